This is an optimization exercise on Yosys and OpenROAD, whose aim is small area and a short achievable clock period, not a production implementation. Where RTL was checked, it was by simulation tests only, not by an equivalence proof against the original. Runs are listed by start time; runs that overlapped did not see each other's results, and the first one shown may already differ from the original design. Not every run is shown, and edits may drop behaviour that the tests do not exercise. Function not checked in runs 2 to 19, 24 to 26, 28, 38, 39, 43, 47, 50, 51, 55 to 57 and 59: the RTL went through the layout flow alone. Power is estimated from default activity; no workload was simulated.

==> flow/design.v <==
`timescale 1ns / 1ps
module and64(
    input [63:0] A,
    input [63:0] B,
    output [63:0] S
    );
	assign S = A & B;
endmodule
`timescale 1ns / 1ps
module or64(
    input [63:0] A,
    input [63:0] B,
    output [63:0] S
    );
	assign S = A | B;
endmodule
`timescale 1ns / 1ps
module xnor64(
    input [63:0] A,
    input [63:0] B,
    output [63:0] S
    );
	assign S = A ^ B;
endmodule
`timescale 1ns / 1ps
module xor64_by_1(
    input [63:0] A,
    input B,
    output [63:0] S
    );
	assign S = A ^ {64{B}};
endmodule
`timescale 1ns / 1ps
module comp_sign_extend(
    input [63:0] din,
    input ext,
    output [64:0] dout
    );
	 assign dout[64:0] = {~ext & din[63], din[63:0]};
endmodule
`timescale 1ns / 1ps
module set_lsb(
    input set,
    output [63:0] dout
    );
	 assign dout[63:0] = {63'd0, set};
endmodule
`timescale 1ns / 1ps
module vadder64(
    input [63:0] A,
    input [63:0] B,
    input Cin,
    output Cout,
    output [63:0] S
    );
	 reg [64:0] out;
	 assign S = out[63:0];
	 assign Cout = out[64];
	 always @(*)
	 begin
		out = A + B + Cin;
	 end
endmodule
`timescale 1ns / 1ps
module shift64(
    input signed [63:0] A,
    input [5:0] V,
	 input [1:0] M,
    output [63:0] S
    );
	reg [63:0] out;
	assign S = out;
	always @(*)
	begin
		case (M)
			2'b00:	out = A << V;
			2'b01:	out = A >> V;
			2'b10:	out = A << V;
			2'b11: 	out = A >>> V;
		endcase
	end
endmodule
`timescale 1ns / 1ps
module lt65(
    input [64:0] a,
    input [64:0] b,
    output a_lt_b
    );
	assign a_lt_b = $signed(a) < $signed(b);
endmodule
`timescale 1ns / 1ps
module gt65(
    input [64:0] a,
    input [64:0] b,
    output a_gt_b
    );
	assign a_gt_b = $signed(a) > $signed(b);
endmodule
`timescale 1ns / 1ps
module mux8_to_1_x64(
    input [63:0] X0,
    input [63:0] X1,
    input [63:0] X2,
    input [63:0] X3,
    input [63:0] X4,
    input [63:0] X5,
    input [63:0] X6,
    input [63:0] X7,
	 input [63:0] XD,
    input [2:0] S,
	 input EN,
    output [63:0] Q
    );
	reg [63:0] out;
	assign Q = out;
	always @(*)
	begin
		if (EN)
		begin
			case (S)
				3'b000:	out = X0;
				3'b001:	out = X1;
				3'b010:	out = X2;
				3'b011:	out = X3;
				3'b100:	out = X4;
				3'b101:	out = X5;
				3'b110:	out = X6;
				3'b111:	out = X7;
				default:	out = X0;
			endcase
		end
		else
		begin
			out = XD;
		end
	end
endmodule
`timescale 1ns / 1ps
module alu64(en, 
             MD, 
             OP, 
             R1, 
             R2, 
             EQ, 
             GT, 
             LT, 
             OVR, 
             Q);
    input en;
    input MD;
    input [2:0] OP;
    input [63:0] R1;
    input [63:0] R2;
   output EQ;
   output GT;
   output LT;
   output OVR;
   output [63:0] Q;
   wire [63:0] add_out;
   wire [63:0] and_out;
   wire [63:0] or_out;
   wire [64:0] R1_cmp;
   wire [64:0] R2_cmp;
   wire [63:0] sgt_out;
   wire [63:0] shift_out;
   wire [63:0] slt_out;
   wire [63:0] XLXN_11;
   wire [63:0] xnor_out;
   wire LT_DUMMY;
   wire GT_DUMMY;
   assign GT = GT_DUMMY;
   assign LT = LT_DUMMY;
   and64 XLXI_2 (.A(R1[63:0]), 
                 .B(R2[63:0]), 
                 .S(and_out[63:0]));
   or64 XLXI_3 (.A(R1[63:0]), 
                .B(R2[63:0]), 
                .S(or_out[63:0]));
   xor64_by_1 XLXI_8 (.A(R2[63:0]), 
                      .B(MD), 
                      .S(XLXN_11[63:0]));
   shift64 XLXI_12 (.A(R1[63:0]), 
                    .M({MD, OP[2]}), 
                    .V(R2[5:0]), 
                    .S(shift_out[63:0]));
   assign EQ = ~(GT_DUMMY | LT_DUMMY);
   xnor64 XLXI_54 (.A(R1[63:0]), 
                   .B(R2[63:0]), 
                   .S(xnor_out[63:0]));
   gt65 XLXI_58 (.a(R1_cmp[64:0]), 
                 .b(R2_cmp[64:0]), 
                 .a_gt_b(GT_DUMMY));
   lt65 XLXI_59 (.a(R1_cmp[64:0]), 
                 .b(R2_cmp[64:0]), 
                 .a_lt_b(LT_DUMMY));
   comp_sign_extend XLXI_60 (.din(R1[63:0]), 
                             .ext(MD), 
                             .dout(R1_cmp[64:0]));
   comp_sign_extend XLXI_61 (.din(R2[63:0]), 
                             .ext(MD), 
                             .dout(R2_cmp[64:0]));
   set_lsb XLXI_64 (.set(LT_DUMMY), 
                    .dout(slt_out[63:0]));
   set_lsb XLXI_65 (.set(GT_DUMMY), 
                    .dout(sgt_out[63:0]));
   vadder64 XLXI_67 (.A(R1[63:0]), 
                     .B(XLXN_11[63:0]), 
                     .Cin(MD), 
                     .Cout(OVR), 
                     .S(add_out[63:0]));
   mux8_to_1_x64 XLXI_69 (.EN(en), 
                          .S(OP[2:0]), 
                          .XD(R1[63:0]), 
                          .X0(add_out[63:0]), 
                          .X1(shift_out[63:0]), 
                          .X2(slt_out[63:0]), 
                          .X3(sgt_out[63:0]), 
                          .X4(xnor_out[63:0]), 
                          .X5(shift_out[63:0]), 
                          .X6(or_out[63:0]), 
                          .X7(and_out[63:0]), 
                          .Q(Q[63:0]));
endmodule
`timescale 1ns / 1ps
module alu64_sync(
    input clk,
    input en,
    input MD,
    input [2:0] OP,
    input [63:0] R1,
    input [63:0] R2,
    output reg EQ,
    output reg GT,
    output reg LT,
    output reg OVR,
    output reg [63:0] Q
    );
	reg en_r, MD_r;
	reg [2:0] OP_r;
	reg [63:0] R1_r, R2_r;
	wire EQ_w, GT_w, LT_w, OVR_w;
	wire [63:0] Q_w;
	always @(posedge clk)
	begin
		en_r <= en;
		MD_r <= MD;
		OP_r <= OP;
		R1_r <= R1;
		R2_r <= R2;
		EQ <= EQ_w;
		GT <= GT_w;
		LT <= LT_w;
		OVR <= OVR_w;
		Q <= Q_w;
	end
	alu64 u_alu (
		.en(en_r),
		.MD(MD_r),
		.OP(OP_r),
		.R1(R1_r),
		.R2(R2_r),
		.EQ(EQ_w),
		.GT(GT_w),
		.LT(LT_w),
		.OVR(OVR_w),
		.Q(Q_w));
endmodule
==> flow/run.sh <==
#!/bin/bash
# synth_recipe.tcl (not shown) runs the flow's synth.tcl, then flattens the netlist and writes it again
# the make line also repeats each setting of config.mk as NAME=value (left out here)
make -C /OpenROAD-flow-scripts/flow DESIGN_CONFIG=/design/flow/config.mk WORK_HOME=/design/flow/orfs CLKGATE_MAP_FILE= SYNTH_SCRIPT=/design/flow/synth_recipe.tcl finish
==> flow/config.mk <==
export PLATFORM = sky130hd
export DESIGN_NAME = alu64_sync
export DESIGN_NICKNAME = alu64_sync
export VERILOG_FILES = /design/flow/design.v
export SDC_FILE = /design/flow/constraint.sdc
export NUM_CORES = 4
export LEC_CHECK = 0
export CAP_MARGIN = 20
export CORE_MARGIN = 2
export CORE_UTILIZATION = 40
export SLEW_MARGIN = 20
==> flow/constraint.sdc <==
create_clock -name core_clock -period 4.0 [get_ports {clk}]
set_input_delay 0.8000 -clock core_clock [delete_from_list [all_inputs] [get_ports {clk}]]
set_output_delay 0.8000 -clock core_clock [all_outputs]
set_load 0.01 [all_outputs]
==> summary.txt, run 1 <==
- The maximum clock frequency is 260 MHz.
- The aggregate global-route resource usage is 36.5%.
- Cell internal power was estimated by the tool at 5.10 mW.
- The post-route netlist has 14.8% of its cells at a drive strength greater than 1.
- Entering global routing, the biggest net connects 148 pins.
- The switching portion of total power is 41.1%.
- The floorplan step set the die height to 249 um.
- The number of setup buffers added after CTS is 0.
- The die is 249 um wide.
- The clock insertion delay at the later pin of the skew report is 0.56 ns.
- The global-route wire length before repair is 169000 um.
- The final worst hold slack is 0.538 ns.
- The critical path is of the reg2reg type.
- The post-route worst setup slack is 0.154 ns.
- The peak fanout along the critical path is 66.
- Sorting the synthesized cells by area gives the leading types as sky130_fd_sc_hd__dfxtp_1 (17%), sky130_fd_sc_hd__ha_1 (13%), sky130_fd_sc_hd__mux4_2 (9.6%), sky130_fd_sc_hd__nor2_1 (6.4%), sky130_fd_sc_hd__a21oi_1 (5.7%).
- The sequential element share of the synthesized area is 16.8%.
- The data arrival time of the critical path is 4.32 ns.
- The number of levels in the clock H-tree is 1.
- The relative contribution of the clock network to total power is 26.7%.
- The root buffer cell is sky130_fd_sc_hd__clkbuf_16.
- The count of fill cells added during filler insertion is 5857.
- The worst path required time is 4.48 ns.
- The total area of multi-input combinational cells is 18000 um2.
- The clock skew after layout is 0.0212 ns.
- The relative max-transition margin is 27.0%.
- The capture instance of the worst register-to-register path is Q[21].
- By instance count, the leading cell after synthesis is sky130_fd_sc_hd__nor2_1.
- On the worst path, the slowest cell contributes a delay of 0.84 ns.
- The total net switching power is 3.56 mW.
- Synthesis produced a netlist with a net count of 3390.
- After the flow finishes, the layout carries non-filler instances totaling 4043.
- The worst hold path belongs to the class reg2reg.
- The congestion estimate from routability-driven global placement came to 1.01.
- The minimum clock period is 3.85 ns.
- Walking the worst path, the cells encountered are buf_12 -> buf_4 -> mux4_2 -> nor2_1 -> nor2_1 -> a21oi_1 -> o22ai_1 -> o21ai_0 -> o22ai_1 -> a221oi_1 -> nor2_1.
- Synthesis produced a netlist whose cell count is 2998.
- The floorplan has 89 rows.
- Sorting the synthesized cells by how often they occur yields sky130_fd_sc_hd__nor2_1 (406), sky130_fd_sc_hd__a21oi_1 (275), sky130_fd_sc_hd__ha_1 (257).
- Using the TritonRoute via totals, the vias-per-cell ratio works out to 6.29.
- The number of enable flip-flop cells after synthesis is 0.
- The capturing element type of the critical path is a flop.
- The cell area after synthesis is 24000 um2.
- The primary flip-flop cell chosen by synthesis mapping is sky130_fd_sc_hd__dfxtp_1.
- For this design the static power due to leakage is 12.3 nW.
- The total count of hold-check failures in the final report came to 0.
- Setup repair after global routing could not meet its margin everywhere.
- The quantity of I/O buffers inserted on ports is 201.
- The worst-case IR drop observed on VDD is 386 uV.
- The slew of the pin with the lowest slew margin is 1.09 ns.
- The clock drives 201 sinks.
- The layout overhead on the synthesized area is 19.2%.
- The starting density of the core is 40.5%.
- The clock tree from TritonCTS is yes.
- The wire-length estimate of the detail-placed layout is 93200 um.
- Among all stages on the critical path, the largest delay is contributed by sky130_fd_sc_hd__o22ai_1.
- After clock tree synthesis, the clock-pin slew on the worst setup and hold paths is 0.06 ns.
- The worst-case setup slack after placement is 0.0578 ns.
- The largest area contributor in the synthesized netlist is sky130_fd_sc_hd__dfxtp_1.
- The kind of cell with the highest combined delay along the critical path is compound AO/OA/AOI/OAI gates.
- The worst hold path stage count is 2.
- The worst register-to-register path has a depth of 11.
- The tool flagged a number of max-cap violations equal to 0.
- After detailed routing, the number of remaining DRC violations is 0.
- The startpoint identified for the worst hold timing path is R1_r[6].
- The final-report max-slew violation count is 0.
- Yosys printed 4 warnings.
- The ratio of total power to cell area is 303 nW/um2.
- The total area inside the core boundary comes to 59100 um2.
- The floorplan step defined a die boundary enclosing 61900 um2.
- The worst setup slack for register-to-register paths is 0.15 ns.
- Each instance of the synthesized netlist takes up on average 7.99 um2.
- The combinational share of power is 46.2%.
- The worst register-to-register path begins at R2_r[1].
- The cell that appears most often on the critical path is sky130_fd_sc_hd__nor2_1.
- The largest buffer count on any clock path is 3.
- The kind of start point of the critical path is a flop.
- The number of global-route vias before repair is 24.0k.
- The share of async-settable or async-resettable flops after synthesis is 0%.
- The register area is 4050 um2.
- For this block, the via count after detailed routing is 25.4k.
- The sum of overflow across all layers after global routing is 0.
- The number of storage elements in the synthesis netlist is 201.
- After the last flow step, the layout net total stands at 3642.
- In this run the remaining antenna-violating nets after routing total 0.
- The number of antenna violations at the first check in global routing is 8.
- The flow ran to the end and the layout has no timing, DRC or antenna violations.
- The path with the worst hold slack has its endpoint at Q[6].
- The setup-violating endpoint count in the final report is 0.
- After detailed routing, the average wire length per cell comes to 28.9 um.
- The number of DRC markers in iteration 0 is 3373.
- The distinct cell type count after synthesis is 106.
- The buffering stage count on the worst path with inverters included is 2.
- For the final routed database, the setup TNS stands at 0 ns.
- After synthesis, the largest area contributor takes up 16.8% of total cell area.
- The total clock buffers created by CTS is 25.
- After detailed routing, the total wire length is 117000 um.
- The I/O pin count is 202.
- The instance count after placement with tap cells included is 3996.
- The post-route fraction of the period consumed by the critical path is 96.1%.
- The total iterations of the first detailed-routing run is 6.
- The share of total power dissipated in sequential elements is 27.2%.
## area by class of cell
| class | count | area share [%] |
|---|---|---|
| tap | 773 | 3.39 |
| sequential | 201 | 14.2 |
| multi-input combinational | 2387 | 63.2 |
| inverter | 194 | 2.56 |
| clock buffer | 27 | 2.29 |
| antenna | 2 | 0.0175 |
| timing repair buffer | 441 | 13.7 |
| clock inverter | 18 | 0.631 |
## how the worst max path moves through the flow
stage	from	endpoint	slack (ns)	cells after the start
after global placement	R1_r[15]	Q[0]	0.16	11
after global routing	MD_r	Q[61]	-0.005	15
after detailed placement	R1_r[15]	Q[0]	0.06	11
after floorplan	MD_r	Q[55]	-0.04	16
after CTS	R2_r[1]	Q[10]	0.18	14
final	R2_r[1]	Q[21]	0.15	11
## per-layer routing
layer,up-vias,GRT usage [%],wire [um]
met1,12400,52.9,50900
met3,179,8.09,13000
met2,1461,53.2,48500
li1,11400,-,-
met4,8,12.3,4330
met5,-,0,42
## state kept, by name, indices dropped and copies added, names as in the netlist, 3 cells and up
name and cells:
Q 64, R2_r 64, OP_r 3, R1_r 64
## power by group through the flow
stage	Combinational, mW	Clock, mW	Sequential (mW)
detailed placement	3.86	0	2.39
floorplan	2.29	0	2.37
CTS	3.88	2.37	2.35
finish	4.00	2.31	2.35
global placement	3.86	0	2.39
global route	4.24	2.44	2.37
## layout by cell type (no fill, tap or decap), types with 19 or more instances in the layout
master                              n
sky130_fd_sc_hd__nor2_1           404
sky130_fd_sc_hd__a21oi_1          274
sky130_fd_sc_hd__ha_1             257
sky130_fd_sc_hd__buf_4            232
sky130_fd_sc_hd__nand2_1          219
sky130_fd_sc_hd__clkdlybuf4s50_1  201
sky130_fd_sc_hd__o21ai_0          194
sky130_fd_sc_hd__dfxtp_1          191
sky130_fd_sc_hd__inv_1            189
sky130_fd_sc_hd__mux2i_1          108
sky130_fd_sc_hd__mux4_2           102
sky130_fd_sc_hd__xor2_1            78
sky130_fd_sc_hd__nor3_1            55
sky130_fd_sc_hd__a211oi_1          44
sky130_fd_sc_hd__a21o_1            42
sky130_fd_sc_hd__a31oi_1           41
sky130_fd_sc_hd__mux2_2            40
sky130_fd_sc_hd__a22oi_1           37
sky130_fd_sc_hd__o22ai_1           36
sky130_fd_sc_hd__nand3_1           35
sky130_fd_sc_hd__o21bai_1          27
sky130_fd_sc_hd__xnor2_1           26
sky130_fd_sc_hd__clkbuf_16         26
sky130_fd_sc_hd__o211ai_1          21
sky130_fd_sc_hd__mux4_1            20
sky130_fd_sc_hd__o21a_1            19
sky130_fd_sc_hd__a221oi_1          19
## logic make-up (layout without fill, tap and decap cells)
family | Yosys count | count (layout) | share of synthesized area [%]
flip-flops | 201 | 201 | 16.8
other | 0 | 2 | 0
AO/OA/AOI/OAI | 907 | 907 | 24.3
adder cells (fa/ha/maj) | 258 | 258 | 13.5
AND/OR/NAND/NOR | 848 | 848 | 15.4
multiplexers | 270 | 270 | 18.2
buffers and inverters | 410 | 680 | 8.06
XOR/XNOR | 104 | 104 | 3.80
## worst min-delay path, stage by stage, from the launching register on
cell and delay [ns]:
sky130_fd_sc_hd__dfxtp_1 0.31, sky130_fd_sc_hd__inv_1 0.07, sky130_fd_sc_hd__o21ai_0 0.10
## repair_timing
action	CTS	global route
setup endpoints to repair	1	6
gates resized for setup	1	4
hold buffers	0	0
## per-stage QoR
stage / cell area (um2) / util [%] / power [mW]
finish: 28600 / 48.3 / 8.66
global route: 28500 / 48.3 / 9.05
floorplan: 24000 / - / 4.65
global placement: 27700 / 46.8 / 6.25
detailed placement: 27700 / 46.8 / 6.25
CTS: 28500 / 48.2 / 8.60
--- run 2: outline of the changes from run 1 ---
flow/design.v: 267 -> 1198 lines; modules unchanged: 12
  alu64: edited, 85 -> 1016 lines, shown in part
==> module alu64 as of run 2, first 50 of 1016 lines <==
module alu64(en, MD, OP, R1, R2, EQ, GT, LT, OVR, Q);
    input en;
    input MD;
    input [2:0] OP;
    input [63:0] R1;
    input [63:0] R2;
    output EQ;
    output GT;
    output LT;
    output OVR;
    output [63:0] Q;
    wire [63:0] a = R1;
    wire [63:0] b = R2;
    wire [63:0] x = a ^ b;           
    wire [63:0] an = a & b;          
    wire [63:0] gt = a & ~b;         
    wire [63:0] p = x ^ {64{MD}};
    wire [63:0] g = MD ? gt : an;
    wire g0c = g[0] | (p[0] & MD);
    wire G0_1 = g[1] | (p[1] & g0c);
    wire P0_1 = p[1] & p[0];
    wire G0_3 = g[3] | (p[3] & g[2]);
    wire P0_3 = p[3] & p[2];
    wire G0_5 = g[5] | (p[5] & g[4]);
    wire P0_5 = p[5] & p[4];
    wire G0_7 = g[7] | (p[7] & g[6]);
    wire P0_7 = p[7] & p[6];
    wire G0_9 = g[9] | (p[9] & g[8]);
    wire P0_9 = p[9] & p[8];
    wire G0_11 = g[11] | (p[11] & g[10]);
    wire P0_11 = p[11] & p[10];
    wire G0_13 = g[13] | (p[13] & g[12]);
    wire P0_13 = p[13] & p[12];
    wire G0_15 = g[15] | (p[15] & g[14]);
    wire P0_15 = p[15] & p[14];
    wire G0_17 = g[17] | (p[17] & g[16]);
    wire P0_17 = p[17] & p[16];
    wire G0_19 = g[19] | (p[19] & g[18]);
    wire P0_19 = p[19] & p[18];
    wire G0_21 = g[21] | (p[21] & g[20]);
    wire P0_21 = p[21] & p[20];
    wire G0_23 = g[23] | (p[23] & g[22]);
    wire P0_23 = p[23] & p[22];
    wire G0_25 = g[25] | (p[25] & g[24]);
    wire P0_25 = p[25] & p[24];
    wire G0_27 = g[27] | (p[27] & g[26]);
    wire P0_27 = p[27] & p[26];
    wire G0_29 = g[29] | (p[29] & g[28]);
    wire P0_29 = p[29] & p[28];
    wire G0_31 = g[31] | (p[31] & g[30]);
--- a/flow/config.mk
+++ b/flow/config.mk
@@ -5,6 +5,7 @@
 export SDC_FILE = /design/flow/constraint.sdc
 export NUM_CORES = 4
 export LEC_CHECK = 0
+export ABC_AREA = 1
 export CAP_MARGIN = 20
 export CORE_MARGIN = 2
 export CORE_UTILIZATION = 40
==> summary.txt, run 2 <==
- In this run the power spent charging and discharging nets is 3.02 mW.
- The category of cells accounting for the largest share of critical-path delay is compound AO/OA/AOI/OAI gates.
- The total area of multi-input combinational cells is 14100 um2.
- In this run the worst hold path is classified as in2reg.
- The count of fill cells added during filler insertion is 5253.
- Global routing used 33.4% of the available tracks across all layers.
- The number of warnings printed during yosys synthesis is 1.
- Sorting the synthesized cells by how often they occur yields sky130_fd_sc_hd__nand2_1 (1357), sky130_fd_sc_hd__nand3_1 (582), sky130_fd_sc_hd__inv_1 (276).
- The classification of the worst setup path is reg2reg.
- The clock-pin slew reported for the worst setup and hold paths after clock tree synthesis is 0.06 ns.
- Synthesis produced a netlist whose cell count is 3403.
- The post-route worst setup slack is 0.484 ns.
- The combinational share of power is 36.9%.
- Once the clock tree was built, the setup fixing pass inserted 0 buffers.
- The final total power is 7.64 mW.
- The maximum single-stage delay on the critical path is 0.64 ns.
- The setup TNS after final layout is 0 ns.
- Static timing analysis puts the maximum clock frequency at 284 MHz.
- Among all stages on the critical path, the largest delay is contributed by sky130_fd_sc_hd__a221oi_1.
- Yosys mapped the design onto 51 distinct sky130hd cell types.
- Setup violations remaining at the end of the flow were counted as 0.
- The slew of the pin with the lowest slew margin is 1.05 ns.
- The routed via count divided by cell count is 5.45.
- The overall routed net length is 88000 um.
- The number of storage elements in the synthesis netlist is 201.
- In this run the remaining antenna-violating nets after routing total 0.
- The global placer's final weighted congestion is 1.00.
- Across the run, the number of max-cap violations was 0.
- In the post-synthesis netlist, the cell with the most instances is sky130_fd_sc_hd__nand2_1.
- The largest registers in the layout are Q x64, R1_r x64, R2_r x64.
- The floorplan step set the die height to 228 um.
- In this run the number of H-tree levels came out at 1.
- The total number of placement rows is 81.
- The count of instances resized after the clock tree is built is 0.
- The run finished with no timing, DRC or antenna violations.
- Headroom to the max-slew limit came out at 30.0%.
- Across the VDD grid, the largest voltage drop is 472 uV.
- The HPWL after detailed placement is 69000 um.
- 0 antenna diodes ended up in the layout.
- The share of total power dissipated in the clock network is 32.4%.
- Counting every net in the synthesized netlist gives 3735.
- Sequential cells account for 30.7% of the total power.
- The internal portion of the total power is 4.62 mW.
- The total count of hold-check failures in the final report was 0.
- The primary flip-flop cell chosen by synthesis mapping is sky130_fd_sc_hd__dfxtp_1.
- The standby leakage power is 11.6 nW.
- The number of buffers and inverters on the critical path is 1.
- Entering global routing, the biggest net connects 105 pins.
- The post-route fraction of the period consumed by the critical path is 87.9%.
- The number of global-route vias before repair is 21.1k.
- TritonCTS created 26 clock buffers.
- The sum of overflow across all layers after global routing is 0.
- During I/O placement, the number of pins put on the boundary was 202.
- Buffers inserted to repair hold after CTS numbered 0.
- Timing analysis after detailed placement gives a worst setup slack of 0.573 ns.
- The largest buffer count on any clock path is 3.
- The die covers 51800 um2.
- The largest total area in the synthesized netlist belongs to sky130_fd_sc_hd__nand2_1.
- Across the routed clock network, the largest skew measured is 0.0358 ns.
- The via count is 22.8k.
- The number of enable flip-flop cells after synthesis is 0.
- The average size of a mapped cell is 5.88 um2.
- The minimum clock period is 3.52 ns.
- The capturing element type of the critical path is a flop.
- For this design the ratio of total power to cell area is 326 nW/um2.
- The signal on the critical path passes through buf_12 -> o21ai_0 -> ha_1 -> a21oi_1 -> nand2_1 -> nand3_1 -> nand2_1 -> nand3_1 -> nand2_2 -> nand3_1 -> nand2_2 -> ha_1 -> nand2_1 -> o21ai_0 -> a221oi_1 -> nand2_1.
- STA puts the critical path data required time at 4.42 ns.
- Leaving out fill and tap cells, the most frequent cells in the layout are sky130_fd_sc_hd__nand2_1 (1357), sky130_fd_sc_hd__nand3_1 (582), sky130_fd_sc_hd__inv_1 (273).
- The final worst hold slack is 0.655 ns.
- The first global-routing pass estimated 130000 um of wire.
- Setup repair after global routing left no endpoint under its margin.
## run 2: path summary, 6_finish.rpt
kind,depth (start not counted),startpoint,slack [ns],end
setup / recovery,16,R2_r[0],0.48,Q[16]
hold / removal,1,R1[14],0.66,R1_r[14]
setup reg to reg,16,R2_r[0],0.48,Q[16]
hold reg to reg,3,R2_r[30],0.70,Q[30]
## run 2: per-layer routing
layer	up-vias	GRT usage (%)	part of all wire, %
met3	148	5.06	7.0
met4	2	14.0	4.9
met5	-	0	0.010
li1	11200	-	-
met2	969	56.3	46
met1	10500	42.6	42
## run 2: cell families after synthesis
kind of cell	share of synthesized area, %
AOI/OAI and AO/OA	8.88
xor gates and xnor gates	3.36
adders and majority gates	12.4
buffers and inverters	9.83
DFF	20.1
muxes	0.200
and+or+nand+nor	45.2
## run 2: area by class of cell
class	count	area share [%]
Sequential cell	201	17.2
Timing Repair Buffer	257	10.7
Tap cell	664	3.55
Clock buffer	34	3.08
Multi-Input combinational cell	2730	60.1
Inverter	290	4.65
Clock inverter	13	0.721
## run 2: through the flow
step	util [%]	instance area (um2)	cells
2_1_floorplan	-	20000	3403
4_1_cts	47.6	23400	4189
6_report	47.6	23400	4189
3_5_place_dp	45.8	22500	4142
5_1_grt	47.6	23400	4189
3_3_place_gp	45.8	22500	4142
## run 2: power by group through the flow
| stage | sequential [mW] | combinational [mW] | clock [mW] |
|---|---|---|---|
| 2_1_floorplan | 2.34 | 1.74 | 0 |
| 3_3_place_gp | 2.39 | 2.75 | 0 |
| 3_5_place_dp | 2.39 | 2.77 | 0 |
| 4_1_cts | 2.35 | 2.79 | 2.52 |
| 5_1_grt | 2.36 | 3.11 | 2.58 |
| 6_report | 2.35 | 2.82 | 2.47 |
## Run 3: large edit since run 2, in outline
flow/design.v: 1198 -> 1181 lines; modules unchanged: 11
  alu64: edited, 1016 -> 999 lines, shown in part
  alu64_sync: edited, 43 -> 43 lines
==> module alu64, changes in run 3, first 29 of 1553 lines <==
@@ -1,21 +1,19 @@
-module alu64(en, MD, OP, R1, R2, EQ, GT, LT, OVR, Q);
+module alu64(en, MD, OP, a, h, EQ, GT, LT, OVR, Q);
     input en;
     input MD;
     input [2:0] OP;
-    input [63:0] R1;
-    input [63:0] R2;
+    input [63:0] a;
+    input [63:0] h;
     output EQ;
     output GT;
     output LT;
     output OVR;
     output [63:0] Q;
-    wire [63:0] a = R1;
-    wire [63:0] b = R2;
-    wire [63:0] x = a ^ b;           
-    wire [63:0] an = a & b;          
-    wire [63:0] gt = a & ~b;         
-    wire [63:0] p = x ^ {64{MD}};
-    wire [63:0] g = MD ? gt : an;
+    wire [63:0] p;                   
+    assign p[63:6] = h[63:6];
+    assign p[5:0] = a[5:0] ^ h[5:0] ^ {6{MD}};
+    wire [63:0] x = p ^ {64{MD}};    
+    wire [63:0] g = a & ~p;          
     wire g0c = g[0] | (p[0] & MD);
     wire G0_1 = g[1] | (p[1] & g0c);
==> module alu64_sync as of run 3 <==
module alu64_sync(
    input clk,
    input en,
    input MD,
    input [2:0] OP,
    input [63:0] R1,
    input [63:0] R2,
    output reg EQ,
    output reg GT,
    output reg LT,
    output reg OVR,
    output reg [63:0] Q
    );
	reg en_r, MD_r;
	reg [2:0] OP_r;
	reg [63:0] R1_r, H_r;
	wire EQ_w, GT_w, LT_w, OVR_w;
	wire [63:0] Q_w;
	always @(posedge clk)
	begin
		en_r <= en;
		MD_r <= MD;
		OP_r <= OP;
		R1_r <= R1;
		H_r <= {R1[63:6] ^ R2[63:6] ^ {58{MD}}, R2[5:0]};
		EQ <= EQ_w;
		GT <= GT_w;
		LT <= LT_w;
		OVR <= OVR_w;
		Q <= Q_w;
	end
	alu64 u_alu (
		.en(en_r),
		.MD(MD_r),
		.OP(OP_r),
		.a(R1_r),
		.h(H_r),
		.EQ(EQ_w),
		.GT(GT_w),
		.LT(LT_w),
		.OVR(OVR_w),
		.Q(Q_w));
endmodule
--- a/flow/config.mk
+++ b/flow/config.mk
@@ -9,4 +9,5 @@
 export CAP_MARGIN = 20
 export CORE_MARGIN = 2
 export CORE_UTILIZATION = 40
+export SETUP_SLACK_MARGIN = 1.5
 export SLEW_MARGIN = 20
==> summary.txt, run 3 <==
- The flow ran to the end and the layout has no timing, DRC or antenna violations.
- In this run the number of H-tree levels came out at 1.
- In this run the mean area of a mapped cell was 6.29 um2.
- The launch point of the worst hold path is R1_r[24].
- The remaining design rule violation count is 0.
- The starting density of the core is 40.7%.
- The setup-violating endpoint count in the final report is 0.
- The number of global-route vias before repair is 17.7k.
- The post-synth net total is 2648.
- For this run, the number of Yosys warnings is 1.
- The number of antenna diodes in the final layout is 0.
- The total count of hold-check failures in the final report is 0.
- The largest buffer count on any clock path is 3.
- Among all flip-flop cells after synthesis, the most frequent one is sky130_fd_sc_hd__dfxtp_1.
- The global placer's final weighted congestion is 0.955.
- The capture instance of the worst register-to-register path is Q[0].
- The floorplan step defined a die boundary enclosing 41100 um2.
- For this block, the via count after detailed routing is 19.3k.
- The minimum clock period is 2.80 ns.
- The worst pin sits at a relative slew slack of 32.3%.
- The largest individual stage delay along the critical path comes from the cell sky130_fd_sc_hd__dfxtp_4.
- The classification of the worst setup path is reg2reg.
- Global routing used 32.9% of the available tracks.
- The remaining antenna violation count is 0.
- After routing, the total negative slack on setup checks comes to 0 ns.
- The largest registers in the layout are H_r x64, Q x64, R1_r x64.
- The HPWL after detailed placement is 50800 um.
- The clock arrives with 0.0204 ns of skew.
- The worst path required time is 4.43 ns.
- For hold timing, the worst endpoint is Q[24].
- The clock-pin slew reported for the worst setup and hold paths after clock tree synthesis is 0.06 ns.
- From left edge to right edge, the die measures 203 um.
- Ranked by total cell area, the synthesized netlist is headed by sky130_fd_sc_hd__dfxtp_1 (25%), sky130_fd_sc_hd__nand2_1 (15%), sky130_fd_sc_hd__o21ai_0 (11%), sky130_fd_sc_hd__xnor2_1 (5.6%), sky130_fd_sc_hd__inv_1 (5.0%).
- The placement-stage cell area is 18300 um2.
- The area of the core region is 38800 um2.
- Setup repair after global routing could not meet its margin everywhere.
- Leaving out fill and tap cells, the most frequent cells in the layout are sky130_fd_sc_hd__nand2_1 (588), sky130_fd_sc_hd__inv_1 (201), sky130_fd_sc_hd__clkdlybuf4s50_1 (201).
- The share of async-settable or async-resettable flops after synthesis is 0%.
- The largest area contributor in the synthesized netlist is sky130_fd_sc_hd__dfxtp_1.
- The worst register-to-register path begins at MD_r.
- The total iterations of the first detailed-routing run is 6.
- The commonest cells after synthesis are sky130_fd_sc_hd__nand2_1 (650), sky130_fd_sc_hd__o21ai_0 (350), sky130_fd_sc_hd__inv_1 (211).
- The standby leakage power is 9.41 nW.
- The tool flagged a number of max-cap violations equal to 0.
- After synthesis the cells add up to 15800 um2.
- The root buffer cell is sky130_fd_sc_hd__clkbuf_16.
- The library cell used most frequently in the layout, excluding fill and tap cells, is sky130_fd_sc_hd__nand2_1.
- The most numerous cell in the Yosys netlist is sky130_fd_sc_hd__nand2_1.
- The cell type with the highest occurrence count on the critical path is sky130_fd_sc_hd__buf_4.
- The class of the most critical hold timing path is reg2reg.
- The share of post-route cells with drive strength above 1 is 22.2%.
- The number of DRC markers in iteration 0 is 2300.
- TritonCTS built the clock tree.
- The peak fanout along the critical path is 5.
- The clock reaches the later pin of the worst-skew pair after 0.56 ns.
- In this run, CTS created clock tree buffers numbering 23.
- Of the synthesized area, sequential elements account for 25.5%.
- The post-route cell area is 22100 um2.
- The final-report max-slew violation count is 0.
- The data arrival time of the critical path is 3.23 ns.
- The cell count after synthesis is 2513.
- Power spread over the standard cell area amounts to 364 nW/um2.
- In the routed layout, each cell is associated on average with a via count of 5.87.
- The maximum clock frequency is 358 MHz.
- The cell count of the worst reg-to-reg path is 15.
- The maximum single-stage delay on the critical path is 0.40 ns.
- The number of enable flip-flop cells after synthesis is 0.
- The global-route wire length before repair is 104000 um.
- The worst setup path is captured at a flop.
- The final layout net count is 2894.
- The largest net degree at the start of global routing is 62.
## run 3: cells by family after synthesis
| group | Yosys count | share of synthesized area (%) |
|---|---|---|
| buf+inv | 378 | 9.65 |
| simple gates | 1076 | 29.1 |
| flops | 201 | 25.5 |
| xor+xnor | 175 | 9.69 |
| compound gates | 641 | 23.4 |
| fa+ha+maj | 1 | 0.0791 |
| mux | 41 | 2.60 |
## run 3: cell type report
type                            instances  area (um2)
Tap cell                              518         648
Clock inverter                          6        72.6
Multi-Input combinational cell       1934       11900
Fill cell                            3766       16700
Sequential cell                       201        4060
Inverter                              227         876
Timing Repair Buffer                  372        3910
Clock buffer                           33         643
## run 3: how the worst max path moves through the flow
stage / from / slack, ns / to / depth (start not counted)
after global placement: OP_r[2] / 0.58 / Q[40] / 13
after global routing: R1_r[32] / 1.04 / Q[59] / 19
after detailed placement: OP_r[2] / 0.58 / Q[34] / 16
after CTS: OP_r[2] / 1.20 / Q[63] / 17
after floorplan: MD_r / 1.78 / Q[47] / 24
final: MD_r / 1.20 / Q[0] / 15
## run 3: power by group
group	switching (mW)	internal (mW)
registers	0.295	2.27
logic	1.99	1.44
clock network	0.854	1.18
## run 3: repair_timing
action / in CTS / in global routing
resized for setup: 253 / 439
pin swaps: 41 / 89
endpoints found under the setup margin: 68 / 68
gates cloned: 5 / 11
buffers inserted: 64 / 35
## run 3: routing by layer
| layer | GRT usage (%) | vias up | routed length (um) |
|---|---|---|---|
| li1 | - | 8970 | - |
| met1 | 46.1 | 9139 | 30500 |
| met2 | 50.8 | 1036 | 32000 |
| met3 | 5.07 | 177 | 7060 |
| met4 | 12.3 | 4 | 3140 |
| met5 | 0 | - | 27 |
## run 3: stage by stage
step                hold WS (ns)  power [mW]  utilization, %  setup slack (ns)  std cells
finish                     0.523        8.04            56.9              1.20       3291
global route               0.546        8.43            56.9              1.04       3291
floorplan                  0.475        4.16               -              1.78       2513
CTS                        0.523        7.63            52.6              1.20       3245
global placement           0.529        5.27            47.2             0.584       3137
detailed placement         0.509        5.28            47.2             0.577       3137
==> run 4: changes to the inputs <==
--- a/flow/config.mk
+++ b/flow/config.mk
@@ -9,5 +9,4 @@
 export CAP_MARGIN = 20
 export CORE_MARGIN = 2
 export CORE_UTILIZATION = 40
-export SETUP_SLACK_MARGIN = 1.5
 export SLEW_MARGIN = 20
==> summary.txt, run 4 <==
- The run finished with no timing, DRC or antenna violations.
- The post-route worst setup slack is 0.399 ns.
- The number of storage elements in the synthesis netlist is 201.
- The setup TNS after final layout is 0 ns.
- The share of total power dissipated in combinational logic is 37.4%.
- The overall routed net length is 65900 um.
- In the synthesized netlist the dominant register cell turns out to be sky130_fd_sc_hd__dfxtp_1.
- The placement-stage cell area is 18300 um2.
- The number of different library cells used by synthesis comes to 55.
- In the layout the commonest cells are sky130_fd_sc_hd__nand2_1 (649), sky130_fd_sc_hd__o21ai_0 (350), sky130_fd_sc_hd__inv_1 (210).
- The clock period could shrink to 3.60 ns.
- The capturing element type of the critical path is a flop.
- The routed via count divided by cell count is 5.73.
- Entering global routing, the biggest net connects 85 pins.
- Of all cell types, the one taking the most synthesized area is sky130_fd_sc_hd__dfxtp_1.
- Buffers inserted during clock tree synthesis total 23.
- The relative max-transition margin is 34.6%.
- The maximum clock frequency is 278 MHz.
- The overall die area is 41100 um2.
- The root buffer cell chosen for the clock tree is sky130_fd_sc_hd__clkbuf_16.
- The area of the core region is 38800 um2.
- Setup repair after global routing left no endpoint under its margin.
- For this design the static power due to leakage is 8.18 nW.
- The number of antenna violations at the first check in global routing is 1.
- Summing every instance area after synthesis gives 15800 um2.
- The aggregate global-route resource usage is 31.3%.
- For this design the ratio of total power to cell area is 385 nW/um2.
- In this run, flip-flops and latches consume 35.0% of the power.
- Once the floorplan was initialized, standard cells occupied 40.7% of the core.
- The cell count after synthesis is 2513.
- The quantity of I/O buffers inserted on ports is 201.
- After layout, the worst path uses 90.0% of the clock period.
- By area the synthesized netlist is led by sky130_fd_sc_hd__dfxtp_1 (25%), sky130_fd_sc_hd__nand2_1 (15%), sky130_fd_sc_hd__o21ai_0 (11%), sky130_fd_sc_hd__xnor2_1 (5.6%), sky130_fd_sc_hd__inv_1 (5.0%).
- For this block, the initial DRC count from the detailed router was 2074.
- The die is 203 um wide.
- The post-CTS setup buffer count is 0.
- Summing all multi-input logic gate instances after layout gives 10300 um2.
- The post-route cell area is 19100 um2.
- The final total power is 7.33 mW.
- The share of the core filled with cells in the final layout is 49.1%.
- Prior to clock tree synthesis, the placed netlist has a worst setup slack of 0.577 ns.
- The most numerous cell in the Yosys netlist is sky130_fd_sc_hd__nand2_1.
- The setup-violating endpoint count in the final report is 0.
- After synthesis, the most frequently instantiated cells are sky130_fd_sc_hd__nand2_1 (650), sky130_fd_sc_hd__o21ai_0 (350), sky130_fd_sc_hd__inv_1 (211).
- The post-synth net total is 2648.
- The commonest non-fill, non-tap cell in the layout is sky130_fd_sc_hd__nand2_1.
- At the end of routability-driven placement, the weighted congestion stood at 0.955.
- The clock-pin slew reported for the worst setup and hold paths after clock tree synthesis is 0.06 ns.
- The I/O pin count is 202.
- The worst setup path is of the reg2reg kind.
- In this run the remaining antenna-violating nets after routing total 0.
- The total number of placement rows is 72.
- The die is 203 um tall.
- The switching portion of total power is 38.2%.
- The clock distribution power is 2.03 mW.
- After detailed routing, the number of remaining DRC violations is 0.
- The count of instances resized after the clock tree is built is 0.
- The first TritonRoute pass finished after 6 iterations.
- The sequential cells in the finished layout cover a total of 4040 um2.
- The number of violations of the max-capacitance limit is 0.
- For the worst setup path, the data arrival time is 4.04 ns.
- The final route contains 18.2k vias.
- The final worst hold slack is 0.528 ns.
- For this run, the post-layout net count is 2779.
- Along the worst path, the maximum fanout reaches 84.
- The power of the sequential group is 2.56 mW.
- The clock tree from TritonCTS is yes.
- The largest buffer count on any clock path is 3.
- The number of hold buffers added after CTS was 0.
- The number of antenna repair diodes is 0.
- The number of enable flip-flop cells after synthesis is 0.
## run 4: critical path, cell delays in order, from the launching register on
cell and delay [ns]:
sky130_fd_sc_hd__dfxtp_4 0.81, sky130_fd_sc_hd__buf_4 0.40, sky130_fd_sc_hd__nand2_1 0.09, sky130_fd_sc_hd__o21ai_0 0.12
sky130_fd_sc_hd__o21ai_0 0.15, sky130_fd_sc_hd__nand2_1 0.08, sky130_fd_sc_hd__nand2_1 0.09, sky130_fd_sc_hd__o21ai_0 0.28
sky130_fd_sc_hd__nand2_1 0.13, sky130_fd_sc_hd__o21ai_0 0.16, sky130_fd_sc_hd__o21ai_0 0.17, sky130_fd_sc_hd__buf_4 0.20
sky130_fd_sc_hd__o21ai_0 0.49, sky130_fd_sc_hd__a21oi_1 0.13, sky130_fd_sc_hd__o221ai_1 0.11
## run 4: path summary, 6_finish.rpt
path	startpoint	endpoint	slack (ns)	cells past startpoint
max	OP_r[2]	Q[34]	0.40	14
min	R1_r[24]	Q[24]	0.53	2
max reg2reg	OP_r[2]	Q[34]	0.40	14
min reg2reg	R1_r[24]	Q[24]	0.53	2
## run 4: cell families after synthesis
| kind of cell | count (synthesis) | synth area share (%) |
|---|---|---|
| buffers and inverters | 378 | 9.65 |
| xor gates and xnor gates | 175 | 9.69 |
| and+or+nand+nor | 1076 | 29.1 |
| DFF | 201 | 25.5 |
| muxes | 41 | 2.60 |
| AOI/OAI and AO/OA | 641 | 23.4 |
| adders and majority gates | 1 | 0.0791 |
## run 4: area by class of cell
class                   instances  area share, %
multi-input cells            1934           54.0
well taps                     518           3.40
repair buffers                257           13.2
clock inverters                 6          0.381
clock buffers                  33           3.37
flip-flops and latches        201           21.2
inverters                     227           4.48
## run 4: layer usage
metal / GRT usage (%) / share of wire (%) / vias up
li1: - / - / 8706
met1: 44.1 / 45 / 8499
met2: 47.7 / 43 / 860
met3: 4.98 / 8.2 / 124
met4: 11.9 / 4.1 / 0
met5: 0 / 0 / -
==> run 5: changes to the inputs <==
--- a/flow/design.v
+++ b/flow/design.v
@@ -150,7 +150,6 @@
     wire [63:0] p;                   
     assign p[63:6] = h[63:6];
     assign p[5:0] = a[5:0] ^ h[5:0] ^ {6{MD}};
-    wire [63:0] x = p ^ {64{MD}};    
     wire [63:0] g = a & ~p;          
     wire g0c = g[0] | (p[0] & MD);
     wire G0_1 = g[1] | (p[1] & g0c);
@@ -463,9 +462,9 @@
     assign OVR = c[64];
     wire [63:0] lg;   
     wire [63:0] le;   
-    assign lg[62:0] = ~a[62:0] & x[62:0];
-    assign lg[63] = MD ? (~a[63] & x[63]) : (a[63] & x[63]);
-    assign le = ~x;
+    assign lg[62:0] = ~a[62:0] & p[62:0];
+    assign lg[63] = a[63] & p[63];
+    assign le = ~p;
     wire CL0_0 = lg[1] | (le[1] & lg[0]);
     wire CE0_0 = le[1] & le[0];
     wire CL0_1 = lg[3] | (le[3] & lg[2]);
@@ -592,8 +591,11 @@
     wire CE4_1 = CE3_3 & CE3_2;
     wire CL5_0 = CL4_1 | (CE4_1 & CL4_0);
     wire CE5_0 = CE4_1 & CE4_0;
-    assign LT = CL5_0;
-    assign EQ = CE5_0;
+    wire lt0 = CL5_0;
+    wire eq0 = CE5_0;
+    wire eq1 = &p;
+    assign LT = MD ? ~c[64] : lt0;
+    assign EQ = MD ? eq1 : eq0;
     assign GT = ~(LT | EQ);
     wire left = ~OP[2];               
     wire fill = MD & a[63] & OP[2];   
--- a/flow/config.mk
+++ b/flow/config.mk
@@ -9,4 +9,5 @@
 export CAP_MARGIN = 20
 export CORE_MARGIN = 2
 export CORE_UTILIZATION = 40
+export SETUP_SLACK_MARGIN = 1.5
 export SLEW_MARGIN = 20
==> summary.txt, run 5 <==
- The largest buffer count on any clock path is 3.
- The total count of hold-check failures in the final report is 0.
- The primary flip-flop cell chosen by synthesis mapping is sky130_fd_sc_hd__dfxtp_1.
- The setup TNS after final layout is 0 ns.
- The capture instance of the worst register-to-register path is Q[13].
- In the post-synthesis netlist, the biggest area contributors are sky130_fd_sc_hd__dfxtp_1 (25%), sky130_fd_sc_hd__nand2_1 (17%), sky130_fd_sc_hd__o21ai_0 (11%), sky130_fd_sc_hd__nand3_1 (5.6%), sky130_fd_sc_hd__inv_1 (4.4%).
- The overall die area is 41200 um2.
- The worst path required time is 4.44 ns.
- The post-synthesis simple-gate area fraction is 31.6%.
- The number of global-route vias before repair is 17.7k.
- For this run, global-route usage on met1 was measured as 49.8%.
- TritonCTS created 24 clock buffers.
- sky130_fd_sc_hd__nand2_1 is the most common cell in the netlist.
- The aggregate global-route resource usage is 35.5%.
- The sum of overflow across all layers after global routing is 0.
- The commonest non-fill, non-tap cell in the layout is sky130_fd_sc_hd__nand2_1.
- The post-route worst setup slack is 1.28 ns.
- Along the worst hold path, the cell count comes to 2.
- The run finished with no timing, DRC or antenna violations.
- The global placer's final weighted congestion is 1.03.
- The setup-violating endpoint count in the final report is 0.
- Measured in cells, the most critical reg-to-reg path has a length of 20.
- The number of antenna violations at the first check in global routing is 1.
- In this run, synthesis inferred 0 flip-flops with an integrated enable.
- In this run the power density over the cells is 369 nW/um2.
- The instance count after placement with tap cells included is 3198.
- The global routing's busiest layer is met2.
- In the final layout, flip-flops and latches occupy 4080 um2.
- The root buffer cell is sky130_fd_sc_hd__clkbuf_16.
- Summing the sequential cell areas from Yosys gives 25.4% of the chip area.
- After detailed placement, the total cell area comes to 18300 um2.
- The class of the most critical hold timing path is reg2reg.
- The final-report max-slew violation count is 0.
- The wire-length estimate of the detail-placed layout is 55800 um.
- The number of antenna repair diodes is 0.
- For this run, asynchronously set or reset flops after synthesis account for 0%.
- STA classifies the critical path startpoint as a flop.
- Once the floorplan was initialized, standard cells occupied 40.7% of the core.
- The routed length on met1 is 33400 um.
- The area fraction in compound gates after synthesis is 25.0%.
- Dividing the synthesized area by the synthesized cell count gives 6.11 um2.
- The number of nets in the synthesized netlist is 2728.
- Setup repair after global routing could not meet its margin everywhere.
- The largest area contributor in the synthesized netlist is sky130_fd_sc_hd__dfxtp_1.
- The overall routed net length is 78300 um.
- The cell count after synthesis is 2594.
- From bottom edge to top edge, the die measures 203 um.
- Following the worst setup path forward leads to its endpoint at Q[13].
- The quantity of I/O buffers inserted on ports is 201.
- The startpoint of the lowest-slack register-to-register path is OP_r[2].
- The clock tree from TritonCTS is yes.
- The worst setup slack for register-to-register paths is 1.28 ns.
- After detailed routing, the number of remaining DRC violations is 0.
- Clock-pin slew was measured on the worst setup and hold paths at 0.07 ns.
- Tracing the worst setup path back leads to its startpoint at OP_r[2].
- The mux share of post-synthesis cell area is 2.08%.
- The relative max-transition margin is 23.6%.
- The distinct cell type count after synthesis is 54.
- Across the VDD grid, the largest voltage drop is 359 uV.
- The detailed router finished its first iteration with 2602 violations.
- In this run the biggest area consumer among cell types represents 25.4% of the synthesized area.
- The data arrival time of the critical path is 3.16 ns.
- The pre-antenna-repair detailed-routing pass consisted of 6 iterations.
- In this run the post-CTS setup repair buffer count came out at 55.
- The core region is 38900 um2.
- The first global-routing pass estimated 111000 um of wire.
- Summing all multi-input logic gate instances after layout gives 12100 um2.
- For met2 alone, demand over resource in global routing was 53.9%.
- The endpoint of the worst hold path is Q[60].
- Detailed routing placed a total of 33200 um of wire on met2.
- OpenSTA, run right after detailed placement, puts the worst setup slack at 0.748 ns.
[run 5: changes by cell type after synthesis, sizes merged, moves of 11 or more]
cell    before  now
a21oi       90  105
a311oi       2   13
a31oi       26   42
a32oi       35    9
inv        225  202
nand2      689  747
nand3      153  186
o21ai      371  399
o22ai       27   10
or2         10   26
xnor2      101   58
xor2        74   62
[run 5: logic make-up after synthesis]
family	after synthesis
and+or+nand+nor	1181
DFF	201
buffers and inverters	366
AOI/OAI and AO/OA	693
xor gates and xnor gates	120
muxes	33
[run 5: power breakdown]
group	switching, mW	leakage, nW	internal, mW
combinational	1.99	7.10	1.32
clock	0.973	0.405	1.34
sequential	0.304	1.70	2.26
total	3.27	9.20	4.93
[run 5: worst max-delay path: stages (launching register included)]
cell and delay, ns:
sky130_fd_sc_hd__dfxtp_4 0.36, sky130_fd_sc_hd__buf_12 0.15, sky130_fd_sc_hd__buf_8 0.14, sky130_fd_sc_hd__buf_16 0.14, sky130_fd_sc_hd__nand2_2 0.06, sky130_fd_sc_hd__o21ai_2 0.08, sky130_fd_sc_hd__o21ai_2 0.21, sky130_fd_sc_hd__nand2_1 0.10
sky130_fd_sc_hd__o21ai_2 0.12, sky130_fd_sc_hd__nand2_1 0.08, sky130_fd_sc_hd__o21ai_1 0.08, sky130_fd_sc_hd__inv_1 0.09, sky130_fd_sc_hd__nand2_1 0.06, sky130_fd_sc_hd__o21ai_1 0.08, sky130_fd_sc_hd__nand2_1 0.14, sky130_fd_sc_hd__o21ai_4 0.11
sky130_fd_sc_hd__nor2_1 0.14, sky130_fd_sc_hd__a31oi_1 0.06, sky130_fd_sc_hd__buf_4 0.23, sky130_fd_sc_hd__nand2_2 0.06, sky130_fd_sc_hd__nand4_1 0.10
[run 5: final cells by class]
type / count / area share [%]
multi-input combinational: 2027 / 54.6
sequential: 201 / 18.4
timing repair buffer: 348 / 16.5
inverter: 204 / 3.78
clock buffer: 33 / 3.08
tap: 518 / 2.92
clock inverter: 10 / 0.631
timing repair inverter: 2 / 0.0733
==> run 6: changes to the inputs <==
==> flow/flow/run.sh (new file) <==
#!/bin/bash
# Standard ORFS layout (standard.sh), with the port buffers made from the
# smallest buffer cell instead of the one buffer_ports picks by default.
set -euo pipefail
bash standard.sh BUFFER_PORTS_ARGS="-buffer_cell sky130_fd_sc_hd__buf_1" finish > standard.log 2>&1
==> flow/standard.sh (new file) <==
#!/bin/bash
# synth_recipe.tcl (not shown) runs the flow's synth.tcl, then flattens the netlist and writes it again
# the make line also repeats each setting of config.mk as NAME=value (left out here)
make -C /OpenROAD-flow-scripts/flow DESIGN_CONFIG=/design/flow/config.mk WORK_HOME=/design/flow/orfs CLKGATE_MAP_FILE= SYNTH_SCRIPT=/design/flow/synth_recipe.tcl "${@:-finish}"
removed: flow/run.sh
==> summary.txt, run 6 <==
- The largest registers in the layout are H_r x64, Q x64, R1_r x64.
- The final layout contains 2940 nets.
- The root buffer cell is sky130_fd_sc_hd__clkbuf_16.
- The worst setup path is launched from a flop.
- For this block, the initial DRC count from the detailed router was 2420.
- The clock-pin slew reported for the worst setup and hold paths after clock tree synthesis is 0.07 ns.
- The number of antenna repair diodes is 0.
- The I/O pin count is 202.
- The number of global-route vias before repair is 17.7k.
- The flow ran to the end and the layout has no timing, DRC or antenna violations.
- The total iterations of the first detailed-routing run is 6.
- The largest individual stage delay along the critical path comes from the cell sky130_fd_sc_hd__dfxtp_4.
- The distinct cell type count after synthesis is 54.
- For the worst-skew pair, the clock arrives at the later sink with an insertion delay of 0.54 ns.
- For the worst flop-to-flop path, the logic depth is 15.
- The minimum clock period is 2.73 ns.
- The final total power is 7.84 mW.
- Of all cell types, the one taking the most synthesized area is sky130_fd_sc_hd__dfxtp_1.
- The largest buffer count on any clock path is 3.
- The number of warnings printed during yosys synthesis is 1.
- The sum of overflow across all layers after global routing is 0.
- The path with the worst hold slack has its endpoint at H_r[1].
- The share of the core filled with cells in the final layout is 53.7%.
- After legalization and detailed placement, the total HPWL measured 52900 um.
- The total count of hold-check failures in the final report is 0.
- The largest net degree at the start of global routing is 63.
- The quantity of I/O buffers inserted on ports is 201.
- The post-route fraction of the period consumed by the critical path is 68.2%.
- After synthesis, the share of flip-flops with an asynchronous set or reset is 0%.
- The class of the most critical hold timing path is in2reg.
- The final-report max-slew violation count came to 0.
- The overall routed net length is 74800 um.
- The worst pin sits at a relative slew slack of 40.8%.
- Along the worst hold path, the cell count comes to 1.
- The final worst hold slack is 0.364 ns.
- The first global-routing pass estimated 108000 um of wire.
- The setup check on the worst reg-to-reg path leaves a slack of 1.27 ns.
- The commonest non-fill, non-tap cell in the layout is sky130_fd_sc_hd__nand2_1.
- Across the run, the number of max-cap violations was 0.
- Across every metal layer, demand over resource in global routing totals 34.3%.
- The via count is 19.6k.
- The maximum single-stage delay on the critical path is 0.44 ns.
- The clock skew after layout is 0.0181 ns.
- For this run, design rule violations remaining after detail routing come to 0.
- The startpoint identified for the worst register-to-register timing path is OP_r[2].
- At the end of routability-driven placement, the weighted congestion stood at 1.04.
- The synthesized design devotes to its leading area cell type 25.4% of total area.
- The capturing element type of the critical path is a flop.
- The capture instance of the worst register-to-register path is Q[53].
- The remaining antenna violation count is 0.
- TritonCTS built the clock tree.
- The total clock buffers created by CTS is 23.
- The finished cells cover 20900 um2.
- The synthesized design contains 201 register bits.
- The share of post-route cells with drive strength above 1 is 22.6%.
- After technology mapping, the gate count stands at 2594.
- For the worst setup path, the data required time is 4.39 ns.
- Of all nets on the critical path, the largest fanout is 8.
- Setup repair after global routing could not meet its margin everywhere.
- The setup TNS after final layout is 0 ns.
- In this run the power density over the cells is 375 nW/um2.
- The die covers 41200 um2.
- The placement-stage cell area is 17000 um2.
- Counting the fill cells in the layout gives 4020.
- The worst voltage drop across the vdd grid is 299 uV.
- Ranked by total cell area, the synthesized netlist is headed by sky130_fd_sc_hd__dfxtp_1 (25%), sky130_fd_sc_hd__nand2_1 (17%), sky130_fd_sc_hd__o21ai_0 (11%), sky130_fd_sc_hd__nand3_1 (5.6%), sky130_fd_sc_hd__inv_1 (4.4%).
- The library cells used most frequently in the layout, excluding fill and tap cells, are sky130_fd_sc_hd__nand2_1 (665), sky130_fd_sc_hd__buf_1 (201), sky130_fd_sc_hd__dfxtp_1 (176).
- In this run, placement finished with an instance count of 3199.
- The die is 203 um tall.
- After synthesis, the most frequently instantiated cells are sky130_fd_sc_hd__nand2_1 (725), sky130_fd_sc_hd__o21ai_0 (354), sky130_fd_sc_hd__dfxtp_1 (201).
- The total number of placement rows is 72.
## run 6: cell counts after synthesis
Identical to the previous run, type by type.
## run 6: cell families (layout without fill, tap and decap cells)
| family | after synthesis | after routing | synth area share, % |
|---|---|---|---|
| simple gates | 1181 | 1181 | 31.6 |
| flops | 201 | 201 | 25.4 |
| buf+inv | 366 | 594 | 9.23 |
| compound gates | 693 | 693 | 25.0 |
| mux | 33 | 33 | 2.08 |
| xor+xnor | 120 | 120 | 6.63 |
## run 6: area by class of cell
type | count | area, um2 | share of cell area (%)
Timing Repair Buffer | 347 | 2360 | 11.3
Clock buffer | 31 | 676 | 3.23
Clock inverter | 10 | 121 | 0.581
Sequential cell | 201 | 4080 | 19.5
Inverter | 204 | 827 | 3.96
Tap cell | 518 | 648 | 3.10
Multi-Input combinational cell | 2027 | 12200 | 58.2
Timing Repair inverter | 2 | 13.8 | 0.0659
## run 6: layer usage
metal	routed length [um]	track usage (%)	up-vias
met5	0	0	-
met4	2900	12.2	0
met3	8300	5.94	162
met2	31800	52.8	1057
met1	31800	48.2	9110
li1	-	-	9239
## run 6: power breakdown
group          internal (mW)  switching, mW  total [mW]
clock                   1.32          0.892        2.22
sequential              2.27          0.298        2.56
combinational           1.09           1.97        3.06
total                   4.68           3.16        7.84
## run 6: worst max path at each step
| stage | to | depth (start not counted) | slack [ns] |
|---|---|---|---|
| after floorplan | Q[29] | 21 | 1.81 |
| after global placement | Q[3] | 13 | 0.58 |
| after detailed placement | Q[3] | 13 | 0.62 |
| after CTS | Q[31] | 18 | 1.32 |
| after global routing | Q[18] | 17 | 1.20 |
| final | Q[53] | 15 | 1.27 |
## run 6: repair_timing
action                                  CTS  global route
endpoints found under the setup margin   68            67
setup buffers                            49            39
cloned                                    7             5
hold buffers                              0             0
resized for setup                       326           405
pin swaps                                44           112
## run 6: worst max-delay path: cells and delay by family, from the launching register on
kind,cells,cell delay (ns)
compound gates,7,1.13
buf+inv,4,0.60
flops,1,0.44
simple gates,4,0.41
==> run 7: too many edits to list; what changed since run 6 <==
flow/design.v: 1183 -> 1327 lines; modules unchanged: 12
  alu64: edited, 1001 -> 1145 lines, shown in part
==> module alu64, changes in run 7, first 48 of 563 lines <==
@@ -78,247 +78,391 @@
     wire P0_61 = p[61] & p[60];
     wire G0_63 = g[63] | (p[63] & g[62]);
     wire P0_63 = p[63] & p[62];
+    wire G1_2 = g[2] | (p[2] & G0_1);
+    wire P1_2 = p[2] & P0_1;
     wire G1_3 = G0_3 | (P0_3 & G0_1);
     wire P1_3 = P0_3 & P0_1;
+    wire G1_6 = g[6] | (p[6] & G0_5);
+    wire P1_6 = p[6] & P0_5;
     wire G1_7 = G0_7 | (P0_7 & G0_5);
     wire P1_7 = P0_7 & P0_5;
+    wire G1_10 = g[10] | (p[10] & G0_9);
+    wire P1_10 = p[10] & P0_9;
     wire G1_11 = G0_11 | (P0_11 & G0_9);
     wire P1_11 = P0_11 & P0_9;
+    wire G1_14 = g[14] | (p[14] & G0_13);
+    wire P1_14 = p[14] & P0_13;
     wire G1_15 = G0_15 | (P0_15 & G0_13);
     wire P1_15 = P0_15 & P0_13;
+    wire G1_18 = g[18] | (p[18] & G0_17);
+    wire P1_18 = p[18] & P0_17;
     wire G1_19 = G0_19 | (P0_19 & G0_17);
     wire P1_19 = P0_19 & P0_17;
+    wire G1_22 = g[22] | (p[22] & G0_21);
+    wire P1_22 = p[22] & P0_21;
     wire G1_23 = G0_23 | (P0_23 & G0_21);
     wire P1_23 = P0_23 & P0_21;
+    wire G1_26 = g[26] | (p[26] & G0_25);
+    wire P1_26 = p[26] & P0_25;
     wire G1_27 = G0_27 | (P0_27 & G0_25);
     wire P1_27 = P0_27 & P0_25;
+    wire G1_30 = g[30] | (p[30] & G0_29);
+    wire P1_30 = p[30] & P0_29;
     wire G1_31 = G0_31 | (P0_31 & G0_29);
     wire P1_31 = P0_31 & P0_29;
+    wire G1_34 = g[34] | (p[34] & G0_33);
+    wire P1_34 = p[34] & P0_33;
     wire G1_35 = G0_35 | (P0_35 & G0_33);
     wire P1_35 = P0_35 & P0_33;
+    wire G1_38 = g[38] | (p[38] & G0_37);
+    wire P1_38 = p[38] & P0_37;
     wire G1_39 = G0_39 | (P0_39 & G0_37);
     wire P1_39 = P0_39 & P0_37;
+    wire G1_42 = g[42] | (p[42] & G0_41);
+    wire P1_42 = p[42] & P0_41;
     wire G1_43 = G0_43 | (P0_43 & G0_41);
     wire P1_43 = P0_43 & P0_41;
==> summary.txt, run 7 <==
- The maximum clock frequency is 382 MHz.
- Overall power consumption after layout is estimated at 7.97 mW.
- In this run, distinct cell masters in the synthesized netlist total 52.
- In this run the count of I/O pins placed on the die edge is 202.
- The slowest stage of the critical path is the sky130_fd_sc_hd__dfxtp_4 cell.
- The post-synth net total is 3023.
- The clock insertion delay at the later pin of the skew report is 0.59 ns.
- The worst setup path startpoint is OP_r[2].
- The maximum single-stage delay on the critical path is 0.40 ns.
- For this run, the register share of the synthesized area comes to 23.6%.
- The clock tree from TritonCTS is yes.
- The HPWL after detailed placement is 70700 um.
- The capturing element type of the critical path is a flop.
- The aggregate global-route resource usage is 41.0%.
- The sum of overflow across all layers after global routing is 0.
- From synthesis to final layout, the design area changed by 20.8%.
- Final hold analysis gives a worst-case slack of 0.311 ns.
- Each instance of the synthesized netlist takes up on average 5.91 um2.
- The detailed router placed 22.1k vias in this run.
- The total iterations of the first detailed-routing run is 6.
- The quantity of I/O buffers inserted on ports is 201.
- Together, buffers and inverters on the worst path number 2.
- The cell area after synthesis is 17100 um2.
- The classification of the worst setup path is reg2reg.
- The core region is 42000 um2.
- CTS built an H-tree with a depth of 1.
- Counting cells, the worst reg-to-reg path comes to 15.
- The largest net degree at the start of global routing is 78.
- The primary flip-flop cell chosen by synthesis mapping is sky130_fd_sc_hd__dfxtp_1.
- Cell internal power was estimated by the tool at 4.55 mW.
- The remaining design rule violation count is 0.
- Dividing the detail-routed wire length by the instance count gives 26.5 um.
- At the pin with the least slew margin, the transition time is 1.01 ns.
- The most numerous cell in the Yosys netlist is sky130_fd_sc_hd__nand2_1.
- The worst voltage drop across the vdd grid is 351 uV.
- The number of enable flip-flop cells after synthesis is 0.
- The analysis attributes to net switching a power of 3.42 mW.
- The number of clock sinks is 201.
- Walking the worst path, the cells encountered are buf_12 -> clkbuf_16 -> o21ai_1 -> nand2_1 -> o21ai_4 -> or2_2 -> nand3_1 -> nand3_1 -> nand2_1 -> nand2_1 -> nand3_4 -> nand3_1 -> nand3_1 -> nor2_1 -> nand2_1.
- Per report_power, the sequential group accounts for 32.9% of the total.
- Synthesis handed over a netlist of 2889 instances.
- 0 antenna diodes ended up in the layout.
- The detailed router finished its first iteration with 2914 violations.
- The worst hold path belongs to the class in2reg.
- The number of antenna violations at the first check in global routing is 6.
- The run finished with no timing, DRC or antenna violations.
- The longest clock path from root to sink contains 3 buffers.
- Setup repair after global routing could not meet its margin everywhere.
- The vertical die dimension is 211 um.
- The count of fill cells added during filler insertion is 4506.
- For the finished layout, the period the worst path requires is 2.62 ns.
- The starting density of the core is 40.6%.
- Counting flops and latches in the post-synthesis netlist gives 201.
- In the layout the commonest cells are sky130_fd_sc_hd__nand2_1 (749), sky130_fd_sc_hd__nand3_1 (447), sky130_fd_sc_hd__buf_1 (201).
- The number of hold buffers added after CTS was 0.
- After synthesis, the share of flip-flops with an asynchronous set or reset is 0%.
- The post-layout instance count excluding filler cells is 3578.
- The synthesized design spends more area on one cell type than any other, namely sky130_fd_sc_hd__dfxtp_1.
- The root buffer cell is sky130_fd_sc_hd__clkbuf_16.
- Of the total power, the share spent switching nets is 42.9%.
- The total count of hold-check failures in the final report came to 0.
- The floorplan step defined a die boundary enclosing 44400 um2.
- At the end of the flow, the number of nets in the layout was 3155.
- The kind of start point of the critical path is a flop.
- In this run the static leakage power is 8.87 nW.
- The overall routed net length is 94700 um.
- The tool flagged a number of max-cap violations equal to 0.
- Along the worst path, the maximum fanout reaches 9.
- The first global-routing pass estimated 134000 um of wire.
- The die is 211 um wide.
- The remaining antenna violation count is 0.
[run 7: cell count changes after synthesis, sizes merged, moves of 12 or more]
cell / change
a21oi: +12
clkbuf: +30
mux2i: -32
nand2: +51
nand3: +341
o2111ai: -18
o211ai: +55
o21ai: -131
or2: +18
[run 7: stage by stage]
step	area, um2	setup slack [ns]
after global placement	18200	0.710
after global routing	20600	1.33
after CTS	19800	1.38
final	20600	1.38
after floorplan	17100	1.98
after detailed placement	18200	0.711
[run 7: path summary, 6_finish.rpt]
path / end / slack (ns)
max: Q[23] / 1.38
min reg2reg: Q[59] / 0.57
min: R1_r[3] / 0.31
max reg2reg: Q[23] / 1.38
[run 7: kinds of logic after synthesis]
| logic type | after synthesis | synth area share [%] |
|---|---|---|
| flops | 201 | 23.6 |
| mux | 1 | 0.0586 |
| simple gates | 1603 | 41.5 |
| compound gates | 572 | 19.4 |
| buf+inv | 396 | 9.52 |
| xor+xnor | 116 | 5.95 |
[run 7: what timing repair did]
action	4_1_cts	5_1_grt
resized for setup	159	192
hold endpoints to repair	0	0
pin swaps	13	53
buffers inserted	19	10
gates cloned	7	3
setup endpoints to repair	67	67
[run 7: layout make-up]
cell class              count  area [um2]  area share (%)
well taps                 539         674            3.27
inverters                 211         821            3.98
clock buffers              30         664            3.22
flip-flops and latches    201        4070            19.7
repair inverters            1        6.26          0.0303
multi-input cells        2294       12500            60.4
clock inverters            15         158           0.765
repair buffers            287        1780            8.61
[run 7: power by group through the flow]
stage          sequential, mW  combinational [mW]  clock, mW
2_1_floorplan            2.50                1.75          0
3_3_place_gp             2.65                2.59          0
3_5_place_dp             2.64                2.59          0
4_1_cts                  2.60                2.79       2.36
5_1_grt                  2.65                3.24       2.42
6_report                 2.62                3.02       2.33
[run 7: metal layers]
| metal | GRT usage [%] | up-vias | share of wire, % |
|---|---|---|---|
| met5 | 0 | - | 0.058 |
| met4 | 26.3 | 8 | 8.1 |
| met3 | 8.16 | 322 | 11 |
| met2 | 60.7 | 1459 | 41 |
| met1 | 54.4 | 10200 | 40 |
| li1 | - | 10100 | - |
==> run 8: changes to the inputs <==
==> flow/design.v: back to that of run 5 <==
--- a/flow/config.mk
+++ b/flow/config.mk
@@ -9,5 +9,5 @@
 export CAP_MARGIN = 20
 export CORE_MARGIN = 2
 export CORE_UTILIZATION = 40
-export SETUP_SLACK_MARGIN = 1.5
+export SETUP_SLACK_MARGIN = 2.0
 export SLEW_MARGIN = 20
==> summary.txt, run 8 <==
- Setup slack on the worst reg-to-reg path comes out at 1.15 ns.
- The peak fanout along the critical path is 6.
- The kind of start point of the critical path is a flop.
- Clock tree synthesis found a total of 201 sinks.
- For the combinational group, total power comes out at 3.10 mW.
- The flow ran to the end and the layout has no timing, DRC or antenna violations.
- For this block, the routed nets add up to 75700 um of wire.
- In this run the number of H-tree levels came out at 1.
- In the layout the commonest cells are sky130_fd_sc_hd__nand2_1 (649), sky130_fd_sc_hd__buf_1 (201), sky130_fd_sc_hd__inv_1 (163).
- Among all flip-flop cells after synthesis, the most frequent one is sky130_fd_sc_hd__dfxtp_1.
- The floorplan step defined a die boundary enclosing 41200 um2.
- Derived from the worst setup path, the maximum achievable clock frequency is 351 MHz.
- The cell at the slowest stage of the critical path is sky130_fd_sc_hd__o211ai_1.
- sky130_fd_sc_hd__nand2_1 is the most common cell in the netlist.
- In the final routed layout, each cell accounts on average for 22.6 um.
- The cell type with the highest occurrence count on the critical path is sky130_fd_sc_hd__o21ai_2.
- From bottom edge to top edge, the die measures 203 um.
- The first global-routing pass estimated 109000 um of wire.
- The relative max-transition margin is 41.0%.
- Measured in cells, the most critical reg-to-reg path has a length of 15.
- The portion of total power attributed to sequential cells is 33.0%.
- The share of post-route cells with drive strength above 1 is 25.1%.
- At the worst endpoint, the arrival time is 3.25 ns.
- The class of the most critical hold timing path is in2reg.
- The share of total power dissipated in the clock network is 27.6%.
- The commonest non-fill, non-tap cell in the layout is sky130_fd_sc_hd__nand2_1.
- The largest area contributor in the synthesized netlist is sky130_fd_sc_hd__dfxtp_1.
- The share of the core filled with cells in the final layout is 54.5%.
- During I/O placement, the number of pins put on the boundary was 202.
- In this run the most critical hold path is launched from R2[2].
- Counting flops with a built-in enable in the synthesized netlist gives 0.
- At the end of routability-driven placement, the weighted congestion stood at 1.02.
- The capture instance of the worst register-to-register path is Q[23].
- The routed length on met1 is 30600 um.
- The number of antenna diodes in the final layout is 0.
- Internal power comes to 4.67 mW.
- Buffers inserted during clock tree synthesis total 22.
- The cell count after synthesis is 2594.
- The global routing usage on met1 is 47.6%.
- The minimum clock period is 2.85 ns.
- The total number of placement rows is 72.
- The post-CTS setup buffer count is 69.
- The total length of routed met3 wires is 9130 um.
- The critical path goes through buf_12 -> buf_8 -> nand2_2 -> o21ai_2 -> nand2_1 -> o21ai_2 -> buf_4 -> mux2i_4 -> o21ai_2 -> o21ai_2 -> o211ai_1 -> o21ai_4 -> buf_4 -> nand2_1 -> nand4_1.
- The clock tree from TritonCTS is yes.
- Entering global routing, the biggest net connects 59 pins.
- In this run the deepest clock path goes through 3 buffers.
- The routed design uses 32000 um of met2 wire.
- Synthesis instantiated 54 different standard cells from the library.
- Setup violations remaining at the end of the flow were counted as 0.
- Setup repair after global routing could not meet its margin everywhere.
- The mapped netlist covers 15900 um2.
- After synthesis, the cell types taking the most area are sky130_fd_sc_hd__dfxtp_1 (25%), sky130_fd_sc_hd__nand2_1 (17%), sky130_fd_sc_hd__o21ai_0 (11%), sky130_fd_sc_hd__nand3_1 (5.6%), sky130_fd_sc_hd__inv_1 (4.4%).
- The core region is 38900 um2.
- The root buffer cell is sky130_fd_sc_hd__clkbuf_16.
- The number of antenna violations at the first check in global routing was 0.
- After synthesis, the share of flip-flops with an asynchronous set or reset is 0%.
- The largest registers in the layout are H_r x64, Q x64, R1_r x64.
- Clock-pin slew was measured on the worst setup and hold paths at 0.07 ns.
- In this run, power in the clock network comes to 2.17 mW.
- The tool flagged a number of max-cap violations equal to 0.
- Clock latency on the worst-skew pair, taken at its later pin, is 0.55 ns.
- The area growth from synthesis to layout is 33.8%.
- The worst hold path stage count is 1.
- The highest metal layer with signal wires is met4.
- The final layout net count is 2952.
- The met2 usage is 51.5%.
- Of the synthesized area, sequential elements account for 25.4%.
- The routed layout has 20.1k vias.
- In the global route stage, met3 resource usage came out at 7.96%.
- The quantity of I/O buffers inserted on ports is 201.
run 8: changes by cell type in the layout (fill, tap and decap cells not counted), sizes merged, moves of 13 or more:
cell / previous run / this run
buf: 282 / 353
inv: 212 / 199
mux2i: 1 / 33
nand2: 800 / 747
nand3: 527 / 186
o2111ai: 2 / 20
o211ai: 85 / 30
o21ai: 268 / 399
or2: 44 / 26
run 8: worst max-delay path: cells and delay by family, from the launching register on:
family	cells	cell delay, ns
simple gates	4	0.32
buf+inv	4	0.66
compound gates	6	1.22
flops	1	0.43
mux	1	0.07
run 8: metrics by stage:
| step | hold slack, ns | cells | setup slack, ns | cell area [um2] | power, mW |
|---|---|---|---|---|---|
| 2_1_floorplan | 0.496 | 2594 | 1.83 | 16000 | 4.12 |
| 3_3_place_gp | 0.556 | 3188 | 0.636 | 17000 | 4.92 |
| 3_5_place_dp | 0.575 | 3188 | 0.642 | 17000 | 4.94 |
| 4_1_cts | 0.323 | 3307 | 1.31 | 19900 | 7.54 |
| 5_1_grt | 0.328 | 3351 | 1.16 | 21200 | 8.23 |
| 6_report | 0.336 | 3351 | 1.15 | 21200 | 7.86 |
run 8: cells by family (layout without fill, tap and decap cells):
logic type,after synthesis,after routing,synth area share [%]
AOI/OAI and AO/OA,693,693,25.0
xor gates and xnor gates,120,120,6.63
buffers and inverters,366,605,9.23
DFF,201,201,25.4
muxes,33,33,2.08
and+or+nand+nor,1181,1181,31.6
run 8: worst max-delay path by stage:
stage             from    end  slack (ns)
6_report       OP_r[2]  Q[23]        1.15
5_1_grt        OP_r[2]  Q[23]        1.16
4_1_cts        OP_r[2]  Q[45]        1.31
3_5_place_dp   OP_r[2]   Q[0]        0.64
3_3_place_gp   OP_r[2]  Q[62]        0.64
2_1_floorplan     MD_r  Q[53]        1.83
run 8: cell type report:
class	instances	area [um2]
Fill cell	3885	17700
Multi-Input combinational cell	2027	12400
Sequential cell	201	4120
Timing Repair Buffer	359	2440
Inverter	204	833
Clock buffer	28	656
Tap cell	518	648
Clock inverter	11	121
Timing Repair inverter	3	21.3
==> run 9: changes to the inputs <==
--- a/flow/config.mk
+++ b/flow/config.mk
@@ -9,5 +9,5 @@
 export CAP_MARGIN = 20
 export CORE_MARGIN = 2
 export CORE_UTILIZATION = 40
-export SETUP_SLACK_MARGIN = 2.0
+export SETUP_SLACK_MARGIN = 1.0
 export SLEW_MARGIN = 20
==> summary.txt, run 9 <==
- The fraction of post-synthesis cell area in the top cell type by area is 25.4%.
- The routed via count divided by cell count is 5.81.
- The total clock buffers created by CTS is 23.
- Among all cell types in the netlist, the one instantiated most often is sky130_fd_sc_hd__nand2_1.
- The number of levels in the clock H-tree is 1.
- Dividing total power by cell area gives a power density of 398 nW/um2.
- Global routing used 32.9% of the available tracks across all layers.
- The signal on the critical path passes through buf_4 -> buf_8 -> nand2_1 -> o21ai_0 -> nand2_1 -> o21ai_0 -> mux2i_1 -> o21ai_1 -> nor2_1 -> a31oi_1 -> o211ai_1 -> o21ai_1 -> nor2_1 -> nor2_1 -> nand3_1.
- The clock-pin slew reported for the worst setup and hold paths after clock tree synthesis is 0.07 ns.
- For this run, the share of the core covered by cells in the final layout is 47.0%.
- The number of DRC markers in iteration 0 is 2307.
- The worst setup path startpoint is OP_r[2].
- The sum of overflow across all layers after global routing is 0.
- The kind of start point of the critical path is a flop.
- Of all nets on the critical path, the largest fanout is 24.
- The top cell types in the final layout, fill and taps aside, are sky130_fd_sc_hd__nand2_1 (719), sky130_fd_sc_hd__o21ai_0 (292), sky130_fd_sc_hd__buf_1 (201).
- The flow ran to the end and the layout has no timing, DRC or antenna violations.
- TritonCTS built the clock tree.
- The first global-routing pass estimated 104000 um of wire.
- In the final layout, the multi-input gates occupy 10600 um2.
- Once layout is done, the placed cells without fillers occupy 18300 um2.
- The HPWL after detailed placement is 52900 um.
- The commonest non-fill, non-tap cell in the layout is sky130_fd_sc_hd__nand2_1.
- The setup TNS after final layout is 0 ns.
- The remaining design rule violation count is 0.
- The count of fill cells added during filler insertion is 4240.
- Ranked by total cell area, the synthesized netlist is headed by sky130_fd_sc_hd__dfxtp_1 (25%), sky130_fd_sc_hd__nand2_1 (17%), sky130_fd_sc_hd__o21ai_0 (11%), sky130_fd_sc_hd__nand3_1 (5.6%), sky130_fd_sc_hd__inv_1 (4.4%).
- The worst path uses 75.6% of the clock period.
- The worst register-to-register path ends at Q[55].
- For the worst flop-to-flop path, the logic depth is 15.
- The routed layout has 18.9k vias.
- The largest single stage delay on the critical path is 0.53 ns.
- Clock latency on the worst-skew pair, taken at its later pin, is 0.54 ns.
- The number of antenna violations at the first check in global routing is 3.
- The area growth from synthesis to layout is 15.5%.
- The relative max-transition margin is 22.4%.
- Entering global routing, the biggest net connects 64 pins.
- Each instance of the synthesized netlist takes up on average 6.11 um2.
- The overall routed net length is 71100 um.
- Dividing the detail-routed wire length by the instance count gives 21.8 um.
- The synthesized netlist occupies a cell area of 15900 um2.
- The maximum clock frequency is 331 MHz.
- The worst path required time is 4.47 ns.
- The largest buffer count on any clock path is 3.
- The overall die area is 41200 um2.
- The number of enable flip-flop cells after synthesis is 0.
- The largest registers in the layout are H_r x64, Q x64, R1_r x64.
- Excluding fillers, the count of instances in the completed layout stands at 3257.
- For this run, the number of Yosys warnings is 1.
- The width of the die is 203 um.
- After synthesis, flip-flops and latches occupy 25.4% of the total area.
- The instance count after placement with tap cells included is 3199.
- The largest area contributor in the synthesized netlist is sky130_fd_sc_hd__dfxtp_1.
- The clock skew after layout is 0.0132 ns.
- In this run the critical register-to-register path is launched from OP_r[2].
- The total iterations of the first detailed-routing run is 6.
- The cell count after synthesis is 2594.
- The floorplan step defined a core boundary enclosing 38900 um2.
- The total number of placement rows is 72.
- The repair_antennas step left the layout with diodes totalling 0.
- The kind of cell with the highest combined delay along the critical path is compound AO/OA/AOI/OAI gates.
- Setup repair after global routing could not meet its margin everywhere.
- The number of nets handed over by synthesis was 2728.
- Clock tree synthesis found a total of 201 sinks.
- The number of violations of the max-capacitance limit is 0.
- The capturing element type of the critical path is a flop.
- Once detail routing completed, the nets flagged for antenna violations numbered 0.
- The worst setup slack for register-to-register paths is 0.98 ns.
- The class of the most critical hold timing path is in2reg.
- The data arrival time of the critical path is 3.50 ns.
- The register area is 4050 um2.
-- run 9: cell counts after synthesis --
No cell type changed its count.
-- run 9: cells by family after synthesis --
logic type | count (synthesis) | synth area share (%)
xor gates and xnor gates | 120 | 6.63
and+or+nand+nor | 1181 | 31.6
buffers and inverters | 366 | 9.23
muxes | 33 | 2.08
AOI/OAI and AO/OA | 693 | 25.0
DFF | 201 | 25.4
-- run 9: worst max-delay path by stage --
| stage | to | depth (start not counted) |
|---|---|---|
| after global routing | Q[55] | 15 |
| final | Q[55] | 15 |
| after CTS | Q[10] | 10 |
| after global placement | Q[3] | 13 |
| after floorplan | Q[29] | 21 |
| after detailed placement | Q[3] | 13 |
-- run 9: per-layer routing --
metal  GRT usage (%)  up-vias  part of all wire, %
li1                -     9039                    -
met1            47.2     8747                   44
met2            50.6     1024                   42
met3            4.69      122                   10
met4            10.7        4                  3.4
met5               0        -                0.037
-- run 9: power breakdown --
part           internal [mW]  leakage (nW)  switching (mW)
sequential              2.26          1.70           0.284
clock                   1.32         0.400           0.889
combinational          0.819          5.66            1.71
total                   4.40          7.75            2.89
-- run 9: layout make-up --
type,instances,share of cell area [%]
clock buffer,31,3.69
clock inverter,10,0.663
tap,518,3.54
inverter,204,4.32
timing repair buffer,265,7.55
sequential,201,22.1
timing repair inverter,1,0.0478
multi-input combinational,2027,58.1
-- run 9: stage by stage --
stage | setup WS [ns] | power (mW)
after floorplan | 1.81 | 4.09
after global placement | 0.585 | 4.92
after detailed placement | 0.617 | 4.93
after CTS | 1.00 | 7.17
after global routing | 0.900 | 7.67
final | 0.976 | 7.29
-- run 9: timing repair --
action / CTS / global route
pin swaps: 0 / 6
resized for setup: 23 / 127
hold endpoints to repair: 0 / 0
endpoints found under the setup margin: 58 / 64
hold buffers: 0 / 0
buffers inserted: 2 / 11
cloned: 0 / 4
==> run 10: changes to the inputs <==
==> flow/design.v: back to that of run 7 <==
==> summary.txt, run 10 <==
- The run finished with no timing, DRC or antenna violations.
- The detailed router used layers up to and including met5.
- Ranked by total cell area, the synthesized netlist is headed by sky130_fd_sc_hd__dfxtp_1 (24%), sky130_fd_sc_hd__nand2_1 (17%), sky130_fd_sc_hd__nand3_1 (15%), sky130_fd_sc_hd__o21ai_0 (7.0%), sky130_fd_sc_hd__inv_1 (4.3%).
- The clock skew after layout is 0.0162 ns.
- The global routing usage on met1 is 52.6%.
- The kind of start point of the critical path is a flop.
- The placement-stage cell area is 18200 um2.
- The worst setup slack for register-to-register paths is 1.04 ns.
- The commonest cells after synthesis are sky130_fd_sc_hd__nand2_1 (780), sky130_fd_sc_hd__nand3_1 (522), sky130_fd_sc_hd__o21ai_0 (240).
- The number of violations of the max-capacitance limit is 0.
- The clock period could shrink to 2.96 ns.
- The library cells used most frequently in the layout, excluding fill and tap cells, are sky130_fd_sc_hd__nand2_1 (779), sky130_fd_sc_hd__nand3_1 (516), sky130_fd_sc_hd__o21ai_0 (223).
- For this design the static power due to leakage is 8.36 nW.
- In this run the critical register-to-register path is captured at Q[15].
- Routability-driven placement finished with a final weighted congestion of 1.06.
- The cell count of the worst reg-to-reg path is 11.
- The cell area after synthesis is 17100 um2.
- After synthesis, the largest family of logic cells by area is simple AND/OR/NAND/NOR gates.
- From synthesis to final layout, the design area changed by 12.3%.
- During I/O placement, the number of pins put on the boundary was 202.
- The total count of hold-check failures in the final report is 0.
- The overall die area is 44400 um2.
- No sink is reached through more buffers than the 3 on the longest clock path.
- The largest area contributor in the synthesized netlist is sky130_fd_sc_hd__dfxtp_1.
- The internal portion of the total power is 4.41 mW.
- After synthesis, the share of cell area in mux cells is 0.0586%.
- The total net switching power is 3.25 mW.
- The share of post-route cells with drive strength above 1 is 6.62%.
- For this run, the total global-route usage over all layers was measured as 39.8%.
- After Yosys synthesis, XOR and XNOR cells account for 5.95% of the synthesized area.
- The final worst hold slack is 0.314 ns.
- The post-route cell area is 19200 um2.
- Yosys mapped a number of flops with a built-in enable equal to 0.
- Yosys instantiated no cell more often than sky130_fd_sc_hd__nand2_1.
- The global-route wire length before repair is 130000 um.
- Counting flops and latches in the post-synthesis netlist gives 201.
- The worst voltage drop across the vdd grid is 346 uV.
- Of the available clock period, the critical path in the final layout requires 74.1%.
- The slew of the pin with the lowest slew margin is 1.03 ns.
- Timing would allow up to 338 MHz.
- The setup TNS after final layout is 0 ns.
- The HPWL after detailed placement is 70700 um.
- Setup violations remaining at the end of the flow were counted as 0.
- After detailed routing, the average wire length per cell comes to 25.8 um.
- The global routing's busiest layer is met2.
- The met2 usage is 60.7%.
- The length of routed met2 wiring is 38600 um.
- Clock tree synthesis inserted a total of 25 buffers.
- The number of warnings printed during yosys synthesis is 1.
- The number of levels in the clock H-tree is 1.
- The remaining antenna violation count is 0.
- Hold repair after CTS inserted 0 buffers.
- The worst pin sits at a relative slew slack of 31.1%.
- The critical path starts at R1_r[7].
- The clock insertion delay at the later pin of the skew report is 0.59 ns.
- The area fraction in compound gates after synthesis is 19.4%.
- Leaving out fill and tap cells, the most frequent cell in the layout is sky130_fd_sc_hd__nand2_1.
- Counting distinct cell types in the post-synthesis netlist gives 52.
- At the worst endpoint, the required time is 4.49 ns.
- In this run, the number of DRC markers left after iteration 0 of detailed routing was 3086.
- The instance count after placement with tap cells included is 3494.
- A synthesized cell averages 5.91 um2.
- The share of total power dissipated in combinational logic is 35.5%.
- In this run, flip-flops and latches consume 34.1% of the power.
- The width of the die is 211 um.
- The primary flip-flop cell chosen by synthesis mapping is sky130_fd_sc_hd__dfxtp_1.
- Once the floorplan was initialized, standard cells occupied 40.6% of the core.
- The critical path ends at Q[15].
- The number of clock sinks is 201.
- The post-layout instance count excluding filler cells is 3543.
- Summed over all layers, the routed wires come to 91500 um.
==> run 10: cell count changes after synthesis, sizes merged, moves of 8 or more <==
cell,change
o2111ai,-18
clkbuf,+30
a21oi,+12
o21a,-8
or2,+18
o211ai,+55
nand2,+51
o31ai,-8
mux2i,-32
nand3,+341
nand4,+10
o21ai,-131
==> run 10: power groups by stage <==
stage	Sequential (mW)	Combinational (mW)	Clock, mW
after floorplan	2.50	1.75	0
after global placement	2.65	2.59	0
after detailed placement	2.64	2.59	0
after CTS	2.60	2.62	2.36
after global routing	2.64	2.94	2.42
final	2.61	2.72	2.32
==> run 10: critical path, stage by stage (launching register included) <==
cell	delay (ns)
sky130_fd_sc_hd__dfxtp_1	0.75
sky130_fd_sc_hd__o21ai_0	0.24
sky130_fd_sc_hd__nand2_1	0.09
sky130_fd_sc_hd__o21ai_0	0.18
sky130_fd_sc_hd__or2_2	0.34
sky130_fd_sc_hd__nand3_1	0.09
sky130_fd_sc_hd__nand3_1	0.18
sky130_fd_sc_hd__nand2_1	0.12
sky130_fd_sc_hd__nand2_1	0.08
sky130_fd_sc_hd__nand3_1	0.29
sky130_fd_sc_hd__nand3_1	0.23
sky130_fd_sc_hd__nand4_1	0.27
==> run 10: worst min-delay path by stage <==
stage               slack (ns)      end  cells after the start      from
finish                    0.31   H_r[3]                      1     R2[3]
global route              0.32  R1_r[3]                      1     R1[3]
CTS                       0.31  R1_r[3]                      1     R1[3]
detailed placement        0.55    Q[59]                      3   H_r[59]
global placement          0.55    Q[59]                      3   H_r[59]
floorplan                 0.47    Q[22]                      2  R1_r[22]
==> run 10: final cells by class <==
| class | instances | area (um2) |
|---|---|---|
| repair buffers | 255 | 1300 |
| inverters | 211 | 810 |
| fillers | 4620 | 22900 |
| clock buffers | 30 | 664 |
| flip-flops and latches | 201 | 4040 |
| well taps | 539 | 674 |
| clock inverters | 15 | 158 |
| multi-input cells | 2292 | 11500 |
==> run 10: repair_timing <==
action	4_1_cts	5_1_grt
gates resized for setup	6	33
setup endpoints to repair	27	46
setup buffers	1	1
pin swaps	0	0
gates cloned	0	2
==> run 11: changes to the inputs <==
==> flow/flow/run.sh (replaced) <==
#!/bin/bash
# Layout flow: standard.sh throughout, with two changes.
#  1. Synthesis runs with a copy of the ORFS scripts whose ABC area script is
#     replaced by flow/abc_area.script (area-oriented mapping with amap);
#     everything else in synthesis (synth_recipe.tcl, synth.tcl) is unchanged.
#  2. The port buffers use the smallest buffer cell (buf_1).
set -euo pipefail
rm -rf scripts_mod
cp -r "$FLOW_HOME/scripts" scripts_mod
cp flow/abc_area.script scripts_mod/abc_area.script
bash standard.sh SCRIPTS_DIR="$PWD/scripts_mod" ABC_AREA=1 synth > synth.log 2>&1
bash standard.sh BUFFER_PORTS_ARGS="-buffer_cell sky130_fd_sc_hd__buf_1" finish > standard.log 2>&1
==> flow/flow/abc_area.script (new file) <==
strash
dch
amap
topo
--- a/flow/config.mk
+++ b/flow/config.mk
@@ -9,5 +9,5 @@
 export CAP_MARGIN = 20
 export CORE_MARGIN = 2
 export CORE_UTILIZATION = 40
-export SETUP_SLACK_MARGIN = 1.0
+export SETUP_SLACK_MARGIN = 1.5
 export SLEW_MARGIN = 20
==> summary.txt, run 11 <==
- The run finished with no timing, DRC or antenna violations.
- For this design the static power due to leakage is 7.04 nW.
- For the pin with the worst max-slew slack, the measured transition is 0.897 ns.
- Of the available clock period, the critical path in the final layout requires 93.0%.
- The signal on the critical path passes through clkinv_8 -> o22ai_4 -> nor2_2 -> a21oi_4 -> inv_4 -> buf_6 -> o21ai_4 -> a222oi_1 -> buf_4 -> o221ai_4 -> a31oi_4 -> buf_4 -> buf_6 -> o21ai_4 -> buf_6 -> inv_2 -> o21ai_2 -> nor2b_4 -> nor2_2 -> nor2_2 -> a211oi_2 -> a2111oi_4 -> o221ai_1.
- The layout overhead on the synthesized area is 43.3%.
- Dividing total power by cell area gives a power density of 367 nW/um2.
- In the layout the commonest cells are sky130_fd_sc_hd__nor2_1 (271), sky130_fd_sc_hd__buf_1 (201), sky130_fd_sc_hd__buf_4 (201).
- The fraction of post-synthesis cell area in the top cell type by area is 29.0%.
- Counting I/O delays and the setup requirement, the final critical path takes 3.72 ns.
- The clock insertion delay at the later pin of the skew report is 0.54 ns.
- After clock tree synthesis, the clock-pin slew on the worst setup and hold paths is 0.07 ns.
- The root buffer cell is sky130_fd_sc_hd__clkbuf_16.
- The clock tree from TritonCTS is yes.
- For this run the aggregate overflow at the end of global routing stands at 0.
- Based on the critical path, the design can be clocked at up to 269 MHz.
- Setup repair after global routing could not meet its margin everywhere.
- Counting the fill cells in the layout gives 3271.
- The largest area contributor in the synthesized netlist is sky130_fd_sc_hd__dfxtp_1.
- The net count of the finished layout is 2565.
- After routing the design area is 19900 um2.
- The post-route worst setup slack is 0.280 ns.
- The width of the die is 190 um.
- After synthesis, the largest family of logic cells by area is compound AO/OA/AOI/OAI gates.
- At the end of routability-driven placement, the weighted congestion stood at 0.999.
- The finished layout holds 2900 standard cells, fillers aside.
- The area of the core region is 34400 um2.
- In this run the number of H-tree levels came out at 1.
- The final total power is 7.30 mW.
- The instance count after placement with tap cells included is 2759.
- The routed via count divided by cell count is 6.53.
- The starting density of the core is 40.3%.
- The worst-case setup slack after placement is -0.344 ns.
- The data arrival time of the critical path is 4.10 ns.
- The largest registers in the layout are H_r x64, Q x64, R1_r x64.
- In this run the cell area measured after placement is 16500 um2.
- The area share of fa/ha/maj cells after synthesis is 0%.
- The area share of xor/xnor cells in the synthesized design is 0%.
- Entering global routing, the biggest net connects 67 pins.
- The setup-violating endpoint count in the final report is 0.
- The capturing element type of the critical path is a flop.
- The commonest cells after synthesis are sky130_fd_sc_hd__nor2_1 (303), sky130_fd_sc_hd__a21oi_1 (219), sky130_fd_sc_hd__dfxtp_1 (201).
- The share of post-route cells with drive strength above 1 is 24.6%.
- The kind of start point of the critical path is a flop.
- The mux share of post-synthesis cell area is 0%.
- The cell at the slowest stage of the critical path is sky130_fd_sc_hd__a2111oi_4.
- The relative max-transition margin is 40.2%.
- In this run, synthesis produced a sequential element count of 201.
- The via count is 18.9k.
- The number of clock sinks is 201.
- The total count of hold-check failures in the final report came to 0.
- The cell count after synthesis is 1961.
- The remaining antenna violation count is 0.
- In this run the critical register-to-register path is captured at Q[29].
- Counting both buffers and inverters, the worst setup path holds a total of 8.
- A synthesized cell averages 7.07 um2.
- For this run, the slowest stage of the critical path takes 0.44 ns.
- For this run, the detailed router's first-pass iteration total came to 8.
- In this run, synthesis inferred 0 flip-flops with an integrated enable.
- Across all register-to-register paths, the minimum setup slack is 0.28 ns.
- The worst voltage drop across the vdd grid is 327 uV.
- After detailed routing, the number of remaining DRC violations is 0.
- The worst setup path startpoint is H_r[1].
- The total clock buffers created by CTS is 23.
- In this run the worst setup path terminates at Q[29].
- The area fraction in compound gates after synthesis is 47.4%.
- The number of warnings printed during yosys synthesis is 1.
- For the final routed database, the setup TNS stands at 0 ns.
- The category of cells accounting for the largest share of critical-path delay is compound AO/OA/AOI/OAI gates.
- The final worst hold slack is 0.357 ns.
- The primary flip-flop cell chosen by synthesis mapping is sky130_fd_sc_hd__dfxtp_1.
-- run 11: how the worst min path moves through the flow --
stage          startpoint  endpoint  slack, ns  depth (start not counted)
3_3_place_gp      H_r[53]     Q[53]       0.64                          3
5_1_grt             OP[2]   OP_r[2]       0.35                          1
2_1_floorplan    R1_r[63]       OVR       0.53                          2
6_report            OP[2]   OP_r[2]       0.36                          1
4_1_cts             R1[0]   R1_r[0]       0.34                          1
3_5_place_dp      H_r[28]     Q[28]       0.63                          2
-- run 11: report_power, final --
| part | internal [mW] | switching (mW) |
|---|---|---|
| clock network | 1.27 | 0.838 |
| registers | 2.21 | 0.214 |
| logic | 1.10 | 1.67 |
| total | 4.58 | 2.72 |
-- run 11: area by class of cell --
| cell class | count | area [um2] | share of cell area, % |
|---|---|---|---|
| tap | 455 | 569 | 2.86 |
| multi-input combinational | 1625 | 11000 | 55.2 |
| clock inverter | 8 | 97.6 | 0.491 |
| sequential | 201 | 4090 | 20.6 |
| timing repair buffer | 444 | 2850 | 14.3 |
| clock buffer | 30 | 652 | 3.28 |
| inverter | 135 | 629 | 3.17 |
| timing repair inverter | 1 | 11.3 | 0.0567 |
| antenna | 1 | 2.50 | 0.0126 |
-- run 11: logic make-up (layout without fill, tap and decap cells) --
| logic type | Yosys count | count (layout) |
|---|---|---|
| buffers and inverters | 135 | 618 |
| DFF | 201 | 201 |
| AOI/OAI and AO/OA | 974 | 974 |
| other | 0 | 1 |
| and+or+nand+nor | 651 | 651 |
-- run 11: what timing repair did --
item,CTS,global route
pin swaps,70,101
resized for setup,174,267
endpoints found under the setup margin,68,68
hold buffers,0,0
gates cloned,1,2
buffers inserted,36,63
-- run 11: metal layers --
| metal | routed length [um] | track usage [%] | share of wire (%) | vias up |
|---|---|---|---|---|
| met2 | 31000 | 57.4 | 44 | 1047 |
| met1 | 28700 | 46.8 | 41 | 8869 |
| met3 | 5750 | 5.24 | 8.2 | 251 |
| met5 | 13 | 0 | 0.019 | - |
| li1 | - | - | - | 8761 |
| met4 | 4420 | 17.9 | 6.3 | 2 |
==> run 12: changes to the inputs <==
--- a/flow/config.mk
+++ b/flow/config.mk
@@ -9,5 +9,5 @@
 export CAP_MARGIN = 20
 export CORE_MARGIN = 2
 export CORE_UTILIZATION = 40
-export SETUP_SLACK_MARGIN = 1.5
+export SETUP_SLACK_MARGIN = 1.0
 export SLEW_MARGIN = 20
==> summary.txt, run 12 <==
- The total number of placement rows is 68.
- The minimum clock period is 3.75 ns.
- In this run the standard cell core region covers 34400 um2.
- The aggregate global-route resource usage is 35.2%.
- The root buffer cell is sky130_fd_sc_hd__clkbuf_16.
- In this run the most critical hold path is launched from R1[4].
- The maximum single-stage delay on the critical path is 0.43 ns.
- The classification of the worst setup path is reg2reg.
- In the final design database the tool counted 2477 nets.
- For the pin with the worst max-slew slack, the measured transition is 1.11 ns.
- The remaining antenna violation count is 0.
- The share of async-settable or async-resettable flops after synthesis is 0%.
- The number of levels in the clock H-tree is 1.
- Summing the sequential cell areas from Yosys gives 29.0% of the chip area.
- In the routed design, unresolved DRC markers number 0.
- The post-synth net total is 2095.
- The synthesized netlist occupies a cell area of 13900 um2.
- In this run the vertical extent of the chip is 190 um.
- The kind of start point of the critical path is a flop.
- The number of antenna violations at the first check in global routing is 2.
- The worst setup path startpoint is R1_r[18].
- The post-route fraction of the period consumed by the critical path is 93.7%.
- In this run, synthesis inferred 0 flip-flops with an integrated enable.
- The first global-routing pass estimated 97300 um of wire.
- STA puts the critical path data required time at 4.39 ns.
- The number of global-route vias before repair is 16.2k.
- The worst voltage drop across the vdd grid is 325 uV.
- The routed via count divided by cell count is 6.52.
- The number of storage elements in the synthesis netlist is 201.
- In the synthesized netlist the dominant register cell turns out to be sky130_fd_sc_hd__dfxtp_1.
- The first detailed-routing pass ran for 6 iterations.
- The via count is 18.3k.
- The data arrival time of the critical path is 4.14 ns.
- The cell at the slowest stage of the critical path is sky130_fd_sc_hd__or3_4.
- The mean routed wirelength per cell is 24.1 um.
- Of all nets on the critical path, the largest fanout is 5.
- The most common cell in the synthesized netlist is sky130_fd_sc_hd__nor2_1.
- The cell type with the highest occurrence count on the critical path is sky130_fd_sc_hd__buf_4.
- During placement, the flow inserted port buffers numbering 201.
- By area the synthesized netlist is led by sky130_fd_sc_hd__dfxtp_1 (29%), sky130_fd_sc_hd__o22ai_1 (9.0%), sky130_fd_sc_hd__o22a_1 (9.0%), sky130_fd_sc_hd__nor2_1 (8.2%), sky130_fd_sc_hd__a21oi_1 (7.9%).
- The capturing element type of the critical path is a flop.
- For this run, the share of the core covered by cells in the final layout is 53.9%.
- The average size of a mapped cell is 7.07 um2.
- On the final layout, the worst hold slack is 0.348 ns.
- The min-delay analysis places its worst path in the category in2reg.
- The cell count after synthesis came out at 1961.
- Setup repair after global routing could not meet its margin everywhere.
- Once the floorplan was initialized, standard cells occupied 40.3% of the core.
- Measured against its own limit, the worst slew margin works out to 25.3%.
- The sum of overflow across all layers after global routing is 0.
- Timing would allow up to 267 MHz.
- The startpoint of the lowest-slack register-to-register path is R1_r[18].
- The share of synthesized area in the top cell type comes to 29.0%.
- The number of DRC markers in iteration 0 is 2159.
- The library cells used most frequently in the layout, excluding fill and tap cells, are sky130_fd_sc_hd__nor2_1 (277), sky130_fd_sc_hd__buf_1 (201), sky130_fd_sc_hd__a21oi_1 (184), sky130_fd_sc_hd__nand2_1 (184), sky130_fd_sc_hd__dfxtp_1 (176).
- Entering global routing, the biggest net connects 67 pins.
- Max-cap violations in this run came to 0.
- The final-report max-slew violation count came to 0.
- In the final layout, the share of cells above drive strength 1 is 17.9%.
- The I/O pin count is 202.
- The setup TNS after final layout is 0 ns.
- The clock tree from TritonCTS is yes.
- The ratio of total power to cell area is 380 nW/um2.
- Overall power consumption after layout is estimated at 7.03 mW.
- The distinct cell type count after synthesis is 48.
- The overall routed net length is 67800 um.
- For this design, the CTS-stage hold fixing added 0 buffers.
- For the worst-skew pair, the clock arrives at the later sink with an insertion delay of 0.54 ns.
- The analysis attributes to cell leakage a power of 6.41 nW.
- The placement-stage cell area is 16200 um2.
- The run finished with no timing, DRC or antenna violations.
[run 12: cell counts after synthesis]
Identical to the previous run, type by type.
[run 12: cell families (layout without fill, tap and decap cells)]
| logic type | Yosys count | after routing | share of synthesized area, % |
|---|---|---|---|
| compound gates | 974 | 974 | 47.4 |
| simple gates | 651 | 651 | 19.9 |
| buf+inv | 135 | 533 | 3.65 |
| flops | 201 | 201 | 29.0 |
[run 12: worst max-delay path: cells and delay by family (launching register included)]
kind,cells,cell delay [ns]
AO/OA/AOI/OAI,7,1.03
AND/OR/NAND/NOR,6,1.23
buffers and inverters,7,0.95
flip-flops,1,0.40
[run 12: through the flow]
step | worst slack, ns | std cells
global route | 0.159 | 2814
finish | 0.252 | 2814
floorplan | -0.255 | 1961
global placement | 0.218 | 2715
detailed placement | 0.177 | 2715
CTS | 0.392 | 2785
[run 12: power breakdown]
group | switching (mW) | internal (mW)
Combinational | 1.56 | 0.970
Sequential | 0.220 | 2.21
Clock | 0.862 | 1.21
[run 12: area by class of cell]
cell class | count | area, um2
fill | 3450 | 15900
multi-input combinational | 1625 | 10400
timing repair inverter | 1 | 11.3
tap | 455 | 569
inverter | 135 | 637
clock inverter | 9 | 104
timing repair buffer | 356 | 2120
sequential | 201 | 4080
clock buffer | 32 | 619
[run 12: final timing paths]
check                           endpoint  slack, ns  depth (start not counted)
worst max-delay path               Q[56]       0.25                         20
worst min-delay path             R1_r[4]       0.35                          1
worst max register to register     Q[56]       0.25                         20
worst min register to register      Q[2]       0.64                          2
[run 12: routing by layer]
metal / vias up / share of wire (%) / track usage, %
li1: 8574 / - / -
met1: 8542 / 41 / 45.9
met2: 1016 / 44 / 56.0
met3: 216 / 8.4 / 5.20
met4: 0 / 6.2 / 19.0
met5: - / 0 / 0
[run 12: repair_timing]
item,CTS,global route
resized for setup,149,149
pin swaps,81,83
gates cloned,0,2
setup endpoints to repair,61,67
buffers inserted,29,27
==> run 13: too many edits to list; what changed since run 12 <==
flow/design.v: 1327 -> 1239 lines; modules unchanged: 10
  shift64: edited, 18 -> 529 lines, shown in part
  alu64: edited, 1145 -> 540 lines, not shown
  alu64_sync: edited, 43 -> 49 lines, not shown
==> module shift64, changes in run 13, first 55 of 547 lines <==
@@ -1,18 +1,529 @@
-module shift64(
-    input signed [63:0] A,
-    input [5:0] V,
-	 input [1:0] M,
-    output [63:0] S
-    );
-	reg [63:0] out;
-	assign S = out;
-	always @(*)
-	begin
-		case (M)
-			2'b00:	out = A << V;
-			2'b01:	out = A >> V;
-			2'b10:	out = A << V;
-			2'b11: 	out = A >>> V;
-		endcase
-	end
+module shift64(D, V, FILL, REV, ADD, BC, S);
+    input [63:0] D;
+    input [5:0] V;
+    input FILL;
+    input REV;
+    input ADD;
+    input [7:1] BC;
+    output [63:0] S;
+    wire [63:0] fl;
+    assign fl[0] = 1'b0;
+    assign fl[1] = 1'b0;
+    assign fl[2] = 1'b0;
+    assign fl[3] = 1'b0;
+    assign fl[4] = 1'b0;
+    assign fl[5] = 1'b0;
+    assign fl[6] = 1'b0;
+    assign fl[7] = 1'b0;
+    assign fl[8] = BC[1];
+    assign fl[9] = BC[1] & (&D[8:8]);
+    assign fl[10] = BC[1] & (&D[9:8]);
+    assign fl[11] = BC[1] & (&D[10:8]);
+    assign fl[12] = BC[1] & (&D[11:8]);
+    assign fl[13] = BC[1] & (&D[12:8]);
+    assign fl[14] = BC[1] & (&D[13:8]);
+    assign fl[15] = BC[1] & (&D[14:8]);
+    assign fl[16] = BC[2];
+    assign fl[17] = BC[2] & (&D[16:16]);
+    assign fl[18] = BC[2] & (&D[17:16]);
+    assign fl[19] = BC[2] & (&D[18:16]);
+    assign fl[20] = BC[2] & (&D[19:16]);
+    assign fl[21] = BC[2] & (&D[20:16]);
+    assign fl[22] = BC[2] & (&D[21:16]);
+    assign fl[23] = BC[2] & (&D[22:16]);
+    assign fl[24] = BC[3];
+    assign fl[25] = BC[3] & (&D[24:24]);
+    assign fl[26] = BC[3] & (&D[25:24]);
+    assign fl[27] = BC[3] & (&D[26:24]);
removed: flow/flow/abc_area.script
==> flow/flow/run.sh (replaced) <==
#!/bin/bash
# Standard ORFS layout (standard.sh), with the port buffers made from the
# smallest buffer cell instead of the one buffer_ports picks by default.
set -euo pipefail
bash standard.sh BUFFER_PORTS_ARGS="-buffer_cell sky130_fd_sc_hd__buf_1" finish > standard.log 2>&1
==> summary.txt, run 13 <==
- The clock passes through at most 2 buffers.
- Walking the worst path, the cells encountered are buf_1 -> nor3_1 -> buf_4 -> nor2_2 -> buf_4 -> nor3_1 -> a2111oi_0 -> o21ai_0.
- The number of antenna repair diodes is 0.
- The cell at the slowest stage of the critical path is sky130_fd_sc_hd__a2111oi_0.
- The global placer's final weighted congestion is 1.01.
- The share of post-route cells with drive strength above 1 is 4.20%.
- The min-delay analysis places its worst path in the category reg2reg.
- The post-layout instance count excluding filler cells is 3667.
- The root buffer cell chosen for the clock tree is sky130_fd_sc_hd__clkbuf_16.
- Counting the buffers created by CTS gives 17.
- The detail route stage leaves a number of antenna-violating nets equal to 0.
- At the later pin of the worst-skew pair, clock insertion delay measures 0.47 ns.
- The number of levels in the clock H-tree is 4.
- The cell count after synthesis is 3018.
- By area the synthesized netlist is led by sky130_fd_sc_hd__nand2_1 (27%), sky130_fd_sc_hd__dfxtp_1 (19%), sky130_fd_sc_hd__nand3_1 (13%), sky130_fd_sc_hd__o21ai_0 (7.6%), sky130_fd_sc_hd__inv_1 (6.9%).
- Dividing total power by cell area gives a power density of 321 nW/um2.
- The number of enable flip-flop cells after synthesis is 0.
- The slew of the pin with the lowest slew margin is 1.00 ns.
- The number of clock sinks is 153.
- sky130_fd_sc_hd__nand2_1 is the most common cell in the netlist.
- The routed via count divided by cell count is 5.60.
- After layout, the worst path uses 71.2% of the clock period.
- Timing would allow up to 351 MHz.
- The average size of a mapped cell is 5.38 um2.
- Of all cell types, the one taking the most synthesized area is sky130_fd_sc_hd__nand2_1.
- The largest registers in the layout are D_r x64, Q x64, BC_r x7.
- The run finished with no timing, DRC or antenna violations.
- The commonest cells after synthesis are sky130_fd_sc_hd__nand2_1 (1155), sky130_fd_sc_hd__nand3_1 (426), sky130_fd_sc_hd__inv_1 (300).
- The data arrival time of the critical path is 3.10 ns.
- The via count is 20.5k.
- The final-report max-slew violation count was 0.
- The distinct cell type count after synthesis is 50.
- Sequential cells were found to cover 18.9% of the synthesized design area.
- The worst-case setup slack after placement is 0.817 ns.
- The top cell types in the final layout, fill and taps aside, are sky130_fd_sc_hd__nand2_1 (1155), sky130_fd_sc_hd__nand3_1 (426), sky130_fd_sc_hd__inv_1 (300).
- The final layout net count is 3270.
- The number of violations of the max-capacitance limit is 0.
- Setup repair after global routing left no endpoint under its margin.
- Wires add up to 67900 um.
- The die covers 42200 um2.
- The width of the die is 205 um.
- The total count of hold-check failures in the final report is 0.
- The largest net degree at the start of global routing is 69.
- The starting density of the core is 40.7%.
- The classification of the worst setup path is in2reg.
- Synthesis produced a netlist with a net count of 3159.
- The HPWL after detailed placement is 52800 um.
- The maximum single-stage delay on the critical path is 0.67 ns.
- The initialized floorplan defines 73 standard-cell rows.
- After floorplanning, the core was sized to cover 39900 um2.
- Setup total negative slack on the finished layout was measured at 0 ns.
- Once routing completed, OpenROAD measured the worst setup slack at 1.15 ns.
- The kind of start point of the critical path is a primary input.
- After detailed routing, the average wire length per cell comes to 18.5 um.
- Setup violations remaining at the end of the flow were counted as 0.
- The first routing iteration left 2262 violations.
- Across the VDD grid, the largest voltage drop is 193 uV.
- The worst path required time is 4.25 ns.
- The sum of overflow across all layers after global routing is 0.
- The clock tree from TritonCTS is yes.
- Once placement completed, the tool counted placed cells totaling 3634.
- The global-route wire length before repair is 102000 um.
- The clock arrives with 0.0190 ns of skew.
- Summing internal, switching and leakage power gives 5.76 mW.
- Once placement finished, the instance area stood at 17300 um2.
- The total area of multi-input combinational cells is 11300 um2.
- The standby leakage power is 8.89 nW.
- The count of fill cells added during filler insertion is 4447.
- The register area is 3070 um2.
- In the global route stage, overall resource usage came out at 31.7%.
- The primary flip-flop cell chosen by synthesis mapping is sky130_fd_sc_hd__dfxtp_1.
## run 13: changes by cell type in the layout (fill, tap and decap cells not counted), moves of 119 or more
cell,delta
sky130_fd_sc_hd__nand2_1,+971
sky130_fd_sc_hd__nand3_1,+403
sky130_fd_sc_hd__inv_1,+300
sky130_fd_sc_hd__o22a_1,-142
sky130_fd_sc_hd__o22ai_1,-140
sky130_fd_sc_hd__nor2_1,-133
sky130_fd_sc_hd__o21ai_0,+119
## run 13: cell type report
class / instances / area share [%]
multi-input cells: 2401 / 63.3
clock inverters: 13 / 0.663
inverters: 318 / 6.66
repair buffers: 238 / 6.08
clock buffers: 19 / 2.53
well taps: 525 / 3.67
flip-flops and latches: 153 / 17.1
## run 13: per-layer routing
metal,vias up,global-route usage [%],share of wire (%)
met3,111,4.04,8.7
li1,10100,-,-
met1,9319,45.4,45
met4,0,11.1,3.6
met2,981,48.6,43
met5,-,0,0
## run 13: repair_timing
item,4_1_cts,5_1_grt
resized for setup,0,1
setup endpoints to repair,0,41
setup buffers,0,1
## run 13: path summary, 6_finish.rpt
path	startpoint	endpoint	slack, ns	cells past startpoint
max	OP[0]	D_r[43]	1.15	8
min	OVR_r	OVR	0.36	0
max reg2reg	V_r[1]	Q[40]	1.26	11
min reg2reg	OVR_r	OVR	0.36	0
## run 13: worst max-delay path, delay by kind of cell
family          cells  cell delay [ns]
simple gates        3             0.34
buf+inv             3             0.93
compound gates      2             1.00
## run 13: cell families after synthesis
group	after synthesis	synth area share (%)
and+or+nand+nor	1816	46.6
AOI/OAI and AO/OA	516	18.3
buffers and inverters	464	11.5
DFF	153	18.9
muxes	32	1.97
xor gates and xnor gates	30	2.24
adders and majority gates	7	0.540
## run 13: stage by stage
stage / hold WS (ns) / util, %
4_1_cts: 0.360 / 44.8
3_5_place_dp: 0.350 / 43.4
3_3_place_gp: 0.355 / 43.4
5_1_grt: 0.361 / 44.9
6_report: 0.356 / 44.9
2_1_floorplan: 0.310 / -
## run 13: where the power goes
part	internal, mW	switching [mW]	total [mW]
clock	0.889	0.712	1.60
combinational	0.687	1.59	2.28
sequential	1.74	0.140	1.88
total	3.32	2.44	5.76
==> run 14: changes to the inputs <==
--- a/flow/config.mk
+++ b/flow/config.mk
@@ -5,9 +5,9 @@
 export SDC_FILE = /design/flow/constraint.sdc
 export NUM_CORES = 4
 export LEC_CHECK = 0
-export ABC_AREA = 1
+export ABC_AREA = 0
 export CAP_MARGIN = 20
 export CORE_MARGIN = 2
 export CORE_UTILIZATION = 40
-export SETUP_SLACK_MARGIN = 1.0
+export SETUP_SLACK_MARGIN = 1.5
 export SLEW_MARGIN = 20
==> summary.txt, run 14 <==
- Once the floorplan was initialized, standard cells occupied 40.5% of the core.
- The cell area after synthesis is 19400 um2.
- Clock skew on the completed layout was measured at 0.0129 ns.
- The worst hold path stage count is 0.
- The first global-routing pass estimated 126000 um of wire.
- The top cell types in the final layout, fill and taps aside, are sky130_fd_sc_hd__nand2_1 (310), sky130_fd_sc_hd__buf_4 (223), sky130_fd_sc_hd__o21ai_0 (206).
- In the post-synthesis netlist, the biggest area contributors are sky130_fd_sc_hd__dfxtp_1 (16%), sky130_fd_sc_hd__o21ai_0 (8.4%), sky130_fd_sc_hd__nand2_1 (6.9%), sky130_fd_sc_hd__mux4_2 (6.6%), sky130_fd_sc_hd__a21oi_1 (5.8%).
- The worst path required time is 4.34 ns.
- The number of antenna violations at the first check in global routing is 11.
- The hold buffer count at CTS is 0.
- The post-route cell area is 26200 um2.
- For this run, the number of Yosys warnings is 1.
- The maximum single-stage delay on the critical path is 0.57 ns.
- The launch point of the worst hold path is OVR_r.
- The number of different library cells used by synthesis comes to 102.
- The path with the worst hold slack has its endpoint at OVR.
- The cell count after synthesis is 2755.
- The final-report max-slew violation count was 0.
- The remaining antenna violation count is 0.
- From left edge to right edge, the die measures 224 um.
- The placement-stage cell area is 21000 um2.
- sky130_fd_sc_hd__nand2_1 is the most common cell in the netlist.
- Setup repair after global routing could not meet its margin everywhere.
- The category of cells accounting for the largest share of critical-path delay is compound AO/OA/AOI/OAI gates.
- The flow ran to the end and the layout has no timing, DRC or antenna violations.
- The total area of multi-input combinational cells is 17300 um2.
- The instance count after placement with tap cells included is 3405.
- The number of levels in the clock H-tree is 4.
- Across all hold checks on the routed design, the worst slack comes to 0.366 ns.
- The average size of a mapped cell is 7.04 um2.
- Measured along the y axis, the die boundary spans 224 um.
- Counting both buffers and inverters, the worst setup path holds a total of 2.
- The minimum clock period is 2.97 ns.
- The class of the most critical hold timing path is reg2reg.
- In this run the critical register-to-register path is captured at Q[27].
- The root buffer cell is sky130_fd_sc_hd__clkbuf_16.
- TritonCTS built the clock tree.
- The fraction of post-synthesis cell area in the top cell type by area is 15.8%.
- The overall routed net length is 85300 um.
- The remaining design rule violation count is 0.
- The clock-pin slew reported for the worst setup and hold paths after clock tree synthesis is 0.07 ns.
- The count of fill cells added during filler insertion is 4564.
- The number of clock sinks is 153.
- The largest area contributor in the synthesized netlist is sky130_fd_sc_hd__dfxtp_1.
- The signal on the critical path passes through buf_2 -> inv_1 -> a21oi_2 -> a211oi_1 -> maj3_1 -> mux2i_1 -> a31oi_2 -> o21ai_0 -> a31oi_1 -> or4b_1 -> o311a_1.
- The kind of start point of the critical path is a primary input.
- Across the VDD grid, the largest voltage drop is 295 uV.
- In this run the critical register-to-register path is launched from V_r[0].
- The commonest non-fill, non-tap cell in the layout is sky130_fd_sc_hd__nand2_1.
- The total count of hold-check failures in the final report is 0.
- The worst pin sits at a relative slew slack of 39.7%.
- The number of global-route vias before repair came to 21.0k.
- The analysis attributes to cell leakage a power of 9.96 nW.
- The commonest cells after synthesis are sky130_fd_sc_hd__nand2_1 (359), sky130_fd_sc_hd__o21ai_0 (327), sky130_fd_sc_hd__a21oi_1 (225).
- Counting every net in the synthesized netlist gives 2896.
- After legalization and detailed placement, the total HPWL measured 60300 um.
- The post-route netlist has 32.9% of its cells at a drive strength greater than 1.
- For this block, the initial DRC count from the detailed router was 2827.
- After floorplanning, the core was sized to cover 47800 um2.
- The layout overhead on the synthesized area is 35.3%.
- For the worst flop-to-flop path, the logic depth is 12.
- Of all flip-flops after synthesis, the portion carrying an async set or reset was 0%.
- The sequential cells in the finished layout cover a total of 3080 um2.
- The aggregate global-route resource usage is 32.1%.
- The largest net degree at the start of global routing is 82.
- Max-cap violations in this run came to 0.
- The sequential element share of the synthesized area is 15.8%.
- The global placer's final weighted congestion is 1.02.
- The design draws 7.39 mW.
- After layout, the worst path uses 74.3% of the clock period.
- The largest registers in the layout are D_r x64, Q x64, BC_r x7.
## run 14: area by class of cell
cell class                      instances  share of cell area, %
Timing Repair Buffer                  503                   15.7
Clock buffer                           19                   1.65
Sequential cell                       153                   11.7
Timing Repair inverter                  2                 0.0668
Clock inverter                         13                  0.644
Inverter                               83                   1.29
Tap cell                              615                   2.93
Multi-Input combinational cell       2227                   65.9
Antenna cell                            6                 0.0572
## run 14: what timing repair did
item                       in CTS  in global routing
pin swaps                     117                160
setup buffers                 112                 50
gates cloned                   13                  3
setup endpoints to repair     100                111
resized for setup             482                331
## run 14: kinds of logic after synthesis
family | Yosys count | synth area share, %
xor+xnor | 210 | 9.55
buf+inv | 375 | 8.61
fa+ha+maj | 73 | 3.90
mux | 137 | 10.9
simple gates | 842 | 19.7
flops | 153 | 15.8
compound gates | 965 | 31.6
## run 14: report_power, final
group / internal (mW) / switching, mW / total [mW] / leakage [nW]
registers: 1.74 / 0.193 / 1.93 / 1.28
clock network: 0.988 / 0.692 / 1.68 / 0.292
logic: 1.62 / 2.16 / 3.78 / 8.38
## run 14: layer usage
| layer | vias up | part of all wire [%] | track usage [%] |
|---|---|---|---|
| li1 | 10500 | - | - |
| met1 | 11300 | 41 | 43.7 |
| met2 | 1315 | 45 | 51.1 |
| met3 | 217 | 8.8 | 4.49 |
| met4 | 6 | 4.4 | 13.9 |
| met5 | - | 0.040 | 0 |
## run 14: worst max-delay path by stage
stage | startpoint | endpoint | slack (ns) | cells past startpoint
5_1_grt | R1[13] | LT_r | 0.99 | 11
4_1_cts | R2[0] | LT_r | 1.04 | 11
3_3_place_gp | R2[4] | LT_r | 0.22 | 11
6_report | R1[13] | LT_r | 1.03 | 11
3_5_place_dp | R2[4] | LT_r | 0.17 | 11
2_1_floorplan | R2[0] | LT_r | 0.78 | 11
## run 14: metrics by stage
step	util (%)	worst slack (ns)
after global placement	44.0	0.223
after global routing	54.8	0.989
after CTS	51.3	1.04
after detailed placement	44.0	0.171
after floorplan	-	0.784
final	54.8	1.03
==> run 15: changes to the inputs <==
--- a/flow/config.mk
+++ b/flow/config.mk
@@ -5,7 +5,7 @@
 export SDC_FILE = /design/flow/constraint.sdc
 export NUM_CORES = 4
 export LEC_CHECK = 0
-export ABC_AREA = 0
+export ABC_AREA = 1
 export CAP_MARGIN = 20
 export CORE_MARGIN = 2
 export CORE_UTILIZATION = 40
==> summary.txt, run 15 <==
- At the pin with the least slew margin, the transition time is 1.07 ns.
- The total count of hold-check failures in the final report came to 0.
- In this run the register-to-register setup slack is 1.57 ns.
- The root buffer cell is sky130_fd_sc_hd__clkbuf_16.
- The total clock buffers created by CTS is 17.
- The standby leakage power is 9.06 nW.
- Among all cell types in the netlist, the one instantiated most often is sky130_fd_sc_hd__nand2_1.
- The setup-violating endpoint count in the final report is 0.
- The kind of start point of the critical path is a flop.
- Hold timing on the final database bottoms out at a slack of 0.356 ns.
- The maximum clock frequency is 411 MHz.
- The number of global-route vias before repair is 18.0k.
- The post-layout instance count excluding filler cells is 3679.
- The total iterations of the first detailed-routing run is 6.
- The remaining design rule violation count is 0.
- Measured along the x axis, the die boundary spans 205 um.
- The top power group is combinational logic.
- After layout, the worst path uses 60.8% of the clock period.
- In this run the power spent charging and discharging nets is 2.48 mW.
- The post-route netlist has 6.06% of its cells at a drive strength greater than 1.
- The number of enable flip-flop cells after synthesis is 0.
- The run finished with no timing, DRC or antenna violations.
- The relative max-transition margin is 28.4%.
- The startpoint identified for the worst hold timing path is OVR_r.
- The combinational share of power is 40.4%.
- Cell internal power was estimated by the tool at 3.36 mW.
- The floorplan step defined a die boundary enclosing 42200 um2.
- The fraction of post-synthesis cell area in the top cell type by area is 26.7%.
- The cell type with the highest occurrence count on the critical path is sky130_fd_sc_hd__nand2_1.
- The endpoint of the worst hold path is OVR.
- The count of nets left with antenna violations once routing finished came out at 0.
- In the synthesized netlist, the number of instances is 3018.
- The portion of total power attributed to sequential cells is 32.2%.
- The worst voltage drop across the vdd grid is 192 uV.
- The clock tree from TritonCTS is yes.
- In this run, post-CTS hold repair placed 0 buffers.
- The number of warnings printed during yosys synthesis is 1.
- The capture instance of the worst register-to-register path is Q[39].
- The final-report max-slew violation count is 0.
- The I/O pin count is 202.
- The clock arrives with 0.0184 ns of skew.
- In the final layout, the registers with the most flip-flops are D_r x64, Q x64, BC_r x7.
- Yosys attributes the largest share of cell area to sky130_fd_sc_hd__nand2_1 (27%), sky130_fd_sc_hd__dfxtp_1 (19%), sky130_fd_sc_hd__nand3_1 (13%), sky130_fd_sc_hd__o21ai_0 (7.6%), sky130_fd_sc_hd__inv_1 (6.9%).
- In the routed layout, each cell is associated on average with a via count of 5.62.
- The quantity of I/O buffers inserted on ports is 201.
- Once layout is done, the placed cells without fillers occupy 18400 um2.
- The area growth from synthesis to layout is 13.0%.
- Summing all multi-input logic gate instances after layout gives 11500 um2.
- Detailed placement finished with a half-perimeter wire length of 52800 um.
- The cell count of the worst reg-to-reg path is 14.
- The final layout net count is 3282.
- The number of antenna violations at the first check in global routing is 0.
- 0 antenna diodes ended up in the layout.
- Of all nets on the critical path, the largest fanout is 14.
- The synthesized netlist contains 50 unique library cells.
- In this run the deepest clock path goes through 2 buffers.
- Clock-pin slew was measured on the worst setup and hold paths at 0.06 ns.
- The class of the most critical hold timing path is reg2reg.
- The clock distribution power is 1.60 mW.
- After detailed routing, the average wire length per cell comes to 18.8 um.
- The number of clock sinks is 153.
- Setup repair after global routing could not meet its margin everywhere.
- Entering global routing, the biggest net connects 69 pins.
- The overall routed net length is 69300 um.
- The worst-case setup slack after placement is 0.817 ns.
- The average size of a mapped cell is 5.38 um2.
- The synthesized netlist occupies a cell area of 16200 um2.
- The most used flip-flop cell after synthesis is sky130_fd_sc_hd__dfxtp_1.
- The global placer's final weighted congestion is 1.01.
- Power comes to 5.84 mW.
- The classification of the worst setup path is reg2reg.
-- run 15: cell count changes after synthesis, sizes merged, moves of 36 or more --
cell    delta
buf       -36
nand3    +368
o21ai     -52
xnor2    -113
nor2      -45
mux4      -57
xor2      -66
a221oi    -71
clkbuf   -110
a22oi     -46
a21oi    -141
maj3      -66
inv      +234
nand2    +799
-- run 15: cells by family (layout without fill, tap and decap cells) --
kind of cell | count (synthesis) | after routing | synth area share (%)
flops | 153 | 153 | 18.9
buf+inv | 464 | 600 | 11.5
compound gates | 516 | 516 | 18.3
mux | 32 | 32 | 1.97
simple gates | 1816 | 1816 | 46.6
fa+ha+maj | 7 | 7 | 0.540
xor+xnor | 30 | 30 | 2.24
-- run 15: layout make-up --
class | count | share of cell area (%)
multi-input cells | 2401 | 62.8
flip-flops and latches | 153 | 16.7
repair buffers | 250 | 7.21
inverters | 318 | 6.60
well taps | 525 | 3.58
clock buffers | 19 | 2.47
clock inverters | 13 | 0.648
-- run 15: how the worst max path moves through the flow --
stage	startpoint	cells past startpoint	slack, ns	endpoint
after floorplan	MD	13	1.76	BC_r[5]
after global placement	en	9	0.87	D_r[43]
after detailed placement	OP[0]	8	0.82	D_r[43]
after CTS	V_r[1]	12	1.48	Q[25]
after global routing	V_r[0]	10	1.43	Q[1]
final	V_r[0]	14	1.57	Q[39]
-- run 15: metal layers --
layer,up-vias,track usage [%],share of wire (%)
met3,128,4.07,9.0
li1,10100,-,-
met5,-,0,0
met2,997,48.6,43
met1,9414,45.3,45
met4,0,11.4,3.7
-- run 15: worst max-delay path, delay by kind of cell (launching register included) --
family | cells | cell delay (ns)
AOI/OAI and AO/OA | 3 | 0.43
muxes | 1 | 0.30
and+or+nand+nor | 7 | 0.67
buffers and inverters | 3 | 0.50
DFF | 1 | 0.38
-- run 15: timing repair --
| action | CTS | global route |
|---|---|---|
| resized for setup | 11 | 90 |
| setup buffers | 3 | 5 |
| setup endpoints to repair | 65 | 102 |
| gates cloned | 0 | 5 |
| pin swaps | 0 | 4 |
==> run 16: changes to the inputs <==
--- a/flow/config.mk
+++ b/flow/config.mk
@@ -9,5 +9,5 @@
 export CAP_MARGIN = 20
 export CORE_MARGIN = 2
 export CORE_UTILIZATION = 40
-export SETUP_SLACK_MARGIN = 1.5
+export SETUP_SLACK_MARGIN = 1.8
 export SLEW_MARGIN = 20
==> summary.txt, run 16 <==
- The run finished with no timing, DRC or antenna violations.
- After synthesis the netlist holds a flip-flop and latch count of 153.
- The category of cells accounting for the largest share of critical-path delay is multiplexers.
- The number of global-route vias before repair came to 19.0k.
- Along the worst path, the maximum fanout reaches 7.
- The largest total area in the synthesized netlist belongs to sky130_fd_sc_hd__nand2_1.
- The number of clock sinks is 153.
- The startpoint identified for the worst hold timing path is OVR_r.
- The most numerous cell in the Yosys netlist is sky130_fd_sc_hd__nand2_1.
- The share of post-route cells with drive strength above 1 is 20.5%.
- The final total power is 6.22 mW.
- For met2 alone, demand over resource in global routing was 52.1%.
- The critical path starts at V_r[0].
- Entering global routing, the biggest net connects 72 pins.
- After synthesis the cells add up to 16200 um2.
- Setup repair after global routing could not meet its margin everywhere.
- In the global route stage, met1 resource usage came out at 47.1%.
- The minimum clock period is 2.24 ns.
- Summed over all nets, the half-perimeter wirelength after detailed placement is 53900 um.
- The relative max-transition margin is 36.0%.
- The cell at the slowest stage of the critical path is sky130_fd_sc_hd__dfxtp_4.
- The width of the die is 205 um.
- The root buffer cell is sky130_fd_sc_hd__clkbuf_16.
- In the layout the commonest cells are sky130_fd_sc_hd__nand2_1 (1025), sky130_fd_sc_hd__nand3_1 (378), sky130_fd_sc_hd__inv_1 (273).
- The library cell used most frequently in the layout, excluding fill and tap cells, is sky130_fd_sc_hd__nand2_1.
- In this run the deepest clock path goes through 2 buffers.
- The mean routed wirelength per cell is 20.5 um.
- The global-route wire length before repair is 110000 um.
- Yosys attributes the largest share of cell area to sky130_fd_sc_hd__nand2_1 (27%), sky130_fd_sc_hd__dfxtp_1 (19%), sky130_fd_sc_hd__nand3_1 (13%), sky130_fd_sc_hd__o21ai_0 (7.6%), sky130_fd_sc_hd__inv_1 (6.9%).
- After detailed placement, the design holds a cell count of 3634.
- In this design, the stage delay of the slowest critical-path cell is 0.44 ns.
- The largest registers in the layout are D_r x64, Q x64, BC_r x7.
- STA classifies the critical path startpoint as a flop.
- The area share of fa/ha/maj cells after synthesis is 0.540%.
- The clock-pin slew reported for the worst setup and hold paths after clock tree synthesis is 0.06 ns.
- The distinct cell type count after synthesis is 50.
- The total count of hold-check failures in the final report is 0.
- The final-report max-slew violation count came to 0.
- The via count is 21.8k.
- Of all flip-flops after synthesis, the portion carrying an async set or reset was 0%.
- Routability-driven placement finished with a final weighted congestion of 1.02.
- Row generation in the floorplan step produced 73 rows.
- The final layout net count is 3366.
- The quantity of I/O buffers inserted on ports is 201.
- The synthesized netlist devotes 2.24% of its cell area to XOR and XNOR gates.
- Dividing the detail-routed via count by the number of cells gives 5.78.
- The aggregate global-route resource usage is 34.5%.
- The synthesized netlist devotes 46.6% of its cell area to simple gates.
- The detail route stage leaves a number of antenna-violating nets equal to 0.
- The die covers 42200 um2.
- The cell count after synthesis is 3018.
- The share of the Yosys chip area taken by registers is 18.9%.
- At the worst endpoint, the arrival time is 2.57 ns.
- When the netlist entered floorplanning its net count stood at 3159.
- The worst-case IR drop observed on VDD is 308 uV.
- The global routing stage identified its most utilized layer as met2.
- The I/O pin count is 202.
- Together, buffers and inverters on the worst path number 2.
- In the synthesized netlist, mux cells make up 1.97% of the area.
- The number of DRC markers in iteration 0 is 2279.
- In the final layout, flip-flops and latches occupy 3080 um2.
- The layout overhead on the synthesized area is 28.7%.
- The setup-violating endpoint count in the final report is 0.
- By area, the combinational part of the netlist is dominated by simple AND/OR/NAND/NOR gates.
- The signal on the critical path passes through buf_12 -> buf_6 -> o21ai_1 -> mux2i_1 -> mux2i_1 -> o211ai_1 -> nand3_2 -> nand3_2 -> nand3_1.
- STA puts the critical path data required time at 4.34 ns.
- The H-tree generated during clock tree synthesis spans 4 levels.
- The starting density of the core is 40.7%.
- Power spread over the standard cell area amounts to 298 nW/um2.
- The total area of multi-input combinational cells is 12900 um2.
- The number of warnings printed during yosys synthesis is 1.
## run 16: worst reg2reg max path, delay by kind of cell, from the launching register on
kind                   cells  cell delay [ns]
buffers and inverters      2             0.34
AO/OA/AOI/OAI              2             0.42
AND/OR/NAND/NOR            3             0.39
multiplexers               2             0.54
flip-flops                 1             0.44
## run 16: cell families after synthesis
group | count (synthesis)
and+or+nand+nor | 1816
AOI/OAI and AO/OA | 516
buffers and inverters | 464
DFF | 153
muxes | 32
xor gates and xnor gates | 30
adders and majority gates | 7
## run 16: final cells by class
cell class / instances / share of cell area, %
clock buffer: 19 / 2.17
timing repair inverter: 7 / 0.503
tap: 525 / 3.14
sequential: 153 / 14.7
antenna: 1 / 0.0120
clock inverter: 13 / 0.473
timing repair buffer: 327 / 11.0
inverter: 318 / 6.03
multi-input combinational: 2401 / 61.9
## run 16: power breakdown
part	internal, mW	switching, mW
Clock	0.826	0.688
Sequential	1.74	0.128
Combinational	0.962	1.88
## run 16: metrics by stage
step	hold slack, ns	setup WS, ns	instance area [um2]	util (%)
2_1_floorplan	0.310	1.80	16400	-
3_3_place_gp	0.311	0.774	17400	43.6
3_5_place_dp	0.316	0.711	17400	43.6
4_1_cts	0.329	1.72	18800	47.1
5_1_grt	0.330	1.66	20900	52.3
6_report	0.327	1.76	20900	52.3
## run 16: worst paths after layout
kind,slack (ns),endpoint,depth (start not counted)
max,1.76,Q[56],9
min,0.33,OVR,0
max reg2reg,1.76,Q[56],9
min reg2reg,0.33,OVR,0
## run 16: metal layers
layer / wire length, um / share of wire [%]
met1: 32000 / 41
met2: 32700 / 42
met3: 7760 / 10
met4: 4720 / 6.1
met5: 10 / 0.013
## run 16: what timing repair did
item	4_1_cts	5_1_grt
hold endpoints to repair	0	0
gates resized for setup	183	493
endpoints found under the setup margin	136	133
gates cloned	10	15
buffers inserted	21	51
pin swaps	20	115
==> run 17: changes to the inputs <==
--- a/flow/config.mk
+++ b/flow/config.mk
@@ -9,5 +9,5 @@
 export CAP_MARGIN = 20
 export CORE_MARGIN = 2
 export CORE_UTILIZATION = 40
-export SETUP_SLACK_MARGIN = 1.8
+export SETUP_SLACK_MARGIN = 2.1
 export SLEW_MARGIN = 20
==> summary.txt, run 17 <==
- The global routing usage on met3 is 6.11%.
- The most critical setup path has its startpoint at V_r[0].
- The total count of hold-check failures in the final report came to 0.
- The I/O pin count is 202.
- The remaining design rule violation count is 0.
- The sequential element share of the synthesized area is 18.9%.
- Combinational logic burns 48.8% of the power.
- The via count is 22.9k.
- The root buffer cell is sky130_fd_sc_hd__clkbuf_16.
- At the end of the flow, the number of nets in the layout was 3506.
- After global routing, the most crowded layer is met2.
- The commonest cells after synthesis are sky130_fd_sc_hd__nand2_1 (1155), sky130_fd_sc_hd__nand3_1 (426), sky130_fd_sc_hd__inv_1 (300).
- The number of enable flip-flop cells after synthesis is 0.
- In this run the vertical extent of the chip is 205 um.
- The maximum clock frequency is 440 MHz.
- Summed over all cells, the static leakage comes to 11.5 nW.
- The pre-antenna-repair detailed-routing pass consisted of 6 iterations.
- The primary flip-flop cell chosen by synthesis mapping is sky130_fd_sc_hd__dfxtp_1.
- Summing all multi-input logic gate instances after layout gives 14600 um2.
- After the first detailed-routing iteration, the DRC count stood at 2567.
- The total length of routed met3 wires is 8130 um.
- In this run the deepest clock path goes through 2 buffers.
- The overall die area is 42200 um2.
- The final worst hold slack is 0.348 ns.
- The met2 usage is 55.8%.
- The run finished with no timing, DRC or antenna violations.
- After detailed placement, the design holds a cell count of 3632.
- The largest registers in the layout are D_r x64, Q x64, BC_r x7.
- The internal power of the cells totals 3.95 mW.
- The worst hold path stage count is 0.
- The sum of overflow across all layers after global routing is 0.
- The aggregate global-route resource usage is 36.3%.
- In the layout the commonest cells are sky130_fd_sc_hd__nand2_1 (916), sky130_fd_sc_hd__nand3_1 (304), sky130_fd_sc_hd__inv_1 (235).
- The total clock buffers created by CTS is 17.
- The data arrival time of the critical path is 2.63 ns.
- Sorting the synthesized cells by area gives the leading types as sky130_fd_sc_hd__nand2_1 (27%), sky130_fd_sc_hd__dfxtp_1 (19%), sky130_fd_sc_hd__nand3_1 (13%), sky130_fd_sc_hd__o21ai_0 (7.6%), sky130_fd_sc_hd__inv_1 (6.9%).
- Cells fill 60.9% of the core in the end.
- The count of nets left with antenna violations once routing finished came out at 0.
- At the later pin of the worst-skew pair, clock insertion delay measures 0.48 ns.
- The clock distribution power is 1.74 mW.
- The final-report max-slew violation count came to 0.
- The starting density of the core is 40.7%.
- The kind of start point of the critical path is a flop.
- The area growth from synthesis to layout is 49.6%.
- The setup TNS after final layout is 0 ns.
- The clock tree from TritonCTS is yes.
- The highest metal layer with signal wires is met4.
- The average size of a mapped cell is 5.38 um2.
- Once routing completed, OpenROAD measured the worst setup slack at 1.73 ns.
- The number of antenna violations at the first check in global routing is 1.
- The number of warnings printed during yosys synthesis is 1.
- For the worst flop-to-flop path, the logic depth is 13.
- Dividing the detail-routed wire length by the instance count gives 21.8 um.
- The HPWL after detailed placement is 54500 um.
- The clock-pin slew reported for the worst setup and hold paths after clock tree synthesis is 0.08 ns.
- The clock skew after layout is 0.0220 ns.
- Of all nets on the critical path, the largest fanout is 6.
- The final critical path takes up 56.9% of the cycle.
- The cell area after synthesis is 16200 um2.
- The cell count after synthesis came out at 3018.
- Entering global routing, the biggest net connects 65 pins.
- The worst-case setup slack after placement is 0.879 ns.
- The worst register-to-register path ends at Q[28].
- The post-route cell area is 24300 um2.
- The relative contribution of the clock network to total power is 24.6%.
- The clock net in this run drives a total of 153 sinks.
- The switching portion of total power is 44.1%.
- The distinct cell type count after synthesis is 50.
- The post-layout instance count excluding filler cells is 3904.
- In the final routing, the length of wire on met1 measures 33500 um.
- In the routed layout, each cell is associated on average with a via count of 5.87.
[run 17: changes by cell type in the layout (fill, tap and decap cells not counted), moves of 34 or more]
cell,before,now
sky130_fd_sc_hd__nand2_2,117,177
sky130_fd_sc_hd__buf_4,88,159
sky130_fd_sc_hd__nand2_4,16,65
sky130_fd_sc_hd__o21ai_0,144,103
sky130_fd_sc_hd__nand2_1,1025,916
sky130_fd_sc_hd__buf_6,15,49
sky130_fd_sc_hd__nand3_1,378,304
sky130_fd_sc_hd__inv_1,273,235
sky130_fd_sc_hd__buf_2,11,55
sky130_fd_sc_hd__nand3_2,47,99
[run 17: area by class of cell]
class / instances / share of cell area, %
well taps: 525 / 2.70
clock inverters: 15 / 0.731
diodes: 1 / 0.0103
repair buffers: 460 / 15.9
clock buffers: 17 / 1.75
inverters: 318 / 5.35
multi-input cells: 2401 / 60.0
repair inverters: 14 / 0.881
flip-flops and latches: 153 / 12.7
[run 17: cell families after synthesis]
kind of cell / count (synthesis) / share of synthesized area (%)
muxes: 32 / 1.97
DFF: 153 / 18.9
adders and majority gates: 7 / 0.540
xor gates and xnor gates: 30 / 2.24
and+or+nand+nor: 1816 / 46.6
AOI/OAI and AO/OA: 516 / 18.3
buffers and inverters: 464 / 11.5
[run 17: timing repair]
item	4_1_cts	5_1_grt
setup endpoints to repair	139	137
endpoints found under the hold margin	0	0
resized for setup	555	558
pin swaps	118	183
cloned	20	13
buffers inserted	130	76
[run 17: critical path, stage by stage, from the launching register on]
cell                       delay, ns
sky130_fd_sc_hd__dfxtp_4        0.39
sky130_fd_sc_hd__buf_8          0.16
sky130_fd_sc_hd__buf_12         0.14
sky130_fd_sc_hd__buf_16         0.14
sky130_fd_sc_hd__nand2_2        0.06
sky130_fd_sc_hd__o21ai_2        0.07
sky130_fd_sc_hd__mux2i_2        0.27
sky130_fd_sc_hd__nand2_1        0.13
sky130_fd_sc_hd__o21ai_2        0.11
sky130_fd_sc_hd__nand2_1        0.09
sky130_fd_sc_hd__nand3_1        0.09
sky130_fd_sc_hd__o211ai_1       0.23
sky130_fd_sc_hd__nand3_1        0.18
sky130_fd_sc_hd__nand3_1        0.08
==> run 18: too many edits to list; what changed since run 17 <==
flow/design.v: 1239 -> 1184 lines; modules unchanged: 10
  shift64: edited, 529 -> 463 lines, shown in part
  alu64: edited, 540 -> 544 lines, not shown
  alu64_sync: edited, 49 -> 56 lines, not shown
==> module shift64 as of run 18, first 46 of 463 lines <==
module shift64(D, V, FILL, REV, ADD, BC, S);
    input [63:0] D;
    input [5:0] V;
    input FILL;
    input REV;
    input ADD;
    input [7:1] BC;
    output [63:0] S;
    wire [63:0] fl;
    assign fl[0] = 1'b0;
    assign fl[1] = 1'b0;
    assign fl[2] = 1'b0;
    assign fl[3] = 1'b0;
    assign fl[4] = 1'b0;
    assign fl[5] = 1'b0;
    assign fl[6] = 1'b0;
    assign fl[7] = 1'b0;
    assign fl[8] = BC[1];
    assign fl[9] = BC[1] & (&D[8:8]);
    assign fl[10] = BC[1] & (&D[9:8]);
    assign fl[11] = BC[1] & (&D[10:8]);
    assign fl[12] = BC[1] & (&D[11:8]);
    assign fl[13] = BC[1] & (&D[12:8]);
    assign fl[14] = BC[1] & (&D[13:8]);
    assign fl[15] = BC[1] & (&D[14:8]);
    assign fl[16] = BC[2];
    assign fl[17] = BC[2] & (&D[16:16]);
    assign fl[18] = BC[2] & (&D[17:16]);
    assign fl[19] = BC[2] & (&D[18:16]);
    assign fl[20] = BC[2] & (&D[19:16]);
    assign fl[21] = BC[2] & (&D[20:16]);
    assign fl[22] = BC[2] & (&D[21:16]);
    assign fl[23] = BC[2] & (&D[22:16]);
    assign fl[24] = BC[3];
    assign fl[25] = BC[3] & (&D[24:24]);
    assign fl[26] = BC[3] & (&D[25:24]);
    assign fl[27] = BC[3] & (&D[26:24]);
    assign fl[28] = BC[3] & (&D[27:24]);
    assign fl[29] = BC[3] & (&D[28:24]);
    assign fl[30] = BC[3] & (&D[29:24]);
    assign fl[31] = BC[3] & (&D[30:24]);
    assign fl[32] = BC[4];
    assign fl[33] = BC[4] & (&D[32:32]);
    assign fl[34] = BC[4] & (&D[33:32]);
    assign fl[35] = BC[4] & (&D[34:32]);
    assign fl[36] = BC[4] & (&D[35:32]);
--- a/flow/config.mk
+++ b/flow/config.mk
@@ -9,5 +9,5 @@
 export CAP_MARGIN = 20
 export CORE_MARGIN = 2
 export CORE_UTILIZATION = 40
-export SETUP_SLACK_MARGIN = 2.1
+export SETUP_SLACK_MARGIN = 1.5
 export SLEW_MARGIN = 20
==> summary.txt, run 18 <==
- The final layout net count is 3166.
- The worst path required time is 4.29 ns.
- The run finished with no timing, DRC or antenna violations.
- The classification of the worst setup path is reg2reg.
- The total count of hold-check failures in the final report is 0.
- The startpoint identified for the worst register-to-register timing path is V_r[1].
- The global-route wire length before repair is 106000 um.
- The post-route fraction of the period consumed by the critical path is 63.6%.
- Leaving out fill and tap cells, the most frequent cells in the layout are sky130_fd_sc_hd__nand2_1 (941), sky130_fd_sc_hd__inv_1 (274), sky130_fd_sc_hd__o21ai_0 (271).
- The final total power is 5.77 mW.
- The relative max-transition margin is 28.5%.
- The mean routed wirelength per cell is 19.8 um.
- Row generation in the floorplan step produced 73 rows.
- The routed design has 70500 um of wire.
- The number of violations of the max-capacitance limit is 0.
- The post-synth net total is 3048.
- For this configuration, the core starts out at a cell density of 40.5%.
- The maximum clock frequency is 393 MHz.
- Setup repair after global routing could not meet its margin everywhere.
- The clock-pin slew reported for the worst setup and hold paths after clock tree synthesis is 0.07 ns.
- The data arrival time of the critical path is 2.83 ns.
- The final-report max-slew violation count is 0.
- The most used flip-flop cell after synthesis is sky130_fd_sc_hd__dfxtp_1.
- The minimum clock period is 2.55 ns.
- The standby leakage power is 8.40 nW.
- The sum of overflow across all layers after global routing is 0.
- By instance count, the leading cell after synthesis is sky130_fd_sc_hd__nand2_1.
- Final hold analysis gives a worst-case slack of 0.336 ns.
- 0 antenna diodes ended up in the layout.
- The aggregate global-route resource usage is 32.9%.
- In the routed layout, each cell is associated on average with a via count of 5.81.
- The I/O pin count is 202.
- Setup violations remaining at the end of the flow were counted as 0.
- In this run, post-CTS hold repair placed 0 buffers.
- The die is 204 um wide.
- STA classifies the critical path endpoint as a flop.
- The number of DRC markers in iteration 0 is 2281.
- The root buffer cell is sky130_fd_sc_hd__clkbuf_16.
- The clock tree synthesis step divided the H-tree into 4 levels.
- The cell area after synthesis is 16100 um2.
- Entering global routing, the biggest net connects 105 pins.
- Ranked by instance count, the synthesized netlist is headed by sky130_fd_sc_hd__nand2_1 (942), sky130_fd_sc_hd__o21ai_0 (280), sky130_fd_sc_hd__inv_1 (278).
- The largest area contributor in the synthesized netlist is sky130_fd_sc_hd__nand2_1.
- Detailed routing inserted a total of 20.7k vias.
- The cell count after synthesis is 2907.
- The average instance in the mapped netlist occupies 5.52 um2.
- The post-route cell area is 18000 um2.
- The min-delay analysis places its worst path in the category reg2reg.
- For this run, the number of Yosys warnings is 1.
- Summed over all nets, the half-perimeter wirelength after detailed placement is 53600 um.
- Counting flops with a built-in enable in the synthesized netlist gives 0.
- In this run the worst setup path terminates at Q2[12].
- Along the worst path, the maximum fanout reaches 52.
- Cells fill 45.3% of the core in the end.
- In the synthesized netlist the async set-or-reset flop fraction comes to 0%.
- The kind of start point of the critical path is a flop.
- Cells with a size suffix above 1 make up 8.76% of the layout.
- VDD sags by at most 288 uV.
- The number of storage elements in the synthesis netlist is 153.
- The fraction of post-synthesis cell area in the top cell type by area is 22.0%.
- Setup slack on the worst reg-to-reg path comes out at 1.45 ns.
- The number of antenna violations at the first check in global routing was 2.
- For this design, the slowest cell found on the critical path is sky130_fd_sc_hd__o21ai_0.
- Traced cell by cell, the critical path runs through buf_16 -> o21ai_0 -> mux2i_1 -> o21ai_1 -> o21ai_0 -> a21oi_1 -> o21ai_0 -> o31ai_1.
- The worst register-to-register path ends at Q2[12].
- The placement-stage cell area is 17100 um2.
- In the final layout, the registers with the most flip-flops are D_r x64, Q2 x64, BC_r x7.
- The overall die area is 41800 um2.
- The commonest non-fill, non-tap cell in the layout is sky130_fd_sc_hd__nand2_1.
- The area of the core region is 39600 um2.
- The detail route stage leaves a number of antenna-violating nets equal to 0.
[run 18: cell type report]
type	count	area, um2	share of cell area (%)
Clock buffer	21	470	2.62
Clock inverter	11	113	0.627
Inverter	348	1330	7.40
Multi-Input combinational cell	2260	11000	61.4
Sequential cell	153	3070	17.1
Tap cell	525	657	3.66
Timing Repair Buffer	244	1280	7.12
Timing Repair inverter	1	8.76	0.0488
[run 18: where the power goes]
group	total (mW)	internal [mW]	switching, mW
clock	1.63	0.914	0.714
sequential	1.89	1.74	0.153
combinational	2.26	0.675	1.58
[run 18: routing by layer]
metal | wire (um) | global-route usage [%]
met5 | 0 | 0
met4 | 3480 | 14.8
met3 | 6880 | 5.45
met2 | 30600 | 51.3
met1 | 29600 | 44.3
[run 18: how the worst min path moves through the flow]
stage / slack [ns] / endpoint / cells after the start
after global routing: 0.35 / REV2 / 0
after CTS: 0.34 / REV2 / 0
after floorplan: 0.31 / OVR / 0
final: 0.34 / REV2 / 0
after global placement: 0.32 / OVR / 0
after detailed placement: 0.32 / OVR / 0
[run 18: repair_timing]
item                                   CTS  global route
buffers inserted                         2             4
endpoints found under the hold margin    0             0
resized for setup                        3            57
cloned                                   0             2
setup endpoints to repair               34            74
pin swaps                                0             3
[run 18: through the flow]
step                worst slack [ns]  std cells
floorplan                       1.77       2907
global placement                1.07       3523
detailed placement              1.07       3523
CTS                             1.53       3557
global route                    1.45       3563
finish                          1.45       3563
[run 18: worst max-delay path, delay by kind of cell, from the launching register on]
| kind | cells | cell delay, ns |
|---|---|---|
| AO/OA/AOI/OAI | 6 | 1.51 |
| flip-flops | 1 | 0.39 |
| multiplexers | 1 | 0.26 |
| buffers and inverters | 1 | 0.20 |
[run 18: cells by family after synthesis]
| logic type | count (synthesis) | synth area share [%] |
|---|---|---|
| xor+xnor | 18 | 1.36 |
| fa+ha+maj | 7 | 0.546 |
| compound gates | 705 | 25.8 |
| simple gates | 1511 | 39.4 |
| flops | 153 | 19.1 |
| mux | 19 | 1.18 |
| buf+inv | 494 | 12.6 |
==> run 19: too many edits to list; what changed since run 18 <==
flow/design.v: 1184 -> 1246 lines; modules unchanged: 10
  shift64: edited, 463 -> 528 lines, not shown
  alu64: edited, 544 -> 541 lines, shown in part
  alu64_sync: edited, 56 -> 56 lines
==> module alu64 as of run 19, first 31 of 541 lines <==
module alu64(en, MD, OP, R1, R2, D, V, FILL, REV, ADD, BC, SLT, SGT, LT, EQ, OVR);
    input en;
    input MD;
    input [2:0] OP;
    input [63:0] R1;
    input [63:0] R2;
    output [63:0] D;       
    output [5:0] V;        
    output FILL;           
    output REV;            
    output ADD;            
    output [7:1] BC;       
    output SLT;            
    output SGT;            
    output LT;
    output EQ;
    output OVR;
    wire [63:0] a = R1;
    wire [63:0] b = R2;
    wire [63:0] p = a ^ b ^ {64{MD}};    
    wire [63:0] g = a & ~p;              
    wire [63:0] cl;    
    wire g0c = g[0] | (p[0] & MD);
    wire G0_1 = g[1] | (p[1] & g0c);
    wire P0_1 = p[1] & p[0];
    wire G0_3 = g[3] | (p[3] & g[2]);
    wire P0_3 = p[3] & p[2];
    wire G0_5 = g[5] | (p[5] & g[4]);
    wire P0_5 = p[5] & p[4];
    wire G0_7 = g[7] | (p[7] & g[6]);
    wire P0_7 = p[7] & p[6];
==> module alu64_sync, changes in run 19 <==
@@ -12,7 +12,7 @@
     output [63:0] Q
     );
 	reg [63:0] D_r;
-	reg [5:1] V_r;
+	reg [5:0] V_r;
 	reg FILL_r, REV_r, ADD_r, SLT_r, SGT_r, LT_r, EQ_r, OVR_r;
 	reg [7:1] BC_r;
 	reg [63:0] Q2;
@@ -25,7 +25,7 @@
 	always @(posedge clk)
 	begin
 		D_r <= D_w;
-		V_r <= V_w[5:1];
+		V_r <= V_w[5:0];
 		FILL_r <= FILL_w;
 		REV_r <= REV_w;
 		ADD_r <= ADD_w;
@@ -51,6 +51,6 @@
 		.D(D_w), .V(V_w), .FILL(FILL_w), .REV(REV_w), .ADD(ADD_w), .BC(BC_w),
 		.SLT(SLT_w), .SGT(SGT_w), .LT(LT_w), .EQ(EQ_w), .OVR(OVR_w));
 	shift64 u_back (
-		.D(D_r), .V({V_r, 1'b0}), .FILL(FILL_r), .REV(REV_r), .ADD(ADD_r), .BC(BC_r),
+		.D(D_r), .V(V_r), .FILL(FILL_r), .REV(REV_r), .ADD(ADD_r), .BC(BC_r),
 		.S(S_w));
 endmodule
==> summary.txt, run 19 <==
- The sequential element share of the synthesized area is 18.9%.
- Global routing used 4.47% of the available met3 tracks.
- The global routing usage on met1 is 42.8%.
- For the pin with the worst max-slew slack, the measured transition is 1.09 ns.
- The floorplan step defined a die boundary enclosing 42400 um2.
- The width of the die is 206 um.
- The flow ran to the end and the layout has no timing, DRC or antenna violations.
- The portion of total power attributed to sequential cells is 31.7%.
- The placement-stage cell area is 17300 um2.
- The aggregate global-route resource usage is 31.4%.
- The repair_antennas step left the layout with diodes totalling 0.
- In this run switching power makes up 42.6% of total power.
- The worst setup path is captured at a flop.
- The number of clock sinks is 154.
- After detailed routing, the number of remaining DRC violations is 0.
- The largest buffer count on any clock path is 2.
- The I/O pin count is 202.
- The starting density of the core is 40.7%.
- For the finished layout, the period the worst path requires is 2.43 ns.
- The final total power is 5.98 mW.
- Hold timing on the final database bottoms out at a slack of 0.326 ns.
- The count of nets left with antenna violations once routing finished came out at 0.
- The number of warnings printed during yosys synthesis is 1.
- For the worst-skew pair, the clock arrives at the later sink with an insertion delay of 0.45 ns.
- The power in combinational cells is 2.38 mW.
- The library cell used most frequently in the layout, excluding fill and tap cells, is sky130_fd_sc_hd__nand2_1.
- The maximum clock frequency is 411 MHz.
- The power of the sequential group is 1.89 mW.
- The post-route fraction of the period consumed by the critical path is 60.8%.
- The post-layout instance count excluding filler cells is 3630.
- The distinct cell type count after synthesis is 52.
- The most numerous cell in the Yosys netlist is sky130_fd_sc_hd__nand2_1.
- Among all flip-flop cells after synthesis, the most frequent one is sky130_fd_sc_hd__dfxtp_1.
- The cell count of the worst reg-to-reg path is 9.
- The mean routed wirelength per cell is 19.3 um.
- The kind of start point of the critical path is a flop.
- The quantity of I/O buffers inserted on ports is 201.
- The layer flagged by global routing as most heavily used is met2.
- In the synthesized netlist the async set-or-reset flop fraction comes to 0%.
- The relative contribution of the clock network to total power is 28.4%.
- The global-route wire length before repair is 102000 um.
- The clock tree from TritonCTS is yes.
- The setup TNS after final layout is 0 ns.
- The worst hold path stage count is 0.
- The cell area that synthesis handed to floorplanning was 16300 um2.
- In this run, CTS created clock tree buffers numbering 17.
- The class of the most critical hold timing path is reg2reg.
- The HPWL after detailed placement is 52500 um.
- The number of global-route vias before repair is 18.1k.
- The biggest area contributor in the post-synthesis netlist is sky130_fd_sc_hd__nand2_1.
- After detailed routing, the total wire length is 70100 um.
- For this block, the initial DRC count from the detailed router was 2038.
- The floorplan step set the die height to 206 um.
- For this design the static power due to leakage is 8.90 nW.
- The clock-pin slew reported for the worst setup and hold paths after clock tree synthesis is 0.07 ns.
- Global routing used 49.0% of the available met2 tracks.
- Of the post-synthesis cell area, the dominant cell type holds 24.3%.
- In the final layout, the registers with the most flip-flops are D_r x64, Q2 x64, BC_r x7.
- The average size of a mapped cell is 5.48 um2.
- The region available for standard cell placement spans 40000 um2.
- For this design the total switching power over the nets is 2.54 mW.
- Synthesis produced 2972 cells.
- In this run the power density over the cells is 327 nW/um2.
- The worst-case IR drop observed on VDD is 264 uV.
- For this run, the detailed router's first-pass iteration total came to 6.
- The combinational share of power is 39.9%.
- The H-tree was split into 4 levels.
- The sum of overflow across all layers after global routing is 0.
- The worst path required time is 4.39 ns.
- For the worst setup path, the data arrival time is 2.82 ns.
- The routed via count divided by cell count is 5.67.
==> run 19: worst paths after layout <==
check                from  slack [ns]    end
hold reg to reg     REV_r        0.33   REV2
hold / removal      REV_r        0.33   REV2
setup / recovery  D_r[29]        1.57  Q2[9]
setup reg to reg  D_r[29]        1.57  Q2[9]
==> run 19: kinds of logic (layout without fill, tap and decap cells) <==
| kind of cell | after synthesis | after routing | share of synthesized area, % |
|---|---|---|---|
| and+or+nand+nor | 1602 | 1602 | 40.7 |
| AOI/OAI and AO/OA | 663 | 663 | 23.1 |
| buffers and inverters | 474 | 607 | 12.1 |
| DFF | 154 | 154 | 18.9 |
| muxes | 37 | 37 | 2.27 |
| xor gates and xnor gates | 35 | 35 | 2.34 |
| adders and majority gates | 7 | 7 | 0.537 |
==> run 19: timing repair <==
| item | CTS | global route |
|---|---|---|
| resized for setup | 11 | 58 |
| pin swaps | 2 | 2 |
| buffers inserted | 1 | 3 |
| cloned | 1 | 6 |
| setup endpoints to repair | 24 | 81 |
| endpoints found under the hold margin | 0 | 0 |
==> run 19: per-layer routing <==
metal / part of all wire [%] / wire (um)
met1: 43 / 30300
met2: 44 / 30700
met3: 8.6 / 6000
met4: 4.5 / 3130
met5: 0 / 0
==> run 19: area by class of cell <==
class / instances / share of cell area [%]
clock buffer: 18 / 2.40
clock inverter: 14 / 0.944
inverter: 328 / 6.86
multi-input combinational: 2344 / 62.0
sequential: 154 / 16.9
tap: 525 / 3.59
timing repair buffer: 245 / 7.17
timing repair inverter: 2 / 0.0752
==> run 19: critical path, cell delays in order (launching register included) <==
cell                       delay, ns
sky130_fd_sc_hd__dfxtp_1        0.46
sky130_fd_sc_hd__inv_1          0.16
sky130_fd_sc_hd__o21ai_0        0.30
sky130_fd_sc_hd__o21ai_1        0.17
sky130_fd_sc_hd__or2_2          0.30
sky130_fd_sc_hd__o21ai_0        0.11
sky130_fd_sc_hd__o21ai_1        0.18
sky130_fd_sc_hd__o211ai_1       0.38
sky130_fd_sc_hd__nand3_1        0.20
sky130_fd_sc_hd__nand2_1        0.10
--- run 20: outline of the changes from run 19 ---
flow/design.v: 1246 -> 1178 lines; modules unchanged: 10
  shift64: edited, 528 -> 464 lines, shown in part
  alu64: edited, 541 -> 544 lines, not shown
  alu64_sync: edited, 56 -> 49 lines, not shown
==> module shift64 as of run 20, first 52 of 464 lines <==
module shift64(D, V, FILL, REV, ADD, BC, S);
    input [63:0] D;
    input [5:0] V;
    input FILL;
    input REV;
    input ADD;
    input [7:1] BC;
    output [63:0] S;
    wire [63:0] fl;
    assign fl[0] = 1'b0;
    assign fl[1] = 1'b0;
    assign fl[2] = 1'b0;
    assign fl[3] = 1'b0;
    assign fl[4] = 1'b0;
    assign fl[5] = 1'b0;
    assign fl[6] = 1'b0;
    assign fl[7] = 1'b0;
    assign fl[8] = BC[1];
    assign fl[9] = BC[1] & (&D[8:8]);
    assign fl[10] = BC[1] & (&D[9:8]);
    assign fl[11] = BC[1] & (&D[10:8]);
    assign fl[12] = BC[1] & (&D[11:8]);
    assign fl[13] = BC[1] & (&D[12:8]);
    assign fl[14] = BC[1] & (&D[13:8]);
    assign fl[15] = BC[1] & (&D[14:8]);
    assign fl[16] = BC[2];
    assign fl[17] = BC[2] & (&D[16:16]);
    assign fl[18] = BC[2] & (&D[17:16]);
    assign fl[19] = BC[2] & (&D[18:16]);
    assign fl[20] = BC[2] & (&D[19:16]);
    assign fl[21] = BC[2] & (&D[20:16]);
    assign fl[22] = BC[2] & (&D[21:16]);
    assign fl[23] = BC[2] & (&D[22:16]);
    assign fl[24] = BC[3];
    assign fl[25] = BC[3] & (&D[24:24]);
    assign fl[26] = BC[3] & (&D[25:24]);
    assign fl[27] = BC[3] & (&D[26:24]);
    assign fl[28] = BC[3] & (&D[27:24]);
    assign fl[29] = BC[3] & (&D[28:24]);
    assign fl[30] = BC[3] & (&D[29:24]);
    assign fl[31] = BC[3] & (&D[30:24]);
    assign fl[32] = BC[4];
    assign fl[33] = BC[4] & (&D[32:32]);
    assign fl[34] = BC[4] & (&D[33:32]);
    assign fl[35] = BC[4] & (&D[34:32]);
    assign fl[36] = BC[4] & (&D[35:32]);
    assign fl[37] = BC[4] & (&D[36:32]);
    assign fl[38] = BC[4] & (&D[37:32]);
    assign fl[39] = BC[4] & (&D[38:32]);
    assign fl[40] = BC[5];
    assign fl[41] = BC[5] & (&D[40:40]);
    assign fl[42] = BC[5] & (&D[41:40]);
==> summary.txt, run 20 <==
- The total number of placement rows is 72.
- The area of the core region is 38600 um2.
- The class of the most critical hold timing path is reg2reg.
- The commonest non-fill, non-tap cell in the layout is sky130_fd_sc_hd__nand2_1.
- In this run the remaining antenna-violating nets after routing total 0.
- The worst setup path startpoint is V_r[1].
- After Yosys synthesis, XOR and XNOR cells account for 1.15% of the synthesized area.
- The worst path required time is 4.32 ns.
- The clock tree from TritonCTS is yes.
- The number of storage elements in the synthesis netlist is 152.
- The total count of hold-check failures in the final report is 0.
- In this run the static leakage power is 8.67 nW.
- The total clock buffers created by CTS is 17.
- The number of antenna diodes in the final layout is 0.
- The total overflow left after global routing is 0.
- The endpoint of the worst setup timing path is Q[56].
- Power spread over the standard cell area amounts to 326 nW/um2.
- The number of levels in the clock H-tree is 4.
- The clock drives 152 sinks.
- Prior to clock tree synthesis, the placed netlist has a worst setup slack of 0.720 ns.
- The classification of the worst setup path is reg2reg.
- The final-report max-slew violation count is 0.
- The post-synth net total is 3007.
- The area growth from synthesis to layout is 15.6%.
- The number of warnings printed during yosys synthesis is 1.
- The worst path uses 61.1% of the clock period.
- The finished cells cover 18100 um2.
- The die is 202 um wide.
- The run finished with no timing, DRC or antenna violations.
- The number of antenna violations at the first check in global routing is 2.
- For the worst-skew pair, the clock arrives at the later sink with an insertion delay of 0.45 ns.
- At the end of the flow the core is filled with cells to 46.8%.
- After synthesis, the largest family of logic cells by area is simple AND/OR/NAND/NOR gates.
- The routed layout has 20.6k vias.
- After synthesis, the share of flip-flops with an asynchronous set or reset is 0%.
- The largest registers in the layout are D_r x64, Q x64, BC_r x7.
- The instance count after placement with tap cells included is 3482.
- At the end of routability-driven placement, the weighted congestion stood at 1.00.
- For the pin with the worst max-slew slack, the measured transition is 0.736 ns.
- The worst setup slack for register-to-register paths is 1.56 ns.
- The maximum clock frequency is 409 MHz.
- No sink is reached through more buffers than the 2 on the longest clock path.
- The share of post-route cells with drive strength above 1 is 7.18%.
- The total iterations of the first detailed-routing run is 6.
- The endpoint identified for the worst register-to-register timing path is Q[56].
- STA classifies the critical path startpoint as a flop.
- For the worst setup path, the data arrival time is 2.76 ns.
- The cell count after synthesis is 2866.
- CTS placed an instance of sky130_fd_sc_hd__clkbuf_16 at the clock tree root.
- The mean routed wirelength per cell is 20.5 um.
- STA classifies the critical path endpoint as a flop.
- For this configuration, the core starts out at a cell density of 40.5%.
- In the routed layout, each cell is associated on average with a via count of 5.83.
- The primary flip-flop cell chosen by synthesis mapping is sky130_fd_sc_hd__dfxtp_1.
- The routed design has 72600 um of wire.
- The largest area contributor in the synthesized netlist is sky130_fd_sc_hd__nand2_1.
- The cell area after synthesis is 15700 um2.
- The number of cells on the worst reg-to-reg path is 12.
- Ranked by total cell area, the synthesized netlist is headed by sky130_fd_sc_hd__nand2_1 (25%), sky130_fd_sc_hd__dfxtp_1 (19%), sky130_fd_sc_hd__nand3_1 (11%), sky130_fd_sc_hd__o21ai_0 (7.5%), sky130_fd_sc_hd__inv_1 (7.2%).
- The post-layout instance count excluding filler cells is 3541.
- The final layout net count is 3151.
- The largest net degree at the start of global routing is 103.
- The first global-routing pass estimated 107000 um of wire.
- The post-synthesis simple-gate area fraction is 43.3%.
- In the post-synthesis netlist, the cell with the most instances is sky130_fd_sc_hd__nand2_1.
- In the global route stage, overall resource usage came out at 33.8%.
- The number of enable flip-flop cells after synthesis is 0.
- The count of buffers added on input and output ports is 201.
- Clock-pin slew was measured on the worst setup and hold paths at 0.07 ns.
- The setup TNS after final layout is 0 ns.
- Across all setup checks in the final design, the least slack found is 1.56 ns.
[run 20: cell type report]
type                    instances  area, um2
well taps                     518        648
clock inverters                13        170
multi-input cells            2256      11000
inverters                     314       1210
repair buffers                269       1610
clock buffers                  19        443
fillers                      4293      20600
flip-flops and latches        152       3050
[run 20: worst min path at each step]
stage	startpoint	slack, ns	end	cells after the start
floorplan	OVR_r	0.31	OVR	0
global placement	OVR_r	0.43	OVR	0
detailed placement	OVR_r	0.42	OVR	0
CTS	OVR_r	0.42	OVR	0
global route	OVR_r	0.40	OVR	0
finish	OVR_r	0.40	OVR	0
[run 20: critical path, cell delays in order, from the launching register on]
cell and delay [ns]:
sky130_fd_sc_hd__dfxtp_4 0.43, sky130_fd_sc_hd__clkinvlp_4 0.14, sky130_fd_sc_hd__buf_4 0.20, sky130_fd_sc_hd__buf_4 0.17, sky130_fd_sc_hd__buf_4 0.16, sky130_fd_sc_hd__o21ai_0 0.21, sky130_fd_sc_hd__nand2_1 0.07, sky130_fd_sc_hd__o21ai_0 0.12
sky130_fd_sc_hd__nand2_1 0.09, sky130_fd_sc_hd__a31oi_1 0.36, sky130_fd_sc_hd__a22oi_1 0.19, sky130_fd_sc_hd__nand2_1 0.10, sky130_fd_sc_hd__nand3_1 0.07
[run 20: layer usage]
metal | track usage, % | share of wire (%)
met2 | 53.3 | 44
met4 | 12.9 | 4.5
met1 | 46.5 | 43
met5 | 0 | 0.021
met3 | 4.84 | 8.9
[run 20: repair_timing]
item | in CTS | in global routing
gates cloned | 0 | 5
gates resized for setup | 15 | 99
endpoints found under the setup margin | 50 | 86
pin swaps | 0 | 2
hold buffers | 0 | 0
buffers inserted | 5 | 17
endpoints found under the hold margin | 0 | 0
[run 20: power by group]
group | leakage [nW] | internal (mW) | total, mW | switching, mW
logic | 7.10 | 0.694 | 2.28 | 1.59
clock network | 0.290 | 1.01 | 1.74 | 0.735
registers | 1.27 | 1.73 | 1.87 | 0.145
==> run 21: changes to the inputs <==
--- a/flow/config.mk
+++ b/flow/config.mk
@@ -8,6 +8,7 @@
 export ABC_AREA = 1
 export CAP_MARGIN = 20
 export CORE_MARGIN = 2
-export CORE_UTILIZATION = 40
+export CORE_UTILIZATION = 60
+export CTS_BUF_LIST = sky130_fd_sc_hd__clkbuf_4 sky130_fd_sc_hd__clkbuf_8
 export SETUP_SLACK_MARGIN = 1.5
 export SLEW_MARGIN = 20
==> summary.txt, run 21 <==
- The number of global-route vias before repair is 18.3k.
- In the final layout, the share of cells above drive strength 1 is 5.66%.
- Setup repair after global routing left no endpoint under its margin.
- Setup violations remaining at the end of the flow were counted as 0.
- The area of the core region is 25800 um2.
- The count of fill cells added during filler insertion is 2475.
- The flow ran to the end and the layout has no timing, DRC or antenna violations.
- The number of clock sinks is 152.
- Sequential cells were found to cover 19.4% of the synthesized design area.
- The number of storage elements in the synthesis netlist is 152.
- Before antenna repair, the detailed router went through 10 iterations.
- The largest total area in the synthesized netlist belongs to sky130_fd_sc_hd__nand2_1.
- From synthesis to final layout, the design area changed by 10.3%.
- The relative max-transition margin is 41.9%.
- The cell kind with the greatest summed area is multi-input gates.
- The largest net degree at the start of global routing is 68.
- In this run the tool buffered the top-level ports with 201 buffer cells.
- The class of the most critical hold timing path is reg2reg.
- There are 152 flip-flops and latches.
- The data arrival time of the critical path is 2.83 ns.
- The overall routed net length is 66400 um.
- STA classifies the critical path endpoint as a flop.
- A synthesized cell averages 5.46 um2.
- The worst path required time is 4.31 ns.
- For this design, the slowest cell found on the critical path is sky130_fd_sc_hd__nor2_2.
- The sequential cell area share is 17.7%.
- The count of inverters other than clock inverters in the layout is 316.
- The cell count after synthesis is 2866.
- In the final routed layout, each cell accounts on average for 19.9 um.
- The HPWL after detailed placement is 49000 um.
- Between clock sinks in the finished design, the worst skew comes to 0.0335 ns.
- The total number of placement rows is 59.
- In the final layout, the registers with the most flip-flops are D_r x64, Q x64, BC_r x7.
- The remaining design rule violation count is 0.
- The sum of overflow across all layers after global routing is 0.
- Measured on the finished design, the core utilization comes to 66.8%.
- After synthesis, the most frequently instantiated cells are sky130_fd_sc_hd__nand2_1 (1057), sky130_fd_sc_hd__nand3_1 (351), sky130_fd_sc_hd__inv_1 (299).
- The number of DRC markers in iteration 0 is 4006.
- The peak fanout along the critical path is 9.
- By area the synthesized netlist is led by sky130_fd_sc_hd__nand2_1 (25%), sky130_fd_sc_hd__dfxtp_1 (19%), sky130_fd_sc_hd__nand3_1 (11%), sky130_fd_sc_hd__o21ai_0 (7.5%), sky130_fd_sc_hd__inv_1 (7.2%).
- The clock tree cell share of total cell area is 2.28%.
- The kind of start point of the critical path is a primary input.
- The distinct cell type count after synthesis is 47.
- The clock insertion delay at the later pin of the skew report is 0.49 ns.
- The total area of multi-input combinational cells is 10900 um2.
- The initial utilization of the core area, before any placement, comes to 60.6%.
- The first global-routing pass estimated 98400 um of wire.
- The post-route fraction of the period consumed by the critical path is 63.1%.
- TritonCTS created 17 clock buffers.
- TritonCTS built the clock tree.
- The setup TNS after final layout is 0 ns.
- The cell type with the highest occurrence count on the critical path is sky130_fd_sc_hd__inv_1.
- The aggregate global-route resource usage is 46.5%.
- Clock-pin slew was measured on the worst setup and hold paths at 0.09 ns.
- The total count of hold-check failures in the final report is 0.
- The most used flip-flop cell after synthesis is sky130_fd_sc_hd__dfxtp_1.
- In the routed layout, each cell is associated on average with a via count of 6.41.
- In the synthesized netlist the async set-or-reset flop fraction comes to 0%.
- The cell area after synthesis is 15700 um2.
- The global placer's final weighted congestion is 1.07.
- VDD sags by at most 271 uV.
- In this run the biggest area consumer among cell types represents 25.4% of the synthesized area.
- The vertical die dimension is 166 um.
- The standby leakage power is 8.42 nW.
- Of all the cell area in the finished design, non-clock buffers hold 7.44%.
- The non-clock buffer total of the final layout is 247.
- The post-synth net total is 3007.
- For this design, the CTS-stage hold fixing added 0 buffers.
- Of the total standard cell area in the layout, the multi-input combinational portion is 63.1%.
- The ratio of total power to cell area is 309 nW/um2.
- Walking the worst path, the cells encountered are buf_1 -> inv_1 -> nor2_1 -> inv_1 -> nor2_1 -> inv_1 -> nor2_2 -> clkinvlp_4 -> buf_4 -> buf_4 -> o22ai_1 -> a21oi_1 -> o2111ai_1.
==> run 21: final timing paths <==
| check | slack [ns] | startpoint | cells past startpoint | end |
|---|---|---|---|---|
| worst min register to register | 0.36 | OVR_r | 0 | OVR |
| worst min-delay path | 0.36 | OVR_r | 0 | OVR |
| worst max-delay path | 1.48 | OP[0] | 13 | D_r[56] |
| worst max register to register | 1.48 | D_r[58] | 10 | Q[37] |
==> run 21: layer usage <==
metal / vias up / routed length, um / global-route usage [%]
met1: 9359 / 24400 / 61.7
met3: 353 / 10600 / 14.9
met2: 1853 / 26800 / 66.9
li1: 9819 / - / -
met4: 4 / 4530 / 24.5
met5: - / 28 / 0
==> run 21: stage by stage <==
| step | instance area, um2 | setup slack, ns | hold slack [ns] | std cells | power, mW |
|---|---|---|---|---|---|
| after global placement | 16600 | 0.928 | 0.333 | 3295 | 3.91 |
| after floorplan | 15700 | 1.77 | 0.310 | 2866 | 3.22 |
| after CTS | 17000 | 1.46 | 0.363 | 3327 | 5.16 |
| after detailed placement | 16600 | 0.885 | 0.353 | 3295 | 3.95 |
| after global routing | 17300 | 1.47 | 0.366 | 3338 | 5.60 |
| final | 17300 | 1.48 | 0.364 | 3338 | 5.34 |
==> run 21: kinds of logic after synthesis <==
| kind of cell | share of synthesized area [%] |
|---|---|
| XOR/XNOR | 1.15 |
| AND/OR/NAND/NOR | 43.3 |
| AO/OA/AOI/OAI | 21.6 |
| buffers and inverters | 11.6 |
| adder cells (fa/ha/maj) | 0.560 |
| flip-flops | 19.4 |
| multiplexers | 2.37 |
==> run 21: critical path: cells and delay by family <==
kind,cells,cell delay (ns)
compound gates,3,0.42
buf+inv,7,1.01
simple gates,3,0.61
==> run 21: repair_timing <==
item / 4_1_cts / 5_1_grt
setup endpoints to repair: 74 / 95
setup buffers: 0 / 7
pin swaps: 0 / 4
cloned: 0 / 4
gates resized for setup: 14 / 62
==> run 21: report_power, final <==
part | internal (mW) | switching (mW)
Sequential | 1.73 | 0.143
Combinational | 0.661 | 1.55
Clock | 0.528 | 0.725
==> run 22: changes to the inputs <==
==> flow/flow/run.sh (replaced) <==
#!/bin/bash
# Layout flow: standard.sh throughout, with two changes.
#  1. Synthesis runs with a copy of the ORFS scripts whose ABC area script is
#     replaced by flow/abc_area.script (logic optimisation before the standard delay-aware mapping);
#     everything else in synthesis (synth_recipe.tcl, synth.tcl) is unchanged.
#  2. The port buffers use the smallest buffer cell (buf_1).
set -euo pipefail
rm -rf scripts_mod
cp -r "$FLOW_HOME/scripts" scripts_mod
cp flow/abc_area.script scripts_mod/abc_area.script
bash standard.sh SCRIPTS_DIR="$PWD/scripts_mod" ABC_AREA=1 synth > synth.log 2>&1
bash standard.sh BUFFER_PORTS_ARGS="-buffer_cell sky130_fd_sc_hd__buf_1" finish > standard.log 2>&1
==> flow/flow/abc_area.script (new file) <==
strash
refactor
rewrite
dc2
dch
map -B 0.9
topo
stime -c
buffer -c
upsize -c
dnsize -c
--- a/flow/config.mk
+++ b/flow/config.mk
@@ -8,7 +8,6 @@
 export ABC_AREA = 1
 export CAP_MARGIN = 20
 export CORE_MARGIN = 2
-export CORE_UTILIZATION = 60
-export CTS_BUF_LIST = sky130_fd_sc_hd__clkbuf_4 sky130_fd_sc_hd__clkbuf_8
+export CORE_UTILIZATION = 40
 export SETUP_SLACK_MARGIN = 1.5
 export SLEW_MARGIN = 20
==> summary.txt, run 22 <==
- The H-tree generated during clock tree synthesis spans 4 levels.
- The floorplan step defined a die boundary enclosing 38300 um2.
- Sorting the synthesized cells by area gives the leading types as sky130_fd_sc_hd__dfxtp_1 (21%), sky130_fd_sc_hd__nand2_1 (14%), sky130_fd_sc_hd__o21ai_0 (11%), sky130_fd_sc_hd__inv_1 (6.7%), sky130_fd_sc_hd__nand3_1 (6.3%).
- In the synthesized netlist the async set-or-reset flop fraction comes to 0%.
- For this design, the slowest cell found on the critical path is sky130_fd_sc_hd__buf_1.
- The most critical setup path has its startpoint at R1[13].
- sky130_fd_sc_hd__nand2_1 is the most common cell in the netlist.
- The number of global-route vias before repair is 17.5k.
- The clock insertion delay at the later pin of the skew report is 0.45 ns.
- The total count of hold-check failures in the final report is 0.
- The buffering stage count on the worst path with inverters included is 1.
- The total length of routed met3 wires is 7320 um.
- For this configuration, the core starts out at a cell density of 40.4%.
- The area of the core region is 36400 um2.
- The cell depth of the worst setup path is 21.
- Sequential cells were found to cover 20.7% of the synthesized design area.
- The commonest cells after synthesis are sky130_fd_sc_hd__nand2_1 (538), sky130_fd_sc_hd__o21ai_0 (309), sky130_fd_sc_hd__inv_1 (262).
- The cell count of the worst reg-to-reg path is 9.
- The sum of overflow across all layers after global routing is 0.
- The number of clock sinks is 152.
- The number of different library cells used by synthesis comes to 59.
- The class of the most critical hold timing path is reg2reg.
- The total clock buffers created by CTS is 17.
- The I/O pin count is 202.
- The kind of start point of the critical path is a primary input.
- For this run, the post-layout net count is 2841.
- The area growth from synthesis to layout is 30.3%.
- In the final layout, the share of cells above drive strength 1 is 18.5%.
- Summed over all cells, the static leakage comes to 8.17 nW.
- The clock period could shrink to 2.81 ns.
- The worst setup path is captured at a flop.
- The commonest non-fill, non-tap cell in the layout is sky130_fd_sc_hd__nand2_1.
- The top cell types in the final layout, fill and taps aside, are sky130_fd_sc_hd__nand2_1 (504), sky130_fd_sc_hd__o21ai_0 (254), sky130_fd_sc_hd__inv_1 (246).
- Synthesis produced a netlist with a net count of 2578.
- At the worst endpoint, the required time is 4.39 ns.
- The clock passes through at most 2 buffers.
- The setup TNS after final layout is 0 ns.
- The fraction of post-synthesis cell area in the top cell type by area is 20.7%.
- The quantity of I/O buffers inserted on ports is 201.
- The flow ran to the end and the layout has no timing, DRC or antenna violations.
- Routability-driven placement finished with a final weighted congestion of 0.968.
- The peak fanout along the critical path is 6.
- The clock arrives with 0.0179 ns of skew.
- Entering global routing, the biggest net connects 90 pins.
- Clock-pin slew was measured on the worst setup and hold paths at 0.07 ns.
- The length of routed met2 wiring is 33900 um.
- The category of cells accounting for the largest share of critical-path delay is simple AND/OR/NAND/NOR gates.
- Summing all multi-input logic gate instances after layout gives 11300 um2.
- The startpoint of the lowest-slack register-to-register path is V_r[1].
- The width of the die is 196 um.
- The cell count after synthesis is 2437.
- The routed via count divided by cell count is 5.99.
- After detailed routing, the total wire length is 74700 um.
- Setup violations remaining at the end of the flow were counted as 0.
- In the finished design, the share of the clock period the worst path needs comes to 70.3%.
- The number of storage elements in the synthesis netlist is 152.
- In this run the top signal layer used is met5.
- The routed length on met1 is 29000 um.
- The worst hold path begins at OVR_r.
- The first global-routing pass estimated 108000 um of wire.
- The maximum single-stage delay on the critical path is 0.29 ns.
- After synthesis, the mean cell area works out to 6.04 um2.
- The relative max-transition margin is 33.5%.
- Counting the fill cells in the layout gives 3734.
- The number of enable flip-flop cells after synthesis is 0.
- The number of antenna violations at the first check in global routing is 7.
- Once detailed placement completed, the half-perimeter wirelength came to 54900 um.
- In the final layout, the registers with the most flip-flops are D_r x64, Q x64, BC_r x7.
- The worst voltage drop across the vdd grid is 306 uV.
- Setup repair after global routing could not meet its margin everywhere.
- The total number of placement rows is 70.
==> run 22: metal layers <==
| layer | global-route usage, % | up-vias |
|---|---|---|
| met1 | 46.3 | 8902 |
| met2 | 60.7 | 1136 |
| met5 | 0 | - |
| li1 | - | 8796 |
| met3 | 7.89 | 230 |
| met4 | 19.2 | 8 |
==> run 22: final timing paths <==
path / endpoint / slack [ns]
setup / recovery: LT_r / 1.19
hold / removal: OVR / 0.39
setup reg to reg: Q[2] / 1.49
hold reg to reg: OVR / 0.39
==> run 22: cells by family after synthesis <==
| group | Yosys count | share of synthesized area, % |
|---|---|---|
| AO/OA/AOI/OAI | 695 | 27.8 |
| XOR/XNOR | 117 | 7.52 |
| flip-flops | 152 | 20.7 |
| multiplexers | 52 | 3.54 |
| adder cells (fa/ha/maj) | 7 | 0.595 |
| buffers and inverters | 413 | 11.3 |
| AND/OR/NAND/NOR | 1001 | 28.5 |
==> run 22: power by group <==
part	internal (mW)	total, mW	leakage (nW)	switching [mW]
clock	0.889	1.62	0.274	0.733
sequential	1.73	1.87	1.27	0.142
combinational	0.960	2.76	6.62	1.80
total	3.58	6.25	8.17	2.67
==> run 22: final cells by class <==
type | count | area share, %
clock buffer | 18 | 2.29
inverter | 273 | 5.58
sequential | 152 | 15.9
multi-input combinational | 1872 | 58.7
clock inverter | 14 | 0.731
antenna | 3 | 0.0391
tap | 468 | 3.05
timing repair buffer | 382 | 13.6
timing repair inverter | 2 | 0.0848
==> run 22: per-stage QoR <==
step	cells	utilization [%]	worst slack, ns	hold slack, ns	instance area, um2
final	3184	52.6	1.19	0.392	19200
after global routing	3181	52.6	1.07	0.406	19200
after CTS	3146	50.0	1.24	0.406	18200
after detailed placement	3038	44.4	0.374	0.394	16200
after global placement	3038	44.4	0.392	0.396	16200
after floorplan	2437	-	0.971	0.310	14800
==> run 22: repair_timing <==
| action | CTS | global route |
|---|---|---|
| setup endpoints to repair | 107 | 113 |
| setup buffers | 72 | 33 |
| hold endpoints to repair | 0 | 0 |
| resized for setup | 228 | 180 |
| hold buffers | 0 | 0 |
| pin swaps | 45 | 72 |
| gates cloned | 4 | 2 |
==> run 23: too many edits to list; what changed since run 22 <==
flow/design.v: 1178 -> 1170 lines; modules unchanged: 10
  shift64: edited, 464 -> 464 lines, not shown
  alu64: edited, 544 -> 536 lines, shown in part
  alu64_sync: edited, 49 -> 49 lines
==> module alu64, changes in run 23, first 34 of 480 lines <==
@@ -9,7 +9,7 @@
     output FILL;           
     output REV;            
     output ADD;            
-    output [7:1] BC;       
+    output [15:1] BC;       
     output SLT;            
     output SGT;            
     output LT;
@@ -25,285 +25,261 @@
     wire P0_1 = p[1] & p[0];
     wire G0_3 = g[3] | (p[3] & g[2]);
     wire P0_3 = p[3] & p[2];
-    wire G0_5 = g[5] | (p[5] & g[4]);
-    wire P0_5 = p[5] & p[4];
-    wire G0_7 = g[7] | (p[7] & g[6]);
-    wire P0_7 = p[7] & p[6];
     wire G1_2 = g[2] | (p[2] & G0_1);
     wire P1_2 = p[2] & P0_1;
     wire G1_3 = G0_3 | (P0_3 & G0_1);
     wire P1_3 = P0_3 & P0_1;
-    wire G1_6 = g[6] | (p[6] & G0_5);
-    wire P1_6 = p[6] & P0_5;
-    wire G1_7 = G0_7 | (P0_7 & G0_5);
-    wire P1_7 = P0_7 & P0_5;
-    wire G2_4 = g[4] | (p[4] & G1_3);
-    wire P2_4 = p[4] & P1_3;
-    wire G2_5 = G0_5 | (P0_5 & G1_3);
-    wire P2_5 = P0_5 & P1_3;
-    wire G2_6 = G1_6 | (P1_6 & G1_3);
-    wire P2_6 = P1_6 & P1_3;
-    wire G2_7 = G1_7 | (P1_7 & G1_3);
-    wire P2_7 = P1_7 & P1_3;
     assign cl[0] = MD;
==> module alu64_sync, changes in run 23 <==
@@ -14,11 +14,11 @@
 	reg [63:0] D_r;
 	reg [5:1] V_r;
 	reg FILL_r, REV_r, ADD_r, SLT_r, SGT_r, LT_r, EQ_r, OVR_r;
-	reg [7:1] BC_r;
+	reg [15:1] BC_r;
 	wire [63:0] D_w, S_w;
 	wire [5:0] V_w;
 	wire FILL_w, REV_w, ADD_w, SLT_w, SGT_w, LT_w, EQ_w, OVR_w;
-	wire [7:1] BC_w;
+	wire [15:1] BC_w;
 	wire GT_1 = ~(LT_r | EQ_r);
 	always @(posedge clk)
 	begin
removed: flow/flow/abc_area.script
==> flow/flow/run.sh (replaced) <==
#!/bin/bash
# Standard ORFS layout (standard.sh), with the port buffers made from the
# smallest buffer cell instead of the one buffer_ports picks by default.
set -euo pipefail
bash standard.sh BUFFER_PORTS_ARGS="-buffer_cell sky130_fd_sc_hd__buf_1" finish > standard.log 2>&1
==> summary.txt, run 23 <==
- The run finished with no timing, DRC or antenna violations.
- For this run, the number of standard cells in the final layout without fillers is 3437.
- In this run the number of H-tree levels came out at 4.
- The worst-case setup slack after placement is 0.791 ns.
- The instance count after placement with tap cells included is 3392.
- The total area inside the core boundary comes to 38500 um2.
- Global routing finished with a remaining overflow of 0.
- The number of antenna violations at the first check in global routing is 0.
- Summed over all failing endpoints, the final setup total negative slack is 0 ns.
- The first routing iteration left 2197 violations.
- The count of fill cells added during filler insertion is 4225.
- The data arrival time of the critical path is 2.87 ns.
- After detailed placement, the total cell area comes to 16600 um2.
- The maximum clock frequency is 403 MHz.
- TritonCTS created 17 clock buffers.
- Hold is met by 0.377 ns.
- The number of antenna repair diodes is 0.
- The share of post-route cells with drive strength above 1 is 6.85%.
- The number of global-route vias before repair is 18.0k.
- For this run, the register share of the synthesized area comes to 20.6%.
- Routability-driven placement finished with a final weighted congestion of 0.965.
- The remaining antenna violation count is 0.
- The worst path required time is 4.39 ns.
- The launch point of the worst hold path is OVR_r.
- The most numerous cell in the Yosys netlist is sky130_fd_sc_hd__nand2_1.
- The classification of the worst setup path is reg2reg.
- In the finished design, the share of the clock period the worst path needs comes to 62.1%.
- Measured along the y axis, the die boundary spans 201 um.
- Total power for the finished layout comes to 5.79 mW.
- The final layout contains routed wiring with a total length of 69800 um.
- Ranked by total cell area, the synthesized netlist is headed by sky130_fd_sc_hd__nand2_1 (24%), sky130_fd_sc_hd__dfxtp_1 (21%), sky130_fd_sc_hd__nand3_1 (9.8%), sky130_fd_sc_hd__o21ai_0 (8.7%), sky130_fd_sc_hd__inv_1 (6.7%).
- The worst setup path is captured at a flop.
- Summing all non-filler instances in the final layout gives an area of 17700 um2.
- Measured against its own limit, the worst slew margin works out to 30.7%.
- TritonCTS built the clock tree.
- Setup repair after global routing could not meet its margin everywhere.
- The worst-case IR drop observed on VDD is 238 uV.
- The floorplan step defined a die boundary enclosing 40400 um2.
- The ratio of total power to cell area is 328 nW/um2.
- For hold timing, the worst endpoint is OVR.
- The worst hold path stage count is 0.
- The routed via count divided by cell count is 5.84.
- The startpoint identified for the worst register-to-register timing path is V_r[1].
- The total count of hold-check failures in the final report is 0.
- The first global-routing pass estimated 104000 um of wire.
- After synthesis the netlist holds a flip-flop and latch count of 160.
- Leaving out fill and tap cells, the most frequent cells in the layout are sky130_fd_sc_hd__nand2_1 (1000), sky130_fd_sc_hd__nand3_1 (303), sky130_fd_sc_hd__inv_1 (273).
- The post-synth net total is 2930.
- The commonest non-fill, non-tap cell in the layout is sky130_fd_sc_hd__nand2_1.
- The setup-violating endpoint count in the final report is 0.
- The clock-pin slew reported for the worst setup and hold paths after clock tree synthesis is 0.07 ns.
- Entering global routing, the biggest net connects 86 pins.
- The tightest min-delay check is of the reg2reg type.
- The via count is 20.1k.
- The post-route worst setup slack is 1.52 ns.
- In this run the worst setup path terminates at Q[59].
- The number of violations of the max-capacitance limit is 0.
- For this design the static power due to leakage is 8.50 nW.
- The peak fanout along the critical path is 23.
- The setup check on the worst reg-to-reg path leaves a slack of 1.52 ns.
- For the finished layout, the period the worst path requires is 2.48 ns.
- The cell area after synthesis is 15500 um2.
- The clock drives 160 sinks.
- The primary flip-flop cell chosen by synthesis mapping is sky130_fd_sc_hd__dfxtp_1.
- The longest clock path from root to sink contains 2 buffers.
- After detailed routing, the average wire length per cell comes to 20.3 um.
- The HPWL after detailed placement is 51500 um.
- Across the routed clock network, the largest skew measured is 0.0195 ns.
- The aggregate global-route resource usage is 33.1%.
- The fraction of post-synthesis cell area in the top cell type by area is 24.3%.
- The number of enable flip-flop cells after synthesis is 0.
==> run 23: critical path, stage by stage, from the launching register on <==
cell                         delay [ns]
sky130_fd_sc_hd__dfxtp_4           0.43
sky130_fd_sc_hd__clkinvlp_4        0.24
sky130_fd_sc_hd__buf_6             0.24
sky130_fd_sc_hd__o21ai_0           0.37
sky130_fd_sc_hd__o21ai_0           0.20
sky130_fd_sc_hd__mux2i_1           0.23
sky130_fd_sc_hd__o21ai_0           0.14
sky130_fd_sc_hd__o22ai_2           0.38
sky130_fd_sc_hd__nand2_1           0.09
sky130_fd_sc_hd__nand3_1           0.10
==> run 23: power breakdown <==
group	switching, mW	internal [mW]
clock	0.760	0.927
sequential	0.167	1.81
combinational	1.49	0.639
total	2.42	3.37
==> run 23: logic make-up (layout without fill, tap and decap cells) <==
| group | Yosys count | count (layout) | share of synthesized area (%) |
|---|---|---|---|
| AND/OR/NAND/NOR | 1500 | 1500 | 39.8 |
| flip-flops | 160 | 160 | 20.6 |
| XOR/XNOR | 19 | 19 | 1.12 |
| multiplexers | 28 | 28 | 1.80 |
| AO/OA/AOI/OAI | 627 | 627 | 24.3 |
| buffers and inverters | 432 | 570 | 11.1 |
| adder cells (fa/ha/maj) | 15 | 15 | 1.21 |
==> run 23: metal layers <==
metal	up-vias	wire length [um]	GRT usage [%]
met1	9241	30500	46.3
met5	-	0	0
met2	1082	29800	49.9
li1	9608	-	-
met3	126	7060	6.79
met4	0	2440	12.5
==> run 23: final cells by class <==
cell class	instances	area [um2]	share of cell area, %
well taps	518	648	3.67
multi-input cells	2189	10800	61.0
flip-flops and latches	160	3210	18.2
repair inverters	2	18.8	0.106
clock buffers	18	429	2.43
clock inverters	14	158	0.893
inverters	290	1130	6.38
repair buffers	246	1300	7.34
==> run 23: what timing repair did <==
action	4_1_cts	5_1_grt
setup endpoints to repair	104	84
hold buffers	0	0
gates cloned	2	3
gates resized for setup	33	101
pin swaps	1	4
buffers inserted	5	3
==> run 24: too many edits to list; what changed since run 23 <==
flow/design.v: 1170 -> 1184 lines; modules unchanged: 10
  shift64: edited, 464 -> 464 lines, not shown
  alu64: edited, 536 -> 546 lines, shown in part
  alu64_sync: edited, 49 -> 53 lines, not shown
==> module alu64, changes in run 24, first 56 of 505 lines <==
@@ -1,4 +1,4 @@
-module alu64(en, MD, OP, R1, R2, D, V, FILL, REV, ADD, BC, SLT, SGT, LT, EQ, OVR);
+module alu64(en, MD, OP, R1, R2, D, V, FILL, REV, ADD, BC, SLT, SGT, LT0, EQ0, EQ1, OVR);
     input en;
     input MD;
     input [2:0] OP;
@@ -9,11 +9,12 @@
     output FILL;           
     output REV;            
     output ADD;            
-    output [15:1] BC;       
+    output [7:1] BC;       
     output SLT;            
     output SGT;            
-    output LT;
-    output EQ;
+    output LT0;            
+    output EQ0;            
+    output EQ1;            
     output OVR;
     wire [63:0] a = R1;
     wire [63:0] b = R2;
@@ -25,261 +26,285 @@
     wire P0_1 = p[1] & p[0];
     wire G0_3 = g[3] | (p[3] & g[2]);
     wire P0_3 = p[3] & p[2];
-    wire G1_2 = g[2] | (p[2] & G0_1);
-    wire P1_2 = p[2] & P0_1;
-    wire G1_3 = G0_3 | (P0_3 & G0_1);
-    wire P1_3 = P0_3 & P0_1;
-    assign cl[0] = MD;
-    assign cl[1] = g0c;
-    assign cl[2] = G0_1;
-    assign cl[3] = G1_2;
     wire G0_5 = g[5] | (p[5] & g[4]);
     wire P0_5 = p[5] & p[4];
     wire G0_7 = g[7] | (p[7] & g[6]);
     wire P0_7 = p[7] & p[6];
+    wire G1_2 = g[2] | (p[2] & G0_1);
+    wire P1_2 = p[2] & P0_1;
+    wire G1_3 = G0_3 | (P0_3 & G0_1);
+    wire P1_3 = P0_3 & P0_1;
     wire G1_6 = g[6] | (p[6] & G0_5);
     wire P1_6 = p[6] & P0_5;
     wire G1_7 = G0_7 | (P0_7 & G0_5);
     wire P1_7 = P0_7 & P0_5;
-    assign cl[4] = 1'b0;
-    assign cl[5] = g[4];
-    assign cl[6] = G0_5;
-    assign cl[7] = G1_6;
+    wire G2_4 = g[4] | (p[4] & G1_3);
+    wire P2_4 = p[4] & P1_3;
+    wire G2_5 = G0_5 | (P0_5 & G1_3);
+    wire P2_5 = P0_5 & P1_3;
+    wire G2_6 = G1_6 | (P1_6 & G1_3);
+    wire P2_6 = P1_6 & P1_3;
==> summary.txt, run 24 <==
- The largest total area in the synthesized netlist belongs to sky130_fd_sc_hd__nand2_1.
- For this run, the leading register cell type out of synthesis is sky130_fd_sc_hd__dfxtp_1.
- In the final layout, the share of cells above drive strength 1 is 6.46%.
- The number of violations of the max-capacitance limit is 0.
- The worst hold path belongs to the class reg2reg.
- The number of antenna violations at the first check in global routing came to 3.
- The post-synth net total is 2978.
- Clock skew on the completed layout was measured at 0.0140 ns.
- The launch point of the worst hold path is OVR_r.
- The slowest stage of the critical path belongs to the cell sky130_fd_sc_hd__a21oi_1.
- The largest buffer count on any clock path is 2.
- The post-route cell area is 18100 um2.
- The capture instance of the worst register-to-register path is Q[29].
- The total iterations of the first detailed-routing run is 8.
- The setup check on the worst reg-to-reg path leaves a slack of 1.52 ns.
- The number of levels in the clock H-tree is 4.
- The worst register-to-register path begins at V_r[3].
- The final layout net count is 3116.
- The HPWL after detailed placement is 53200 um.
- The path with the worst hold slack has its endpoint at OVR.
- The slew of the pin with the lowest slew margin is 0.998 ns.
- After synthesis, the largest family of logic cells by area is simple AND/OR/NAND/NOR gates.
- The commonest non-fill, non-tap cell in the layout is sky130_fd_sc_hd__nand2_1.
- The count of fill cells added during filler insertion is 4322.
- The mapped netlist covers 15800 um2.
- In the layout the commonest cells are sky130_fd_sc_hd__nand2_1 (979), sky130_fd_sc_hd__nand3_1 (356), sky130_fd_sc_hd__inv_1 (279).
- The critical path goes through clkbuf_8 -> nand2_1 -> inv_1 -> a21oi_1 -> o21ai_0 -> nor2_1 -> a21oi_1 -> nand2_1 -> nand3_1.
- The number of placed instances, taps included, is 3453.
- The width of the die is 203 um.
- In this run the cell area measured after placement is 16900 um2.
- The relative max-transition margin is 33.4%.
- At the later pin of the worst-skew pair, clock insertion delay measures 0.45 ns.
- The fraction of post-synthesis cell area in the top cell type by area is 23.3%.
- Wires add up to 71300 um.
- The final total power is 6.04 mW.
- The area share of fa/ha/maj cells after synthesis is 0.554%.
- The largest net degree at the start of global routing is 75.
- The classification of the worst setup path is reg2reg.
- In this run the count of I/O pins placed on the die edge is 202.
- The ratio of total power to cell area is 335 nW/um2.
- The root buffer cell chosen for the clock tree is sky130_fd_sc_hd__clkbuf_16.
- The number of enable flip-flop cells after synthesis is 0.
- The worst path required time is 4.37 ns.
- Setup violations remaining at the end of the flow were counted as 0.
- 0 antenna diodes ended up in the layout.
- The area share of xor/xnor cells in the synthesized design is 3.24%.
- The total number of placement rows is 72.
- The cell count after synthesis is 2837.
- The quantity of I/O buffers inserted on ports is 201.
- Once detail routing completed, the nets flagged for antenna violations numbered 0.
- The worst register-to-register path has a depth of 9.
- The internal power is 3.57 mW.
- In the final routed layout, each cell accounts on average for 20.4 um.
- The area of the core region is 38800 um2.
- The post-layout instance count excluding filler cells is 3505.
- The buffering stage count on the worst path with inverters included is 2.
- The combinational share of power is 38.6%.
- Across the VDD grid, the largest voltage drop is 296 uV.
- The kind of start point of the critical path is a flop.
- The number of warnings printed during yosys synthesis is 1.
- The total area of multi-input combinational cells is 11100 um2.
- Setup repair after global routing could not meet its margin everywhere.
- The clock-pin slew reported for the worst setup and hold paths after clock tree synthesis is 0.07 ns.
- For this run, the top clock speed supported by timing is 403 MHz.
- The global-route wire length before repair is 106000 um.
- The portion of total power attributed to sequential cells is 31.2%.
- The flow ran to the end and the layout has no timing, DRC or antenna violations.
- The starting density of the core is 40.7%.
- In this run, CTS created clock tree buffers numbering 17.
- The hold buffer count at CTS is 0.
- Sorting the synthesized cells by area gives the leading types as sky130_fd_sc_hd__nand2_1 (23%), sky130_fd_sc_hd__dfxtp_1 (19%), sky130_fd_sc_hd__nand3_1 (11%), sky130_fd_sc_hd__o21ai_0 (8.4%), sky130_fd_sc_hd__inv_1 (6.7%).
-- run 24: cell count changes after synthesis, sizes merged, moves of 10 or more --
cell and change:
nor2 +30, o2111ai -27, nand3 +52, a221oi -14
nand2 -29, xor2 +25, nand4 +17, a311oi +13
a21oi -20, o211ai -10, inv +11
-- run 24: power by group through the flow --
stage / sequential (mW) / clock, mW / combinational, mW
2_1_floorplan: 1.93 / 0 / 1.37
3_3_place_gp: 1.92 / 0 / 2.19
3_5_place_dp: 1.92 / 0 / 2.20
4_1_cts: 1.89 / 1.84 / 2.23
5_1_grt: 1.90 / 1.90 / 2.56
6_report: 1.89 / 1.83 / 2.33
-- run 24: worst max-delay path by stage --
stage	depth (start not counted)	slack, ns	to	from
after global routing	14	1.48	BC_r[7]	MD
final	9	1.52	Q[29]	V_r[3]
after floorplan	15	1.72	BC_r[6]	MD
after global placement	12	0.87	D_r[35]	OP[1]
after detailed placement	13	0.80	BC_r[7]	MD
after CTS	9	1.50	D_r[23]	OP[0]
-- run 24: repair_timing --
action,in CTS,in global routing
endpoints found under the setup margin,85,82
gates resized for setup,27,60
pin swaps,0,2
buffers inserted,2,15
gates cloned,2,2
-- run 24: cells by family after synthesis --
family                     Yosys count
adders and majority gates            7
and+or+nand+nor                   1586
muxes                               31
DFF                                154
xor gates and xnor gates            44
AOI/OAI and AO/OA                  574
buffers and inverters              441
-- run 24: per-stage QoR --
stage | utilization, % | hold WS (ns) | worst slack, ns
after floorplan | - | 0.331 | 1.72
after global placement | 43.6 | 0.442 | 0.873
after detailed placement | 43.6 | 0.436 | 0.801
after CTS | 45.5 | 0.446 | 1.50
after global routing | 46.5 | 0.444 | 1.48
final | 46.5 | 0.434 | 1.52
-- run 24: layer usage --
metal	global-route usage, %	up-vias	wire (um)
met1	44.8	9250	29900
met5	0	-	29
li1	-	9753	-
met3	3.98	167	6290
met2	53.7	1102	32200
met4	14.2	4	2940
-- run 24: final cells by class --
class,count,area share (%)
clock inverter,10,1.05
timing repair inverter,2,0.111
clock buffer,21,2.49
timing repair buffer,259,7.75
multi-input combinational,2242,61.4
tap,518,3.59
sequential,154,17.1
inverter,299,6.44
==> run 25: too many edits to list; what changed since run 24 <==
flow/design.v: 1184 -> 1176 lines; modules unchanged: 10
  shift64: edited, 464 -> 464 lines, not shown
  alu64: edited, 546 -> 538 lines, shown in part
  alu64_sync: edited, 53 -> 53 lines
==> module alu64, changes in run 25, first 38 of 480 lines <==
@@ -9,7 +9,7 @@
     output FILL;           
     output REV;            
     output ADD;            
-    output [7:1] BC;       
+    output [15:1] BC;       
     output SLT;            
     output SGT;            
     output LT0;            
@@ -26,285 +26,261 @@
     wire P0_1 = p[1] & p[0];
     wire G0_3 = g[3] | (p[3] & g[2]);
     wire P0_3 = p[3] & p[2];
-    wire G0_5 = g[5] | (p[5] & g[4]);
-    wire P0_5 = p[5] & p[4];
-    wire G0_7 = g[7] | (p[7] & g[6]);
-    wire P0_7 = p[7] & p[6];
     wire G1_2 = g[2] | (p[2] & G0_1);
     wire P1_2 = p[2] & P0_1;
     wire G1_3 = G0_3 | (P0_3 & G0_1);
     wire P1_3 = P0_3 & P0_1;
-    wire G1_6 = g[6] | (p[6] & G0_5);
-    wire P1_6 = p[6] & P0_5;
-    wire G1_7 = G0_7 | (P0_7 & G0_5);
-    wire P1_7 = P0_7 & P0_5;
-    wire G2_4 = g[4] | (p[4] & G1_3);
-    wire P2_4 = p[4] & P1_3;
-    wire G2_5 = G0_5 | (P0_5 & G1_3);
-    wire P2_5 = P0_5 & P1_3;
-    wire G2_6 = G1_6 | (P1_6 & G1_3);
-    wire P2_6 = P1_6 & P1_3;
-    wire G2_7 = G1_7 | (P1_7 & G1_3);
-    wire P2_7 = P1_7 & P1_3;
     assign cl[0] = MD;
     assign cl[1] = g0c;
     assign cl[2] = G0_1;
     assign cl[3] = G1_2;
-    assign cl[4] = G1_3;
==> module alu64_sync, changes in run 25 <==
@@ -14,11 +14,11 @@
 	reg [63:0] D_r;
 	reg [5:1] V_r;
 	reg FILL_r, REV_r, ADD_r, SLT_r, SGT_r, LT0_r, EQ0_r, EQ1_r, MD_r, OVR_r;
-	reg [7:1] BC_r;
+	reg [15:1] BC_r;
 	wire [63:0] D_w, S_w;
 	wire [5:0] V_w;
 	wire FILL_w, REV_w, ADD_w, SLT_w, SGT_w, LT0_w, EQ0_w, EQ1_w, OVR_w;
-	wire [7:1] BC_w;
+	wire [15:1] BC_w;
 	wire LT_r = MD_r ? ~OVR_r : LT0_r;
 	wire EQ_r = MD_r ? EQ1_r : EQ0_r;
 	wire GT_1 = ~(LT_r | EQ_r);
==> summary.txt, run 25 <==
- The global placer's final weighted congestion is 0.994.
- The area growth from synthesis to layout is 13.2%.
- The number of hold buffers added after CTS was 0.
- The post-route fraction of the period consumed by the critical path is 62.0%.
- The I/O pin count is 202.
- The total iterations of the first detailed-routing run is 7.
- STA classifies the critical path endpoint as a flop.
- For this design, the sink count on the clock tree is 162.
- The maximum single-stage delay on the critical path is 0.47 ns.
- Derived from the worst setup path, the maximum achievable clock frequency is 403 MHz.
- The tightest min-delay check is of the reg2reg type.
- The clock-pin slew reported for the worst setup and hold paths after clock tree synthesis is 0.07 ns.
- In this run the worst path has a maximum fanout of 46.
- The number of enable flip-flop cells after synthesis is 0.
- The clock tree from TritonCTS is yes.
- The slew of the pin with the lowest slew margin is 0.813 ns.
- The commonest non-fill, non-tap cell in the layout is sky130_fd_sc_hd__nand2_1.
- The largest registers in the layout are D_r x64, Q x64, BC_r x15.
- The worst setup path is launched from a flop.
- The setup TNS after final layout is 0 ns.
- The cell count of the worst reg-to-reg path is 11.
- The post-synth net total is 2994.
- The initial utilization of the core area, before any placement, comes to 40.6%.
- Counting instances, the worst hold path has a depth of 0.
- Setup repair after global routing could not meet its margin everywhere.
- The post-route worst setup slack is 1.52 ns.
- In this run, synthesis produced a sequential element count of 162.
- In the routed layout, each cell is associated on average with a via count of 5.83.
- Counting along the longest clock path gives a buffer depth of 2.
- The worst pin sits at a relative slew slack of 45.2%.
- The post-layout instance count excluding filler cells is 3498.
- The filler cells instantiated in the layout total 4255.
- The classification of the worst setup path is reg2reg.
- The share of synthesized area in the top cell type comes to 23.7%.
- The critical path goes through buf_12 -> o21ai_0 -> nand2_1 -> nand2_1 -> nor2_1 -> a31oi_1 -> o21ai_1 -> buf_4 -> nand2_1 -> nand3_1 -> nand3_1.
- The number of levels in the clock H-tree is 4.
- The share of async-settable or async-resettable flops after synthesis is 0%.
- The slowest stage of the critical path belongs to the cell sky130_fd_sc_hd__o21ai_0.
- The area of the core region is 38700 um2.
- Across the VDD grid, the largest voltage drop is 287 uV.
- The run finished with no timing, DRC or antenna violations.
- Ranked by total cell area, the synthesized netlist is headed by sky130_fd_sc_hd__nand2_1 (24%), sky130_fd_sc_hd__dfxtp_1 (21%), sky130_fd_sc_hd__nand3_1 (13%), sky130_fd_sc_hd__o21ai_0 (8.5%), sky130_fd_sc_hd__inv_1 (6.5%).
- The distinct cell type count after synthesis is 43.
- After legalization and detailed placement, the total HPWL measured 54000 um.
- The root buffer cell is sky130_fd_sc_hd__clkbuf_16.
- Detailed routing inserted a total of 20.4k vias.
- In this run the cell area of the synthesized design comes to 15700 um2.
- In this run the cell area measured after placement is 17000 um2.
- A synthesized cell averages 5.53 um2.
- The launch point of the worst hold path is OVR_r.
- The endpoint of the worst hold path is OVR.
- Setup violations remaining at the end of the flow were counted as 0.
- During placement, the flow inserted port buffers numbering 201.
- For this block, the routed nets add up to 71300 um of wire.
- The repair_antennas step left the layout with diodes totalling 0.
- The floorplan has 72 rows.
- Once detail routing completed, the nets flagged for antenna violations numbered 0.
- The data arrival time of the critical path is 2.86 ns.
- Among all cell types in the netlist, the one instantiated most often is sky130_fd_sc_hd__nand2_1.
- In this design, the largest share of critical-path delay is due to compound AO/OA/AOI/OAI gates.
- The finished cells cover 17800 um2.
- Counting I/O delays and the setup requirement, the final critical path takes 2.48 ns.
- The final total power is 5.76 mW.
- Between clock sinks in the finished design, the worst skew comes to 0.0150 ns.
- The total clock buffers created by CTS is 17.
- The global-route wire length before repair is 105000 um.
- The clock insertion delay at the later pin of the skew report is 0.45 ns.
- The instance count after placement with tap cells included is 3461.
- The worst register-to-register path begins at V_r[1].
- The standby leakage power is 8.59 nW.
- The number of global-route vias before repair is 18.1k.
-- run 25: cell types whose count changed in the layout (fill, tap and decap cells not counted), moves of 11 or more --
cell,change
sky130_fd_sc_hd__nand3_1,+35
sky130_fd_sc_hd__a311oi_1,-12
sky130_fd_sc_hd__o2111ai_1,+15
sky130_fd_sc_hd__nand4_1,-16
sky130_fd_sc_hd__o21ai_1,-14
sky130_fd_sc_hd__inv_1,-13
sky130_fd_sc_hd__a221oi_1,-11
sky130_fd_sc_hd__nor2_1,-45
sky130_fd_sc_hd__a21oi_1,+48
-- run 25: final cells by class --
type	instances	area (um2)	area share [%]
multi-input cells	2249	10900	61.4
well taps	518	648	3.64
clock buffers	19	433	2.43
clock inverters	10	114	0.639
inverters	290	1100	6.20
repair buffers	249	1320	7.42
flip-flops and latches	162	3250	18.3
repair inverters	1	6.26	0.0351
-- run 25: what timing repair did --
action                                  in CTS  in global routing
endpoints found under the setup margin      73                 60
pin swaps                                    0                  3
resized for setup                           22                 52
gates cloned                                 3                  1
buffers inserted                             1                  3
-- run 25: report_power, final --
group          leakage (nW)  internal (mW)  switching (mW)
combinational          6.96          0.652            1.54
clock                 0.269          0.907           0.703
sequential             1.36           1.83           0.125
-- run 25: cell families after synthesis --
logic type	share of synthesized area, %
fa+ha+maj	1.19
xor+xnor	1.26
flops	20.6
simple gates	41.5
mux	2.36
buf+inv	10.8
compound gates	22.3
-- run 25: worst max path at each step --
stage | start | endpoint | depth (start not counted)
floorplan | MD | OVR_r | 15
CTS | V_r[1] | Q[23] | 10
finish | V_r[1] | Q[56] | 11
global placement | MD | LT0_r | 13
detailed placement | MD | EQ0_r | 11
global route | OP[1] | D_r[47] | 11
-- run 25: routing by layer --
metal | GRT usage (%) | up-vias | wire, um
met3 | 6.47 | 165 | 7860
met1 | 45.5 | 9248 | 30100
met2 | 50.3 | 1181 | 29600
met4 | 16.2 | 2 | 3700
li1 | - | 9794 | -
met5 | 0 | - | 13
==> run 26: changes to the inputs <==
--- a/flow/design.v
+++ b/flow/design.v
@@ -62,12 +62,11 @@
 	 end
 endmodule
 `timescale 1ns / 1ps
-module shift64(D, V, FILL, REV, ADD, BC, S);
+module shift64(D, V, FILL, REV, BC, S);
     input [63:0] D;
     input [5:0] V;
     input FILL;
     input REV;
-    input ADD;
     input [15:1] BC;
     output [63:0] S;
     wire [63:0] fl;
@@ -460,71 +459,70 @@
     assign sr5[61] = V[5] ? FILL : sr4[61];
     assign sr5[62] = V[5] ? FILL : sr4[62];
     assign sr5[63] = V[5] ? FILL : sr4[63];
-    wire nrm = ~REV & ~ADD;
-    assign S[0] = (REV & sr5[63]) | (nrm & sr5[0]) | (ADD & (D[0] ^ fl[0]));
-    assign S[1] = (REV & sr5[62]) | (nrm & sr5[1]) | (ADD & (D[1] ^ fl[1]));
-    assign S[2] = (REV & sr5[61]) | (nrm & sr5[2]) | (ADD & (D[2] ^ fl[2]));
-    assign S[3] = (REV & sr5[60]) | (nrm & sr5[3]) | (ADD & (D[3] ^ fl[3]));
-    assign S[4] = (REV & sr5[59]) | (nrm & sr5[4]) | (ADD & (D[4] ^ fl[4]));
-    assign S[5] = (REV & sr5[58]) | (nrm & sr5[5]) | (ADD & (D[5] ^ fl[5]));
-    assign S[6] = (REV & sr5[57]) | (nrm & sr5[6]) | (ADD & (D[6] ^ fl[6]));
-    assign S[7] = (REV & sr5[56]) | (nrm & sr5[7]) | (ADD & (D[7] ^ fl[7]));
-    assign S[8] = (REV & sr5[55]) | (nrm & sr5[8]) | (ADD & (D[8] ^ fl[8]));
-    assign S[9] = (REV & sr5[54]) | (nrm & sr5[9]) | (ADD & (D[9] ^ fl[9]));
-    assign S[10] = (REV & sr5[53]) | (nrm & sr5[10]) | (ADD & (D[10] ^ fl[10]));
-    assign S[11] = (REV & sr5[52]) | (nrm & sr5[11]) | (ADD & (D[11] ^ fl[11]));
-    assign S[12] = (REV & sr5[51]) | (nrm & sr5[12]) | (ADD & (D[12] ^ fl[12]));
-    assign S[13] = (REV & sr5[50]) | (nrm & sr5[13]) | (ADD & (D[13] ^ fl[13]));
-    assign S[14] = (REV & sr5[49]) | (nrm & sr5[14]) | (ADD & (D[14] ^ fl[14]));
-    assign S[15] = (REV & sr5[48]) | (nrm & sr5[15]) | (ADD & (D[15] ^ fl[15]));
-    assign S[16] = (REV & sr5[47]) | (nrm & sr5[16]) | (ADD & (D[16] ^ fl[16]));
-    assign S[17] = (REV & sr5[46]) | (nrm & sr5[17]) | (ADD & (D[17] ^ fl[17]));
-    assign S[18] = (REV & sr5[45]) | (nrm & sr5[18]) | (ADD & (D[18] ^ fl[18]));
-    assign S[19] = (REV & sr5[44]) | (nrm & sr5[19]) | (ADD & (D[19] ^ fl[19]));
-    assign S[20] = (REV & sr5[43]) | (nrm & sr5[20]) | (ADD & (D[20] ^ fl[20]));
-    assign S[21] = (REV & sr5[42]) | (nrm & sr5[21]) | (ADD & (D[21] ^ fl[21]));
-    assign S[22] = (REV & sr5[41]) | (nrm & sr5[22]) | (ADD & (D[22] ^ fl[22]));
-    assign S[23] = (REV & sr5[40]) | (nrm & sr5[23]) | (ADD & (D[23] ^ fl[23]));
-    assign S[24] = (REV & sr5[39]) | (nrm & sr5[24]) | (ADD & (D[24] ^ fl[24]));
-    assign S[25] = (REV & sr5[38]) | (nrm & sr5[25]) | (ADD & (D[25] ^ fl[25]));
-    assign S[26] = (REV & sr5[37]) | (nrm & sr5[26]) | (ADD & (D[26] ^ fl[26]));
-    assign S[27] = (REV & sr5[36]) | (nrm & sr5[27]) | (ADD & (D[27] ^ fl[27]));
-    assign S[28] = (REV & sr5[35]) | (nrm & sr5[28]) | (ADD & (D[28] ^ fl[28]));
-    assign S[29] = (REV & sr5[34]) | (nrm & sr5[29]) | (ADD & (D[29] ^ fl[29]));
-    assign S[30] = (REV & sr5[33]) | (nrm & sr5[30]) | (ADD & (D[30] ^ fl[30]));
-    assign S[31] = (REV & sr5[32]) | (nrm & sr5[31]) | (ADD & (D[31] ^ fl[31]));
-    assign S[32] = (REV & sr5[31]) | (nrm & sr5[32]) | (ADD & (D[32] ^ fl[32]));
-    assign S[33] = (REV & sr5[30]) | (nrm & sr5[33]) | (ADD & (D[33] ^ fl[33]));
-    assign S[34] = (REV & sr5[29]) | (nrm & sr5[34]) | (ADD & (D[34] ^ fl[34]));
-    assign S[35] = (REV & sr5[28]) | (nrm & sr5[35]) | (ADD & (D[35] ^ fl[35]));
-    assign S[36] = (REV & sr5[27]) | (nrm & sr5[36]) | (ADD & (D[36] ^ fl[36]));
-    assign S[37] = (REV & sr5[26]) | (nrm & sr5[37]) | (ADD & (D[37] ^ fl[37]));
-    assign S[38] = (REV & sr5[25]) | (nrm & sr5[38]) | (ADD & (D[38] ^ fl[38]));
-    assign S[39] = (REV & sr5[24]) | (nrm & sr5[39]) | (ADD & (D[39] ^ fl[39]));
-    assign S[40] = (REV & sr5[23]) | (nrm & sr5[40]) | (ADD & (D[40] ^ fl[40]));
-    assign S[41] = (REV & sr5[22]) | (nrm & sr5[41]) | (ADD & (D[41] ^ fl[41]));
-    assign S[42] = (REV & sr5[21]) | (nrm & sr5[42]) | (ADD & (D[42] ^ fl[42]));
-    assign S[43] = (REV & sr5[20]) | (nrm & sr5[43]) | (ADD & (D[43] ^ fl[43]));
-    assign S[44] = (REV & sr5[19]) | (nrm & sr5[44]) | (ADD & (D[44] ^ fl[44]));
-    assign S[45] = (REV & sr5[18]) | (nrm & sr5[45]) | (ADD & (D[45] ^ fl[45]));
-    assign S[46] = (REV & sr5[17]) | (nrm & sr5[46]) | (ADD & (D[46] ^ fl[46]));
-    assign S[47] = (REV & sr5[16]) | (nrm & sr5[47]) | (ADD & (D[47] ^ fl[47]));
-    assign S[48] = (REV & sr5[15]) | (nrm & sr5[48]) | (ADD & (D[48] ^ fl[48]));
-    assign S[49] = (REV & sr5[14]) | (nrm & sr5[49]) | (ADD & (D[49] ^ fl[49]));
-    assign S[50] = (REV & sr5[13]) | (nrm & sr5[50]) | (ADD & (D[50] ^ fl[50]));
-    assign S[51] = (REV & sr5[12]) | (nrm & sr5[51]) | (ADD & (D[51] ^ fl[51]));
-    assign S[52] = (REV & sr5[11]) | (nrm & sr5[52]) | (ADD & (D[52] ^ fl[52]));
-    assign S[53] = (REV & sr5[10]) | (nrm & sr5[53]) | (ADD & (D[53] ^ fl[53]));
-    assign S[54] = (REV & sr5[9]) | (nrm & sr5[54]) | (ADD & (D[54] ^ fl[54]));
-    assign S[55] = (REV & sr5[8]) | (nrm & sr5[55]) | (ADD & (D[55] ^ fl[55]));
-    assign S[56] = (REV & sr5[7]) | (nrm & sr5[56]) | (ADD & (D[56] ^ fl[56]));
-    assign S[57] = (REV & sr5[6]) | (nrm & sr5[57]) | (ADD & (D[57] ^ fl[57]));
-    assign S[58] = (REV & sr5[5]) | (nrm & sr5[58]) | (ADD & (D[58] ^ fl[58]));
-    assign S[59] = (REV & sr5[4]) | (nrm & sr5[59]) | (ADD & (D[59] ^ fl[59]));
-    assign S[60] = (REV & sr5[3]) | (nrm & sr5[60]) | (ADD & (D[60] ^ fl[60]));
-    assign S[61] = (REV & sr5[2]) | (nrm & sr5[61]) | (ADD & (D[61] ^ fl[61]));
-    assign S[62] = (REV & sr5[1]) | (nrm & sr5[62]) | (ADD & (D[62] ^ fl[62]));
-    assign S[63] = (REV & sr5[0]) | (nrm & sr5[63]) | (ADD & (D[63] ^ fl[63]));
+    assign S[0] = (REV ? sr5[63] : sr5[0]) ^ fl[0];
+    assign S[1] = (REV ? sr5[62] : sr5[1]) ^ fl[1];
+    assign S[2] = (REV ? sr5[61] : sr5[2]) ^ fl[2];
+    assign S[3] = (REV ? sr5[60] : sr5[3]) ^ fl[3];
+    assign S[4] = (REV ? sr5[59] : sr5[4]) ^ fl[4];
+    assign S[5] = (REV ? sr5[58] : sr5[5]) ^ fl[5];
+    assign S[6] = (REV ? sr5[57] : sr5[6]) ^ fl[6];
+    assign S[7] = (REV ? sr5[56] : sr5[7]) ^ fl[7];
+    assign S[8] = (REV ? sr5[55] : sr5[8]) ^ fl[8];
+    assign S[9] = (REV ? sr5[54] : sr5[9]) ^ fl[9];
+    assign S[10] = (REV ? sr5[53] : sr5[10]) ^ fl[10];
+    assign S[11] = (REV ? sr5[52] : sr5[11]) ^ fl[11];
+    assign S[12] = (REV ? sr5[51] : sr5[12]) ^ fl[12];
+    assign S[13] = (REV ? sr5[50] : sr5[13]) ^ fl[13];
+    assign S[14] = (REV ? sr5[49] : sr5[14]) ^ fl[14];
+    assign S[15] = (REV ? sr5[48] : sr5[15]) ^ fl[15];
+    assign S[16] = (REV ? sr5[47] : sr5[16]) ^ fl[16];
+    assign S[17] = (REV ? sr5[46] : sr5[17]) ^ fl[17];
+    assign S[18] = (REV ? sr5[45] : sr5[18]) ^ fl[18];
+    assign S[19] = (REV ? sr5[44] : sr5[19]) ^ fl[19];
+    assign S[20] = (REV ? sr5[43] : sr5[20]) ^ fl[20];
+    assign S[21] = (REV ? sr5[42] : sr5[21]) ^ fl[21];
+    assign S[22] = (REV ? sr5[41] : sr5[22]) ^ fl[22];
+    assign S[23] = (REV ? sr5[40] : sr5[23]) ^ fl[23];
+    assign S[24] = (REV ? sr5[39] : sr5[24]) ^ fl[24];
+    assign S[25] = (REV ? sr5[38] : sr5[25]) ^ fl[25];
+    assign S[26] = (REV ? sr5[37] : sr5[26]) ^ fl[26];
+    assign S[27] = (REV ? sr5[36] : sr5[27]) ^ fl[27];
+    assign S[28] = (REV ? sr5[35] : sr5[28]) ^ fl[28];
+    assign S[29] = (REV ? sr5[34] : sr5[29]) ^ fl[29];
+    assign S[30] = (REV ? sr5[33] : sr5[30]) ^ fl[30];
+    assign S[31] = (REV ? sr5[32] : sr5[31]) ^ fl[31];
+    assign S[32] = (REV ? sr5[31] : sr5[32]) ^ fl[32];
+    assign S[33] = (REV ? sr5[30] : sr5[33]) ^ fl[33];
+    assign S[34] = (REV ? sr5[29] : sr5[34]) ^ fl[34];
+    assign S[35] = (REV ? sr5[28] : sr5[35]) ^ fl[35];
+    assign S[36] = (REV ? sr5[27] : sr5[36]) ^ fl[36];
+    assign S[37] = (REV ? sr5[26] : sr5[37]) ^ fl[37];
+    assign S[38] = (REV ? sr5[25] : sr5[38]) ^ fl[38];
+    assign S[39] = (REV ? sr5[24] : sr5[39]) ^ fl[39];
+    assign S[40] = (REV ? sr5[23] : sr5[40]) ^ fl[40];
+    assign S[41] = (REV ? sr5[22] : sr5[41]) ^ fl[41];
+    assign S[42] = (REV ? sr5[21] : sr5[42]) ^ fl[42];
+    assign S[43] = (REV ? sr5[20] : sr5[43]) ^ fl[43];
+    assign S[44] = (REV ? sr5[19] : sr5[44]) ^ fl[44];
+    assign S[45] = (REV ? sr5[18] : sr5[45]) ^ fl[45];
+    assign S[46] = (REV ? sr5[17] : sr5[46]) ^ fl[46];
+    assign S[47] = (REV ? sr5[16] : sr5[47]) ^ fl[47];
+    assign S[48] = (REV ? sr5[15] : sr5[48]) ^ fl[48];
+    assign S[49] = (REV ? sr5[14] : sr5[49]) ^ fl[49];
+    assign S[50] = (REV ? sr5[13] : sr5[50]) ^ fl[50];
+    assign S[51] = (REV ? sr5[12] : sr5[51]) ^ fl[51];
+    assign S[52] = (REV ? sr5[11] : sr5[52]) ^ fl[52];
+    assign S[53] = (REV ? sr5[10] : sr5[53]) ^ fl[53];
+    assign S[54] = (REV ? sr5[9] : sr5[54]) ^ fl[54];
+    assign S[55] = (REV ? sr5[8] : sr5[55]) ^ fl[55];
+    assign S[56] = (REV ? sr5[7] : sr5[56]) ^ fl[56];
+    assign S[57] = (REV ? sr5[6] : sr5[57]) ^ fl[57];
+    assign S[58] = (REV ? sr5[5] : sr5[58]) ^ fl[58];
+    assign S[59] = (REV ? sr5[4] : sr5[59]) ^ fl[59];
+    assign S[60] = (REV ? sr5[3] : sr5[60]) ^ fl[60];
+    assign S[61] = (REV ? sr5[2] : sr5[61]) ^ fl[61];
+    assign S[62] = (REV ? sr5[1] : sr5[62]) ^ fl[62];
+    assign S[63] = (REV ? sr5[0] : sr5[63]) ^ fl[63];
 endmodule
 `timescale 1ns / 1ps
 module lt65(
@@ -582,7 +580,7 @@
 	end
 endmodule
 `timescale 1ns / 1ps
-module alu64(en, MD, OP, R1, R2, D, V, FILL, REV, ADD, BC, SLT, SGT, LT0, EQ0, EQ1, OVR);
+module alu64(en, MD, OP, R1, R2, D, V, FILL, REV, BC, SLT, SGT, LT, EQ, OVR);
     input en;
     input MD;
     input [2:0] OP;
@@ -592,13 +590,11 @@
     output [5:0] V;        
     output FILL;           
     output REV;            
-    output ADD;            
     output [15:1] BC;       
     output SLT;            
     output SGT;            
-    output LT0;            
-    output EQ0;            
-    output EQ1;            
+    output LT;
+    output EQ;
     output OVR;
     wire [63:0] a = R1;
     wire [63:0] b = R2;
@@ -1016,9 +1012,8 @@
     wire lt0 = CL5_0;
     wire eq0 = CE5_0;
     wire eq1 = &p;
-    assign LT0 = lt0;
-    assign EQ0 = eq0;
-    assign EQ1 = eq1;
+    assign LT = MD ? ~OVR : lt0;
+    assign EQ = MD ? eq1 : eq0;
     wire s_add = en & (OP == 3'b000);
     wire s_shl = en & (OP == 3'b001);
     wire s_shr = en & (OP == 3'b101);
@@ -1036,7 +1031,6 @@
     wire t11 = op_o | op_a | pas | shr_a;
     assign SLT = en & (OP == 3'b010);
     assign SGT = en & (OP == 3'b011);
-    assign ADD = s_add;
     assign REV = s_shl;
     assign FILL = s_shr & MD & a[63];
     assign V = {(s_shl | s_shr) ? b[5:1] : 5'd0, 1'b0};
@@ -1136,14 +1130,12 @@
     );
 	reg [63:0] D_r;
 	reg [5:1] V_r;
-	reg FILL_r, REV_r, ADD_r, SLT_r, SGT_r, LT0_r, EQ0_r, EQ1_r, MD_r, OVR_r;
+	reg FILL_r, REV_r, SLT_r, SGT_r, LT_r, EQ_r, OVR_r;
 	reg [15:1] BC_r;
 	wire [63:0] D_w, S_w;
 	wire [5:0] V_w;
-	wire FILL_w, REV_w, ADD_w, SLT_w, SGT_w, LT0_w, EQ0_w, EQ1_w, OVR_w;
+	wire FILL_w, REV_w, SLT_w, SGT_w, LT_w, EQ_w, OVR_w;
 	wire [15:1] BC_w;
-	wire LT_r = MD_r ? ~OVR_r : LT0_r;
-	wire EQ_r = MD_r ? EQ1_r : EQ0_r;
 	wire GT_1 = ~(LT_r | EQ_r);
 	always @(posedge clk)
 	begin
@@ -1151,14 +1143,11 @@
 		V_r <= V_w[5:1];
 		FILL_r <= FILL_w;
 		REV_r <= REV_w;
-		ADD_r <= ADD_w;
 		BC_r <= BC_w;
 		SLT_r <= SLT_w;
 		SGT_r <= SGT_w;
-		LT0_r <= LT0_w;
-		EQ0_r <= EQ0_w;
-		EQ1_r <= EQ1_w;
-		MD_r <= MD;
+		LT_r <= LT_w;
+		EQ_r <= EQ_w;
 		OVR_r <= OVR_w;
 		EQ <= EQ_r;
 		GT <= GT_1;
@@ -1168,9 +1157,9 @@
 	end
 	alu64 u_front (
 		.en(en), .MD(MD), .OP(OP), .R1(R1), .R2(R2),
-		.D(D_w), .V(V_w), .FILL(FILL_w), .REV(REV_w), .ADD(ADD_w), .BC(BC_w),
-		.SLT(SLT_w), .SGT(SGT_w), .LT0(LT0_w), .EQ0(EQ0_w), .EQ1(EQ1_w), .OVR(OVR_w));
+		.D(D_w), .V(V_w), .FILL(FILL_w), .REV(REV_w), .BC(BC_w),
+		.SLT(SLT_w), .SGT(SGT_w), .LT(LT_w), .EQ(EQ_w), .OVR(OVR_w));
 	shift64 u_back (
-		.D(D_r), .V({V_r, 1'b0}), .FILL(FILL_r), .REV(REV_r), .ADD(ADD_r), .BC(BC_r),
+		.D(D_r), .V({V_r, 1'b0}), .FILL(FILL_r), .REV(REV_r), .BC(BC_r),
 		.S(S_w));
 endmodule
--- a/flow/config.mk
+++ b/flow/config.mk
@@ -9,5 +9,6 @@
 export CAP_MARGIN = 20
 export CORE_MARGIN = 2
 export CORE_UTILIZATION = 40
+export CTS_BUF_LIST = sky130_fd_sc_hd__clkbuf_4 sky130_fd_sc_hd__clkbuf_8
 export SETUP_SLACK_MARGIN = 1.5
 export SLEW_MARGIN = 20
==> summary.txt, run 26 <==
- The run finished with no timing, DRC or antenna violations.
- TritonCTS built the clock tree.
- At the worst endpoint, the arrival time is 2.91 ns.
- Summed over all failing endpoints, the final setup total negative slack is 0 ns.
- The synthesized design contains 0 enable-type register cells.
- Summing all placed instances gives a cell area of 16700 um2.
- The mean routed wirelength per cell is 20.5 um.
- In the final layout, the registers with the most flip-flops are D_r x64, Q x64, BC_r x15.
- The relative contribution of the clock network to total power is 22.6%.
- The cell area after synthesis is 15600 um2.
- The worst voltage drop across the vdd grid is 158 uV.
- The global-route wire length before repair is 104000 um.
- The fraction of post-synthesis cell area in the top cell type by area is 25.6%.
- Hold is met by 0.409 ns.
- Timing would allow up to 404 MHz.
- Port buffering added 201 buffers.
- The portion of total power attributed to sequential cells is 35.9%.
- The final layout net count is 3062.
- The area share of xor/xnor cells in the synthesized design is 2.56%.
- The hold buffer count at CTS is 0.
- Setup violations remaining at the end of the flow were counted as 0.
- The filler cells instantiated in the layout total 4364.
- The global placer's final weighted congestion is 1.00.
- 0 antenna diodes ended up in the layout.
- With fillers left out, the area of the finished cells amounts to 17500 um2.
- Once the floorplan was initialized, standard cells occupied 40.5% of the core.
- In the layout the commonest cells are sky130_fd_sc_hd__nand2_1 (1063), sky130_fd_sc_hd__nand3_1 (280), sky130_fd_sc_hd__inv_1 (272).
- Synthesis inferred 159 register bits.
- Timing analysis after detailed placement gives a worst setup slack of 0.714 ns.
- For the pin with the worst max-slew slack, the measured transition is 0.888 ns.
- The number of levels in the clock H-tree is 4.
- Counting every net in the synthesized netlist gives 2937.
- 202 I/O pins were placed.
- The kind of start point of the critical path is a primary input.
- The remaining design rule violation count is 0.
- The library cell used most frequently in the layout, excluding fill and tap cells, is sky130_fd_sc_hd__nand2_1.
- The share of async-settable or async-resettable flops after synthesis is 0%.
- Across the routed clock network, the largest skew measured is 0.0260 ns.
- Yosys instantiated no cell more often than sky130_fd_sc_hd__nand2_1.
- For this run, the register share of the synthesized area comes to 20.4%.
- The final-report max-slew violation count is 0.
- The cell count after synthesis is 2803.
- Entering global routing, the biggest net connects 92 pins.
- The HPWL after detailed placement is 52300 um.
- Measured along the y axis, the die boundary spans 201 um.
- The number of clock sinks is 159.
- Once layout is complete, the utilization of the core stands at 45.5%.
- The distinct cell type count after synthesis is 46.
- The clock network consumes a total of 1.22 mW.
- In this run, power in flip-flops and latches comes to 1.93 mW.
- Combinational cells consume a total of 2.23 mW.
- The ratio of total power to cell area is 307 nW/um2.
- The mux share of post-synthesis cell area is 1.41%.
- The post-route worst setup slack is 1.52 ns.
- The number of warnings printed during yosys synthesis is 1.
- Summed over all cells, the static leakage comes to 8.51 nW.
- The total iterations of the first detailed-routing run is 6.
- The average size of a mapped cell is 5.57 um2.
- In the synthesized netlist the dominant register cell turns out to be sky130_fd_sc_hd__dfxtp_1.
- After synthesis, the most frequently instantiated cells are sky130_fd_sc_hd__nand2_1 (1065), sky130_fd_sc_hd__nand3_1 (280), sky130_fd_sc_hd__inv_1 (277).
- The number of DRC markers in iteration 0 is 2394.
- The share of total power dissipated in combinational logic is 41.5%.
- The total number of placement rows is 72.
- The clock passes through at most 2 buffers.
- In this run the post-CTS setup repair buffer count came out at 0.
- Buffers inserted during clock tree synthesis total 17.
- The via count is 20.1k.
- In this run the horizontal extent of the chip is 201 um.
- The aggregate global-route resource usage is 33.0%.
- For the worst setup path, the data required time is 4.43 ns.
- In the routed layout, each cell is associated on average with a via count of 5.81.
## run 26: cell count changes in the layout (fill, tap and decap cells not counted), sizes merged, moves of 8 or more
cell     change
o22ai       +10
buf         -16
a221oi      +25
xor2         +8
a31oi        -9
nand3      -108
xnor2       +15
clkbuf      +14
o2111ai     +19
mux2i       -14
ha          -15
a21oi       -43
nand2       +84
o21ai       -23
## run 26: cell families after synthesis
family,count (synthesis)
simple gates,1566
compound gates,578
buf+inv,435
flops,159
xor+xnor,43
mux,22
## run 26: area by class of cell
type                    count  area, um2  share of cell area [%]
flip-flops and latches    159       3190                    18.2
repair buffers            244       1360                    7.77
multi-input cells        2209      10800                    61.5
clock inverters            11        106                   0.607
inverters                 295       1150                    6.57
clock buffers              21        277                    1.58
well taps                 518        648                    3.70
repair inverters            2       16.3                  0.0928
## run 26: metal layers
metal  wire [um]  GRT usage (%)  share of wire (%)  up-vias
met2       30800           51.7                 43     1120
met1       30100           45.8                 43     9240
met3        6980           5.05                9.8      155
met5           0              0                  0        -
met4        2970           12.0                4.2        0
li1            -              -                  -     9576
## run 26: worst max-delay path, cell delays in order
cell                      delay, ns
sky130_fd_sc_hd__buf_1         0.22
sky130_fd_sc_hd__inv_1         0.18
sky130_fd_sc_hd__nand2_1       0.13
sky130_fd_sc_hd__nand2_1       0.13
sky130_fd_sc_hd__xor2_4        0.27
sky130_fd_sc_hd__inv_2         0.08
sky130_fd_sc_hd__nor3_2        0.26
sky130_fd_sc_hd__nand2_1       0.19
sky130_fd_sc_hd__nor2_2        0.20
sky130_fd_sc_hd__and3_1        0.21
sky130_fd_sc_hd__nand2_1       0.06
sky130_fd_sc_hd__nand2_1       0.05
sky130_fd_sc_hd__nand2_1       0.05
sky130_fd_sc_hd__nand2_1       0.07
## run 26: worst paths after layout
kind	end	slack, ns	start	cells past startpoint
worst max-delay path	LT_r	1.52	R1[61]	14
worst min register to register	OVR	0.41	OVR_r	0
worst max register to register	Q[28]	1.57	V_r[1]	12
worst min-delay path	OVR	0.41	OVR_r	0
==> run 27: changes to the inputs <==
==> flow/design.v: back to that of run 23 <==
--- a/flow/config.mk
+++ b/flow/config.mk
@@ -10,5 +10,5 @@
 export CORE_MARGIN = 2
 export CORE_UTILIZATION = 40
 export CTS_BUF_LIST = sky130_fd_sc_hd__clkbuf_4 sky130_fd_sc_hd__clkbuf_8
-export SETUP_SLACK_MARGIN = 1.5
+export SETUP_SLACK_MARGIN = 1.3
 export SLEW_MARGIN = 20
==> summary.txt, run 27 <==
- Clock tree synthesis inserted a total of 17 buffers.
- The remaining design rule violation count is 0.
- The top power group is combinational logic.
- In this run the biggest area consumer among cell types represents 24.3% of the synthesized area.
- The ratio of total power to cell area is 310 nW/um2.
- The cell area after synthesis is 15500 um2.
- The relative contribution of the clock network to total power is 23.9%.
- The classification of the worst setup path is in2reg.
- The final layout net count is 3050.
- The routed via count divided by cell count is 5.83.
- The die covers 40400 um2.
- The floorplan has 72 rows.
- When the netlist entered floorplanning its net count stood at 2930.
- The number of antenna violations at the first check in global routing is 0.
- The HPWL after detailed placement is 51500 um.
- The largest buffer count on any clock path is 2.
- The clock tree from TritonCTS is yes.
- At the worst endpoint, the required time is 4.36 ns.
- Measured along the y axis, the die boundary spans 201 um.
- In this run the register-to-register setup slack is 1.41 ns.
- The maximum single-stage delay on the critical path is 0.74 ns.
- The setup TNS after final layout is 0 ns.
- By area, the combinational part of the netlist is dominated by simple AND/OR/NAND/NOR gates.
- The congestion estimate from routability-driven global placement came to 0.965.
- Compared with the post-synthesis result, the final layout area differs by 10.6%.
- The count of fill cells added during filler insertion is 4290.
- In this run the tightest slew margin relative to its limit is 30.9%.
- The area share of xor/xnor cells in the synthesized design is 1.12%.
- The H-tree was split into 4 levels.
- The most numerous cell in the Yosys netlist is sky130_fd_sc_hd__nand2_1.
- Static timing analysis puts the maximum clock frequency at 381 MHz.
- The area share of fa/ha/maj cells after synthesis is 1.21%.
- VDD sags by at most 181 uV.
- The largest area contributor in the synthesized netlist is sky130_fd_sc_hd__nand2_1.
- The area fraction in compound gates after synthesis is 24.3%.
- After synthesis, the share of cell area in mux cells is 1.80%.
- The buffering stage count on the worst path with inverters included is 3.
- The run finished with no timing, DRC or antenna violations.
- In this run, synthesis produced a sequential element count of 160.
- Summed over all nets, the switching power comes to 2.33 mW.
- The tree is rooted in a sky130_fd_sc_hd__clkbuf_8.
- For this run, the detailed router's first-pass iteration total came to 10.
- The capturing element type of the critical path is a flop.
- After Yosys synthesis, and, or, nand and nor cells account for 39.8% of the synthesized area.
- After technology mapping, the gate count stands at 2781.
- The total count of hold-check failures in the final report is 0.
- The remaining antenna violation count is 0.
- The repair_antennas step left the layout with diodes totalling 0.
- The quantity of I/O buffers inserted on ports is 201.
- The power in combinational cells is 2.08 mW.
- The share of async-settable or async-resettable flops after synthesis is 0%.
- The internal power is 2.99 mW.
- The number of warnings printed during yosys synthesis is 1.
- The minimum clock period is 2.63 ns.
- The number of enable flip-flop cells after synthesis is 0.
- The critical path goes through buf_1 -> inv_1 -> nand2_1 -> clkinv_1 -> a221oi_1 -> o2111ai_1.
- On the critical path the largest part of the delay comes from buffers and inverters.
- The routed layout has 20.0k vias.
- For the pin with the worst max-slew slack, the measured transition is 1.04 ns.
- Data arrives at the worst endpoint at 2.99 ns.
- The clock distribution power is 1.27 mW.
- The kind of start point of the critical path is a primary input.
- The largest registers in the layout are D_r x64, Q x64, BC_r x15.
- The power of the sequential group is 1.97 mW.
- For this configuration, the core starts out at a cell density of 40.4%.
- On the final layout, the worst clock skew is 0.0281 ns.
- The number of global-route vias before repair came to 17.9k.
- In the final routed layout, each cell accounts on average for 20.1 um.
- The first global-routing pass estimated 103000 um of wire.
- Setup repair after global routing could not meet its margin everywhere.
- In this run switching power makes up 43.8% of total power.
==> run 27: changes by cell type after synthesis, moves of 9 or more <==
cell	before	now
sky130_fd_sc_hd__a21oi_1	108	121
sky130_fd_sc_hd__buf_2	32	20
sky130_fd_sc_hd__clkbuf_1	69	86
sky130_fd_sc_hd__ha_1	0	15
sky130_fd_sc_hd__nand2_1	1065	1006
sky130_fd_sc_hd__nand3_1	280	304
sky130_fd_sc_hd__nor2_1	124	133
sky130_fd_sc_hd__o21ai_0	231	271
sky130_fd_sc_hd__o21ai_1	18	4
sky130_fd_sc_hd__or2_2	17	3
sky130_fd_sc_hd__xnor2_1	15	0
==> run 27: area by class of cell <==
type                    instances  area, um2  area share [%]
repair buffers                241       1150            6.69
inverters                     290       1120            6.53
flip-flops and latches        160       3210            18.7
repair inverters                2       16.3          0.0947
multi-input cells            2189      10600            61.9
clock inverters                14        158           0.917
well taps                     518        648            3.77
clock buffers                  18        241            1.41
==> run 27: per-layer routing <==
metal	wire length (um)	share of wire [%]	GRT usage (%)	vias to the layer above
met5	0	0	0	-
met4	2290	3.3	10.8	0
met3	7610	11	6.92	120
met2	29200	42	49.0	1112
met1	29700	43	46.2	9186
li1	-	-	-	9591
==> run 27: final timing paths <==
kind,from,end,cells after the start
worst max-delay path,R2[0],D_r[18],6
worst min-delay path,OVR_r,OVR,0
worst max register to register,V_r[1],Q[34],10
worst min register to register,OVR_r,OVR,0
==> run 27: repair_timing <==
action	in CTS	in global routing
endpoints found under the setup margin	12	67
endpoints found under the hold margin	0	0
resized for setup	4	27
setup buffers	0	5
pin swaps	0	0
cloned	0	3
==> run 27: metrics by stage <==
stage / hold slack, ns / area (um2) / total power, mW / setup slack, ns / utilization [%]
after floorplan: 0.310 / 15500 / 3.23 / 1.68 / -
after global placement: 0.382 / 16600 / 3.98 / 0.818 / 43.2
after detailed placement: 0.385 / 16600 / 4.00 / 0.791 / 43.2
after CTS: 0.393 / 17000 / 5.27 / 1.32 / 44.3
after global routing: 0.379 / 17200 / 5.65 / 1.26 / 44.7
final: 0.384 / 17200 / 5.32 / 1.37 / 44.7
==> run 28: changes to the inputs <==
==> flow/design.v: back to that of run 26 <==
==> flow/flow/run.sh (replaced) <==
#!/bin/bash
# Layout flow: standard.sh throughout, with two changes.
#  1. Synthesis runs with a copy of the ORFS scripts whose ABC area script is
#     replaced by flow/abc_area.script (the &nf mapper with area recovery);
#     everything else in synthesis (synth_recipe.tcl, synth.tcl) is unchanged.
#  2. The port buffers use the smallest buffer cell (buf_1).
set -euo pipefail
rm -rf scripts_mod
cp -r "$FLOW_HOME/scripts" scripts_mod
cp flow/abc_area.script scripts_mod/abc_area.script
bash standard.sh SCRIPTS_DIR="$PWD/scripts_mod" ABC_AREA=1 synth > synth.log 2>&1
bash standard.sh BUFFER_PORTS_ARGS="-buffer_cell sky130_fd_sc_hd__buf_1" finish > standard.log 2>&1
==> flow/flow/abc_area.script (new file) <==
strash
&get -n
&st
&dch
&nf
&put
topo
stime -c
buffer -c
upsize -c
dnsize -c
--- a/flow/config.mk
+++ b/flow/config.mk
@@ -10,5 +10,5 @@
 export CORE_MARGIN = 2
 export CORE_UTILIZATION = 40
 export CTS_BUF_LIST = sky130_fd_sc_hd__clkbuf_4 sky130_fd_sc_hd__clkbuf_8
-export SETUP_SLACK_MARGIN = 1.3
+export SETUP_SLACK_MARGIN = 1.5
 export SLEW_MARGIN = 20
==> summary.txt, run 28 <==
- For the pin with the worst max-slew slack, the measured transition is 1.00 ns.
- The classification of the worst setup path is in2reg.
- The length of routed met2 wiring is 27800 um.
- STA classifies the critical path startpoint as a primary input.
- The number of enable flip-flop cells after synthesis is 0.
- The initialized floorplan defines 71 standard-cell rows.
- The most numerous cell in the Yosys netlist is sky130_fd_sc_hd__o21ai_0.
- The total count of hold-check failures in the final report came to 0.
- The share of post-route cells with drive strength above 1 is 19.2%.
- The number of storage elements in the synthesis netlist is 159.
- The post-layout instance count excluding filler cells is 2597.
- The class of the most critical hold timing path is reg2reg.
- The placement-stage cell area is 16500 um2.
- The critical path crosses 10 cells after its start point.
- In this run the vertical extent of the chip is 199 um.
- In the final design database the tool counted 2206 nets.
- Sorting the synthesized cells by area gives the leading types as sky130_fd_sc_hd__dfxtp_1 (21%), sky130_fd_sc_hd__o21ai_0 (7.7%), sky130_fd_sc_hd__mux4_2 (6.2%), sky130_fd_sc_hd__xnor3_1 (5.6%), sky130_fd_sc_hd__nand2_1 (5.5%).
- The tool flagged a number of max-cap violations equal to 0.
- The clock skew after layout is 0.0203 ns.
- For this run, asynchronously set or reset flops after synthesis account for 0%.
- Summed over all nets, wire length on met3 after detailed routing comes to 4290 um.
- The overall die area is 39400 um2.
- The maximum single-stage delay on the critical path is 0.40 ns.
- The width of the die is 199 um.
- The sum of overflow across all layers after global routing is 0.
- The fraction of post-synthesis cell area in the top cell type by area is 21.0%.
- The worst setup path is captured at a flop.
- The setup-violating endpoint count in the final report is 0.
- TritonCTS built the clock tree.
- Global routing used 29.9% of the available tracks.
- The buffering stage count on the worst path with inverters included is 3.
- The worst setup path startpoint is MD.
- The quantity of I/O buffers inserted on ports is 201.
- Sequential elements use 21.0% of the synthesized area.
- The cell count after synthesis came out at 1916.
- The root buffer cell chosen for the clock tree is sky130_fd_sc_hd__clkbuf_8.
- Leaving out fill and tap cells, the most frequent cell in the layout is sky130_fd_sc_hd__nand2_1.
- The wire-length estimate of the detail-placed layout is 44800 um.
- The detail route stage leaves a number of antenna-violating nets equal to 0.
- The clock-pin slew reported for the worst setup and hold paths after clock tree synthesis is 0.11 ns.
- The cell count of the worst reg-to-reg path is 9.
- For this design, the sink count on the clock tree is 159.
- The number of antenna violations at the first check in global routing is 6.
- In the finished design, the share of the clock period the worst path needs comes to 71.4%.
- The relative max-transition margin is 33.3%.
- The remaining design rule violation count is 0.
- Relative to the synthesized area, the layout overhead comes to 19.2%.
- After detailed routing, the number of vias per cell comes to 6.07.
- The number of warnings printed during yosys synthesis is 1.
- Clock tree synthesis inserted a total of 17 buffers.
- In the layout the commonest cells are sky130_fd_sc_hd__nand2_1 (219), sky130_fd_sc_hd__o21ai_0 (197), sky130_fd_sc_hd__buf_1 (180).
- The maximum clock frequency is 350 MHz.
- The data arrival time of the critical path is 3.22 ns.
- The setup TNS after final layout is 0 ns.
- After detailed placement, the design holds a cell count of 2508.
- The highest metal layer with signal wires is met5.
- The peak fanout along the critical path is 5.
- The category of cells accounting for the largest share of critical-path delay is compound AO/OA/AOI/OAI gates.
- Across all layers, the routed design uses 15.8k vias.
- In this run, the number of DRC markers left after iteration 0 of detailed routing was 1696.
- The startpoint of the lowest-slack register-to-register path is V_r[1].
- Setup repair after global routing could not meet its margin everywhere.
- The synthesized netlist contains 71 unique library cells.
- The worst path required time is 4.37 ns.
- The largest registers in the layout are D_r x64, Q x64, BC_r x15.
- The endpoint identified for the worst register-to-register timing path is Q[63].
- The number of nets in the synthesized netlist is 2050.
- The total iterations of the first detailed-routing run is 6.
- The largest net degree at the start of global routing is 112.
- The flow ran to the end and the layout has no timing, DRC or antenna violations.
- The cell type with the highest occurrence count on the critical path is sky130_fd_sc_hd__a221o_1.
==> run 28: cell types whose count changed after synthesis, sizes merged, moves of 42 or more <==
cell     previous run  this run
mux4                0        42
nand2            1018       222
mux2                0        47
o21ai             276       232
clkbuf             89       131
mux2i              28        71
nand3             310        55
o22ai              63         4
inv               287        40
o2111ai            56         3
xor2               19        63
xnor2               0        67
==> run 28: layer usage <==
layer / vias up / track usage [%]
met2: 768 / 48.2
met3: 96 / 3.22
li1: 7304 / -
met1: 7589 / 41.8
met5: - / 0
met4: 6 / 9.62
==> run 28: worst min-delay path by stage <==
stage,end,cells past startpoint,slack [ns],start
3_3_place_gp,OVR,0,0.31,OVR_r
6_report,OVR,0,0.34,OVR_r
2_1_floorplan,OVR,0,0.31,OVR_r
5_1_grt,OVR,0,0.35,OVR_r
3_5_place_dp,OVR,0,0.32,OVR_r
4_1_cts,OVR,0,0.34,OVR_r
==> run 28: logic make-up after synthesis <==
group / synth area share [%]
AOI/OAI and AO/OA: 26.1
muxes: 14.5
and+or+nand+nor: 16.2
DFF: 21.0
buffers and inverters: 5.89
xor gates and xnor gates: 16.3
==> run 28: per-stage QoR <==
stage,total power [mW],util [%],worst slack (ns),hold WS [ns]
6_report,5.86,48.2,1.14,0.341
5_1_grt,6.17,48.2,1.11,0.349
4_1_cts,5.74,46.9,1.11,0.344
3_5_place_dp,4.39,44.1,0.310,0.324
3_3_place_gp,4.37,44.1,0.415,0.315
2_1_floorplan,3.60,-,0.826,0.310
==> run 28: area by class of cell <==
type                    instances  area, um2
diodes                          1       2.50
clock buffers                  17        234
clock inverters                15        173
fillers                      3788      19400
inverters                      41        159
multi-input cells            1535      11700
flip-flops and latches        159       3200
well taps                     511        639
repair buffers                318       2000
==> run 28: what timing repair did <==
item	CTS	global route
gates cloned	3	2
gates resized for setup	85	103
endpoints found under the hold margin	0	0
setup buffers	37	13
setup endpoints to repair	111	97
pin swaps	23	37
hold buffers	0	0
==> run 28: power by group <==
part / internal [mW] / switching, mW / total, mW
Sequential: 1.81 / 0.210 / 2.02
Clock: 0.528 / 0.704 / 1.23
Combinational: 1.12 / 1.49 / 2.61
==> run 29: changes to the inputs <==
==> flow/design.v: back to that of run 23 <==
==> flow/flow/run.sh (replaced) <==
#!/bin/bash
# Standard ORFS layout (standard.sh), with the port buffers made from the
# smallest buffer cell instead of the one buffer_ports picks by default.
set -euo pipefail
bash standard.sh BUFFER_PORTS_ARGS="-buffer_cell sky130_fd_sc_hd__buf_1" finish > standard.log 2>&1
removed: flow/flow/abc_area.script
==> summary.txt, run 29 <==
- The overall die area is 40400 um2.
- The number of enable flip-flop cells after synthesis is 0.
- After synthesis, the most frequently instantiated cells are sky130_fd_sc_hd__nand2_1 (1006), sky130_fd_sc_hd__nand3_1 (304), sky130_fd_sc_hd__inv_1 (279).
- The first global-routing pass estimated 104000 um of wire.
- The total area of multi-input combinational cells is 10700 um2.
- The combinational share of power is 39.4%.
- The clock tree from TritonCTS is yes.
- The average size of a mapped cell is 5.58 um2.
- met2 is the most crowded layer.
- The share of async-settable or async-resettable flops after synthesis is 0%.
- The core region is 38500 um2.
- The clock-pin slew reported for the worst setup and hold paths after clock tree synthesis is 0.10 ns.
- The clock skew after layout is 0.0271 ns.
- The commonest non-fill, non-tap cell in the layout is sky130_fd_sc_hd__nand2_1.
- The total count of hold-check failures in the final report is 0.
- For the pin with the worst max-slew slack, the measured transition is 1.07 ns.
- The fraction of post-synthesis cell area in the top cell type by area is 24.3%.
- VDD sags by at most 180 uV.
- For this run, design rule violations remaining after detail routing come to 0.
- The peak fanout along the critical path is 63.
- Counting flops and latches in the post-synthesis netlist gives 160.
- Summed over all nets, the switching power comes to 2.35 mW.
- The highest metal layer with signal wires is met4.
- Setup repair after global routing could not meet its margin everywhere.
- The clock passes through at most 2 buffers.
- The setup TNS after final layout is 0 ns.
- The clock reaches the later pin of the worst-skew pair after 0.52 ns.
- The number of global-route vias before repair is 17.9k.
- The layout overhead on the synthesized area is 11.8%.
- The internal power is 3.01 mW.
- The number of antenna repair diodes is 0.
- The number of DRC markers in iteration 0 is 2458.
- In this run the vertical extent of the chip is 201 um.
- The largest registers in the layout are D_r x64, Q x64, BC_r x15.
- In this run, power in the clock network comes to 1.27 mW.
- The top cell types in the final layout, fill and taps aside, are sky130_fd_sc_hd__nand2_1 (1005), sky130_fd_sc_hd__nand3_1 (303), sky130_fd_sc_hd__inv_1 (276).
- The flow ran to the end and the layout has no timing, DRC or antenna violations.
- Synthesis produced 2781 cells.
- The register area is 3210 um2.
- In this run the horizontal extent of the chip is 201 um.
- The relative max-transition margin is 28.5%.
- Based on the critical path, the design can be clocked at up to 412 MHz.
- The total iterations of the first detailed-routing run is 5.
- The post-route worst setup slack is 1.58 ns.
- The final layout net count is 3056.
- The largest area contributor in the synthesized netlist is sky130_fd_sc_hd__nand2_1.
- The overall routed net length is 69500 um.
- Summed over all sequential cells, the power is 1.97 mW.
- In this run the number of H-tree levels came out at 4.
- In the post-synthesis netlist, the biggest area contributors are sky130_fd_sc_hd__nand2_1 (24%), sky130_fd_sc_hd__dfxtp_1 (21%), sky130_fd_sc_hd__nand3_1 (9.8%), sky130_fd_sc_hd__o21ai_0 (8.7%), sky130_fd_sc_hd__inv_1 (6.7%).
- Of the cells placed in the final design, the portion with a size suffix greater than 1 is 6.06%.
- The total clock buffers created by CTS is 17.
- The routed length on met1 is 30400 um.
- The sequential element share of the synthesized area is 20.6%.
- After detailed routing, the met2 layer carries 29600 um of wire.
- The worst hold path stage count is 0.
- After floorplanning, the core was divided into 72 placement rows.
- Global routing consumed, on the met3 layer, 6.88% of the routing resources.
- The remaining antenna violation count is 0.
- Detailed placement ended at an HPWL of 51500 um.
- The worst setup path is captured at a flop.
- Data arrives at the worst endpoint at 2.78 ns.
- The worst setup slack for register-to-register paths is 1.61 ns.
- During I/O placement, the number of pins put on the boundary was 202.
- The worst path required time is 4.36 ns.
- The final-report max-slew violation count is 0.
- The classification of the worst setup path is in2reg.
- Prior to clock tree synthesis, the placed netlist has a worst setup slack of 0.791 ns.
- The sum of overflow across all layers after global routing is 0.
- The worst hold path begins at OVR_r.
- The routed design uses 7180 um of met3 wire.
## run 29: worst max-delay path by stage
| stage | from | to | slack (ns) | depth (start not counted) |
|---|---|---|---|---|
| CTS | R1[22] | LT_r | 1.50 | 16 |
| global placement | MD | LT_r | 0.82 | 12 |
| floorplan | MD | LT_r | 1.68 | 16 |
| global route | R1[21] | LT_r | 1.45 | 15 |
| finish | OP[0] | D_r[18] | 1.58 | 7 |
| detailed placement | MD | LT_r | 0.79 | 12 |
## run 29: cells by family (layout without fill, tap and decap cells)
logic type	count (synthesis)	count (layout)	share of synthesized area, %
XOR/XNOR	19	19	1.12
buffers and inverters	432	571	11.1
adder cells (fa/ha/maj)	15	15	1.21
multiplexers	28	28	1.80
flip-flops	160	160	20.6
AND/OR/NAND/NOR	1500	1500	39.8
AO/OA/AOI/OAI	627	627	24.3
## run 29: timing repair
| item | in CTS | in global routing |
|---|---|---|
| cloned | 1 | 4 |
| setup endpoints to repair | 71 | 124 |
| pin swaps | 0 | 3 |
| resized for setup | 24 | 72 |
| buffers inserted | 1 | 8 |
## run 29: worst max-delay path: stages
cell                        delay [ns]
sky130_fd_sc_hd__buf_1            0.24
sky130_fd_sc_hd__nor3_1           0.17
sky130_fd_sc_hd__inv_2            0.11
sky130_fd_sc_hd__buf_4            0.60
sky130_fd_sc_hd__o22ai_1          0.13
sky130_fd_sc_hd__a221oi_1         0.45
sky130_fd_sc_hd__o2111ai_1        0.18
## run 29: cell type report
type,instances,area share (%)
repair buffers,246,7.10
repair inverters,3,0.151
clock inverters,14,0.908
flip-flops and latches,160,18.5
multi-input cells,2189,61.8
clock buffers,18,1.39
inverters,290,6.47
well taps,518,3.73
## run 29: metrics by stage
step | cell area (um2) | total power [mW] | hold slack, ns
after floorplan | 15500 | 3.23 | 0.310
after global placement | 16600 | 3.98 | 0.382
after detailed placement | 16600 | 4.00 | 0.385
after CTS | 17100 | 5.28 | 0.393
after global routing | 17400 | 5.68 | 0.379
final | 17400 | 5.36 | 0.391
==> run 30: changes to the inputs <==
--- a/flow/config.mk
+++ b/flow/config.mk
@@ -10,5 +10,5 @@
 export CORE_MARGIN = 2
 export CORE_UTILIZATION = 40
 export CTS_BUF_LIST = sky130_fd_sc_hd__clkbuf_4 sky130_fd_sc_hd__clkbuf_8
-export SETUP_SLACK_MARGIN = 1.5
+export SETUP_SLACK_MARGIN = 1.7
 export SLEW_MARGIN = 20
==> summary.txt, run 30 <==
- The run finished with no timing, DRC or antenna violations.
- The relative max-transition margin is 48.5%.
- By area the synthesized netlist is led by sky130_fd_sc_hd__nand2_1 (24%), sky130_fd_sc_hd__dfxtp_1 (21%), sky130_fd_sc_hd__nand3_1 (9.8%), sky130_fd_sc_hd__o21ai_0 (8.7%), sky130_fd_sc_hd__inv_1 (6.7%).
- Measured on the finished design, the core utilization comes to 46.9%.
- The routed design has 71200 um of wire.
- After the flow finishes, the layout carries non-filler instances totaling 3462.
- The clock tree synthesis step divided the H-tree into 4 levels.
- STA puts the critical path data required time at 4.35 ns.
- The clock insertion delay at the later pin of the skew report is 0.49 ns.
- The endpoint of the worst setup timing path is D_r[44].
- The post-route fraction of the period consumed by the critical path is 58.0%.
- The worst setup path is launched from a primary input.
- In this run the standard cell core region covers 38500 um2.
- Pin placement for this block handled 202 I/O pins.
- sky130_fd_sc_hd__nand2_1 takes more of the synthesized area than any other cell.
- The cell depth of the worst setup path is 8.
- The global placer's final weighted congestion is 1.02.
- In this run, the number of DRC markers left after iteration 0 of detailed routing was 2202.
- In the synthesized netlist the async set-or-reset flop fraction comes to 0%.
- 0 antenna diodes ended up in the layout.
- Setup repair after global routing could not meet its margin everywhere.
- The number of nets handed over by synthesis was 2930.
- The total net switching power is 2.36 mW.
- On the final layout, the worst clock skew is 0.0189 ns.
- The average size of a mapped cell is 5.58 um2.
- The slowest stage of the critical path is the sky130_fd_sc_hd__nor3_1 cell.
- The share of total power dissipated in combinational logic is 42.2%.
- Per report_power, the sequential group accounts for 35.9% of the total.
- Summed over all cells, the static leakage comes to 8.68 nW.
- The longest clock path from root to sink contains 2 buffers.
- The remaining design rule violation count is 0.
- In the final layout, the registers with the most flip-flops are D_r x64, Q x64, BC_r x15.
- The total clock buffers created by CTS is 17.
- The share of post-route cells with drive strength above 1 is 10.7%.
- The cell family contributing the most delay on the critical path is buffers and inverters.
- Of the post-synthesis cell area, the dominant cell type holds 24.3%.
- The number of antenna violations at the first check in global routing was 4.
- The minimum clock period is 2.32 ns.
- The relative contribution of the clock network to total power is 21.9%.
- The clock-pin slew reported for the worst setup and hold paths after clock tree synthesis is 0.10 ns.
- The final-report max-slew violation count was 0.
- The first global-routing pass estimated 105000 um of wire.
- The clock distribution power is 1.17 mW.
- In this run the core area contains 72 standard-cell rows.
- The quantity of I/O buffers inserted on ports is 201.
- After synthesis the netlist holds a flip-flop and latch count of 160.
- The internal power is 3.00 mW.
- The final layout net count is 3080.
- Summed over all sequential cells, the power is 1.93 mW.
- The layout overhead on the synthesized area is 16.1%.
- The remaining antenna violation count is 0.
- The library cells used most frequently in the layout, excluding fill and tap cells, are sky130_fd_sc_hd__nand2_1 (992), sky130_fd_sc_hd__nand3_1 (301), sky130_fd_sc_hd__inv_1 (272).
- The startpoint of the lowest-slack register-to-register path is V_r[1].
- The capture instance of the worst register-to-register path is Q[27].
- The die is 201 um wide.
- Along the worst hold path, the cell count comes to 0.
- Net switching is 44.1% of the power.
- The number of clock sinks is 160.
- The peak fanout along the critical path is 18.
- The distinct cell type count after synthesis is 49.
- Including well taps, the total number of placed cells is 3399.
- In the routed layout, each cell is associated on average with a via count of 5.83.
- The most numerous cell in the Yosys netlist is sky130_fd_sc_hd__nand2_1.
- The sequential element share of the synthesized area is 20.6%.
- The number of warnings printed during yosys synthesis is 1.
- The cell count after synthesis is 2781.
- The commonest cells after synthesis are sky130_fd_sc_hd__nand2_1 (1006), sky130_fd_sc_hd__nand3_1 (304), sky130_fd_sc_hd__inv_1 (279).
- In this run the worst setup path begins at en.
- Dividing total power by cell area gives a power density of 298 nW/um2.
- At the pin with the least slew margin, the transition time is 0.771 ns.
- The path with the worst hold slack has its endpoint at OVR.
[run 30: changes by cell type in the layout (fill, tap and decap cells not counted), moves of 26 or more]
cell	before	now
sky130_fd_sc_hd__o2111ai_2	0	32
sky130_fd_sc_hd__o21ai_0	243	194
sky130_fd_sc_hd__o2111ai_1	56	24
sky130_fd_sc_hd__buf_1	177	151
sky130_fd_sc_hd__o21ai_1	25	65
[run 30: cell type report]
cell class | count | area [um2]
clock buffers | 18 | 241
clock inverters | 14 | 131
fillers | 4264 | 20400
inverters | 290 | 1130
multi-input cells | 2189 | 11100
flip-flops and latches | 160 | 3210
well taps | 518 | 648
repair buffers | 269 | 1500
repair inverters | 4 | 42.5
[run 30: cell families (layout without fill, tap and decap cells)]
kind of cell             after synthesis  in the layout  share of synthesized area, %
flip-flops                           160            160                          20.6
AO/OA/AOI/OAI                        627            627                          24.3
multiplexers                          28             28                          1.80
adder cells (fa/ha/maj)               15             15                          1.21
XOR/XNOR                              19             19                          1.12
buffers and inverters                432            595                          11.1
AND/OR/NAND/NOR                     1500           1500                          39.8
[run 30: layer usage]
metal | wire (um) | GRT usage, % | vias to the layer above | share of wire, %
li1 | - | - | 9642 | -
met1 | 31000 | 45.9 | 9261 | 44
met2 | 30400 | 50.3 | 1126 | 43
met3 | 6740 | 6.82 | 153 | 9.5
met4 | 3050 | 15.8 | 0 | 4.3
met5 | 0 | 0.952 | - | 0
[run 30: per-stage QoR]
| stage | hold WS (ns) | total power [mW] | area (um2) |
|---|---|---|---|
| detailed placement | 0.407 | 4.00 | 16600 |
| global placement | 0.408 | 3.99 | 16600 |
| CTS | 0.413 | 5.24 | 17400 |
| global route | 0.413 | 5.69 | 18000 |
| finish | 0.403 | 5.37 | 18000 |
| floorplan | 0.310 | 3.23 | 15500 |
[run 30: timing repair]
| action | in CTS | in global routing |
|---|---|---|
| cloned | 5 | 3 |
| gates resized for setup | 78 | 205 |
| endpoints found under the setup margin | 137 | 131 |
| buffers inserted | 13 | 9 |
| hold endpoints to repair | 0 | 0 |
| pin swaps | 4 | 18 |
==> run 31: changes to the inputs <==
--- a/flow/design.v
+++ b/flow/design.v
@@ -881,11 +881,12 @@
     assign bc[16] = BG3_15;
     wire [63:0] s0 = p ^ cl;
     assign OVR = bc[16];
-    wire [63:0] lg;
-    wire [63:0] le;
-    assign lg[62:0] = ~a[62:0] & p[62:0];
-    assign lg[63] = a[63] & p[63];
-    assign le = ~p;
+    wire [63:0] x = a ^ b;
+    wire [63:0] lg;    
+    wire [63:0] le;    
+    assign lg[62:0] = ~a[62:0] & x[62:0];
+    assign lg[63] = x[63] & (a[63] ^ MD);
+    assign le = ~x;
     wire CL0_0 = lg[1] | (le[1] & lg[0]);
     wire CE0_0 = le[1] & le[0];
     wire CL0_1 = lg[3] | (le[3] & lg[2]);
@@ -1012,11 +1013,8 @@
     wire CE4_1 = CE3_3 & CE3_2;
     wire CL5_0 = CL4_1 | (CE4_1 & CL4_0);
     wire CE5_0 = CE4_1 & CE4_0;
-    wire lt0 = CL5_0;
-    wire eq0 = CE5_0;
-    wire eq1 = &p;
-    assign LT = MD ? ~OVR : lt0;
-    assign EQ = MD ? eq1 : eq0;
+    assign LT = CL5_0;
+    assign EQ = CE5_0;
     wire s_add = en & (OP == 3'b000);
     wire s_shl = en & (OP == 3'b001);
     wire s_shr = en & (OP == 3'b101);
--- a/flow/config.mk
+++ b/flow/config.mk
@@ -10,5 +10,5 @@
 export CORE_MARGIN = 2
 export CORE_UTILIZATION = 40
 export CTS_BUF_LIST = sky130_fd_sc_hd__clkbuf_4 sky130_fd_sc_hd__clkbuf_8
-export SETUP_SLACK_MARGIN = 1.7
+export SETUP_SLACK_MARGIN = 1.5
 export SLEW_MARGIN = 20
==> summary.txt, run 31 <==
- The classification of the worst setup path is in2reg.
- The first routing iteration left 2261 violations.
- The slew of the pin with the lowest slew margin is 0.785 ns.
- The routed via count divided by cell count is 6.02.
- Of the available clock period, the critical path in the final layout requires 61.8%.
- Counting the buffers created by CTS gives 17.
- The overall die area is 40100 um2.
- The peak fanout along the critical path is 22.
- In the routed design, unresolved DRC markers number 0.
- The area fraction in compound gates after synthesis is 22.4%.
- For the worst setup path, the data required time is 4.38 ns.
- Ranked by total cell area, the synthesized netlist is headed by sky130_fd_sc_hd__dfxtp_1 (21%), sky130_fd_sc_hd__nand2_1 (20%), sky130_fd_sc_hd__nand3_1 (11%), sky130_fd_sc_hd__o21ai_0 (8.3%), sky130_fd_sc_hd__inv_1 (6.1%).
- Setup repair after global routing could not meet its margin everywhere.
- For this run, the leading register cell type out of synthesis is sky130_fd_sc_hd__dfxtp_1.
- The standby leakage power is 7.89 nW.
- The post-synth net total is 2808.
- The relative max-transition margin is 47.6%.
- The width of the die is 200 um.
- The cell area after synthesis is 15400 um2.
- The synthesized design contains 0 enable-type register cells.
- The global routing usage on met3 is 5.86%.
- The quantity of I/O buffers inserted on ports is 201.
- The met2 usage is 59.4%.
- Counting distinct cell types in the post-synthesis netlist gives 52.
- After detailed routing, the total wire length is 76000 um.
- In this run the count of I/O pins placed on the die edge is 202.
- Summed over all nets, the half-perimeter wirelength after detailed placement is 58900 um.
- The clock net in this run drives a total of 160 sinks.
- After synthesis, flip-flops and latches occupy 20.8% of the total area.
- The share of post-route cells with drive strength above 1 is 6.31%.
- The total iterations of the first detailed-routing run is 6.
- The count of fill cells added during filler insertion is 4197.
- By count the netlist is led by sky130_fd_sc_hd__nand2_1 (803), sky130_fd_sc_hd__nand3_1 (326), sky130_fd_sc_hd__o21ai_0 (254).
- For met1 alone, demand over resource in global routing was 46.8%.
- The global routing stage identified its most utilized layer as met2.
- For this run, the number of Yosys warnings is 1.
- The root buffer cell is sky130_fd_sc_hd__clkbuf_8.
- The synthesized netlist devotes 3.82% of its cell area to adder and majority cells.
- The number of storage elements in the synthesis netlist is 160.
- The final layout net count is 2926.
- The clock-pin slew reported for the worst setup and hold paths after clock tree synthesis is 0.10 ns.
- The aggregate global-route resource usage is 36.7%.
- The number of hold buffers added after CTS was 0.
- In this run the standard cell core region covers 37800 um2.
- Dividing the synthesized area by the synthesized cell count gives 5.86 um2.
- In the final layout, the registers with the most flip-flops are D_r x64, Q x64, BC_r x15.
- The largest buffer count on any clock path is 2.
- The number of antenna violations at the first check in global routing was 3.
- For the worst setup path, the data arrival time is 2.86 ns.
- The first global-routing pass estimated 112000 um of wire.
- The share of async-settable or async-resettable flops after synthesis is 0%.
- The post-synthesis simple-gate area fraction is 37.1%.
- The vertical die dimension is 200 um.
- The minimum clock period is 2.47 ns.
- The kind of start point of the critical path is a primary input.
- The class of the most critical hold timing path is reg2reg.
- The clock tree from TritonCTS is yes.
- For this configuration, the core starts out at a cell density of 40.8%.
- Of the total synthesized cell area, the portion taken by XOR and XNOR cells is 3.07%.
- The sum of overflow across all layers after global routing is 0.
- The largest net degree at the start of global routing is 92.
- In the synthesized netlist, the number of instances is 2627.
- The placement-stage cell area is 16400 um2.
- Summing all non-filler instances in the final layout gives an area of 17100 um2.
- In the final timing run, aggregate negative setup slack is 0 ns.
- The congestion estimate from routability-driven global placement came to 1.03.
- The ratio of total power to cell area is 314 nW/um2.
- The maximum clock frequency is 405 MHz.
- The number of global-route vias before repair is 17.9k.
- The fraction of post-synthesis cell area in the top cell type by area is 20.8%.
- The flow ran to the end and the layout has no timing, DRC or antenna violations.
==> run 31: cells by family after synthesis <==
| family | count (synthesis) |
|---|---|
| AND/OR/NAND/NOR | 1359 |
| flip-flops | 160 |
| XOR/XNOR | 47 |
| multiplexers | 32 |
| adder cells (fa/ha/maj) | 47 |
| AO/OA/AOI/OAI | 577 |
| buffers and inverters | 405 |
==> run 31: worst paths after layout <==
check	startpoint	to	slack, ns	cells after the start
setup / recovery	OP[0]	D_r[9]	1.53	9
hold / removal	OVR_r	OVR	0.39	0
setup reg to reg	V_r[1]	Q[2]	1.54	8
hold reg to reg	OVR_r	OVR	0.39	0
==> run 31: critical path: stages <==
cell                       delay, ns
sky130_fd_sc_hd__buf_1          0.27
sky130_fd_sc_hd__inv_2          0.10
sky130_fd_sc_hd__nor3_1         0.40
sky130_fd_sc_hd__nand2_1        0.15
sky130_fd_sc_hd__inv_2          0.52
sky130_fd_sc_hd__a21oi_1        0.16
sky130_fd_sc_hd__o21ai_0        0.13
sky130_fd_sc_hd__a31oi_1        0.07
sky130_fd_sc_hd__o211ai_1       0.24
==> run 31: cell type report <==
type	count	share of cell area (%)
inverters	264	5.93
repair buffers	240	6.82
clock buffers	20	1.50
flip-flops and latches	160	18.7
clock inverters	12	0.658
well taps	511	3.74
multi-input cells	2062	62.6
diodes	2	0.0292
==> run 31: metrics by stage <==
stage                     hold slack, ns  power (mW)  util [%]  setup WS [ns]  std cells
final                              0.387        5.37      45.3           1.53       3271
after global routing               0.386        5.68      45.3           1.48       3270
after CTS                          0.392        5.28      44.6           1.49       3265
after detailed placement           0.362        4.09      43.6          0.800       3233
after global placement             0.379        4.08      43.6          0.889       3233
after floorplan                    0.310        3.25         -           1.56       2627
==> run 31: repair_timing <==
item                                    in CTS  in global routing
pin swaps                                    0                  2
buffers inserted                             0                  1
cloned                                       0                  2
gates resized for setup                     13                 70
endpoints found under the setup margin      34                 68
==> run 31: report_power, final <==
part | switching (mW) | total (mW) | internal (mW)
registers | 0.169 | 1.98 | 1.81
clock network | 0.688 | 1.20 | 0.514
logic | 1.54 | 2.19 | 0.657
total | 2.40 | 5.37 | 2.98
==> run 32: changes to the inputs <==
==> flow/flow/run.sh (replaced) <==
#!/bin/bash
# Layout flow: standard.sh throughout, with two changes.
#  1. Synthesis runs with a copy of the ORFS scripts whose ABC area script is
#     replaced by flow/abc_area.script (ABC map in area mode);
#     everything else in synthesis (synth_recipe.tcl, synth.tcl) is unchanged.
#  2. The port buffers use the smallest buffer cell (buf_1).
set -euo pipefail
rm -rf scripts_mod
cp -r "$FLOW_HOME/scripts" scripts_mod
cp flow/abc_area.script scripts_mod/abc_area.script
bash standard.sh SCRIPTS_DIR="$PWD/scripts_mod" ABC_AREA=1 synth > synth.log 2>&1
bash standard.sh BUFFER_PORTS_ARGS="-buffer_cell sky130_fd_sc_hd__buf_1" finish > standard.log 2>&1
==> flow/flow/abc_area.script (new file) <==
strash
dch
map -a
topo
stime -c
buffer -c
upsize -c
dnsize -c
==> summary.txt, run 32 <==
- The post-route fraction of the period consumed by the critical path is 70.3%.
- Across the VDD grid, the largest voltage drop is 199 uV.
- The worst-case setup slack after placement is 0.213 ns.
- Per report_power, the sequential group accounts for 35.1% of the total.
- The distinct cell type count after synthesis is 54.
- The number of warnings printed during yosys synthesis is 1.
- Setup violations remaining at the end of the flow were counted as 0.
- The number of clock sinks is 160.
- The root buffer cell is sky130_fd_sc_hd__clkbuf_8.
- The number of storage elements in the synthesis netlist is 160.
- The design draws 5.56 mW.
- The first detailed-routing pass ran for 23 iterations.
- After detailed placement, the total cell area comes to 15900 um2.
- The most numerous cell in the Yosys netlist is sky130_fd_sc_hd__nand2_1.
- The worst setup path startpoint is R2[4].
- The vertical die dimension is 195 um.
- The largest registers in the layout are D_r x64, Q x64, BC_r x15.
- The largest net degree at the start of global routing is 71.
- For this block, the routed nets add up to 68800 um of wire.
- Global routing used 34.5% of the available tracks.
- The first global-routing pass estimated 100000 um of wire.
- The floorplan step defined a core boundary enclosing 35700 um2.
- For the worst setup path, the data arrival time is 3.23 ns.
- In the layout the commonest cells are sky130_fd_sc_hd__nand2_1 (412), sky130_fd_sc_hd__nor2_1 (249), sky130_fd_sc_hd__o21ai_0 (230).
- For this design, the CTS-stage hold fixing added 0 buffers.
- The biggest area contributor in the post-synthesis netlist is sky130_fd_sc_hd__dfxtp_1.
- Once the floorplan was initialized, standard cells occupied 40.7% of the core.
- The relative max-transition margin is 34.9%.
- The clock skew after layout is 0.0216 ns.
- The number of antenna violations at the first check in global routing is 1.
- The share of the core filled with cells in the final layout is 50.3%.
- The clock-pin slew reported for the worst setup and hold paths after clock tree synthesis is 0.10 ns.
- The number of violations of the max-capacitance limit is 0.
- The final-report max-slew violation count was 0.
- The worst hold path stage count is 0.
- The critical path goes through buf_4 -> ha_4 -> xor2_4 -> inv_2 -> nor3_4 -> a21oi_2 -> nor2_2 -> nor3_2 -> a21oi_2 -> a21oi_2 -> or3_4 -> nand2_4 -> nor4b_4 -> nor2_2 -> nor2_4 -> inv_2 -> o21ai_2.
- The wire-length estimate of the detail-placed layout is 50000 um.
- The internal power is 3.20 mW.
- The I/O pin count is 202.
- The number of enable flip-flop cells after synthesis is 0.
- The total clock buffers created by CTS is 17.
- The setup TNS after final layout is 0 ns.
- The final layout net count is 2739.
- The largest buffer count on any clock path is 2.
- Dividing the detail-routed via count by the number of cells gives 6.08.
- The classification of the worst setup path is in2reg.
- The maximum single-stage delay on the critical path is 0.37 ns.
- At the later pin of the worst-skew pair, clock insertion delay measures 0.48 ns.
- At the pin with the least slew margin, the transition time is 0.964 ns.
- TritonCTS built the clock tree.
- The standby leakage power is 7.64 nW.
- The remaining design rule violation count is 0.
- The total count of hold-check failures in the final report was 0.
- The run finished with no timing, DRC or antenna violations.
- The share of the Yosys chip area taken by registers is 22.0%.
- The number of DRC markers in iteration 0 is 2061.
- Dividing total power by cell area gives a power density of 310 nW/um2.
- The startpoint of the lowest-slack register-to-register path is V_r[1].
- The cell depth of the worst setup path is 17.
- The total net switching power is 2.36 mW.
- The maximum clock frequency is 355 MHz.
- The launch point of the worst hold path is OVR_r.
- Of all nets on the critical path, the largest fanout is 4.
- Among all stages on the critical path, the largest delay is contributed by sky130_fd_sc_hd__or3_4.
- The post-synth net total is 2542.
- The relative contribution of the clock network to total power is 21.5%.
- For the finished layout, the period the worst path requires is 2.81 ns.
- The commonest non-fill, non-tap cell in the layout is sky130_fd_sc_hd__nand2_1.
- The average size of a mapped cell is 6.15 um2.
- Setup repair after global routing could not meet its margin everywhere.
- In this run the horizontal extent of the chip is 195 um.
-- run 32: worst paths after layout --
check / end / slack [ns]
worst max-delay path: BC_r[11] / 1.19
worst min-delay path: OVR / 0.34
worst max register to register: Q[38] / 1.55
worst min register to register: OVR / 0.34
-- run 32: cells by family after synthesis --
kind of cell / synth area share, %
XOR/XNOR: 3.80
flip-flops: 22.0
multiplexers: 1.17
adder cells (fa/ha/maj): 4.05
buffers and inverters: 10.4
AND/OR/NAND/NOR: 24.8
AO/OA/AOI/OAI: 33.7
-- run 32: metrics by stage --
stage          cells  hold WS (ns)
3_3_place_gp    2936         0.327
6_report        3034         0.338
2_1_floorplan   2361         0.310
4_1_cts         3002         0.341
3_5_place_dp    2936         0.321
5_1_grt         3032         0.343
-- run 32: area by class of cell --
type,instances,area [um2]
Clock buffer,22,290
Timing Repair Buffer,310,1970
Multi-Input combinational cell,1808,10700
Fill cell,3781,17700
Sequential cell,160,3210
Clock inverter,10,104
Timing Repair inverter,2,12.5
Inverter,259,1040
Antenna cell,2,5.00
Tap cell,461,577
-- run 32: power groups by stage --
stage / clock (mW) / combinational [mW] / sequential (mW)
finish: 1.20 / 2.42 / 1.95
global route: 1.28 / 2.60 / 1.98
CTS: 1.21 / 2.21 / 1.94
detailed placement: 0 / 2.05 / 1.98
global placement: 0 / 2.05 / 1.98
floorplan: 0 / 1.23 / 2.00
-- run 32: what timing repair did --
| item | CTS | global route |
|---|---|---|
| pin swaps | 25 | 35 |
| buffers inserted | 28 | 27 |
| endpoints found under the hold margin | 0 | 0 |
| resized for setup | 117 | 199 |
| endpoints found under the setup margin | 78 | 130 |
| cloned | 6 | 3 |
-- run 32: per-layer routing --
metal	up-vias	GRT usage [%]	share of wire, %
met5	-	0	0
met4	0	13.1	4.1
met3	162	6.21	9.7
met2	1009	54.3	44
met1	8652	46.8	42
li1	8628	-	-
==> run 33: changes to the inputs <==
--- a/flow/design.v
+++ b/flow/design.v
@@ -881,12 +881,11 @@
     assign bc[16] = BG3_15;
     wire [63:0] s0 = p ^ cl;
     assign OVR = bc[16];
-    wire [63:0] x = a ^ b;
-    wire [63:0] lg;    
-    wire [63:0] le;    
-    assign lg[62:0] = ~a[62:0] & x[62:0];
-    assign lg[63] = x[63] & (a[63] ^ MD);
-    assign le = ~x;
+    wire [63:0] lg;
+    wire [63:0] le;
+    assign lg[62:0] = ~a[62:0] & p[62:0];
+    assign lg[63] = a[63] & p[63];
+    assign le = ~p;
     wire CL0_0 = lg[1] | (le[1] & lg[0]);
     wire CE0_0 = le[1] & le[0];
     wire CL0_1 = lg[3] | (le[3] & lg[2]);
@@ -1013,8 +1012,11 @@
     wire CE4_1 = CE3_3 & CE3_2;
     wire CL5_0 = CL4_1 | (CE4_1 & CL4_0);
     wire CE5_0 = CE4_1 & CE4_0;
-    assign LT = CL5_0;
-    assign EQ = CE5_0;
+    wire lt0 = CL5_0;
+    wire eq0 = CE5_0;
+    wire eq1 = &p;
+    assign LT = MD ? ~OVR : lt0;
+    assign EQ = MD ? eq1 : eq0;
     wire s_add = en & (OP == 3'b000);
     wire s_shl = en & (OP == 3'b001);
     wire s_shr = en & (OP == 3'b101);
==> flow/flow/run.sh (replaced) <==
#!/bin/bash
# Standard ORFS layout (standard.sh), with the port buffers made from the
# smallest buffer cell instead of the one buffer_ports picks by default.
set -euo pipefail
bash standard.sh BUFFER_PORTS_ARGS="-buffer_cell sky130_fd_sc_hd__buf_1" finish > standard.log 2>&1
--- a/flow/config.mk
+++ b/flow/config.mk
@@ -8,7 +8,7 @@
 export ABC_AREA = 1
 export CAP_MARGIN = 20
 export CORE_MARGIN = 2
-export CORE_UTILIZATION = 40
+export CORE_UTILIZATION = 50
 export CTS_BUF_LIST = sky130_fd_sc_hd__clkbuf_4 sky130_fd_sc_hd__clkbuf_8
 export SETUP_SLACK_MARGIN = 1.5
 export SLEW_MARGIN = 20
removed: flow/flow/abc_area.script
==> summary.txt, run 33 <==
- The primary flip-flop cell chosen by synthesis mapping is sky130_fd_sc_hd__dfxtp_1.
- The global-route wire length before repair is 100000 um.
- The setup TNS after final layout is 0 ns.
- The number of levels in the clock H-tree is 4.
- The worst setup path is of the in2reg kind.
- The total count of hold-check failures in the final report is 0.
- The most critical setup path has its startpoint at R1[61].
- Setup repair after global routing could not meet its margin everywhere.
- The number of DRC markers in iteration 0 is 2829.
- Timing would allow up to 406 MHz.
- The total net switching power is 2.37 mW.
- After detailed routing, the total wire length is 66900 um.
- The first TritonRoute pass finished after 9 iterations.
- The power of the sequential group is 1.97 mW.
- The commonest cells after synthesis are sky130_fd_sc_hd__nand2_1 (1006), sky130_fd_sc_hd__nand3_1 (304), sky130_fd_sc_hd__inv_1 (279).
- The maximum single-stage delay on the critical path is 0.27 ns.
- STA classifies the critical path startpoint as a primary input.
- The minimum clock period is 2.46 ns.
- The commonest non-fill, non-tap cell in the layout is sky130_fd_sc_hd__nand2_1.
- The final-report max-slew violation count is 0.
- Setup violations remaining at the end of the flow were counted as 0.
- The HPWL after detailed placement is 50500 um.
- Once the floorplan was initialized, standard cells occupied 50.8% of the core.
- The clock passes through at most 2 buffers.
- Fill cells in the final layout number 3228.
- The number of global-route vias before repair came to 18.0k.
- A synthesized cell averages 5.58 um2.
- The worst hold path was traced through 0 stages.
- The switching portion of total power is 44.5%.
- The aggregate global-route resource usage is 38.8%.
- After detailed routing, the number of remaining DRC violations is 0.
- The power in combinational cells is 2.13 mW.
- The clock net in this run drives a total of 160 sinks.
- In the synthesized netlist, the number of instances is 2781.
- The sum of overflow across all layers after global routing is 0.
- The flow ran to the end and the layout has no timing, DRC or antenna violations.
- The worst setup slack for register-to-register paths is 1.55 ns.
- The total clock buffers created by CTS is 17.
- The capture instance of the worst register-to-register path is Q[7].
- The number of antenna violations at the first check in global routing is 1.
- In this run the power density over the cells is 306 nW/um2.
- Clock tree synthesis selected as its root buffer the cell sky130_fd_sc_hd__clkbuf_8.
- The internal power is 2.95 mW.
- The final total power is 5.32 mW.
- The post-synth net total is 2930.
- Measured against its own limit, the worst slew margin works out to 24.3%.
- After layout, the worst path uses 61.6% of the clock period.
- Counting flops with an async set or reset pin after synthesis yields a share of 0%.
- The fraction of post-synthesis cell area in the top cell type by area is 24.3%.
- The total area inside the core boundary comes to 30600 um2.
- The quantity of I/O buffers inserted on ports is 201.
- Yosys mapped the design onto 49 distinct sky130hd cell types.
- The largest registers in the layout are D_r x64, Q x64, BC_r x15.
- The data arrival time of the critical path is 2.88 ns.
- The count of nets left with antenna violations once routing finished came out at 0.
- The global placer's final weighted congestion is 1.06.
- In the layout the commonest cells are sky130_fd_sc_hd__nand2_1 (998), sky130_fd_sc_hd__nand3_1 (302), sky130_fd_sc_hd__inv_1 (271).
- The cell count of the worst reg-to-reg path is 10.
- Sequential cells account for 37.0% of the total power.
- In the post-route analysis, the smallest setup slack over all paths is 1.54 ns.
- For the worst setup path, the data required time is 4.42 ns.
- Counting flops with a built-in enable in the synthesized netlist gives 0.
- The clock skew after layout is 0.0179 ns.
- After clock tree synthesis, the clock-pin slew on the worst setup and hold paths is 0.08 ns.
- Across the run, the number of max-cap violations was 0.
- The biggest area contributor in the post-synthesis netlist is sky130_fd_sc_hd__nand2_1.
- The worst-case setup slack after placement is 0.856 ns.
- The via count is 20.6k.
- By area the synthesized netlist is led by sky130_fd_sc_hd__nand2_1 (24%), sky130_fd_sc_hd__dfxtp_1 (21%), sky130_fd_sc_hd__nand3_1 (9.8%), sky130_fd_sc_hd__o21ai_0 (8.7%), sky130_fd_sc_hd__inv_1 (6.7%).
- The largest net degree at the start of global routing is 86.
- The path class of the tightest hold or removal check is reg2reg.
[run 33: per-layer routing]
metal / global-route usage [%] / up-vias / share of wire (%) / routed length, um
met2: 57.7 / 1462 / 41 / 27600
met5: 0 / - / 0 / 0
met4: 19.1 / 0 / 5.5 / 3690
met1: 54.0 / 9249 / 41 / 27300
met3: 6.69 / 228 / 12 / 8230
li1: - / 9621 / - / -
[run 33: stage by stage]
step | instances | instance area [um2] | hold slack [ns]
2_1_floorplan | 2781 | 15500 | 0.310
3_3_place_gp | 3278 | 16500 | 0.314
3_5_place_dp | 3278 | 16500 | 0.318
4_1_cts | 3313 | 17000 | 0.338
5_1_grt | 3325 | 17400 | 0.343
6_report | 3325 | 17400 | 0.335
[run 33: worst max-delay path, delay by kind of cell]
family,cells,cell delay [ns]
XOR/XNOR,1,0.22
buffers and inverters,3,0.39
AND/OR/NAND/NOR,10,1.47
[run 33: worst max-delay path by stage]
| stage | slack (ns) | endpoint |
|---|---|---|
| floorplan | 1.68 | LT_r |
| global placement | 0.95 | D_r[3] |
| detailed placement | 0.86 | D_r[3] |
| CTS | 1.45 | Q[6] |
| global route | 1.47 | D_r[3] |
| finish | 1.54 | LT_r |
[run 33: kinds of logic (layout without fill, tap and decap cells)]
kind of cell               Yosys count  count (layout)  share of synthesized area, %
buffers and inverters              432             579                          11.1
and+or+nand+nor                   1500            1500                          39.8
DFF                                160             160                          20.6
adders and majority gates           15              15                          1.21
AOI/OAI and AO/OA                  627             627                          24.3
other                                0               1                             0
muxes                               28              28                          1.80
xor gates and xnor gates            19              19                          1.12
[run 33: timing repair]
item / in CTS / in global routing
pin swaps: 1 / 5
setup endpoints to repair: 56 / 85
cloned: 0 / 3
hold buffers: 0 / 0
gates resized for setup: 24 / 106
setup buffers: 5 / 8
[run 33: layout make-up]
cell class                 count  area (um2)  share of cell area (%)
timing repair inverter         1        5.00                  0.0288
tap                          396         495                    2.85
timing repair buffer         258        1360                    7.81
antenna                        1        2.50                  0.0144
clock inverter                13         131                   0.757
inverter                     290        1120                    6.45
sequential                   160        3210                    18.5
clock buffer                  17         234                    1.35
multi-input combinational   2189       10800                    62.2
==> run 34: changes to the inputs <==
--- a/flow/config.mk
+++ b/flow/config.mk
@@ -10,5 +10,5 @@
 export CORE_MARGIN = 2
 export CORE_UTILIZATION = 50
 export CTS_BUF_LIST = sky130_fd_sc_hd__clkbuf_4 sky130_fd_sc_hd__clkbuf_8
-export SETUP_SLACK_MARGIN = 1.5
+export SETUP_SLACK_MARGIN = 1.9
 export SLEW_MARGIN = 20
==> summary.txt, run 34 <==
- Setup violations remaining at the end of the flow were counted as 0.
- The root buffer cell is sky130_fd_sc_hd__clkbuf_8.
- For the pin with the worst max-slew slack, the measured transition is 0.768 ns.
- The fraction of post-synthesis cell area in the top cell type by area is 24.3%.
- The standby leakage power is 9.40 nW.
- Summed over all failing endpoints, the final setup total negative slack is 0 ns.
- The layout overhead on the synthesized area is 28.2%.
- The commonest non-fill, non-tap cell in the layout is sky130_fd_sc_hd__nand2_1.
- The mean routed wirelength per cell is 21.4 um.
- The worst-case setup slack after placement is 1.01 ns.
- The die covers 32500 um2.
- The first detailed-routing pass took 9 iterations.
- The clock insertion delay at the later pin of the skew report is 0.51 ns.
- The remaining design rule violation count is 0.
- In the final layout, the registers with the most flip-flops are D_r x64, Q x64, BC_r x15.
- Global routing used 40.4% of the available tracks.
- The combinational share of power is 43.8%.
- Power attributed to the clock group is 1.41 mW.
- The area fraction in compound gates after synthesis is 24.3%.
- Setup repair after global routing could not meet its margin everywhere.
- The endpoint of the worst hold path is OVR.
- The largest net degree at the start of global routing is 65.
- After the first detailed-routing iteration, the DRC count stood at 2896.
- In this run the register-to-register setup slack is 1.83 ns.
- The clock-pin slew reported for the worst setup and hold paths after clock tree synthesis is 0.11 ns.
- The primary flip-flop cell chosen by synthesis mapping is sky130_fd_sc_hd__dfxtp_1.
- The run finished with no timing, DRC or antenna violations.
- Cells with a size suffix above 1 make up 23.9% of the layout.
- After synthesis, the mean cell area works out to 5.58 um2.
- Derived from the worst setup path, the maximum achievable clock frequency is 461 MHz.
- Sorting the synthesized cells by area gives the leading types as sky130_fd_sc_hd__nand2_1 (24%), sky130_fd_sc_hd__dfxtp_1 (21%), sky130_fd_sc_hd__nand3_1 (9.8%), sky130_fd_sc_hd__o21ai_0 (8.7%), sky130_fd_sc_hd__inv_1 (6.7%).
- The sequential element share of the synthesized area is 20.6%.
- The worst setup path is launched from a flop.
- In this run the number of H-tree levels came out at 4.
- Using the TritonRoute via totals, the vias-per-cell ratio works out to 6.27.
- The count of fill cells added during filler insertion is 2964.
- The post-synth net total is 2930.
- On the final layout, the worst clock skew is 0.0246 ns.
- The number of antenna violations at the first check in global routing is 3.
- The most numerous cell in the Yosys netlist is sky130_fd_sc_hd__nand2_1.
- The number of violations of the max-capacitance limit is 0.
- Of the total power, the clock network draws 23.5%.
- The switching portion of total power is 44.4%.
- The completed layout was analyzed and its total power is 5.99 mW.
- The remaining antenna violation count is 0.
- STA puts the critical path data arrival time at 2.61 ns.
- In this run the worst setup path begins at V_r[1].
- Across all setup checks in the final design, the least slack found is 1.83 ns.
- The worst voltage drop across the vdd grid is 220 uV.
- The HPWL after detailed placement is 50000 um.
- Sorting the synthesized cells by how often they occur yields sky130_fd_sc_hd__nand2_1 (1006), sky130_fd_sc_hd__nand3_1 (304), sky130_fd_sc_hd__inv_1 (279).
- The sum of overflow across all layers after global routing is 0.
- The via count is 21.2k.
- The cell count after synthesis is 2781.
- The final layout net count is 3128.
- The classification of the worst setup path is reg2reg.
- Headroom to the max-slew limit came out at 48.8%.
- The startpoint of the lowest-slack register-to-register path is V_r[1].
- The first global-routing pass estimated 103000 um of wire.
- The startpoint identified for the worst hold timing path is OVR_r.
- Following the worst setup path forward leads to its endpoint at Q[6].
- The number of clock sinks is 160.
- The final-report max-slew violation count is 0.
- The width of the die is 180 um.
- In this run, CTS created clock tree buffers numbering 17.
- The cell count of the worst reg-to-reg path is 9.
- Power attributed to combinational cells is 2.62 mW.
- The worst hold path stage count is 0.
- The largest buffer count on any clock path is 2.
- The minimum clock period is 2.17 ns.
- The post-route fraction of the period consumed by the critical path is 54.2%.
## run 34: cell counts after synthesis
No cell type changed its count.
## run 34: stage by stage
stage                     utilization (%)  cells  instance area, um2  hold WS (ns)
after floorplan                         -   2781               15600         0.310
after global placement               54.1   3270               16500         0.313
after detailed placement             54.1   3270               16500         0.316
after CTS                            58.2   3334               17800         0.364
after global routing                 65.1   3389               19900         0.368
final                                65.1   3389               19900         0.370
## run 34: per-layer routing
| metal | wire (um) | part of all wire, % | global-route usage [%] |
|---|---|---|---|
| met1 | 27600 | 38 | 54.7 |
| met2 | 30600 | 42 | 62.0 |
| met3 | 9410 | 13 | 7.76 |
| met4 | 5040 | 6.9 | 18.7 |
| met5 | 22 | 0.030 | 0 |
## run 34: timing repair
action	4_1_cts	5_1_grt
endpoints found under the setup margin	141	117
setup buffers	27	42
pin swaps	27	94
resized for setup	237	564
hold buffers	0	0
gates cloned	5	12
endpoints found under the hold margin	0	0
## run 34: worst max-delay path: stages (launching register included)
cell	delay, ns
sky130_fd_sc_hd__dfxtp_4	0.40
sky130_fd_sc_hd__buf_2	0.19
sky130_fd_sc_hd__o21ai_0	0.50
sky130_fd_sc_hd__mux2i_1	0.21
sky130_fd_sc_hd__o211ai_1	0.30
sky130_fd_sc_hd__nand3_2	0.13
sky130_fd_sc_hd__o21ai_2	0.08
sky130_fd_sc_hd__buf_4	0.17
sky130_fd_sc_hd__nand2_1	0.06
sky130_fd_sc_hd__nand3_1	0.08
## run 34: final cells by class
class	count	share of cell area [%]
Clock inverter	15	1.05
Timing Repair inverter	4	0.390
Multi-Input combinational cell	2189	61.7
Sequential cell	160	16.1
Timing Repair Buffer	317	11.2
Inverter	290	5.88
Clock buffer	17	1.18
Antenna cell	1	0.0126
Tap cell	396	2.49
## run 34: kinds of logic (layout without fill, tap and decap cells)
logic type | after synthesis | in the layout
DFF | 160 | 160
and+or+nand+nor | 1500 | 1500
other | 0 | 1
AOI/OAI and AO/OA | 627 | 627
muxes | 28 | 28
xor gates and xnor gates | 19 | 19
buffers and inverters | 432 | 643
adders and majority gates | 15 | 15
==> run 35: changes to the inputs <==
--- a/flow/config.mk
+++ b/flow/config.mk
@@ -10,5 +10,6 @@
 export CORE_MARGIN = 2
 export CORE_UTILIZATION = 50
 export CTS_BUF_LIST = sky130_fd_sc_hd__clkbuf_4 sky130_fd_sc_hd__clkbuf_8
-export SETUP_SLACK_MARGIN = 1.9
+export PLACE_DENSITY = 0.75
+export SETUP_SLACK_MARGIN = 1.7
 export SLEW_MARGIN = 20
==> summary.txt, run 35 <==
- The width of the die is 180 um.
- Setup repair after global routing could not meet its margin everywhere.
- In the detailed route, the total length drawn on met2 is 28100 um.
- The startpoint identified for the worst hold timing path is OVR_r.
- Timing analysis after detailed placement gives a worst setup slack of 0.706 ns.
- Data on the critical path arrives at its endpoint at 2.71 ns.
- Among all cell types in the netlist, the one instantiated most often is sky130_fd_sc_hd__nand2_1.
- The total count of hold-check failures in the final report is 0.
- Cells with a size suffix above 1 make up 11.2% of the layout.
- The sequential element share of the synthesized area is 20.6%.
- After detailed routing, the average wire length per cell comes to 20.2 um.
- The class of the most critical hold timing path is reg2reg.
- Summed over all nets, the half-perimeter wirelength after detailed placement is 48900 um.
- The count of fill cells added during filler insertion is 3257.
- The largest area contributor in the synthesized netlist is sky130_fd_sc_hd__nand2_1.
- The tool flagged a number of max-cap violations equal to 0.
- The layout overhead on the synthesized area is 14.8%.
- After floorplanning, the core was sized to cover 30600 um2.
- The routed via count divided by cell count is 6.18.
- In this run the most used layer during global routing was met2.
- The clock-pin slew reported for the worst setup and hold paths after clock tree synthesis is 0.12 ns.
- Synthesis produced 2781 cells.
- The number of levels in the clock H-tree is 4.
- The clock skew after layout is 0.0224 ns.
- Global routing consumed, on the met1 layer, 52.8% of the routing resources.
- Across all layers, the routed design uses 20.6k vias.
- The post-route cell area is 17800 um2.
- The number of placed instances, taps included, is 3270.
- After the last flow step, the layout net total stands at 3066.
- The global routing usage on met3 is 8.73%.
- The number of clock sinks is 160.
- The portion of total power attributed to sequential cells is 36.0%.
- The total length of routed met3 wires is 8630 um.
- The overall die area is 32500 um2.
- For this run, the share of the core covered by cells in the final layout is 58.3%.
- After floorplanning, the core was divided into 64 placement rows.
- The quantity of I/O buffers inserted on ports is 201.
- The switching portion of total power is 45.0%.
- The distinct cell type count after synthesis is 49.
- Once detail routing completed, the nets flagged for antenna violations numbered 0.
- The post-route worst setup slack is 1.66 ns.
- After the first detailed-routing iteration, the DRC count stood at 2779.
- The clock tree from TritonCTS is yes.
- After layout, the worst path uses 58.4% of the clock period.
- For this run, the number of Yosys warnings is 1.
- The combinational share of power is 41.6%.
- The number of nets handed over by synthesis was 2930.
- The hold buffer count at CTS is 0.
- The relative max-transition margin is 37.7%.
- For this run, asynchronously set or reset flops after synthesis account for 0%.
- Summing every instance area after synthesis gives 15500 um2.
- The commonest cells after synthesis are sky130_fd_sc_hd__nand2_1 (1006), sky130_fd_sc_hd__nand3_1 (304), sky130_fd_sc_hd__inv_1 (279).
- The fraction of post-synthesis cell area in the top cell type by area is 24.3%.
- In the final routing, the length of wire on met1 measures 26700 um.
- At the worst endpoint, the required time is 4.37 ns.
- The worst setup path is of the in2reg kind.
- The peak fanout along the critical path is 18.
- The clock insertion delay at the later pin of the skew report is 0.50 ns.
- For this design the static power due to leakage is 8.62 nW.
- The vertical die dimension is 180 um.
- At the pin with the least slew margin, the transition time is 0.933 ns.
- The placement-stage cell area is 16500 um2.
- The largest registers in the layout are D_r x64, Q x64, BC_r x15.
- Counting along the longest clock path gives a buffer depth of 2.
- In the layout the commonest cells are sky130_fd_sc_hd__nand2_1 (970), sky130_fd_sc_hd__nand3_1 (296), sky130_fd_sc_hd__inv_1 (261).
- The run finished with no timing, DRC or antenna violations.
- The worst setup path startpoint is OP[1].
- In the routed design, unresolved DRC markers number 0.
- The number of storage elements in the synthesis netlist is 160.
- Each instance of the synthesized netlist takes up on average 5.58 um2.
- After global routing the overflow that remains totals 0.
run 35: repair_timing:
action	CTS	global route
gates cloned	3	4
setup buffers	6	11
gates resized for setup	76	223
setup endpoints to repair	130	131
endpoints found under the hold margin	0	0
pin swaps	3	17
run 35: cells by family (layout without fill, tap and decap cells):
group,Yosys count,count (layout),synth area share (%)
other,0,1,0
muxes,28,28,1.80
AOI/OAI and AO/OA,627,627,24.3
xor gates and xnor gates,19,19,1.12
adders and majority gates,15,15,1.21
DFF,160,160,20.6
and+or+nand+nor,1500,1500,39.8
buffers and inverters,432,581,11.1
run 35: cell type report:
cell class / instances / area (um2) / area share (%)
tap: 396 / 495 / 2.78
antenna: 1 / 2.50 / 0.0140
timing repair buffer: 255 / 1450 / 8.11
clock buffer: 17 / 234 / 1.31
multi-input combinational: 2189 / 11100 / 62.4
sequential: 160 / 3210 / 18.0
clock inverter: 15 / 149 / 0.835
inverter: 290 / 1120 / 6.31
timing repair inverter: 4 / 37.5 / 0.211
run 35: power by group through the flow:
stage          clock [mW]  combinational [mW]  sequential [mW]
6_report             1.20                2.24             1.94
5_1_grt              1.28                2.42             1.96
4_1_cts              1.21                2.04             1.93
3_5_place_dp            0                1.98             1.97
3_3_place_gp            0                1.97             1.97
2_1_floorplan           0                1.24             1.99
run 35: critical path, cell delays in order:
cell and delay [ns]:
sky130_fd_sc_hd__buf_1 0.17, sky130_fd_sc_hd__inv_1 0.08, sky130_fd_sc_hd__nand2_1 0.10, sky130_fd_sc_hd__nor2_1 0.05, sky130_fd_sc_hd__inv_1 0.17, sky130_fd_sc_hd__nor2_1 0.08
sky130_fd_sc_hd__nand2_1 0.13, sky130_fd_sc_hd__nand3_4 0.21, sky130_fd_sc_hd__inv_2 0.17, sky130_fd_sc_hd__buf_6 0.23, sky130_fd_sc_hd__nor2_1 0.06, sky130_fd_sc_hd__a2111oi_1 0.30
sky130_fd_sc_hd__o211ai_1 0.14
run 35: final timing paths:
check                                to  slack [ns]  depth (start not counted)
worst max-delay path            D_r[17]        1.66                         13
worst min-delay path                OVR        0.41                          0
worst max register to register     Q[3]        1.71                          9
worst min register to register      OVR        0.41                          0
==> run 36: changes to the inputs <==
--- a/flow/design.v
+++ b/flow/design.v
@@ -881,11 +881,12 @@
     assign bc[16] = BG3_15;
     wire [63:0] s0 = p ^ cl;
     assign OVR = bc[16];
-    wire [63:0] lg;
-    wire [63:0] le;
-    assign lg[62:0] = ~a[62:0] & p[62:0];
-    assign lg[63] = a[63] & p[63];
-    assign le = ~p;
+    wire [63:0] x = a ^ b;
+    wire [63:0] lg;    
+    wire [63:0] le;    
+    assign lg[62:0] = ~a[62:0] & x[62:0];
+    assign lg[63] = x[63] & (a[63] ^ MD);
+    assign le = ~x;
     wire CL0_0 = lg[1] | (le[1] & lg[0]);
     wire CE0_0 = le[1] & le[0];
     wire CL0_1 = lg[3] | (le[3] & lg[2]);
@@ -1012,11 +1013,8 @@
     wire CE4_1 = CE3_3 & CE3_2;
     wire CL5_0 = CL4_1 | (CE4_1 & CL4_0);
     wire CE5_0 = CE4_1 & CE4_0;
-    wire lt0 = CL5_0;
-    wire eq0 = CE5_0;
-    wire eq1 = &p;
-    assign LT = MD ? ~OVR : lt0;
-    assign EQ = MD ? eq1 : eq0;
+    assign LT = CL5_0;
+    assign EQ = CE5_0;
     wire s_add = en & (OP == 3'b000);
     wire s_shl = en & (OP == 3'b001);
     wire s_shr = en & (OP == 3'b101);
--- a/flow/config.mk
+++ b/flow/config.mk
@@ -10,6 +10,5 @@
 export CORE_MARGIN = 2
 export CORE_UTILIZATION = 50
 export CTS_BUF_LIST = sky130_fd_sc_hd__clkbuf_4 sky130_fd_sc_hd__clkbuf_8
-export PLACE_DENSITY = 0.75
 export SETUP_SLACK_MARGIN = 1.7
 export SLEW_MARGIN = 20
==> summary.txt, run 36 <==
- The flow ran to the end and the layout has no timing, DRC or antenna violations.
- The number of antenna violations at the first check in global routing came to 0.
- The first global-routing pass estimated 101000 um of wire.
- Dividing the detail-routed wire length by the instance count gives 21.4 um.
- The buffering stage count on the worst path with inverters included is 2.
- The width of the die is 179 um.
- The commonest non-fill, non-tap cell in the layout is sky130_fd_sc_hd__nand2_1.
- The number of cells on the worst reg-to-reg path is 8.
- In this run the core area contains 64 standard-cell rows.
- The class of the most critical hold timing path is reg2reg.
- In this run, the number of DRC markers left after iteration 0 of detailed routing was 2490.
- The overall routed net length is 67900 um.
- The endpoint of the worst hold path is OVR.
- The sum of overflow across all layers after global routing is 0.
- The largest net degree at the start of global routing is 72.
- For this run, the post-layout net count is 2947.
- The post-route cell area is 17800 um2.
- The average size of a mapped cell is 5.86 um2.
- The count of buffers added on input and output ports is 201.
- The distinct cell type count after synthesis is 52.
- The cell count after synthesis is 2627.
- TritonCTS built the clock tree.
- The post-route fraction of the period consumed by the critical path is 58.8%.
- At the worst endpoint, the arrival time is 2.79 ns.
- The placement-stage cell area is 16400 um2.
- The launch point of the worst hold path is OVR_r.
- CTS saw 160 sinks.
- Summed over all failing endpoints, the final setup total negative slack is 0 ns.
- The worst voltage drop across the vdd grid is 195 uV.
- The most critical setup path has its startpoint at V_r[1].
- The relative max-transition margin is 43.1%.
- The worst register-to-register path ends at Q[56].
- The remaining antenna violation count is 0.
- Walking the worst path, the cells encountered are buf_6 -> buf_4 -> o21ai_0 -> o21ai_0 -> a21oi_1 -> o311ai_1 -> nand3_1 -> nand3_1.
- Power spread over the standard cell area amounts to 310 nW/um2.
- The clock-pin slew reported for the worst setup and hold paths after clock tree synthesis is 0.10 ns.
- The commonest cells after synthesis are sky130_fd_sc_hd__nand2_1 (803), sky130_fd_sc_hd__nand3_1 (326), sky130_fd_sc_hd__o21ai_0 (254).
- The post-route worst setup slack is 1.65 ns.
- At the end of routability-driven placement, the weighted congestion stood at 1.02.
- The total iterations of the first detailed-routing run is 6.
- After synthesis, the share of flip-flops with an asynchronous set or reset is 0%.
- The repair_antennas step left the layout with diodes totalling 0.
- The cell at the slowest stage of the critical path is sky130_fd_sc_hd__o311ai_1.
- In this run the number of H-tree levels came out at 4.
- The maximum clock frequency is 425 MHz.
- Excluding fillers, the count of instances in the completed layout stands at 3175.
- The fraction of post-synthesis cell area in the top cell type by area is 20.8%.
- The clock insertion delay at the later pin of the skew report is 0.49 ns.
- Once the floorplan was initialized, standard cells occupied 50.6% of the core.
- Setup repair after global routing could not meet its margin everywhere.
- The synthesized netlist occupies a cell area of 15400 um2.
- By instance count, the leading cell after synthesis is sky130_fd_sc_hd__nand2_1.
- The standby leakage power is 8.21 nW.
- After legalization and detailed placement, the total HPWL measured 50400 um.
- The post-synth net total is 2808.
- Including well taps, the total number of placed cells is 3124.
- From bottom edge to top edge, the die measures 179 um.
- The I/O pin count is 202.
- Global routing consumed, over all layers together, 40.2% of the routing resources.
- The sequential element share of the synthesized area is 20.8%.
- The largest buffer count on any clock path is 2.
- The number of global-route vias before repair is 17.9k.
- The final-report max-slew violation count is 0.
- The largest registers in the layout are D_r x64, Q x64, BC_r x15.
- The total count of hold-check failures in the final report is 0.
- At the pin with the least slew margin, the transition time is 0.852 ns.
- The worst path required time is 4.43 ns.
- Relative to the synthesized area, the layout overhead comes to 15.7%.
- The primary flip-flop cell chosen by synthesis mapping is sky130_fd_sc_hd__dfxtp_1.
- The total clock buffers created by CTS is 17.
- For this run, the number of Yosys warnings is 1.
## run 36: cell types whose count changed after synthesis, sizes merged, moves of 9 or more
cell	previous run	this run
buf	53	71
xor2	19	39
nor2	139	164
a21oi	122	111
inv	287	262
ha	15	47
clkbuf	89	70
nand3	310	328
o21ai	276	267
o221ai	6	33
o2111ai	56	25
nand2	1018	811
## run 36: what timing repair did
item / 4_1_cts / 5_1_grt
endpoints found under the setup margin: 106 / 124
buffers inserted: 4 / 13
hold buffers: 0 / 0
pin swaps: 6 / 36
resized for setup: 69 / 182
gates cloned: 0 / 1
## run 36: layer usage
metal  routed length [um]  vias to the layer above  GRT usage, %
met1                26000                     8877          52.0
met4                 3950                        0          21.7
met3                 8650                      233          8.53
met5                    0                        -             0
li1                     -                     9155             -
met2                29300                     1388          62.4
## run 36: final cells by class
type | instances | area, um2
inverter | 264 | 1030
sequential | 160 | 3210
fill | 3175 | 12600
clock inverter | 14 | 149
timing repair buffer | 261 | 1470
clock buffer | 18 | 248
tap | 396 | 495
multi-input combinational | 2062 | 11200
## run 36: cells by family (layout without fill, tap and decap cells)
| group | after synthesis | in the layout | synth area share [%] |
|---|---|---|---|
| AOI/OAI and AO/OA | 577 | 577 | 22.4 |
| adders and majority gates | 47 | 47 | 3.82 |
| muxes | 32 | 32 | 2.08 |
| and+or+nand+nor | 1359 | 1359 | 37.1 |
| DFF | 160 | 160 | 20.8 |
| buffers and inverters | 405 | 557 | 10.7 |
| xor gates and xnor gates | 47 | 47 | 3.07 |
## run 36: power by group
| part | switching (mW) | internal (mW) | total, mW |
|---|---|---|---|
| sequential | 0.146 | 1.81 | 1.95 |
| clock | 0.736 | 0.535 | 1.27 |
| combinational | 1.56 | 0.739 | 2.30 |
## run 36: metrics by stage
| step | hold WS (ns) | power [mW] |
|---|---|---|
| after floorplan | 0.310 | 3.25 |
| after global placement | 0.364 | 4.02 |
| after detailed placement | 0.369 | 4.03 |
| after CTS | 0.381 | 5.31 |
| final | 0.376 | 5.53 |
| after global routing | 0.384 | 5.80 |
==> run 37: changes to the inputs <==
--- a/flow/design.v
+++ b/flow/design.v
@@ -881,12 +881,11 @@
     assign bc[16] = BG3_15;
     wire [63:0] s0 = p ^ cl;
     assign OVR = bc[16];
-    wire [63:0] x = a ^ b;
-    wire [63:0] lg;    
-    wire [63:0] le;    
-    assign lg[62:0] = ~a[62:0] & x[62:0];
-    assign lg[63] = x[63] & (a[63] ^ MD);
-    assign le = ~x;
+    wire [63:0] lg;
+    wire [63:0] le;
+    assign lg[62:0] = ~a[62:0] & p[62:0];
+    assign lg[63] = a[63] & p[63];
+    assign le = ~p;
     wire CL0_0 = lg[1] | (le[1] & lg[0]);
     wire CE0_0 = le[1] & le[0];
     wire CL0_1 = lg[3] | (le[3] & lg[2]);
@@ -1013,8 +1012,11 @@
     wire CE4_1 = CE3_3 & CE3_2;
     wire CL5_0 = CL4_1 | (CE4_1 & CL4_0);
     wire CE5_0 = CE4_1 & CE4_0;
-    assign LT = CL5_0;
-    assign EQ = CE5_0;
+    wire lt0 = CL5_0;
+    wire eq0 = CE5_0;
+    wire eq1 = &p;
+    assign LT = MD ? ~OVR : lt0;
+    assign EQ = MD ? eq1 : eq0;
     wire s_add = en & (OP == 3'b000);
     wire s_shl = en & (OP == 3'b001);
     wire s_shr = en & (OP == 3'b101);
==> summary.txt, run 37 <==
- The first global-routing pass estimated 101000 um of wire.
- The cell count after synthesis is 2781.
- The standby leakage power is 8.64 nW.
- The number of DRC markers in iteration 0 is 2912.
- The class of the most critical hold timing path is reg2reg.
- The peak fanout along the critical path is 28.
- The remaining design rule violation count is 0.
- In the post-synthesis netlist, the biggest area contributors are sky130_fd_sc_hd__nand2_1 (24%), sky130_fd_sc_hd__dfxtp_1 (21%), sky130_fd_sc_hd__nand3_1 (9.8%), sky130_fd_sc_hd__o21ai_0 (8.7%), sky130_fd_sc_hd__inv_1 (6.7%).
- The largest buffer count on any clock path is 2.
- The I/O pin count is 202.
- The cell type with the highest occurrence count on the critical path is sky130_fd_sc_hd__o21ai_0.
- The number of antenna violations at the first check in global routing is 4.
- Once placement finished, the instance area stood at 16500 um2.
- The number of cells on the worst reg-to-reg path is 11.
- In this run the worst setup path begins at V_r[1].
- The setup TNS after final layout is 0 ns.
- The die covers 32500 um2.
- The library cells used most frequently in the layout, excluding fill and tap cells, are sky130_fd_sc_hd__nand2_1 (972), sky130_fd_sc_hd__nand3_1 (301), sky130_fd_sc_hd__inv_1 (264).
- The overall routed net length is 67100 um.
- Counting the buffers created by CTS gives 17.
- The finished layout holds 3328 standard cells, fillers aside.
- Once the floorplan was initialized, standard cells occupied 50.8% of the core.
- The fraction of post-synthesis cell area in the top cell type by area is 24.3%.
- After floorplanning, the core was sized to cover 30600 um2.
- The number of clock sinks is 160.
- The total iterations of the first detailed-routing run is 7.
- The largest registers in the layout are D_r x64, Q x64, BC_r x15.
- The clock insertion delay at the later pin of the skew report is 0.49 ns.
- Across all register-to-register paths, the minimum setup slack is 1.73 ns.
- In this run the power density over the cells is 305 nW/um2.
- The number of warnings printed during yosys synthesis is 1.
- Counting flops with a built-in enable in the synthesized netlist gives 0.
- After filler insertion, the fill cell instance count of the layout stands at 3230.
- At the pin with the least slew margin, the transition time is 0.952 ns.
- The root buffer cell chosen for the clock tree is sky130_fd_sc_hd__clkbuf_8.
- The remaining antenna violation count is 0.
- Ranked by instance count, the synthesized netlist is headed by sky130_fd_sc_hd__nand2_1 (1006), sky130_fd_sc_hd__nand3_1 (304), sky130_fd_sc_hd__inv_1 (279).
- The launch point of the worst hold path is OVR_r.
- Buffers placed on the I/O ports in this run total 201.
- For the final database, setup skew stands at 0.0271 ns.
- The vertical die dimension is 180 um.
- The total overflow left after global routing is 0.
- The post-route fraction of the period consumed by the critical path is 56.8%.
- In this run the critical register-to-register path is captured at Q[6].
- The clock-pin slew reported for the worst setup and hold paths after clock tree synthesis is 0.11 ns.
- The cell area after synthesis is 15500 um2.
- The flow ran to the end and the layout has no timing, DRC or antenna violations.
- The distinct cell type count after synthesis is 49.
- The share of the core filled with cells in the final layout is 58.4%.
- The buffering stage count on the worst path with inverters included is 2.
- The number of storage elements in the synthesis netlist is 160.
- In this run the core area contains 64 standard-cell rows.
- The worst hold path stage count is 0.
- The final layout net count is 3067.
- After detailed routing, the number of vias per cell comes to 6.20.
- Measured against its own limit, the worst slew margin works out to 36.6%.
- At the end of routability-driven placement, the weighted congestion stood at 1.03.
- The final worst hold slack is 0.319 ns.
- The capturing element type of the critical path is a flop.
- The post-route cell area is 17900 um2.
- For this design, the CTS-stage hold fixing added 0 buffers.
- Global routing used 39.5% of the available tracks.
- The setup-violating endpoint count in the final report is 0.
- The data arrival time of the critical path is 2.70 ns.
- The signal on the critical path passes through buf_12 -> o21ai_0 -> nor2_1 -> a31oi_1 -> nand2_1 -> o21ai_0 -> o21ai_0 -> o21ai_2 -> buf_4 -> nand2_1 -> nand3_1.
- The number of violations of the max-capacitance limit is 0.
- The kind of start point of the critical path is a flop.
- On the critical path the largest part of the delay comes from compound AO/OA/AOI/OAI gates.
- When the netlist entered floorplanning its net count stood at 2930.
- The final-report max-slew violation count is 0.
- The average size of a mapped cell is 5.58 um2.
-- run 37: how the worst max path moves through the flow --
stage	to	slack (ns)	cells after the start
2_1_floorplan	LT_r	1.70	16
3_3_place_gp	LT_r	0.79	12
3_5_place_dp	D_r[17]	0.71	13
4_1_cts	Q[36]	1.66	11
5_1_grt	Q[4]	1.66	10
6_report	Q[6]	1.73	11
-- run 37: per-stage QoR --
stage          setup slack [ns]  power [mW]
2_1_floorplan              1.70        3.23
3_5_place_dp              0.710        3.96
6_report                   1.73        5.45
4_1_cts                    1.66        5.29
3_3_place_gp              0.791        3.94
5_1_grt                    1.66        5.76
-- run 37: what timing repair did --
item                       4_1_cts  5_1_grt
pin swaps                        3       13
cloned                           4        2
buffers inserted                 5        6
resized for setup               63      213
setup endpoints to repair      136      130
-- run 37: per-layer routing --
layer | part of all wire (%) | track usage (%) | vias to the layer above
li1 | - | - | 9605
met1 | 40 | 54.0 | 9281
met2 | 41 | 58.0 | 1473
met3 | 12 | 7.50 | 257
met4 | 6.4 | 22.9 | 2
met5 | 0.019 | 0 | -
-- run 37: cells by family (layout without fill, tap and decap cells) --
| family | count (synthesis) | count (layout) | share of synthesized area (%) |
|---|---|---|---|
| and+or+nand+nor | 1500 | 1500 | 39.8 |
| adders and majority gates | 15 | 15 | 1.21 |
| AOI/OAI and AO/OA | 627 | 627 | 24.3 |
| xor gates and xnor gates | 19 | 19 | 1.12 |
| muxes | 28 | 28 | 1.80 |
| DFF | 160 | 160 | 20.6 |
| other | 0 | 1 | 0 |
| buffers and inverters | 432 | 582 | 11.1 |
-- run 37: area by class of cell --
cell class	count	area share, %
repair buffers	259	8.52
inverters	290	6.33
diodes	1	0.0140
clock buffers	18	1.39
clock inverters	14	0.897
multi-input cells	2189	62.1
repair inverters	1	0.0630
flip-flops and latches	160	18.0
well taps	396	2.77
-- run 37: power breakdown --
part	switching (mW)	internal [mW]
Combinational	1.55	0.685
Clock	0.734	0.544
Sequential	0.125	1.81
Total	2.41	3.04
==> run 38: changes to the inputs <==
--- a/flow/design.v
+++ b/flow/design.v
@@ -395,136 +395,70 @@
     assign sr4[61] = V[4] ? FILL : sr3[61];
     assign sr4[62] = V[4] ? FILL : sr3[62];
     assign sr4[63] = V[4] ? FILL : sr3[63];
-    wire [63:0] sr5;
-    assign sr5[0] = V[5] ? sr4[32] : sr4[0];
-    assign sr5[1] = V[5] ? sr4[33] : sr4[1];
-    assign sr5[2] = V[5] ? sr4[34] : sr4[2];
-    assign sr5[3] = V[5] ? sr4[35] : sr4[3];
-    assign sr5[4] = V[5] ? sr4[36] : sr4[4];
-    assign sr5[5] = V[5] ? sr4[37] : sr4[5];
-    assign sr5[6] = V[5] ? sr4[38] : sr4[6];
-    assign sr5[7] = V[5] ? sr4[39] : sr4[7];
-    assign sr5[8] = V[5] ? sr4[40] : sr4[8];
-    assign sr5[9] = V[5] ? sr4[41] : sr4[9];
-    assign sr5[10] = V[5] ? sr4[42] : sr4[10];
-    assign sr5[11] = V[5] ? sr4[43] : sr4[11];
-    assign sr5[12] = V[5] ? sr4[44] : sr4[12];
-    assign sr5[13] = V[5] ? sr4[45] : sr4[13];
-    assign sr5[14] = V[5] ? sr4[46] : sr4[14];
-    assign sr5[15] = V[5] ? sr4[47] : sr4[15];
-    assign sr5[16] = V[5] ? sr4[48] : sr4[16];
-    assign sr5[17] = V[5] ? sr4[49] : sr4[17];
-    assign sr5[18] = V[5] ? sr4[50] : sr4[18];
-    assign sr5[19] = V[5] ? sr4[51] : sr4[19];
-    assign sr5[20] = V[5] ? sr4[52] : sr4[20];
-    assign sr5[21] = V[5] ? sr4[53] : sr4[21];
-    assign sr5[22] = V[5] ? sr4[54] : sr4[22];
-    assign sr5[23] = V[5] ? sr4[55] : sr4[23];
-    assign sr5[24] = V[5] ? sr4[56] : sr4[24];
-    assign sr5[25] = V[5] ? sr4[57] : sr4[25];
-    assign sr5[26] = V[5] ? sr4[58] : sr4[26];
-    assign sr5[27] = V[5] ? sr4[59] : sr4[27];
-    assign sr5[28] = V[5] ? sr4[60] : sr4[28];
-    assign sr5[29] = V[5] ? sr4[61] : sr4[29];
-    assign sr5[30] = V[5] ? sr4[62] : sr4[30];
-    assign sr5[31] = V[5] ? sr4[63] : sr4[31];
-    assign sr5[32] = V[5] ? FILL : sr4[32];
-    assign sr5[33] = V[5] ? FILL : sr4[33];
-    assign sr5[34] = V[5] ? FILL : sr4[34];
-    assign sr5[35] = V[5] ? FILL : sr4[35];
-    assign sr5[36] = V[5] ? FILL : sr4[36];
-    assign sr5[37] = V[5] ? FILL : sr4[37];
-    assign sr5[38] = V[5] ? FILL : sr4[38];
-    assign sr5[39] = V[5] ? FILL : sr4[39];
-    assign sr5[40] = V[5] ? FILL : sr4[40];
-    assign sr5[41] = V[5] ? FILL : sr4[41];
-    assign sr5[42] = V[5] ? FILL : sr4[42];
-    assign sr5[43] = V[5] ? FILL : sr4[43];
-    assign sr5[44] = V[5] ? FILL : sr4[44];
-    assign sr5[45] = V[5] ? FILL : sr4[45];
-    assign sr5[46] = V[5] ? FILL : sr4[46];
-    assign sr5[47] = V[5] ? FILL : sr4[47];
-    assign sr5[48] = V[5] ? FILL : sr4[48];
-    assign sr5[49] = V[5] ? FILL : sr4[49];
-    assign sr5[50] = V[5] ? FILL : sr4[50];
-    assign sr5[51] = V[5] ? FILL : sr4[51];
-    assign sr5[52] = V[5] ? FILL : sr4[52];
-    assign sr5[53] = V[5] ? FILL : sr4[53];
-    assign sr5[54] = V[5] ? FILL : sr4[54];
-    assign sr5[55] = V[5] ? FILL : sr4[55];
-    assign sr5[56] = V[5] ? FILL : sr4[56];
-    assign sr5[57] = V[5] ? FILL : sr4[57];
-    assign sr5[58] = V[5] ? FILL : sr4[58];
-    assign sr5[59] = V[5] ? FILL : sr4[59];
-    assign sr5[60] = V[5] ? FILL : sr4[60];
-    assign sr5[61] = V[5] ? FILL : sr4[61];
-    assign sr5[62] = V[5] ? FILL : sr4[62];
-    assign sr5[63] = V[5] ? FILL : sr4[63];
-    wire nrm = ~REV & ~ADD;
-    assign S[0] = (REV & sr5[63]) | (nrm & sr5[0]) | (ADD & (D[0] ^ fl[0]));
-    assign S[1] = (REV & sr5[62]) | (nrm & sr5[1]) | (ADD & (D[1] ^ fl[1]));
-    assign S[2] = (REV & sr5[61]) | (nrm & sr5[2]) | (ADD & (D[2] ^ fl[2]));
-    assign S[3] = (REV & sr5[60]) | (nrm & sr5[3]) | (ADD & (D[3] ^ fl[3]));
-    assign S[4] = (REV & sr5[59]) | (nrm & sr5[4]) | (ADD & (D[4] ^ fl[4]));
-    assign S[5] = (REV & sr5[58]) | (nrm & sr5[5]) | (ADD & (D[5] ^ fl[5]));
-    assign S[6] = (REV & sr5[57]) | (nrm & sr5[6]) | (ADD & (D[6] ^ fl[6]));
-    assign S[7] = (REV & sr5[56]) | (nrm & sr5[7]) | (ADD & (D[7] ^ fl[7]));
-    assign S[8] = (REV & sr5[55]) | (nrm & sr5[8]) | (ADD & (D[8] ^ fl[8]));
-    assign S[9] = (REV & sr5[54]) | (nrm & sr5[9]) | (ADD & (D[9] ^ fl[9]));
-    assign S[10] = (REV & sr5[53]) | (nrm & sr5[10]) | (ADD & (D[10] ^ fl[10]));
-    assign S[11] = (REV & sr5[52]) | (nrm & sr5[11]) | (ADD & (D[11] ^ fl[11]));
-    assign S[12] = (REV & sr5[51]) | (nrm & sr5[12]) | (ADD & (D[12] ^ fl[12]));
-    assign S[13] = (REV & sr5[50]) | (nrm & sr5[13]) | (ADD & (D[13] ^ fl[13]));
-    assign S[14] = (REV & sr5[49]) | (nrm & sr5[14]) | (ADD & (D[14] ^ fl[14]));
-    assign S[15] = (REV & sr5[48]) | (nrm & sr5[15]) | (ADD & (D[15] ^ fl[15]));
-    assign S[16] = (REV & sr5[47]) | (nrm & sr5[16]) | (ADD & (D[16] ^ fl[16]));
-    assign S[17] = (REV & sr5[46]) | (nrm & sr5[17]) | (ADD & (D[17] ^ fl[17]));
-    assign S[18] = (REV & sr5[45]) | (nrm & sr5[18]) | (ADD & (D[18] ^ fl[18]));
-    assign S[19] = (REV & sr5[44]) | (nrm & sr5[19]) | (ADD & (D[19] ^ fl[19]));
-    assign S[20] = (REV & sr5[43]) | (nrm & sr5[20]) | (ADD & (D[20] ^ fl[20]));
-    assign S[21] = (REV & sr5[42]) | (nrm & sr5[21]) | (ADD & (D[21] ^ fl[21]));
-    assign S[22] = (REV & sr5[41]) | (nrm & sr5[22]) | (ADD & (D[22] ^ fl[22]));
-    assign S[23] = (REV & sr5[40]) | (nrm & sr5[23]) | (ADD & (D[23] ^ fl[23]));
-    assign S[24] = (REV & sr5[39]) | (nrm & sr5[24]) | (ADD & (D[24] ^ fl[24]));
-    assign S[25] = (REV & sr5[38]) | (nrm & sr5[25]) | (ADD & (D[25] ^ fl[25]));
-    assign S[26] = (REV & sr5[37]) | (nrm & sr5[26]) | (ADD & (D[26] ^ fl[26]));
-    assign S[27] = (REV & sr5[36]) | (nrm & sr5[27]) | (ADD & (D[27] ^ fl[27]));
-    assign S[28] = (REV & sr5[35]) | (nrm & sr5[28]) | (ADD & (D[28] ^ fl[28]));
-    assign S[29] = (REV & sr5[34]) | (nrm & sr5[29]) | (ADD & (D[29] ^ fl[29]));
-    assign S[30] = (REV & sr5[33]) | (nrm & sr5[30]) | (ADD & (D[30] ^ fl[30]));
-    assign S[31] = (REV & sr5[32]) | (nrm & sr5[31]) | (ADD & (D[31] ^ fl[31]));
-    assign S[32] = (REV & sr5[31]) | (nrm & sr5[32]) | (ADD & (D[32] ^ fl[32]));
-    assign S[33] = (REV & sr5[30]) | (nrm & sr5[33]) | (ADD & (D[33] ^ fl[33]));
-    assign S[34] = (REV & sr5[29]) | (nrm & sr5[34]) | (ADD & (D[34] ^ fl[34]));
-    assign S[35] = (REV & sr5[28]) | (nrm & sr5[35]) | (ADD & (D[35] ^ fl[35]));
-    assign S[36] = (REV & sr5[27]) | (nrm & sr5[36]) | (ADD & (D[36] ^ fl[36]));
-    assign S[37] = (REV & sr5[26]) | (nrm & sr5[37]) | (ADD & (D[37] ^ fl[37]));
-    assign S[38] = (REV & sr5[25]) | (nrm & sr5[38]) | (ADD & (D[38] ^ fl[38]));
-    assign S[39] = (REV & sr5[24]) | (nrm & sr5[39]) | (ADD & (D[39] ^ fl[39]));
-    assign S[40] = (REV & sr5[23]) | (nrm & sr5[40]) | (ADD & (D[40] ^ fl[40]));
-    assign S[41] = (REV & sr5[22]) | (nrm & sr5[41]) | (ADD & (D[41] ^ fl[41]));
-    assign S[42] = (REV & sr5[21]) | (nrm & sr5[42]) | (ADD & (D[42] ^ fl[42]));
-    assign S[43] = (REV & sr5[20]) | (nrm & sr5[43]) | (ADD & (D[43] ^ fl[43]));
-    assign S[44] = (REV & sr5[19]) | (nrm & sr5[44]) | (ADD & (D[44] ^ fl[44]));
-    assign S[45] = (REV & sr5[18]) | (nrm & sr5[45]) | (ADD & (D[45] ^ fl[45]));
-    assign S[46] = (REV & sr5[17]) | (nrm & sr5[46]) | (ADD & (D[46] ^ fl[46]));
-    assign S[47] = (REV & sr5[16]) | (nrm & sr5[47]) | (ADD & (D[47] ^ fl[47]));
-    assign S[48] = (REV & sr5[15]) | (nrm & sr5[48]) | (ADD & (D[48] ^ fl[48]));
-    assign S[49] = (REV & sr5[14]) | (nrm & sr5[49]) | (ADD & (D[49] ^ fl[49]));
-    assign S[50] = (REV & sr5[13]) | (nrm & sr5[50]) | (ADD & (D[50] ^ fl[50]));
-    assign S[51] = (REV & sr5[12]) | (nrm & sr5[51]) | (ADD & (D[51] ^ fl[51]));
-    assign S[52] = (REV & sr5[11]) | (nrm & sr5[52]) | (ADD & (D[52] ^ fl[52]));
-    assign S[53] = (REV & sr5[10]) | (nrm & sr5[53]) | (ADD & (D[53] ^ fl[53]));
-    assign S[54] = (REV & sr5[9]) | (nrm & sr5[54]) | (ADD & (D[54] ^ fl[54]));
-    assign S[55] = (REV & sr5[8]) | (nrm & sr5[55]) | (ADD & (D[55] ^ fl[55]));
-    assign S[56] = (REV & sr5[7]) | (nrm & sr5[56]) | (ADD & (D[56] ^ fl[56]));
-    assign S[57] = (REV & sr5[6]) | (nrm & sr5[57]) | (ADD & (D[57] ^ fl[57]));
-    assign S[58] = (REV & sr5[5]) | (nrm & sr5[58]) | (ADD & (D[58] ^ fl[58]));
-    assign S[59] = (REV & sr5[4]) | (nrm & sr5[59]) | (ADD & (D[59] ^ fl[59]));
-    assign S[60] = (REV & sr5[3]) | (nrm & sr5[60]) | (ADD & (D[60] ^ fl[60]));
-    assign S[61] = (REV & sr5[2]) | (nrm & sr5[61]) | (ADD & (D[61] ^ fl[61]));
-    assign S[62] = (REV & sr5[1]) | (nrm & sr5[62]) | (ADD & (D[62] ^ fl[62]));
-    assign S[63] = (REV & sr5[0]) | (nrm & sr5[63]) | (ADD & (D[63] ^ fl[63]));
+    assign S[0] = ADD ? (D[0] ^ fl[0]) : sr4[0];
+    assign S[1] = ADD ? (D[1] ^ fl[1]) : sr4[1];
+    assign S[2] = ADD ? (D[2] ^ fl[2]) : sr4[2];
+    assign S[3] = ADD ? (D[3] ^ fl[3]) : sr4[3];
+    assign S[4] = ADD ? (D[4] ^ fl[4]) : sr4[4];
+    assign S[5] = ADD ? (D[5] ^ fl[5]) : sr4[5];
+    assign S[6] = ADD ? (D[6] ^ fl[6]) : sr4[6];
+    assign S[7] = ADD ? (D[7] ^ fl[7]) : sr4[7];
+    assign S[8] = ADD ? (D[8] ^ fl[8]) : sr4[8];
+    assign S[9] = ADD ? (D[9] ^ fl[9]) : sr4[9];
+    assign S[10] = ADD ? (D[10] ^ fl[10]) : sr4[10];
+    assign S[11] = ADD ? (D[11] ^ fl[11]) : sr4[11];
+    assign S[12] = ADD ? (D[12] ^ fl[12]) : sr4[12];
+    assign S[13] = ADD ? (D[13] ^ fl[13]) : sr4[13];
+    assign S[14] = ADD ? (D[14] ^ fl[14]) : sr4[14];
+    assign S[15] = ADD ? (D[15] ^ fl[15]) : sr4[15];
+    assign S[16] = ADD ? (D[16] ^ fl[16]) : sr4[16];
+    assign S[17] = ADD ? (D[17] ^ fl[17]) : sr4[17];
+    assign S[18] = ADD ? (D[18] ^ fl[18]) : sr4[18];
+    assign S[19] = ADD ? (D[19] ^ fl[19]) : sr4[19];
+    assign S[20] = ADD ? (D[20] ^ fl[20]) : sr4[20];
+    assign S[21] = ADD ? (D[21] ^ fl[21]) : sr4[21];
+    assign S[22] = ADD ? (D[22] ^ fl[22]) : sr4[22];
+    assign S[23] = ADD ? (D[23] ^ fl[23]) : sr4[23];
+    assign S[24] = ADD ? (D[24] ^ fl[24]) : sr4[24];
+    assign S[25] = ADD ? (D[25] ^ fl[25]) : sr4[25];
+    assign S[26] = ADD ? (D[26] ^ fl[26]) : sr4[26];
+    assign S[27] = ADD ? (D[27] ^ fl[27]) : sr4[27];
+    assign S[28] = ADD ? (D[28] ^ fl[28]) : sr4[28];
+    assign S[29] = ADD ? (D[29] ^ fl[29]) : sr4[29];
+    assign S[30] = ADD ? (D[30] ^ fl[30]) : sr4[30];
+    assign S[31] = ADD ? (D[31] ^ fl[31]) : sr4[31];
+    assign S[32] = ADD ? (D[32] ^ fl[32]) : sr4[32];
+    assign S[33] = ADD ? (D[33] ^ fl[33]) : sr4[33];
+    assign S[34] = ADD ? (D[34] ^ fl[34]) : sr4[34];
+    assign S[35] = ADD ? (D[35] ^ fl[35]) : sr4[35];
+    assign S[36] = ADD ? (D[36] ^ fl[36]) : sr4[36];
+    assign S[37] = ADD ? (D[37] ^ fl[37]) : sr4[37];
+    assign S[38] = ADD ? (D[38] ^ fl[38]) : sr4[38];
+    assign S[39] = ADD ? (D[39] ^ fl[39]) : sr4[39];
+    assign S[40] = ADD ? (D[40] ^ fl[40]) : sr4[40];
+    assign S[41] = ADD ? (D[41] ^ fl[41]) : sr4[41];
+    assign S[42] = ADD ? (D[42] ^ fl[42]) : sr4[42];
+    assign S[43] = ADD ? (D[43] ^ fl[43]) : sr4[43];
+    assign S[44] = ADD ? (D[44] ^ fl[44]) : sr4[44];
+    assign S[45] = ADD ? (D[45] ^ fl[45]) : sr4[45];
+    assign S[46] = ADD ? (D[46] ^ fl[46]) : sr4[46];
+    assign S[47] = ADD ? (D[47] ^ fl[47]) : sr4[47];
+    assign S[48] = ADD ? (D[48] ^ fl[48]) : sr4[48];
+    assign S[49] = ADD ? (D[49] ^ fl[49]) : sr4[49];
+    assign S[50] = ADD ? (D[50] ^ fl[50]) : sr4[50];
+    assign S[51] = ADD ? (D[51] ^ fl[51]) : sr4[51];
+    assign S[52] = ADD ? (D[52] ^ fl[52]) : sr4[52];
+    assign S[53] = ADD ? (D[53] ^ fl[53]) : sr4[53];
+    assign S[54] = ADD ? (D[54] ^ fl[54]) : sr4[54];
+    assign S[55] = ADD ? (D[55] ^ fl[55]) : sr4[55];
+    assign S[56] = ADD ? (D[56] ^ fl[56]) : sr4[56];
+    assign S[57] = ADD ? (D[57] ^ fl[57]) : sr4[57];
+    assign S[58] = ADD ? (D[58] ^ fl[58]) : sr4[58];
+    assign S[59] = ADD ? (D[59] ^ fl[59]) : sr4[59];
+    assign S[60] = ADD ? (D[60] ^ fl[60]) : sr4[60];
+    assign S[61] = ADD ? (D[61] ^ fl[61]) : sr4[61];
+    assign S[62] = ADD ? (D[62] ^ fl[62]) : sr4[62];
+    assign S[63] = ADD ? (D[63] ^ fl[63]) : sr4[63];
 endmodule
 `timescale 1ns / 1ps
 module lt65(
@@ -1130,12 +1064,15 @@
     output reg GT,
     output reg LT,
     output reg OVR,
-    output reg [63:0] Q
+    output [63:0] Q
     );
 	reg [63:0] D_r;
 	reg [5:1] V_r;
 	reg FILL_r, REV_r, ADD_r, SLT_r, SGT_r, LT_r, EQ_r, OVR_r;
 	reg [15:1] BC_r;
+	reg [63:0] Q2;
+	reg REV2;
+	reg V52, FILL2;
 	wire [63:0] D_w, S_w;
 	wire [5:0] V_w;
 	wire FILL_w, REV_w, ADD_w, SLT_w, SGT_w, LT_w, EQ_w, OVR_w;
@@ -1158,13 +1095,21 @@
 		GT <= GT_1;
 		LT <= LT_r;
 		OVR <= OVR_r;
-		Q <= {S_w[63:1], S_w[0] | (SLT_r & LT_r) | (SGT_r & GT_1)};
+		Q2 <= {S_w[63:1], S_w[0] | (SLT_r & LT_r) | (SGT_r & GT_1)};
+		REV2 <= REV_r;
+		V52 <= V_r[5];
+		FILL2 <= FILL_r;
 	end
+	wire [63:0] T2 = V52 ? {{32{FILL2}}, Q2[63:32]} : Q2;
+	genvar i;
+	generate for (i = 0; i < 64; i = i + 1) begin : g_q
+		assign Q[i] = REV2 ? T2[63 - i] : T2[i];
+	end endgenerate
 	alu64 u_front (
 		.en(en), .MD(MD), .OP(OP), .R1(R1), .R2(R2),
 		.D(D_w), .V(V_w), .FILL(FILL_w), .REV(REV_w), .ADD(ADD_w), .BC(BC_w),
 		.SLT(SLT_w), .SGT(SGT_w), .LT(LT_w), .EQ(EQ_w), .OVR(OVR_w));
 	shift64 u_back (
-		.D(D_r), .V({V_r, 1'b0}), .FILL(FILL_r), .REV(REV_r), .ADD(ADD_r), .BC(BC_r),
+		.D(D_r), .V({1'b0, V_r[4:1], 1'b0}), .FILL(FILL_r), .REV(REV_r), .ADD(ADD_r), .BC(BC_r),
 		.S(S_w));
 endmodule
==> summary.txt, run 38 <==
- The flow ran to the end and the layout has no timing, DRC or antenna violations.
- The netlist uses 57 different library cells.
- The area fraction in compound gates after synthesis is 27.9%.
- By area, the combinational part of the netlist is dominated by simple AND/OR/NAND/NOR gates.
- Of the total synthesized cell area, the portion taken by AND, OR, NAND and NOR gates is 34.7%.
- The clock insertion delay at the later pin of the skew report is 0.49 ns.
- The standby leakage power is 8.74 nW.
- After floorplanning, the core was sized to cover 31400 um2.
- The number of warnings printed during yosys synthesis is 1.
- Averaged over all synthesized cells, the footprint is 5.65 um2.
- The register area is 3270 um2.
- The first detailed-routing pass took 6 iterations.
- The final total power is 5.58 mW.
- The number of antenna repair diodes is 0.
- Once layout is complete, the cells apart from fillers number 3359.
- The slew of the pin with the lowest slew margin is 0.838 ns.
- The number of DRC markers in iteration 0 is 2592.
- The most numerous cell in the Yosys netlist is sky130_fd_sc_hd__nand2_1.
- The worst setup path is launched from a flop.
- The final layout contains 3093 nets.
- By area the synthesized netlist is led by sky130_fd_sc_hd__nand2_1 (21%), sky130_fd_sc_hd__dfxtp_1 (21%), sky130_fd_sc_hd__o21ai_0 (12%), sky130_fd_sc_hd__inv_1 (7.3%), sky130_fd_sc_hd__nand3_1 (6.4%).
- STA puts the critical path data arrival time at 1.71 ns.
- The width of the die is 182 um.
- Compared with the post-synthesis result, the final layout area differs by 15.9%.
- Entering global routing, the biggest net connects 65 pins.
- The instance count after placement with tap cells included is 3304.
- Traced cell by cell, the critical path runs through clkbuf_16 -> o21ai_0 -> nand2_1 -> o21ai_0 -> buf_2.
- The remaining design rule violation count is 0.
- The wire-length estimate of the detail-placed layout is 49300 um.
- In this run the deepest clock path goes through 2 buffers.
- Timing would allow up to 398 MHz.
- Across all hold checks on the routed design, the worst slack comes to 0.323 ns.
- The overall routed net length is 68700 um.
- The path class of the tightest hold or removal check is reg2reg.
- In the final layout, the registers with the most flip-flops are D_r x64, Q2 x64, BC_r x15.
- By startpoint and endpoint, the worst setup path is classified as reg2out.
- Setup repair after global routing could not meet its margin everywhere.
- The largest total area in the synthesized netlist belongs to sky130_fd_sc_hd__nand2_1.
- The setup TNS after final layout is 0 ns.
- The total area of multi-input combinational cells is 11200 um2.
- The cell type with the highest occurrence count on the critical path is sky130_fd_sc_hd__o21ai_0.
- At the placement stage, the worst setup path has a slack of 0.756 ns.
- The share of post-route cells with drive strength above 1 is 12.3%.
- Across the run, the number of max-cap violations was 0.
- The commonest non-fill, non-tap cell in the layout is sky130_fd_sc_hd__nand2_1.
- Counting flops with an async set or reset pin after synthesis yields a share of 0%.
- The capturing element type of the critical path is an output port.
- The number of antenna violations at the first check in global routing came to 13.
- The mux share of post-synthesis cell area is 2.46%.
- TritonCTS built the clock tree.
- The count of fill cells added during filler insertion is 3237.
- The number of storage elements in the synthesis netlist is 163.
- The slowest stage of the critical path belongs to the cell sky130_fd_sc_hd__dfxtp_4.
- Setup violations remaining at the end of the flow were counted as 0.
- The minimum clock period is 2.51 ns.
- In this run the tool buffered the top-level ports with 201 buffer cells.
- The tree is rooted in a sky130_fd_sc_hd__clkbuf_8.
- The aggregate global-route resource usage is 39.1%.
- The ratio of total power to cell area is 304 nW/um2.
- The die covers 33100 um2.
- STA puts the critical path data required time at 3.20 ns.
- The maximum single-stage delay on the critical path is 0.43 ns.
- The number of global-route vias before repair is 17.8k.
- The remaining antenna violation count is 0.
- Across the VDD grid, the largest voltage drop is 205 uV.
- The first global-routing pass estimated 100000 um of wire.
- The post-synth net total is 2956.
- The starting density of the core is 50.5%.
- For this design, the sink count on the clock tree is 163.
- The global placer's final weighted congestion is 1.01.
- The worst pin sits at a relative slew slack of 44.1%.
## run 38: cell types whose count changed after synthesis, moves of 26 or more
cell                       previous run  this run
sky130_fd_sc_hd__a21oi_1            121       156
sky130_fd_sc_hd__inv_1              279       308
sky130_fd_sc_hd__nand2_1           1006       895
sky130_fd_sc_hd__nand3_1            304       203
sky130_fd_sc_hd__o211ai_1            32         6
sky130_fd_sc_hd__o21ai_0            271       386
## run 38: layout make-up
type                       instances  area share, %
multi-input combinational       2172           61.2
sequential                       163           17.8
timing repair buffer             260           8.87
inverter                         329           7.01
tap                              402           2.74
clock buffer                      18           1.31
clock inverter                    14           1.00
timing repair inverter             1         0.0613
## run 38: per-stage QoR
stage               instance area [um2]  util [%]
floorplan                         15800         -
global placement                  16800      53.6
detailed placement                16800      53.6
CTS                               17500      55.9
global route                      18400      58.5
finish                            18400      58.5
## run 38: routing by layer
metal	track usage, %	vias to the layer above	part of all wire [%]
met3	7.92	243	12
met1	51.1	9118	39
met5	0	-	0.098
met2	61.2	1354	43
li1	-	9718	-
met4	19.9	10	5.6
## run 38: worst max-delay path, delay by kind of cell (launching register included)
family	cells	cell delay, ns
AND/OR/NAND/NOR	1	0.08
AO/OA/AOI/OAI	2	0.33
flip-flops	1	0.43
buffers and inverters	2	0.39
## run 38: path summary, 6_finish.rpt
| check | startpoint | endpoint | slack, ns | depth (start not counted) |
|---|---|---|---|---|
| hold / removal | OVR_r | OVR | 0.32 | 0 |
| setup reg to reg | V_r[1] | Q2[33] | 1.74 | 6 |
| setup / recovery | V52 | Q[17] | 1.49 | 5 |
| hold reg to reg | OVR_r | OVR | 0.32 | 0 |
## run 38: where the power goes
group | switching, mW | internal, mW
registers | 0.128 | 1.83
logic | 1.58 | 0.724
clock network | 0.718 | 0.597
total | 2.43 | 3.15
## run 38: timing repair
| item | in CTS | in global routing |
|---|---|---|
| setup buffers | 3 | 10 |
| setup endpoints to repair | 174 | 152 |
| cloned | 4 | 6 |
| resized for setup | 74 | 239 |
| pin swaps | 2 | 24 |
| hold buffers | 0 | 0 |
==> run 39: too many edits to list; what changed since run 38 <==
flow/design.v: 1115 -> 1177 lines; modules unchanged: 10
  shift64: edited, 398 -> 463 lines, not shown
  alu64: edited, 536 -> 533 lines, shown in part
  alu64_sync: edited, 60 -> 60 lines, not shown
==> module alu64 as of run 39, first 59 of 533 lines <==
module alu64(en, MD, OP, R1, R2, D, V, FILL, REV, ADD, BC, SLT, SGT, LT, EQ, OVR);
    input en;
    input MD;
    input [2:0] OP;
    input [63:0] R1;
    input [63:0] R2;
    output [63:0] D;       
    output [5:0] V;        
    output FILL;           
    output REV;            
    output ADD;            
    output [15:1] BC;       
    output SLT;            
    output SGT;            
    output LT;
    output EQ;
    output OVR;
    wire [63:0] a = R1;
    wire [63:0] b = R2;
    wire [63:0] p = a ^ b ^ {64{MD}};    
    wire [63:0] g = a & ~p;              
    wire [63:0] cl;    
    wire g0c = g[0] | (p[0] & MD);
    wire G0_1 = g[1] | (p[1] & g0c);
    wire P0_1 = p[1] & p[0];
    wire G0_3 = g[3] | (p[3] & g[2]);
    wire P0_3 = p[3] & p[2];
    wire G1_2 = g[2] | (p[2] & G0_1);
    wire P1_2 = p[2] & P0_1;
    wire G1_3 = G0_3 | (P0_3 & G0_1);
    wire P1_3 = P0_3 & P0_1;
    assign cl[0] = MD;
    assign cl[1] = g0c;
    assign cl[2] = G0_1;
    assign cl[3] = G1_2;
    wire G0_5 = g[5] | (p[5] & g[4]);
    wire P0_5 = p[5] & p[4];
    wire G0_7 = g[7] | (p[7] & g[6]);
    wire P0_7 = p[7] & p[6];
    wire G1_6 = g[6] | (p[6] & G0_5);
    wire P1_6 = p[6] & P0_5;
    wire G1_7 = G0_7 | (P0_7 & G0_5);
    wire P1_7 = P0_7 & P0_5;
    assign cl[4] = 1'b0;
    assign cl[5] = g[4];
    assign cl[6] = G0_5;
    assign cl[7] = G1_6;
    wire G0_9 = g[9] | (p[9] & g[8]);
    wire P0_9 = p[9] & p[8];
    wire G0_11 = g[11] | (p[11] & g[10]);
    wire P0_11 = p[11] & p[10];
    wire G1_10 = g[10] | (p[10] & G0_9);
    wire P1_10 = p[10] & P0_9;
    wire G1_11 = G0_11 | (P0_11 & G0_9);
    wire P1_11 = P0_11 & P0_9;
    assign cl[8] = 1'b0;
    assign cl[9] = g[8];
    assign cl[10] = G0_9;
    assign cl[11] = G1_10;
==> summary.txt, run 39 <==
- The width of the die is 185 um.
- The cell area that synthesis handed to floorplanning was 16400 um2.
- Across the run, the number of max-cap violations was 0.
- The worst hold path terminates at V52.
- The setup-violating endpoint count in the final report is 0.
- For this run, global-route usage on met1 was measured as 46.8%.
- The global-route wire length before repair is 102000 um.
- Measured on the finished design, the core utilization comes to 58.0%.
- The number of enable flip-flop cells after synthesis is 0.
- Of all power groups, the one with the highest power is combinational logic.
- The final layout net count is 3292.
- Summed over all instances, the cell type with the most area after synthesis is sky130_fd_sc_hd__nand2_1.
- The global routing usage on met3 is 6.02%.
- The total number of placement rows is 66.
- For this run, the total global-route usage over all layers was measured as 39.7%.
- In this run, power in combinational logic comes to 2.43 mW.
- Summed over all nets, wire length on met3 after detailed routing comes to 6510 um.
- Of the total power, the clock network draws 22.0%.
- The internal portion of the total power is 3.22 mW.
- The post-layout instance count excluding filler cells is 3601.
- The worst setup path is launched from a flop.
- The detailed router finished its first iteration with 2300 violations.
- The remaining design rule violation count is 0.
- Once detail routing completed, the nets flagged for antenna violations numbered 0.
- Measured along the y axis, the die boundary spans 185 um.
- The mean routed wirelength per cell is 19.8 um.
- The power of the sequential group is 1.96 mW.
- The total iterations of the first detailed-routing run is 9.
- In the synthesized netlist the async set-or-reset flop fraction comes to 0%.
- The floorplan step defined a die boundary enclosing 34300 um2.
- Buffers inserted to repair hold after CTS numbered 0.
- The detailed router used layers up to and including met5.
- The combinational share of power is 43.1%.
- Leaving out fill and tap cells, the most frequent cells in the layout are sky130_fd_sc_hd__nand2_1 (1060), sky130_fd_sc_hd__o21ai_0 (336), sky130_fd_sc_hd__inv_1 (305).
- Port buffering added 201 buffers.
- The number of antenna violations at the first check in global routing was 5.
- The run finished with no timing, DRC or antenna violations.
- The I/O pin count is 202.
- The layer flagged by global routing as most heavily used is met2.
- The area of the core region is 32500 um2.
- The total count of hold-check failures in the final report is 0.
- At the pin with the least slew margin, the transition time is 1.01 ns.
- Relative to the synthesized area, the layout overhead comes to 14.5%.
- After detailed routing, the number of vias per cell comes to 5.80.
- The number of clock sinks is 164.
- The number of levels in the clock H-tree is 4.
- The cell sitting at the root of the clock tree is a sky130_fd_sc_hd__clkbuf_8.
- In the final layout, the share of cells above drive strength 1 is 10.8%.
- The data arrival time of the critical path is 1.68 ns.
- In the final timing run, aggregate negative setup slack is 0 ns.
- The post-route worst setup slack is 1.52 ns.
- The number of warnings printed during yosys synthesis is 1.
- At the placement stage, the worst setup path has a slack of 0.674 ns.
- The tightest hold path in the finished design has a slack of 0.331 ns.
- The clock distribution power is 1.24 mW.
- Dividing the final minimum period by the clock period gives 62.0%.
- Power spread over the standard cell area amounts to 299 nW/um2.
- IR analysis of the VDD net gives a maximum drop of 148 uV.
- Synthesis produced a netlist with a net count of 3152.
- Total power for the finished layout comes to 5.63 mW.
- The number of global-route vias before repair is 18.2k.
- The routed length on met1 is 26900 um.
- The via count is 20.9k.
- The class of the most critical hold timing path is reg2reg.
- The distinct cell type count after synthesis is 55.
- Summed over all nets, the switching power comes to 2.41 mW.
- The number of cells on the worst reg-to-reg path is 9.
- The worst pin sits at a relative slew slack of 32.5%.
- STA puts the critical path data required time at 3.20 ns.
- Of the total power, the share spent switching nets is 42.8%.
- The share of the Yosys chip area taken by registers is 20.0%.
## run 39: cell count changes in the layout (fill, tap and decap cells not counted), sizes merged, moves of 11 or more
| cell | previous run | this run |
|---|---|---|
| a21oi | 158 | 188 |
| nand4 | 13 | 42 |
| nor2 | 160 | 132 |
| nand3 | 211 | 267 |
| o22ai | 73 | 3 |
| nand2 | 914 | 1099 |
| clkbuf | 94 | 112 |
| o211ai | 6 | 17 |
| a221oi | 41 | 0 |
| o21ai | 391 | 420 |
| inv | 334 | 323 |
| o2111ai | 57 | 14 |
## run 39: cells by family (layout without fill, tap and decap cells)
group	after synthesis	count (layout)	synth area share, %
AO/OA/AOI/OAI	688	688	22.3
buffers and inverters	481	632	11.6
adder cells (fa/ha/maj)	15	15	1.14
other	0	4	0
multiplexers	48	48	2.93
AND/OR/NAND/NOR	1579	1579	40.1
flip-flops	164	164	20.0
XOR/XNOR	28	29	1.88
## run 39: repair_timing
item                                    4_1_cts  5_1_grt
endpoints found under the hold margin         0        0
setup buffers                                 5       20
pin swaps                                     0        9
resized for setup                            75      205
endpoints found under the setup margin      152      138
gates cloned                                  3        8
## run 39: critical path, stage by stage (launching register included)
cell	delay, ns
sky130_fd_sc_hd__dfxtp_4	0.43
sky130_fd_sc_hd__clkbuf_16	0.22
sky130_fd_sc_hd__o21ai_0	0.22
sky130_fd_sc_hd__nand2_1	0.07
sky130_fd_sc_hd__o21ai_0	0.07
sky130_fd_sc_hd__buf_1	0.17
## run 39: worst max-delay path by stage
stage               start  endpoint  slack (ns)  depth (start not counted)
finish                V52      Q[5]        1.52                          5
global route          V52     Q[22]        1.43                          4
CTS                   V52     Q[25]        1.53                          4
detailed placement     en   D_r[58]        0.67                          8
global placement       en   D_r[58]        0.70                          8
floorplan              MD      LT_r        1.65                         14
## run 39: final cells by class
type	instances	area [um2]
inverter	325	1270
tap	442	553
clock inverter	10	124
multi-input combinational	2359	11600
clock buffer	21	277
timing repair inverter	1	11.3
sequential	164	3290
timing repair buffer	275	1720
fill	3482	13600
antenna	4	10.0
==> run 40: changes to the inputs <==
==> flow/design.v: back to that of run 23 <==
==> flow/flow/run.sh (replaced) <==
#!/bin/bash
# Layout flow: standard.sh throughout, with two changes.
#  1. Synthesis runs with a copy of the ORFS scripts whose ABC area script is
#     replaced by flow/abc_area.script (ABC map with a required time of 1500 ps instead of delay-optimal mapping);
#     everything else in synthesis (synth_recipe.tcl, synth.tcl) is unchanged.
#  2. The port buffers use the smallest buffer cell (buf_1).
set -euo pipefail
rm -rf scripts_mod
cp -r "$FLOW_HOME/scripts" scripts_mod
cp flow/abc_area.script scripts_mod/abc_area.script
bash standard.sh SCRIPTS_DIR="$PWD/scripts_mod" ABC_AREA=1 synth > synth.log 2>&1
bash standard.sh BUFFER_PORTS_ARGS="-buffer_cell sky130_fd_sc_hd__buf_1" finish > standard.log 2>&1
==> flow/flow/abc_area.script (new file) <==
strash
dch
map -D 1500
topo
stime -c
buffer -c
upsize -c
dnsize -c
==> summary.txt, run 40 <==
- The routed design could run at a clock period as short as 2.43 ns.
- The number of antenna violations at the first check in global routing came to 4.
- Clock latency on the worst-skew pair, taken at its later pin, is 0.48 ns.
- The sequential element share of the synthesized area is 21.4%.
- The distinct cell type count after synthesis is 68.
- The number of violations of the max-capacitance limit is 0.
- The mapped netlist covers 15000 um2.
- The number of global-route vias before repair is 17.6k.
- The length of routed met2 wiring is 30500 um.
- The floorplan has 63 rows.
- TritonCTS built the clock tree.
- After synthesis, the largest area contributor takes up 21.4% of total cell area.
- The total count of hold-check failures in the final report is 0.
- The maximum single-stage delay on the critical path is 0.34 ns.
- The library cell used most frequently in the layout, excluding fill and tap cells, is sky130_fd_sc_hd__nand2_1.
- The relative max-transition margin is 46.4%.
- Static timing analysis puts the maximum clock frequency at 411 MHz.
- The endpoint of the worst setup timing path is EQ_r.
- The final-report max-slew violation count is 0.
- The cell count of the worst reg-to-reg path is 11.
- The final layout net count is 2816.
- The data arrival time of the critical path is 2.79 ns.
- The worst setup path startpoint is R1[63].
- The routed via count divided by cell count is 6.49.
- Dividing total power by cell area gives a power density of 304 nW/um2.
- Once routing completed, OpenROAD measured the worst setup slack at 1.57 ns.
- For this run, global-route usage on met3 was measured as 8.89%.
- The placed instances occupy a cell area of 16100 um2.
- The starting density of the core is 50.7%.
- The routed design has 70600 um of wire.
- The cell at the slowest stage of the critical path is sky130_fd_sc_hd__o32ai_4.
- Measured along the x axis, the die boundary spans 177 um.
- For the pin with the worst max-slew slack, the measured transition is 0.795 ns.
- After legalization and detailed placement, the total HPWL measured 48800 um.
- The clock skew after layout is 0.0194 ns.
- The cell count after synthesis is 2413.
- The finished cells cover 19700 um2.
- The number of enable flip-flop cells after synthesis is 0.
- Routed signal wires occupy layers up through met5.
- The vertical die dimension is 177 um.
- The endpoint identified for the worst register-to-register timing path is Q[50].
- The mean routed wirelength per cell is 23.0 um.
- The met2 usage is 65.6%.
- Entering global routing, the biggest net connects 82 pins.
- met2 is the most crowded layer.
- The root buffer cell is sky130_fd_sc_hd__clkbuf_8.
- The aggregate global-route resource usage is 42.2%.
- The area of the core region is 29600 um2.
- The remaining design rule violation count is 0.
- Counting instances in the post-synthesis netlist gives the leading cell types as sky130_fd_sc_hd__nand2_1 (518), sky130_fd_sc_hd__o21ai_0 (303), sky130_fd_sc_hd__inv_1 (255).
- The quantity of I/O buffers inserted on ports is 201.
- The first detailed-routing pass ran for 7 iterations.
- For this design, the sink count on the clock tree is 160.
- The worst voltage drop across the vdd grid is 210 uV.
- The standby leakage power is 8.43 nW.
- The flow ran to the end and the layout has no timing, DRC or antenna violations.
- The number of DRC markers in iteration 0 is 2353.
- The class of the most critical hold timing path is reg2reg.
- The worst-case setup slack after placement is 0.255 ns.
- The number of antenna repair diodes is 0.
- Counting flops with an async set or reset pin after synthesis yields a share of 0%.
- The setup-violating endpoint count in the final report is 0.
- The H-tree was split into 4 levels.
- Of the available clock period, the critical path in the final layout requires 60.8%.
- The worst setup slack for register-to-register paths is 1.61 ns.
- The remaining antenna violation count is 0.
- The biggest area contributor in the post-synthesis netlist is sky130_fd_sc_hd__dfxtp_1.
- Setup repair after global routing could not meet its margin everywhere.
- sky130_fd_sc_hd__nand2_1 is the most common cell in the netlist.
- The post-synth net total is 2562.
- Clock-pin slew was measured on the worst setup and hold paths at 0.10 ns.
run 40: cell count changes in the layout (fill, tap and decap cells not counted), sizes merged, moves of 25 or more:
cell / change
buf: +164
o21ai: -105
o22ai: +51
mux2i: -35
nand2: -575
o2111ai: +48
nor2: +25
inv: -42
a22oi: +56
a221oi: +41
clkbuf: -65
nand3: -127
xor2: +65
nand4: -26
run 40: timing repair:
action,CTS,global route
hold endpoints to repair,0,0
setup buffers,88,38
endpoints found under the setup margin,145,135
pin swaps,48,82
hold buffers,0,0
gates resized for setup,246,332
gates cloned,7,4
run 40: worst min-delay path by stage:
stage	start	endpoint	slack (ns)	cells after the start
after floorplan	OVR_r	OVR	0.31	0
after global placement	OVR_r	OVR	0.35	0
after detailed placement	OVR_r	OVR	0.34	0
after CTS	EQ_r	EQ	0.37	0
after global routing	OVR_r	OVR	0.38	0
final	EQ_r	EQ	0.37	0
run 40: cell families after synthesis:
kind of cell             after synthesis  share of synthesized area (%)
XOR/XNOR                              82                           5.87
AO/OA/AOI/OAI                        830                           34.4
multiplexers                          13                          0.869
adder cells (fa/ha/maj)               15                           1.25
AND/OR/NAND/NOR                      889                           25.1
flip-flops                           160                           21.4
buffers and inverters                424                           11.2
run 40: layout make-up:
cell class | instances | area (um2)
multi-input combinational | 1829 | 11900
tap | 390 | 488
timing repair inverter | 4 | 28.8
timing repair buffer | 378 | 2600
sequential | 160 | 3210
clock buffer | 17 | 234
clock inverter | 15 | 165
inverter | 277 | 1100
fill | 2760 | 9880
run 40: where the power goes:
group	leakage, nW	total, mW	switching [mW]	internal, mW
logic	6.89	2.79	1.81	0.981
clock network	0.200	1.22	0.749	0.474
registers	1.34	1.96	0.147	1.81
total	8.43	5.97	2.71	3.26
run 40: through the flow:
stage | util (%) | hold slack (ns) | instances | power, mW
after global routing | 66.6 | 0.381 | 3070 | 6.24
after global placement | 54.4 | 0.348 | 2901 | 4.08
final | 66.6 | 0.369 | 3070 | 5.97
after floorplan | - | 0.310 | 2413 | 3.32
after detailed placement | 54.4 | 0.338 | 2901 | 4.10
after CTS | 61.7 | 0.368 | 3028 | 5.59
==> run 41: changes to the inputs <==
--- a/flow/flow/run.sh
+++ b/flow/flow/run.sh
@@ -1,7 +1,7 @@
 #!/bin/bash
 # Layout flow: standard.sh throughout, with two changes.
 #  1. Synthesis runs with a copy of the ORFS scripts whose ABC area script is
-#     replaced by flow/abc_area.script (ABC map with a required time of 1500 ps instead of delay-optimal mapping);
+#     replaced by flow/abc_area.script (ABC map with a required time of 2000 ps instead of delay-optimal mapping);
 #     everything else in synthesis (synth_recipe.tcl, synth.tcl) is unchanged.
 #  2. The port buffers use the smallest buffer cell (buf_1).
 set -euo pipefail
==> flow/flow/abc_area.script (replaced) <==
strash
dch
map -D 2000
topo
stime -c
buffer -c
upsize -c
dnsize -c
==> summary.txt, run 41 <==
- The flow ran to the end and the layout has no timing, DRC or antenna violations.
- The quantity of I/O buffers inserted on ports is 201.
- The clock insertion delay at the later pin of the skew report is 0.49 ns.
- Power comes to 6.32 mW.
- For this run, the number of Yosys warnings is 1.
- Once layout is done, the placed cells without fillers occupy 20900 um2.
- The sum of overflow across all layers after global routing is 0.
- In the layout the commonest cells are sky130_fd_sc_hd__nand2_1 (423), sky130_fd_sc_hd__o21ai_0 (196), sky130_fd_sc_hd__inv_1 (189).
- The count of instances resized after the clock tree is built is 220.
- The remaining antenna violation count is 0.
- The share of total power dissipated in sequential elements is 30.9%.
- The top power group is combinational logic.
- Setup repair after global routing could not meet its margin everywhere.
- Summed over all nets, the switching power comes to 2.75 mW.
- The number of levels in the clock H-tree is 4.
- The startpoint of the lowest-slack register-to-register path is V_r[1].
- The worst path required time is 4.42 ns.
- The number of global-route vias before repair came to 17.4k.
- The post-synth net total is 2538.
- The power of the sequential group is 1.95 mW.
- The final route contains 20.9k vias.
- Static timing analysis puts the maximum clock frequency at 365 MHz.
- After the last flow step, the layout net total stands at 2853.
- The post-route fraction of the period consumed by the critical path is 68.4%.
- The worst hold path passes through 0 cells.
- The relative contribution of the clock network to total power is 19.8%.
- The slew of the pin with the lowest slew margin is 0.761 ns.
- The endpoint of the worst setup timing path is LT_r.
- The final worst hold slack is 0.363 ns.
- From left edge to right edge, the die measures 176 um.
- The commonest non-fill, non-tap cell in the layout is sky130_fd_sc_hd__nand2_1.
- The path class of the tightest hold or removal check is reg2reg.
- The worst voltage drop across the vdd grid is 212 uV.
- In the post-synthesis netlist, the biggest area contributors are sky130_fd_sc_hd__dfxtp_1 (22%), sky130_fd_sc_hd__nand2_1 (12%), sky130_fd_sc_hd__o21ai_0 (10%), sky130_fd_sc_hd__inv_1 (6.9%), sky130_fd_sc_hd__a21oi_1 (5.5%).
- The overall die area is 30900 um2.
- The largest registers in the layout are D_r x64, Q x64, BC_r x15.
- The ratio of total power to cell area is 303 nW/um2.
- The combinational share of power is 49.3%.
- The number of hold buffers added after CTS was 0.
- The first global-routing pass estimated 98800 um of wire.
- Per report_power, the Clock row totals 1.25 mW.
- Global routing used 65.2% of the available met2 tracks.
- The total count of hold-check failures in the final report is 0.
- The kind of start point of the critical path is a primary input.
- The total iterations of the first detailed-routing run is 10.
- Detailed placement finished with a half-perimeter wire length of 47700 um.
- The capture instance of the worst register-to-register path is Q[31].
- After detailed routing, the average wire length per cell comes to 24.3 um.
- The register area is 3210 um2.
- The fraction of post-synthesis cell area in the top cell type by area is 21.7%.
- The count of fill cells added during filler insertion is 2296.
- Entering global routing, the biggest net connects 78 pins.
- The primary flip-flop cell chosen by synthesis mapping is sky130_fd_sc_hd__dfxtp_1.
- For hold timing, the worst endpoint is OVR.
- The number of antenna violations at the first check in global routing is 4.
- Leaving out filler cells and counting taps, the final layout contains 3102.
- The vertical die dimension is 176 um.
- The relative max-transition margin is 49.3%.
- Yosys mapped the design onto 60 distinct sky130hd cell types.
- The total number of placement rows is 62.
- The global placer's final weighted congestion is 0.999.
- The remaining design rule violation count is 0.
- In this run the worst path has a maximum fanout of 3.
- Synthesis produced a netlist whose cell count is 2389.
- The classification of the worst setup path is in2reg.
- The I/O pin count is 202.
- The global routing usage on met1 is 52.8%.
- Measured in cells, the most critical reg-to-reg path has a length of 11.
- Counting flops with an async set or reset pin after synthesis yields a share of 0%.
- The post-CTS setup buffer count is 70.
- The data arrival time of the critical path is 3.16 ns.
[run 41: cell count changes in the layout (fill, tap and decap cells not counted), moves of 18 or more]
cell / delta
sky130_fd_sc_hd__buf_6: +24
sky130_fd_sc_hd__nand2_1: -54
sky130_fd_sc_hd__xor2_4: +21
sky130_fd_sc_hd__inv_2: +28
sky130_fd_sc_hd__buf_4: +27
sky130_fd_sc_hd__nand3_1: -18
sky130_fd_sc_hd__inv_1: -31
[run 41: layer usage]
layer	routed length [um]	share of wire, %	vias to the layer above
li1	-	-	8965
met1	26400	35	9457
met2	32000	42	1873
met3	9820	13	606
met4	7170	9.5	4
met5	27	0.036	-
[run 41: logic make-up (layout without fill, tap and decap cells)]
kind of cell,Yosys count,in the layout,share of synthesized area (%)
AND/OR/NAND/NOR,864,864,24.1
buffers and inverters,430,758,11.5
flip-flops,160,160,21.7
XOR/XNOR,88,88,6.26
adder cells (fa/ha/maj),15,15,1.27
multiplexers,16,16,1.08
other,0,1,0
AO/OA/AOI/OAI,816,816,34.1
[run 41: worst max-delay path: stages]
cell and delay, ns:
sky130_fd_sc_hd__buf_1 0.19, sky130_fd_sc_hd__xor2_1 0.32, sky130_fd_sc_hd__xor2_2 0.19, sky130_fd_sc_hd__buf_4 0.19
sky130_fd_sc_hd__nor2_1 0.16, sky130_fd_sc_hd__nand3_1 0.20, sky130_fd_sc_hd__nor4_4 0.39, sky130_fd_sc_hd__o21a_1 0.25
sky130_fd_sc_hd__o21ai_1 0.10, sky130_fd_sc_hd__a21oi_2 0.17, sky130_fd_sc_hd__nor4_2 0.06, sky130_fd_sc_hd__mux2i_1 0.15
[run 41: area by class of cell]
class,count,area share [%]
Multi-Input combinational cell,1799,58.4
Inverter,287,5.67
Clock inverter,11,0.617
Sequential cell,160,15.4
Timing Repair Buffer,435,16.1
Antenna cell,1,0.0120
Clock buffer,21,1.35
Tap cell,384,2.30
Timing Repair inverter,4,0.138
==> run 42: changes to the inputs <==
==> flow/flow/run.sh (replaced) <==
#!/bin/bash
# Standard ORFS layout (standard.sh), with the port buffers made from the
# smallest buffer cell instead of the one buffer_ports picks by default.
set -euo pipefail
bash standard.sh BUFFER_PORTS_ARGS="-buffer_cell sky130_fd_sc_hd__buf_1" finish > standard.log 2>&1
--- a/flow/config.mk
+++ b/flow/config.mk
@@ -10,5 +10,5 @@
 export CORE_MARGIN = 2
 export CORE_UTILIZATION = 50
 export CTS_BUF_LIST = sky130_fd_sc_hd__clkbuf_4 sky130_fd_sc_hd__clkbuf_8
-export SETUP_SLACK_MARGIN = 1.7
+export SETUP_SLACK_MARGIN = 1.6
 export SLEW_MARGIN = 20
removed: flow/flow/abc_area.script
==> summary.txt, run 42 <==
- The mean routed wirelength per cell is 20.4 um.
- The launch point of the worst hold path is OVR_r.
- Walking the worst path, the cells encountered are buf_1 -> nand2_1 -> nor2_1 -> inv_1 -> nor2_1 -> nand2_1 -> o211ai_1 -> buf_4 -> inv_1 -> o221ai_1.
- Dividing the detail-routed via count by the number of cells gives 6.21.
- Of the total power, combinational logic draws 40.8%.
- The worst path required time is 4.35 ns.
- The worst-case setup slack after placement is 0.856 ns.
- By instance count, the leading cell after synthesis is sky130_fd_sc_hd__nand2_1.
- The run finished with no timing, DRC or antenna violations.
- The maximum single-stage delay on the critical path is 0.39 ns.
- Across all setup checks in the final design, the least slack found is 1.60 ns.
- In the detailed route, the total length drawn on met3 is 8740 um.
- After floorplanning, the core was divided into 64 placement rows.
- The count of fill cells added during filler insertion is 3189.
- By area the synthesized netlist is led by sky130_fd_sc_hd__nand2_1 (24%), sky130_fd_sc_hd__dfxtp_1 (21%), sky130_fd_sc_hd__nand3_1 (9.8%), sky130_fd_sc_hd__o21ai_0 (8.7%), sky130_fd_sc_hd__inv_1 (6.7%).
- The largest registers in the layout are D_r x64, Q x64, BC_r x15.
- The worst register-to-register path begins at V_r[2].
- The final-report max-slew violation count is 0.
- Measured along the x axis, the die boundary spans 180 um.
- In this run the tightest slew margin relative to its limit is 24.1%.
- Setup repair after global routing could not meet its margin everywhere.
- The I/O pin count is 202.
- The clock network consumes a total of 1.22 mW.
- In the detailed route, the total length drawn on met2 is 28500 um.
- The largest buffer count on any clock path is 2.
- Power attributed to sequential cells is 1.97 mW.
- Counting flops and latches in the post-synthesis netlist gives 160.
- The via count is 20.7k.
- After the first detailed-routing iteration, the DRC count stood at 2828.
- The tool flagged a number of max-cap violations equal to 0.
- Per report_power, the Combinational row totals 2.20 mW.
- VDD sags by at most 215 uV.
- Counting every net in the synthesized netlist gives 2930.
- The highest metal layer with signal wires is met4.
- The number of warnings printed during yosys synthesis is 1.
- In the global route stage, overall resource usage came out at 39.1%.
- The internal power is 2.98 mW.
- The number of global-route vias before repair is 18.0k.
- The final layout net count is 3081.
- The switching portion of total power is 44.6%.
- The overall die area is 32500 um2.
- The sequential cells in the finished layout cover a total of 3210 um2.
- The total overflow left after global routing is 0.
- The instance count after placement with tap cells included is 3278.
- The detail route stage leaves a number of antenna-violating nets equal to 0.
- The HPWL after detailed placement is 50500 um.
- The worst hold path passes through 0 cells.
- The worst path needs 2.40 ns of the cycle, external delays included.
- In this run, the clock network consumes 22.6% of the power.
- The remaining design rule violation count is 0.
- Before antenna repair, the detailed router went through 17 iterations.
- The total net switching power is 2.40 mW.
- The setup check on the worst reg-to-reg path leaves a slack of 1.66 ns.
- The number of clock sinks is 160.
- In this run, post-CTS hold repair placed 0 buffers.
- On the critical path, the stage with the largest delay is an instance of sky130_fd_sc_hd__o221ai_1.
- The overall routed net length is 68000 um.
- The global-route wire length before repair is 101000 um.
- The setup-violating endpoint count in the final report is 0.
- The top power group is combinational logic.
- The worst setup path is captured at a flop.
- Buffers inserted during clock tree synthesis total 17.
- The slew of the pin with the lowest slew margin is 1.14 ns.
- The clock-pin slew reported for the worst setup and hold paths after clock tree synthesis is 0.09 ns.
- The largest net degree at the start of global routing is 86.
- The share of async-settable or async-resettable flops after synthesis is 0%.
- After synthesis, the most frequently instantiated cells are sky130_fd_sc_hd__nand2_1 (1006), sky130_fd_sc_hd__nand3_1 (304), sky130_fd_sc_hd__inv_1 (279).
- The data arrival time of the critical path is 2.75 ns.
- The clock skew after layout is 0.0200 ns.
- Counting cells, the worst reg-to-reg path comes to 10.
- A synthesized cell averages 5.58 um2.
==> run 42: area by class of cell <==
| cell class | count | area share [%] |
|---|---|---|
| Multi-Input combinational cell | 2189 | 61.9 |
| Timing Repair Buffer | 273 | 8.80 |
| Sequential cell | 160 | 18.1 |
| Clock buffer | 17 | 1.32 |
| Tap cell | 396 | 2.79 |
| Clock inverter | 13 | 0.741 |
| Antenna cell | 1 | 0.0141 |
| Inverter | 290 | 6.30 |
| Timing Repair inverter | 1 | 0.0282 |
==> run 42: metal layers <==
metal | GRT usage, % | up-vias
met2 | 58.3 | 1519
met4 | 19.5 | 0
li1 | - | 9659
met5 | 0 | -
met3 | 7.60 | 234
met1 | 53.8 | 9336
==> run 42: metrics by stage <==
step	power, mW	hold slack, ns	area (um2)
after floorplan	3.23	0.310	15500
after global placement	3.96	0.314	16500
after detailed placement	3.98	0.318	16500
after CTS	5.21	0.338	17100
after global routing	5.65	0.343	17700
final	5.38	0.334	17700
==> run 42: timing repair <==
action,in CTS,in global routing
setup buffers,10,16
pin swaps,2,13
setup endpoints to repair,108,95
gates resized for setup,43,169
endpoints found under the hold margin,0,0
cloned,1,4
==> run 42: logic make-up (layout without fill, tap and decap cells) <==
kind of cell / after synthesis / count (layout) / share of synthesized area [%]
xor gates and xnor gates: 19 / 19 / 1.12
and+or+nand+nor: 1500 / 1500 / 39.8
DFF: 160 / 160 / 20.6
buffers and inverters: 432 / 594 / 11.1
other: 0 / 1 / 0
muxes: 28 / 28 / 1.80
AOI/OAI and AO/OA: 627 / 627 / 24.3
adders and majority gates: 15 / 15 / 1.21
==> run 42: worst max path at each step <==
stage,from,to,cells after the start
global placement,OP[1],D_r[3],12
detailed placement,OP[1],D_r[3],12
CTS,MD,BC_r[14],13
global route,MD,LT_r,15
floorplan,MD,LT_r,16
finish,OP[0],D_r[4],10
==> run 42: worst max-delay path, delay by kind of cell <==
| family | cells | cell delay, ns |
|---|---|---|
| buffers and inverters | 4 | 0.88 |
| AND/OR/NAND/NOR | 4 | 0.49 |
| AO/OA/AOI/OAI | 2 | 0.58 |
--- run 43: outline of the changes from run 42 ---
flow/design.v: 1170 -> 1168 lines; modules unchanged: 12
  alu64: edited, 536 -> 534 lines, shown in part
==> module alu64, changes in run 43, first 46 of 174 lines <==
@@ -17,7 +17,8 @@
     output OVR;
     wire [63:0] a = R1;
     wire [63:0] b = R2;
-    wire [63:0] p = a ^ b ^ {64{MD}};    
+    wire [63:0] x = a ^ b;
+    wire [63:0] p = x ^ {64{MD}};        
     wire [63:0] g = a & ~p;              
     wire [63:0] cl;    
     wire g0c = g[0] | (p[0] & MD);
@@ -297,11 +298,11 @@
     assign bc[16] = BG3_15;
     wire [63:0] s0 = p ^ cl;
     assign OVR = bc[16];
-    wire [63:0] lg;
-    wire [63:0] le;
-    assign lg[62:0] = ~a[62:0] & p[62:0];
-    assign lg[63] = a[63] & p[63];
-    assign le = ~p;
+    wire [63:0] lg;    
+    wire [63:0] le;    
+    assign lg[62:0] = ~a[62:0] & x[62:0];
+    assign lg[63] = x[63] & (a[63] ^ MD);
+    assign le = ~x;
     wire CL0_0 = lg[1] | (le[1] & lg[0]);
     wire CE0_0 = le[1] & le[0];
     wire CL0_1 = lg[3] | (le[3] & lg[2]);
@@ -428,11 +429,8 @@
     wire CE4_1 = CE3_3 & CE3_2;
     wire CL5_0 = CL4_1 | (CE4_1 & CL4_0);
     wire CE5_0 = CE4_1 & CE4_0;
-    wire lt0 = CL5_0;
-    wire eq0 = CE5_0;
-    wire eq1 = &p;
-    assign LT = MD ? ~OVR : lt0;
-    assign EQ = MD ? eq1 : eq0;
+    assign LT = CL5_0;
+    assign EQ = CE5_0;
     wire s_add = en & (OP == 3'b000);
     wire s_shl = en & (OP == 3'b001);
     wire s_shr = en & (OP == 3'b101);
@@ -469,68 +467,68 @@
     assign BC[13] = s_add & bc[13];
     assign BC[14] = s_add & bc[14];
     assign BC[15] = s_add & bc[15];
-    assign D[0] = (s_add & s0[0]) | (b[0] ? (a[0] ? t11 : t01) : (a[0] & t10)) | (shl_a & a[63]) | (shr_b & a[1]) | (shl_b & a[62]);
--- a/flow/config.mk
+++ b/flow/config.mk
@@ -10,5 +10,5 @@
 export CORE_MARGIN = 2
 export CORE_UTILIZATION = 50
 export CTS_BUF_LIST = sky130_fd_sc_hd__clkbuf_4 sky130_fd_sc_hd__clkbuf_8
-export SETUP_SLACK_MARGIN = 1.6
+export SETUP_SLACK_MARGIN = 1.7
 export SLEW_MARGIN = 20
==> summary.txt, run 43 <==
- Measured along the y axis, the die boundary spans 180 um.
- Summed over all cells, the static leakage comes to 8.35 nW.
- The later pin in the worst-skew pair is clocked with a latency of 0.49 ns.
- The worst-case IR drop observed on VDD is 227 uV.
- The global-route wire length before repair is 101000 um.
- In this run the clock root is driven by a sky130_fd_sc_hd__clkbuf_8.
- The detail route stage leaves a number of antenna-violating nets equal to 0.
- For hold timing, the worst endpoint is OVR.
- The largest registers in the layout are D_r x64, Q x64, BC_r x15.
- The relative max-transition margin is 36.0%.
- After detailed routing, the average wire length per cell comes to 21.3 um.
- After synthesis the cells add up to 15400 um2.
- Global routing consumed, on the met1 layer, 55.0% of the routing resources.
- The clock tree from TritonCTS is yes.
- In the global route stage, met2 resource usage came out at 60.0%.
- The die covers 32200 um2.
- For this run, the top clock speed supported by timing is 432 MHz.
- The total clock buffers created by CTS is 17.
- The share of async-settable or async-resettable flops after synthesis is 0%.
- The clock tree synthesis step divided the H-tree into 4 levels.
- The capturing element type of the critical path is a flop.
- In this run the biggest area consumer among cell types represents 20.8% of the synthesized area.
- Setup repair after global routing could not meet its margin everywhere.
- The width of the die is 180 um.
- The remaining design rule violation count is 0.
- The global routing usage on met3 is 7.31%.
- In the final routing, the length of wire on met1 measures 28000 um.
- The setup TNS after final layout is 0 ns.
- The count of instances resized after the clock tree is built is 102.
- The HPWL after detailed placement is 51000 um.
- For this design, the CTS-stage hold fixing added 0 buffers.
- For this run, the number of Yosys warnings is 1.
- The worst hold path begins at OVR_r.
- The synthesized netlist contains 57 unique library cells.
- The minimum clock period is 2.31 ns.
- The highest layer touched by signal routing is met4.
- The library cells used most frequently in the layout, excluding fill and tap cells, are sky130_fd_sc_hd__nand2_1 (803), sky130_fd_sc_hd__nand3_1 (278), sky130_fd_sc_hd__inv_1 (240).
- Measured in cells, the most critical reg-to-reg path has a length of 9.
- The capture instance of the worst register-to-register path is Q[23].
- The commonest non-fill, non-tap cell in the layout is sky130_fd_sc_hd__nand2_1.
- The classification of the worst setup path is in2reg.
- The data arrival time of the critical path is 2.66 ns.
- For this design, the sink count on the clock tree is 160.
- The core region is 30500 um2.
- The via count is 19.8k.
- In this run, placement finished with an instance count of 3134.
- The run finished with no timing, DRC or antenna violations.
- The number of global-route vias before repair is 17.3k.
- Summed over all nets, wire length on met2 after detailed routing comes to 28800 um.
- After detailed routing, the met3 layer carries 7750 um of wire.
- Buffers placed on the I/O ports in this run total 201.
- The cell count after synthesis is 2644.
- After synthesis, the most frequently instantiated cells are sky130_fd_sc_hd__nand2_1 (814), sky130_fd_sc_hd__nand3_1 (282), sky130_fd_sc_hd__inv_1 (260).
- In this run the worst path has a maximum fanout of 7.
- In this run the most used layer during global routing was met2.
- In the final layout, the share of cells above drive strength 1 is 11.9%.
- The class of the most critical hold timing path is reg2reg.
- The number of antenna violations at the first check in global routing is 2.
- The slew of the pin with the lowest slew margin is 0.957 ns.
- The sum of overflow across all layers after global routing is 0.
- For this run, the leading register cell type out of synthesis is sky130_fd_sc_hd__dfxtp_1.
- Setup violations remaining at the end of the flow were counted as 0.
- The worst setup path startpoint is R1[14].
- The number of enable flip-flop cells after synthesis is 0.
- Compared with the post-synthesis result, the final layout area differs by 17.2%.
- 202 I/O pins were placed.
- The clock passes through at most 2 buffers.
- Routability-driven placement finished with a final weighted congestion of 1.06.
- The initial utilization of the core area, before any placement, comes to 50.5%.
- The clock-pin slew reported for the worst setup and hold paths after clock tree synthesis is 0.09 ns.
- In the routed layout, each cell is associated on average with a via count of 6.18.
==> run 43: kinds of logic (layout without fill, tap and decap cells) <==
family | after synthesis | after routing | synth area share [%]
AO/OA/AOI/OAI | 582 | 582 | 22.4
XOR/XNOR | 60 | 60 | 3.75
adder cells (fa/ha/maj) | 47 | 47 | 3.82
buffers and inverters | 412 | 572 | 10.9
flip-flops | 160 | 160 | 20.8
multiplexers | 31 | 31 | 2.01
AND/OR/NAND/NOR | 1352 | 1352 | 36.4
==> run 43: worst max-delay path: stages <==
cell                      delay [ns]
sky130_fd_sc_hd__buf_2          0.15
sky130_fd_sc_hd__inv_1          0.11
sky130_fd_sc_hd__ha_4           0.27
sky130_fd_sc_hd__xor2_1         0.19
sky130_fd_sc_hd__and2_1         0.19
sky130_fd_sc_hd__o21ai_0        0.22
sky130_fd_sc_hd__nand2_1        0.11
sky130_fd_sc_hd__a21oi_2        0.14
sky130_fd_sc_hd__nand2_2        0.10
sky130_fd_sc_hd__nand2_2        0.10
sky130_fd_sc_hd__nand2_4        0.11
sky130_fd_sc_hd__nand3_1        0.09
sky130_fd_sc_hd__nand3_1        0.09
==> run 43: power by group <==
| part | internal [mW] | switching, mW |
|---|---|---|
| Combinational | 0.808 | 1.60 |
| Sequential | 1.82 | 0.173 |
| Clock | 0.606 | 0.698 |
==> run 43: cell type report <==
class	count	area [um2]
inverter	271	1080
timing repair buffer	269	1590
multi-input combinational	2072	11300
sequential	160	3210
tap	396	495
clock buffer	21	277
clock inverter	11	130
fill	3109	12400
==> run 43: stage by stage <==
stage | hold slack [ns] | area (um2) | worst slack, ns | total power [mW] | utilization, %
final | 0.368 | 18100 | 1.69 | 5.70 | 59.2
after global placement | 0.333 | 16500 | 0.912 | 4.10 | 54.1
after global routing | 0.377 | 18100 | 1.62 | 5.97 | 59.2
after floorplan | 0.310 | 15600 | 1.70 | 3.36 | -
after CTS | 0.378 | 17400 | 1.65 | 5.49 | 57.0
after detailed placement | 0.356 | 16500 | 0.855 | 4.13 | 54.1
==> run 44: changes to the inputs <==
==> flow/design.v: back to that of run 23 <==
--- a/flow/config.mk
+++ b/flow/config.mk
@@ -9,6 +9,6 @@
 export CAP_MARGIN = 20
 export CORE_MARGIN = 2
 export CORE_UTILIZATION = 50
-export CTS_BUF_LIST = sky130_fd_sc_hd__clkbuf_4 sky130_fd_sc_hd__clkbuf_8
+export CTS_BUF_LIST = sky130_fd_sc_hd__clkbuf_8
 export SETUP_SLACK_MARGIN = 1.7
 export SLEW_MARGIN = 20
==> summary.txt, run 44 <==
- Synthesis produced 2781 cells.
- The capturing element type of the critical path is a flop.
- In the layout the commonest cells are sky130_fd_sc_hd__nand2_1 (972), sky130_fd_sc_hd__nand3_1 (301), sky130_fd_sc_hd__inv_1 (264).
- With fillers left out, the area of the finished cells amounts to 17900 um2.
- The routed via count divided by cell count is 6.20.
- The overall die area is 32500 um2.
- The largest buffer count on any clock path is 2.
- The number of warnings printed during yosys synthesis is 1.
- The slew of the pin with the lowest slew margin is 0.952 ns.
- The global-route wire length before repair is 101000 um.
- The routed design has 67100 um of wire.
- The quantity of I/O buffers inserted on ports is 201.
- The aggregate global-route resource usage is 39.5%.
- The number of storage elements in the synthesis netlist is 160.
- The final worst hold slack is 0.319 ns.
- After clock tree synthesis, the clock-pin slew on the worst setup and hold paths is 0.11 ns.
- Setup slack closes at 1.73 ns.
- Entering global routing, the biggest net connects 64 pins.
- The number of DRC markers in iteration 0 is 2912.
- For this run, the top clock speed supported by timing is 440 MHz.
- The post-layout instance count excluding filler cells is 3328.
- The share of post-route cells with drive strength above 1 is 10.8%.
- The kind of start point of the critical path is a flop.
- For this run, the share of the core covered by cells in the final layout is 58.4%.
- The area of the core region is 30600 um2.
- In this run the static leakage power is 8.64 nW.
- The largest area contributor in the synthesized netlist is sky130_fd_sc_hd__nand2_1.
- The total count of hold-check failures in the final report is 0.
- The post-synth net total is 2930.
- In this run, the clock network consumes 23.5% of the power.
- Sequential cells were found to cover 20.6% of the synthesized design area.
- The portion of total power attributed to sequential cells is 35.5%.
- Dividing the detail-routed wire length by the instance count gives 20.2 um.
- For flop-to-flop paths, the worst setup slack is 1.73 ns.
- The endpoint of the worst setup timing path is Q[6].
- The worst hold path stage count is 0.
- Averaged over all synthesized cells, the footprint is 5.58 um2.
- Buffers inserted to repair hold after CTS numbered 0.
- In this run the power density over the cells is 305 nW/um2.
- The count of fill cells added during filler insertion is 3230.
- By area the synthesized netlist is led by sky130_fd_sc_hd__nand2_1 (24%), sky130_fd_sc_hd__dfxtp_1 (21%), sky130_fd_sc_hd__nand3_1 (9.8%), sky130_fd_sc_hd__o21ai_0 (8.7%), sky130_fd_sc_hd__inv_1 (6.7%).
- For the worst setup path, the data arrival time is 2.70 ns.
- Cell internal power was estimated by the tool at 3.04 mW.
- The flow ran to the end and the layout has no timing, DRC or antenna violations.
- The largest individual stage delay along the critical path comes from the cell sky130_fd_sc_hd__dfxtp_2.
- The I/O pin count is 202.
- The relative max-transition margin is 36.6%.
- The minimum clock period is 2.27 ns.
- The final layout net count is 3067.
- The cell count of the worst reg-to-reg path is 11.
- In this run the number of H-tree levels came out at 4.
- The HPWL after detailed placement is 49200 um.
- The startpoint of the lowest-slack register-to-register path is V_r[1].
- The maximum single-stage delay on the critical path is 0.36 ns.
- The capture instance of the worst register-to-register path is Q[6].
- In this run, CTS created clock tree buffers numbering 17.
- The largest registers in the layout are D_r x64, Q x64, BC_r x15.
- The final-report max-slew violation count is 0.
- The share of async-settable or async-resettable flops after synthesis is 0%.
- The number of violations of the max-capacitance limit is 0.
- The placement-stage cell area is 16500 um2.
- The clock skew after layout is 0.0271 ns.
- The root buffer cell is sky130_fd_sc_hd__clkbuf_8.
- The count of nets left with antenna violations once routing finished came out at 0.
- Data on the critical path is required at its endpoint by 4.43 ns.
- The commonest cells after synthesis are sky130_fd_sc_hd__nand2_1 (1006), sky130_fd_sc_hd__nand3_1 (304), sky130_fd_sc_hd__inv_1 (279).
- Setup repair after global routing could not meet its margin everywhere.
- Summed over all layers, the global routing overflow is 0.
- Prior to clock tree synthesis, the placed netlist has a worst setup slack of 0.710 ns.
- The top cell type by area accounts for 24.3% of the synthesized area.
- The most numerous cell in the Yosys netlist is sky130_fd_sc_hd__nand2_1.
## run 44: changes by cell type after synthesis, sizes merged, moves of 10 or more
cell	previous run	this run
a21oi	157	122
a221oi	18	44
ha	47	15
inv	270	287
nand2	820	1018
nand3	283	310
nor2	199	139
o2111ai	41	56
o211ai	48	32
o21ai	217	276
or2	13	3
xnor2	15	0
xor2	45	19
## run 44: metal layers
metal  global-route usage [%]  part of all wire (%)
met1                     54.0                    40
met2                     58.0                    41
met3                     7.50                    12
met4                     22.9                   6.4
met5                        0                 0.019
## run 44: cell type report
type	count	area, um2	area share [%]
repair buffers	259	1520	8.52
well taps	396	495	2.77
multi-input cells	2189	11100	62.1
clock inverters	14	160	0.897
repair inverters	1	11.3	0.0630
flip-flops and latches	160	3210	18.0
diodes	1	2.50	0.0140
inverters	290	1130	6.33
clock buffers	18	248	1.39
## run 44: worst min-delay path by stage
stage                     end  slack, ns
after floorplan           OVR       0.31
after global placement    OVR       0.32
after detailed placement  OVR       0.32
after CTS                 OVR       0.32
after global routing      OVR       0.33
final                     OVR       0.32
## run 44: power by group through the flow
stage	combinational (mW)	sequential (mW)	clock [mW]
after floorplan	1.24	1.99	0
after global routing	2.44	1.95	1.36
after global placement	1.98	1.96	0
after CTS	2.06	1.93	1.29
after detailed placement	1.99	1.97	0
final	2.24	1.93	1.28
## run 44: what timing repair did
item,4_1_cts,5_1_grt
buffers inserted,5,6
setup endpoints to repair,136,130
cloned,4,2
pin swaps,3,13
gates resized for setup,63,213
## run 44: kinds of logic (layout without fill, tap and decap cells)
group | count (synthesis) | in the layout | synth area share [%]
mux | 28 | 28 | 1.80
compound gates | 627 | 627 | 24.3
buf+inv | 432 | 582 | 11.1
other cells | 0 | 1 | 0
xor+xnor | 19 | 19 | 1.12
simple gates | 1500 | 1500 | 39.8
flops | 160 | 160 | 20.6
fa+ha+maj | 15 | 15 | 1.21
## run 44: critical path: cells and delay by family (launching register included)
family	cells	cell delay, ns
AOI/OAI and AO/OA	5	1.21
DFF	1	0.36
buffers and inverters	2	0.33
and+or+nand+nor	4	0.33
==> run 45: changes to the inputs <==
--- a/flow/config.mk
+++ b/flow/config.mk
@@ -6,9 +6,9 @@
 export NUM_CORES = 4
 export LEC_CHECK = 0
 export ABC_AREA = 1
-export CAP_MARGIN = 20
+export CAP_MARGIN = 5
 export CORE_MARGIN = 2
 export CORE_UTILIZATION = 50
-export CTS_BUF_LIST = sky130_fd_sc_hd__clkbuf_8
+export CTS_BUF_LIST = sky130_fd_sc_hd__clkbuf_4 sky130_fd_sc_hd__clkbuf_8
 export SETUP_SLACK_MARGIN = 1.7
-export SLEW_MARGIN = 20
+export SLEW_MARGIN = 5
==> summary.txt, run 45 <==
- The run finished with no timing, DRC or antenna violations.
- Once detailed placement completed, the half-perimeter wirelength came to 49200 um.
- The number of DRC markers in iteration 0 is 2895.
- The number of global-route vias before repair is 18.3k.
- The tool flagged a number of max-cap violations equal to 0.
- The kind of start point of the critical path is a flop.
- In the post-synthesis netlist, the cell with the most instances is sky130_fd_sc_hd__nand2_1.
- In the synthesized netlist the dominant register cell turns out to be sky130_fd_sc_hd__dfxtp_1.
- The global placer's final weighted congestion is 1.03.
- The maximum clock frequency is 438 MHz.
- The floorplan has 64 rows.
- Summed over all layers, the routed wires come to 67100 um.
- Among cell families on the critical path, the largest total delay comes from compound AO/OA/AOI/OAI gates.
- The final worst hold slack is 0.318 ns.
- Of the post-synthesis cell area, the dominant cell type holds 24.3%.
- Clock tree synthesis inserted a total of 17 buffers.
- The total iterations of the first detailed-routing run is 7.
- The cell area after synthesis is 15500 um2.
- TritonCTS built the clock tree.
- For met3 alone, demand over resource in global routing was 7.50%.
- The commonest cells after synthesis are sky130_fd_sc_hd__nand2_1 (1006), sky130_fd_sc_hd__nand3_1 (304), sky130_fd_sc_hd__inv_1 (279).
- 202 I/O pins were placed.
- The number of levels in the clock H-tree is 4.
- The largest buffer count on any clock path is 2.
- The post-synth net total is 2930.
- In this run the worst path has a maximum fanout of 28.
- The largest registers in the layout are D_r x64, Q x64, BC_r x15.
- The routed layout has 20.4k vias.
- For the final database, setup skew stands at 0.0258 ns.
- The class of the most critical hold timing path is reg2reg.
- In this run, post-CTS hold repair placed 0 buffers.
- In this run, synthesis produced a sequential element count of 160.
- Dividing the detail-routed wire length by the instance count gives 20.2 um.
- The total length of routed met3 wires is 8140 um.
- For the pin with the worst max-slew slack, the measured transition is 0.942 ns.
- The length of routed met2 wiring is 27900 um.
- The number of warnings printed during yosys synthesis is 1.
- The setup-violating endpoint count in the final report is 0.
- After layout, the worst path uses 57.1% of the clock period.
- Walking the worst path, the cells encountered are buf_12 -> o21ai_0 -> nor2_1 -> a31oi_1 -> nand2_1 -> o21ai_0 -> o21ai_0 -> o21ai_2 -> buf_4 -> nand2_1 -> nand3_1.
- The total count of hold-check failures in the final report came to 0.
- STA classifies the critical path endpoint as a flop.
- The width of the die is 180 um.
- Entering global routing, the biggest net connects 64 pins.
- The cell count after synthesis is 2781.
- STA puts the critical path data required time at 4.43 ns.
- In the routed layout, each cell is associated on average with a via count of 6.13.
- The quantity of I/O buffers inserted on ports is 201.
- The remaining design rule violation count is 0.
- The maximum single-stage delay on the critical path is 0.36 ns.
- The worst setup slack for register-to-register paths is 1.72 ns.
- The top cell types in the final layout, fill and taps aside, are sky130_fd_sc_hd__nand2_1 (972), sky130_fd_sc_hd__nand3_1 (301), sky130_fd_sc_hd__inv_1 (264).
- The sum of overflow across all layers after global routing is 0.
- After synthesis, the cell types taking the most area are sky130_fd_sc_hd__nand2_1 (24%), sky130_fd_sc_hd__dfxtp_1 (21%), sky130_fd_sc_hd__nand3_1 (9.8%), sky130_fd_sc_hd__o21ai_0 (8.7%), sky130_fd_sc_hd__inv_1 (6.7%).
- Measured against its own limit, the worst slew margin works out to 37.2%.
- The sequential element share of the synthesized area is 20.6%.
- The standby leakage power is 8.65 nW.
- The aggregate global-route resource usage is 39.5%.
- Summed over all failing endpoints, the final setup total negative slack is 0 ns.
- The number of buffers and inverters on the critical path is 2.
- The count of nets left with antenna violations once routing finished came out at 0.
- Clock tree synthesis found a total of 160 sinks.
- The number of enable flip-flop cells after synthesis is 0.
- For the worst-skew pair, the clock arrives at the later sink with an insertion delay of 0.49 ns.
- The clock-pin slew reported for the worst setup and hold paths after clock tree synthesis is 0.11 ns.
- The met2 usage is 58.0%.
- Dividing the synthesized area by the synthesized cell count gives 5.58 um2.
- The share of async-settable or async-resettable flops after synthesis is 0%.
- The count of instances resized after the clock tree is built is 63.
- The die covers 32500 um2.
- The commonest non-fill, non-tap cell in the layout is sky130_fd_sc_hd__nand2_1.
==> run 45: cell types whose count changed in the layout (fill, tap and decap cells not counted), sizes merged <==
cell	previous run	this run
buf	212	213
==> run 45: area by class of cell <==
| cell class | count | area, um2 |
|---|---|---|
| inverter | 290 | 1130 |
| antenna | 1 | 2.50 |
| timing repair buffer | 260 | 1530 |
| sequential | 160 | 3210 |
| clock buffer | 18 | 248 |
| timing repair inverter | 1 | 11.3 |
| tap | 396 | 495 |
| fill | 3231 | 12700 |
| clock inverter | 14 | 160 |
| multi-input combinational | 2189 | 11100 |
==> run 45: logic make-up after synthesis <==
| logic type | count (synthesis) | share of synthesized area [%] |
|---|---|---|
| multiplexers | 28 | 1.80 |
| AND/OR/NAND/NOR | 1500 | 39.8 |
| AO/OA/AOI/OAI | 627 | 24.3 |
| buffers and inverters | 432 | 11.1 |
| XOR/XNOR | 19 | 1.12 |
| flip-flops | 160 | 20.6 |
| adder cells (fa/ha/maj) | 15 | 1.21 |
==> run 45: report_power, final <==
| group | total [mW] | leakage (nW) | switching [mW] | internal, mW |
|---|---|---|---|---|
| sequential | 1.93 | 1.34 | 0.125 | 1.81 |
| combinational | 2.24 | 7.10 | 1.55 | 0.687 |
| clock | 1.28 | 0.207 | 0.738 | 0.544 |
| total | 5.45 | 8.65 | 2.41 | 3.04 |
==> run 45: final timing paths <==
check	endpoint	cells past startpoint	from
worst max-delay path	Q[6]	11	V_r[1]
worst min-delay path	OVR	0	OVR_r
worst max register to register	Q[6]	11	V_r[1]
worst min register to register	OVR	0	OVR_r
==> run 45: metrics by stage <==
step / total power, mW / area [um2] / cells / util (%) / worst slack (ns)
6_report: 5.45 / 17900 / 3329 / 58.4 / 1.72
5_1_grt: 5.76 / 17900 / 3328 / 58.4 / 1.66
4_1_cts: 5.29 / 17300 / 3319 / 56.4 / 1.66
3_5_place_dp: 3.96 / 16500 / 3278 / 54.0 / 0.710
3_3_place_gp: 3.94 / 16500 / 3278 / 54.0 / 0.791
2_1_floorplan: 3.23 / 15500 / 2781 / - / 1.70
==> run 46: changes to the inputs <==
==> flow/design.v: back to that of run 20 <==
--- a/flow/config.mk
+++ b/flow/config.mk
@@ -6,9 +6,9 @@
 export NUM_CORES = 4
 export LEC_CHECK = 0
 export ABC_AREA = 1
-export CAP_MARGIN = 5
+export CAP_MARGIN = 20
 export CORE_MARGIN = 2
 export CORE_UTILIZATION = 50
 export CTS_BUF_LIST = sky130_fd_sc_hd__clkbuf_4 sky130_fd_sc_hd__clkbuf_8
 export SETUP_SLACK_MARGIN = 1.7
-export SLEW_MARGIN = 5
+export SLEW_MARGIN = 20
==> summary.txt, run 46 <==
- The global placer's final weighted congestion is 1.05.
- The distinct cell type count after synthesis is 47.
- At the later pin of the worst-skew pair, clock insertion delay measures 0.48 ns.
- The filler cells instantiated in the layout total 3194.
- The final worst hold slack is 0.358 ns.
- Timing would allow up to 429 MHz.
- The largest buffer count on any clock path is 2.
- The worst setup path is launched from a primary input.
- In this run the post-CTS setup repair buffer count came out at 6.
- The area of the core region is 30700 um2.
- In the post-synthesis netlist, the biggest area contributors are sky130_fd_sc_hd__nand2_1 (25%), sky130_fd_sc_hd__dfxtp_1 (19%), sky130_fd_sc_hd__nand3_1 (11%), sky130_fd_sc_hd__o21ai_0 (7.5%), sky130_fd_sc_hd__inv_1 (7.2%).
- The largest net degree at the start of global routing is 65.
- The critical path goes through buf_8 -> inv_8 -> bufbuf_16 -> nand3_1 -> nand2_2 -> inv_4 -> nand2_4 -> nor3_4 -> nand4_1 -> buf_4 -> nor2_1 -> a21oi_1 -> nand3_1 -> nand2_1.
- The largest registers in the layout are D_r x64, Q x64, BC_r x7.
- The worst voltage drop across the vdd grid is 219 uV.
- The buffering stage count on the worst path with inverters included is 5.
- Counting flops with a built-in enable in the synthesized netlist gives 0.
- Setup violations remaining at the end of the flow were counted as 0.
- Overall power consumption after layout is estimated at 5.35 mW.
- On the critical path the largest part of the delay comes from simple AND/OR/NAND/NOR gates.
- Subtracting the final worst setup slack from the clock period gives 2.33 ns.
- Counting the buffers created by CTS gives 17.
- The floorplan step defined a die boundary enclosing 32700 um2.
- Counting flops with an async set or reset pin after synthesis yields a share of 0%.
- The die is 181 um wide.
- For this run, the detailed router's first-pass iteration total came to 9.
- The share of the core filled with cells in the final layout is 58.4%.
- The mapped netlist covers 15700 um2.
- The instance count after placement with tap cells included is 3354.
- Headroom to the max-slew limit came out at 43.5%.
- The number of storage elements in the synthesis netlist is 152.
- The overall routed net length is 67900 um.
- After global routing the overflow that remains totals 0.
- TritonCTS built the clock tree.
- The cell type with the highest occurrence count on the critical path is sky130_fd_sc_hd__nand3_1.
- The run finished with no timing, DRC or antenna violations.
- The number of antenna violations at the first check in global routing came to 6.
- The number of clock sinks is 152.
- For this run, global-route usage on met3 was measured as 6.97%.
- The most numerous cell in the Yosys netlist is sky130_fd_sc_hd__nand2_1.
- The global-route wire length before repair is 101000 um.
- The peak fanout along the critical path is 15.
- The post-route fraction of the period consumed by the critical path is 58.2%.
- The number of violations of the max-capacitance limit is 0.
- STA classifies the critical path endpoint as a flop.
- At the pin with the least slew margin, the transition time is 0.839 ns.
- The primary flip-flop cell chosen by synthesis mapping is sky130_fd_sc_hd__dfxtp_1.
- The vertical die dimension is 181 um.
- The HPWL after detailed placement is 50400 um.
- The share of post-route cells with drive strength above 1 is 10.1%.
- The commonest non-fill, non-tap cell in the layout is sky130_fd_sc_hd__nand2_1.
- The count of buffers added on input and output ports is 201.
- The routed via count divided by cell count is 6.12.
- The post-layout instance count excluding filler cells is 3419.
- The clock-pin slew reported for the worst setup and hold paths after clock tree synthesis is 0.08 ns.
- The sequential element share of the synthesized area is 19.4%.
- Compared with the post-synthesis result, the final layout area differs by 14.5%.
- The final-report max-slew violation count is 0.
- In the routed design, unresolved DRC markers number 0.
- The largest area contributor in the synthesized netlist is sky130_fd_sc_hd__nand2_1.
- The number of nets in the synthesized netlist is 3007.
- The number of global-route vias before repair is 18.0k.
- The critical path is of the in2reg type.
- In the layout the commonest cells are sky130_fd_sc_hd__nand2_1 (1027), sky130_fd_sc_hd__nand3_1 (345), sky130_fd_sc_hd__inv_1 (279).
- The ratio of total power to cell area is 298 nW/um2.
- After technology mapping, the gate count stands at 2866.
- The final layout net count is 3150.
- The global routing's busiest layer is met2.
- The mean routed wirelength per cell is 19.9 um.
- Detailed routing inserted a total of 20.9k vias.
- Summed over all cells, the static leakage comes to 8.70 nW.
## run 46: cell types whose count changed after synthesis, moves of 9 or more
cell,before,now
sky130_fd_sc_hd__nor2_1,133,160
sky130_fd_sc_hd__nand4_1,10,22
sky130_fd_sc_hd__nor3_1,10,24
sky130_fd_sc_hd__buf_2,20,29
sky130_fd_sc_hd__nand2_1,1006,1057
sky130_fd_sc_hd__buf_1,24,12
sky130_fd_sc_hd__o21ai_0,271,234
sky130_fd_sc_hd__a21oi_1,121,91
sky130_fd_sc_hd__mux2i_1,28,37
sky130_fd_sc_hd__nand3_1,304,351
sky130_fd_sc_hd__inv_1,279,299
## run 46: kinds of logic (layout without fill, tap and decap cells)
family,Yosys count,after routing,share of synthesized area (%)
compound gates,558,558,21.6
mux,37,37,2.37
fa+ha+maj,7,7,0.560
flops,152,152,19.4
other cells,0,1,0
simple gates,1639,1639,43.3
buf+inv,458,614,11.6
xor+xnor,15,15,1.15
## run 46: report_power, final
group,internal [mW],switching (mW),total [mW]
logic,0.718,1.61,2.33
clock network,0.468,0.700,1.17
registers,1.73,0.124,1.85
## run 46: final cells by class
cell class | count | area (um2) | area share [%]
clock inverters | 15 | 154 | 0.859
clock buffers | 17 | 234 | 1.31
well taps | 396 | 495 | 2.76
flip-flops and latches | 152 | 3050 | 17.0
multi-input cells | 2256 | 11200 | 62.3
repair buffers | 268 | 1610 | 8.96
inverters | 314 | 1210 | 6.75
diodes | 1 | 2.50 | 0.0140
## run 46: layer usage
layer | share of wire [%] | up-vias
met5 | 0.015 | -
met4 | 5.6 | 2
met3 | 12 | 228
met2 | 42 | 1433
met1 | 40 | 9409
li1 | - | 9854
## run 46: final timing paths
path	from	end	slack [ns]	cells past startpoint
hold / removal	OVR_r	OVR	0.36	0
hold reg to reg	OVR_r	OVR	0.36	0
setup reg to reg	V_r[1]	Q[52]	1.71	10
setup / recovery	MD	LT_r	1.67	14
## run 46: per-stage QoR
step	cell area, um2	worst slack (ns)
global placement	16600	0.857
finish	17900	1.67
floorplan	15700	1.77
global route	17900	1.60
CTS	17200	1.63
detailed placement	16600	0.768
--- run 47: outline of the changes from run 46 ---
flow/design.v: 1178 -> 1176 lines; modules unchanged: 10
  shift64: edited, 464 -> 463 lines, not shown
  alu64: edited, 544 -> 536 lines, shown in part
  alu64_sync: edited, 49 -> 56 lines, not shown
==> module alu64, changes in run 47, first 56 of 480 lines <==
@@ -9,7 +9,7 @@
     output FILL;           
     output REV;            
     output ADD;            
-    output [7:1] BC;       
+    output [15:1] BC;       
     output SLT;            
     output SGT;            
     output LT;
@@ -25,285 +25,261 @@
     wire P0_1 = p[1] & p[0];
     wire G0_3 = g[3] | (p[3] & g[2]);
     wire P0_3 = p[3] & p[2];
-    wire G0_5 = g[5] | (p[5] & g[4]);
-    wire P0_5 = p[5] & p[4];
-    wire G0_7 = g[7] | (p[7] & g[6]);
-    wire P0_7 = p[7] & p[6];
     wire G1_2 = g[2] | (p[2] & G0_1);
     wire P1_2 = p[2] & P0_1;
     wire G1_3 = G0_3 | (P0_3 & G0_1);
     wire P1_3 = P0_3 & P0_1;
-    wire G1_6 = g[6] | (p[6] & G0_5);
-    wire P1_6 = p[6] & P0_5;
-    wire G1_7 = G0_7 | (P0_7 & G0_5);
-    wire P1_7 = P0_7 & P0_5;
-    wire G2_4 = g[4] | (p[4] & G1_3);
-    wire P2_4 = p[4] & P1_3;
-    wire G2_5 = G0_5 | (P0_5 & G1_3);
-    wire P2_5 = P0_5 & P1_3;
-    wire G2_6 = G1_6 | (P1_6 & G1_3);
-    wire P2_6 = P1_6 & P1_3;
-    wire G2_7 = G1_7 | (P1_7 & G1_3);
-    wire P2_7 = P1_7 & P1_3;
     assign cl[0] = MD;
     assign cl[1] = g0c;
     assign cl[2] = G0_1;
     assign cl[3] = G1_2;
-    assign cl[4] = G1_3;
-    assign cl[5] = G2_4;
-    assign cl[6] = G2_5;
-    assign cl[7] = G2_6;
+    wire G0_5 = g[5] | (p[5] & g[4]);
+    wire P0_5 = p[5] & p[4];
+    wire G0_7 = g[7] | (p[7] & g[6]);
+    wire P0_7 = p[7] & p[6];
+    wire G1_6 = g[6] | (p[6] & G0_5);
+    wire P1_6 = p[6] & P0_5;
+    wire G1_7 = G0_7 | (P0_7 & G0_5);
+    wire P1_7 = P0_7 & P0_5;
+    assign cl[4] = 1'b0;
+    assign cl[5] = g[4];
+    assign cl[6] = G0_5;
+    assign cl[7] = G1_6;
     wire G0_9 = g[9] | (p[9] & g[8]);
     wire P0_9 = p[9] & p[8];
     wire G0_11 = g[11] | (p[11] & g[10]);
==> summary.txt, run 47 <==
- The total iterations of the first detailed-routing run is 9.
- The final layout net count is 3109.
- The category of cells accounting for the largest share of critical-path delay is compound AO/OA/AOI/OAI gates.
- After clock tree synthesis, the clock-pin slew on the worst setup and hold paths is 0.11 ns.
- The detail route stage leaves a number of antenna-violating nets equal to 0.
- The aggregate global-route resource usage is 40.3%.
- The number of DRC markers in iteration 0 is 2831.
- The fraction of post-synthesis cell area in the top cell type by area is 21.9%.
- The worst voltage drop across the vdd grid is 223 uV.
- For this design, the CTS-stage hold fixing added 0 buffers.
- The synthesized netlist devotes 1.06% of its cell area to XOR and XNOR gates.
- The relative max-transition margin is 29.2%.
- Summing all placed instances gives a cell area of 16700 um2.
- The sequential element share of the synthesized area is 20.4%.
- The largest registers in the layout are D_r x64, Q2 x64, BC_r x15.
- The maximum single-stage delay on the critical path is 0.47 ns.
- The run finished with no timing, DRC or antenna violations.
- The share of the core filled with cells in the final layout is 57.7%.
- With fillers left out, the area of the finished cells amounts to 18100 um2.
- The number of antenna repair diodes is 0.
- The number of clock sinks is 161.
- The area of the core region is 31300 um2.
- The HPWL after detailed placement is 49500 um.
- TritonCTS built the clock tree.
- The largest family of logic cells by synthesized area is simple AND/OR/NAND/NOR gates.
- Summing the areas of all compound-gate instances in the mapped netlist gives 27.5% of the synthesized area.
- Global routing used 60.9% of the available met2 tracks.
- The number of antenna violations at the first check in global routing is 1.
- The average size of a mapped cell is 5.59 um2.
- On the final layout, the worst clock skew is 0.0254 ns.
- Prior to clock tree synthesis, the placed netlist has a worst setup slack of 0.791 ns.
- The instance count after placement with tap cells included is 3310.
- Routability-driven placement finished with a final weighted congestion of 1.03.
- The most used flip-flop cell after synthesis is sky130_fd_sc_hd__dfxtp_1.
- Of the total synthesized cell area, the portion taken by full adders, half adders and majority gates is 1.19%.
- The post-CTS setup buffer count is 10.
- The data arrival time of the critical path is 2.81 ns.
- Of the available clock period, the critical path in the final layout requires 59.7%.
- The commonest non-fill, non-tap cell in the layout is sky130_fd_sc_hd__nand2_1.
- The count of instances resized after the clock tree is built is 61.
- Walking the worst path, the cells encountered are buf_16 -> nor2_1 -> a21oi_1 -> nand2_1 -> o21ai_1 -> o21ai_0 -> o211ai_1 -> o21ai_1 -> o21ai_1.
- The root buffer cell is sky130_fd_sc_hd__clkbuf_8.
- Setup violations remaining at the end of the flow were counted as 0.
- The I/O pin count is 202.
- The die covers 33000 um2.
- The worst setup path is captured at a flop.
- After synthesis, the most frequently instantiated cells are sky130_fd_sc_hd__nand2_1 (920), sky130_fd_sc_hd__inv_1 (314), sky130_fd_sc_hd__o21ai_0 (290).
- The class of the most critical hold timing path is reg2reg.
- The most numerous cell in the Yosys netlist is sky130_fd_sc_hd__nand2_1.
- The largest buffer count on any clock path is 2.
- The final-report max-slew violation count is 0.
- The peak fanout along the critical path is 34.
- After filler insertion, the fill cell instance count of the layout stands at 3243.
- Yosys mapped the design onto 47 distinct sky130hd cell types.
- Counting both buffers and inverters, the worst setup path holds a total of 1.
- The worst setup path is of the reg2reg kind.
- After synthesis, the cell types taking the most area are sky130_fd_sc_hd__nand2_1 (22%), sky130_fd_sc_hd__dfxtp_1 (20%), sky130_fd_sc_hd__o21ai_0 (9.2%), sky130_fd_sc_hd__inv_1 (7.5%), sky130_fd_sc_hd__nand3_1 (7.0%).
- The worst path required time is 4.43 ns.
- The largest net degree at the start of global routing is 69.
- The detailed router placed 20.8k vias in this run.
- The remaining design rule violation count is 0.
- The total count of hold-check failures in the final report is 0.
- The floorplan has 65 rows.
- The slew of the pin with the lowest slew margin is 1.06 ns.
- Power spread over the standard cell area amounts to 307 nW/um2.
- The clock reaches the later pin of the worst-skew pair after 0.51 ns.
- On the final layout, the worst hold slack is 0.334 ns.
- The minimum clock period is 2.39 ns.
- The mux share of post-synthesis cell area is 1.59%.
- For this run, global-route usage on met1 was measured as 55.1%.
- Synthesis produced 2822 cells.
[run 47: cell count changes after synthesis, sizes merged, moves of 9 or more]
cell | before | now
o2111ai | 50 | 60
nand2 | 1062 | 936
mux2i | 37 | 25
o21ai | 248 | 295
dfxtp | 152 | 161
nor2 | 162 | 186
inv | 312 | 327
nor3 | 31 | 16
xnor2 | 0 | 11
a22oi | 6 | 20
nand3 | 351 | 222
a21oi | 92 | 204
[run 47: per-layer routing]
metal,up-vias,share of wire (%)
li1,9740,-
met1,9338,41
met3,268,12
met5,-,0.019
met4,2,5.6
met2,1431,42
[run 47: report_power, final]
| part | switching, mW | internal, mW |
|---|---|---|
| clock network | 0.769 | 0.542 |
| logic | 1.54 | 0.701 |
| registers | 0.181 | 1.81 |
[run 47: path summary, 6_finish.rpt]
check | startpoint | cells past startpoint | slack [ns] | to
setup reg to reg | V_r[1] | 9 | 1.61 | Q2[24]
hold reg to reg | REV_r | 0 | 0.33 | REV2
setup / recovery | V_r[1] | 9 | 1.61 | Q2[24]
hold / removal | REV_r | 0 | 0.33 | REV2
[run 47: worst reg2reg max path, cell delays in order, from the launching register on]
cell and delay, ns:
sky130_fd_sc_hd__dfxtp_4 0.47, sky130_fd_sc_hd__buf_16 0.21, sky130_fd_sc_hd__nor2_1 0.09, sky130_fd_sc_hd__a21oi_1 0.28
sky130_fd_sc_hd__nand2_1 0.08, sky130_fd_sc_hd__o21ai_1 0.19, sky130_fd_sc_hd__o21ai_0 0.16, sky130_fd_sc_hd__o211ai_1 0.26
sky130_fd_sc_hd__o21ai_1 0.30, sky130_fd_sc_hd__o21ai_1 0.27
[run 47: cell type report]
type                            count  area [um2]  share of cell area (%)
Multi-Input combinational cell   2185       11000                    60.7
Sequential cell                   161        3230                    17.9
Timing Repair Buffer              267        1690                    9.36
Inverter                          328        1260                    6.99
Tap cell                          402         503                    2.78
Clock buffer                       18         248                    1.37
Clock inverter                     14         160                   0.887
[run 47: kinds of logic after synthesis]
logic type | after synthesis
xor+xnor | 19
simple gates | 1390
mux | 25
flops | 161
buf+inv | 476
compound gates | 736
fa+ha+maj | 15
==> run 48: changes to the inputs <==
==> flow/design.v: back to that of run 31 <==
--- a/flow/config.mk
+++ b/flow/config.mk
@@ -8,7 +8,7 @@
 export ABC_AREA = 1
 export CAP_MARGIN = 20
 export CORE_MARGIN = 2
-export CORE_UTILIZATION = 50
+export CORE_UTILIZATION = 55
 export CTS_BUF_LIST = sky130_fd_sc_hd__clkbuf_4 sky130_fd_sc_hd__clkbuf_8
 export SETUP_SLACK_MARGIN = 1.7
 export SLEW_MARGIN = 20
==> summary.txt, run 48 <==
- The final total power is 5.49 mW.
- Summed over all failing endpoints, the final setup total negative slack is 0 ns.
- Power spread over the standard cell area amounts to 309 nW/um2.
- The via count is 19.9k.
- The maximum single-stage delay on the critical path is 0.51 ns.
- The standby leakage power is 8.19 nW.
- The synthesized netlist occupies a cell area of 15400 um2.
- In the layout the commonest cells are sky130_fd_sc_hd__nand2_1 (784), sky130_fd_sc_hd__nand3_1 (319), sky130_fd_sc_hd__inv_1 (219).
- Along the worst path, the maximum fanout reaches 41.
- The number of DRC markers in iteration 0 is 2696.
- After synthesis, the netlist uses 52 different library cells.
- In this run the core area contains 61 standard-cell rows.
- The average size of a mapped cell is 5.86 um2.
- Subtracting the final worst setup slack from the clock period gives 2.31 ns.
- Counting every sink on the clock net gives 160.
- Wire segments on met2 add up to 27700 um in the final route.
- Data on the critical path is required at its endpoint by 4.36 ns.
- Yosys attributes the largest share of cell area to sky130_fd_sc_hd__dfxtp_1 (21%), sky130_fd_sc_hd__nand2_1 (20%), sky130_fd_sc_hd__nand3_1 (11%), sky130_fd_sc_hd__o21ai_0 (8.3%), sky130_fd_sc_hd__inv_1 (6.1%).
- The clock insertion delay at the later pin of the skew report is 0.49 ns.
- The global-route wire length before repair is 97200 um.
- The remaining design rule violation count is 0.
- The highest metal layer carrying signal wires in the routed design is met4.
- The hold buffer count at CTS is 0.
- The run finished with no timing, DRC or antenna violations.
- The width of the die is 171 um.
- The starting density of the core is 55.7%.
- After technology mapping, the gate count stands at 2627.
- The slew of the pin with the lowest slew margin is 0.820 ns.
- The kind of start point of the critical path is a flop.
- The total iterations of the first detailed-routing run is 7.
- The vertical die dimension is 171 um.
- The total length of routed met3 wires is 8740 um.
- The sum of overflow across all layers after global routing is 0.
- The class of the most critical hold timing path is reg2reg.
- Synthesis inferred 160 register bits.
- The number of antenna violations at the first check in global routing is 1.
- The tree is rooted in a sky130_fd_sc_hd__clkbuf_8.
- Clock tree synthesis inserted a total of 17 buffers.
- The clock tree from TritonCTS is yes.
- The largest individual stage delay along the critical path comes from the cell sky130_fd_sc_hd__mux2i_1.
- STA classifies the critical path endpoint as a flop.
- The post-route cell area is 17800 um2.
- The HPWL after detailed placement is 48100 um.
- The maximum clock frequency is 433 MHz.
- The overall die area is 29300 um2.
- The remaining antenna violation count is 0.
- The signal on the critical path passes through inv_8 -> mux2i_1 -> nand2_1 -> o21ai_1 -> nand2_1 -> o21ai_0 -> nand2_1 -> nand3_1 -> nand3_1.
- Among all cell types in the netlist, the one instantiated most often is sky130_fd_sc_hd__nand2_1.
- The global placer's final weighted congestion is 1.03.
- The overall routed net length is 66100 um.
- The largest area contributor in the synthesized netlist is sky130_fd_sc_hd__dfxtp_1.
- The tool flagged a number of max-cap violations equal to 0.
- The critical path is of the reg2reg type.
- Port buffering added 201 buffers.
- The clock arrives with 0.0219 ns of skew.
- The routed via count divided by cell count is 6.31.
- The number of global-route vias before repair is 17.3k.
- The post-synth net total is 2808.
- Entering global routing, the biggest net connects 65 pins.
- The relative max-transition margin is 45.3%.
- The count of fill cells added during filler insertion is 2766.
- The setup-violating endpoint count in the final report is 0.
- The number of antenna repair diodes is 0.
- The share of post-route cells with drive strength above 1 is 11.6%.
- The synthesized design contains 0 enable-type register cells.
- After detailed routing, the average wire length per cell comes to 21.0 um.
- The register area is 3210 um2.
- The clock-pin slew reported for the worst setup and hold paths after clock tree synthesis is 0.09 ns.
- In the final layout, the registers with the most flip-flops are D_r x64, Q x64, BC_r x15.
- No sink is reached through more buffers than the 2 on the longest clock path.
- The routed length on met1 is 25200 um.
run 48: worst register-to-register path: cells and delay by family, from the launching register on:
| family | cells | cell delay [ns] |
|---|---|---|
| compound gates | 2 | 0.33 |
| simple gates | 5 | 0.72 |
| flops | 1 | 0.39 |
| mux | 1 | 0.52 |
| buf+inv | 1 | 0.25 |
run 48: logic make-up (layout without fill, tap and decap cells):
group,Yosys count,in the layout,share of synthesized area [%]
flops,160,160,20.8
compound gates,577,577,22.4
buf+inv,405,553,10.7
simple gates,1359,1359,37.1
mux,32,32,2.08
xor+xnor,47,47,3.07
fa+ha+maj,47,47,3.82
run 48: area by class of cell:
cell class	instances	area share [%]
flip-flops and latches	160	18.1
clock buffers	20	1.55
repair inverters	2	0.0775
multi-input cells	2062	62.9
inverters	264	5.84
well taps	378	2.66
repair buffers	257	8.25
clock inverters	10	0.634
run 48: path summary, 6_finish.rpt:
check,cells after the start,slack (ns),start,end
worst max-delay path,9,1.69,V_r[2],Q[6]
worst min-delay path,0,0.40,OVR_r,OVR
worst max register to register,9,1.69,V_r[2],Q[6]
worst min register to register,0,0.40,OVR_r,OVR
run 48: per-stage QoR:
stage	worst slack (ns)	std cells	hold slack [ns]	util [%]
finish	1.69	3153	0.403	64.3
global route	1.65	3153	0.407	64.3
floorplan	1.70	2627	0.310	-
global placement	0.917	3098	0.413	59.2
detailed placement	0.934	3098	0.410	59.2
CTS	1.64	3131	0.415	61.5
run 48: report_power, final:
part	switching (mW)	internal, mW
clock	0.650	0.595
sequential	0.154	1.81
combinational	1.55	0.736
total	2.35	3.14
run 48: per-layer routing:
layer,GRT usage (%),vias to the layer above
met3,8.81,309
met2,65.5,1494
met5,0,-
met1,57.2,8930
met4,23.8,0
li1,-,9151
run 48: repair_timing:
item	CTS	global route
pin swaps	6	40
resized for setup	78	198
gates cloned	1	4
endpoints found under the setup margin	126	127
endpoints found under the hold margin	0	0
setup buffers	2	18
==> run 49: changes to the inputs <==
--- a/flow/config.mk
+++ b/flow/config.mk
@@ -8,7 +8,7 @@
 export ABC_AREA = 1
 export CAP_MARGIN = 20
 export CORE_MARGIN = 2
-export CORE_UTILIZATION = 55
+export CORE_UTILIZATION = 60
 export CTS_BUF_LIST = sky130_fd_sc_hd__clkbuf_4 sky130_fd_sc_hd__clkbuf_8
 export SETUP_SLACK_MARGIN = 1.7
 export SLEW_MARGIN = 20
==> summary.txt, run 49 <==
- The run finished with no timing, DRC or antenna violations.
- The clock passes through at most 2 buffers.
- The data arrival time of the critical path is 2.83 ns.
- The post-route fraction of the period consumed by the critical path is 61.1%.
- The largest net degree at the start of global routing is 72.
- In the layout the commonest cells are sky130_fd_sc_hd__nand2_1 (780), sky130_fd_sc_hd__nand3_1 (318), sky130_fd_sc_hd__inv_1 (229).
- The final total power is 5.57 mW.
- The clock tree from TritonCTS is yes.
- The post-layout instance count excluding filler cells is 3125.
- The classification of the worst setup path is reg2reg.
- The startpoint of the lowest-slack register-to-register path is V_r[1].
- The worst voltage drop across the vdd grid is 256 uV.
- The number of cells on the worst reg-to-reg path is 10.
- The capturing element type of the critical path is a flop.
- After routing the design area is 18000 um2.
- For this run, the register share of the synthesized area comes to 20.8%.
- The final layout contains 2963 nets.
- Setup repair after global routing could not meet its margin everywhere.
- The share of post-route cells with drive strength above 1 is 12.4%.
- The root buffer cell is sky130_fd_sc_hd__clkbuf_8.
- The maximum clock frequency is 409 MHz.
- For this design, the CTS-stage hold fixing added 0 buffers.
- Counting stages on the worst path, the most repeated cell is sky130_fd_sc_hd__nand2_1.
- The minimum clock period is 2.45 ns.
- In this run, synthesis produced a sequential element count of 160.
- The routed via count divided by cell count is 6.63.
- Counting flops with a built-in enable in the synthesized netlist gives 0.
- The width of the die is 164 um.
- The clock skew after layout is 0.0240 ns.
- Cells fill 71.6% of the core in the end.
- Walking the worst path, the cells encountered are buf_12 -> clkbuf_16 -> nand2_1 -> nand2_1 -> o21ai_0 -> o21ai_0 -> o21ai_1 -> nand2_1 -> nand3_1 -> nand3_1.
- Buffers placed on the I/O ports in this run total 201.
- The count of fill cells added during filler insertion is 2189.
- In the global route stage, overall resource usage came out at 47.3%.
- Across all setup checks in the final design, the least slack found is 1.55 ns.
- The ratio of total power to cell area is 309 nW/um2.
- The primary flip-flop cell chosen by synthesis mapping is sky130_fd_sc_hd__dfxtp_1.
- The first global-routing pass estimated 98400 um of wire.
- The mean routed wirelength per cell is 21.7 um.
- The standby leakage power is 8.30 nW.
- In this run the worst path has a maximum fanout of 32.
- The critical path crosses 10 cells after its start point.
- Summed over all layers, the routed wires come to 67700 um.
- The number of violations of the max-capacitance limit is 0.
- The commonest cells after synthesis are sky130_fd_sc_hd__nand2_1 (803), sky130_fd_sc_hd__nand3_1 (326), sky130_fd_sc_hd__o21ai_0 (254).
- In this run the tightest slew margin relative to its limit is 22.9%.
- The placement-stage cell area is 16300 um2.
- The layout overhead on the synthesized area is 17.1%.
- The launch point of the worst hold path is OVR_r.
- The total count of hold-check failures in the final report is 0.
- The clock tree synthesis step divided the H-tree into 4 levels.
- The area of the core region is 25200 um2.
- For this run, the detailed router's first-pass iteration total came to 17.
- The final-report max-slew violation count is 0.
- Counting instances, the worst hold path has a depth of 0.
- The capture instance of the worst register-to-register path is Q[4].
- Setup violations remaining at the end of the flow were counted as 0.
- The via count is 20.7k.
- The endpoint of the worst hold path is OVR.
- In this run the mean area of a mapped cell was 5.86 um2.
- Yosys attributes the largest share of cell area to sky130_fd_sc_hd__dfxtp_1 (21%), sky130_fd_sc_hd__nand2_1 (20%), sky130_fd_sc_hd__nand3_1 (11%), sky130_fd_sc_hd__o21ai_0 (8.3%), sky130_fd_sc_hd__inv_1 (6.1%).
- The class of the most critical hold timing path is reg2reg.
- In the final timing run, aggregate negative setup slack is 0 ns.
- The largest registers in the layout are D_r x64, Q x64, BC_r x15.
- The number of global-route vias before repair is 18.0k.
- In this run the core area contains 58 standard-cell rows.
- 202 I/O pins were placed.
- Final hold analysis gives a worst-case slack of 0.342 ns.
- The later pin in the worst-skew pair is clocked with a latency of 0.49 ns.
- The maximum single-stage delay on the critical path is 0.42 ns.
- The number of antenna violations at the first check in global routing is 2.
run 49: cell counts after synthesis:
No cell type changed its count.
run 49: cell families after synthesis:
logic type / after synthesis / synth area share (%)
adders and majority gates: 47 / 3.82
AOI/OAI and AO/OA: 577 / 22.4
DFF: 160 / 20.8
muxes: 32 / 2.08
and+or+nand+nor: 1359 / 37.1
buffers and inverters: 405 / 10.7
xor gates and xnor gates: 47 / 3.07
run 49: per-layer routing:
metal | up-vias | track usage [%] | share of wire (%)
li1 | 9196 | - | -
met1 | 9142 | 60.2 | 35
met2 | 1919 | 70.0 | 41
met3 | 449 | 13.4 | 16
met4 | 2 | 30.1 | 7.9
met5 | - | 0 | 0.096
run 49: how the worst max path moves through the flow:
stage	slack (ns)	end	from
after detailed placement	0.92	BC_r[14]	MD
after global routing	1.60	Q[38]	V_r[1]
after CTS	1.67	Q[7]	V_r[3]
after global placement	0.98	BC_r[15]	MD
final	1.55	Q[4]	V_r[1]
after floorplan	1.70	BC_r[15]	R1[36]
run 49: cell type report:
cell class | count | area (um2) | share of cell area [%]
Timing Repair Buffer | 275 | 1590 | 8.84
Inverter | 264 | 1080 | 6.00
Clock inverter | 14 | 145 | 0.805
Tap cell | 330 | 413 | 2.29
Timing Repair inverter | 2 | 18.8 | 0.104
Multi-Input combinational cell | 2062 | 11300 | 62.8
Clock buffer | 18 | 248 | 1.37
Sequential cell | 160 | 3210 | 17.8
run 49: report_power, final:
group	internal (mW)	switching, mW
clock	0.482	0.766
combinational	0.761	1.62
sequential	1.81	0.135
run 49: what timing repair did:
| action | CTS | global route |
|---|---|---|
| gates cloned | 2 | 3 |
| gates resized for setup | 79 | 223 |
| setup buffers | 3 | 27 |
| setup endpoints to repair | 122 | 130 |
| pin swaps | 5 | 37 |
==> run 50: too many edits to list; what changed since run 49 <==
flow/design.v: 1168 -> 1176 lines; modules unchanged: 10
  shift64: edited, 464 -> 464 lines, not shown
  alu64: edited, 534 -> 542 lines, shown in part
  alu64_sync: edited, 49 -> 49 lines
==> module alu64, changes in run 50, first 32 of 480 lines <==
@@ -9,7 +9,7 @@
     output FILL;           
     output REV;            
     output ADD;            
-    output [15:1] BC;       
+    output [7:1] BC;       
     output SLT;            
     output SGT;            
     output LT;
@@ -25,261 +25,285 @@
     wire P0_1 = p[1] & p[0];
     wire G0_3 = g[3] | (p[3] & g[2]);
     wire P0_3 = p[3] & p[2];
-    wire G1_2 = g[2] | (p[2] & G0_1);
-    wire P1_2 = p[2] & P0_1;
-    wire G1_3 = G0_3 | (P0_3 & G0_1);
-    wire P1_3 = P0_3 & P0_1;
-    assign cl[0] = MD;
-    assign cl[1] = g0c;
-    assign cl[2] = G0_1;
-    assign cl[3] = G1_2;
     wire G0_5 = g[5] | (p[5] & g[4]);
     wire P0_5 = p[5] & p[4];
     wire G0_7 = g[7] | (p[7] & g[6]);
     wire P0_7 = p[7] & p[6];
+    wire G1_2 = g[2] | (p[2] & G0_1);
+    wire P1_2 = p[2] & P0_1;
+    wire G1_3 = G0_3 | (P0_3 & G0_1);
+    wire P1_3 = P0_3 & P0_1;
     wire G1_6 = g[6] | (p[6] & G0_5);
     wire P1_6 = p[6] & P0_5;
     wire G1_7 = G0_7 | (P0_7 & G0_5);
==> module alu64_sync, changes in run 50 <==
@@ -14,11 +14,11 @@
 	reg [63:0] D_r;
 	reg [5:1] V_r;
 	reg FILL_r, REV_r, ADD_r, SLT_r, SGT_r, LT_r, EQ_r, OVR_r;
-	reg [15:1] BC_r;
+	reg [7:1] BC_r;
 	wire [63:0] D_w, S_w;
 	wire [5:0] V_w;
 	wire FILL_w, REV_w, ADD_w, SLT_w, SGT_w, LT_w, EQ_w, OVR_w;
-	wire [15:1] BC_w;
+	wire [7:1] BC_w;
 	wire GT_1 = ~(LT_r | EQ_r);
 	always @(posedge clk)
 	begin
--- a/flow/config.mk
+++ b/flow/config.mk
@@ -8,7 +8,7 @@
 export ABC_AREA = 1
 export CAP_MARGIN = 20
 export CORE_MARGIN = 2
-export CORE_UTILIZATION = 60
+export CORE_UTILIZATION = 55
 export CTS_BUF_LIST = sky130_fd_sc_hd__clkbuf_4 sky130_fd_sc_hd__clkbuf_8
 export SETUP_SLACK_MARGIN = 1.7
 export SLEW_MARGIN = 20
==> summary.txt, run 50 <==
- The clock tree from TritonCTS is yes.
- Dividing total power by cell area gives a power density of 307 nW/um2.
- The analysis attributes to cell leakage a power of 8.43 nW.
- The final-report max-slew violation count is 0.
- The number of global-route vias before repair is 18.0k.
- The number of DRC markers in iteration 0 is 3028.
- The starting density of the core is 55.6%.
- Fill cells in the final layout number 2720.
- The total count of hold-check failures in the final report came to 0.
- The root buffer cell is sky130_fd_sc_hd__clkbuf_8.
- The kind of start point of the critical path is a flop.
- The maximum clock frequency is 432 MHz.
- In this run, post-CTS hold repair placed 0 buffers.
- Among all flip-flop cells after synthesis, the most frequent one is sky130_fd_sc_hd__dfxtp_1.
- For hold timing, the worst endpoint is OVR.
- Summed over all layers, the global routing overflow is 0.
- The category of cells accounting for the largest share of critical-path delay is simple AND/OR/NAND/NOR gates.
- The largest registers in the layout are D_r x64, Q x64, BC_r x7.
- The power in combinational cells is 2.42 mW.
- Counting both buffers and inverters, the worst setup path holds a total of 2.
- Once detailed placement completed, the half-perimeter wirelength came to 49000 um.
- Setup repair after global routing could not meet its margin everywhere.
- The capturing element type of the critical path is a flop.
- VDD sags by at most 214 uV.
- In the synthesized netlist, the cells that appear most often are sky130_fd_sc_hd__nand2_1 (828), sky130_fd_sc_hd__nand3_1 (328), sky130_fd_sc_hd__inv_1 (277).
- The flow ran to the end and the layout has no timing, DRC or antenna violations.
- For met1 alone, demand over resource in global routing was 56.1%.
- The number of clock buffers added by TritonCTS is 17.
- The critical path is of the reg2reg type.
- The first global-routing pass estimated 98200 um of wire.
- The global placer's final weighted congestion is 1.05.
- The quantity of I/O buffers inserted on ports is 201.
- The post-route fraction of the period consumed by the critical path is 57.8%.
- The synthesized design contains 152 register bits.
- The minimum clock period is 2.31 ns.
- Dividing the synthesized area by the synthesized cell count gives 5.71 um2.
- The top power group is combinational logic.
- The remaining antenna violation count is 0.
- The internal power is 3.08 mW.
- The switching portion of total power is 44.5%.
- In the routed layout, each cell is associated on average with a via count of 6.40.
- The clock insertion delay at the later pin of the skew report is 0.50 ns.
- STA puts the critical path data required time at 4.37 ns.
- Once routing completed, OpenROAD measured the worst setup slack at 1.69 ns.
- The worst-case setup slack after placement is 0.802 ns.
- Clock-pin slew was measured on the worst setup and hold paths at 0.11 ns.
- Measured in cells, the most critical reg-to-reg path has a length of 11.
- The largest net degree at the start of global routing is 74.
- In this run the standard cell core region covers 27600 um2.
- The layout overhead on the synthesized area is 18.0%.
- For this run, the total global-route usage over all layers was measured as 43.5%.
- The number of antenna violations at the first check in global routing came to 5.
- After global routing, the most crowded layer is met2.
- The critical path goes through clkinvlp_4 -> buf_12 -> nand2_1 -> o21ai_4 -> or2_2 -> o21ai_2 -> mux2i_1 -> o22ai_1 -> nand2_1 -> nand3_1 -> nand3_1.
- The total iterations of the first detailed-routing run is 10.
- The portion of total power attributed to sequential cells is 33.5%.
- The setup TNS after final layout is 0 ns.
- The synthesized netlist occupies a cell area of 15400 um2.
- The total number of placement rows is 61.
- From left edge to right edge, the die measures 171 um.
- Setup violations remaining at the end of the flow were counted as 0.
- The most common cell in the synthesized netlist is sky130_fd_sc_hd__nand2_1.
- Combinational cells account for 43.6% of the total power.
- The slowest stage of the critical path is the sky130_fd_sc_hd__dfxtp_4 cell.
- The launch point of the worst hold path is OVR_r.
- For this run, the number of Yosys warnings is 1.
- Counting flops with an async set or reset pin after synthesis yields a share of 0%.
- The relative max-transition margin is 28.5%.
- Counting flops with a built-in enable in the synthesized netlist gives 0.
- The final layout net count is 3020.
- At the pin with the least slew margin, the transition time is 1.07 ns.
[run 50: kinds of logic after synthesis]
logic type / after synthesis / share of synthesized area (%)
flip-flops: 152 / 19.8
AO/OA/AOI/OAI: 572 / 21.9
XOR/XNOR: 33 / 2.30
multiplexers: 40 / 2.61
adder cells (fa/ha/maj): 39 / 3.18
AND/OR/NAND/NOR: 1428 / 39.2
buffers and inverters: 423 / 11.0
[run 50: worst max path at each step]
stage,to,from,slack (ns)
3_5_place_dp,BC_r[5],R1[20],0.80
2_1_floorplan,D_r[47],R1[42],1.70
5_1_grt,Q[21],V_r[1],1.55
3_3_place_gp,BC_r[5],R1[20],0.76
6_report,Q[8],V_r[1],1.69
4_1_cts,BC_r[5],R1[20],1.67
[run 50: through the flow]
step / util [%] / total power, mW / instances / hold slack, ns / cell area [um2]
final: 65.6 / 5.55 / 3239 / 0.331 / 18100
after global routing: 65.6 / 5.83 / 3238 / 0.337 / 18100
after CTS: 62.1 / 5.27 / 3209 / 0.332 / 17200
after detailed placement: 59.4 / 3.97 / 3166 / 0.312 / 16400
after global placement: 59.4 / 3.92 / 3166 / 0.318 / 16400
after floorplan: - / 3.22 / 2687 / 0.310 / 15500
[run 50: what timing repair did]
action / 4_1_cts / 5_1_grt
pin swaps: 10 / 37
setup endpoints to repair: 112 / 134
gates cloned: 1 / 7
setup buffers: 10 / 22
resized for setup: 86 / 222
[run 50: layout make-up]
cell class	instances	area share (%)
Timing Repair Buffer	274	8.91
Sequential cell	152	16.8
Inverter	289	6.44
Clock inverter	15	0.932
Antenna cell	1	0.0138
Tap cell	378	2.61
Multi-Input combinational cell	2112	62.9
Timing Repair inverter	1	0.0483
Clock buffer	17	1.29
[run 50: layer usage]
metal / up-vias / part of all wire (%)
met1: 9288 / 36
met4: 4 / 7.7
li1: 9376 / -
met2: 1668 / 42
met3: 381 / 14
met5: - / 0.038
==> run 51: changes to the inputs <==
==> flow/design.v: back to that of run 43 <==
==> summary.txt, run 51 <==
- The flow ran to the end and the layout has no timing, DRC or antenna violations.
- The overall die area is 29400 um2.
- Setup repair after global routing could not meet its margin everywhere.
- Measured in cells, the most critical reg-to-reg path has a length of 10.
- The biggest area contributor in the post-synthesis netlist is sky130_fd_sc_hd__dfxtp_1.
- The kind of start point of the critical path is a flop.
- The width of the die is 171 um.
- The hold buffer count at CTS is 0.
- The worst hold path was traced through 0 stages.
- For this run, asynchronously set or reset flops after synthesis account for 0%.
- The post-CTS setup buffer count is 9.
- Post-CTS repair changed the size of 71 cells.
- The final total power is 5.53 mW.
- The starting density of the core is 55.6%.
- The number of global-route vias before repair is 17.6k.
- The distinct cell type count after synthesis is 57.
- The largest registers in the layout are D_r x64, Q x64, BC_r x15.
- The number of DRC markers in iteration 0 is 2831.
- Synthesis inferred 160 register bits.
- The total count of hold-check failures in the final report is 0.
- Setup total negative slack on the finished layout was measured at 0 ns.
- In this run the static leakage power is 8.33 nW.
- The post-route worst setup slack is 1.61 ns.
- The cell at the slowest stage of the critical path is sky130_fd_sc_hd__dfxtp_4.
- The cell count after synthesis is 2644.
- The number of warnings printed during yosys synthesis is 1.
- After synthesis the cells add up to 15400 um2.
- The commonest non-fill, non-tap cell in the layout is sky130_fd_sc_hd__nand2_1.
- The floorplan step set the die height to 171 um.
- The detailed router placed 20.2k vias in this run.
- The clock insertion delay at the later pin of the skew report is 0.50 ns.
- The largest buffer count on any clock path is 2.
- The finished cells cover 18000 um2.
- In the post-synthesis netlist, the biggest area contributors are sky130_fd_sc_hd__dfxtp_1 (21%), sky130_fd_sc_hd__nand2_1 (20%), sky130_fd_sc_hd__nand3_1 (9.2%), sky130_fd_sc_hd__o21ai_0 (6.8%), sky130_fd_sc_hd__inv_1 (6.3%).
- The clock-pin slew reported for the worst setup and hold paths after clock tree synthesis is 0.10 ns.
- The filler cells instantiated in the layout total 2703.
- The number of antenna violations at the first check in global routing is 4.
- Input and output buffers added on the ports amount to 201.
- The placement-stage cell area is 16500 um2.
- The maximum single-stage delay on the critical path is 0.43 ns.
- The post-route netlist has 11.8% of its cells at a drive strength greater than 1.
- The first global-routing pass estimated 99100 um of wire.
- The overall routed net length is 67000 um.
- STA classifies the critical path endpoint as a flop.
- The number of clock sinks is 160.
- The worst-case IR drop observed on VDD is 222 uV.
- Counting the buffers created by CTS gives 17.
- The ratio of total power to cell area is 307 nW/um2.
- The most numerous cell in the Yosys netlist is sky130_fd_sc_hd__nand2_1.
- A synthesized cell averages 5.83 um2.
- The root buffer cell is sky130_fd_sc_hd__clkbuf_8.
- Global routing consumed, over all layers together, 44.1% of the routing resources.
- Compared with the post-synthesis result, the final layout area differs by 16.6%.
- The tool flagged a number of max-cap violations equal to 0.
- The most numerous cell type found on the critical path is sky130_fd_sc_hd__nand3_1.
- After floorplanning, the core was divided into 61 placement rows.
- The sequential element share of the synthesized area is 20.8%.
- The class of the most critical hold timing path is reg2reg.
- Using the TritonRoute via totals, the vias-per-cell ratio works out to 6.34.
- The number of levels in the clock H-tree is 4.
- At the end of the flow, the number of nets in the layout was 2977.
- The worst path required time is 4.37 ns.
- The post-synth net total is 2825.
- The post-route fraction of the period consumed by the critical path is 59.7%.
- Leaving out filler cells and counting taps, the final layout contains 3190.
- Detailed placement ended at an HPWL of 49200 um.
- The mean routed wirelength per cell is 21.0 um.
- The worst-case setup slack after placement is 0.821 ns.
- The maximum clock frequency is 419 MHz.
- Hold timing on the final database bottoms out at a slack of 0.357 ns.
- Together, buffers and inverters on the worst path number 1.
run 51: cell types whose count changed after synthesis, sizes merged, moves of 12 or more:
cell and delta:
a21oi +45, clkbuf +17, inv -17, nand2 -12, nand3 -46, nand4 -22
nor2 +26, nor3 -14, o2111ai +21, o211ai +26, o21ai -55, o221ai -18
xor2 +20
run 51: cell type report:
class | instances | area [um2] | share of cell area, %
well taps | 378 | 473 | 2.63
repair inverters | 1 | 7.51 | 0.0418
inverters | 271 | 1060 | 5.88
diodes | 3 | 7.51 | 0.0418
flip-flops and latches | 160 | 3210 | 17.9
clock buffers | 18 | 241 | 1.34
clock inverters | 14 | 111 | 0.620
multi-input cells | 2072 | 11300 | 62.9
repair buffers | 273 | 1550 | 8.65
run 51: cells by family (layout without fill, tap and decap cells):
logic type | Yosys count | after routing | share of synthesized area, %
AO/OA/AOI/OAI | 582 | 582 | 22.4
adder cells (fa/ha/maj) | 47 | 47 | 3.82
XOR/XNOR | 60 | 60 | 3.75
multiplexers | 31 | 31 | 2.01
buffers and inverters | 412 | 577 | 10.9
AND/OR/NAND/NOR | 1352 | 1352 | 36.4
flip-flops | 160 | 160 | 20.8
other | 0 | 3 | 0
run 51: worst paths after layout:
kind         slack (ns)  endpoint   start
max                1.61      Q[2]  V_r[1]
min                0.36       OVR   OVR_r
max reg2reg        1.61      Q[2]  V_r[1]
min reg2reg        0.36       OVR   OVR_r
run 51: layer usage:
layer  vias up  routed length [um]  GRT usage [%]
met5         -                  28              0
met4         4                4400           22.9
met1      9077               25100           58.5
li1       9148                   -              -
met2      1668               27900           66.1
met3       318                9600           10.8
run 51: worst reg2reg max path, delay by kind of cell, from the launching register on:
kind | cells | cell delay (ns)
and+or+nand+nor | 5 | 0.88
DFF | 1 | 0.43
buffers and inverters | 1 | 0.23
muxes | 1 | 0.17
AOI/OAI and AO/OA | 3 | 0.58
run 51: power by group:
group / switching [mW] / internal [mW] / leakage, nW
clock: 0.677 / 0.447 / 0.184
sequential: 0.151 / 1.82 / 1.34
combinational: 1.63 / 0.799 / 6.81
==> run 52: changes to the inputs <==
==> flow/design.v: back to that of run 31 <==
--- a/flow/config.mk
+++ b/flow/config.mk
@@ -10,5 +10,5 @@
 export CORE_MARGIN = 2
 export CORE_UTILIZATION = 55
 export CTS_BUF_LIST = sky130_fd_sc_hd__clkbuf_4 sky130_fd_sc_hd__clkbuf_8
-export SETUP_SLACK_MARGIN = 1.7
+export SETUP_SLACK_MARGIN = 1.8
 export SLEW_MARGIN = 20
==> summary.txt, run 52 <==
- Entering global routing, the biggest net connects 71 pins.
- At the worst endpoint, the arrival time is 2.58 ns.
- The cell kind with the greatest summed area is multi-input gates.
- OpenSTA, run right after detailed placement, puts the worst setup slack at 0.768 ns.
- The largest area contributor in the synthesized netlist is sky130_fd_sc_hd__dfxtp_1.
- The quantity of I/O buffers inserted on ports is 201.
- The HPWL after detailed placement is 49800 um.
- The maximum clock frequency is 442 MHz.
- For this run, the number of standard cells in the final layout without fillers is 3178.
- The maximum single-stage delay on the critical path is 0.36 ns.
- Combinational cells account for 42.1% of the total power.
- The global-route wire length before repair is 100000 um.
- The most numerous cell in the Yosys netlist is sky130_fd_sc_hd__nand2_1.
- In the final layout, the registers with the most flip-flops are D_r x64, Q x64, BC_r x15.
- The worst hold path stage count is 0.
- The post-route netlist has 14.1% of its cells at a drive strength greater than 1.
- Of the total standard cell area in the layout, the sequential portion is 17.6%.
- The final route contains 20.4k vias.
- The peak fanout along the critical path is 38.
- The internal power is 3.16 mW.
- The top power group is combinational logic.
- The I/O pin count is 202.
- The number of antenna violations at the first check in global routing is 3.
- After detailed routing, the average wire length per cell comes to 21.6 um.
- Dividing the detail-routed via count by the number of cells gives 6.41.
- No sink is reached through more buffers than the 2 on the longest clock path.
- CTS built an H-tree with a depth of 4.
- The post-route worst setup slack is 1.74 ns.
- The congestion estimate from routability-driven global placement came to 1.05.
- The post-route fraction of the period consumed by the critical path is 56.5%.
- The total count of hold-check failures in the final report came to 0.
- The relative contribution of the clock network to total power is 22.8%.
- The final total power is 5.65 mW.
- The standby leakage power is 8.36 nW.
- The clock tree from TritonCTS is yes.
- The minimum clock period is 2.26 ns.
- The total area of multi-input combinational cells is 11400 um2.
- Counting flops with a built-in enable in the synthesized netlist gives 0.
- The first detailed-routing pass took 9 iterations.
- Counting instances in the post-synthesis netlist gives the leading cell types as sky130_fd_sc_hd__nand2_1 (803), sky130_fd_sc_hd__nand3_1 (326), sky130_fd_sc_hd__o21ai_0 (254).
- At the end of the flow the core is filled with cells to 66.0%.
- The switching portion of total power is 44.1%.
- Yosys mapped the design onto 52 distinct sky130hd cell types.
- The final layout net count is 2968.
- From synthesis to final layout, the design area changed by 18.5%.
- The endpoint identified for the worst register-to-register timing path is Q[41].
- Counting flops and latches in the post-synthesis netlist gives 160.
- The aggregate global-route resource usage is 44.7%.
- A synthesized cell averages 5.86 um2.
- For the pin with the worst max-slew slack, the measured transition is 0.817 ns.
- Measured against its own limit, the worst slew margin works out to 45.5%.
- The ratio of total power to cell area is 310 nW/um2.
- The number of global-route vias before repair came to 17.6k.
- The starting density of the core is 55.7%.
- The instance count after placement with tap cells included is 3103.
- The number of clock buffers added by TritonCTS is 17.
- After global routing the overflow that remains totals 0.
- Registers take 3210 um2.
- In the layout the commonest cells are sky130_fd_sc_hd__nand2_1 (770), sky130_fd_sc_hd__nand3_1 (314), sky130_fd_sc_hd__inv_1 (227).
- For the worst-skew pair, the clock arrives at the later sink with an insertion delay of 0.51 ns.
- The cell at the slowest stage of the critical path is sky130_fd_sc_hd__clkbuf_8.
- The worst hold path terminates at OVR.
- The commonest non-fill, non-tap cell in the layout is sky130_fd_sc_hd__nand2_1.
- Measured on the final layout, the clock distribution area share stands at 2.18%.
- The final-report max-slew violation count is 0.
- The clock skew after layout is 0.0255 ns.
- After synthesis, flip-flops and latches occupy 20.8% of the total area.
- The setup TNS after final layout is 0 ns.
- The flow ran to the end and the layout has no timing, DRC or antenna violations.
- In this run the vertical extent of the chip is 171 um.
- For this design the total switching power over the nets is 2.49 mW.
run 52: cell types whose count changed in the layout (fill, tap and decap cells not counted), moves of 14 or more:
cell / delta
sky130_fd_sc_hd__o21ai_0: +32
sky130_fd_sc_hd__nand3_1: +36
sky130_fd_sc_hd__inv_1: -17
sky130_fd_sc_hd__nand2_1: -21
sky130_fd_sc_hd__a221oi_1: +18
sky130_fd_sc_hd__nor2_1: -31
sky130_fd_sc_hd__o221ai_1: +25
sky130_fd_sc_hd__o211ai_1: -19
sky130_fd_sc_hd__buf_2: +14
sky130_fd_sc_hd__a21oi_1: -45
run 52: worst max path at each step:
stage | startpoint | to | cells after the start
2_1_floorplan | R1[2] | BC_r[9] | 15
3_3_place_gp | R1[2] | BC_r[11] | 17
3_5_place_dp | R1[2] | BC_r[11] | 17
4_1_cts | V_r[3] | Q[28] | 9
5_1_grt | OP[2] | D_r[25] | 11
6_report | OP[2] | D_r[25] | 11
run 52: routing by layer:
metal	routed length [um]	share of wire, %	GRT usage, %	vias to the layer above
met5	0	0	0	-
met4	5500	8.0	28.1	0
met3	8690	13	8.70	362
met2	29300	43	68.8	1592
met1	25000	37	57.5	9195
li1	-	-	-	9214
run 52: repair_timing:
| item | 4_1_cts | 5_1_grt |
|---|---|---|
| endpoints found under the setup margin | 129 | 126 |
| hold buffers | 0 | 0 |
| gates resized for setup | 141 | 202 |
| setup buffers | 17 | 22 |
| pin swaps | 19 | 46 |
| cloned | 3 | 1 |
run 52: kinds of logic (layout without fill, tap and decap cells):
logic type               Yosys count  after routing  share of synthesized area [%]
AO/OA/AOI/OAI                    577            577                           22.4
multiplexers                      32             32                           2.08
buffers and inverters            405            578                           10.7
flip-flops                       160            160                           20.8
AND/OR/NAND/NOR                 1359           1359                           37.1
adder cells (fa/ha/maj)           47             47                           3.82
XOR/XNOR                          47             47                           3.07
run 52: metrics by stage:
step / hold slack [ns] / area, um2
floorplan: 0.310 / 15600
global placement: 0.311 / 16500
detailed placement: 0.322 / 16500
CTS: 0.341 / 17400
global route: 0.341 / 18200
finish: 0.340 / 18200
==> run 53: changes to the inputs <==
--- a/flow/config.mk
+++ b/flow/config.mk
@@ -10,5 +10,5 @@
 export CORE_MARGIN = 2
 export CORE_UTILIZATION = 55
 export CTS_BUF_LIST = sky130_fd_sc_hd__clkbuf_4 sky130_fd_sc_hd__clkbuf_8
-export SETUP_SLACK_MARGIN = 1.8
+export SETUP_SLACK_MARGIN = 1.6
 export SLEW_MARGIN = 20
==> summary.txt, run 53 <==
- The count of fill cells added during filler insertion is 2707.
- Of the total synthesized cell area, the portion taken by AND, OR, NAND and NOR gates is 37.1%.
- There are 160 flip-flops and latches.
- The root buffer cell chosen for the clock tree is sky130_fd_sc_hd__clkbuf_8.
- Clock buffers in the final layout number 20.
- The data arrival time of the critical path is 2.77 ns.
- The area of the core region is 27600 um2.
- The worst path required time is 4.33 ns.
- The number of enable flip-flop cells after synthesis is 0.
- The layout has 265 inverters outside the clock class.
- The clock tree from TritonCTS is yes.
- The kind of start point of the critical path is a primary input.
- The overall routed net length is 72900 um.
- The worst register-to-register path begins at V_r[1].
- Leaving out fill and tap cells, the most frequent cell in the layout is sky130_fd_sc_hd__nand2_1.
- The worst path uses 61.1% of the clock period.
- After clock tree synthesis, the clock-pin slew on the worst setup and hold paths is 0.09 ns.
- For this run, the total global-route usage over all layers was measured as 47.9%.
- The global placer's final weighted congestion is 1.11.
- Power spread over the standard cell area amounts to 309 nW/um2.
- In this run the mean area of a mapped cell was 5.86 um2.
- Across the VDD grid, the largest voltage drop is 213 uV.
- The clock tree synthesis step divided the H-tree into 4 levels.
- The largest buffer count on any clock path is 2.
- The register area is 3210 um2.
- The setup-violating endpoint count in the final report is 0.
- The worst-case setup slack after placement is 0.828 ns.
- Among all flip-flop cells after synthesis, the most frequent one is sky130_fd_sc_hd__dfxtp_1.
- The worst setup path is of the in2reg kind.
- The sequential element share of the synthesized area is 20.8%.
- The portion of synthesized area spent on multiplexers is 2.08%.
- The total iterations of the first detailed-routing run is 14.
- The remaining antenna violation count is 0.
- At the pin with the least slew margin, the transition time is 0.930 ns.
- Once placement finished, the instance area stood at 16300 um2.
- The number of storage elements in the synthesis netlist is 160.
- The HPWL after detailed placement is 53300 um.
- After technology mapping, the gate count stands at 2627.
- After synthesis, the cell types taking the most area are sky130_fd_sc_hd__dfxtp_1 (21%), sky130_fd_sc_hd__nand2_1 (20%), sky130_fd_sc_hd__nand3_1 (11%), sky130_fd_sc_hd__o21ai_0 (8.3%), sky130_fd_sc_hd__inv_1 (6.1%).
- STA classifies the critical path endpoint as a flop.
- The launch point of the worst hold path is OVR_r.
- 2062 cells are multi-input combinational gates.
- The cell area after synthesis is 15400 um2.
- The layout overhead on the synthesized area is 13.5%.
- For this design the top-level I/O count stands at 202.
- For this run, the top clock speed supported by timing is 409 MHz.
- In the final layout, the registers with the most flip-flops are D_r x64, Q x64, BC_r x15.
- Hold timing on the final database bottoms out at a slack of 0.385 ns.
- For this design, the sink count on the clock tree is 160.
- The number of cells on the worst reg-to-reg path is 10.
- The global-route wire length before repair is 106000 um.
- The most numerous cell in the Yosys netlist is sky130_fd_sc_hd__nand2_1.
- In this run the worst path has a maximum fanout of 47.
- The remaining design rule violation count is 0.
- The final-report max-slew violation count was 0.
- The post-route cell area is 17500 um2.
- The standby leakage power is 8.11 nW.
- The post-route worst setup slack is 1.56 ns.
- The run finished with no timing, DRC or antenna violations.
- The share of post-route cells with drive strength above 1 is 9.44%.
- The top cell types in the final layout, fill and taps aside, are sky130_fd_sc_hd__nand2_1 (794), sky130_fd_sc_hd__nand3_1 (316), sky130_fd_sc_hd__inv_1 (234).
- The most critical setup path has its startpoint at OP[0].
- The non-clock buffer share of cell area is 7.93%.
- The class of the most critical hold timing path is reg2reg.
- By area, the combinational part of the netlist is dominated by simple AND/OR/NAND/NOR gates.
- During tapcell insertion the tool placed 378 well taps.
- The area share of xor/xnor cells in the synthesized design is 3.07%.
- Of the total synthesized cell area, the portion taken by full adders, half adders and majority gates is 3.82%.
- The post-synth net total is 2808.
- The total area of multi-input combinational cells is 11000 um2.
- Summed over all layers, the global routing overflow is 0.
## run 53: cells by family (layout without fill, tap and decap cells)
family	count (synthesis)	after routing
AND/OR/NAND/NOR	1359	1359
AO/OA/AOI/OAI	577	577
buffers and inverters	405	552
flip-flops	160	160
adder cells (fa/ha/maj)	47	47
XOR/XNOR	47	47
multiplexers	32	32
other	0	3
## run 53: final timing paths
check | end | slack, ns
worst max-delay path | D_r[40] | 1.56
worst min-delay path | OVR | 0.38
worst max register to register | Q[51] | 1.57
worst min register to register | OVR | 0.38
## run 53: per-layer routing
layer  vias to the layer above  GRT usage [%]  wire (um)
met5                         -              0         53
met4                         8           37.6       8210
met3                       558           12.4      10000
met2                      1799           74.1      30200
met1                      9163           56.3      24400
li1                       9158              -          -
## run 53: worst max-delay path, cell delays in order
cell,delay [ns]
sky130_fd_sc_hd__clkbuf_2,0.18
sky130_fd_sc_hd__inv_2,0.08
sky130_fd_sc_hd__nor2_1,0.13
sky130_fd_sc_hd__nand2_2,0.15
sky130_fd_sc_hd__nor2_1,0.25
sky130_fd_sc_hd__nand2_1,0.12
sky130_fd_sc_hd__nand4_1,0.19
sky130_fd_sc_hd__clkbuf_16,0.31
sky130_fd_sc_hd__nor2_1,0.07
sky130_fd_sc_hd__o221ai_1,0.43
## run 53: power by group
part	total, mW	switching, mW	internal [mW]
Clock	1.15	0.672	0.483
Sequential	1.94	0.129	1.81
Combinational	2.31	1.61	0.700
## run 53: timing repair
| item | 4_1_cts | 5_1_grt |
|---|---|---|
| cloned | 1 | 4 |
| pin swaps | 2 | 15 |
| gates resized for setup | 46 | 153 |
| endpoints found under the setup margin | 101 | 126 |
| buffers inserted | 1 | 7 |
| endpoints found under the hold margin | 0 | 0 |
| hold buffers | 0 | 0 |
## run 53: metrics by stage
step           util, %  power (mW)  cells
2_1_floorplan        -        3.25   2627
3_3_place_gp      59.2        3.98   3107
3_5_place_dp      59.2        4.02   3107
4_1_cts           61.1        5.17   3141
5_1_grt           63.2        5.66   3152
6_report          63.2        5.40   3155
==> run 54: changes to the inputs <==
--- a/flow/config.mk
+++ b/flow/config.mk
@@ -10,5 +10,6 @@
 export CORE_MARGIN = 2
 export CORE_UTILIZATION = 55
 export CTS_BUF_LIST = sky130_fd_sc_hd__clkbuf_4 sky130_fd_sc_hd__clkbuf_8
-export SETUP_SLACK_MARGIN = 1.6
+export SETUP_SLACK_MARGIN = 1.7
 export SLEW_MARGIN = 20
+export SYNTH_HIERARCHICAL = 1
==> summary.txt, run 54 <==
- The clock insertion delay at the later pin of the skew report is 0.48 ns.
- The number of DRC markers in iteration 0 is 3331.
- The flow ran to the end and the layout has no timing, DRC or antenna violations.
- The peak fanout along the critical path is 28.
- Setup repair after global routing could not meet its margin everywhere.
- The post-route cell area is 17800 um2.
- The class of the most critical hold timing path is reg2reg.
- The worst hold path stage count is 0.
- For the worst flop-to-flop path, the logic depth is 8.
- Fill cells in the final layout number 2833.
- In this run the most critical hold path is launched from OVR_r.
- By instance count, the cell type seen most on the critical path is sky130_fd_sc_hd__nor2_1.
- STA classifies the critical path endpoint as a flop.
- The total length of routed met3 wires is 9930 um.
- The I/O pin count is 202.
- Traced cell by cell, the critical path runs through buf_1 -> nor2_1 -> nand2_2 -> nor2_1 -> nand2_1 -> buf_4 -> o22ai_1 -> a221oi_1 -> o2111ai_1.
- Cells fill 62.4% of the core in the end.
- The aggregate global-route resource usage is 43.7%.
- The final total power is 5.47 mW.
- The maximum single-stage delay on the critical path is 0.38 ns.
- The root buffer cell is sky130_fd_sc_hd__clkbuf_8.
- After detailed routing, the wire length on met1 is 26500 um.
- The register area is 3210 um2.
- Dividing the detail-routed wire length by the instance count gives 21.5 um.
- Prior to clock tree synthesis, the placed netlist has a worst setup slack of 0.941 ns.
- Once routing completed, OpenROAD measured the worst setup slack at 1.74 ns.
- The endpoint of the worst setup timing path is D_r[29].
- The number of global-route vias before repair came to 18.1k.
- The worst setup path startpoint is OP[1].
- The worst pin sits at a relative slew slack of 34.5%.
- The cell at the slowest stage of the critical path is sky130_fd_sc_hd__buf_4.
- The overall die area is 30200 um2.
- STA classifies the critical path startpoint as a primary input.
- The area of the core region is 28500 um2.
- The final-report max-slew violation count was 0.
- Global routing finished with a remaining overflow of 0.
- During synthesis, Yosys emitted a total of 7 warnings.
- In this run the critical register-to-register path is launched from V_r[2].
- The number of violations of the max-capacitance limit is 0.
- The minimum clock period is 2.26 ns.
- The share of post-route cells with drive strength above 1 is 9.76%.
- In this run the critical register-to-register path is captured at Q[1].
- Power spread over the standard cell area amounts to 307 nW/um2.
- Across all layers, the routed design uses 20.9k vias.
- Relative to the synthesized area, the layout overhead comes to 12.5%.
- The average size of a mapped cell is 5.81 um2.
- The total count of hold-check failures in the final report is 0.
- The routed via count divided by cell count is 6.42.
- The setup path with the least slack is of type in2reg.
- The data arrival time of the critical path is 2.53 ns.
- In this run the static leakage power is 8.61 nW.
- The remaining antenna violation count is 0.
- The largest net degree at the start of global routing is 68.
- Clock tree synthesis inserted a total of 17 buffers.
- The setup-violating endpoint count in the final report is 0.
- The die is 174 um tall.
- Synthesis produced a netlist with a net count of 2909.
- The detailed router used layers up to and including met5.
- The largest buffer count on any clock path is 2.
- In the routed design, unresolved DRC markers number 0.
- The total iterations of the first detailed-routing run is 8.
- On the final layout, the worst clock skew is 0.0228 ns.
- In the final layout, the registers with the most flip-flops are D_r x64, Q x64, BC_r x15.
- Row generation in the floorplan step produced 62 rows.
- Across all register-to-register paths, the minimum setup slack is 1.77 ns.
- The first global-routing pass estimated 103000 um of wire.
- The final layout net count is 3038.
- In the final layout, the multi-input gates occupy 11500 um2.
- Of the available clock period, the critical path in the final layout requires 56.4%.
- The overall routed net length is 70100 um.
- TritonCTS built the clock tree.
-- run 54: cell count changes in the layout (fill, tap and decap cells not counted), moves of 15 or more --
| cell | change |
|---|---|
| sky130_fd_sc_hd__inv_1 | -50 |
| sky130_fd_sc_hd__nand3_1 | +301 |
| sky130_fd_sc_hd__o22ai_1 | +18 |
| sky130_fd_sc_hd__o221ai_1 | -15 |
| sky130_fd_sc_hd__nor2_1 | -33 |
| sky130_fd_sc_hd__mux2i_1 | -26 |
| sky130_fd_sc_hd__nand2_2 | +20 |
| sky130_fd_sc_hd__a21oi_1 | -26 |
| sky130_fd_sc_hd__o21ai_0 | -121 |
| sky130_fd_sc_hd__a21boi_0 | +16 |
| sky130_fd_sc_hd__nand2_1 | +51 |
-- run 54: routing by layer --
metal / global-route usage [%] / up-vias
met5: 0 / -
met4: 24.0 / 4
met3: 9.96 / 317
met2: 64.8 / 1675
met1: 58.7 / 9326
li1: - / 9567
-- run 54: timing repair --
item	4_1_cts	5_1_grt
buffers inserted	3	12
hold buffers	0	0
cloned	0	3
pin swaps	4	20
resized for setup	28	132
setup endpoints to repair	70	95
-- run 54: worst min-delay path by stage --
stage / end / slack (ns)
final: OVR / 0.34
after global routing: OVR / 0.35
after CTS: OVR / 0.34
after detailed placement: OVR / 0.34
after global placement: OVR / 0.32
after floorplan: OVR / 0.31
-- run 54: worst max-delay path: cells and delay by family --
family                 cells  cell delay (ns)
AO/OA/AOI/OAI              3             0.61
buffers and inverters      2             0.58
AND/OR/NAND/NOR            4             0.52
-- run 54: final cells by class --
type / instances / area share [%]
clock inverter: 10 / 0.695
multi-input combinational: 2208 / 64.7
antenna: 2 / 0.0281
clock buffer: 22 / 1.66
timing repair buffer: 252 / 7.41
tap: 384 / 2.70
inverter: 218 / 4.82
sequential: 160 / 18.0
-- run 54: power by group --
| part | internal (mW) | total (mW) | leakage, nW | switching, mW |
|---|---|---|---|---|
| combinational | 0.703 | 2.21 | 7.07 | 1.51 |
| clock | 0.633 | 1.29 | 0.198 | 0.654 |
| sequential | 1.80 | 1.97 | 1.34 | 0.165 |
--- run 55: outline of the changes from run 54 ---
flow/design.v: 1168 -> 1230 lines; modules unchanged: 10
  shift64: edited, 464 -> 529 lines, not shown
  alu64: edited, 534 -> 531 lines, shown in part
  alu64_sync: edited, 49 -> 49 lines, not shown
==> module alu64 as of run 55, first 51 of 531 lines <==
module alu64(en, MD, OP, R1, R2, D, V, FILL, REV, ADD, BC, SLT, SGT, LT, EQ, OVR);
    input en;
    input MD;
    input [2:0] OP;
    input [63:0] R1;
    input [63:0] R2;
    output [63:0] D;       
    output [5:0] V;        
    output FILL;           
    output REV;            
    output ADD;            
    output [15:1] BC;       
    output SLT;            
    output SGT;            
    output LT;
    output EQ;
    output OVR;
    wire [63:0] a = R1;
    wire [63:0] b = R2;
    wire [63:0] p = a ^ b ^ {64{MD}};    
    wire [63:0] g = a & ~p;              
    wire [63:0] cl;    
    wire g0c = g[0] | (p[0] & MD);
    wire G0_1 = g[1] | (p[1] & g0c);
    wire P0_1 = p[1] & p[0];
    wire G0_3 = g[3] | (p[3] & g[2]);
    wire P0_3 = p[3] & p[2];
    wire G1_2 = g[2] | (p[2] & G0_1);
    wire P1_2 = p[2] & P0_1;
    wire G1_3 = G0_3 | (P0_3 & G0_1);
    wire P1_3 = P0_3 & P0_1;
    assign cl[0] = MD;
    assign cl[1] = g0c;
    assign cl[2] = G0_1;
    assign cl[3] = G1_2;
    wire G0_5 = g[5] | (p[5] & g[4]);
    wire P0_5 = p[5] & p[4];
    wire G0_7 = g[7] | (p[7] & g[6]);
    wire P0_7 = p[7] & p[6];
    wire G1_6 = g[6] | (p[6] & G0_5);
    wire P1_6 = p[6] & P0_5;
    wire G1_7 = G0_7 | (P0_7 & G0_5);
    wire P1_7 = P0_7 & P0_5;
    assign cl[4] = 1'b0;
    assign cl[5] = g[4];
    assign cl[6] = G0_5;
    assign cl[7] = G1_6;
    wire G0_9 = g[9] | (p[9] & g[8]);
    wire P0_9 = p[9] & p[8];
    wire G0_11 = g[11] | (p[11] & g[10]);
    wire P0_11 = p[11] & p[10];
--- a/flow/config.mk
+++ b/flow/config.mk
@@ -12,4 +12,3 @@
 export CTS_BUF_LIST = sky130_fd_sc_hd__clkbuf_4 sky130_fd_sc_hd__clkbuf_8
 export SETUP_SLACK_MARGIN = 1.7
 export SLEW_MARGIN = 20
-export SYNTH_HIERARCHICAL = 1
==> summary.txt, run 55 <==
- Walking the worst path, the cells encountered are inv_8 -> o21ai_1 -> nand2_1 -> o21ai_1 -> nand2_1 -> nand3_1 -> nand2_1 -> nand2_1 -> nand3_1 -> nand2_1 -> nand2_1 -> nand3_1.
- The sequential element share of the synthesized area is 20.3%.
- For the worst-skew pair, the clock arrives at the later sink with an insertion delay of 0.50 ns.
- The post-route fraction of the period consumed by the critical path is 57.6%.
- The most critical setup path has its startpoint at V_r[0].
- The number of warnings printed during yosys synthesis is 1.
- The sum of overflow across all layers after global routing is 0.
- In the synthesized netlist the dominant register cell turns out to be sky130_fd_sc_hd__dfxtp_1.
- After the first detailed-routing iteration, the DRC count stood at 2910.
- Across the routed clock network, the largest skew measured is 0.0227 ns.
- After detailed routing, the total wire length is 69300 um.
- At the end of the flow, the number of nets in the layout was 3127.
- The finished cells cover 18100 um2.
- The maximum clock frequency is 434 MHz.
- In this run the cell area measured after placement is 16800 um2.
- The maximum single-stage delay on the critical path is 0.49 ns.
- For this design, the CTS-stage hold fixing added 0 buffers.
- By count the netlist is led by sky130_fd_sc_hd__nand2_1 (911), sky130_fd_sc_hd__nand3_1 (521), sky130_fd_sc_hd__inv_1 (270).
- The biggest area contributor in the post-synthesis netlist is sky130_fd_sc_hd__nand2_1.
- The remaining antenna violation count is 0.
- Counting tap cells, the placed design contains a total of 3284 instances.
- The HPWL after detailed placement is 51600 um.
- After detailed routing, the number of remaining DRC violations is 0.
- The setup-violating endpoint count in the final report is 0.
- The worst path required time is 4.43 ns.
- The mean routed wirelength per cell is 20.7 um.
- The final total power is 5.54 mW.
- The data arrival time of the critical path is 2.73 ns.
- Along the worst path, the maximum fanout reaches 33.
- The global-route wire length before repair is 102000 um.
- The number of levels in the clock H-tree is 4.
- The launch point of the worst hold path is OVR_r.
- The analysis attributes to cell leakage a power of 8.70 nW.
- The largest registers in the layout are D_r x64, Q x64, BC_r x15.
- In this run the power density over the cells is 307 nW/um2.
- Leaving out filler cells and counting taps, the final layout contains 3347.
- The startpoint of the lowest-slack register-to-register path is V_r[0].
- In this run the count of I/O pins placed on the die edge is 202.
- The library cell used most frequently in the layout, excluding fill and tap cells, is sky130_fd_sc_hd__nand2_1.
- The routed via count divided by cell count is 6.24.
- Across all layers, the routed design uses 20.9k vias.
- The number of violations of the max-capacitance limit is 0.
- The run finished with no timing, DRC or antenna violations.
- The root buffer cell is sky130_fd_sc_hd__clkbuf_8.
- The share of async-settable or async-resettable flops after synthesis is 0%.
- The final-report max-slew violation count is 0.
- Buffers inserted during clock tree synthesis total 17.
- After synthesis, the cell types taking the most area are sky130_fd_sc_hd__nand2_1 (22%), sky130_fd_sc_hd__dfxtp_1 (20%), sky130_fd_sc_hd__nand3_1 (16%), sky130_fd_sc_hd__o21ai_0 (7.0%), sky130_fd_sc_hd__inv_1 (6.4%).
- The global placer's final weighted congestion is 1.04.
- The cell area after synthesis is 15900 um2.
- The cell type with the highest occurrence count on the critical path is sky130_fd_sc_hd__nand2_1.
- The clock tree from TritonCTS is yes.
- The classification of the worst setup path is reg2reg.
- The number of storage elements in the synthesis netlist is 161.
- The distinct cell type count after synthesis is 47.
- The largest individual stage delay along the critical path comes from the cell sky130_fd_sc_hd__dfxtp_4.
- The post-route netlist has 8.58% of its cells at a drive strength greater than 1.
- The vertical die dimension is 174 um.
- The number of global-route vias before repair came to 18.2k.
- The fraction of post-synthesis cell area in the top cell type by area is 21.5%.
- sky130_fd_sc_hd__nand2_1 is the most common cell in the netlist.
- The quantity of I/O buffers inserted on ports is 201.
- The total count of hold-check failures in the final report is 0.
- The cell count of the worst reg-to-reg path is 12.
- The clock-pin slew reported for the worst setup and hold paths after clock tree synthesis is 0.10 ns.
- The average instance in the mapped netlist occupies 5.64 um2.
- The setup TNS after final layout is 0 ns.
- The worst hold path passes through 0 cells.
- Entering global routing, the biggest net connects 68 pins.
- The post-synth net total is 2997.
- Counting I/O delays and the setup requirement, the final critical path takes 2.31 ns.
run 55: repair_timing:
action | 4_1_cts | 5_1_grt
pin swaps | 7 | 25
gates cloned | 0 | 5
gates resized for setup | 50 | 128
buffers inserted | 8 | 14
endpoints found under the setup margin | 96 | 90
run 55: final timing paths:
path / slack (ns) / end
worst max-delay path: 1.69 / Q[26]
worst min-delay path: 0.34 / OVR
worst max register to register: 1.69 / Q[26]
worst min register to register: 0.34 / OVR
run 55: cell families after synthesis:
group | count (synthesis) | synth area share, %
buffers and inverters | 424 | 10.7
XOR/XNOR | 43 | 2.70
AND/OR/NAND/NOR | 1627 | 43.8
adder cells (fa/ha/maj) | 47 | 3.70
AO/OA/AOI/OAI | 508 | 18.4
multiplexers | 6 | 0.378
flip-flops | 161 | 20.3
run 55: power breakdown:
part	switching [mW]	internal, mW
registers	0.142	1.82
logic	1.62	0.741
clock network	0.756	0.469
total	2.51	3.03
run 55: area by class of cell:
cell class | instances | area, um2
antenna | 4 | 10.0
clock buffer | 17 | 234
clock inverter | 15 | 160
fill | 2827 | 10500
inverter | 277 | 1080
multi-input combinational | 2231 | 11500
sequential | 161 | 3240
tap | 384 | 480
timing repair buffer | 257 | 1380
timing repair inverter | 1 | 8.76
run 55: critical path: cells and delay by family (launching register included):
family          cells  cell delay, ns
compound gates      2            0.54
buf+inv             1            0.12
flops               1            0.49
simple gates        9            1.07
run 55: layer usage:
metal	up-vias	track usage, %	wire length (um)
li1	9662	-	-
met1	9341	53.2	25200
met2	1568	69.2	29900
met3	323	9.67	8640
met4	0	27.3	5530
met5	-	0	0
run 55: metrics by stage:
stage	setup slack, ns	hold slack [ns]
2_1_floorplan	1.65	0.310
3_3_place_gp	0.625	0.315
3_5_place_dp	0.689	0.313
4_1_cts	1.68	0.336
5_1_grt	1.61	0.353
6_report	1.69	0.335
==> run 56: too many edits to list; what changed since run 55 <==
flow/design.v: 1230 -> 1163 lines; modules unchanged: 10
  shift64: edited, 529 -> 462 lines, shown in part
  alu64: edited, 531 -> 532 lines, not shown
  alu64_sync: edited, 49 -> 48 lines, not shown
==> module shift64 as of run 56, first 52 of 462 lines <==
module shift64(D, V, FILL, REV, BC, S);
    input [63:0] D;
    input [5:0] V;
    input FILL;
    input REV;
    input [15:1] BC;
    output [63:0] S;
    wire [63:0] fl;
    assign fl[0] = 1'b0;
    assign fl[1] = 1'b0;
    assign fl[2] = 1'b0;
    assign fl[3] = 1'b0;
    assign fl[4] = BC[1];
    assign fl[5] = BC[1] & (&D[4:4]);
    assign fl[6] = BC[1] & (&D[5:4]);
    assign fl[7] = BC[1] & (&D[6:4]);
    assign fl[8] = BC[2];
    assign fl[9] = BC[2] & (&D[8:8]);
    assign fl[10] = BC[2] & (&D[9:8]);
    assign fl[11] = BC[2] & (&D[10:8]);
    assign fl[12] = BC[3];
    assign fl[13] = BC[3] & (&D[12:12]);
    assign fl[14] = BC[3] & (&D[13:12]);
    assign fl[15] = BC[3] & (&D[14:12]);
    assign fl[16] = BC[4];
    assign fl[17] = BC[4] & (&D[16:16]);
    assign fl[18] = BC[4] & (&D[17:16]);
    assign fl[19] = BC[4] & (&D[18:16]);
    assign fl[20] = BC[5];
    assign fl[21] = BC[5] & (&D[20:20]);
    assign fl[22] = BC[5] & (&D[21:20]);
    assign fl[23] = BC[5] & (&D[22:20]);
    assign fl[24] = BC[6];
    assign fl[25] = BC[6] & (&D[24:24]);
    assign fl[26] = BC[6] & (&D[25:24]);
    assign fl[27] = BC[6] & (&D[26:24]);
    assign fl[28] = BC[7];
    assign fl[29] = BC[7] & (&D[28:28]);
    assign fl[30] = BC[7] & (&D[29:28]);
    assign fl[31] = BC[7] & (&D[30:28]);
    assign fl[32] = BC[8];
    assign fl[33] = BC[8] & (&D[32:32]);
    assign fl[34] = BC[8] & (&D[33:32]);
    assign fl[35] = BC[8] & (&D[34:32]);
    assign fl[36] = BC[9];
    assign fl[37] = BC[9] & (&D[36:36]);
    assign fl[38] = BC[9] & (&D[37:36]);
    assign fl[39] = BC[9] & (&D[38:36]);
    assign fl[40] = BC[10];
    assign fl[41] = BC[10] & (&D[40:40]);
    assign fl[42] = BC[10] & (&D[41:40]);
    assign fl[43] = BC[10] & (&D[42:40]);
==> summary.txt, run 56 <==
- The launch point of the worst hold path is OVR_r.
- The sum of overflow across all layers after global routing is 0.
- TritonCTS built the clock tree.
- The share of async-settable or async-resettable flops after synthesis is 0%.
- Power spread over the standard cell area amounts to 309 nW/um2.
- The remaining antenna violation count is 0.
- The H-tree was split into 4 levels.
- The post-layout instance count excluding filler cells is 3247.
- The area of the core region is 27800 um2.
- The slowest stage of the critical path belongs to the cell sky130_fd_sc_hd__or2_4.
- The average size of a mapped cell is 5.70 um2.
- Setup violations remaining at the end of the flow were counted as 0.
- The final-report max-slew violation count is 0.
- The worst setup path startpoint is MD.
- The maximum single-stage delay on the critical path is 0.28 ns.
- The total number of placement rows is 61.
- For the pin with the worst max-slew slack, the measured transition is 0.703 ns.
- For this run, the top clock speed supported by timing is 444 MHz.
- The number of antenna violations at the first check in global routing is 1.
- The layout overhead on the synthesized area is 14.9%.
- The number of DRC markers in iteration 0 is 2920.
- The data arrival time of the critical path is 2.68 ns.
- The clock skew after layout is 0.0208 ns.
- The first TritonRoute pass finished after 9 iterations.
- The number of storage elements in the synthesis netlist is 159.
- The largest registers in the layout are D_r x64, Q x64, BC_r x15.
- The worst setup path is launched from a primary input.
- The remaining design rule violation count is 0.
- Using the TritonRoute via totals, the vias-per-cell ratio works out to 6.30.
- The synthesized design contains 0 enable-type register cells.
- In this run the deepest clock path goes through 2 buffers.
- Cells with a size suffix above 1 make up 10.8% of the layout.
- The width of the die is 172 um.
- VDD sags by at most 205 uV.
- Dividing the detail-routed wire length by the instance count gives 20.4 um.
- The global-route wire length before repair is 97900 um.
- Input and output buffers added on the ports amount to 201.
- The clock-pin slew reported for the worst setup and hold paths after clock tree synthesis is 0.10 ns.
- STA classifies the critical path endpoint as a flop.
- The flow ran to the end and the layout has no timing, DRC or antenna violations.
- After layout, the worst path uses 56.3% of the clock period.
- The instance count after placement with tap cells included is 3196.
- TritonCTS created 17 clock buffers.
- The via count is 20.5k.
- Entering global routing, the biggest net connects 70 pins.
- Summed over its instances, the top area cell type makes up 22.2% of the synthesized netlist area.
- Of the synthesized area, sequential elements account for 20.6%.
- The relative max-transition margin is 53.1%.
- For the worst setup path, the data required time is 4.43 ns.
- The post-route cell area is 17800 um2.
- The placement-stage cell area is 16500 um2.
- The floorplan step defined a die boundary enclosing 29500 um2.
- 202 I/O pins were placed.
- The aggregate global-route resource usage is 43.1%.
- The primary flip-flop cell chosen by synthesis mapping is sky130_fd_sc_hd__dfxtp_1.
- Clock latency on the worst-skew pair, taken at its later pin, is 0.49 ns.
- At the end of routability-driven placement, the weighted congestion stood at 1.04.
- The final layout net count is 3023.
- The commonest cells after synthesis are sky130_fd_sc_hd__nand2_1 (916), sky130_fd_sc_hd__nand3_1 (340), sky130_fd_sc_hd__inv_1 (270).
- Walking the worst path, the cells encountered are buf_4 -> inv_8 -> buf_4 -> nand2_1 -> and2_4 -> inv_1 -> nand3_1 -> or2_4 -> nor2_2 -> nand2_1 -> nor2_1 -> nand3_1 -> nand2_1.
- Setup repair after global routing could not meet its margin everywhere.
- The peak fanout along the critical path is 29.
- The startpoint of the lowest-slack register-to-register path is V_r[1].
- The number of global-route vias before repair is 17.6k.
- The setup TNS after final layout is 0 ns.
- The largest area contributor in the synthesized netlist is sky130_fd_sc_hd__nand2_1.
- The tool flagged a number of max-cap violations equal to 0.
- In the synthesized netlist, the number of instances is 2715.
- The root buffer cell is sky130_fd_sc_hd__clkbuf_8.
- Among the stages of the critical path, the cell type that occurs most often is sky130_fd_sc_hd__nand2_1.
- Detailed placement finished with a half-perimeter wire length of 49300 um.
## run 56: changes by cell type after synthesis, sizes merged, moves of 9 or more
cell	change
o22ai	+38
o211ai	-15
xnor2	+13
o21ai	-40
nand3	-181
a221oi	+36
clkbuf	-14
or2	-9
nand3b	+12
ha	-15
nor2	+30
nand2	+9
o221ai	+27
## run 56: layer usage
metal,GRT usage (%),vias to the layer above,routed length (um)
li1,-,9408,-
met1,58.1,9156,25300
met2,64.8,1582,27300
met3,8.40,306,8850
met4,23.3,2,4750
met5,0,-,13
## run 56: critical path: cells and delay by family
kind / cells / cell delay, ns
buf+inv: 4 / 0.71
simple gates: 9 / 1.13
## run 56: cell type report
class	count	area [um2]
flip-flops and latches	159	3190
clock buffers	18	241
multi-input cells	2140	11200
repair buffers	261	1440
well taps	378	473
clock inverters	13	155
fillers	2743	9990
inverters	278	1070
## run 56: logic make-up (layout without fill, tap and decap cells)
group	count (synthesis)	in the layout	share of synthesized area (%)
simple gates	1496	1496	40.6
compound gates	550	550	21.5
buf+inv	416	570	10.9
flops	159	159	20.6
xor+xnor	55	55	3.40
fa+ha+maj	32	32	2.59
mux	7	7	0.453
## run 56: what timing repair did
action / 4_1_cts / 5_1_grt
gates resized for setup: 52 / 186
cloned: 0 / 3
setup endpoints to repair: 97 / 109
pin swaps: 3 / 31
buffers inserted: 6 / 10
hold buffers: 0 / 0
## run 56: path summary, 6_finish.rpt
path	end	cells past startpoint	slack [ns]
worst max-delay path	BC_r[15]	13	1.75
worst min-delay path	OVR	0	0.45
worst max register to register	Q[24]	12	1.75
worst min register to register	OVR	0	0.45
## run 56: report_power, final
part	internal [mW]	leakage, nW	switching [mW]
combinational	0.744	6.96	1.55
clock	0.571	0.186	0.691
sequential	1.80	1.33	0.137
total	3.11	8.48	2.38
## run 56: through the flow
step           setup WS (ns)  util [%]  hold WS, ns  power, mW
3_3_place_gp           0.895      59.4        0.414       3.98
6_report                1.75      64.0        0.452       5.49
5_1_grt                 1.65      64.0        0.448       5.79
2_1_floorplan           1.70         -        0.310       3.30
4_1_cts                 1.70      61.5        0.450       5.28
3_5_place_dp           0.837      59.4        0.418       4.01
==> run 57: changes to the inputs <==
--- a/flow/config.mk
+++ b/flow/config.mk
@@ -8,7 +8,7 @@
 export ABC_AREA = 1
 export CAP_MARGIN = 20
 export CORE_MARGIN = 2
-export CORE_UTILIZATION = 55
+export CORE_UTILIZATION = 50
 export CTS_BUF_LIST = sky130_fd_sc_hd__clkbuf_4 sky130_fd_sc_hd__clkbuf_8
 export SETUP_SLACK_MARGIN = 1.7
 export SLEW_MARGIN = 20
==> summary.txt, run 57 <==
- The run finished with no timing, DRC or antenna violations.
- The number of DRC markers in iteration 0 is 2547.
- Summing all placed instances gives a cell area of 16500 um2.
- The mean routed wirelength per cell is 20.5 um.
- In the synthesized netlist the async set-or-reset flop fraction comes to 0%.
- Synthesis instantiated 51 different standard cells from the library.
- The setup TNS after final layout is 0 ns.
- The largest single stage delay on the critical path is 0.41 ns.
- The primary flip-flop cell chosen by synthesis mapping is sky130_fd_sc_hd__dfxtp_1.
- CTS placed an instance of sky130_fd_sc_hd__clkbuf_8 at the clock tree root.
- The largest net degree at the start of global routing is 70.
- The instance count after placement with tap cells included is 3213.
- The critical path goes through buf_8 -> nand3_1 -> o21ai_1 -> nand2_1 -> o21ai_0 -> o21ai_1 -> or2_2 -> nand3_1 -> nand2_1 -> xor2_1.
- The floorplan step set the die width to 180 um.
- The number of antenna violations at the first check in global routing came to 2.
- The number of enable flip-flop cells after synthesis is 0.
- The data arrival time of the critical path is 2.68 ns.
- The final-report max-slew violation count is 0.
- The standby leakage power is 8.44 nW.
- The commonest non-fill, non-tap cell in the layout is sky130_fd_sc_hd__nand2_1.
- The remaining antenna violation count is 0.
- For the finished layout, the period the worst path requires is 2.31 ns.
- The starting density of the core is 50.7%.
- The layout overhead on the synthesized area is 14.5%.
- The critical path in this run is classified as reg2reg.
- sky130_fd_sc_hd__nand2_1 takes more of the synthesized area than any other cell.
- The worst pin sits at a relative slew slack of 29.3%.
- The via count is 20.1k.
- The clock tree from TritonCTS is yes.
- The routed via count divided by cell count is 6.16.
- Across every metal layer, demand over resource in global routing totals 39.1%.
- Counting the buffers created by CTS gives 17.
- The clock tree synthesis step divided the H-tree into 4 levels.
- The worst-case setup slack after placement is 0.701 ns.
- Counting flops and latches in the post-synthesis netlist gives 159.
- In the post-synthesis netlist, the biggest area contributors are sky130_fd_sc_hd__nand2_1 (22%), sky130_fd_sc_hd__dfxtp_1 (21%), sky130_fd_sc_hd__nand3_1 (11%), sky130_fd_sc_hd__o21ai_0 (6.8%), sky130_fd_sc_hd__inv_1 (6.5%).
- Buffers inserted to repair hold after CTS numbered 0.
- The clock passes through at most 2 buffers.
- Power comes to 5.43 mW.
- The peak fanout along the critical path is 57.
- Leaving out fill and tap cells, the most frequent cells in the layout are sky130_fd_sc_hd__nand2_1 (902), sky130_fd_sc_hd__nand3_1 (330), sky130_fd_sc_hd__inv_1 (250).
- After legalization and detailed placement, the total HPWL measured 49900 um.
- The core region is 30500 um2.
- In this run the biggest area consumer among cell types represents 22.2% of the synthesized area.
- After layout, the worst path uses 57.9% of the clock period.
- The final layout contains 3026 nets.
- The sum of overflow across all layers after global routing is 0.
- The cell area after synthesis is 15500 um2.
- Of the synthesized area, sequential elements account for 20.6%.
- The post-route worst setup slack is 1.69 ns.
- The first detailed-routing pass took 6 iterations.
- Hold timing on the final database bottoms out at a slack of 0.412 ns.
- At the end of routability-driven placement, the weighted congestion stood at 1.04.
- The worst setup slack for register-to-register paths is 1.69 ns.
- Setup repair after global routing could not meet its margin everywhere.
- The post-route netlist has 10.5% of its cells at a drive strength greater than 1.
- For this design the ratio of total power to cell area is 306 nW/um2.
- The first global-routing pass estimated 99900 um of wire.
- The cell count after synthesis is 2715.
- The total number of placement rows is 64.
- The die is 180 um tall.
- The clock-pin slew reported for the worst setup and hold paths after clock tree synthesis is 0.09 ns.
- The total count of hold-check failures in the final report came to 0.
- The post-layout instance count excluding filler cells is 3269.
- The overall routed net length is 67000 um.
- The quantity of I/O buffers inserted on ports is 201.
- The share of the core filled with cells in the final layout is 58.1%.
- For this run, the number of Yosys warnings is 1.
- The slowest stage of the critical path is the sky130_fd_sc_hd__dfxtp_2 cell.
- Setup violations remaining at the end of the flow were counted as 0.
- For the pin with the worst max-slew slack, the measured transition is 1.06 ns.
## run 57: cell types whose count changed in the layout (fill, tap and decap cells not counted), sizes merged
cell      previous run  this run
clkinvlp             6         5
bufinv               2         0
bufbuf               0         1
inv                280       286
clkbuf              52        46
buf                227       233
## run 57: path summary, 6_finish.rpt
path                              from  cells past startpoint     to
worst min register to register   OVR_r                      0    OVR
worst max register to register  V_r[2]                     10  Q[23]
worst max-delay path            V_r[2]                     10  Q[23]
worst min-delay path             OVR_r                      0    OVR
## run 57: layout make-up
type	instances	area, um2	share of cell area [%]
multi-input combinational	2140	11100	62.9
sequential	159	3190	18.0
timing repair buffer	262	1410	7.94
inverter	278	1090	6.13
tap	396	495	2.80
clock buffer	18	248	1.40
clock inverter	14	134	0.755
timing repair inverter	2	16.3	0.0918
## run 57: logic make-up after synthesis
logic type	count (synthesis)	synth area share (%)
DFF	159	20.6
and+or+nand+nor	1496	40.6
muxes	7	0.453
adders and majority gates	32	2.59
AOI/OAI and AO/OA	550	21.5
buffers and inverters	416	10.9
xor gates and xnor gates	55	3.40
## run 57: worst max-delay path: cells and delay by family, from the launching register on
family	cells	cell delay, ns
AND/OR/NAND/NOR	5	0.79
AO/OA/AOI/OAI	3	0.50
flip-flops	1	0.41
buffers and inverters	1	0.34
XOR/XNOR	1	0.15
## run 57: repair_timing
item,CTS,global route
resized for setup,70,154
hold endpoints to repair,0,0
buffers inserted,6,14
setup endpoints to repair,133,131
pin swaps,5,22
cloned,2,2
## run 57: power by group
group | switching [mW] | leakage (nW) | internal (mW) | total [mW]
Clock | 0.728 | 0.196 | 0.482 | 1.21
Combinational | 1.57 | 6.92 | 0.740 | 2.31
Sequential | 0.116 | 1.33 | 1.80 | 1.91
Total | 2.41 | 8.44 | 3.02 | 5.43
## run 57: routing by layer
layer / share of wire, % / routed length, um / vias to the layer above / track usage, %
li1: - / - / 9413 / -
met1: 40 / 26500 / 9009 / 53.8
met4: 6.2 / 4130 / 0 / 20.4
met5: 0 / 0 / - / 0
met2: 42 / 27900 / 1463 / 58.5
met3: 13 / 8510 / 258 / 6.93
==> run 58: changes to the inputs <==
==> flow/design.v: back to that of run 31 <==
--- a/flow/config.mk
+++ b/flow/config.mk
@@ -8,7 +8,7 @@
 export ABC_AREA = 1
 export CAP_MARGIN = 20
 export CORE_MARGIN = 2
-export CORE_UTILIZATION = 50
+export CORE_UTILIZATION = 55
 export CTS_BUF_LIST = sky130_fd_sc_hd__clkbuf_4 sky130_fd_sc_hd__clkbuf_8
-export SETUP_SLACK_MARGIN = 1.7
+export SETUP_SLACK_MARGIN = 1.65
 export SLEW_MARGIN = 20
==> summary.txt, run 58 <==
- In this run the number of H-tree levels came out at 4.
- Before antenna repair, the detailed router went through 6 iterations.
- In this run, CTS created clock tree buffers numbering 17.
- Pin placement for this block handled 202 I/O pins.
- Counting every net in the synthesized netlist gives 2808.
- The worst voltage drop across the vdd grid is 171 uV.
- In the post-synthesis netlist, the cell with the most instances is sky130_fd_sc_hd__nand2_1.
- The detail route stage leaves a number of antenna-violating nets equal to 0.
- Clock tree synthesis found a total of 160 sinks.
- Timing would allow up to 418 MHz.
- The distinct cell type count after synthesis is 52.
- At the worst endpoint, the required time is 4.43 ns.
- For this run, the register share of the synthesized area comes to 20.8%.
- The flow ran to the end and the layout has no timing, DRC or antenna violations.
- The kind of start point of the critical path is a flop.
- The count of fill cells added during filler insertion is 2712.
- Using the TritonRoute via totals, the vias-per-cell ratio works out to 6.52.
- The share of post-route cells with drive strength above 1 is 11.1%.
- For the pin with the worst max-slew slack, the measured transition is 1.03 ns.
- By area the synthesized netlist is led by sky130_fd_sc_hd__dfxtp_1 (21%), sky130_fd_sc_hd__nand2_1 (20%), sky130_fd_sc_hd__nand3_1 (11%), sky130_fd_sc_hd__o21ai_0 (8.3%), sky130_fd_sc_hd__inv_1 (6.1%).
- The critical path in this run is classified as reg2reg.
- The post-route worst setup slack is 1.61 ns.
- The number of antenna violations at the first check in global routing is 7.
- The analysis attributes to cell leakage a power of 8.15 nW.
- The relative contribution of the clock network to total power is 21.7%.
- The total count of hold-check failures in the final report is 0.
- The starting density of the core is 55.7%.
- The tightest min-delay check is of the reg2reg type.
- TritonCTS built the clock tree.
- The largest net degree at the start of global routing is 71.
- Global routing used 48.6% of the available tracks across all layers.
- The tool flagged a number of max-cap violations equal to 0.
- The global-route wire length before repair is 107000 um.
- The share of the core filled with cells in the final layout is 63.9%.
- Detailed placement finished with a half-perimeter wire length of 53400 um.
- The routed design has 72900 um of wire.
- Per report_power, the combinational group accounts for 42.5% of the total.
- The total number of placement rows is 61.
- The width of the die is 171 um.
- The floorplan step set the die height to 171 um.
- By count the netlist is led by sky130_fd_sc_hd__nand2_1 (803), sky130_fd_sc_hd__nand3_1 (326), sky130_fd_sc_hd__o21ai_0 (254).
- Counting flops with an async set or reset pin after synthesis yields a share of 0%.
- In the layout the commonest cells are sky130_fd_sc_hd__nand2_1 (789), sky130_fd_sc_hd__nand3_1 (319), sky130_fd_sc_hd__inv_1 (233).
- In the final layout, flip-flops and latches occupy 3210 um2.
- The library cell used most frequently in the layout, excluding fill and tap cells, is sky130_fd_sc_hd__nand2_1.
- The number of DRC markers in iteration 0 is 3129.
- The clock insertion delay at the later pin of the skew report is 0.50 ns.
- The worst-case setup slack after placement is 0.659 ns.
- After detailed routing, the average wire length per cell comes to 23.1 um.
- The category of cells accounting for the largest share of critical-path delay is compound AO/OA/AOI/OAI gates.
- Across all layers, the routed design uses 20.6k vias.
- Headroom to the max-slew limit came out at 31.4%.
- The quantity of I/O buffers inserted on ports is 201.
- Counting both buffers and inverters, the worst setup path holds a total of 1.
- The routed design could run at a clock period as short as 2.39 ns.
- The data arrival time of the critical path is 2.82 ns.
- The clock-pin slew reported for the worst setup and hold paths after clock tree synthesis is 0.11 ns.
- The mapped netlist covers 15400 um2.
- The remaining design rule violation count is 0.
- The die covers 29300 um2.
- Net switching is 45.5% of the power.
- The average size of a mapped cell is 5.86 um2.
- The primary flip-flop cell chosen by synthesis mapping is sky130_fd_sc_hd__dfxtp_1.
- Setup repair after global routing could not meet its margin everywhere.
- The peak fanout along the critical path is 8.
- For this run the aggregate overflow at the end of global routing stands at 0.
- The final layout net count is 2951.
- The total net switching power is 2.49 mW.
- After clock tree synthesis, the flow added hold-fix buffers numbering 0.
- The largest single stage delay on the critical path is 0.55 ns.
- After synthesis the netlist holds a flip-flop and latch count of 160.
[run 58: power groups by stage]
stage	clock, mW	combinational [mW]	sequential, mW
after floorplan	0	1.26	1.99
after global placement	0	2.00	1.99
after detailed placement	0	2.02	1.99
after CTS	1.16	2.07	1.95
after global routing	1.23	2.50	1.98
final	1.19	2.33	1.96
[run 58: through the flow]
stage               total power [mW]  area, um2  hold WS (ns)  std cells
finish                          5.48      17700         0.382       3161
detailed placement              4.01      16300         0.352       3100
global placement                3.99      16300         0.347       3100
floorplan                       3.25      15400         0.310       2627
global route                    5.71      17700         0.399       3161
CTS                             5.18      16800         0.373       3134
[run 58: path summary, 6_finish.rpt]
check          from     to  slack, ns  depth (start not counted)
max          V_r[1]  Q[19]       1.61                          8
min            LT_r     LT       0.38                          0
min reg2reg    LT_r     LT       0.38                          0
max reg2reg  V_r[1]  Q[19]       1.61                          8
[run 58: cells by family after synthesis]
group	synth area share, %
compound gates	22.4
xor+xnor	3.07
fa+ha+maj	3.82
buf+inv	10.7
flops	20.8
mux	2.08
simple gates	37.1
[run 58: repair_timing]
| item | 4_1_cts | 5_1_grt |
|---|---|---|
| cloned | 0 | 1 |
| setup endpoints to repair | 140 | 133 |
| pin swaps | 2 | 24 |
| hold endpoints to repair | 0 | 0 |
| buffers inserted | 2 | 26 |
| resized for setup | 80 | 179 |
[run 58: layout make-up]
type / instances / area share [%]
timing repair inverter: 1 / 0.0496
multi-input combinational: 2062 / 63.1
sequential: 160 / 18.2
tap: 378 / 2.68
clock inverter: 13 / 0.588
timing repair buffer: 264 / 8.06
clock buffer: 19 / 1.45
inverter: 264 / 5.89
[run 58: per-layer routing]
metal	GRT usage, %	vias up	share of wire, %
li1	-	9174	-
met3	14.9	487	14
met2	74.2	1829	42
met4	34.9	10	9.3
met1	57.8	9105	34
met5	0	-	0.086
==> run 59: changes to the inputs <==
==> flow/design.v: back to that of run 56 <==
--- a/flow/config.mk
+++ b/flow/config.mk
@@ -10,5 +10,5 @@
 export CORE_MARGIN = 2
 export CORE_UTILIZATION = 55
 export CTS_BUF_LIST = sky130_fd_sc_hd__clkbuf_4 sky130_fd_sc_hd__clkbuf_8
-export SETUP_SLACK_MARGIN = 1.65
+export SETUP_SLACK_MARGIN = 1.75
 export SLEW_MARGIN = 20
==> summary.txt, run 59 <==
- Summed over its instances, the top area cell type makes up 22.2% of the synthesized netlist area.
- The category of cells accounting for the largest share of critical-path delay is simple AND/OR/NAND/NOR gates.
- Ranked by total cell area, the synthesized netlist is headed by sky130_fd_sc_hd__nand2_1 (22%), sky130_fd_sc_hd__dfxtp_1 (21%), sky130_fd_sc_hd__nand3_1 (11%), sky130_fd_sc_hd__o21ai_0 (6.8%), sky130_fd_sc_hd__inv_1 (6.5%).
- The final layout net count is 3032.
- In this design, the stage delay of the slowest critical-path cell is 0.42 ns.
- Setup repair after global routing could not meet its margin everywhere.
- The worst path meets setup with 1.69 ns of slack.
- The maximum clock frequency is 433 MHz.
- The placed instances occupy a cell area of 16600 um2.
- For this run, the number of Yosys warnings is 1.
- The number of antenna repair diodes is 1.
- The HPWL after detailed placement is 49700 um.
- Entering global routing, the biggest net connects 67 pins.
- The cell at the slowest stage of the critical path is sky130_fd_sc_hd__dfxtp_4.
- Counting both buffers and inverters, the worst setup path holds a total of 1.
- The min-delay analysis places its worst path in the category reg2reg.
- Sequential cells were found to cover 20.6% of the synthesized design area.
- The data arrival time of the critical path is 2.67 ns.
- The global placer's final weighted congestion is 1.06.
- The count of inverters other than clock inverters in the layout is 281.
- The worst pin sits at a relative slew slack of 49.3%.
- The total net switching power is 2.39 mW.
- STA classifies the critical path startpoint as a flop.
- The classification of the worst setup path is reg2reg.
- The worst hold path was traced through 0 stages.
- The library cells used most frequently in the layout, excluding fill and tap cells, are sky130_fd_sc_hd__nand2_1 (895), sky130_fd_sc_hd__nand3_1 (319), sky130_fd_sc_hd__inv_1 (243).
- Timing analysis after detailed placement gives a worst setup slack of 0.952 ns.
- The vertical die dimension is 172 um.
- After detailed placement, the design holds a cell count of 3191.
- The sequential cell count is 159.
- Of the total power, registers draw 34.4%.
- The launch point of the worst hold path is OVR_r.
- The finished cells cover 18100 um2.
- The number of enable flip-flop cells after synthesis is 0.
- The number of hold buffers added after CTS was 0.
- The via count is 21.0k.
- The largest registers in the layout are D_r x64, Q x64, BC_r x15.
- The peak fanout along the critical path is 21.
- Counting flops and latches in the post-synthesis netlist gives 159.
- The routed via count divided by cell count is 6.45.
- In the final layout, the multi-input gates occupy 11400 um2.
- The average size of a mapped cell is 5.70 um2.
- The flow ran to the end and the layout has no timing, DRC or antenna violations.
- Hold is met by 0.421 ns.
- In this run the static leakage power is 8.59 nW.
- After synthesis, the share of flip-flops with an asynchronous set or reset is 0%.
- The cell area after synthesis is 15500 um2.
- The critical path goes through clkbuf_16 -> o21ai_0 -> nand2_1 -> nand2_1 -> a21oi_1 -> o21ai_0 -> nand2_1 -> nand3_1 -> nand2_1 -> nand2_1 -> nand2_1.
- Net switching is 42.3% of the power.
- The post-synth net total is 2881.
- Cells with a size suffix above 1 make up 12.1% of the layout.
- The capturing element type of the critical path is a flop.
- For the final routed database, the setup TNS stands at 0 ns.
- The cell kind with the greatest summed area is multi-input gates.
- The number of violations of the max-capacitance limit is 0.
- sky130_fd_sc_hd__nand2_1 is the most common cell in the netlist.
- Clock latency on the worst-skew pair, taken at its later pin, is 0.50 ns.
- The setup-violating endpoint count in the final report is 0.
- The ratio of total power to cell area is 312 nW/um2.
- The die covers 29500 um2.
- The fraction of area in multi-input gates is 62.7%.
- Subtracting the final worst setup slack from the clock period gives 2.31 ns.
- The cell sitting at the root of the clock tree is a sky130_fd_sc_hd__clkbuf_8.
- The combinational share of power is 41.8%.
- The number of levels in the clock H-tree is 4.
- The area of the core region is 27800 um2.
- The clock tree from TritonCTS is yes.
- The cell count after synthesis is 2715.
- The remaining antenna violation count is 0.
- The I/O pin count is 202.
- In this run, distinct cell masters in the synthesized netlist total 51.
## run 59: changes by cell type in the layout (fill, tap and decap cells not counted), moves of 12 or more
cell and change:
sky130_fd_sc_hd__nand2_1 +106, sky130_fd_sc_hd__o21ai_0 -45, sky130_fd_sc_hd__nand3_2 +12, sky130_fd_sc_hd__or2_2 +15, sky130_fd_sc_hd__ha_1 -24, sky130_fd_sc_hd__o211ai_1 +17, sky130_fd_sc_hd__mux2i_1 -20
## run 59: power by group through the flow
stage | clock network, mW | registers, mW | logic, mW
3_5_place_dp | 0 | 1.97 | 2.06
5_1_grt | 1.40 | 1.96 | 2.57
2_1_floorplan | 0 | 1.97 | 1.34
4_1_cts | 1.34 | 1.93 | 2.12
6_report | 1.35 | 1.95 | 2.37
3_3_place_gp | 0 | 1.96 | 2.03
## run 59: cells by family after synthesis
logic type,after synthesis,share of synthesized area [%]
flip-flops,159,20.6
buffers and inverters,416,10.9
multiplexers,7,0.453
XOR/XNOR,55,3.40
AND/OR/NAND/NOR,1496,40.6
adder cells (fa/ha/maj),32,2.59
AO/OA/AOI/OAI,550,21.5
## run 59: metal layers
metal / routed length, um / vias up / GRT usage (%) / share of wire (%)
met2: 28300 / 1827 / 64.6 / 41
met1: 25100 / 9360 / 57.9 / 36
li1: - / 9441 / - / -
met4: 5320 / 0 / 27.9 / 7.7
met5: 0 / - / 0 / 0
met3: 10400 / 371 / 10.5 / 15
## run 59: repair_timing
action | in CTS | in global routing
endpoints found under the hold margin | 0 | 0
setup buffers | 1 | 25
cloned | 3 | 5
pin swaps | 2 | 31
gates resized for setup | 78 | 192
endpoints found under the setup margin | 112 | 140
## run 59: worst max-delay path by stage
stage / start / endpoint / cells past startpoint
global route: V_r[1] / Q[20] / 13
floorplan: R1[14] / BC_r[10] / 14
CTS: V_r[1] / Q[24] / 12
detailed placement: R1[16] / BC_r[9] / 14
global placement: R1[16] / BC_r[9] / 14
finish: V_r[1] / Q[32] / 11

-- re-timing with driven ports --
Ports are ideal in the flow. The routed layouts listed here were re-timed in OpenROAD. Step 1, drivers: a clkbuf_16 drives clk and a buf_2 each remaining input, both assumed. Step 2 also shifts input and output timing later by t, the mid clock arrival at the registers, as if the neighbouring blocks saw the same clock. Three values: ideal, step 1, step 2; two values: the first two.
run | t, ns | slack for setup (ns) | worst hold slack (ns) | worst register clock-pin slew, ns | cell pins on the clock port's net
run 1 | 0.607 | 0.154 / 0.154 / 0.154 | 0.538 / 0.538 / 0.538 | 0.07 / 0.07 | 1
run 2 | 0.618 | 0.484 / 0.484 / 0.484 | 0.655 / 0.631 / 0.700 | 0.07 / 0.07 | 1
run 3 | 0.607 | 1.204 / 1.204 / 1.204 | 0.523 / 0.523 / 0.523 | 0.06 / 0.06 | 1
run 4 | 0.606 | 0.399 / 0.399 / 0.399 | 0.528 / 0.528 / 0.528 | 0.06 / 0.06 | 1
run 5 | 0.627 | 1.281 / 1.281 / 1.281 | 0.553 / 0.553 / 0.553 | 0.07 / 0.07 | 1
run 6 | 0.590 | 1.273 / 1.273 / 1.273 | 0.364 / 0.331 / 0.544 | 0.07 / 0.07 | 1
run 7 | 0.640 | 1.381 / 1.381 / 1.381 | 0.311 / 0.276 / 0.572 | 0.08 / 0.08 | 1
run 8 | 0.589 | 1.148 / 1.148 / 1.148 | 0.336 / 0.305 / 0.592 | 0.07 / 0.07 | 1
run 9 | 0.588 | 0.976 / 0.976 / 0.976 | 0.354 / 0.325 / 0.548 | 0.07 / 0.07 | 1
run 10 | 0.637 | 1.037 / 1.037 / 1.037 | 0.314 / 0.276 / 0.563 | 0.07 / 0.07 | 1
run 11 | 0.585 | 0.280 / 0.280 / 0.280 | 0.357 / 0.331 / 0.615 | 0.07 / 0.07 | 1
run 12 | 0.591 | 0.252 / 0.252 / 0.252 | 0.348 / 0.319 / 0.645 | 0.07 / 0.07 | 1
run 13 | 0.516 | 1.153 / 1.186 / 0.671 | 0.356 / 0.356 / 0.356 | 0.08 / 0.08 | 1
run 14 | 0.493 | 1.030 / 0.959 / 0.466 | 0.366 / 0.366 / 0.366 | 0.07 / 0.07 | 1
run 15 | 0.510 | 1.567 / 1.567 / 1.127 | 0.356 / 0.356 / 0.356 | 0.08 / 0.08 | 1
run 16 | 0.514 | 1.762 / 1.744 / 1.229 | 0.327 / 0.327 / 0.327 | 0.07 / 0.07 | 1
run 17 | 0.527 | 1.726 / 1.726 / 1.218 | 0.348 / 0.348 / 0.348 | 0.09 / 0.09 | 1
run 18 | 0.506 | 1.454 / 1.454 / 1.069 | 0.336 / 0.336 / 0.336 | 0.07 / 0.07 | 1
run 19 | 0.501 | 1.568 / 1.568 / 1.166 | 0.326 / 0.326 / 0.326 | 0.08 / 0.08 | 1
run 20 | 0.492 | 1.557 / 1.557 / 1.108 | 0.403 / 0.403 / 0.403 | 0.08 / 0.08 | 1
run 21 | 0.526 | 1.476 / 1.483 / 0.981 | 0.364 / 0.364 / 0.364 | 0.12 / 0.12 | 1
run 22 | 0.494 | 1.189 / 1.173 / 0.679 | 0.392 / 0.392 / 0.392 | 0.07 / 0.07 | 1
run 23 | 0.514 | 1.518 / 1.518 / 1.107 | 0.377 / 0.377 / 0.377 | 0.08 / 0.08 | 1
run 24 | 0.492 | 1.521 / 1.521 / 1.082 | 0.434 / 0.434 / 0.434 | 0.07 / 0.07 | 1
run 25 | 0.493 | 1.521 / 1.521 / 1.161 | 0.420 / 0.420 / 0.420 | 0.07 / 0.07 | 1
run 26 | 0.551 | 1.524 / 1.548 / 0.997 | 0.409 / 0.409 / 0.409 | 0.11 / 0.11 | 1
run 27 | 0.554 | 1.372 / 1.400 / 0.846 | 0.384 / 0.384 / 0.384 | 0.11 / 0.11 | 1
run 28 | 0.532 | 1.145 / 1.151 / 0.619 | 0.341 / 0.341 / 0.341 | 0.11 / 0.11 | 1
run 29 | 0.552 | 1.575 / 1.604 / 1.051 | 0.391 / 0.391 / 0.391 | 0.11 / 0.11 | 1
run 30 | 0.532 | 1.679 / 1.707 / 1.175 | 0.403 / 0.403 / 0.403 | 0.10 / 0.10 | 1
run 31 | 0.585 | 1.528 / 1.540 / 0.964 | 0.387 / 0.387 / 0.387 | 0.10 / 0.10 | 1
run 32 | 0.518 | 1.187 / 1.175 / 0.657 | 0.338 / 0.338 / 0.338 | 0.10 / 0.10 | 1
run 33 | 0.520 | 1.538 / 1.546 / 1.028 | 0.335 / 0.335 / 0.335 | 0.11 / 0.11 | 1
run 34 | 0.531 | 1.832 / 1.800 / 1.269 | 0.370 / 0.370 / 0.370 | 0.12 / 0.12 | 1
run 35 | 0.532 | 1.663 / 1.682 / 1.150 | 0.413 / 0.413 / 0.413 | 0.12 / 0.12 | 1
run 36 | 0.530 | 1.648 / 1.648 / 1.183 | 0.376 / 0.376 / 0.376 | 0.11 / 0.11 | 1
run 37 | 0.510 | 1.729 / 1.729 / 1.257 | 0.319 / 0.319 / 0.319 | 0.11 / 0.11 | 1
run 38 | 0.520 | 1.487 / 1.439 / 1.165 | 0.323 / 0.323 / 0.323 | 0.12 / 0.12 | 1
run 39 | 0.541 | 1.521 / 1.475 / 1.223 | 0.331 / 0.331 / 0.331 | 0.11 / 0.11 | 1
run 40 | 0.508 | 1.569 / 1.484 / 0.977 | 0.369 / 0.369 / 0.369 | 0.11 / 0.11 | 1
run 41 | 0.518 | 1.263 / 1.245 / 0.726 | 0.363 / 0.363 / 0.363 | 0.10 / 0.10 | 1
run 42 | 0.516 | 1.602 / 1.615 / 1.099 | 0.334 / 0.334 / 0.334 | 0.11 / 0.11 | 1
run 43 | 0.518 | 1.687 / 1.625 / 1.107 | 0.368 / 0.368 / 0.368 | 0.11 / 0.11 | 1
run 44 | 0.510 | 1.729 / 1.729 / 1.257 | 0.319 / 0.319 / 0.319 | 0.11 / 0.11 | 1
run 45 | 0.515 | 1.716 / 1.716 / 1.273 | 0.318 / 0.318 / 0.318 | 0.11 / 0.11 | 1
run 46 | 0.510 | 1.671 / 1.658 / 1.148 | 0.358 / 0.358 / 0.358 | 0.11 / 0.11 | 1
run 47 | 0.542 | 1.614 / 1.614 / 1.185 | 0.334 / 0.334 / 0.334 | 0.12 / 0.12 | 1
run 48 | 0.524 | 1.692 / 1.692 / 1.226 | 0.403 / 0.403 / 0.403 | 0.10 / 0.10 | 1
run 49 | 0.510 | 1.554 / 1.554 / 1.113 | 0.342 / 0.342 / 0.342 | 0.11 / 0.11 | 1
run 50 | 0.522 | 1.687 / 1.687 / 1.204 | 0.331 / 0.331 / 0.331 | 0.12 / 0.12 | 1
run 51 | 0.520 | 1.612 / 1.605 / 1.086 | 0.357 / 0.357 / 0.357 | 0.11 / 0.11 | 1
run 52 | 0.538 | 1.738 / 1.734 / 1.196 | 0.340 / 0.340 / 0.340 | 0.12 / 0.12 | 1
run 53 | 0.530 | 1.555 / 1.570 / 1.051 | 0.385 / 0.385 / 0.385 | 0.11 / 0.11 | 1
run 54 | 0.516 | 1.743 / 1.768 / 1.252 | 0.342 / 0.342 / 0.342 | 0.11 / 0.11 | 1
run 55 | 0.534 | 1.695 / 1.695 / 1.180 | 0.335 / 0.335 / 0.335 | 0.12 / 0.12 | 1
run 56 | 0.518 | 1.746 / 1.747 / 1.233 | 0.452 / 0.452 / 0.452 | 0.11 / 0.11 | 1
run 57 | 0.504 | 1.685 / 1.685 / 1.206 | 0.412 / 0.412 / 0.412 | 0.11 / 0.11 | 1
run 58 | 0.542 | 1.608 / 1.608 / 1.113 | 0.382 / 0.382 / 0.382 | 0.11 / 0.11 | 1
run 59 | 0.516 | 1.693 / 1.693 / 1.245 | 0.421 / 0.421 / 0.421 | 0.12 / 0.12 | 1
After both steps setup and hold are still met in every run listed. For run 40, which loses most, drivers alone change the setup slack by -0.085 ns; drivers and shift together by -0.592 ns.
